This design comes from an exercise in tuning for small area on the open sky130 flow, not from production work.
At most, simulation tests tie the RTL to the original design; equivalence was not proved.
The runs stand in the order in which they began. Some may have run side by side, so a run need not build on the results above it, and the first need not be the original design.
The series may have gaps, and a smaller design here may also do less where the tests do not look.
For runs 2, 4 to 8, 12, 13, 15, 19 and 20, only the layout was checked, not whether the RTL still works.

--- flow/design.v ---
module cordic_pipelined #(
    parameter MODE                    = 0,      
    parameter STAGES                  = 16,
    parameter CORDIC_WIDTH            = 16,
    parameter CORDIC_INTERNAL_WIDTH   = 20,
    parameter SFIXED_ZERO             = 32'd0,
    parameter SFIXED_PI               = 32'h3243F6A8,
    parameter SFIXED_PI_OVER_2        = 32'h1921FB54,
    parameter SFIXED_TWO_PI           = 32'h6487ED51
)(
    input  wire                                clk,
    input  wire                                rst,
    input  wire                                valid_in,
    input  wire  signed [CORDIC_WIDTH-1:0]      x_in,
    input  wire  signed [CORDIC_WIDTH-1:0]      y_in,
    input  wire  signed [CORDIC_INTERNAL_WIDTH-1:0] z_in,
    output reg                                 valid_out,
    output wire signed [CORDIC_WIDTH-1:0]      x_out,
    output wire signed [CORDIC_WIDTH-1:0]      y_out,
    output wire signed [CORDIC_WIDTH-1:0]      z_out
);
    wire signed [31:0] ANGLES [0:31];
    assign ANGLES[0]  = 32'h0000C90F;
    assign ANGLES[1]  = 32'h000076B1;
    assign ANGLES[2]  = 32'h00003EB6;
    assign ANGLES[3]  = 32'h00001FD5;
    assign ANGLES[4]  = 32'h00000FFA;
	 assign ANGLES[5]  = 32'h000007FF;
    assign ANGLES[6]  = 32'h000003FF;
    assign ANGLES[7]  = 32'h000001FF;
    assign ANGLES[8]  = 32'h000000FF;
    assign ANGLES[9]  = 32'h0000007F;
    assign ANGLES[10] = 32'h0000003F;
    assign ANGLES[11] = 32'h0000001F;
	  assign ANGLES[12] = 32'h0000000F;
    assign ANGLES[13] = 32'h00000007;
    assign ANGLES[14] = 32'h00000003;
    assign ANGLES[15] = 32'h00000001;
    assign ANGLES[16] = 32'h00000000;
    assign ANGLES[17] = 32'h00000000;
    assign ANGLES[18] = 32'h00000000;
	  assign ANGLES[19] = 32'h00000000;
    assign ANGLES[20] = 32'h00000000;
    assign ANGLES[21] = 32'h00000000;
    assign ANGLES[22] = 32'h00000000;
    assign ANGLES[23] = 32'h00000000;
    assign ANGLES[24] = 32'h00000000;
    assign ANGLES[25] = 32'h00000000;
    assign ANGLES[26] = 32'h00000000;
    assign ANGLES[27] = 32'h00000000;
	  assign ANGLES[28] = 32'h00000000;
    assign ANGLES[29] = 32'h00000000;
    assign ANGLES[30] = 32'h00000000;
    assign ANGLES[31] = 32'h00000000;
	  reg signed [CORDIC_INTERNAL_WIDTH-1:0] x_pipe [0:STAGES];
    reg signed [CORDIC_INTERNAL_WIDTH-1:0] y_pipe [0:STAGES];
    reg signed [CORDIC_INTERNAL_WIDTH-1:0] z_pipe [0:STAGES];
    reg [1:0]  quadrant_stages [0:STAGES];
    reg        valid_pipe      [0:STAGES];
    reg signed [CORDIC_INTERNAL_WIDTH-1:0] x_corrected,y_corrected,z_wrapped;
    localparam [31:0] PI_SH         = SFIXED_PI        >> 12;
    localparam [31:0] PI_OVER_2_SH  = SFIXED_PI_OVER_2 >> 12;
    localparam [31:0] TWO_PI_SH     = SFIXED_TWO_PI    >> 12;
    localparam signed [CORDIC_INTERNAL_WIDTH-1:0] Z_ZERO      = 0;
    localparam signed [CORDIC_INTERNAL_WIDTH-1:0] Z_PI        = PI_SH[CORDIC_INTERNAL_WIDTH-1:0];
    localparam signed [CORDIC_INTERNAL_WIDTH-1:0] Z_PI_OVER_2 = PI_OVER_2_SH[CORDIC_INTERNAL_WIDTH-1:0];
    localparam signed [CORDIC_INTERNAL_WIDTH-1:0] Z_TWO_PI    = TWO_PI_SH[CORDIC_INTERNAL_WIDTH-1:0];
    always @(posedge clk) begin
      if (rst) begin
         x_pipe[0] <= 0; y_pipe[0] <= 0; z_pipe[0] <= 0;
         quadrant_stages[0] <= 2'b00;
         valid_pipe[0] <= 0;
      end else begin
         z_wrapped = z_in;
         if (z_wrapped >  Z_PI)   z_wrapped =  z_wrapped-Z_TWO_PI;
         else if (z_wrapped <= -Z_PI) z_wrapped =  z_wrapped+Z_TWO_PI;
         if((z_wrapped>=Z_ZERO)&&(z_wrapped<=Z_PI_OVER_2)) begin
            quadrant_stages[0]<=2'b00;  z_pipe[0]<=z_wrapped;
         end
			else if((z_wrapped>Z_PI_OVER_2)&&((z_wrapped<=Z_PI)||(z_wrapped>= -Z_PI_OVER_2))) begin
            quadrant_stages[0]<=2'b01;  z_pipe[0]<=Z_PI-z_wrapped;
         end
         else if((z_wrapped<Z_ZERO)&&(z_wrapped>=-Z_PI_OVER_2)) begin
            quadrant_stages[0]<=2'b11;  z_pipe[0]<= -z_wrapped;
         end
			else begin
            quadrant_stages[0]<=2'b10;  z_pipe[0]<= -(Z_PI+z_wrapped);
         end
         x_pipe[0] <= {{(CORDIC_INTERNAL_WIDTH-CORDIC_WIDTH){x_in[CORDIC_WIDTH-1]}},x_in};
         y_pipe[0] <= {{(CORDIC_INTERNAL_WIDTH-CORDIC_WIDTH){y_in[CORDIC_WIDTH-1]}},y_in};
         valid_pipe[0] <= valid_in;
      end
   end
   genvar i;
   generate
      for (i=0; i<STAGES; i=i+1) begin : STAGES_GEN
         reg signed [CORDIC_INTERNAL_WIDTH-1:0] angle, dx, dy;
         reg sigma;
         always @(posedge clk) begin
           angle = ANGLES[i];
           sigma = (MODE==0) ? z_pipe[i][CORDIC_INTERNAL_WIDTH-1] : y_pipe[i][CORDIC_INTERNAL_WIDTH-1];
            dx    = (y_pipe[i] >>> i);
            dy    = (x_pipe[i] >>> i);
            if (sigma==0) begin
               x_pipe[i+1] <= x_pipe[i] - dx;
               y_pipe[i+1] <= y_pipe[i] + dy;
               z_pipe[i+1] <= z_pipe[i] - angle;
            end else begin
              x_pipe[i+1] <= x_pipe[i] + dx;
               y_pipe[i+1] <= y_pipe[i] - dy;
               z_pipe[i+1] <= z_pipe[i] + angle;
            end
            valid_pipe[i+1]      <= rst ? 1'b0 : valid_pipe[i];
            quadrant_stages[i+1] <= quadrant_stages[i];
         end
      end
   endgenerate
	 always @(posedge clk) begin
      case(quadrant_stages[STAGES])
         2'b00:  begin x_corrected <=  x_pipe[STAGES]; y_corrected <= y_pipe[STAGES]; end
         2'b11:  begin x_corrected <=  x_pipe[STAGES]; y_corrected <= -y_pipe[STAGES];end
         default:begin x_corrected <= -x_pipe[STAGES]; y_corrected <=  y_pipe[STAGES];end
      endcase
      valid_out <= rst ? 1'b0 : valid_pipe[STAGES];
   end
   assign x_out = x_corrected[CORDIC_WIDTH-1:0];
   assign y_out = y_corrected[CORDIC_WIDTH-1:0];
   assign z_out = z_pipe[STAGES][CORDIC_WIDTH-1:0];
endmodule
module cordic_oscillator #(
    parameter SFIXED_WIDTH = 32,            
    parameter CORDIC_WIDTH = 16,            
    parameter SFIXED_TWO_PI = 32'h6487ED51,          
    parameter SFIXED_ZERO   = 32'd0,
    parameter CORDIC_GAIN   = 16'h26DD           
	 )(
    input  wire                      clk,
    input  wire                      rst,
    input  wire                      ce,
    input  wire signed [SFIXED_WIDTH-1:0] tuning_word,
    output wire signed [CORDIC_WIDTH-1:0] sin_out,
    output wire signed [CORDIC_WIDTH-1:0] cos_out,
    output wire                      valid_out
);
    reg signed [SFIXED_WIDTH-1:0] phase_acc;
    reg signed [SFIXED_WIDTH-1:0] next_phase;
    localparam signed [SFIXED_WIDTH-1:0] TWO_PI_S = SFIXED_TWO_PI;
    always @(posedge clk) begin
        if (rst) begin
            phase_acc <= {SFIXED_WIDTH{1'b0}};
        end
		  else if (ce) begin
            next_phase = phase_acc + tuning_word;
            if (next_phase >= TWO_PI_S)
                phase_acc <= next_phase - TWO_PI_S;
            else if (next_phase < 0)
                phase_acc <= next_phase + TWO_PI_S;
            else
                phase_acc <= next_phase;
        end
    end
    wire signed [CORDIC_WIDTH-1:0] x_fixed  = CORDIC_GAIN;   
    wire signed [CORDIC_WIDTH-1:0] y_fixed  = {CORDIC_WIDTH{1'b0}};
    wire signed [CORDIC_WIDTH-1:0] x_out;
    wire signed [CORDIC_WIDTH-1:0] y_out;
    wire        valid_pipe;
	 cordic_pipelined cordic_inst (
        .clk       (clk),
        .rst       (rst),
        .x_in      (x_fixed),
        .y_in      (y_fixed),
        .z_in      (phase_acc[31:12]),
        .x_out     (x_out),
        .y_out     (y_out),
        .z_out     (),           
        .valid_in  (1'b1),
        .valid_out (valid_pipe)
    );
    assign sin_out   = y_out;
    assign cos_out   = x_out;
    assign valid_out = valid_pipe;
endmodule
--- flow/run.sh ---
#!/bin/bash
# synth_recipe.tcl (not shown) runs the flow's synth.tcl, then flattens the netlist and writes it again
# the make line also repeats each setting of config.mk as NAME=value (left out here)
make -C /OpenROAD-flow-scripts/flow DESIGN_CONFIG=/design/flow/config.mk WORK_HOME=/design/flow/orfs CLKGATE_MAP_FILE= SYNTH_SCRIPT=/design/flow/synth_recipe.tcl finish
--- flow/config.mk ---
export PLATFORM = sky130hd
export DESIGN_NAME = cordic_oscillator
export DESIGN_NICKNAME = cordic_oscillator
export VERILOG_FILES = /design/flow/design.v
export SDC_FILE = /design/flow/constraint.sdc
export NUM_CORES = 4
export LEC_CHECK = 0
export CAP_MARGIN = 20
export CORE_MARGIN = 2
export CORE_UTILIZATION = 40
export SLEW_MARGIN = 20
--- flow/constraint.sdc ---
create_clock -name core_clock -period 5.5 [get_ports {clk}]
set_input_delay 1.1000 -clock core_clock [delete_from_list [all_inputs] [get_ports {clk}]]
set_output_delay 1.1000 -clock core_clock [all_outputs]
set_load 0.01 [all_outputs]
==> flow_metrics.py, run 1 <==
metrics = {
    "worst_setup_path": {
        "crit_arrival_ns": 5.60,
        "critPathKind": "flip-flop to flip-flop",
        "crit-reg2reg-capture": "cordic_inst.z_pipe[0][3]",
        "crit_required_ns": 6.17,
        "r2r_setup_slack_ns": 0.57,
        "reg2reg_depth": 12,
        "start_kind": "flip-flop",
        "endpoint_kind": "flip-flop",
        "worstPathMaxFanout": 17,
        "reg2reg_from": "phase_acc[22]",
    },
    "timing": {
        "fmax_ghz": 0.2030,
        "fin_skew_ns": 0.07252,
        "slew_viol_final": 0,
        "fin_crit_ns": 4.926,
        "tightest_slew_ns": 0.9581,
        "finalSetupViolations": 0,
        "hold_violations": 0,
        "hold_ws_ns": 0.3247,
        "setup-tns-final_ns": 0,
        "fin_crit_sh_pct": 89.56,
        "rsz0062_at_grt": "no",
        "slew_headroom_pct": 35.67,
    },
    "floorplan": {
        "core_sq_um": 171000,
        "die_x_um": 418.3,
        "rows": 152,
        "dieHeight_um": 418.3,
        "die_area_sq_um": 174900,
        "pin_count": 68,
        "initial_utilization_pct": 40.15,
    },
    "placed_design": {
        "gp_congestion": 0.8837,
        "numPlacedInstances": 10211,
        "io_buffers": 67,
        "hpwl_mm": 132.5,
    },
    "clocking": {
        "cts_setup_buffers": 0,
        "hold_buffers": 0,
        "cts_root_buf": "clkbuf_16",
        "cts-htree-levels": 3,
        "cts_tree": "yes",
        "cts_buffers": 114,
        "clkTransAtPathRegs_ns": 0.06,
        "clk_latency_ns": 0.76,
        "cts-resized-gates": 0,
        "numClockSinks": 1011,
        "cts_buffer_depth": 3,
    },
    "logic_synthesis": {
        "synth_flop_cell": "dfxtp_1",
        "yosysWarningCount": 7,
        "avgSynthCellArea_sq_um": 8.654,
        "synth_top_area_cell": "dfxtp_1",
        "syn-cell-area_sq_um": 68640,
        "syn_inst": 7932,
        "synth.most_common_cell": "dfxtp_1",
        "synthesis.nets": 8925,
        "synth_edf_count": 0,
        "netlist.area_leader.share_pct": 29.48,
        "async_flop_share_pct": 0,
        "synth.distinct_cells": 100,
        "yosysSeqAreaShare_pct": 29.48,
        "synth_area_leaders": "dfxtp_1, ha_1, xnor2_1",
        "ys_ff_latch": 1011,
        "synth_common_cells": "dfxtp_1, ha_1, nor2_1",
    },
    "route": {
        "via_per_inst": 5.335,
        "drc_errors": 0,
        "drt_iter0_drc": 2998,
        "routed_wl_mm": 164.8,
        "dr.pass1.iters": 5,
        "wl_per_cell_um": 15.81,
        "via_count": 55627,
        "drtAntennaViolNets": 0,
    },
    "cells_and_area": {
        "num-fill-cells": 16462,
        "nNetsFinal": 9087,
        "fin_cells": 10427,
        "syn_to_final_growth_pct": 11.64,
        "drive_gt1_share_pct": 5.285,
    },
    "global_routing": {
        "antenna_found_initial": 1,
        "first_global_vias": 53042,
        "grt_max_degree": 43,
        "gr-total-overflow": 0,
        "grt_pass1_wl_mm": 268.3,
        "grt_usage_pct": 18.38,
    },
    "worst_hold_path": {
        "hp-start": "cordic_inst.quadrant_stages[2][0]",
        "min_path_type": "flip-flop to flip-flop",
        "hold_path_end": "cordic_inst.quadrant_stages[3][0]",
        "worstHoldPathCells": 0,
    },
    "run": {
        "cap_violations": 0,
    },
    "outcome": {
        "status": "finished clean",
    },
}
[cells in the final DEF, fill, tap and decap left out, drive strengths merged, types with 29 or more instances in the layout]
| master | synthesis | final |
|---|---|---|
| mux2 | 31 | 31 |
| o21a | 93 | 93 |
| o21bai | 94 | 94 |
| a211oi | 117 | 117 |
| a21o | 230 | 230 |
| inv | 404 | 410 |
| nand4 | 30 | 30 |
| and3 | 55 | 55 |
| o211ai | 42 | 42 |
| nand2b | 61 | 61 |
| or2 | 42 | 42 |
| xnor2 | 704 | 704 |
| nor4 | 58 | 58 |
| and2 | 50 | 50 |
| fa | 44 | 44 |
| buf | 41 | 114 |
| a21oi | 601 | 601 |
| clkbuf | 94 | 152 |
| a31oi | 113 | 113 |
| mux2i | 45 | 45 |
| nor2b | 157 | 157 |
| nand3 | 150 | 150 |
| or4 | 29 | 29 |
| a21boi | 53 | 53 |
| o21ai | 451 | 451 |
| nand2 | 391 | 391 |
| nor3 | 354 | 354 |
| o41ai | 45 | 45 |
| clkdlybuf4s50 | 0 | 67 |
| xor2 | 331 | 331 |
| dfxtp | 1011 | 1011 |
| nor2 | 729 | 729 |
| o31ai | 32 | 32 |
| or3 | 43 | 43 |
| ha | 914 | 914 |
[worst max-delay path, stage by stage, from the launching register on]
cell and delay, ns:
dfxtp_1 0.82, o41ai_2 0.21, a32oi_1 0.74, a21oi_1 0.23
a2111oi_4 0.70, ha_1 0.31, and3_1 0.19, o2111ai_1 0.12
o2bb2ai_2 0.63, buf_4 0.28, a21oi_1 0.09, or3_1 0.34
a21oi_1 0.18
[worst max path at each step]
stage	from	end	cells after the start	slack (ns)
global route	phase_acc[22]	cordic_inst.z_pipe[0][3]	12	0.17
detailed placement	tuning_word[0]	phase_acc[16]	16	-0.07
global placement	tuning_word[0]	phase_acc[16]	16	-0.09
floorplan	tuning_word[0]	phase_acc[22]	15	0.80
finish	phase_acc[22]	cordic_inst.z_pipe[0][3]	12	0.57
CTS	phase_acc[22]	cordic_inst.z_pipe[0][3]	12	0.71
[routing by layer]
| layer | routed length, um | GRT usage [%] |
|---|---|---|
| met4 | 4039 | 4.816 |
| met5 | 0 | 0 |
| met1 | 77600 | 23.98 |
| met2 | 77630 | 31.89 |
| met3 | 5576 | 2.236 |
[layout make-up]
class	instances	area, sq um	area share (%)
multi-input cells	6379	46320	60.45
clock inverters	63	991.0	1.293
clock buffers	152	3206	4.183
inverters	407	1528	1.993
well taps	2233	2794	3.646
diodes	1	2.502	0.003265
flip-flops and latches	1011	20240	26.41
repair buffers	181	1551	2.024
[state kept, by name, indices dropped and copies added (netlist names)]
signal,flops
cordic_inst.y_corrected,16
cordic_inst.x_corrected,16
cordic_inst.y_pipe,299
cordic_inst.valid_out,1
cordic_inst.z_pipe,301
cordic_inst.quadrant_stages,34
phase_acc,32
cordic_inst.x_pipe,296
cordic_inst.valid_pipe,16
[cell families after synthesis]
| kind of cell | share of synthesized area (%) |
|---|---|
| AO/OA/AOI/OAI | 19.85 |
| XOR/XNOR | 13.21 |
| adder cells (fa/ha/maj) | 17.94 |
| buffers and inverters | 3.039 |
| flip-flops | 29.48 |
| multiplexers | 1.165 |
| AND/OR/NAND/NOR | 15.31 |
[per-stage QoR]
step	util, %	worst slack, ns	area, sq um
final	44.82	0.5744	76640
after detailed placement	42.37	-0.07431	72440
after global routing	44.82	0.1731	76630
after global placement	42.37	-0.08771	72440
after CTS	44.82	0.7145	76630
after floorplan	-	0.7975	68640
Power of run 1 is left out: the tool's default activity adds up to more than one toggle a clock period on the data nets, which glitch-free logic cannot reach.
==> inputs of run 2 (changes only) <==
==> flow/design.v (replaced) <==
module cordic_pipelined (
    input  wire        clk,
    input  wire        rst,
    input  wire [19:0] z_in,
    output reg  [15:0] x_out,
    output reg  [15:0] y_out,
    output wire        valid_out
);
    reg signed [15:0] z_2_q1;
    reg signed [12:0] z_5_q2;
    reg signed [10:0] z_8_q3;
    reg signed [7:0] z_11_q4;
    reg signed [4:0] z_14_q5;
    reg [0:0] d_4_q2;
    reg [0:0] d_3_q2;
    reg [0:0] d_2_q2;
    reg [0:0] d_1_q1;
    reg [0:0] d_1_q2;
    reg [0:0] d_0_q1;
    reg [0:0] d_0_q2;
    reg signed [15:0] x_5_q3;
    reg signed [15:0] y_5_q3;
    reg [0:0] d_5_q3;
    reg [0:0] d_6_q3;
    reg signed [15:0] x_7_q4;
    reg signed [15:0] y_7_q4;
    reg [0:0] d_7_q3;
    reg [0:0] d_7_q4;
    reg [0:0] d_8_q4;
    reg signed [15:0] x_9_q5;
    reg signed [15:0] y_9_q5;
    reg [0:0] d_9_q4;
    reg [0:0] d_9_q5;
    reg [0:0] d_10_q4;
    reg [0:0] d_10_q5;
    reg signed [15:0] x_11_q6;
    reg signed [15:0] y_11_q6;
    reg [0:0] d_11_q5;
    reg [0:0] d_11_q6;
    reg [0:0] d_12_q5;
    reg [0:0] d_12_q6;
    reg signed [15:0] x_13_q7;
    reg signed [15:0] y_13_q7;
    reg [0:0] d_13_q5;
    reg [0:0] d_13_q6;
    reg [0:0] d_13_q7;
    reg [0:0] d_14_q6;
    reg [0:0] d_14_q7;
    reg signed [15:0] x_15_q8;
    reg signed [15:0] y_15_q8;
    reg [0:0] d_15_q6;
    reg [0:0] d_15_q7;
    reg [0:0] d_15_q8;
    reg [0:0] negx_q1;
    reg [0:0] negx_q2;
    reg [0:0] negx_q3;
    reg [0:0] negx_q4;
    reg [0:0] negx_q5;
    reg [0:0] negx_q6;
    reg [0:0] negx_q7;
    reg [0:0] negx_q8;
    reg [0:0] negy_q1;
    reg [0:0] negy_q2;
    reg [0:0] negy_q3;
    reg [0:0] negy_q4;
    reg [0:0] negy_q5;
    reg [0:0] negy_q6;
    reg [0:0] negy_q7;
    reg [0:0] negy_q8;
    always @(posedge clk) begin   
        z_2_q1 <= z_2;
        d_1_q1 <= d_1;
        d_0_q1 <= d_0;
        negx_q1 <= negx;
        negy_q1 <= negy;
    end
    always @(posedge clk) begin   
        z_5_q2 <= z_5;
        d_4_q2 <= d_4;
        d_3_q2 <= d_3;
        d_2_q2 <= d_2;
        d_1_q2 <= d_1_q1;
        d_0_q2 <= d_0_q1;
        negx_q2 <= negx_q1;
        negy_q2 <= negy_q1;
    end
    always @(posedge clk) begin   
        z_8_q3 <= z_8;
        x_5_q3 <= x_5;
        y_5_q3 <= y_5;
        d_5_q3 <= d_5;
        d_6_q3 <= d_6;
        d_7_q3 <= d_7;
        negx_q3 <= negx_q2;
        negy_q3 <= negy_q2;
    end
    always @(posedge clk) begin   
        z_11_q4 <= z_11;
        x_7_q4 <= x_7;
        y_7_q4 <= y_7;
        d_7_q4 <= d_7_q3;
        d_8_q4 <= d_8;
        d_9_q4 <= d_9;
        d_10_q4 <= d_10;
        negx_q4 <= negx_q3;
        negy_q4 <= negy_q3;
    end
    always @(posedge clk) begin   
        z_14_q5 <= z_14;
        x_9_q5 <= x_9;
        y_9_q5 <= y_9;
        d_9_q5 <= d_9_q4;
        d_10_q5 <= d_10_q4;
        d_11_q5 <= d_11;
        d_12_q5 <= d_12;
        d_13_q5 <= d_13;
        negx_q5 <= negx_q4;
        negy_q5 <= negy_q4;
    end
    always @(posedge clk) begin   
        x_11_q6 <= x_11;
        y_11_q6 <= y_11;
        d_11_q6 <= d_11_q5;
        d_12_q6 <= d_12_q5;
        d_13_q6 <= d_13_q5;
        d_14_q6 <= d_14;
        d_15_q6 <= d_15;
        negx_q6 <= negx_q5;
        negy_q6 <= negy_q5;
    end
    always @(posedge clk) begin   
        x_13_q7 <= x_13;
        y_13_q7 <= y_13;
        d_13_q7 <= d_13_q6;
        d_14_q7 <= d_14_q6;
        d_15_q7 <= d_15_q6;
        negx_q7 <= negx_q6;
        negy_q7 <= negy_q6;
    end
    always @(posedge clk) begin   
        x_15_q8 <= x_15;
        y_15_q8 <= y_15;
        d_15_q8 <= d_15_q7;
        negx_q8 <= negx_q7;
        negy_q8 <= negy_q7;
    end
    localparam signed [19:0] Z_PI = 20'h3243F, Z_PI2 = 20'h1921F, Z_2PI = 20'h6487E;
    reg signed [19:0] zw, zf;
    reg [1:0] qf;
    always @* begin
        zw = z_in;
        if (zw > Z_PI) zw = zw - Z_2PI;
        else if (zw <= -Z_PI) zw = zw + Z_2PI;
        if (zw >= 0 && zw <= Z_PI2) begin qf = 2'b00; zf = zw; end
        else if (zw > Z_PI2) begin qf = 2'b01; zf = Z_PI - zw; end
        else if (zw >= -Z_PI2) begin qf = 2'b11; zf = -zw; end
        else begin qf = 2'b10; zf = -(Z_PI + zw); end
    end
    wire signed [17:0] z_0 = zf[17:0];
    wire negx = qf == 2'b01 || qf == 2'b10;
    wire negy = qf == 2'b11;
    wire [0:0] d_0 = z_0[17];
    wire signed [16:0] z_1 = z_0 + (d_0 ? 17'sd51471 : -17'sd51471);
    wire [0:0] d_1 = z_1[16];
    wire signed [15:0] z_2 = z_1 + (d_1 ? 16'sd30385 : -16'sd30385);
    wire [0:0] d_2 = z_2_q1[15];
    wire signed [14:0] z_3 = z_2_q1 + (d_2 ? 15'sd16054 : -15'sd16054);
    wire [0:0] d_3 = z_3[14];
    wire signed [13:0] z_4 = z_3 + (d_3 ? 14'sd8149 : -14'sd8149);
    wire [0:0] d_4 = z_4[13];
    wire signed [12:0] z_5 = z_4 + (d_4 ? 13'sd4090 : -13'sd4090);
    wire [0:0] d_5 = z_5_q2[12];
    wire signed [11:0] z_6 = z_5_q2 + (d_5 ? 12'sd2047 : -12'sd2047);
    wire [0:0] d_6 = z_6[11];
    wire signed [10:0] z_7 = z_6 + (d_6 ? 11'sd1023 : -11'sd1023);
    wire [0:0] d_7 = z_7[10];
    wire signed [10:0] z_8 = z_7 + (d_7 ? 11'sd511 : -11'sd511);
    wire [0:0] d_8 = z_8_q3[10];
    wire signed [9:0] z_9 = z_8_q3 + (d_8 ? 10'sd255 : -10'sd255);
    wire [0:0] d_9 = z_9[9];
    wire signed [8:0] z_10 = z_9 + (d_9 ? 9'sd127 : -9'sd127);
    wire [0:0] d_10 = z_10[8];
    wire signed [7:0] z_11 = z_10 + (d_10 ? 8'sd63 : -8'sd63);
    wire [0:0] d_11 = z_11_q4[7];
    wire signed [6:0] z_12 = z_11_q4 + (d_11 ? 7'sd31 : -7'sd31);
    wire [0:0] d_12 = z_12[6];
    wire signed [5:0] z_13 = z_12 + (d_12 ? 6'sd15 : -6'sd15);
    wire [0:0] d_13 = z_13[5];
    wire signed [4:0] z_14 = z_13 + (d_13 ? 5'sd7 : -5'sd7);
    wire [0:0] d_14 = z_14_q5[4];
    wire signed [4:0] z_15 = z_14_q5 + (d_14 ? 5'sd3 : -5'sd3);
    wire [0:0] d_15 = z_15[4];
    function [31:0] xy_table(input [4:0] d);
        case (d)
            5'd0: xy_table = {16'hf8fd, 16'h3f90};
            5'd1: xy_table = {16'h3f94, 16'h0705};
            5'd2: xy_table = {16'h2ea6, 16'h2bc2};
            5'd3: xy_table = {16'h2bc2, 16'hd15a};
            5'd4: xy_table = {16'h17b8, 16'h3b65};
            5'd5: xy_table = {16'h3b67, 16'he847};
            5'd6: xy_table = {16'h3dbf, 16'h10a9};
            5'd7: xy_table = {16'h10a9, 16'hc241};
            5'd8: xy_table = {16'h08d9, 16'h3f57};
            5'd9: xy_table = {16'h3f59, 16'hf727};
            5'd10: xy_table = {16'h37fb, 16'h1eee};
            5'd11: xy_table = {16'h1eee, 16'hc805};
            5'd12: xy_table = {16'h259c, 16'h33ba};
            5'd13: xy_table = {16'h33ba, 16'hda62};
            5'd14: xy_table = {16'h3ff2, 16'h00f5};
            5'd15: xy_table = {16'h00f3, 16'hc00e};
            5'd16: xy_table = {16'h00f5, 16'h3ff2};
            5'd17: xy_table = {16'h3ff4, 16'hff0d};
            5'd18: xy_table = {16'h33ba, 16'h259c};
            5'd19: xy_table = {16'h259c, 16'hcc46};
            5'd20: xy_table = {16'h1eee, 16'h37fb};
            5'd21: xy_table = {16'h37fb, 16'he111};
            5'd22: xy_table = {16'h3f57, 16'h08d9};
            5'd23: xy_table = {16'h08d7, 16'hc0a9};
            5'd24: xy_table = {16'h10a9, 16'h3dbf};
            5'd25: xy_table = {16'h3dbf, 16'hef57};
            5'd26: xy_table = {16'h3b65, 16'h17b8};
            5'd27: xy_table = {16'h17b8, 16'hc49b};
            5'd28: xy_table = {16'h2bc2, 16'h2ea6};
            5'd29: xy_table = {16'h2ea4, 16'hd43e};
            5'd30: xy_table = {16'h3f90, 16'hf8fd};
            5'd31: xy_table = {16'hf8f9, 16'hc070};
        endcase
    endfunction
    wire [31:0] tab = xy_table({d_4_q2, d_3_q2, d_2_q2, d_1_q2, d_0_q2});
    wire signed [15:0] x_5 = tab[31:16];
    wire signed [15:0] y_5 = tab[15:0];
    wire signed [15:0] xo_5 = (y_5_q3 >>> 5) ^ $signed({16{~d_5_q3}});
    wire signed [15:0] yo_5 = (x_5_q3 >>> 5) ^ $signed({16{d_5_q3}});
    wire signed [15:0] x_6 = x_5_q3 + xo_5 + $signed({15'd0, ~d_5_q3});
    wire signed [15:0] y_6 = y_5_q3 + yo_5 + $signed({15'd0, d_5_q3});
    wire signed [15:0] xo_6 = (y_6 >>> 6) ^ $signed({16{~d_6_q3}});
    wire signed [15:0] yo_6 = (x_6 >>> 6) ^ $signed({16{d_6_q3}});
    wire signed [15:0] x_7 = x_6 + xo_6 + $signed({15'd0, ~d_6_q3});
    wire signed [15:0] y_7 = y_6 + yo_6 + $signed({15'd0, d_6_q3});
    wire signed [15:0] xo_7 = (y_7_q4 >>> 7) ^ $signed({16{~d_7_q4}});
    wire signed [15:0] yo_7 = (x_7_q4 >>> 7) ^ $signed({16{d_7_q4}});
    wire signed [15:0] x_8 = x_7_q4 + xo_7 + $signed({15'd0, ~d_7_q4});
    wire signed [15:0] y_8 = y_7_q4 + yo_7 + $signed({15'd0, d_7_q4});
    wire signed [15:0] xo_8 = (y_8 >>> 8) ^ $signed({16{~d_8_q4}});
    wire signed [15:0] yo_8 = (x_8 >>> 8) ^ $signed({16{d_8_q4}});
    wire signed [15:0] x_9 = x_8 + xo_8 + $signed({15'd0, ~d_8_q4});
    wire signed [15:0] y_9 = y_8 + yo_8 + $signed({15'd0, d_8_q4});
    wire signed [15:0] xo_9 = (y_9_q5 >>> 9) ^ $signed({16{~d_9_q5}});
    wire signed [15:0] yo_9 = (x_9_q5 >>> 9) ^ $signed({16{d_9_q5}});
    wire signed [15:0] x_10 = x_9_q5 + xo_9 + $signed({15'd0, ~d_9_q5});
    wire signed [15:0] y_10 = y_9_q5 + yo_9 + $signed({15'd0, d_9_q5});
    wire signed [15:0] xo_10 = (y_10 >>> 10) ^ $signed({16{~d_10_q5}});
    wire signed [15:0] yo_10 = (x_10 >>> 10) ^ $signed({16{d_10_q5}});
    wire signed [15:0] x_11 = x_10 + xo_10 + $signed({15'd0, ~d_10_q5});
    wire signed [15:0] y_11 = y_10 + yo_10 + $signed({15'd0, d_10_q5});
    wire signed [15:0] xo_11 = (y_11_q6 >>> 11) ^ $signed({16{~d_11_q6}});
    wire signed [15:0] yo_11 = (x_11_q6 >>> 11) ^ $signed({16{d_11_q6}});
    wire signed [15:0] x_12 = x_11_q6 + xo_11 + $signed({15'd0, ~d_11_q6});
    wire signed [15:0] y_12 = y_11_q6 + yo_11 + $signed({15'd0, d_11_q6});
    wire signed [15:0] xo_12 = (y_12 >>> 12) ^ $signed({16{~d_12_q6}});
    wire signed [15:0] yo_12 = (x_12 >>> 12) ^ $signed({16{d_12_q6}});
    wire signed [15:0] x_13 = x_12 + xo_12 + $signed({15'd0, ~d_12_q6});
    wire signed [15:0] y_13 = y_12 + yo_12 + $signed({15'd0, d_12_q6});
    wire signed [15:0] xo_13 = (y_13_q7 >>> 13) ^ $signed({16{~d_13_q7}});
    wire signed [15:0] yo_13 = (x_13_q7 >>> 13) ^ $signed({16{d_13_q7}});
    wire signed [15:0] x_14 = x_13_q7 + xo_13 + $signed({15'd0, ~d_13_q7});
    wire signed [15:0] y_14 = y_13_q7 + yo_13 + $signed({15'd0, d_13_q7});
    wire signed [15:0] xo_14 = (y_14 >>> 14) ^ $signed({16{~d_14_q7}});
    wire signed [15:0] yo_14 = (x_14 >>> 14) ^ $signed({16{d_14_q7}});
    wire signed [15:0] x_15 = x_14 + xo_14 + $signed({15'd0, ~d_14_q7});
    wire signed [15:0] y_15 = y_14 + yo_14 + $signed({15'd0, d_14_q7});
    wire signed [15:0] xo_15 = (y_15_q8 >>> 15) ^ $signed({16{~d_15_q8}});
    wire signed [15:0] yo_15 = (x_15_q8 >>> 15) ^ $signed({16{d_15_q8}});
    wire signed [15:0] x_16 = x_15_q8 + xo_15 + $signed({15'd0, ~d_15_q8});
    wire signed [15:0] y_16 = y_15_q8 + yo_15 + $signed({15'd0, d_15_q8});
    always @(posedge clk) begin
        x_out <= negx_q8 ? -x_16 : x_16;
        y_out <= negy_q8 ? -y_16 : y_16;
    end
    reg [3:0] vcnt;
    always @(posedge clk)
        if (rst) vcnt <= 0;
        else if (vcnt != 9) vcnt <= vcnt + 1'b1;
    assign valid_out = vcnt == 9;
endmodule
module add_rca #(parameter W = 16) (
    input  wire [W-1:0] a,
    input  wire [W-1:0] b,
    input  wire         ci,
    output wire [W-1:0] s
);
    wire [W:0] c;
    assign c[0] = ci;
    genvar i;
    generate
        for (i = 0; i < W; i = i + 1) begin : bit_
            assign s[i]   = a[i] ^ b[i] ^ c[i];
            assign c[i+1] = (a[i] & b[i]) | (c[i] & (a[i] ^ b[i]));
        end
    endgenerate
endmodule
module add_csel #(parameter W = 16, parameter LO = 8) (
    input  wire [W-1:0] a,
    input  wire [W-1:0] b,
    input  wire         ci,
    output wire [W-1:0] s
);
    wire [LO:0] c;
    assign c[0] = ci;
    wire [W-1:LO] h0, h1;
    wire [W:LO] c0, c1;
    assign c0[LO] = 1'b0;
    assign c1[LO] = 1'b1;
    genvar i;
    generate
        for (i = 0; i < LO; i = i + 1) begin : lo_
            assign s[i]   = a[i] ^ b[i] ^ c[i];
            assign c[i+1] = (a[i] & b[i]) | (c[i] & (a[i] ^ b[i]));
        end
        for (i = LO; i < W; i = i + 1) begin : hi_
            assign h0[i]   = a[i] ^ b[i] ^ c0[i];
            assign c0[i+1] = (a[i] & b[i]) | (c0[i] & (a[i] ^ b[i]));
            assign h1[i]   = a[i] ^ b[i] ^ c1[i];
            assign c1[i+1] = (a[i] & b[i]) | (c1[i] & (a[i] ^ b[i]));
        end
    endgenerate
    assign s[W-1:LO] = c[LO] ? h1 : h0;
endmodule
module add_cla2 #(parameter W = 16) (
    input  wire [W-1:0] a,
    input  wire [W-1:0] b,
    input  wire         ci,
    output wire [W-1:0] s
);
    wire [W-1:0] g = a & b;
    wire [W-1:0] p = a ^ b;
    wire [W:0] c;
    assign c[0] = ci;
    genvar i;
    generate
        for (i = 0; i < W; i = i + 1) begin : bit_
            if (i % 2 == 0)
                assign c[i+1] = g[i] | (p[i] & c[i]);
            else
                assign c[i+1] = g[i] | (p[i] & g[i-1]) | (p[i] & p[i-1] & c[i-1]);
        end
    endgenerate
    assign s = p ^ c[W-1:0];
endmodule
module cordic_oscillator (
    input  wire               clk,
    input  wire               rst,
    input  wire               ce,
    input  wire signed [31:0] tuning_word,
    output wire signed [15:0] sin_out,
    output wire signed [15:0] cos_out,
    output wire               valid_out
);
    localparam signed [31:0] TWO_PI = 32'h6487ED51;
    reg  signed [31:0] phase_acc;
    wire signed [31:0] n = phase_acc + tuning_word;
    wire signed [31:0] corr = (n >= TWO_PI) ? -TWO_PI : (n < 0) ? TWO_PI : 32'sd0;
    always @(posedge clk) begin
        if (rst)
            phase_acc <= 32'd0;
        else if (ce)
            phase_acc <= n + corr;
    end
    cordic_pipelined core (
        .clk(clk), .rst(rst), .z_in(phase_acc[31:12]),
        .x_out(cos_out), .y_out(sin_out), .valid_out(valid_out));
endmodule
==> run 2 against run 1 <==
Now fails the layout checks on setup timing. Count of clock-buffer cells in the layout down 97. Final cell count shrank 40%. Wire length fell by 45%. First-iteration DRC count is 50% lower. Sequential cell count shrank 656. Synthesized cell count decreased by 50%. Setup slack got worse by 3.5 ns. Worst hold slack about the same. Final area down 37%. Register-to-register slack worse by 3.3 ns. Fmax fell by 42%. Global-route usage is 1.5 points higher.
==> flow_metrics.py, run 2 <==
metrics = {
    "outcome": {
        "status": "finished with violations",
        "violations": "setup timing",
    },
    "global_routing": {
        "first_global_vias": 31298,
        "grtUsageMet3_pct": 2.022,
        "grt_usage_pct": 19.91,
        "top_usage_layer": "met2",
        "gr-total-overflow": 0,
        "met1_usage_pct": 24.18,
        "grt_pass1_wl_mm": 146.0,
        "grt_use_met2_pct": 36.97,
        "antenna_found_initial": 3,
        "grt_max_degree": 57,
    },
    "logic_synthesis": {
        "synthSimpleGateAreaFrac_pct": 12.50,
        "synth.most_common_cell": "ha_1",
        "synth_edf_count": 0,
        "yosysWarningCount": 2,
        "synth_area_leaders": "dfxtp_1, ha_1, xnor2_1",
        "async_flop_share_pct": 0,
        "avgSynthCellArea_sq_um": 8.498,
        "muxShareOfSynthArea_pct": 1.769,
        "yosysSeqAreaShare_pct": 20.93,
        "synth_common_cells": "ha_1, xnor2_1, a21oi_1",
        "synth_compound_area_share_pct": 21.72,
        "synth_flop_cell": "dfxtp_1",
        "synth_top_area_cell": "dfxtp_1",
        "synth_xor_area_share_pct": 17.85,
        "synthesis.nets": 4582,
        "synth.distinct_cells": 109,
        "ys_ff_latch": 355,
        "synth_top_family_by_area": "compound AO/OA/AOI/OAI gates",
        "yosys.area_share.adder_pct": 21.02,
        "netlist.area_leader.share_pct": 20.93,
        "syn_inst": 3996,
        "syn-cell-area_sq_um": 33960,
    },
    "clocking": {
        "cts_buffer_depth": 3,
        "cts_tree": "yes",
        "clkTransAtPathRegs_ns": 0.06,
        "clk_latency_ns": 0.61,
        "numClockSinks": 355,
        "cts-htree-levels": 2,
        "cts_root_buf": "clkbuf_16",
        "hold_buffers": 0,
        "cts_buffers": 46,
    },
    "timing": {
        "fmax_ghz": 0.1181,
        "hold_ws_ns": 0.3245,
        "fin_crit_sh_pct": 154.0,
        "fin_ws_ns": -2.967,
        "slew_viol_final": 0,
        "hold_violations": 0,
        "setup-tns-final_ns": -97.62,
        "finalSetupViolations": 62,
        "fin_crit_ns": 8.467,
        "tightest_slew_ns": 1.080,
        "slew_headroom_pct": 27.78,
        "fin_skew_ns": 0.03239,
        "rsz0062_at_grt": "yes",
    },
    "cells_and_area": {
        "multiInputGateArea_sq_um": 28260,
        "top_register": "phase_acc",
        "syn_to_final_growth_pct": 43.03,
        "final_cell_area_sq_um": 48570,
        "largest_reg_flops": 32,
        "seq_area_sq_um": 7146,
        "fin_cells": 6279,
        "final_common_cell": "buf_4",
        "num-fill-cells": 7338,
        "most-common-layout-cells": "buf_4, ha_1, xnor2_1, dfxtp_1, inv_1",
        "nNetsFinal": 5691,
        "drive_gt1_share_pct": 32.64,
    },
    "placed_design": {
        "gp_congestion": 0.8818,
        "placed_area_sq_um": 42980,
        "hpwl_mm": 67.99,
        "numPlacedInstances": 5954,
        "io_buffers": 67,
    },
    "worst_setup_path": {
        "max_stage_delay_ns": 0.56,
        "critPathKind": "input pin to flip-flop",
        "crit_required_ns": 6.01,
        "cp_common_cell": "a21oi_2",
        "crit_arrival_ns": 8.97,
        "start_kind": "input pin",
        "cp_slowest_cell": "or4_4",
        "reg2reg_depth": 43,
        "endpoint_kind": "flip-flop",
        "worstPathMaxFanout": 2,
    },
    "floorplan": {
        "rows": 106,
        "die_x_um": 295.4,
        "initial_utilization_pct": 40.51,
        "core_sq_um": 83820,
        "pin_count": 68,
        "die_area_sq_um": 87240,
        "dieHeight_um": 295.4,
    },
    "route": {
        "routed_wl_mm": 90.52,
        "drtAntennaViolNets": 0,
        "dr.pass1.iters": 5,
        "wl_per_cell_um": 14.42,
        "drc_errors": 0,
        "via_count": 31670,
        "drt_iter0_drc": 1498,
        "via_per_inst": 5.044,
    },
    "run": {
        "cap_violations": 0,
    },
    "worst_hold_path": {
        "worstHoldPathCells": 0,
        "min_path_type": "flip-flop to flip-flop",
    },
}
## run 2: final cells by class
type,instances,area share [%]
antenna,4,0.02061
tap,1134,2.921
sequential,355,14.71
clock buffer,55,2.563
clock inverter,29,0.7187
multi-input combinational,3269,58.18
inverter,287,2.270
timing repair buffer,1146,18.62
## run 2: layer usage
layer	up-vias	part of all wire [%]
met3	133	2.7
met1	14704	44
li1	16419	-
met2	414	51
met5	-	0
met4	0	2.3
## run 2: kinds of logic after synthesis
| group | Yosys count |
|---|---|
| muxes | 54 |
| xor gates and xnor gates | 681 |
| adders and majority gates | 552 |
| buffers and inverters | 372 |
| DFF | 355 |
| and+or+nand+nor | 864 |
| AOI/OAI and AO/OA | 1118 |
## run 2: final timing paths
path	endpoint	start	slack, ns
setup / recovery	phase_acc[29]	tuning_word[0]	-2.97
hold / removal	core.negx_q3	core.negx_q2	0.32
setup reg to reg	phase_acc[29]	phase_acc[0]	-2.74
hold reg to reg	core.negx_q3	core.negx_q2	0.32
## run 2: worst max-delay path: cells and delay by family
family	cells	cell delay, ns
AOI/OAI and AO/OA	30	5.29
adders and majority gates	4	0.67
and+or+nand+nor	5	1.41
xor gates and xnor gates	1	0.16
buffers and inverters	4	0.30
## run 2: timing repair
action                     4_1_cts  5_1_grt
gates resized for setup        220      263
pin swaps                      217      294
setup endpoints to repair       88      114
gates cloned                     0        0
setup buffers                  173       94
## run 2: through the flow
step / setup WS [ns] / utilization (%)
3_5_place_dp: -4.087 / 51.28
5_1_grt: -3.313 / 57.94
6_report: -2.967 / 57.94
2_1_floorplan: -2.798 / -
3_3_place_gp: -3.987 / 51.28
4_1_cts: -2.724 / 55.80
Power of run 2 is left out for the same reason.
==> inputs of run 3 (changes only) <==
--- a/flow/design.v
+++ b/flow/design.v
@@ -6,15 +6,13 @@
     output reg  [15:0] y_out,
     output wire        valid_out
 );
-    reg signed [15:0] z_2_q1;
+    reg signed [16:0] z_1_q1;
     reg signed [12:0] z_5_q2;
-    reg signed [10:0] z_8_q3;
-    reg signed [7:0] z_11_q4;
-    reg signed [4:0] z_14_q5;
+    reg signed [9:0] z_9_q3;
+    reg signed [5:0] z_13_q4;
     reg [0:0] d_4_q2;
     reg [0:0] d_3_q2;
     reg [0:0] d_2_q2;
-    reg [0:0] d_1_q1;
     reg [0:0] d_1_q2;
     reg [0:0] d_0_q1;
     reg [0:0] d_0_q2;
@@ -26,6 +24,7 @@
     reg signed [15:0] y_7_q4;
     reg [0:0] d_7_q3;
     reg [0:0] d_7_q4;
+    reg [0:0] d_8_q3;
     reg [0:0] d_8_q4;
     reg signed [15:0] x_9_q5;
     reg signed [15:0] y_9_q5;
@@ -35,8 +34,10 @@
     reg [0:0] d_10_q5;
     reg signed [15:0] x_11_q6;
     reg signed [15:0] y_11_q6;
+    reg [0:0] d_11_q4;
     reg [0:0] d_11_q5;
     reg [0:0] d_11_q6;
+    reg [0:0] d_12_q4;
     reg [0:0] d_12_q5;
     reg [0:0] d_12_q6;
     reg signed [15:0] x_13_q7;
@@ -44,10 +45,12 @@
     reg [0:0] d_13_q5;
     reg [0:0] d_13_q6;
     reg [0:0] d_13_q7;
+    reg [0:0] d_14_q5;
     reg [0:0] d_14_q6;
     reg [0:0] d_14_q7;
     reg signed [15:0] x_15_q8;
     reg signed [15:0] y_15_q8;
+    reg [0:0] d_15_q5;
     reg [0:0] d_15_q6;
     reg [0:0] d_15_q7;
     reg [0:0] d_15_q8;
@@ -68,8 +71,7 @@
     reg [0:0] negy_q7;
     reg [0:0] negy_q8;
     always @(posedge clk) begin   
-        z_2_q1 <= z_2;
-        d_1_q1 <= d_1;
+        z_1_q1 <= z_1;
         d_0_q1 <= d_0;
         negx_q1 <= negx;
         negy_q1 <= negy;
@@ -79,41 +81,45 @@
         d_4_q2 <= d_4;
         d_3_q2 <= d_3;
         d_2_q2 <= d_2;
-        d_1_q2 <= d_1_q1;
+        d_1_q2 <= d_1;
         d_0_q2 <= d_0_q1;
         negx_q2 <= negx_q1;
         negy_q2 <= negy_q1;
     end
     always @(posedge clk) begin   
-        z_8_q3 <= z_8;
+        z_9_q3 <= z_9;
         x_5_q3 <= x_5;
         y_5_q3 <= y_5;
         d_5_q3 <= d_5;
         d_6_q3 <= d_6;
         d_7_q3 <= d_7;
+        d_8_q3 <= d_8;
         negx_q3 <= negx_q2;
         negy_q3 <= negy_q2;
     end
     always @(posedge clk) begin   
-        z_11_q4 <= z_11;
+        z_13_q4 <= z_13;
         x_7_q4 <= x_7;
         y_7_q4 <= y_7;
         d_7_q4 <= d_7_q3;
-        d_8_q4 <= d_8;
+        d_8_q4 <= d_8_q3;
         d_9_q4 <= d_9;
         d_10_q4 <= d_10;
+        d_11_q4 <= d_11;
+        d_12_q4 <= d_12;
         negx_q4 <= negx_q3;
         negy_q4 <= negy_q3;
     end
     always @(posedge clk) begin   
-        z_14_q5 <= z_14;
         x_9_q5 <= x_9;
         y_9_q5 <= y_9;
         d_9_q5 <= d_9_q4;
         d_10_q5 <= d_10_q4;
-        d_11_q5 <= d_11;
-        d_12_q5 <= d_12;
+        d_11_q5 <= d_11_q4;
+        d_12_q5 <= d_12_q4;
         d_13_q5 <= d_13;
+        d_14_q5 <= d_14;
+        d_15_q5 <= d_15;
         negx_q5 <= negx_q4;
         negy_q5 <= negy_q4;
     end
@@ -123,8 +129,8 @@
         d_11_q6 <= d_11_q5;
         d_12_q6 <= d_12_q5;
         d_13_q6 <= d_13_q5;
-        d_14_q6 <= d_14;
-        d_15_q6 <= d_15;
+        d_14_q6 <= d_14_q5;
+        d_15_q6 <= d_15_q5;
         negx_q6 <= negx_q5;
         negy_q6 <= negy_q5;
     end
@@ -161,10 +167,10 @@
     wire negy = qf == 2'b11;
     wire [0:0] d_0 = z_0[17];
     wire signed [16:0] z_1 = z_0 + (d_0 ? 17'sd51471 : -17'sd51471);
-    wire [0:0] d_1 = z_1[16];
-    wire signed [15:0] z_2 = z_1 + (d_1 ? 16'sd30385 : -16'sd30385);
-    wire [0:0] d_2 = z_2_q1[15];
-    wire signed [14:0] z_3 = z_2_q1 + (d_2 ? 15'sd16054 : -15'sd16054);
+    wire [0:0] d_1 = z_1_q1[16];
+    wire signed [15:0] z_2 = z_1_q1 + (d_1 ? 16'sd30385 : -16'sd30385);
+    wire [0:0] d_2 = z_2[15];
+    wire signed [14:0] z_3 = z_2 + (d_2 ? 15'sd16054 : -15'sd16054);
     wire [0:0] d_3 = z_3[14];
     wire signed [13:0] z_4 = z_3 + (d_3 ? 14'sd8149 : -14'sd8149);
     wire [0:0] d_4 = z_4[13];
@@ -175,20 +181,20 @@
     wire signed [10:0] z_7 = z_6 + (d_6 ? 11'sd1023 : -11'sd1023);
     wire [0:0] d_7 = z_7[10];
     wire signed [10:0] z_8 = z_7 + (d_7 ? 11'sd511 : -11'sd511);
-    wire [0:0] d_8 = z_8_q3[10];
-    wire signed [9:0] z_9 = z_8_q3 + (d_8 ? 10'sd255 : -10'sd255);
-    wire [0:0] d_9 = z_9[9];
-    wire signed [8:0] z_10 = z_9 + (d_9 ? 9'sd127 : -9'sd127);
+    wire [0:0] d_8 = z_8[10];
+    wire signed [9:0] z_9 = z_8 + (d_8 ? 10'sd255 : -10'sd255);
+    wire [0:0] d_9 = z_9_q3[9];
+    wire signed [8:0] z_10 = z_9_q3 + (d_9 ? 9'sd127 : -9'sd127);
     wire [0:0] d_10 = z_10[8];
     wire signed [7:0] z_11 = z_10 + (d_10 ? 8'sd63 : -8'sd63);
-    wire [0:0] d_11 = z_11_q4[7];
-    wire signed [6:0] z_12 = z_11_q4 + (d_11 ? 7'sd31 : -7'sd31);
+    wire [0:0] d_11 = z_11[7];
+    wire signed [6:0] z_12 = z_11 + (d_11 ? 7'sd31 : -7'sd31);
     wire [0:0] d_12 = z_12[6];
     wire signed [5:0] z_13 = z_12 + (d_12 ? 6'sd15 : -6'sd15);
-    wire [0:0] d_13 = z_13[5];
-    wire signed [4:0] z_14 = z_13 + (d_13 ? 5'sd7 : -5'sd7);
-    wire [0:0] d_14 = z_14_q5[4];
-    wire signed [4:0] z_15 = z_14_q5 + (d_14 ? 5'sd3 : -5'sd3);
+    wire [0:0] d_13 = z_13_q4[5];
+    wire signed [4:0] z_14 = z_13_q4 + (d_13 ? 5'sd7 : -5'sd7);
+    wire [0:0] d_14 = z_14[4];
+    wire signed [4:0] z_15 = z_14 + (d_14 ? 5'sd3 : -5'sd3);
     wire [0:0] d_15 = z_15[4];
     function [31:0] xy_table(input [4:0] d);
         case (d)
@@ -229,50 +235,72 @@
     wire [31:0] tab = xy_table({d_4_q2, d_3_q2, d_2_q2, d_1_q2, d_0_q2});
     wire signed [15:0] x_5 = tab[31:16];
     wire signed [15:0] y_5 = tab[15:0];
-    wire signed [15:0] xo_5 = (y_5_q3 >>> 5) ^ $signed({16{~d_5_q3}});
-    wire signed [15:0] yo_5 = (x_5_q3 >>> 5) ^ $signed({16{d_5_q3}});
-    wire signed [15:0] x_6 = x_5_q3 + xo_5 + $signed({15'd0, ~d_5_q3});
-    wire signed [15:0] y_6 = y_5_q3 + yo_5 + $signed({15'd0, d_5_q3});
-    wire signed [15:0] xo_6 = (y_6 >>> 6) ^ $signed({16{~d_6_q3}});
-    wire signed [15:0] yo_6 = (x_6 >>> 6) ^ $signed({16{d_6_q3}});
-    wire signed [15:0] x_7 = x_6 + xo_6 + $signed({15'd0, ~d_6_q3});
-    wire signed [15:0] y_7 = y_6 + yo_6 + $signed({15'd0, d_6_q3});
-    wire signed [15:0] xo_7 = (y_7_q4 >>> 7) ^ $signed({16{~d_7_q4}});
-    wire signed [15:0] yo_7 = (x_7_q4 >>> 7) ^ $signed({16{d_7_q4}});
-    wire signed [15:0] x_8 = x_7_q4 + xo_7 + $signed({15'd0, ~d_7_q4});
-    wire signed [15:0] y_8 = y_7_q4 + yo_7 + $signed({15'd0, d_7_q4});
-    wire signed [15:0] xo_8 = (y_8 >>> 8) ^ $signed({16{~d_8_q4}});
-    wire signed [15:0] yo_8 = (x_8 >>> 8) ^ $signed({16{d_8_q4}});
-    wire signed [15:0] x_9 = x_8 + xo_8 + $signed({15'd0, ~d_8_q4});
-    wire signed [15:0] y_9 = y_8 + yo_8 + $signed({15'd0, d_8_q4});
-    wire signed [15:0] xo_9 = (y_9_q5 >>> 9) ^ $signed({16{~d_9_q5}});
-    wire signed [15:0] yo_9 = (x_9_q5 >>> 9) ^ $signed({16{d_9_q5}});
-    wire signed [15:0] x_10 = x_9_q5 + xo_9 + $signed({15'd0, ~d_9_q5});
-    wire signed [15:0] y_10 = y_9_q5 + yo_9 + $signed({15'd0, d_9_q5});
-    wire signed [15:0] xo_10 = (y_10 >>> 10) ^ $signed({16{~d_10_q5}});
-    wire signed [15:0] yo_10 = (x_10 >>> 10) ^ $signed({16{d_10_q5}});
-    wire signed [15:0] x_11 = x_10 + xo_10 + $signed({15'd0, ~d_10_q5});
-    wire signed [15:0] y_11 = y_10 + yo_10 + $signed({15'd0, d_10_q5});
-    wire signed [15:0] xo_11 = (y_11_q6 >>> 11) ^ $signed({16{~d_11_q6}});
-    wire signed [15:0] yo_11 = (x_11_q6 >>> 11) ^ $signed({16{d_11_q6}});
-    wire signed [15:0] x_12 = x_11_q6 + xo_11 + $signed({15'd0, ~d_11_q6});
-    wire signed [15:0] y_12 = y_11_q6 + yo_11 + $signed({15'd0, d_11_q6});
-    wire signed [15:0] xo_12 = (y_12 >>> 12) ^ $signed({16{~d_12_q6}});
-    wire signed [15:0] yo_12 = (x_12 >>> 12) ^ $signed({16{d_12_q6}});
-    wire signed [15:0] x_13 = x_12 + xo_12 + $signed({15'd0, ~d_12_q6});
-    wire signed [15:0] y_13 = y_12 + yo_12 + $signed({15'd0, d_12_q6});
-    wire signed [15:0] xo_13 = (y_13_q7 >>> 13) ^ $signed({16{~d_13_q7}});
-    wire signed [15:0] yo_13 = (x_13_q7 >>> 13) ^ $signed({16{d_13_q7}});
-    wire signed [15:0] x_14 = x_13_q7 + xo_13 + $signed({15'd0, ~d_13_q7});
-    wire signed [15:0] y_14 = y_13_q7 + yo_13 + $signed({15'd0, d_13_q7});
-    wire signed [15:0] xo_14 = (y_14 >>> 14) ^ $signed({16{~d_14_q7}});
-    wire signed [15:0] yo_14 = (x_14 >>> 14) ^ $signed({16{d_14_q7}});
-    wire signed [15:0] x_15 = x_14 + xo_14 + $signed({15'd0, ~d_14_q7});
-    wire signed [15:0] y_15 = y_14 + yo_14 + $signed({15'd0, d_14_q7});
-    wire signed [15:0] xo_15 = (y_15_q8 >>> 15) ^ $signed({16{~d_15_q8}});
-    wire signed [15:0] yo_15 = (x_15_q8 >>> 15) ^ $signed({16{d_15_q8}});
-    wire signed [15:0] x_16 = x_15_q8 + xo_15 + $signed({15'd0, ~d_15_q8});
-    wire signed [15:0] y_16 = y_15_q8 + yo_15 + $signed({15'd0, d_15_q8});
+    wire signed [15:0] mx_5 = {16{~d_5_q3}}, my_5 = {16{d_5_q3}};
+    wire signed [15:0] xo_5 = (y_5_q3 >>> 5) ^ mx_5;
+    wire signed [15:0] yo_5 = (x_5_q3 >>> 5) ^ my_5;
+    wire signed [15:0] cx_5 = {15'd0, ~d_5_q3}, cy_5 = {15'd0, d_5_q3};
+    wire signed [15:0] x_6 = x_5_q3 + xo_5 + cx_5;
+    wire signed [15:0] y_6 = y_5_q3 + yo_5 + cy_5;
+    wire signed [15:0] mx_6 = {16{~d_6_q3}}, my_6 = {16{d_6_q3}};
+    wire signed [15:0] xo_6 = (y_6 >>> 6) ^ mx_6;
+    wire signed [15:0] yo_6 = (x_6 >>> 6) ^ my_6;
+    wire signed [15:0] cx_6 = {15'd0, ~d_6_q3}, cy_6 = {15'd0, d_6_q3};
+    wire signed [15:0] x_7 = x_6 + xo_6 + cx_6;
+    wire signed [15:0] y_7 = y_6 + yo_6 + cy_6;
+    wire signed [15:0] mx_7 = {16{~d_7_q4}}, my_7 = {16{d_7_q4}};
+    wire signed [15:0] xo_7 = (y_7_q4 >>> 7) ^ mx_7;
+    wire signed [15:0] yo_7 = (x_7_q4 >>> 7) ^ my_7;
+    wire signed [15:0] cx_7 = {15'd0, ~d_7_q4}, cy_7 = {15'd0, d_7_q4};
+    wire signed [15:0] x_8 = x_7_q4 + xo_7 + cx_7;
+    wire signed [15:0] y_8 = y_7_q4 + yo_7 + cy_7;
+    wire signed [15:0] mx_8 = {16{~d_8_q4}}, my_8 = {16{d_8_q4}};
+    wire signed [15:0] xo_8 = (y_8 >>> 8) ^ mx_8;
+    wire signed [15:0] yo_8 = (x_8 >>> 8) ^ my_8;
+    wire signed [15:0] cx_8 = {15'd0, ~d_8_q4}, cy_8 = {15'd0, d_8_q4};
+    wire signed [15:0] x_9 = x_8 + xo_8 + cx_8;
+    wire signed [15:0] y_9 = y_8 + yo_8 + cy_8;
+    wire signed [15:0] mx_9 = {16{~d_9_q5}}, my_9 = {16{d_9_q5}};
+    wire signed [15:0] xo_9 = (y_9_q5 >>> 9) ^ mx_9;
+    wire signed [15:0] yo_9 = (x_9_q5 >>> 9) ^ my_9;
+    wire signed [15:0] cx_9 = {15'd0, ~d_9_q5}, cy_9 = {15'd0, d_9_q5};
+    wire signed [15:0] x_10 = x_9_q5 + xo_9 + cx_9;
+    wire signed [15:0] y_10 = y_9_q5 + yo_9 + cy_9;
+    wire signed [15:0] mx_10 = {16{~d_10_q5}}, my_10 = {16{d_10_q5}};
+    wire signed [15:0] xo_10 = (y_10 >>> 10) ^ mx_10;
+    wire signed [15:0] yo_10 = (x_10 >>> 10) ^ my_10;
+    wire signed [15:0] cx_10 = {15'd0, ~d_10_q5}, cy_10 = {15'd0, d_10_q5};
+    wire signed [15:0] x_11 = x_10 + xo_10 + cx_10;
+    wire signed [15:0] y_11 = y_10 + yo_10 + cy_10;
+    wire signed [15:0] mx_11 = {16{~d_11_q6}}, my_11 = {16{d_11_q6}};
+    wire signed [15:0] xo_11 = (y_11_q6 >>> 11) ^ mx_11;
+    wire signed [15:0] yo_11 = (x_11_q6 >>> 11) ^ my_11;
+    wire signed [15:0] cx_11 = {15'd0, ~d_11_q6}, cy_11 = {15'd0, d_11_q6};
+    wire signed [15:0] x_12 = x_11_q6 + xo_11 + cx_11;
+    wire signed [15:0] y_12 = y_11_q6 + yo_11 + cy_11;
+    wire signed [15:0] mx_12 = {16{~d_12_q6}}, my_12 = {16{d_12_q6}};
+    wire signed [15:0] xo_12 = (y_12 >>> 12) ^ mx_12;
+    wire signed [15:0] yo_12 = (x_12 >>> 12) ^ my_12;
+    wire signed [15:0] cx_12 = {15'd0, ~d_12_q6}, cy_12 = {15'd0, d_12_q6};
+    wire signed [15:0] x_13 = x_12 + xo_12 + cx_12;
+    wire signed [15:0] y_13 = y_12 + yo_12 + cy_12;
+    wire signed [15:0] mx_13 = {16{~d_13_q7}}, my_13 = {16{d_13_q7}};
+    wire signed [15:0] xo_13 = (y_13_q7 >>> 13) ^ mx_13;
+    wire signed [15:0] yo_13 = (x_13_q7 >>> 13) ^ my_13;
+    wire signed [15:0] cx_13 = {15'd0, ~d_13_q7}, cy_13 = {15'd0, d_13_q7};
+    wire signed [15:0] x_14 = x_13_q7 + xo_13 + cx_13;
+    wire signed [15:0] y_14 = y_13_q7 + yo_13 + cy_13;
+    wire signed [15:0] mx_14 = {16{~d_14_q7}}, my_14 = {16{d_14_q7}};
+    wire signed [15:0] xo_14 = (y_14 >>> 14) ^ mx_14;
+    wire signed [15:0] yo_14 = (x_14 >>> 14) ^ my_14;
+    wire signed [15:0] cx_14 = {15'd0, ~d_14_q7}, cy_14 = {15'd0, d_14_q7};
+    wire signed [15:0] x_15 = x_14 + xo_14 + cx_14;
+    wire signed [15:0] y_15 = y_14 + yo_14 + cy_14;
+    wire signed [15:0] mx_15 = {16{~d_15_q8}}, my_15 = {16{d_15_q8}};
+    wire signed [15:0] xo_15 = (y_15_q8 >>> 15) ^ mx_15;
+    wire signed [15:0] yo_15 = (x_15_q8 >>> 15) ^ my_15;
+    wire signed [15:0] cx_15 = {15'd0, ~d_15_q8}, cy_15 = {15'd0, d_15_q8};
+    wire signed [15:0] x_16 = x_15_q8 + xo_15 + cx_15;
+    wire signed [15:0] y_16 = y_15_q8 + yo_15 + cy_15;
     always @(posedge clk) begin
         x_out <= negx_q8 ? -x_16 : x_16;
         y_out <= negy_q8 ? -y_16 : y_16;
@@ -356,15 +384,16 @@
     output wire signed [15:0] cos_out,
     output wire               valid_out
 );
-    localparam signed [31:0] TWO_PI = 32'h6487ED51;
-    reg  signed [31:0] phase_acc;
-    wire signed [31:0] n = phase_acc + tuning_word;
-    wire signed [31:0] corr = (n >= TWO_PI) ? -TWO_PI : (n < 0) ? TWO_PI : 32'sd0;
+    localparam [31:0] TWO_PI = 32'h6487ED51;
+    reg  [31:0] phase_acc;
+    wire [31:0] n  = phase_acc + tuning_word;
+    wire [31:0] n1 = phase_acc + tuning_word - TWO_PI;
+    wire [31:0] n2 = phase_acc + tuning_word + TWO_PI;
     always @(posedge clk) begin
         if (rst)
             phase_acc <= 32'd0;
         else if (ce)
-            phase_acc <= n + corr;
+            phase_acc <= (!n[31] && !n1[31]) ? n1 : n[31] ? n2 : n;
     end
     cordic_pipelined core (
         .clk(clk), .rst(rst), .z_in(phase_acc[31:12]),
--- a/flow/config.mk
+++ b/flow/config.mk
@@ -5,6 +5,7 @@
 export SDC_FILE = /design/flow/constraint.sdc
 export NUM_CORES = 4
 export LEC_CHECK = 0
+export ABC_AREA = 1
 export CAP_MARGIN = 20
 export CORE_MARGIN = 2
 export CORE_UTILIZATION = 40
==> run 3 against run 2 <==
Non-clock buffer count shrank 452. Worst hold slack lost 0.012 ns. Final area shrank 7.7%. The layout still fails its checks (setup timing). Count of clock-buffer cells in the layout grew 4. Area after synthesis grew 2.0%.
==> flow_metrics.py, run 3 <==
metrics = {
    "clocking": {
        "clkTransAtPathRegs_ns": 0.06,
        "clk_latency_ns": 0.62,
        "cts_buffer_depth": 3,
        "cts_tree": "yes",
        "cts_buffers": 46,
        "cts_root_buf": "clkbuf_16",
        "numClockSinks": 352,
        "cts-htree-levels": 2,
    },
    "worst_setup_path": {
        "max_stage_delay_ns": 0.39,
        "critPathKind": "flip-flop to flip-flop",
        "r2r_setup_slack_ns": -0.21,
        "crit_arrival_ns": 6.25,
        "crit_family": "compound AO/OA/AOI/OAI gates",
        "cp_common_cell": "a21oi_2",
        "crit_buf_inv": 3,
        "crit_required_ns": 6.04,
        "cp_slowest_cell": "dfxtp_4",
        "worstPathMaxFanout": 7,
        "endpoint_kind": "flip-flop",
        "start_kind": "flip-flop",
    },
    "logic_synthesis": {
        "syn-cell-area_sq_um": 34630,
        "async_flop_share_pct": 0,
        "synth_common_cells": "nand2_1, inv_1, ha_1",
        "synth_flop_cell": "dfxtp_1",
        "synthesis.nets": 5414,
        "avgSynthCellArea_sq_um": 7.106,
        "synth_edf_count": 0,
        "ys_ff_latch": 352,
        "synth_area_leaders": "dfxtp_1, ha_1, xor2_1",
        "synth.distinct_cells": 68,
        "syn_inst": 4873,
        "netlist.area_leader.share_pct": 20.35,
        "synth_top_area_cell": "dfxtp_1",
        "yosysSeqAreaShare_pct": 20.35,
        "yosysWarningCount": 2,
        "synth.most_common_cell": "nand2_1",
    },
    "route": {
        "via_per_inst": 4.908,
        "drt_iter0_drc": 1811,
        "drc_errors": 0,
        "drtAntennaViolNets": 0,
        "routed_wl_mm": 90.50,
        "wl_per_cell_um": 13.44,
        "via_count": 33048,
        "dr.pass1.iters": 8,
    },
    "placed_design": {
        "hpwl_mm": 72.30,
        "io_buffers": 67,
        "placed_area_sq_um": 40820,
        "gp_congestion": 0.9112,
    },
    "cells_and_area": {
        "most-common-layout-cells": "nand2_1, inv_1, buf_4, xor2_1, a21oi_1",
        "nNetsFinal": 6100,
        "syn_to_final_growth_pct": 29.40,
        "final_cell_area_sq_um": 44810,
        "largest_reg_flops": 32,
        "drive_gt1_share_pct": 20.09,
        "antennaDiodeCount": 0,
        "top_register": "phase_acc",
        "final_common_cell": "nand2_1",
    },
    "timing": {
        "tightest_slew_ns": 0.8906,
        "fin_crit_sh_pct": 103.8,
        "hold_violations": 0,
        "fin_crit_ns": 5.708,
        "finalSetupViolations": 2,
        "setup-tns-final_ns": -0.2386,
        "fin_ws_ns": -0.2079,
        "slew_headroom_pct": 40.56,
        "fin_skew_ns": 0.05671,
        "slew_viol_final": 0,
        "fmax_ghz": 0.1752,
        "rsz0062_at_grt": "yes",
    },
    "global_routing": {
        "first_global_vias": 31328,
        "grt_max_degree": 49,
        "gr-total-overflow": 0,
        "antenna_found_initial": 0,
        "grt_usage_pct": 19.69,
        "grt_pass1_wl_mm": 148.0,
    },
    "floorplan": {
        "core_sq_um": 85410,
        "dieHeight_um": 298.2,
        "die_area_sq_um": 88940,
        "die_x_um": 298.2,
        "initial_utilization_pct": 40.54,
        "rows": 107,
        "pin_count": 68,
    },
    "outcome": {
        "violations": "setup timing",
        "status": "finished with violations",
    },
    "run": {
        "cap_violations": 0,
    },
    "worst_hold_path": {
        "min_path_type": "flip-flop to flip-flop",
    },
}
[run 3: changes by cell type in the layout (fill, tap and decap cells not counted), moves of 72 or more]
cell / previous run / this run
o21bai_1: 152 / 80
xor2_1: 173 / 448
buf_4: 1012 / 598
nand3_1: 70 / 236
a21oi_2: 153 / 50
a21o_1: 129 / 16
inv_1: 270 / 657
xnor2_1: 435 / 160
a21oi_1: 200 / 425
nand2_1: 168 / 836
[run 3: per-layer routing]
layer / global-route usage, % / vias up / part of all wire, %
li1: - / 17458 / -
met1: 25.53 / 14913 / 47
met2: 34.40 / 569 / 47
met3: 2.246 / 108 / 3.8
met4: 5.288 / 0 / 2.1
met5: 0 / - / 0
[run 3: cells by family after synthesis]
group           share of synthesized area (%)
flops                                   20.35
mux                                   0.09033
xor+xnor                                16.17
fa+ha+maj                               18.89
buf+inv                                 8.321
simple gates                            20.20
compound gates                          15.97
[run 3: area by class of cell]
class / instances / area [sq um]
fillers: 8398 / 40600
multi-input cells: 3761 / 26610
flip-flops and latches: 352 / 7089
repair buffers: 694 / 5518
inverters: 704 / 2660
well taps: 1144 / 1431
clock buffers: 59 / 1280
clock inverters: 20 / 224.0
[run 3: final timing paths]
path | start | to | cells past startpoint
worst max-delay path | core.z_5_q2[12] | core.z_9_q3[9] | 38
worst min-delay path | core.d_11_q5 | core.d_11_q6 | 0
worst max register to register | core.z_5_q2[12] | core.z_9_q3[9] | 38
worst min register to register | core.d_11_q5 | core.d_11_q6 | 0
[run 3: per-stage QoR]
| stage | utilization, % | worst slack (ns) | hold slack [ns] | cells |
|---|---|---|---|---|
| global route | 52.46 | -0.6488 | 0.3236 | 6734 |
| finish | 52.46 | -0.2079 | 0.3124 | 6734 |
| detailed placement | 47.79 | -0.6554 | 0.3121 | 6567 |
| global placement | 47.79 | -0.5869 | 0.3104 | 6567 |
| CTS | 50.01 | -0.2054 | 0.3141 | 6660 |
| floorplan | - | -0.2528 | 0.3096 | 4873 |
[run 3: timing repair]
item,in CTS,in global routing
gates resized for setup,66,379
setup buffers,14,72
cloned,0,2
hold buffers,0,0
pin swaps,49,224
hold endpoints to repair,0,0
setup endpoints to repair,17,86
Power of run 3 is left out for the same reason.
==> inputs of run 4 (changes only) <==
--- a/flow/design.v
+++ b/flow/design.v
@@ -150,23 +150,38 @@
         negx_q8 <= negx_q7;
         negy_q8 <= negy_q7;
     end
-    localparam signed [19:0] Z_PI = 20'h3243F, Z_PI2 = 20'h1921F, Z_2PI = 20'h6487E;
-    reg signed [19:0] zw, zf;
-    reg [1:0] qf;
+    wire signed [19:0] z = z_in;
+    wire w_dn = z > 20'sd205887;             
+    wire w_up = z <= -20'sd205887;           
+    wire ge0   = w_dn ? z >= 20'sd411774 : w_up ? z >= -20'sd411774 : z >= 20'sd0;
+    wire lepi2 = w_dn ? z <= 20'sd514717 : w_up ? z <= -20'sd308831 : z <= 20'sd102943;
+    wire gempi2 = w_dn ? z >= 20'sd308831 : w_up ? z >= -20'sd514717 : z >= -20'sd102943;
+    wire [1:0] qf = !ge0 ? (gempi2 ? 2'b11 : 2'b10) : (lepi2 ? 2'b00 : 2'b01);
+    wire negz = qf != 2'b00;
+    reg [16:0] c1;
     always @* begin
-        zw = z_in;
-        if (zw > Z_PI) zw = zw - Z_2PI;
-        else if (zw <= -Z_PI) zw = zw + Z_2PI;
-        if (zw >= 0 && zw <= Z_PI2) begin qf = 2'b00; zf = zw; end
-        else if (zw > Z_PI2) begin qf = 2'b01; zf = Z_PI - zw; end
-        else if (zw >= -Z_PI2) begin qf = 2'b11; zf = -zw; end
-        else begin qf = 2'b10; zf = -(Z_PI + zw); end
+        case ({w_dn, w_up, qf})
+            4'b0000: c1 = 17'h136f1;
+            4'b0001: c1 = 17'h05b30;
+            4'b0010: c1 = 17'h1a4d0;
+            4'b0011: c1 = 17'h136f1;
+            4'b1000: c1 = 17'h0ee73;
+            4'b1001: c1 = 17'h0a3ae;
+            4'b1010: c1 = 17'h1ed4e;
+            4'b1011: c1 = 17'h17f6f;
+            4'b0100: c1 = 17'h17f6f;
+            4'b0101: c1 = 17'h012b2;
+            4'b0110: c1 = 17'h15c52;
+            4'b0111: c1 = 17'h0ee73;
+            default: c1 = 17'h00000;
+        endcase
     end
-    wire signed [17:0] z_0 = zf[17:0];
+    wire d_0 = qf == 2'b10;
     wire negx = qf == 2'b01 || qf == 2'b10;
     wire negy = qf == 2'b11;
-    wire [0:0] d_0 = z_0[17];
-    wire signed [16:0] z_1 = z_0 + (d_0 ? 17'sd51471 : -17'sd51471);
+    wire [16:0] zn = z[16:0] ^ {17{negz}};
+    wire [16:0] zn1 = {16'd0, negz};
+    wire signed [16:0] z_1 = zn + c1 + zn1;
     wire [0:0] d_1 = z_1_q1[16];
     wire signed [15:0] z_2 = z_1_q1 + (d_1 ? 16'sd30385 : -16'sd30385);
     wire [0:0] d_2 = z_2[15];
--- a/flow/config.mk
+++ b/flow/config.mk
@@ -9,4 +9,5 @@
 export CAP_MARGIN = 20
 export CORE_MARGIN = 2
 export CORE_UTILIZATION = 40
+export GPL_TIMING_DRIVEN = 0
 export SLEW_MARGIN = 20
==> run 4 against run 3 <==
Still fails the layout checks on setup timing. Die area is 3.4% lower. Final area is 8.6% lower. Utilization is 3.2 points lower. Critical endpoint unchanged.
==> flow_metrics.py, run 4 <==
metrics = {
    "logic_synthesis": {
        "async_flop_share_pct": 0,
        "yosysSeqAreaShare_pct": 21.08,
        "avgSynthCellArea_sq_um": 7.288,
        "synth_edf_count": 0,
        "netlist.area_leader.share_pct": 21.08,
        "synth_area_leaders": "dfxtp_1, ha_1, xor2_1",
        "yosysWarningCount": 2,
        "ys_ff_latch": 352,
        "syn-cell-area_sq_um": 33420,
        "synth_flop_cell": "dfxtp_1",
        "synth.distinct_cells": 61,
        "synth.most_common_cell": "nand2_1",
        "syn_inst": 4586,
        "synth_common_cells": "nand2_1, inv_1, ha_1",
        "synth_top_area_cell": "dfxtp_1",
        "synthesis.nets": 5117,
    },
    "clocking": {
        "cts_buffers": 44,
        "cts_buffer_depth": 3,
        "cts_root_buf": "clkbuf_16",
        "cts-htree-levels": 2,
        "hold_buffers": 0,
        "clk_latency_ns": 0.60,
        "cts_tree": "yes",
        "clkTransAtPathRegs_ns": 0.05,
        "numClockSinks": 352,
    },
    "worst_hold_path": {
        "hp-start": "core.d_7_q3",
        "worstHoldPathCells": 0,
        "min_path_type": "flip-flop to flip-flop",
        "hold_path_end": "core.d_7_q4",
    },
    "cells_and_area": {
        "fin_cells": 6009,
        "drive_gt1_share_pct": 14.87,
        "most-common-layout-cells": "nand2_1, inv_1, xor2_1, ha_1, a21oi_1",
        "seq_area_sq_um": 7079,
        "multiInputGateArea_sq_um": 25880,
        "final_core_util_pct": 49.24,
        "final_common_cell": "nand2_1",
        "nNetsFinal": 5427,
        "syn_to_final_growth_pct": 22.51,
        "num-fill-cells": 7981,
        "largest_reg_flops": 32,
        "top_register": "phase_acc",
        "antennaDiodeCount": 0,
    },
    "worst_setup_path": {
        "reg2reg_depth": 40,
        "reg2reg_from": "core.z_5_q2[12]",
        "crit-reg2reg-capture": "core.z_9_q3[9]",
        "start_kind": "flip-flop",
        "endpoint_kind": "flip-flop",
        "cp_common_cell": "o21bai_1",
        "max_stage_delay_ns": 0.38,
        "cp_slowest_cell": "dfxtp_4",
        "critPathKind": "flip-flop to flip-flop",
        "crit_arrival_ns": 7.03,
        "r2r_setup_slack_ns": -1.02,
        "worstPathMaxFanout": 6,
        "crit_required_ns": 6.02,
    },
    "floorplan": {
        "core_sq_um": 83160,
        "die_area_sq_um": 85880,
        "dieHeight_um": 293.1,
        "rows": 106,
        "initial_utilization_pct": 40.19,
        "die_x_um": 293.1,
        "pin_count": 68,
    },
    "timing": {
        "fin_ws_ns": -1.019,
        "slew_viol_final": 0,
        "hold_violations": 0,
        "rsz0062_at_grt": "yes",
        "slew_headroom_pct": 41.64,
        "tightest_slew_ns": 0.8724,
        "fin_crit_sh_pct": 118.5,
        "fin_crit_ns": 6.519,
        "hold_ws_ns": 0.3237,
        "finalSetupViolations": 8,
        "fin_skew_ns": 0.04337,
        "fmax_ghz": 0.1534,
    },
    "outcome": {
        "violations": "setup timing",
        "status": "finished with violations",
    },
    "route": {
        "drt_iter0_drc": 1416,
        "via_count": 29954,
        "via_per_inst": 4.985,
        "routed_wl_mm": 83.29,
        "drc_errors": 0,
        "wl_per_cell_um": 13.86,
        "dr.pass1.iters": 5,
        "drtAntennaViolNets": 0,
    },
    "global_routing": {
        "gr-total-overflow": 0,
        "antenna_found_initial": 0,
        "grt_max_degree": 17,
        "grt_pass1_wl_mm": 133.0,
        "grt_usage_pct": 18.44,
        "first_global_vias": 28238,
    },
    "run": {
        "cap_violations": 0,
    },
    "placed_design": {
        "io_buffers": 67,
        "hpwl_mm": 63.55,
        "gp_congestion": 0.8806,
        "numPlacedInstances": 5733,
    },
}
run 4: metrics by stage:
| step | setup TNS, ns | area [sq um] | worst slack (ns) |
|---|---|---|---|
| after CTS | -1.367 | 38660 | -0.6228 |
| final | -2.881 | 40950 | -1.019 |
| after global routing | -5.650 | 40950 | -1.358 |
| after global placement | -85.69 | 35700 | -1.824 |
| after detailed placement | -87.19 | 35710 | -1.831 |
| after floorplan | -0.5065 | 33680 | -0.4391 |
run 4: per-layer routing:
layer	global-route usage (%)	vias up	wire, um
li1	-	15793	-
met2	33.52	480	40710
met1	22.94	13558	37530
met4	4.640	0	1999
met5	0	-	0
met3	2.216	123	3048
run 4: worst max path at each step:
stage	start	to	slack [ns]
floorplan	core.z_5_q2[12]	core.z_9_q3[9]	-0.44
global placement	tuning_word[0]	phase_acc[19]	-1.82
detailed placement	tuning_word[0]	phase_acc[19]	-1.83
CTS	core.z_5_q2[12]	core.z_9_q3[9]	-0.62
global route	core.z_5_q2[12]	core.z_9_q3[9]	-1.36
finish	core.z_5_q2[12]	core.z_9_q3[9]	-1.02
run 4: logic make-up (layout without fill, tap and decap cells):
group                      Yosys count  count (layout)  synth area share [%]
xor gates and xnor gates           624             624                 16.42
and+or+nand+nor                   1449            1452                 18.91
muxes                                3               3                0.1011
AOI/OAI and AO/OA                  948             948                 16.27
adders and majority gates          496             496                 19.20
buffers and inverters              714            1054                 8.026
DFF                                352             352                 21.08
run 4: cell type report:
type                            instances  area share, %
Clock buffer                           57          2.958
Buffer                                 51         0.6111
Tap cell                             1080          3.300
Clock inverter                         22          1.024
Multi-Input combinational cell       3523          63.20
Timing Repair inverter                  1        0.01528
Inverter                              658          6.093
Sequential cell                       352          17.29
Timing Repair Buffer                  265          5.506
run 4: timing repair:
action | 4_1_cts | 5_1_grt
endpoints found under the setup margin | 126 | 90
pin swaps | 61 | 181
cloned | 1 | 3
setup buffers | 84 | 123
resized for setup | 134 | 313
run 4: critical path: cells and delay by family, from the launching register on:
| family | cells | cell delay, ns |
|---|---|---|
| AOI/OAI and AO/OA | 16 | 2.54 |
| xor gates and xnor gates | 5 | 0.71 |
| adders and majority gates | 4 | 1.12 |
| buffers and inverters | 4 | 0.57 |
| DFF | 1 | 0.38 |
| and+or+nand+nor | 11 | 1.11 |
Power of run 4 is left out for the same reason.
==> inputs of run 5 (changes only) <==
--- a/flow/config.mk
+++ b/flow/config.mk
@@ -6,8 +6,8 @@
 export NUM_CORES = 4
 export LEC_CHECK = 0
 export ABC_AREA = 1
-export CAP_MARGIN = 20
+export CAP_MARGIN = 0
 export CORE_MARGIN = 2
 export CORE_UTILIZATION = 40
 export GPL_TIMING_DRIVEN = 0
-export SLEW_MARGIN = 20
+export SLEW_MARGIN = 0
==> run 5 against run 4 <==
Still fails the layout checks on setup timing. Non-clock buffer count down 26. Utilization decreased by 0.32 points. Global-route usage hardly changed. Worst hold slack got worse by 0.0033 ns. Clock skew fell by 0.0063 ns. Die area unchanged. First-iteration DRC count fell by 8.3%. Final cell count shrank 0.47%. Largest cell class unchanged.
==> flow_metrics.py, run 5 <==
metrics = {
    "outcome": {
        "status": "finished with violations",
        "violations": "setup timing",
    },
    "run": {
        "cap_violations": 0,
    },
    "logic_synthesis": {
        "synth_edf_count": 0,
        "syn-cell-area_sq_um": 33420,
        "synth.most_common_cell": "nand2_1",
        "synthesis.nets": 5117,
        "synth_area_leaders": "dfxtp_1, ha_1, xor2_1",
        "yosysWarningCount": 2,
        "yosysSeqAreaShare_pct": 21.08,
        "yosys.area_share.adder_pct": 19.20,
        "syn_inst": 4586,
        "ys_ff_latch": 352,
        "synth_top_family_by_area": "adder cells",
        "synth_compound_area_share_pct": 16.27,
        "muxShareOfSynthArea_pct": 0.1011,
        "synth.distinct_cells": 61,
        "netlist.area_leader.share_pct": 21.08,
        "avgSynthCellArea_sq_um": 7.288,
        "synth_xor_area_share_pct": 16.42,
        "async_flop_share_pct": 0,
        "synth_flop_cell": "dfxtp_1",
        "synth_top_area_cell": "dfxtp_1",
        "synth_common_cells": "nand2_1, inv_1, ha_1",
        "synthSimpleGateAreaFrac_pct": 18.91,
    },
    "cells_and_area": {
        "most-common-layout-cells": "nand2_1, inv_1, xor2_1, ha_1, a21oi_1",
        "antennaDiodeCount": 0,
        "num-fill-cells": 8013,
        "fin_cells": 5981,
        "largest_reg_flops": 32,
        "top_register": "phase_acc",
        "syn_to_final_growth_pct": 21.71,
        "drive_gt1_share_pct": 14.10,
        "nNetsFinal": 5401,
        "final_common_cell": "nand2_1",
    },
    "global_routing": {
        "gr-total-overflow": 0,
        "grt_max_degree": 17,
        "grt_pass1_wl_mm": 133.1,
        "first_global_vias": 28271,
        "grt_usage_pct": 18.47,
        "antenna_found_initial": 1,
    },
    "floorplan": {
        "die_area_sq_um": 85880,
        "dieHeight_um": 293.1,
        "initial_utilization_pct": 40.19,
        "core_sq_um": 83160,
        "die_x_um": 293.1,
        "pin_count": 68,
        "rows": 106,
    },
    "timing": {
        "fin_ws_ns": -0.8121,
        "slew_viol_final": 0,
        "hold_violations": 0,
        "hold_ws_ns": 0.3204,
        "fin_skew_ns": 0.03709,
        "fin_crit_ns": 6.312,
        "slew_headroom_pct": 27.60,
        "fin_crit_sh_pct": 114.8,
        "finalSetupViolations": 7,
        "fmax_ghz": 0.1584,
        "rsz0062_at_grt": "yes",
        "tightest_slew_ns": 1.082,
    },
    "worst_setup_path": {
        "worstPathMaxFanout": 5,
        "r2r_setup_slack_ns": -0.81,
        "crit_required_ns": 6.02,
        "endpoint_kind": "flip-flop",
        "critPathKind": "flip-flop to flip-flop",
        "cp_slowest_cell": "dfxtp_4",
        "max_stage_delay_ns": 0.38,
        "start_kind": "flip-flop",
        "crit-reg2reg-capture": "core.z_9_q3[9]",
        "cp_common_cell": "o21bai_1",
        "reg2reg_from": "core.z_5_q2[12]",
        "crit_arrival_ns": 6.84,
        "reg2reg_depth": 41,
    },
    "worst_hold_path": {
        "hold_path_end": "core.d_11_q6",
        "min_path_type": "flip-flop to flip-flop",
        "worstHoldPathCells": 0,
        "hp-start": "core.d_11_q5",
    },
    "clocking": {
        "cts_tree": "yes",
        "cts_root_buf": "clkbuf_16",
        "clkTransAtPathRegs_ns": 0.06,
        "cts_buffer_depth": 3,
        "cts-htree-levels": 2,
        "cts_buffers": 44,
        "hold_buffers": 0,
        "clk_latency_ns": 0.59,
        "numClockSinks": 352,
    },
    "placed_design": {
        "hpwl_mm": 64.07,
        "gp_congestion": 0.8806,
        "numPlacedInstances": 5733,
        "io_buffers": 67,
    },
    "route": {
        "drc_errors": 0,
        "routed_wl_mm": 82.47,
        "dr.pass1.iters": 5,
        "via_per_inst": 4.973,
        "wl_per_cell_um": 13.79,
        "via_count": 29744,
        "drt_iter0_drc": 1298,
        "drtAntennaViolNets": 0,
    },
}
-- run 5: changes by cell type in the layout (fill, tap and decap cells not counted), sizes merged --
cell / change
buf: -26
bufinv: -2
clkinv: -2
inv: +2
clkbuf: -1
clkinvlp: +1
-- run 5: layout make-up --
class	count	area [sq um]	share of cell area (%)
inverter	658	2494	6.130
sequential	352	7076	17.39
tap	1080	1351	3.322
buffer	51	249.0	0.6121
timing repair buffer	239	2103	5.171
clock inverter	21	385.4	0.9474
multi-input combinational	3523	25760	63.34
timing repair inverter	1	7.507	0.01846
clock buffer	56	1247	3.067
-- run 5: worst max-delay path: cells and delay by family (launching register included) --
kind | cells | cell delay, ns
buf+inv | 4 | 0.45
flops | 1 | 0.38
simple gates | 8 | 0.56
xor+xnor | 5 | 0.77
compound gates | 20 | 3.01
fa+ha+maj | 4 | 1.11
-- run 5: kinds of logic after synthesis --
family                     after synthesis
AOI/OAI and AO/OA                      948
xor gates and xnor gates               624
buffers and inverters                  714
adders and majority gates              496
muxes                                    3
and+or+nand+nor                       1449
DFF                                    352
-- run 5: timing repair --
action | in CTS | in global routing
setup endpoints to repair | 126 | 89
pin swaps | 63 | 187
cloned | 2 | 2
resized for setup | 136 | 295
buffers inserted | 70 | 104
-- run 5: routing by layer --
layer  track usage [%]  vias up  wire length, um
met4             3.827        2             1398
met3             2.148       97             2928
li1                  -    15760                -
met1             23.08    13449            37660
met2             33.89      436            40470
met5                 0        -               13
-- run 5: worst max-delay path by stage --
stage	from	to	slack [ns]
after floorplan	core.z_5_q2[12]	core.z_9_q3[9]	-0.44
after global placement	tuning_word[0]	phase_acc[19]	-1.82
after detailed placement	tuning_word[0]	phase_acc[19]	-1.88
after CTS	core.z_5_q2[12]	core.z_9_q3[9]	-0.63
after global routing	core.z_5_q2[12]	core.z_9_q3[9]	-1.31
final	core.z_5_q2[12]	core.z_9_q3[9]	-0.81
-- run 5: through the flow --
stage                     cell area [sq um]  setup TNS (ns)  setup WS (ns)  util (%)
after global placement                35700          -85.69         -1.824     42.93
after CTS                             38550          -1.883        -0.6252     46.36
after detailed placement              35700          -88.34         -1.883     42.93
after global routing                  40680          -9.782         -1.314     48.92
final                                 40680          -2.620        -0.8121     48.92
after floorplan                       33680         -0.5065        -0.4391         -
Power of run 5 is left out for the same reason.
==> inputs of run 6 (changes only) <==
==> flow/design.v (replaced) <==
module cordic_pipelined (
    input  wire        clk,
    input  wire        rst,
    input  wire [19:0] z_in,
    output reg  [15:0] x_out,
    output reg  [15:0] y_out,
    output wire        valid_out
);
    reg signed [16:0] z_1_q1;
    reg signed [14:0] z_3_q2;
    reg signed [11:0] z_6_q3;
    reg signed [9:0] z_9_q4;
    reg signed [6:0] z_12_q5;
    reg signed [4:0] z_15_q6;
    reg [0:0] d_4_q3;
    reg [0:0] d_3_q3;
    reg [0:0] d_2_q2;
    reg [0:0] d_2_q3;
    reg [0:0] d_1_q2;
    reg [0:0] d_1_q3;
    reg [0:0] d_0_q1;
    reg [0:0] d_0_q2;
    reg [0:0] d_0_q3;
    reg [0:0] d_5_q3;
    reg [0:0] d_6_q4;
    reg signed [15:0] x_6_q4;
    reg signed [15:0] y_6_q4;
    reg [0:0] d_7_q4;
    reg [0:0] d_8_q4;
    reg [0:0] d_8_q5;
    reg signed [15:0] x_8_q5;
    reg signed [15:0] y_8_q5;
    reg [0:0] d_9_q5;
    reg [0:0] d_10_q5;
    reg [0:0] d_10_q6;
    reg signed [15:0] x_10_q6;
    reg signed [15:0] y_10_q6;
    reg [0:0] d_11_q5;
    reg [0:0] d_11_q6;
    reg [0:0] d_12_q6;
    reg [0:0] d_12_q7;
    reg signed [15:0] x_12_q7;
    reg signed [15:0] y_12_q7;
    reg [0:0] d_13_q6;
    reg [0:0] d_13_q7;
    reg [0:0] d_14_q6;
    reg [0:0] d_14_q7;
    reg [0:0] d_14_q8;
    reg signed [15:0] x_14_q8;
    reg signed [15:0] y_14_q8;
    reg [0:0] d_15_q7;
    reg [0:0] d_15_q8;
    reg [0:0] negx_q1;
    reg [0:0] negx_q2;
    reg [0:0] negx_q3;
    reg [0:0] negx_q4;
    reg [0:0] negx_q5;
    reg [0:0] negx_q6;
    reg [0:0] negx_q7;
    reg [0:0] negx_q8;
    reg [0:0] negy_q1;
    reg [0:0] negy_q2;
    reg [0:0] negy_q3;
    reg [0:0] negy_q4;
    reg [0:0] negy_q5;
    reg [0:0] negy_q6;
    reg [0:0] negy_q7;
    reg [0:0] negy_q8;
    always @(posedge clk) begin   
        z_1_q1 <= z_1;
        d_0_q1 <= d_0;
        negx_q1 <= negx;
        negy_q1 <= negy;
    end
    always @(posedge clk) begin   
        z_3_q2 <= z_3;
        d_2_q2 <= d_2;
        d_1_q2 <= d_1;
        d_0_q2 <= d_0_q1;
        negx_q2 <= negx_q1;
        negy_q2 <= negy_q1;
    end
    always @(posedge clk) begin   
        z_6_q3 <= z_6;
        d_4_q3 <= d_4;
        d_3_q3 <= d_3;
        d_2_q3 <= d_2_q2;
        d_1_q3 <= d_1_q2;
        d_0_q3 <= d_0_q2;
        d_5_q3 <= d_5;
        negx_q3 <= negx_q2;
        negy_q3 <= negy_q2;
    end
    always @(posedge clk) begin   
        z_9_q4 <= z_9;
        d_6_q4 <= d_6;
        x_6_q4 <= x_6;
        y_6_q4 <= y_6;
        d_7_q4 <= d_7;
        d_8_q4 <= d_8;
        negx_q4 <= negx_q3;
        negy_q4 <= negy_q3;
    end
    always @(posedge clk) begin   
        z_12_q5 <= z_12;
        d_8_q5 <= d_8_q4;
        x_8_q5 <= x_8;
        y_8_q5 <= y_8;
        d_9_q5 <= d_9;
        d_10_q5 <= d_10;
        d_11_q5 <= d_11;
        negx_q5 <= negx_q4;
        negy_q5 <= negy_q4;
    end
    always @(posedge clk) begin   
        z_15_q6 <= z_15;
        d_10_q6 <= d_10_q5;
        x_10_q6 <= x_10;
        y_10_q6 <= y_10;
        d_11_q6 <= d_11_q5;
        d_12_q6 <= d_12;
        d_13_q6 <= d_13;
        d_14_q6 <= d_14;
        negx_q6 <= negx_q5;
        negy_q6 <= negy_q5;
    end
    always @(posedge clk) begin   
        d_12_q7 <= d_12_q6;
        x_12_q7 <= x_12;
        y_12_q7 <= y_12;
        d_13_q7 <= d_13_q6;
        d_14_q7 <= d_14_q6;
        d_15_q7 <= d_15;
        negx_q7 <= negx_q6;
        negy_q7 <= negy_q6;
    end
    always @(posedge clk) begin   
        d_14_q8 <= d_14_q7;
        x_14_q8 <= x_14;
        y_14_q8 <= y_14;
        d_15_q8 <= d_15_q7;
        negx_q8 <= negx_q7;
        negy_q8 <= negy_q7;
    end
    wire signed [19:0] z = z_in;
    wire w_dn = z > 20'sd205887;             
    wire w_up = z <= -20'sd205887;           
    wire ge0   = w_dn ? z >= 20'sd411774 : w_up ? z >= -20'sd411774 : z >= 20'sd0;
    wire lepi2 = w_dn ? z <= 20'sd514717 : w_up ? z <= -20'sd308831 : z <= 20'sd102943;
    wire gempi2 = w_dn ? z >= 20'sd308831 : w_up ? z >= -20'sd514717 : z >= -20'sd102943;
    wire [1:0] qf = !ge0 ? (gempi2 ? 2'b11 : 2'b10) : (lepi2 ? 2'b00 : 2'b01);
    wire negz = qf != 2'b00;
    reg [16:0] c1;
    always @* begin
        case ({w_dn, w_up, qf})
            4'b0000: c1 = 17'h136f1;
            4'b0001: c1 = 17'h05b30;
            4'b0010: c1 = 17'h1a4d0;
            4'b0011: c1 = 17'h136f1;
            4'b1000: c1 = 17'h0ee73;
            4'b1001: c1 = 17'h0a3ae;
            4'b1010: c1 = 17'h1ed4e;
            4'b1011: c1 = 17'h17f6f;
            4'b0100: c1 = 17'h17f6f;
            4'b0101: c1 = 17'h012b2;
            4'b0110: c1 = 17'h15c52;
            4'b0111: c1 = 17'h0ee73;
            default: c1 = 17'h00000;
        endcase
    end
    wire d_0 = qf == 2'b10;
    wire negx = qf == 2'b01 || qf == 2'b10;
    wire negy = qf == 2'b11;
    wire [16:0] zn = z[16:0] ^ {17{negz}};
    wire [16:0] zn1 = {16'd0, negz};
    wire signed [16:0] z_1 = zn + c1 + zn1;
    wire [0:0] d_1 = z_1_q1[16];
    wire signed [15:0] z_2 = z_1_q1 + (d_1 ? 16'sd30385 : -16'sd30385);
    wire [0:0] d_2 = z_2[15];
    wire signed [14:0] z_3 = z_2 + (d_2 ? 15'sd16054 : -15'sd16054);
    wire [0:0] d_3 = z_3_q2[14];
    wire signed [13:0] z_4 = z_3_q2 + (d_3 ? 14'sd8149 : -14'sd8149);
    wire [0:0] d_4 = z_4[13];
    wire signed [12:0] z_5 = z_4 + (d_4 ? 13'sd4090 : -13'sd4090);
    wire [0:0] d_5 = z_5[12];
    wire signed [11:0] z_6 = z_5 + (d_5 ? 12'sd2047 : -12'sd2047);
    wire [0:0] d_6 = z_6_q3[11];
    wire signed [10:0] z_7 = z_6_q3 + (d_6 ? 11'sd1023 : -11'sd1023);
    wire [0:0] d_7 = z_7[10];
    wire signed [10:0] z_8 = z_7 + (d_7 ? 11'sd511 : -11'sd511);
    wire [0:0] d_8 = z_8[10];
    wire signed [9:0] z_9 = z_8 + (d_8 ? 10'sd255 : -10'sd255);
    wire [0:0] d_9 = z_9_q4[9];
    wire signed [8:0] z_10 = z_9_q4 + (d_9 ? 9'sd127 : -9'sd127);
    wire [0:0] d_10 = z_10[8];
    wire signed [7:0] z_11 = z_10 + (d_10 ? 8'sd63 : -8'sd63);
    wire [0:0] d_11 = z_11[7];
    wire signed [6:0] z_12 = z_11 + (d_11 ? 7'sd31 : -7'sd31);
    wire [0:0] d_12 = z_12_q5[6];
    wire signed [5:0] z_13 = z_12_q5 + (d_12 ? 6'sd15 : -6'sd15);
    wire [0:0] d_13 = z_13[5];
    wire signed [4:0] z_14 = z_13 + (d_13 ? 5'sd7 : -5'sd7);
    wire [0:0] d_14 = z_14[4];
    wire signed [4:0] z_15 = z_14 + (d_14 ? 5'sd3 : -5'sd3);
    wire [0:0] d_15 = z_15_q6[4];
    function [31:0] xy_table(input [4:0] d);
        case (d)
            5'd0: xy_table = {16'hf8fd, 16'h3f90};
            5'd1: xy_table = {16'h3f94, 16'h0705};
            5'd2: xy_table = {16'h2ea6, 16'h2bc2};
            5'd3: xy_table = {16'h2bc2, 16'hd15a};
            5'd4: xy_table = {16'h17b8, 16'h3b65};
            5'd5: xy_table = {16'h3b67, 16'he847};
            5'd6: xy_table = {16'h3dbf, 16'h10a9};
            5'd7: xy_table = {16'h10a9, 16'hc241};
            5'd8: xy_table = {16'h08d9, 16'h3f57};
            5'd9: xy_table = {16'h3f59, 16'hf727};
            5'd10: xy_table = {16'h37fb, 16'h1eee};
            5'd11: xy_table = {16'h1eee, 16'hc805};
            5'd12: xy_table = {16'h259c, 16'h33ba};
            5'd13: xy_table = {16'h33ba, 16'hda62};
            5'd14: xy_table = {16'h3ff2, 16'h00f5};
            5'd15: xy_table = {16'h00f3, 16'hc00e};
            5'd16: xy_table = {16'h00f5, 16'h3ff2};
            5'd17: xy_table = {16'h3ff4, 16'hff0d};
            5'd18: xy_table = {16'h33ba, 16'h259c};
            5'd19: xy_table = {16'h259c, 16'hcc46};
            5'd20: xy_table = {16'h1eee, 16'h37fb};
            5'd21: xy_table = {16'h37fb, 16'he111};
            5'd22: xy_table = {16'h3f57, 16'h08d9};
            5'd23: xy_table = {16'h08d7, 16'hc0a9};
            5'd24: xy_table = {16'h10a9, 16'h3dbf};
            5'd25: xy_table = {16'h3dbf, 16'hef57};
            5'd26: xy_table = {16'h3b65, 16'h17b8};
            5'd27: xy_table = {16'h17b8, 16'hc49b};
            5'd28: xy_table = {16'h2bc2, 16'h2ea6};
            5'd29: xy_table = {16'h2ea4, 16'hd43e};
            5'd30: xy_table = {16'h3f90, 16'hf8fd};
            5'd31: xy_table = {16'hf8f9, 16'hc070};
        endcase
    endfunction
    wire [31:0] tab = xy_table({d_4_q3, d_3_q3, d_2_q3, d_1_q3, d_0_q3});
    wire signed [15:0] x_5 = tab[31:16];
    wire signed [15:0] y_5 = tab[15:0];
    wire signed [15:0] mx_5 = {16{~d_5_q3}}, my_5 = {16{d_5_q3}};
    wire signed [15:0] xo_5 = (y_5 >>> 5) ^ mx_5;
    wire signed [15:0] yo_5 = (x_5 >>> 5) ^ my_5;
    wire signed [15:0] cx_5 = {15'd0, ~d_5_q3}, cy_5 = {15'd0, d_5_q3};
    wire signed [15:0] x_6 = x_5 + xo_5 + cx_5;
    wire signed [15:0] y_6 = y_5 + yo_5 + cy_5;
    wire signed [15:0] mx_6 = {16{~d_6_q4}}, my_6 = {16{d_6_q4}};
    wire signed [15:0] xo_6 = (y_6_q4 >>> 6) ^ mx_6;
    wire signed [15:0] yo_6 = (x_6_q4 >>> 6) ^ my_6;
    wire signed [15:0] cx_6 = {15'd0, ~d_6_q4}, cy_6 = {15'd0, d_6_q4};
    wire signed [15:0] x_7 = x_6_q4 + xo_6 + cx_6;
    wire signed [15:0] y_7 = y_6_q4 + yo_6 + cy_6;
    wire signed [15:0] mx_7 = {16{~d_7_q4}}, my_7 = {16{d_7_q4}};
    wire signed [15:0] xo_7 = (y_7 >>> 7) ^ mx_7;
    wire signed [15:0] yo_7 = (x_7 >>> 7) ^ my_7;
    wire signed [15:0] cx_7 = {15'd0, ~d_7_q4}, cy_7 = {15'd0, d_7_q4};
    wire signed [15:0] x_8 = x_7 + xo_7 + cx_7;
    wire signed [15:0] y_8 = y_7 + yo_7 + cy_7;
    wire signed [7:0] xh5 = x_8_q5[15:8];
    wire signed [7:0] yh5 = y_8_q5[15:8];
    wire signed [9:0] rxe_8 = {2'd0, x_8_q5[7:0]};
    wire signed [9:0] rye_8 = {2'd0, y_8_q5[7:0]};
    wire signed [9:0] mx_8 = {10{~d_8_q5}}, my_8 = {10{d_8_q5}};
    wire signed [9:0] ox_8 = yh5 >>> 0, oy_8 = xh5 >>> 0;
    wire signed [9:0] cx_8 = {9'd0, ~d_8_q5}, cy_8 = {9'd0, d_8_q5};
    wire signed [9:0] rx_9 = rxe_8 + (ox_8 ^ mx_8) + cx_8;
    wire signed [9:0] ry_9 = rye_8 + (oy_8 ^ my_8) + cy_8;
    wire signed [7:0] xh_p5 = xh5 + 8'sd1, xh_m5 = xh5 - 8'sd1;
    wire signed [7:0] xs_9 = rx_9[9] ? xh_m5 : rx_9[8] ? xh_p5 : xh5;
    wire signed [7:0] yh_p5 = yh5 + 8'sd1, yh_m5 = yh5 - 8'sd1;
    wire signed [7:0] ys_9 = ry_9[9] ? yh_m5 : ry_9[8] ? yh_p5 : yh5;
    wire signed [9:0] mx_9 = {10{~d_9_q5}}, my_9 = {10{d_9_q5}};
    wire signed [9:0] ox_9 = ys_9 >>> 1, oy_9 = xs_9 >>> 1;
    wire signed [9:0] cx_9 = {9'd0, ~d_9_q5}, cy_9 = {9'd0, d_9_q5};
    wire signed [9:0] rx_10 = rx_9 + (ox_9 ^ mx_9) + cx_9;
    wire signed [9:0] ry_10 = ry_9 + (oy_9 ^ my_9) + cy_9;
    wire signed [7:0] xs_10 = rx_10[9] ? xh_m5 : rx_10[8] ? xh_p5 : xh5;
    wire signed [7:0] ys_10 = ry_10[9] ? yh_m5 : ry_10[8] ? yh_p5 : yh5;
    wire signed [15:0] x_10 = {xs_10, rx_10[7:0]};
    wire signed [15:0] y_10 = {ys_10, ry_10[7:0]};
    wire signed [7:0] xh6 = x_10_q6[15:8];
    wire signed [7:0] yh6 = y_10_q6[15:8];
    wire signed [9:0] rxe_10 = {2'd0, x_10_q6[7:0]};
    wire signed [9:0] rye_10 = {2'd0, y_10_q6[7:0]};
    wire signed [9:0] mx_10 = {10{~d_10_q6}}, my_10 = {10{d_10_q6}};
    wire signed [9:0] ox_10 = yh6 >>> 2, oy_10 = xh6 >>> 2;
    wire signed [9:0] cx_10 = {9'd0, ~d_10_q6}, cy_10 = {9'd0, d_10_q6};
    wire signed [9:0] rx_11 = rxe_10 + (ox_10 ^ mx_10) + cx_10;
    wire signed [9:0] ry_11 = rye_10 + (oy_10 ^ my_10) + cy_10;
    wire signed [7:0] xh_p6 = xh6 + 8'sd1, xh_m6 = xh6 - 8'sd1;
    wire signed [7:0] xs_11 = rx_11[9] ? xh_m6 : rx_11[8] ? xh_p6 : xh6;
    wire signed [7:0] yh_p6 = yh6 + 8'sd1, yh_m6 = yh6 - 8'sd1;
    wire signed [7:0] ys_11 = ry_11[9] ? yh_m6 : ry_11[8] ? yh_p6 : yh6;
    wire signed [9:0] mx_11 = {10{~d_11_q6}}, my_11 = {10{d_11_q6}};
    wire signed [9:0] ox_11 = ys_11 >>> 3, oy_11 = xs_11 >>> 3;
    wire signed [9:0] cx_11 = {9'd0, ~d_11_q6}, cy_11 = {9'd0, d_11_q6};
    wire signed [9:0] rx_12 = rx_11 + (ox_11 ^ mx_11) + cx_11;
    wire signed [9:0] ry_12 = ry_11 + (oy_11 ^ my_11) + cy_11;
    wire signed [7:0] xs_12 = rx_12[9] ? xh_m6 : rx_12[8] ? xh_p6 : xh6;
    wire signed [7:0] ys_12 = ry_12[9] ? yh_m6 : ry_12[8] ? yh_p6 : yh6;
    wire signed [15:0] x_12 = {xs_12, rx_12[7:0]};
    wire signed [15:0] y_12 = {ys_12, ry_12[7:0]};
    wire signed [7:0] xh7 = x_12_q7[15:8];
    wire signed [7:0] yh7 = y_12_q7[15:8];
    wire signed [9:0] rxe_12 = {2'd0, x_12_q7[7:0]};
    wire signed [9:0] rye_12 = {2'd0, y_12_q7[7:0]};
    wire signed [9:0] mx_12 = {10{~d_12_q7}}, my_12 = {10{d_12_q7}};
    wire signed [9:0] ox_12 = yh7 >>> 4, oy_12 = xh7 >>> 4;
    wire signed [9:0] cx_12 = {9'd0, ~d_12_q7}, cy_12 = {9'd0, d_12_q7};
    wire signed [9:0] rx_13 = rxe_12 + (ox_12 ^ mx_12) + cx_12;
    wire signed [9:0] ry_13 = rye_12 + (oy_12 ^ my_12) + cy_12;
    wire signed [7:0] xh_p7 = xh7 + 8'sd1, xh_m7 = xh7 - 8'sd1;
    wire signed [7:0] xs_13 = rx_13[9] ? xh_m7 : rx_13[8] ? xh_p7 : xh7;
    wire signed [7:0] yh_p7 = yh7 + 8'sd1, yh_m7 = yh7 - 8'sd1;
    wire signed [7:0] ys_13 = ry_13[9] ? yh_m7 : ry_13[8] ? yh_p7 : yh7;
    wire signed [9:0] mx_13 = {10{~d_13_q7}}, my_13 = {10{d_13_q7}};
    wire signed [9:0] ox_13 = ys_13 >>> 5, oy_13 = xs_13 >>> 5;
    wire signed [9:0] cx_13 = {9'd0, ~d_13_q7}, cy_13 = {9'd0, d_13_q7};
    wire signed [9:0] rx_14 = rx_13 + (ox_13 ^ mx_13) + cx_13;
    wire signed [9:0] ry_14 = ry_13 + (oy_13 ^ my_13) + cy_13;
    wire signed [7:0] xs_14 = rx_14[9] ? xh_m7 : rx_14[8] ? xh_p7 : xh7;
    wire signed [7:0] ys_14 = ry_14[9] ? yh_m7 : ry_14[8] ? yh_p7 : yh7;
    wire signed [15:0] x_14 = {xs_14, rx_14[7:0]};
    wire signed [15:0] y_14 = {ys_14, ry_14[7:0]};
    wire signed [7:0] xh8 = x_14_q8[15:8];
    wire signed [7:0] yh8 = y_14_q8[15:8];
    wire signed [9:0] rxe_14 = {2'd0, x_14_q8[7:0]};
    wire signed [9:0] rye_14 = {2'd0, y_14_q8[7:0]};
    wire signed [9:0] mx_14 = {10{~d_14_q8}}, my_14 = {10{d_14_q8}};
    wire signed [9:0] ox_14 = yh8 >>> 6, oy_14 = xh8 >>> 6;
    wire signed [9:0] cx_14 = {9'd0, ~d_14_q8}, cy_14 = {9'd0, d_14_q8};
    wire signed [9:0] rx_15 = rxe_14 + (ox_14 ^ mx_14) + cx_14;
    wire signed [9:0] ry_15 = rye_14 + (oy_14 ^ my_14) + cy_14;
    wire signed [7:0] xh_p8 = xh8 + 8'sd1, xh_m8 = xh8 - 8'sd1;
    wire signed [7:0] xs_15 = rx_15[9] ? xh_m8 : rx_15[8] ? xh_p8 : xh8;
    wire signed [7:0] yh_p8 = yh8 + 8'sd1, yh_m8 = yh8 - 8'sd1;
    wire signed [7:0] ys_15 = ry_15[9] ? yh_m8 : ry_15[8] ? yh_p8 : yh8;
    wire signed [9:0] mx_15 = {10{~d_15_q8}}, my_15 = {10{d_15_q8}};
    wire signed [9:0] ox_15 = ys_15 >>> 7, oy_15 = xs_15 >>> 7;
    wire signed [9:0] cx_15 = {9'd0, ~d_15_q8}, cy_15 = {9'd0, d_15_q8};
    wire signed [9:0] rx_16 = rx_15 + (ox_15 ^ mx_15) + cx_15;
    wire signed [9:0] ry_16 = ry_15 + (oy_15 ^ my_15) + cy_15;
    wire signed [7:0] xs_16 = rx_16[9] ? xh_m8 : rx_16[8] ? xh_p8 : xh8;
    wire signed [7:0] ys_16 = ry_16[9] ? yh_m8 : ry_16[8] ? yh_p8 : yh8;
    wire signed [15:0] x_16 = {xs_16, rx_16[7:0]};
    wire signed [15:0] y_16 = {ys_16, ry_16[7:0]};
    always @* begin
        x_out = negx_q8 ? -x_16 : x_16;
        y_out = negy_q8 ? -y_16 : y_16;
    end
    reg [3:0] vcnt;
    always @(posedge clk)
        if (rst) vcnt <= 0;
        else if (vcnt != 8) vcnt <= vcnt + 1'b1;
    assign valid_out = vcnt == 8;
endmodule
module add_rca #(parameter W = 16) (
    input  wire [W-1:0] a,
    input  wire [W-1:0] b,
    input  wire         ci,
    output wire [W-1:0] s
);
    wire [W:0] c;
    assign c[0] = ci;
    genvar i;
    generate
        for (i = 0; i < W; i = i + 1) begin : bit_
            assign s[i]   = a[i] ^ b[i] ^ c[i];
            assign c[i+1] = (a[i] & b[i]) | (c[i] & (a[i] ^ b[i]));
        end
    endgenerate
endmodule
module add_csel #(parameter W = 16, parameter LO = 8) (
    input  wire [W-1:0] a,
    input  wire [W-1:0] b,
    input  wire         ci,
    output wire [W-1:0] s
);
    wire [LO:0] c;
    assign c[0] = ci;
    wire [W-1:LO] h0, h1;
    wire [W:LO] c0, c1;
    assign c0[LO] = 1'b0;
    assign c1[LO] = 1'b1;
    genvar i;
    generate
        for (i = 0; i < LO; i = i + 1) begin : lo_
            assign s[i]   = a[i] ^ b[i] ^ c[i];
            assign c[i+1] = (a[i] & b[i]) | (c[i] & (a[i] ^ b[i]));
        end
        for (i = LO; i < W; i = i + 1) begin : hi_
            assign h0[i]   = a[i] ^ b[i] ^ c0[i];
            assign c0[i+1] = (a[i] & b[i]) | (c0[i] & (a[i] ^ b[i]));
            assign h1[i]   = a[i] ^ b[i] ^ c1[i];
            assign c1[i+1] = (a[i] & b[i]) | (c1[i] & (a[i] ^ b[i]));
        end
    endgenerate
    assign s[W-1:LO] = c[LO] ? h1 : h0;
endmodule
module add_cla2 #(parameter W = 16) (
    input  wire [W-1:0] a,
    input  wire [W-1:0] b,
    input  wire         ci,
    output wire [W-1:0] s
);
    wire [W-1:0] g = a & b;
    wire [W-1:0] p = a ^ b;
    wire [W:0] c;
    assign c[0] = ci;
    genvar i;
    generate
        for (i = 0; i < W; i = i + 1) begin : bit_
            if (i % 2 == 0)
                assign c[i+1] = g[i] | (p[i] & c[i]);
            else
                assign c[i+1] = g[i] | (p[i] & g[i-1]) | (p[i] & p[i-1] & c[i-1]);
        end
    endgenerate
    assign s = p ^ c[W-1:0];
endmodule
module cordic_oscillator (
    input  wire               clk,
    input  wire               rst,
    input  wire               ce,
    input  wire signed [31:0] tuning_word,
    output wire signed [15:0] sin_out,
    output wire signed [15:0] cos_out,
    output wire               valid_out
);
    localparam [31:0] TWO_PI = 32'h6487ED51;
    reg  [31:0] phase_acc;
    wire [31:0] n  = phase_acc + tuning_word;
    wire [31:0] n1 = phase_acc + tuning_word - TWO_PI;
    wire [31:0] n2 = phase_acc + tuning_word + TWO_PI;
    always @(posedge clk) begin
        if (rst)
            phase_acc <= 32'd0;
        else if (ce)
            phase_acc <= (!n[31] && !n1[31]) ? n1 : n[31] ? n2 : n;
    end
    cordic_pipelined core (
        .clk(clk), .rst(rst), .z_in(phase_acc[31:12]),
        .x_out(cos_out), .y_out(sin_out), .valid_out(valid_out));
endmodule
--- a/flow/config.mk
+++ b/flow/config.mk
@@ -6,8 +6,8 @@
 export NUM_CORES = 4
 export LEC_CHECK = 0
 export ABC_AREA = 1
-export CAP_MARGIN = 0
+export CAP_MARGIN = 20
 export CORE_MARGIN = 2
-export CORE_UTILIZATION = 40
+export CORE_UTILIZATION = 70
 export GPL_TIMING_DRIVEN = 0
-export SLEW_MARGIN = 0
+export SLEW_MARGIN = 20
==> run 6 against run 5 <==
The run now fails in global routing. Synthesized cell count rose by 16%. Area after synthesis rose by 5.1%.
==> flow_metrics.py, run 6 <==
metrics = {
    "clocking": {
        "cts_buffers": 39,
        "cts-htree-levels": 2,
        "cts_root_buf": "clkbuf_16",
        "hold_buffers": 0,
        "cts_buffer_depth": 3,
        "numClockSinks": 327,
    },
    "logic_synthesis": {
        "synth_top_area_cell": "dfxtp_1",
        "yosys.area_share.adder_pct": 16.02,
        "ys_ff_latch": 327,
        "synth.distinct_cells": 63,
        "syn_inst": 5320,
        "yosysSeqAreaShare_pct": 18.64,
        "synth_xor_area_share_pct": 14.35,
        "synth.most_common_cell": "nand2_1",
        "netlist.area_leader.share_pct": 18.64,
        "synthesis.nets": 5786,
        "synthSimpleGateAreaFrac_pct": 26.94,
        "synth_flop_cell": "dfxtp_1",
        "muxShareOfSynthArea_pct": 0.02851,
        "synth_common_cells": "nand2_1, inv_1, xor2_1",
        "async_flop_share_pct": 0,
        "synth_edf_count": 0,
        "avgSynthCellArea_sq_um": 6.600,
        "synth_area_leaders": "dfxtp_1, ha_1, nand2_1",
        "synth_compound_area_share_pct": 14.67,
        "syn-cell-area_sq_um": 35110,
        "synth_top_family_by_area": "simple AND/OR/NAND/NOR gates",
        "yosysWarningCount": 2,
    },
    "floorplan": {
        "dieHeight_um": 228.0,
        "die_x_um": 228.0,
        "pin_count": 68,
        "initial_utilization_pct": 70.42,
        "rows": 82,
    },
    "placed_design": {
        "placed_area_sq_um": 36620,
        "numPlacedInstances": 6058,
        "io_buffers": 66,
        "hpwl_mm": 74.53,
        "gp_congestion": 0.9864,
    },
    "outcome": {
        "stop_stage": "global routing",
        "status": "stopped before the end",
        "toolErrorMsg": "[ERROR GRT-0232] Routing congestion too high. Check the congestion heatmap in the GUI.",
    },
    "global_routing": {
        "gr-total-overflow": 768,
        "grt_max_degree": 19,
        "grt_usage_pct": 77.95,
    },
    "timing": {
        "grt-worst-endpoint": "sin_out[15]",
        "endpoint_type": "primary output",
    },
}
[run 6: worst min-delay path by stage]
| stage | from | end | slack [ns] | depth (start not counted) |
|---|---|---|---|---|
| after floorplan | core.d_0_q1 | core.d_0_q2 | 0.31 | 0 |
| after global placement | core.negx_q7 | core.negx_q8 | 0.31 | 0 |
| after detailed placement | core.negy_q1 | core.negy_q2 | 0.31 | 0 |
| after CTS | core.negx_q2 | core.negx_q3 | 0.31 | 0 |
[run 6: logic make-up after synthesis]
logic type,after synthesis
buffers and inverters,855
adders and majority gates,431
AOI/OAI and AO/OA,924
xor gates and xnor gates,568
and+or+nand+nor,2214
DFF,327
muxes,1
[run 6: per-stage QoR]
stage                     setup WS [ns]  TNS [ns]  hold slack, ns
after floorplan               -0.007447  -0.01068          0.3096
after global placement           -1.572    -52.51          0.3109
after detailed placement         -1.587    -58.72          0.3121
after CTS                       -0.6174    -8.580          0.3150
[run 6: repair_timing]
action,in CTS
setup endpoints to repair,80
gates resized for setup,321
buffers inserted,98
endpoints found under the hold margin,0
pin swaps,106
gates cloned,5
[run 6: per-layer routing]
metal  GRT overflow  GRT usage, %
met1             95         80.25
met2            394         92.85
met3             90         65.06
met4            178         68.50
met5             11         44.39
==> inputs of run 7 (changes only) <==
--- a/flow/config.mk
+++ b/flow/config.mk
@@ -9,5 +9,4 @@
 export CAP_MARGIN = 20
 export CORE_MARGIN = 2
 export CORE_UTILIZATION = 70
-export GPL_TIMING_DRIVEN = 0
 export SLEW_MARGIN = 20
==> run 7 against run 6 <==
Now fails the layout checks on setup timing. Synthesized cell count stayed put. Area after synthesis unchanged.
==> flow_metrics.py, run 7 <==
metrics = {
    "logic_synthesis": {
        "ys_ff_latch": 327,
        "synth_edf_count": 0,
        "synthesis.nets": 5786,
        "syn_inst": 5320,
        "syn-cell-area_sq_um": 35110,
        "yosysSeqAreaShare_pct": 18.64,
        "synth_common_cells": "nand2_1, inv_1, xor2_1",
        "netlist.area_leader.share_pct": 18.64,
        "synth.distinct_cells": 63,
        "synth.most_common_cell": "nand2_1",
        "yosysWarningCount": 2,
        "async_flop_share_pct": 0,
        "avgSynthCellArea_sq_um": 6.600,
        "synth_top_area_cell": "dfxtp_1",
        "synth_area_leaders": "dfxtp_1, ha_1, nand2_1",
        "synth_flop_cell": "dfxtp_1",
    },
    "route": {
        "via_per_inst": 5.890,
        "via_count": 37123,
        "wl_per_cell_um": 16.76,
        "routed_wl_mm": 105.6,
        "dr.pass1.iters": 10,
        "drt_iter0_drc": 3061,
        "drc_errors": 0,
        "drtAntennaViolNets": 0,
    },
    "clocking": {
        "clkTransAtPathRegs_ns": 0.07,
        "cts_buffers": 40,
        "numClockSinks": 327,
        "cts_root_buf": "clkbuf_16",
        "clk_latency_ns": 0.59,
        "cts_tree": "yes",
        "cts-htree-levels": 2,
        "cts_buffer_depth": 3,
        "hold_buffers": 0,
    },
    "timing": {
        "fin_ws_ns": -2.341,
        "fmax_ghz": 0.1275,
        "rsz0062_at_grt": "yes",
        "slew_headroom_pct": 26.56,
        "slew_viol_final": 0,
        "fin_skew_ns": 0.01750,
        "fin_crit_ns": 7.841,
        "fin_crit_sh_pct": 142.6,
        "hold_violations": 0,
        "tightest_slew_ns": 1.100,
        "finalSetupViolations": 37,
    },
    "cells_and_area": {
        "final_core_util_pct": 81.82,
        "top_register": "phase_acc",
        "largest_reg_flops": 32,
        "antennaDiodeCount": 0,
        "multiInputGateArea_sq_um": 26410,
        "nNetsFinal": 6065,
        "drive_gt1_share_pct": 12.38,
        "most-common-layout-cells": "nand2_1, inv_1, xor2_1, ha_1, a21oi_1",
        "final_cell_area_sq_um": 40800,
        "seq_area_sq_um": 6563,
        "num-fill-cells": 3459,
        "syn_to_final_growth_pct": 16.20,
        "final_common_cell": "nand2_1",
    },
    "global_routing": {
        "grt_usage_pct": 36.80,
        "first_global_vias": 35149,
        "grt_pass1_wl_mm": 162.6,
        "antenna_found_initial": 1,
        "grt_max_degree": 38,
        "gr-total-overflow": 0,
    },
    "worst_setup_path": {
        "crit_arrival_ns": 6.74,
        "max_stage_delay_ns": 0.85,
        "crit_required_ns": 4.40,
        "reg2reg_depth": 28,
        "worstPathMaxFanout": 6,
        "start_kind": "flip-flop",
        "critPathKind": "flip-flop to output port",
        "cp_slowest_cell": "xor2_1",
        "r2r_setup_slack_ns": -0.19,
        "endpoint_kind": "output port",
        "crit-reg2reg-capture": "core.y_14_q8[12]",
        "reg2reg_from": "core.y_12_q7[15]",
    },
    "floorplan": {
        "die_area_sq_um": 51970,
        "initial_utilization_pct": 70.42,
        "pin_count": 68,
        "dieHeight_um": 228.0,
        "rows": 82,
        "core_sq_um": 49860,
        "die_x_um": 228.0,
    },
    "outcome": {
        "status": "finished with violations",
        "violations": "setup timing",
    },
    "placed_design": {
        "hpwl_mm": 73.24,
        "placed_area_sq_um": 37810,
        "io_buffers": 67,
        "gp_congestion": 1.008,
    },
    "worst_hold_path": {
        "hold_path_end": "core.negx_q3",
        "hp-start": "core.negx_q2",
        "worstHoldPathCells": 0,
        "min_path_type": "flip-flop to flip-flop",
    },
    "run": {
        "cap_violations": 0,
    },
}
## run 7: worst max-delay path by stage
stage | startpoint | end | slack (ns) | cells after the start
floorplan | core.d_14_q8 | sin_out[14] | -0.007 | 34
global placement | core.d_14_q8 | sin_out[10] | -0.57 | 33
detailed placement | core.d_14_q8 | sin_out[10] | -0.74 | 32
CTS | core.d_14_q8 | sin_out[12] | -0.66 | 36
global route | core.x_14_q8[15] | sin_out[10] | -2.28 | 26
finish | core.x_14_q8[15] | sin_out[10] | -2.34 | 26
## run 7: per-layer routing
layer  vias up  share of wire, %  track usage, %
met3       608               7.6           4.638
met5         -             0.013               0
li1      17952                 -               -
met2      1707                47           66.40
met4         2               6.4           16.20
met1     16854                39           43.65
## run 7: area by class of cell
cell class / instances / share of cell area [%]
Multi-Input combinational cell: 4139 / 64.72
Sequential cell: 327 / 16.09
Inverter: 757 / 7.004
Timing Repair Buffer: 332 / 6.649
Clock buffer: 50 / 2.693
Tap cell: 672 / 2.061
Clock inverter: 24 / 0.7483
Timing Repair inverter: 2 / 0.03680
## run 7: cell families (layout without fill, tap and decap cells)
family                     count (synthesis)  after routing  synth area share, %
buffers and inverters                    855           1165                9.340
adders and majority gates                431            431                16.02
xor gates and xnor gates                 568            568                14.35
AOI/OAI and AO/OA                        924            924                14.67
muxes                                      1              1              0.02851
and+or+nand+nor                         2214           2215                26.94
DFF                                      327            327                18.64
## run 7: metrics by stage
stage / hold slack, ns / setup TNS, ns / setup slack, ns / std cells
2_1_floorplan: 0.3096 / -0.01068 / -0.007447 / 5320
3_3_place_gp: 0.3096 / -7.209 / -0.5716 / 6175
3_5_place_dp: 0.3121 / -9.471 / -0.7448 / 6175
4_1_cts: 0.3244 / -11.23 / -0.6565 / 6289
5_1_grt: 0.3301 / -42.48 / -2.277 / 6303
6_report: 0.3218 / -36.17 / -2.341 / 6303
## run 7: what timing repair did
action                     CTS  global route
cloned                       4             0
setup buffers               37            17
gates resized for setup    258           158
pin swaps                  101            75
setup endpoints to repair   29            91
## run 7: critical path: cells and delay by family (launching register included)
| family | cells | cell delay [ns] |
|---|---|---|
| AO/OA/AOI/OAI | 5 | 1.10 |
| adder cells (fa/ha/maj) | 2 | 0.65 |
| buffers and inverters | 8 | 1.44 |
| AND/OR/NAND/NOR | 8 | 0.79 |
| XOR/XNOR | 3 | 1.66 |
| flip-flops | 1 | 0.48 |
Power of run 7 is left out for the same reason.
==> inputs of run 8 (changes only) <==
--- a/flow/config.mk
+++ b/flow/config.mk
@@ -8,5 +8,5 @@
 export ABC_AREA = 1
 export CAP_MARGIN = 20
 export CORE_MARGIN = 2
-export CORE_UTILIZATION = 70
+export CORE_UTILIZATION = 55
 export SLEW_MARGIN = 20
==> run 8 against run 7 <==
Non-clock buffer count increased by 46. Global-route usage decreased by 8.8 points. Wire length decreased by 10%. Register-to-register slack improved by 0.61 ns. Final area increased by 1.1%. Critical path depth increased by 9. The layout still fails its checks (setup timing). Clock skew decreased by 0.0035 ns. Utilization decreased by 16 points. Setup slack improved by 1.5 ns. Largest cell class unchanged.
==> flow_metrics.py, run 8 <==
metrics = {
    "outcome": {
        "status": "finished with violations",
        "violations": "setup timing",
    },
    "logic_synthesis": {
        "netlist.area_leader.share_pct": 18.64,
        "yosysWarningCount": 2,
        "synthesis.nets": 5786,
        "synth_common_cells": "nand2_1, inv_1, xor2_1",
        "synth.distinct_cells": 63,
        "syn_inst": 5320,
        "synth_flop_cell": "dfxtp_1",
        "synth_edf_count": 0,
        "synth_top_area_cell": "dfxtp_1",
        "synth.most_common_cell": "nand2_1",
        "syn-cell-area_sq_um": 35110,
        "async_flop_share_pct": 0,
        "ys_ff_latch": 327,
        "yosysSeqAreaShare_pct": 18.64,
        "synth_area_leaders": "dfxtp_1, ha_1, nand2_1",
        "avgSynthCellArea_sq_um": 6.600,
    },
    "timing": {
        "fin_crit_ns": 6.368,
        "fin_ws_ns": -0.8682,
        "hold_violations": 0,
        "rsz0062_at_grt": "yes",
        "slew_viol_final": 0,
        "fin_crit_sh_pct": 115.8,
        "slew_headroom_pct": 39.80,
        "finalSetupViolations": 22,
        "tightest_slew_ns": 0.9018,
        "fin_skew_ns": 0.01399,
        "setup-tns-final_ns": -13.32,
        "fmax_ghz": 0.1570,
    },
    "route": {
        "via_per_inst": 5.292,
        "wl_per_cell_um": 14.54,
        "routed_wl_mm": 94.87,
        "drtAntennaViolNets": 0,
        "dr.pass1.iters": 7,
        "drc_errors": 0,
        "drt_iter0_drc": 1977,
        "via_count": 34520,
    },
    "worst_setup_path": {
        "r2r_setup_slack_ns": 0.42,
        "critPathKind": "flip-flop to output port",
        "endpoint_kind": "output port",
        "crit_required_ns": 4.40,
        "max_stage_delay_ns": 0.40,
        "crit-reg2reg-capture": "core.x_14_q8[15]",
        "cp_common_cell": "nand2_1",
        "start_kind": "flip-flop",
        "cp_slowest_cell": "fa_2",
        "reg2reg_from": "core.d_12_q7",
        "crit_arrival_ns": 5.27,
        "reg2reg_depth": 32,
        "worstPathMaxFanout": 6,
    },
    "clocking": {
        "clk_latency_ns": 0.56,
        "clkTransAtPathRegs_ns": 0.06,
        "cts-htree-levels": 2,
        "cts_buffers": 40,
        "cts_tree": "yes",
        "hold_buffers": 0,
        "cts_buffer_depth": 3,
        "numClockSinks": 327,
        "cts_root_buf": "clkbuf_16",
    },
    "global_routing": {
        "grt_usage_pct": 27.98,
        "grt_pass1_wl_mm": 156.4,
        "first_global_vias": 33030,
        "grt_max_degree": 38,
        "gr-total-overflow": 0,
        "antenna_found_initial": 0,
    },
    "cells_and_area": {
        "num-fill-cells": 5913,
        "nNetsFinal": 6112,
        "most-common-layout-cells": "nand2_1, inv_1, xor2_1, ha_1, a21oi_1",
        "final_cell_area_sq_um": 41250,
        "final_common_cell": "nand2_1",
        "syn_to_final_growth_pct": 17.49,
        "final_core_util_pct": 65.40,
        "largest_reg_flops": 32,
        "antennaDiodeCount": 0,
        "drive_gt1_share_pct": 12.91,
        "top_register": "phase_acc",
    },
    "worst_hold_path": {
        "worstHoldPathCells": 0,
        "min_path_type": "flip-flop to flip-flop",
        "hp-start": "core.d_12_q6",
        "hold_path_end": "core.d_12_q7",
    },
    "floorplan": {
        "die_x_um": 256.7,
        "rows": 92,
        "core_sq_um": 63080,
        "pin_count": 68,
        "initial_utilization_pct": 55.66,
        "dieHeight_um": 256.7,
        "die_area_sq_um": 65880,
    },
    "placed_design": {
        "io_buffers": 67,
        "hpwl_mm": 74.53,
        "gp_congestion": 0.9534,
        "placed_area_sq_um": 38170,
        "place_ws_ns": -0.6667,
    },
    "run": {
        "cap_violations": 0,
    },
}
-- run 8: cell types whose count changed in the layout (fill, tap and decap cells not counted), moves of 5 or more --
cell,previous run,this run
buf_6,33,23
clkinv_2,7,12
clkinv_4,6,1
a21oi_1,351,357
inv_6,1,8
buf_4,231,282
-- run 8: how the worst max path moves through the flow --
stage,cells after the start,slack (ns),start,end
floorplan,34,-0.007,core.d_14_q8,sin_out[14]
global placement,36,-0.54,core.d_14_q8,sin_out[15]
detailed placement,33,-0.67,core.d_14_q8,sin_out[10]
CTS,37,-0.62,core.d_14_q8,sin_out[15]
global route,38,-1.15,core.d_14_q8,sin_out[15]
finish,35,-0.87,core.d_14_q8,sin_out[10]
-- run 8: kinds of logic after synthesis --
kind of cell / share of synthesized area (%)
DFF: 18.64
buffers and inverters: 9.340
muxes: 0.02851
xor gates and xnor gates: 14.35
adders and majority gates: 16.02
and+or+nand+nor: 26.94
AOI/OAI and AO/OA: 14.67
-- run 8: area by class of cell --
| type | count | area (sq um) | area share [%] |
|---|---|---|---|
| Tap cell | 846 | 1059 | 2.566 |
| Inverter | 757 | 2856 | 6.924 |
| Sequential cell | 327 | 6564 | 15.91 |
| Multi-Input combinational cell | 4140 | 26430 | 64.06 |
| Clock inverter | 26 | 224.0 | 0.5429 |
| Clock buffer | 47 | 1069 | 2.590 |
| Timing Repair inverter | 2 | 15.01 | 0.03639 |
| Timing Repair Buffer | 378 | 3039 | 7.367 |
-- run 8: metrics by stage --
| stage | hold WS, ns | instances |
|---|---|---|
| 6_report | 0.3180 | 6523 |
| 5_1_grt | 0.3163 | 6523 |
| 4_1_cts | 0.3154 | 6501 |
| 3_5_place_dp | 0.3121 | 6366 |
| 3_3_place_gp | 0.3110 | 6366 |
| 2_1_floorplan | 0.3096 | 5320 |
-- run 8: critical path: cells and delay by family (launching register included) --
family,cells,cell delay [ns]
AO/OA/AOI/OAI,2,0.16
XOR/XNOR,3,0.49
adder cells (fa/ha/maj),2,0.78
buffers and inverters,6,0.70
flip-flops,1,0.39
AND/OR/NAND/NOR,22,2.16
-- run 8: layer usage --
metal  global-route usage (%)  routed length [um]
met1                    34.78               42330
met2                    50.73               46580
met3                    2.580                3054
met4                    8.737                2906
met5                        0                   0
-- run 8: repair_timing --
item / 4_1_cts / 5_1_grt
setup endpoints to repair: 29 / 81
pin swaps: 79 / 69
buffers inserted: 58 / 22
gates resized for setup: 253 / 156
gates cloned: 5 / 0
Power of run 8 is left out for the same reason.
==> inputs of run 9 (changes only) <==
--- a/flow/design.v
+++ b/flow/design.v
@@ -348,15 +348,15 @@
     wire signed [7:0] ys_16 = ry_16[9] ? yh_m8 : ry_16[8] ? yh_p8 : yh8;
     wire signed [15:0] x_16 = {xs_16, rx_16[7:0]};
     wire signed [15:0] y_16 = {ys_16, ry_16[7:0]};
-    always @* begin
-        x_out = negx_q8 ? -x_16 : x_16;
-        y_out = negy_q8 ? -y_16 : y_16;
+    always @(posedge clk) begin
+        x_out <= negx_q8 ? -x_16 : x_16;
+        y_out <= negy_q8 ? -y_16 : y_16;
     end
     reg [3:0] vcnt;
     always @(posedge clk)
         if (rst) vcnt <= 0;
-        else if (vcnt != 8) vcnt <= vcnt + 1'b1;
-    assign valid_out = vcnt == 8;
+        else if (vcnt != 9) vcnt <= vcnt + 1'b1;
+    assign valid_out = vcnt == 9;
 endmodule
 module add_rca #(parameter W = 16) (
     input  wire [W-1:0] a,
==> run 9 against run 8 <==
Highest routed layer unchanged. Now clean on timing, DRC and antenna. Largest cell class unchanged. Critical endpoint is now core.x_14_q8[12]. Clock skew increased by 0.011 ns. Sequential cell count rose by 32. Area after synthesis increased by 2.2%.
==> flow_metrics.py, run 9 <==
metrics = {
    "logic_synthesis": {
        "synth_edf_count": 0,
        "synth_common_cells": "nand2_1, inv_1, xor2_1",
        "synth_area_leaders": "dfxtp_1, ha_1, nand2_1",
        "synth_flop_cell": "dfxtp_1",
        "async_flop_share_pct": 0,
        "synthesis.nets": 5818,
        "syn_inst": 5352,
        "yosysWarningCount": 2,
        "synth.most_common_cell": "nand2_1",
        "ys_ff_latch": 359,
        "netlist.area_leader.share_pct": 20.02,
        "syn-cell-area_sq_um": 35900,
        "yosysSeqAreaShare_pct": 20.02,
        "synth.distinct_cells": 66,
        "avgSynthCellArea_sq_um": 6.708,
        "synth_top_area_cell": "dfxtp_1",
    },
    "placed_design": {
        "io_buffers": 67,
        "gp_congestion": 0.9569,
        "numPlacedInstances": 6220,
        "hpwl_mm": 74.69,
    },
    "worst_setup_path": {
        "endpoint_kind": "flip-flop",
        "critPathKind": "flip-flop to flip-flop",
        "crit-reg2reg-capture": "core.x_14_q8[12]",
        "reg2reg_depth": 28,
        "max_stage_delay_ns": 0.55,
        "cp_common_cell": "nand2_1",
        "crit_arrival_ns": 5.65,
        "reg2reg_from": "core.x_12_q7[15]",
        "cp_slowest_cell": "dfxtp_1",
        "worstPathMaxFanout": 12,
        "crit_required_ns": 6.01,
        "r2r_setup_slack_ns": 0.37,
        "start_kind": "flip-flop",
    },
    "cells_and_area": {
        "largest_reg_flops": 32,
        "final_common_cell": "nand2_1",
        "nNetsFinal": 5877,
        "fin_cells": 6302,
        "most-common-layout-cells": "nand2_1, inv_1, xor2_1, ha_1, a21oi_1",
        "antennaDiodeCount": 0,
        "syn_to_final_growth_pct": 9.257,
        "num-fill-cells": 6284,
        "drive_gt1_share_pct": 5.765,
        "top_register": "phase_acc",
    },
    "route": {
        "dr.pass1.iters": 6,
        "drtAntennaViolNets": 0,
        "routed_wl_mm": 91.54,
        "drc_errors": 0,
        "wl_per_cell_um": 14.52,
        "drt_iter0_drc": 2021,
        "via_count": 33137,
        "via_per_inst": 5.258,
    },
    "clocking": {
        "clk_latency_ns": 0.59,
        "cts_buffer_depth": 3,
        "cts_root_buf": "clkbuf_16",
        "cts_buffers": 44,
        "clkTransAtPathRegs_ns": 0.06,
        "cts_tree": "yes",
        "numClockSinks": 359,
        "cts_setup_buffers": 0,
        "cts-htree-levels": 2,
    },
    "floorplan": {
        "rows": 93,
        "die_x_um": 259.5,
        "initial_utilization_pct": 55.69,
        "die_area_sq_um": 67330,
        "dieHeight_um": 259.5,
        "pin_count": 68,
        "core_sq_um": 64460,
    },
    "global_routing": {
        "grt_max_degree": 40,
        "grt_pass1_wl_mm": 151.7,
        "grt_usage_pct": 26.93,
        "antenna_found_initial": 0,
        "gr-total-overflow": 0,
        "first_global_vias": 31251,
    },
    "outcome": {
        "status": "finished clean",
    },
    "worst_hold_path": {
        "min_path_type": "flip-flop to flip-flop",
        "hp-start": "core.negx_q6",
        "worstHoldPathCells": 0,
        "hold_path_end": "core.negx_q7",
    },
    "timing": {
        "fmax_ghz": 0.1949,
        "fin_crit_ns": 5.132,
        "hold_violations": 0,
        "tightest_slew_ns": 0.9115,
        "finalSetupViolations": 0,
        "fin_skew_ns": 0.02542,
        "fin_crit_sh_pct": 93.30,
        "slew_viol_final": 0,
        "slew_headroom_pct": 38.86,
    },
    "run": {
        "cap_violations": 0,
    },
}
[run 9: changes by cell type after synthesis, moves of 7 or more]
cell,before,now
a21oi_1,369,378
dfxtp_1,327,359
inv_1,729,696
inv_2,26,37
nand2_1,1238,1258
nand3_1,370,355
nor2_1,343,351
o21ai_0,316,291
o21ai_1,37,30
[run 9: area by class of cell]
class                   count  area (sq um)  share of cell area (%)
clock buffers              59          1280                   3.263
clock inverters            23         297.8                  0.7592
inverters                 734          2755                   7.024
multi-input cells        4159         25600                   65.27
flip-flops and latches    359          7199                   18.35
well taps                 855          1070                   2.727
repair buffers            113          1020                   2.600
[run 9: per-layer routing]
metal / wire length (um) / up-vias / global-route usage, %
li1: - / 17550 / -
met1: 44350 / 14810 / 36.36
met2: 41500 / 620 / 45.55
met3: 3467 / 157 / 2.929
met4: 2220 / 0 / 7.168
met5: 0 / - / 0
[run 9: repair_timing]
action,CTS,global route
endpoints found under the setup margin,0,57
hold buffers,0,0
gates resized for setup,0,38
hold endpoints to repair,0,0
[run 9: how the worst max path moves through the flow]
stage,end,cells past startpoint,from
2_1_floorplan,core.z_6_q3[9],30,core.z_3_q2[14]
3_3_place_gp,core.x_14_q8[12],28,core.d_12_q7
3_5_place_dp,core.y_14_q8[12],29,core.d_12_q7
4_1_cts,core.x_14_q8[12],28,core.d_12_q7
5_1_grt,core.x_14_q8[12],28,core.x_12_q7[15]
6_report,core.x_14_q8[12],28,core.x_12_q7[15]
[run 9: cell families (layout without fill, tap and decap cells)]
logic type	after synthesis	count (layout)	synth area share (%)
simple gates	2259	2259	27.13
buf+inv	834	929	8.922
flops	359	359	20.02
mux	2	2	0.05576
compound gates	895	895	13.97
fa+ha+maj	431	431	15.67
xor+xnor	572	572	14.23
[run 9: critical path, delay by kind of cell, from the launching register on]
family                   cells  cell delay [ns]
buffers and inverters        5             0.62
adder cells (fa/ha/maj)      2             0.86
flip-flops                   1             0.55
XOR/XNOR                     3             0.68
AO/OA/AOI/OAI                9             1.42
AND/OR/NAND/NOR              9             0.91
[run 9: through the flow]
step           area, sq um  worst slack, ns  utilization, %  hold slack [ns]  setup TNS, ns
2_1_floorplan        35900           0.4256               -           0.3096              0
3_3_place_gp         37540           0.1705           58.23           0.3097              0
3_5_place_dp         37540          0.07605           58.23           0.3121              0
4_1_cts              39120          0.01099           60.68           0.3240              0
5_1_grt              39220         -0.02706           60.85           0.3308       -0.02706
6_report             39220           0.3684           60.85           0.3242              0
Power of run 9 is left out for the same reason.
==> inputs of run 10 (changes only) <==
--- a/flow/config.mk
+++ b/flow/config.mk
@@ -9,4 +9,5 @@
 export CAP_MARGIN = 20
 export CORE_MARGIN = 2
 export CORE_UTILIZATION = 55
+export CTS_BUF_LIST = sky130_fd_sc_hd__clkbuf_8
 export SLEW_MARGIN = 20
==> run 10 against run 9 <==
Non-clock buffer count stayed put. Synthesized cell count stayed put. Die area stayed put. Sequential share of layout area is 0.059 points higher. Area after synthesis stayed put. Worst hold slack worse by 0.016 ns. Clock skew is 0.017 ns higher. Fmax is 0.89% higher. Count of clock-buffer cells in the layout is 21 higher. Via count is 0.44% higher. Sequential cell count stayed put. Global-route usage is 0.16 points higher. Critical endpoint unchanged.
==> flow_metrics.py, run 10 <==
metrics = {
    "outcome": {
        "status": "finished clean",
    },
    "logic_synthesis": {
        "ys_ff_latch": 359,
        "synth_area_leaders": "dfxtp_1, ha_1, nand2_1",
        "yosysSeqAreaShare_pct": 20.02,
        "netlist.area_leader.share_pct": 20.02,
        "synth.most_common_cell": "nand2_1",
        "synthesis.nets": 5818,
        "avgSynthCellArea_sq_um": 6.708,
        "synth.distinct_cells": 66,
        "syn-cell-area_sq_um": 35900,
        "synth_edf_count": 0,
        "synth_top_area_cell": "dfxtp_1",
        "yosysWarningCount": 2,
        "synth_common_cells": "nand2_1, inv_1, xor2_1",
        "syn_inst": 5352,
        "async_flop_share_pct": 0,
        "synth_flop_cell": "dfxtp_1",
    },
    "clocking": {
        "cts_buffer_depth": 3,
        "numClockSinks": 359,
        "clkTransAtPathRegs_ns": 0.06,
        "clk_latency_ns": 0.68,
        "hold_buffers": 0,
        "cts_buffers": 69,
        "cts_root_buf": "clkbuf_8",
        "cts-htree-levels": 3,
        "cts_tree": "yes",
    },
    "global_routing": {
        "grt_use_met2_pct": 45.56,
        "first_global_vias": 31499,
        "top_usage_layer": "met2",
        "grt_usage_pct": 27.09,
        "grtUsageMet3_pct": 3.359,
        "gr-total-overflow": 0,
        "antenna_found_initial": 1,
        "grt_max_degree": 40,
        "grt_pass1_wl_mm": 152.0,
        "met1_usage_pct": 36.22,
    },
    "worst_setup_path": {
        "critPathKind": "flip-flop to flip-flop",
        "cp_common_cell": "nand2_1",
        "cp_slowest_cell": "dfxtp_1",
        "crit-reg2reg-capture": "core.x_14_q8[12]",
        "r2r_setup_slack_ns": 0.41,
        "reg2reg_from": "core.x_12_q7[15]",
        "worstPathMaxFanout": 12,
        "crit_required_ns": 6.12,
        "max_stage_delay_ns": 0.54,
        "crit_arrival_ns": 5.71,
        "endpoint_kind": "flip-flop",
        "start_kind": "flip-flop",
        "reg2reg_depth": 28,
    },
    "route": {
        "wl_per_cell_um": 14.48,
        "drt_iter0_drc": 2126,
        "drtAntennaViolNets": 0,
        "dr.pass1.iters": 6,
        "via_count": 33284,
        "routed_wl_mm": 91.79,
        "via_per_inst": 5.250,
        "drc_errors": 0,
    },
    "timing": {
        "finalSetupViolations": 0,
        "slew_viol_final": 0,
        "fin_skew_ns": 0.04206,
        "fmax_ghz": 0.1966,
        "fin_crit_ns": 5.086,
        "slew_headroom_pct": 37.43,
        "hold_violations": 0,
        "fin_crit_sh_pct": 92.48,
        "tightest_slew_ns": 0.9328,
    },
    "run": {
        "cap_violations": 0,
    },
    "placed_design": {
        "gp_congestion": 0.9569,
        "hpwl_mm": 74.69,
        "io_buffers": 67,
        "numPlacedInstances": 6220,
    },
    "cells_and_area": {
        "seq_area_sq_um": 7198,
        "most-common-layout-cells": "nand2_1, inv_1, xor2_1, ha_1, a21oi_1",
        "drive_gt1_share_pct": 6.291,
        "num-fill-cells": 6338,
        "largest_reg_flops": 32,
        "top_register": "phase_acc",
        "multiInputGateArea_sq_um": 25610,
        "nNetsFinal": 5902,
        "syn_to_final_growth_pct": 8.887,
        "final_common_cell": "nand2_1",
        "fin_cells": 6340,
    },
    "worst_hold_path": {
        "min_path_type": "flip-flop to flip-flop",
        "worstHoldPathCells": 0,
        "hp-start": "core.negy_q5",
        "hold_path_end": "core.negy_q6",
    },
    "floorplan": {
        "die_area_sq_um": 67330,
        "core_sq_um": 64460,
        "rows": 93,
        "die_x_um": 259.5,
        "initial_utilization_pct": 55.69,
        "pin_count": 68,
        "dieHeight_um": 259.5,
    },
}
[run 10: cell counts after synthesis]
No cell type changed its count.
[run 10: worst max path at each step]
stage	slack, ns	endpoint	startpoint
floorplan	0.43	core.z_6_q3[9]	core.z_3_q2[14]
global placement	0.17	core.x_14_q8[12]	core.d_12_q7
detailed placement	0.08	core.y_14_q8[12]	core.d_12_q7
CTS	0.02	core.y_14_q8[12]	core.d_12_q7
global route	-0.0002	core.x_10_q6[15]	core.d_8_q5
finish	0.41	core.x_14_q8[12]	core.x_12_q7[15]
[run 10: through the flow]
step | area (sq um) | hold slack (ns) | setup TNS [ns] | setup slack, ns | utilization [%]
finish | 39090 | 0.3082 | 0 | 0.4138 | 60.64
global route | 39090 | 0.3042 | -0.0002403 | -0.0002403 | 60.64
CTS | 38980 | 0.2976 | 0 | 0.02400 | 60.46
detailed placement | 37540 | 0.3121 | 0 | 0.07605 | 58.23
global placement | 37540 | 0.3097 | 0 | 0.1705 | 58.23
floorplan | 35900 | 0.3096 | 0 | 0.4256 | -
[run 10: cell type report]
class	instances	share of cell area, %
Sequential cell	359	18.41
Clock inverter	39	0.8610
Antenna cell	1	0.006401
Clock buffer	80	2.817
Multi-Input combinational cell	4159	65.51
Tap cell	855	2.737
Inverter	734	7.048
Timing Repair Buffer	113	2.609
[run 10: cell families (layout without fill, tap and decap cells)]
logic type | count (synthesis) | after routing | synth area share (%)
xor+xnor | 572 | 572 | 14.23
compound gates | 895 | 895 | 13.97
flops | 359 | 359 | 20.02
buf+inv | 834 | 966 | 8.922
simple gates | 2259 | 2259 | 27.13
fa+ha+maj | 431 | 431 | 15.67
other cells | 0 | 1 | 0
mux | 2 | 2 | 0.05576
[run 10: repair_timing]
| item | in CTS | in global routing |
|---|---|---|
| resized for setup | 0 | 39 |
| endpoints found under the setup margin | 0 | 59 |
| buffers inserted | 0 | 0 |
[run 10: critical path, delay by kind of cell, from the launching register on]
| family | cells | cell delay (ns) |
|---|---|---|
| AO/OA/AOI/OAI | 9 | 1.42 |
| XOR/XNOR | 3 | 0.67 |
| adder cells (fa/ha/maj) | 2 | 0.86 |
| buffers and inverters | 5 | 0.60 |
| flip-flops | 1 | 0.54 |
| AND/OR/NAND/NOR | 9 | 0.92 |
[run 10: per-layer routing]
layer / vias to the layer above / wire (um)
met5: - / 0
met2: 651 / 41700
met4: 0 / 2122
met3: 148 / 3844
li1: 17609 / -
met1: 14876 / 44120
Power of run 10 is left out for the same reason.
==> inputs of run 11 (changes only) <==
--- a/flow/config.mk
+++ b/flow/config.mk
@@ -9,5 +9,6 @@
 export CAP_MARGIN = 20
 export CORE_MARGIN = 2
 export CORE_UTILIZATION = 55
-export CTS_BUF_LIST = sky130_fd_sc_hd__clkbuf_8
+export CTS_BUF_LIST = sky130_fd_sc_hd__clkbuf_8 sky130_fd_sc_hd__clkbuf_16
+export CTS_CLUSTER_SIZE = 20
 export SLEW_MARGIN = 20
==> run 11 against run 10 <==
Highest routed layer unchanged. Critical path type unchanged. Setup slack got worse by 0.042 ns. Global-route usage fell by 0.16 points. Fmax fell by 0.82%.
==> flow_metrics.py, run 11 <==
metrics = {
    "route": {
        "wl_per_cell_um": 14.52,
        "via_count": 33116,
        "drtAntennaViolNets": 0,
        "drt_iter0_drc": 2018,
        "routed_wl_mm": 91.49,
        "dr.pass1.iters": 6,
        "via_per_inst": 5.255,
        "drc_errors": 0,
    },
    "floorplan": {
        "rows": 93,
        "pin_count": 68,
        "core_sq_um": 64460,
        "die_area_sq_um": 67330,
        "dieHeight_um": 259.5,
        "initial_utilization_pct": 55.69,
        "die_x_um": 259.5,
    },
    "clocking": {
        "cts_tree": "yes",
        "cts_buffers": 44,
        "cts_root_buf": "clkbuf_16",
        "cts-htree-levels": 2,
        "numClockSinks": 359,
        "cts_setup_buffers": 0,
        "cts_buffer_depth": 3,
        "clkTransAtPathRegs_ns": 0.06,
        "clk_latency_ns": 0.59,
    },
    "run": {
        "cap_violations": 0,
    },
    "logic_synthesis": {
        "synth_top_area_cell": "dfxtp_1",
        "synth_xor_area_share_pct": 14.23,
        "synth_common_cells": "nand2_1, inv_1, xor2_1",
        "yosysWarningCount": 2,
        "muxShareOfSynthArea_pct": 0.05576,
        "yosysSeqAreaShare_pct": 20.02,
        "synth_flop_cell": "dfxtp_1",
        "yosys.area_share.adder_pct": 15.67,
        "netlist.area_leader.share_pct": 20.02,
        "ys_ff_latch": 359,
        "synthesis.nets": 5818,
        "synthSimpleGateAreaFrac_pct": 27.13,
        "synth.distinct_cells": 66,
        "synth.most_common_cell": "nand2_1",
        "async_flop_share_pct": 0,
        "synth_edf_count": 0,
        "synth_compound_area_share_pct": 13.97,
        "synth_area_leaders": "dfxtp_1, ha_1, nand2_1",
        "syn_inst": 5352,
        "syn-cell-area_sq_um": 35900,
        "avgSynthCellArea_sq_um": 6.708,
        "synth_top_family_by_area": "simple AND/OR/NAND/NOR gates",
    },
    "global_routing": {
        "grt_pass1_wl_mm": 151.7,
        "grt_max_degree": 40,
        "first_global_vias": 31250,
        "gr-total-overflow": 0,
        "grt_usage_pct": 26.93,
        "antenna_found_initial": 0,
    },
    "cells_and_area": {
        "num-fill-cells": 6284,
        "nNetsFinal": 5877,
        "most-common-layout-cells": "nand2_1, inv_1, xor2_1, ha_1, a21oi_1",
        "fin_cells": 6302,
        "top_register": "phase_acc",
        "final_common_cell": "nand2_1",
        "largest_reg_flops": 32,
        "drive_gt1_share_pct": 5.765,
        "antennaDiodeCount": 0,
        "syn_to_final_growth_pct": 9.257,
    },
    "placed_design": {
        "gp_congestion": 0.9569,
        "numPlacedInstances": 6220,
        "io_buffers": 67,
        "hpwl_mm": 74.69,
    },
    "timing": {
        "finalSetupViolations": 0,
        "slew_headroom_pct": 39.05,
        "hold_violations": 0,
        "setup-tns-final_ns": 0,
        "fmax_ghz": 0.1950,
        "fin_crit_ns": 5.128,
        "hold_ws_ns": 0.3242,
        "tightest_slew_ns": 0.9086,
        "fin_crit_sh_pct": 93.24,
        "slew_viol_final": 0,
        "fin_skew_ns": 0.02545,
    },
    "worst_setup_path": {
        "crit-reg2reg-capture": "core.x_14_q8[12]",
        "reg2reg_from": "core.x_12_q7[15]",
        "endpoint_kind": "flip-flop",
        "critPathKind": "flip-flop to flip-flop",
        "cp_slowest_cell": "dfxtp_1",
        "start_kind": "flip-flop",
        "crit_required_ns": 6.01,
        "cp_common_cell": "nand2_1",
        "r2r_setup_slack_ns": 0.37,
        "crit_arrival_ns": 5.64,
        "worstPathMaxFanout": 12,
        "max_stage_delay_ns": 0.55,
        "reg2reg_depth": 28,
    },
    "outcome": {
        "status": "finished clean",
    },
    "worst_hold_path": {
        "hold_path_end": "core.negx_q7",
        "worstHoldPathCells": 0,
        "hp-start": "core.negx_q6",
        "min_path_type": "flip-flop to flip-flop",
    },
}
-- run 11: per-stage QoR --
stage	utilization, %	cell area (sq um)	setup WS, ns
after floorplan	-	35900	0.4256
after global placement	58.23	37540	0.1705
after global routing	60.85	39220	-0.02706
final	60.85	39220	0.3717
after detailed placement	58.23	37540	0.07605
after CTS	60.68	39120	0.01099
-- run 11: final cells by class --
class	instances	area (sq um)	share of cell area, %
sequential	359	7199	18.35
clock inverter	28	316.6	0.8070
inverter	734	2755	7.024
clock buffer	54	1261	3.215
multi-input combinational	4159	25600	65.27
timing repair buffer	113	1020	2.600
tap	855	1070	2.727
-- run 11: critical path, delay by kind of cell (launching register included) --
kind | cells | cell delay (ns)
AO/OA/AOI/OAI | 9 | 1.42
AND/OR/NAND/NOR | 9 | 0.91
adder cells (fa/ha/maj) | 2 | 0.86
XOR/XNOR | 3 | 0.68
buffers and inverters | 5 | 0.62
flip-flops | 1 | 0.55
-- run 11: cell families after synthesis --
group | after synthesis
DFF | 359
and+or+nand+nor | 2259
adders and majority gates | 431
buffers and inverters | 834
AOI/OAI and AO/OA | 895
muxes | 2
xor gates and xnor gates | 572
-- run 11: repair_timing --
action / CTS / global route
endpoints found under the setup margin: 0 / 57
hold buffers: 0 / 0
resized for setup: 0 / 38
-- run 11: layer usage --
metal	up-vias	wire [um]	GRT usage, %
met1	14790	44320	36.35
met3	157	3488	2.929
met2	619	41470	45.55
met5	-	0	0
li1	17550	-	-
met4	0	2221	7.168
-- run 11: how the worst max path moves through the flow --
stage                           from               end  slack, ns  depth (start not counted)
CTS                     core.d_12_q7  core.x_14_q8[12]       0.01                         28
global placement        core.d_12_q7  core.x_14_q8[12]       0.17                         28
finish              core.x_12_q7[15]  core.x_14_q8[12]       0.37                         28
floorplan            core.z_3_q2[14]    core.z_6_q3[9]       0.43                         30
detailed placement      core.d_12_q7  core.y_14_q8[12]       0.08                         29
global route        core.x_12_q7[15]  core.x_14_q8[12]      -0.03                         28
Power of run 11 is left out for the same reason.
==> inputs of run 12 (changes only) <==
==> flow/design.v (replaced) <==
module cordic_pipelined (
    input  wire        clk,
    input  wire        rst,
    input  wire [19:0] z_in,
    output reg  [15:0] x_out,
    output reg  [15:0] y_out,
    output wire        valid_out
);
    reg signed [16:0] z_1_q1;
    reg signed [14:0] z_3_q2;
    reg signed [12:0] z_5_q3;
    reg signed [10:0] z_7_q4;
    reg signed [8:0] z_10_q5;
    reg signed [5:0] z_13_q6;
    reg [0:0] d_6_q4;
    reg [0:0] d_5_q4;
    reg [0:0] d_4_q3;
    reg [0:0] d_4_q4;
    reg [0:0] d_3_q3;
    reg [0:0] d_3_q4;
    reg [0:0] d_2_q2;
    reg [0:0] d_2_q3;
    reg [0:0] d_2_q4;
    reg [0:0] d_1_q2;
    reg [0:0] d_1_q3;
    reg [0:0] d_1_q4;
    reg [0:0] d_0_q1;
    reg [0:0] d_0_q2;
    reg [0:0] d_0_q3;
    reg [0:0] d_0_q4;
    reg [0:0] d_8_q5;
    reg signed [15:0] x_8_q5;
    reg signed [15:0] y_8_q5;
    reg [0:0] d_9_q5;
    reg [0:0] d_10_q6;
    reg signed [15:0] x_10_q6;
    reg signed [15:0] y_10_q6;
    reg [0:0] d_11_q6;
    reg [0:0] d_12_q6;
    reg [0:0] d_13_q7;
    reg signed [15:0] x_13_q7;
    reg signed [15:0] y_13_q7;
    reg [0:0] d_14_q7;
    reg [0:0] d_15_q7;
    reg [0:0] negx_q1;
    reg [0:0] negx_q2;
    reg [0:0] negx_q3;
    reg [0:0] negx_q4;
    reg [0:0] negx_q5;
    reg [0:0] negx_q6;
    reg [0:0] negx_q7;
    reg [0:0] negy_q1;
    reg [0:0] negy_q2;
    reg [0:0] negy_q3;
    reg [0:0] negy_q4;
    reg [0:0] negy_q5;
    reg [0:0] negy_q6;
    reg [0:0] negy_q7;
    always @(posedge clk) begin   
        z_1_q1 <= z_1;
        d_0_q1 <= d_0;
        negx_q1 <= negx;
        negy_q1 <= negy;
    end
    always @(posedge clk) begin   
        z_3_q2 <= z_3;
        d_2_q2 <= d_2;
        d_1_q2 <= d_1;
        d_0_q2 <= d_0_q1;
        negx_q2 <= negx_q1;
        negy_q2 <= negy_q1;
    end
    always @(posedge clk) begin   
        z_5_q3 <= z_5;
        d_4_q3 <= d_4;
        d_3_q3 <= d_3;
        d_2_q3 <= d_2_q2;
        d_1_q3 <= d_1_q2;
        d_0_q3 <= d_0_q2;
        negx_q3 <= negx_q2;
        negy_q3 <= negy_q2;
    end
    always @(posedge clk) begin   
        z_7_q4 <= z_7;
        d_6_q4 <= d_6;
        d_5_q4 <= d_5;
        d_4_q4 <= d_4_q3;
        d_3_q4 <= d_3_q3;
        d_2_q4 <= d_2_q3;
        d_1_q4 <= d_1_q3;
        d_0_q4 <= d_0_q3;
        negx_q4 <= negx_q3;
        negy_q4 <= negy_q3;
    end
    always @(posedge clk) begin   
        z_10_q5 <= z_10;
        d_8_q5 <= d_8;
        x_8_q5 <= x_8;
        y_8_q5 <= y_8;
        d_9_q5 <= d_9;
        negx_q5 <= negx_q4;
        negy_q5 <= negy_q4;
    end
    always @(posedge clk) begin   
        z_13_q6 <= z_13;
        d_10_q6 <= d_10;
        x_10_q6 <= x_10;
        y_10_q6 <= y_10;
        d_11_q6 <= d_11;
        d_12_q6 <= d_12;
        negx_q6 <= negx_q5;
        negy_q6 <= negy_q5;
    end
    always @(posedge clk) begin   
        d_13_q7 <= d_13;
        x_13_q7 <= x_13;
        y_13_q7 <= y_13;
        d_14_q7 <= d_14;
        d_15_q7 <= d_15;
        negx_q7 <= negx_q6;
        negy_q7 <= negy_q6;
    end
    wire signed [19:0] z = z_in;
    wire w_dn = z > 20'sd205887;             
    wire w_up = z <= -20'sd205887;           
    wire ge0   = w_dn ? z >= 20'sd411774 : w_up ? z >= -20'sd411774 : z >= 20'sd0;
    wire lepi2 = w_dn ? z <= 20'sd514717 : w_up ? z <= -20'sd308831 : z <= 20'sd102943;
    wire gempi2 = w_dn ? z >= 20'sd308831 : w_up ? z >= -20'sd514717 : z >= -20'sd102943;
    wire [1:0] qf = !ge0 ? (gempi2 ? 2'b11 : 2'b10) : (lepi2 ? 2'b00 : 2'b01);
    wire negz = qf != 2'b00;
    reg [16:0] c1;
    always @* begin
        case ({w_dn, w_up, qf})
            4'b0000: c1 = 17'h136f1;
            4'b0001: c1 = 17'h05b30;
            4'b0010: c1 = 17'h1a4d0;
            4'b0011: c1 = 17'h136f1;
            4'b1000: c1 = 17'h0ee73;
            4'b1001: c1 = 17'h0a3ae;
            4'b1010: c1 = 17'h1ed4e;
            4'b1011: c1 = 17'h17f6f;
            4'b0100: c1 = 17'h17f6f;
            4'b0101: c1 = 17'h012b2;
            4'b0110: c1 = 17'h15c52;
            4'b0111: c1 = 17'h0ee73;
            default: c1 = 17'h00000;
        endcase
    end
    wire d_0 = qf == 2'b10;
    wire negx = qf == 2'b01 || qf == 2'b10;
    wire negy = qf == 2'b11;
    wire [16:0] zn = z[16:0] ^ {17{negz}};
    wire [16:0] zn1 = {16'd0, negz};
    wire signed [16:0] z_1 = zn + c1 + zn1;
    wire [0:0] d_1 = z_1_q1[16];
    wire signed [15:0] z_2 = z_1_q1 + (d_1 ? 16'sd30385 : -16'sd30385);
    wire [0:0] d_2 = z_2[15];
    wire signed [14:0] z_3 = z_2 + (d_2 ? 15'sd16054 : -15'sd16054);
    wire [0:0] d_3 = z_3_q2[14];
    wire signed [13:0] z_4 = z_3_q2 + (d_3 ? 14'sd8149 : -14'sd8149);
    wire [0:0] d_4 = z_4[13];
    wire signed [12:0] z_5 = z_4 + (d_4 ? 13'sd4090 : -13'sd4090);
    wire [0:0] d_5 = z_5_q3[12];
    wire signed [11:0] z_6 = z_5_q3 + (d_5 ? 12'sd2047 : -12'sd2047);
    wire [0:0] d_6 = z_6[11];
    wire signed [10:0] z_7 = z_6 + (d_6 ? 11'sd1023 : -11'sd1023);
    wire [0:0] d_7 = z_7_q4[10];
    wire signed [10:0] z_8 = z_7_q4 + (d_7 ? 11'sd511 : -11'sd511);
    wire [0:0] d_8 = z_8[10];
    wire signed [9:0] z_9 = z_8 + (d_8 ? 10'sd255 : -10'sd255);
    wire [0:0] d_9 = z_9[9];
    wire signed [8:0] z_10 = z_9 + (d_9 ? 9'sd127 : -9'sd127);
    wire [0:0] d_10 = z_10_q5[8];
    wire signed [7:0] z_11 = z_10_q5 + (d_10 ? 8'sd63 : -8'sd63);
    wire [0:0] d_11 = z_11[7];
    wire signed [6:0] z_12 = z_11 + (d_11 ? 7'sd31 : -7'sd31);
    wire [0:0] d_12 = z_12[6];
    wire signed [5:0] z_13 = z_12 + (d_12 ? 6'sd15 : -6'sd15);
    wire [0:0] d_13 = z_13_q6[5];
    wire signed [4:0] z_14 = z_13_q6 + (d_13 ? 5'sd7 : -5'sd7);
    wire [0:0] d_14 = z_14[4];
    wire signed [4:0] z_15 = z_14 + (d_14 ? 5'sd3 : -5'sd3);
    wire [0:0] d_15 = z_15[4];
    function [31:0] xy_table(input [6:0] d);
        case (d)
            7'd0: xy_table = {16'hf604, 16'h3f33};
            7'd1: xy_table = {16'h3f38, 16'h09fe};
            7'd2: xy_table = {16'h2c94, 16'h2dec};
            7'd3: xy_table = {16'h2dee, 16'hd36c};
            7'd4: xy_table = {16'h14ed, 16'h3c79};
            7'd5: xy_table = {16'h3c7d, 16'heb12};
            7'd6: xy_table = {16'h3cf0, 16'h138a};
            7'd7: xy_table = {16'h138c, 16'hc310};
            7'd8: xy_table = {16'h05e1, 16'h3fb8};
            7'd9: xy_table = {16'h3fbc, 16'hfa1f};
            7'd10: xy_table = {16'h3682, 16'h2189};
            7'd11: xy_table = {16'h218b, 16'hc97e};
            7'd12: xy_table = {16'h232c, 16'h3575};
            7'd13: xy_table = {16'h3578, 16'hdcd2};
            7'd14: xy_table = {16'h3fe0, 16'h03f3};
            7'd15: xy_table = {16'h03f3, 16'hc020};
            7'd16: xy_table = {16'hfdf7, 16'h3ff4};
            7'd17: xy_table = {16'h3ff8, 16'h020b};
            7'd18: xy_table = {16'h31f2, 16'h2803};
            7'd19: xy_table = {16'h2805, 16'hce0e};
            7'd20: xy_table = {16'h1c4c, 16'h3966};
            7'd21: xy_table = {16'h3968, 16'he3b3};
            7'd22: xy_table = {16'h3ee6, 16'h0bcf};
            7'd23: xy_table = {16'h0bcf, 16'hc11a};
            7'd24: xy_table = {16'h0dc3, 16'h3e7e};
            7'd25: xy_table = {16'h3e80, 16'hf23d};
            7'd26: xy_table = {16'h3a42, 16'h1a7d};
            7'd27: xy_table = {16'h1a7f, 16'hc5be};
            7'd28: xy_table = {16'h298d, 16'h30ad};
            7'd29: xy_table = {16'h30ad, 16'hd673};
            7'd30: xy_table = {16'h3fde, 16'hfbf8};
            7'd31: xy_table = {16'hfbf6, 16'hc022};
            7'd32: xy_table = {16'hf9fa, 16'h3fb4};
            7'd33: xy_table = {16'h3fb8, 16'h0608};
            7'd34: xy_table = {16'h2f5b, 16'h2b0d};
            7'd35: xy_table = {16'h2b0d, 16'hd0a5};
            7'd36: xy_table = {16'h18a9, 16'h3b0e};
            7'd37: xy_table = {16'h3b10, 16'he756};
            7'd38: xy_table = {16'h3e0a, 16'h0fb5};
            7'd39: xy_table = {16'h0fb5, 16'hc1f6};
            7'd40: xy_table = {16'h09d7, 16'h3f3c};
            7'd41: xy_table = {16'h3f3e, 16'hf629};
            7'd42: xy_table = {16'h387e, 16'h1e12};
            7'd43: xy_table = {16'h1e12, 16'hc782};
            7'd44: xy_table = {16'h266f, 16'h332a};
            7'd45: xy_table = {16'h332a, 16'hd98f};
            7'd46: xy_table = {16'h3ffe, 16'hfff5};
            7'd47: xy_table = {16'hfff3, 16'hc002};
            7'd48: xy_table = {16'h01f5, 16'h3ff6};
            7'd49: xy_table = {16'h3ff8, 16'hfe0d};
            7'd50: xy_table = {16'h3457, 16'h24d2};
            7'd51: xy_table = {16'h24d2, 16'hcba9};
            7'd52: xy_table = {16'h1fd1, 16'h3786};
            7'd53: xy_table = {16'h3786, 16'he02e};
            7'd54: xy_table = {16'h3f82, 16'h07dd};
            7'd55: xy_table = {16'h07db, 16'hc07e};
            7'd56: xy_table = {16'h11a2, 16'h3d84};
            7'd57: xy_table = {16'h3d84, 16'hee5e};
            7'd58: xy_table = {16'h3bcb, 16'h16cd};
            7'd59: xy_table = {16'h16cd, 16'hc435};
            7'd60: xy_table = {16'h2c82, 16'h2dfc};
            7'd61: xy_table = {16'h2dfa, 16'hd37e};
            7'd62: xy_table = {16'h3f7b, 16'hf7fe};
            7'd63: xy_table = {16'hf7fa, 16'hc084};
            7'd64: xy_table = {16'hf7fe, 16'h3f7b};
            7'd65: xy_table = {16'h3f80, 16'h0804};
            7'd66: xy_table = {16'h2dfc, 16'h2c82};
            7'd67: xy_table = {16'h2c82, 16'hd204};
            7'd68: xy_table = {16'h16cd, 16'h3bcb};
            7'd69: xy_table = {16'h3bcd, 16'he932};
            7'd70: xy_table = {16'h3d84, 16'h11a2};
            7'd71: xy_table = {16'h11a2, 16'hc27c};
            7'd72: xy_table = {16'h07dd, 16'h3f82};
            7'd73: xy_table = {16'h3f84, 16'hf823};
            7'd74: xy_table = {16'h3786, 16'h1fd1};
            7'd75: xy_table = {16'h1fd1, 16'hc87a};
            7'd76: xy_table = {16'h24d2, 16'h3457};
            7'd77: xy_table = {16'h3456, 16'hdb2c};
            7'd78: xy_table = {16'h3ff6, 16'h01f5};
            7'd79: xy_table = {16'h01f3, 16'hc00a};
            7'd80: xy_table = {16'hfff5, 16'h3ffe};
            7'd81: xy_table = {16'h4000, 16'h000d};
            7'd82: xy_table = {16'h332a, 16'h266f};
            7'd83: xy_table = {16'h266f, 16'hccd6};
            7'd84: xy_table = {16'h1e12, 16'h387e};
            7'd85: xy_table = {16'h387e, 16'he1ed};
            7'd86: xy_table = {16'h3f3c, 16'h09d7};
            7'd87: xy_table = {16'h09d5, 16'hc0c4};
            7'd88: xy_table = {16'h0fb5, 16'h3e0a};
            7'd89: xy_table = {16'h3e0a, 16'hf04b};
            7'd90: xy_table = {16'h3b0e, 16'h18a9};
            7'd91: xy_table = {16'h18a9, 16'hc4f2};
            7'd92: xy_table = {16'h2b0d, 16'h2f5b};
            7'd93: xy_table = {16'h2f59, 16'hd4f3};
            7'd94: xy_table = {16'h3fb4, 16'hf9fa};
            7'd95: xy_table = {16'hf9f6, 16'hc04c};
            7'd96: xy_table = {16'hfbf8, 16'h3fde};
            7'd97: xy_table = {16'h3fe0, 16'h040a};
            7'd98: xy_table = {16'h30ad, 16'h298d};
            7'd99: xy_table = {16'h298b, 16'hcf53};
            7'd100: xy_table = {16'h1a7d, 16'h3a42};
            7'd101: xy_table = {16'h3a42, 16'he582};
            7'd102: xy_table = {16'h3e7e, 16'h0dc3};
            7'd103: xy_table = {16'h0dc1, 16'hc182};
            7'd104: xy_table = {16'h0bcf, 16'h3ee6};
            7'd105: xy_table = {16'h3ee6, 16'hf431};
            7'd106: xy_table = {16'h3966, 16'h1c4c};
            7'd107: xy_table = {16'h1c4a, 16'hc69a};
            7'd108: xy_table = {16'h2803, 16'h31f2};
            7'd109: xy_table = {16'h31f0, 16'hd7fb};
            7'd110: xy_table = {16'h3ff4, 16'hfdf7};
            7'd111: xy_table = {16'hfdf3, 16'hc00c};
            7'd112: xy_table = {16'h03f3, 16'h3fe0};
            7'd113: xy_table = {16'h3fe0, 16'hfc0f};
            7'd114: xy_table = {16'h3575, 16'h232c};
            7'd115: xy_table = {16'h232a, 16'hca8b};
            7'd116: xy_table = {16'h2189, 16'h3682};
            7'd117: xy_table = {16'h3680, 16'hde76};
            7'd118: xy_table = {16'h3fb8, 16'h05e1};
            7'd119: xy_table = {16'h05dd, 16'hc048};
            7'd120: xy_table = {16'h138a, 16'h3cf0};
            7'd121: xy_table = {16'h3cee, 16'hec76};
            7'd122: xy_table = {16'h3c79, 16'h14ed};
            7'd123: xy_table = {16'h14eb, 16'hc387};
            7'd124: xy_table = {16'h2dec, 16'h2c94};
            7'd125: xy_table = {16'h2c90, 16'hd214};
            7'd126: xy_table = {16'h3f33, 16'hf604};
            7'd127: xy_table = {16'hf5fe, 16'hc0ce};
        endcase
    endfunction
    wire [31:0] tab = xy_table({d_6_q4, d_5_q4, d_4_q4, d_3_q4, d_2_q4, d_1_q4, d_0_q4});
    wire signed [15:0] x_7 = tab[31:16];
    wire signed [15:0] y_7 = tab[15:0];
    wire signed [15:0] mx_7 = {16{~d_7}}, my_7 = {16{d_7}};
    wire signed [15:0] xo_7 = (y_7 >>> 7) ^ mx_7;
    wire signed [15:0] yo_7 = (x_7 >>> 7) ^ my_7;
    wire signed [15:0] cx_7 = {15'd0, ~d_7}, cy_7 = {15'd0, d_7};
    wire signed [15:0] x_8 = x_7 + xo_7 + cx_7;
    wire signed [15:0] y_8 = y_7 + yo_7 + cy_7;
    wire signed [8:0] xh5 = x_8_q5[15:7];
    wire signed [8:0] yh5 = y_8_q5[15:7];
    wire signed [8:0] rxe_8 = {2'd0, x_8_q5[6:0]};
    wire signed [8:0] rye_8 = {2'd0, y_8_q5[6:0]};
    wire signed [8:0] mx_8 = {9{~d_8_q5}}, my_8 = {9{d_8_q5}};
    wire signed [8:0] ox_8 = yh5 >>> 1, oy_8 = xh5 >>> 1;
    wire signed [8:0] cx_8 = {8'd0, ~d_8_q5}, cy_8 = {8'd0, d_8_q5};
    wire signed [8:0] rx_9 = rxe_8 + (ox_8 ^ mx_8) + cx_8;
    wire signed [8:0] ry_9 = rye_8 + (oy_8 ^ my_8) + cy_8;
    wire signed [8:0] xh_p5 = xh5 + 9'sd1, xh_m5 = xh5 - 9'sd1;
    wire signed [8:0] xs_9 = rx_9[8] ? xh_m5 : rx_9[7] ? xh_p5 : xh5;
    wire signed [8:0] yh_p5 = yh5 + 9'sd1, yh_m5 = yh5 - 9'sd1;
    wire signed [8:0] ys_9 = ry_9[8] ? yh_m5 : ry_9[7] ? yh_p5 : yh5;
    wire signed [8:0] mx_9 = {9{~d_9_q5}}, my_9 = {9{d_9_q5}};
    wire signed [8:0] ox_9 = ys_9 >>> 2, oy_9 = xs_9 >>> 2;
    wire signed [8:0] cx_9 = {8'd0, ~d_9_q5}, cy_9 = {8'd0, d_9_q5};
    wire signed [8:0] rx_10 = rx_9 + (ox_9 ^ mx_9) + cx_9;
    wire signed [8:0] ry_10 = ry_9 + (oy_9 ^ my_9) + cy_9;
    wire signed [8:0] xs_10 = rx_10[8] ? xh_m5 : rx_10[7] ? xh_p5 : xh5;
    wire signed [8:0] ys_10 = ry_10[8] ? yh_m5 : ry_10[7] ? yh_p5 : yh5;
    wire signed [15:0] x_10 = {xs_10, rx_10[6:0]};
    wire signed [15:0] y_10 = {ys_10, ry_10[6:0]};
    wire signed [10:0] xh6 = x_10_q6[15:5];
    wire signed [10:0] yh6 = y_10_q6[15:5];
    wire signed [6:0] rxe_10 = {2'd0, x_10_q6[4:0]};
    wire signed [6:0] rye_10 = {2'd0, y_10_q6[4:0]};
    wire signed [6:0] mx_10 = {7{~d_10_q6}}, my_10 = {7{d_10_q6}};
    wire signed [6:0] ox_10 = yh6 >>> 5, oy_10 = xh6 >>> 5;
    wire signed [6:0] cx_10 = {6'd0, ~d_10_q6}, cy_10 = {6'd0, d_10_q6};
    wire signed [6:0] rx_11 = rxe_10 + (ox_10 ^ mx_10) + cx_10;
    wire signed [6:0] ry_11 = rye_10 + (oy_10 ^ my_10) + cy_10;
    wire signed [10:0] xh_p6 = xh6 + 11'sd1, xh_m6 = xh6 - 11'sd1;
    wire signed [10:0] xs_11 = rx_11[6] ? xh_m6 : rx_11[5] ? xh_p6 : xh6;
    wire signed [10:0] yh_p6 = yh6 + 11'sd1, yh_m6 = yh6 - 11'sd1;
    wire signed [10:0] ys_11 = ry_11[6] ? yh_m6 : ry_11[5] ? yh_p6 : yh6;
    wire signed [6:0] mx_11 = {7{~d_11_q6}}, my_11 = {7{d_11_q6}};
    wire signed [6:0] ox_11 = ys_11 >>> 6, oy_11 = xs_11 >>> 6;
    wire signed [6:0] cx_11 = {6'd0, ~d_11_q6}, cy_11 = {6'd0, d_11_q6};
    wire signed [6:0] rx_12 = rx_11 + (ox_11 ^ mx_11) + cx_11;
    wire signed [6:0] ry_12 = ry_11 + (oy_11 ^ my_11) + cy_11;
    wire signed [10:0] xs_12 = rx_12[6] ? xh_m6 : rx_12[5] ? xh_p6 : xh6;
    wire signed [10:0] ys_12 = ry_12[6] ? yh_m6 : ry_12[5] ? yh_p6 : yh6;
    wire signed [6:0] mx_12 = {7{~d_12_q6}}, my_12 = {7{d_12_q6}};
    wire signed [6:0] ox_12 = ys_12 >>> 7, oy_12 = xs_12 >>> 7;
    wire signed [6:0] cx_12 = {6'd0, ~d_12_q6}, cy_12 = {6'd0, d_12_q6};
    wire signed [6:0] rx_13 = rx_12 + (ox_12 ^ mx_12) + cx_12;
    wire signed [6:0] ry_13 = ry_12 + (oy_12 ^ my_12) + cy_12;
    wire signed [10:0] xs_13 = rx_13[6] ? xh_m6 : rx_13[5] ? xh_p6 : xh6;
    wire signed [10:0] ys_13 = ry_13[6] ? yh_m6 : ry_13[5] ? yh_p6 : yh6;
    wire signed [15:0] x_13 = {xs_13, rx_13[4:0]};
    wire signed [15:0] y_13 = {ys_13, ry_13[4:0]};
    wire signed [12:0] xh7 = x_13_q7[15:3];
    wire signed [12:0] yh7 = y_13_q7[15:3];
    wire signed [4:0] rxe_13 = {2'd0, x_13_q7[2:0]};
    wire signed [4:0] rye_13 = {2'd0, y_13_q7[2:0]};
    wire signed [4:0] mx_13 = {5{~d_13_q7}}, my_13 = {5{d_13_q7}};
    wire signed [4:0] ox_13 = yh7 >>> 10, oy_13 = xh7 >>> 10;
    wire signed [4:0] cx_13 = {4'd0, ~d_13_q7}, cy_13 = {4'd0, d_13_q7};
    wire signed [4:0] rx_14 = rxe_13 + (ox_13 ^ mx_13) + cx_13;
    wire signed [4:0] ry_14 = rye_13 + (oy_13 ^ my_13) + cy_13;
    wire signed [12:0] xh_p7 = xh7 + 13'sd1, xh_m7 = xh7 - 13'sd1;
    wire signed [12:0] xs_14 = rx_14[4] ? xh_m7 : rx_14[3] ? xh_p7 : xh7;
    wire signed [12:0] yh_p7 = yh7 + 13'sd1, yh_m7 = yh7 - 13'sd1;
    wire signed [12:0] ys_14 = ry_14[4] ? yh_m7 : ry_14[3] ? yh_p7 : yh7;
    wire signed [4:0] mx_14 = {5{~d_14_q7}}, my_14 = {5{d_14_q7}};
    wire signed [4:0] ox_14 = ys_14 >>> 11, oy_14 = xs_14 >>> 11;
    wire signed [4:0] cx_14 = {4'd0, ~d_14_q7}, cy_14 = {4'd0, d_14_q7};
    wire signed [4:0] rx_15 = rx_14 + (ox_14 ^ mx_14) + cx_14;
    wire signed [4:0] ry_15 = ry_14 + (oy_14 ^ my_14) + cy_14;
    wire signed [12:0] xs_15 = rx_15[4] ? xh_m7 : rx_15[3] ? xh_p7 : xh7;
    wire signed [12:0] ys_15 = ry_15[4] ? yh_m7 : ry_15[3] ? yh_p7 : yh7;
    wire signed [4:0] mx_15 = {5{~d_15_q7}}, my_15 = {5{d_15_q7}};
    wire signed [4:0] ox_15 = ys_15 >>> 12, oy_15 = xs_15 >>> 12;
    wire signed [4:0] cx_15 = {4'd0, ~d_15_q7}, cy_15 = {4'd0, d_15_q7};
    wire signed [4:0] rx_16 = rx_15 + (ox_15 ^ mx_15) + cx_15;
    wire signed [4:0] ry_16 = ry_15 + (oy_15 ^ my_15) + cy_15;
    wire signed [12:0] xh_m27 = xh7 - 13'sd2;
    wire x_z = rx_16[2:0] == 3'd0;
    wire [1:0] x_eff = {rx_16[4], rx_16[3]} - {1'b0, negx_q7 & x_z};
    reg signed [12:0] x_hv;
    always @* case (x_eff) 2'b10: x_hv = xh_m27; 2'b11: x_hv = xh_m7; 2'b01: x_hv = xh_p7; default: x_hv = xh7; endcase
    wire [2:0] x_lo = (rx_16[2:0] ^ {3{negx_q7}}) + {2'd0, negx_q7};
    wire [15:0] x_fin = {x_hv ^ {13{negx_q7}}, x_lo};
    wire signed [12:0] yh_m27 = yh7 - 13'sd2;
    wire y_z = ry_16[2:0] == 3'd0;
    wire [1:0] y_eff = {ry_16[4], ry_16[3]} - {1'b0, negy_q7 & y_z};
    reg signed [12:0] y_hv;
    always @* case (y_eff) 2'b10: y_hv = yh_m27; 2'b11: y_hv = yh_m7; 2'b01: y_hv = yh_p7; default: y_hv = yh7; endcase
    wire [2:0] y_lo = (ry_16[2:0] ^ {3{negy_q7}}) + {2'd0, negy_q7};
    wire [15:0] y_fin = {y_hv ^ {13{negy_q7}}, y_lo};
    always @(posedge clk) begin
        x_out <= x_fin;
        y_out <= y_fin;
    end
    reg [3:0] vcnt;
    always @(posedge clk)
        if (rst) vcnt <= 0;
        else if (vcnt != 8) vcnt <= vcnt + 1'b1;
    assign valid_out = vcnt == 8;
endmodule
module add_rca #(parameter W = 16) (
    input  wire [W-1:0] a,
    input  wire [W-1:0] b,
    input  wire         ci,
    output wire [W-1:0] s
);
    wire [W:0] c;
    assign c[0] = ci;
    genvar i;
    generate
        for (i = 0; i < W; i = i + 1) begin : bit_
            assign s[i]   = a[i] ^ b[i] ^ c[i];
            assign c[i+1] = (a[i] & b[i]) | (c[i] & (a[i] ^ b[i]));
        end
    endgenerate
endmodule
module add_csel #(parameter W = 16, parameter LO = 8) (
    input  wire [W-1:0] a,
    input  wire [W-1:0] b,
    input  wire         ci,
    output wire [W-1:0] s
);
    wire [LO:0] c;
    assign c[0] = ci;
    wire [W-1:LO] h0, h1;
    wire [W:LO] c0, c1;
    assign c0[LO] = 1'b0;
    assign c1[LO] = 1'b1;
    genvar i;
    generate
        for (i = 0; i < LO; i = i + 1) begin : lo_
            assign s[i]   = a[i] ^ b[i] ^ c[i];
            assign c[i+1] = (a[i] & b[i]) | (c[i] & (a[i] ^ b[i]));
        end
        for (i = LO; i < W; i = i + 1) begin : hi_
            assign h0[i]   = a[i] ^ b[i] ^ c0[i];
            assign c0[i+1] = (a[i] & b[i]) | (c0[i] & (a[i] ^ b[i]));
            assign h1[i]   = a[i] ^ b[i] ^ c1[i];
            assign c1[i+1] = (a[i] & b[i]) | (c1[i] & (a[i] ^ b[i]));
        end
    endgenerate
    assign s[W-1:LO] = c[LO] ? h1 : h0;
endmodule
module add_cla2 #(parameter W = 16) (
    input  wire [W-1:0] a,
    input  wire [W-1:0] b,
    input  wire         ci,
    output wire [W-1:0] s
);
    wire [W-1:0] g = a & b;
    wire [W-1:0] p = a ^ b;
    wire [W:0] c;
    assign c[0] = ci;
    genvar i;
    generate
        for (i = 0; i < W; i = i + 1) begin : bit_
            if (i % 2 == 0)
                assign c[i+1] = g[i] | (p[i] & c[i]);
            else
                assign c[i+1] = g[i] | (p[i] & g[i-1]) | (p[i] & p[i-1] & c[i-1]);
        end
    endgenerate
    assign s = p ^ c[W-1:0];
endmodule
module cordic_oscillator (
    input  wire               clk,
    input  wire               rst,
    input  wire               ce,
    input  wire signed [31:0] tuning_word,
    output wire signed [15:0] sin_out,
    output wire signed [15:0] cos_out,
    output wire               valid_out
);
    localparam [31:0] TWO_PI = 32'h6487ED51;
    reg  [31:0] phase_acc;
    wire [31:0] n  = phase_acc + tuning_word;
    wire [31:0] n1 = phase_acc + tuning_word - TWO_PI;
    wire [31:0] n2 = phase_acc + tuning_word + TWO_PI;
    always @(posedge clk) begin
        if (rst)
            phase_acc <= 32'd0;
        else if (ce)
            phase_acc <= (!n[31] && !n1[31]) ? n1 : n[31] ? n2 : n;
    end
    cordic_pipelined core (
        .clk(clk), .rst(rst), .z_in(phase_acc[31:12]),
        .x_out(cos_out), .y_out(sin_out), .valid_out(valid_out));
endmodule
--- a/flow/config.mk
+++ b/flow/config.mk
@@ -9,6 +9,5 @@
 export CAP_MARGIN = 20
 export CORE_MARGIN = 2
 export CORE_UTILIZATION = 55
-export CTS_BUF_LIST = sky130_fd_sc_hd__clkbuf_8 sky130_fd_sc_hd__clkbuf_16
-export CTS_CLUSTER_SIZE = 20
+export CTS_BUF_LIST = sky130_fd_sc_hd__clkbuf_8
 export SLEW_MARGIN = 20
==> run 12 against run 11 <==
Count of clock-buffer cells in the layout increased by 10. Final area decreased by 0.70%. The layout now fails its checks (setup timing). Non-clock buffer count increased by 384. Final cell count decreased by 4.0%. Sequential cell count decreased by 62. Wire length increased by 18%. Critical path depth increased by 17. Sequential share of layout area decreased by 3.0 points. Via count increased by 3.3%. Register-to-register slack got worse by 0.71 ns. Largest cell class unchanged. Utilization increased by 6.9 points.
==> flow_metrics.py, run 12 <==
metrics = {
    "global_routing": {
        "grt_pass1_wl_mm": 166.6,
        "antenna_found_initial": 1,
        "grt_usage_pct": 34.13,
        "first_global_vias": 32061,
        "gr-total-overflow": 0,
        "grt_max_degree": 76,
    },
    "logic_synthesis": {
        "synth_area_leaders": "dfxtp_1, ha_1, nand2_1",
        "async_flop_share_pct": 0,
        "synth_common_cells": "nand2_1, inv_1, nand3_1",
        "ys_ff_latch": 297,
        "yosysWarningCount": 2,
        "yosysSeqAreaShare_pct": 18.66,
        "syn_inst": 4835,
        "avgSynthCellArea_sq_um": 6.591,
        "synth_flop_cell": "dfxtp_1",
        "syn-cell-area_sq_um": 31870,
        "synthesis.nets": 5195,
        "synth.distinct_cells": 72,
        "synth.most_common_cell": "nand2_1",
        "netlist.area_leader.share_pct": 18.66,
        "synth_top_area_cell": "dfxtp_1",
        "synth_edf_count": 0,
    },
    "worst_setup_path": {
        "max_stage_delay_ns": 0.38,
        "crit_required_ns": 6.15,
        "crit_cells": 45,
        "worstPathMaxFanout": 5,
        "cp_common_cell": "nand2_1",
        "start_kind": "flip-flop",
        "endpoint_kind": "flip-flop",
        "cp_slowest_cell": "fa_2",
        "crit_family": "simple AND/OR/NAND/NOR gates",
        "crit_start": "core.d_13_q7",
        "crit_arrival_ns": 6.48,
        "critPathKind": "flip-flop to flip-flop",
        "reg2reg_depth": 45,
        "crit_buf_inv": 10,
        "reg2reg_from": "core.d_13_q7",
    },
    "timing": {
        "fmax_ghz": 0.1714,
        "fin_ws_ns": -0.3345,
        "slew_viol_final": 0,
        "setup-tns-final_ns": -10.06,
        "hold_ws_ns": 0.3122,
        "hold_violations": 0,
        "slew_headroom_pct": 29.07,
        "rsz0062_at_grt": "yes",
        "fin_crit_ns": 5.834,
        "finalSetupViolations": 46,
        "tightest_slew_ns": 1.061,
        "fin_skew_ns": 0.05123,
        "fin_crit_sh_pct": 106.1,
    },
    "floorplan": {
        "die_x_um": 244.7,
        "initial_utilization_pct": 55.44,
        "pin_count": 68,
        "die_area_sq_um": 59880,
        "dieHeight_um": 244.7,
        "rows": 88,
        "core_sq_um": 57480,
    },
    "worst_hold_path": {
        "hp-start": "core.negx_q5",
        "worstHoldPathCells": 0,
        "min_path_type": "flip-flop to flip-flop",
    },
    "cells_and_area": {
        "largest_reg_flops": 32,
        "drive_gt1_share_pct": 16.78,
        "final_common_cell": "nand2_1",
        "syn_to_final_growth_pct": 22.23,
        "top_register": "phase_acc",
        "num-fill-cells": 5011,
        "most-common-layout-cells": "nand2_1, inv_1, buf_4, nor2_1, nand3_1",
        "nNetsFinal": 5600,
    },
    "route": {
        "via_count": 34210,
        "drtAntennaViolNets": 0,
        "routed_wl_mm": 108.1,
        "via_per_inst": 5.652,
        "dr.pass1.iters": 6,
        "drc_errors": 0,
        "drt_iter0_drc": 2828,
        "wl_per_cell_um": 17.87,
    },
    "clocking": {
        "cts_buffer_depth": 3,
        "cts-htree-levels": 2,
        "numClockSinks": 297,
        "cts_buffers": 56,
        "cts_root_buf": "clkbuf_8",
        "cts_tree": "yes",
        "clk_latency_ns": 0.69,
        "hold_buffers": 0,
        "clkTransAtPathRegs_ns": 0.07,
    },
    "outcome": {
        "status": "finished with violations",
        "violations": "setup timing",
    },
    "placed_design": {
        "gp_congestion": 1.024,
        "hpwl_mm": 80.97,
        "io_buffers": 67,
    },
    "run": {
        "cap_violations": 0,
    },
}
[run 12: cell types whose count changed after synthesis, sizes merged, moves of 32 or more]
cell	delta
nand2	-350
ha	-102
xor2	-73
a21oi	-68
dfxtp	-62
o211ai	+61
inv	-45
nand3	+42
o21ai	-41
nor2	+32
[run 12: through the flow]
stage                     worst slack, ns  cells  cell area [sq um]  util (%)
after floorplan                  -0.01096   4835              31930         -
after global placement            -0.1993   5883              35670     62.06
after detailed placement          -0.3474   5883              35670     62.06
after CTS                         -0.1954   6008              37540     65.32
after global routing              -0.7507   6052              38950     67.77
final                             -0.3345   6053              38950     67.77
[run 12: worst register-to-register path: cells and delay by family (launching register included)]
| family | cells | cell delay [ns] |
|---|---|---|
| flops | 1 | 0.36 |
| simple gates | 27 | 2.80 |
| buf+inv | 10 | 0.77 |
| fa+ha+maj | 4 | 1.12 |
| xor+xnor | 4 | 0.71 |
[run 12: path summary, 6_finish.rpt]
check | endpoint | slack, ns
setup / recovery | core.x_out[7] | -0.33
hold / removal | core.negx_q6 | 0.31
setup reg to reg | core.x_out[7] | -0.33
hold reg to reg | core.negx_q6 | 0.31
[run 12: kinds of logic (layout without fill, tap and decap cells)]
logic type,count (synthesis),after routing,share of synthesized area [%]
other,0,1,0
xor gates and xnor gates,465,465,13.02
DFF,297,297,18.66
AOI/OAI and AO/OA,924,924,17.09
buffers and inverters,845,1295,10.55
muxes,3,3,0.09816
adders and majority gates,325,325,13.40
and+or+nand+nor,1976,1978,27.19
[run 12: repair_timing]
action | CTS | global route
pin swaps | 47 | 140
buffers inserted | 18 | 39
endpoints found under the setup margin | 48 | 61
gates cloned | 3 | 5
resized for setup | 81 | 240
[run 12: final cells by class]
type | count | area [sq um] | share of cell area (%)
clock buffers | 64 | 880.8 | 2.261
inverters | 693 | 2641 | 6.781
multi-input cells | 3695 | 23830 | 61.18
flip-flops and latches | 297 | 5963 | 15.31
clock inverters | 41 | 495.5 | 1.272
well taps | 765 | 957.2 | 2.457
diodes | 1 | 2.502 | 0.006424
repair buffers | 497 | 4182 | 10.74
[run 12: per-layer routing]
layer	track usage (%)	up-vias	part of all wire, %
met3	4.942	337	6.9
met5	0	-	0
met2	56.72	1335	46
li1	-	16860	-
met1	44.10	15678	43
met4	14.38	0	4.6
Power of run 12 is left out for the same reason.
==> inputs of run 13 (changes only) <==
--- a/flow/config.mk
+++ b/flow/config.mk
@@ -5,7 +5,7 @@
 export SDC_FILE = /design/flow/constraint.sdc
 export NUM_CORES = 4
 export LEC_CHECK = 0
-export ABC_AREA = 1
+export ABC_AREA = 0
 export CAP_MARGIN = 20
 export CORE_MARGIN = 2
 export CORE_UTILIZATION = 55
==> run 13 against run 12 <==
The layout still fails its checks (setup timing). First-iteration DRC count grew 22%. Via count is 1.0% lower. Die area decreased by 3.2%. Critical path type unchanged. Critical endpoint is now core.x_out[6]. Largest cell class unchanged.
==> flow_metrics.py, run 13 <==
metrics = {
    "route": {
        "drc_errors": 0,
        "drtAntennaViolNets": 0,
        "wl_per_cell_um": 20.83,
        "highest-signal-layer": "met5",
        "wl_met2_mm": 52.42,
        "route.met3.wl_mm": 9.347,
        "via_count": 33852,
        "dr.pass1.iters": 6,
        "wl_met1_mm": 44.77,
        "via_per_inst": 6.247,
        "routed_wl_mm": 112.9,
        "drt_iter0_drc": 3458,
    },
    "clocking": {
        "cts_buffers": 54,
        "cts_tree": "yes",
        "cts-htree-levels": 2,
        "cts_root_buf": "clkbuf_8",
        "cts_buffer_depth": 3,
        "numClockSinks": 297,
        "clk_latency_ns": 0.72,
        "clkTransAtPathRegs_ns": 0.06,
    },
    "timing": {
        "rsz0062_at_grt": "yes",
        "fin_crit_ns": 7.291,
        "fin_skew_ns": 0.07496,
        "slew_viol_final": 0,
        "finalSetupViolations": 55,
        "hold_violations": 0,
        "fin_ws_ns": -1.791,
        "fmax_ghz": 0.1372,
        "fin_crit_sh_pct": 132.6,
        "slew_headroom_pct": 23.22,
        "tightest_slew_ns": 1.149,
    },
    "worst_setup_path": {
        "r2r_setup_slack_ns": -1.79,
        "crit-reg2reg-capture": "core.x_out[6]",
        "reg2reg_depth": 32,
        "crit_buf_inv": 4,
        "crit_family": "simple AND/OR/NAND/NOR gates",
        "max_stage_delay_ns": 0.55,
        "crit_required_ns": 6.12,
        "start_kind": "flip-flop",
        "endpoint_kind": "flip-flop",
        "critPathKind": "flip-flop to flip-flop",
        "crit_arrival_ns": 7.91,
        "worstPathMaxFanout": 8,
        "cp_slowest_cell": "or4_4",
        "reg2reg_from": "core.d_13_q7",
        "cp_common_cell": "fa_2",
    },
    "cells_and_area": {
        "nNetsFinal": 4990,
        "final_common_cell": "buf_4",
        "final_cell_area_sq_um": 40430,
        "syn_to_final_growth_pct": 31.09,
        "most-common-layout-cells": "buf_4, nor2_1, xnor2_1, a21oi_1, nand2_1",
        "drive_gt1_share_pct": 25.81,
        "top_register": "phase_acc",
        "largest_reg_flops": 32,
    },
    "floorplan": {
        "rows": 86,
        "initial_utilization_pct": 55.76,
        "core_sq_um": 55310,
        "die_x_um": 240.8,
        "die_area_sq_um": 57980,
        "pin_count": 68,
        "dieHeight_um": 240.8,
    },
    "global_routing": {
        "gr-total-overflow": 0,
        "grt_max_degree": 86,
        "grt_usage_pct": 36.36,
        "first_global_vias": 32642,
        "antenna_found_initial": 3,
        "grt_pass1_wl_mm": 170.7,
    },
    "outcome": {
        "status": "finished with violations",
        "violations": "setup timing",
    },
    "logic_synthesis": {
        "synth_flop_cell": "dfxtp_1",
        "synth_top_area_cell": "dfxtp_1",
        "synth_area_leaders": "dfxtp_1, ha_1, xnor2_1",
        "avgSynthCellArea_sq_um": 7.641,
        "synth_common_cells": "a21oi_1, nor2_1, xnor2_1",
        "async_flop_share_pct": 0,
        "synth.distinct_cells": 112,
        "yosysWarningCount": 2,
        "netlist.area_leader.share_pct": 19.28,
        "synthesis.nets": 4396,
        "ys_ff_latch": 297,
        "synth_edf_count": 0,
        "yosysSeqAreaShare_pct": 19.28,
        "syn-cell-area_sq_um": 30840,
        "syn_inst": 4036,
    },
    "run": {
        "cap_violations": 0,
    },
    "worst_hold_path": {
        "hold_path_end": "core.negx_q5",
        "worstHoldPathCells": 0,
        "hp-start": "core.negx_q4",
        "min_path_type": "flip-flop to flip-flop",
    },
    "placed_design": {
        "gp_congestion": 1.037,
        "placed_area_sq_um": 36500,
        "hpwl_mm": 79.83,
        "io_buffers": 67,
    },
}
## run 13: cell types whose count changed after synthesis, sizes merged, moves of 60 or more
cell    previous run  this run
nand2b             0        60
xor2             363       167
clkbuf            77       175
xnor2            102       327
nand2            956       295
inv              688       227
nand3            414       127
nor2             397       326
## run 13: how the worst max path moves through the flow
stage	from	to	slack, ns	depth (start not counted)
4_1_cts	core.d_13_q7	core.x_out[10]	-1.72	29
2_1_floorplan	core.d_13_q7	core.x_out[15]	-1.69	32
3_5_place_dp	core.d_13_q7	core.x_out[10]	-2.01	29
3_3_place_gp	core.d_13_q7	core.x_out[10]	-1.79	29
5_1_grt	core.d_13_q7	core.x_out[6]	-2.05	32
6_report	core.d_13_q7	core.x_out[6]	-1.79	32
## run 13: per-layer routing
metal	track usage, %	up-vias
li1	-	15718
met1	45.16	15940
met2	61.45	1716
met3	6.405	476
met4	16.24	2
met5	1.178	-
## run 13: cells by family after synthesis
group | Yosys count | synth area share (%)
AO/OA/AOI/OAI | 1182 | 24.82
XOR/XNOR | 498 | 14.57
adder cells (fa/ha/maj) | 325 | 13.84
buffers and inverters | 454 | 5.753
flip-flops | 297 | 19.28
multiplexers | 71 | 2.491
AND/OR/NAND/NOR | 1209 | 19.25
## run 13: timing repair
item | in CTS | in global routing
pin swaps | 126 | 220
setup buffers | 71 | 57
endpoints found under the hold margin | 0 | 0
setup endpoints to repair | 79 | 126
cloned | 2 | 1
resized for setup | 151 | 274
hold buffers | 0 | 0
## run 13: stage by stage
stage,util [%],worst slack [ns],TNS [ns],hold WS (ns),instances
2_1_floorplan,-,-1.686,-52.33,0.3096,4036
3_3_place_gp,65.99,-1.787,-78.16,0.3098,5213
3_5_place_dp,65.99,-2.007,-94.88,0.3138,5213
4_1_cts,70.28,-1.722,-62.52,0.3183,5373
5_1_grt,73.08,-2.054,-82.33,0.3254,5417
6_report,73.09,-1.791,-68.40,0.3058,5419
## run 13: area by class of cell
type,count,area (sq um)
Antenna cell,3,7.507
Sequential cell,297,5988
Clock buffer,64,880.8
Fill cell,4089,14880
Timing Repair Buffer,763,6147
Inverter,229,870.8
Multi-Input combinational cell,3285,25260
Clock inverter,30,336.6
Tap cell,748,935.9
Power of run 13 is left out for the same reason.
==> inputs of run 14 (changes only) <==
--- a/flow/design.v
+++ b/flow/design.v
@@ -37,11 +37,16 @@
     reg signed [15:0] y_10_q6;
     reg [0:0] d_11_q6;
     reg [0:0] d_12_q6;
+    reg [0:0] d_12_q7;
+    reg signed [15:0] x_12_q7;
+    reg signed [15:0] y_12_q7;
     reg [0:0] d_13_q7;
-    reg signed [15:0] x_13_q7;
-    reg signed [15:0] y_13_q7;
     reg [0:0] d_14_q7;
+    reg [0:0] d_14_q8;
+    reg signed [15:0] x_14_q8;
+    reg signed [15:0] y_14_q8;
     reg [0:0] d_15_q7;
+    reg [0:0] d_15_q8;
     reg [0:0] negx_q1;
     reg [0:0] negx_q2;
     reg [0:0] negx_q3;
@@ -49,6 +54,7 @@
     reg [0:0] negx_q5;
     reg [0:0] negx_q6;
     reg [0:0] negx_q7;
+    reg [0:0] negx_q8;
     reg [0:0] negy_q1;
     reg [0:0] negy_q2;
     reg [0:0] negy_q3;
@@ -56,6 +62,7 @@
     reg [0:0] negy_q5;
     reg [0:0] negy_q6;
     reg [0:0] negy_q7;
+    reg [0:0] negy_q8;
     always @(posedge clk) begin   
         z_1_q1 <= z_1;
         d_0_q1 <= d_0;
@@ -112,14 +119,23 @@
         negy_q6 <= negy_q5;
     end
     always @(posedge clk) begin   
+        d_12_q7 <= d_12_q6;
+        x_12_q7 <= x_12;
+        y_12_q7 <= y_12;
         d_13_q7 <= d_13;
-        x_13_q7 <= x_13;
-        y_13_q7 <= y_13;
         d_14_q7 <= d_14;
         d_15_q7 <= d_15;
         negx_q7 <= negx_q6;
         negy_q7 <= negy_q6;
     end
+    always @(posedge clk) begin   
+        d_14_q8 <= d_14_q7;
+        x_14_q8 <= x_14;
+        y_14_q8 <= y_14;
+        d_15_q8 <= d_15_q7;
+        negx_q8 <= negx_q7;
+        negy_q8 <= negy_q7;
+    end
     wire signed [19:0] z = z_in;
     wire w_dn = z > 20'sd205887;             
     wire w_up = z <= -20'sd205887;           
@@ -364,63 +380,61 @@
     wire signed [6:0] ry_12 = ry_11 + (oy_11 ^ my_11) + cy_11;
     wire signed [10:0] xs_12 = rx_12[6] ? xh_m6 : rx_12[5] ? xh_p6 : xh6;
     wire signed [10:0] ys_12 = ry_12[6] ? yh_m6 : ry_12[5] ? yh_p6 : yh6;
-    wire signed [6:0] mx_12 = {7{~d_12_q6}}, my_12 = {7{d_12_q6}};
-    wire signed [6:0] ox_12 = ys_12 >>> 7, oy_12 = xs_12 >>> 7;
-    wire signed [6:0] cx_12 = {6'd0, ~d_12_q6}, cy_12 = {6'd0, d_12_q6};
-    wire signed [6:0] rx_13 = rx_12 + (ox_12 ^ mx_12) + cx_12;
-    wire signed [6:0] ry_13 = ry_12 + (oy_12 ^ my_12) + cy_12;
-    wire signed [10:0] xs_13 = rx_13[6] ? xh_m6 : rx_13[5] ? xh_p6 : xh6;
-    wire signed [10:0] ys_13 = ry_13[6] ? yh_m6 : ry_13[5] ? yh_p6 : yh6;
-    wire signed [15:0] x_13 = {xs_13, rx_13[4:0]};
-    wire signed [15:0] y_13 = {ys_13, ry_13[4:0]};
-    wire signed [12:0] xh7 = x_13_q7[15:3];
-    wire signed [12:0] yh7 = y_13_q7[15:3];
-    wire signed [4:0] rxe_13 = {2'd0, x_13_q7[2:0]};
-    wire signed [4:0] rye_13 = {2'd0, y_13_q7[2:0]};
+    wire signed [15:0] x_12 = {xs_12, rx_12[4:0]};
+    wire signed [15:0] y_12 = {ys_12, ry_12[4:0]};
+    wire signed [12:0] xh7 = x_12_q7[15:3];
+    wire signed [12:0] yh7 = y_12_q7[15:3];
+    wire signed [4:0] rxe_12 = {2'd0, x_12_q7[2:0]};
+    wire signed [4:0] rye_12 = {2'd0, y_12_q7[2:0]};
+    wire signed [4:0] mx_12 = {5{~d_12_q7}}, my_12 = {5{d_12_q7}};
+    wire signed [4:0] ox_12 = yh7 >>> 9, oy_12 = xh7 >>> 9;
+    wire signed [4:0] cx_12 = {4'd0, ~d_12_q7}, cy_12 = {4'd0, d_12_q7};
+    wire signed [4:0] rx_13 = rxe_12 + (ox_12 ^ mx_12) + cx_12;
+    wire signed [4:0] ry_13 = rye_12 + (oy_12 ^ my_12) + cy_12;
+    wire signed [12:0] xh_p7 = xh7 + 13'sd1, xh_m7 = xh7 - 13'sd1;
+    wire signed [12:0] xs_13 = rx_13[4] ? xh_m7 : rx_13[3] ? xh_p7 : xh7;
+    wire signed [12:0] yh_p7 = yh7 + 13'sd1, yh_m7 = yh7 - 13'sd1;
+    wire signed [12:0] ys_13 = ry_13[4] ? yh_m7 : ry_13[3] ? yh_p7 : yh7;
     wire signed [4:0] mx_13 = {5{~d_13_q7}}, my_13 = {5{d_13_q7}};
-    wire signed [4:0] ox_13 = yh7 >>> 10, oy_13 = xh7 >>> 10;
+    wire signed [4:0] ox_13 = ys_13 >>> 10, oy_13 = xs_13 >>> 10;
     wire signed [4:0] cx_13 = {4'd0, ~d_13_q7}, cy_13 = {4'd0, d_13_q7};
-    wire signed [4:0] rx_14 = rxe_13 + (ox_13 ^ mx_13) + cx_13;
-    wire signed [4:0] ry_14 = rye_13 + (oy_13 ^ my_13) + cy_13;
-    wire signed [12:0] xh_p7 = xh7 + 13'sd1, xh_m7 = xh7 - 13'sd1;
+    wire signed [4:0] rx_14 = rx_13 + (ox_13 ^ mx_13) + cx_13;
+    wire signed [4:0] ry_14 = ry_13 + (oy_13 ^ my_13) + cy_13;
     wire signed [12:0] xs_14 = rx_14[4] ? xh_m7 : rx_14[3] ? xh_p7 : xh7;
-    wire signed [12:0] yh_p7 = yh7 + 13'sd1, yh_m7 = yh7 - 13'sd1;
     wire signed [12:0] ys_14 = ry_14[4] ? yh_m7 : ry_14[3] ? yh_p7 : yh7;
-    wire signed [4:0] mx_14 = {5{~d_14_q7}}, my_14 = {5{d_14_q7}};
-    wire signed [4:0] ox_14 = ys_14 >>> 11, oy_14 = xs_14 >>> 11;
-    wire signed [4:0] cx_14 = {4'd0, ~d_14_q7}, cy_14 = {4'd0, d_14_q7};
-    wire signed [4:0] rx_15 = rx_14 + (ox_14 ^ mx_14) + cx_14;
-    wire signed [4:0] ry_15 = ry_14 + (oy_14 ^ my_14) + cy_14;
-    wire signed [12:0] xs_15 = rx_15[4] ? xh_m7 : rx_15[3] ? xh_p7 : xh7;
-    wire signed [12:0] ys_15 = ry_15[4] ? yh_m7 : ry_15[3] ? yh_p7 : yh7;
-    wire signed [4:0] mx_15 = {5{~d_15_q7}}, my_15 = {5{d_15_q7}};
-    wire signed [4:0] ox_15 = ys_15 >>> 12, oy_15 = xs_15 >>> 12;
-    wire signed [4:0] cx_15 = {4'd0, ~d_15_q7}, cy_15 = {4'd0, d_15_q7};
-    wire signed [4:0] rx_16 = rx_15 + (ox_15 ^ mx_15) + cx_15;
-    wire signed [4:0] ry_16 = ry_15 + (oy_15 ^ my_15) + cy_15;
-    wire signed [12:0] xh_m27 = xh7 - 13'sd2;
-    wire x_z = rx_16[2:0] == 3'd0;
-    wire [1:0] x_eff = {rx_16[4], rx_16[3]} - {1'b0, negx_q7 & x_z};
-    reg signed [12:0] x_hv;
-    always @* case (x_eff) 2'b10: x_hv = xh_m27; 2'b11: x_hv = xh_m7; 2'b01: x_hv = xh_p7; default: x_hv = xh7; endcase
-    wire [2:0] x_lo = (rx_16[2:0] ^ {3{negx_q7}}) + {2'd0, negx_q7};
-    wire [15:0] x_fin = {x_hv ^ {13{negx_q7}}, x_lo};
-    wire signed [12:0] yh_m27 = yh7 - 13'sd2;
-    wire y_z = ry_16[2:0] == 3'd0;
-    wire [1:0] y_eff = {ry_16[4], ry_16[3]} - {1'b0, negy_q7 & y_z};
-    reg signed [12:0] y_hv;
-    always @* case (y_eff) 2'b10: y_hv = yh_m27; 2'b11: y_hv = yh_m7; 2'b01: y_hv = yh_p7; default: y_hv = yh7; endcase
-    wire [2:0] y_lo = (ry_16[2:0] ^ {3{negy_q7}}) + {2'd0, negy_q7};
-    wire [15:0] y_fin = {y_hv ^ {13{negy_q7}}, y_lo};
+    wire signed [15:0] x_14 = {xs_14, rx_14[2:0]};
+    wire signed [15:0] y_14 = {ys_14, ry_14[2:0]};
+    wire signed [13:0] xh8 = x_14_q8[15:2];
+    wire signed [13:0] yh8 = y_14_q8[15:2];
+    wire signed [3:0] rxe_14 = {2'd0, x_14_q8[1:0]};
+    wire signed [3:0] rye_14 = {2'd0, y_14_q8[1:0]};
+    wire signed [3:0] mx_14 = {4{~d_14_q8}}, my_14 = {4{d_14_q8}};
+    wire signed [3:0] ox_14 = yh8 >>> 12, oy_14 = xh8 >>> 12;
+    wire signed [3:0] cx_14 = {3'd0, ~d_14_q8}, cy_14 = {3'd0, d_14_q8};
+    wire signed [3:0] rx_15 = rxe_14 + (ox_14 ^ mx_14) + cx_14;
+    wire signed [3:0] ry_15 = rye_14 + (oy_14 ^ my_14) + cy_14;
+    wire signed [13:0] xh_p8 = xh8 + 14'sd1, xh_m8 = xh8 - 14'sd1;
+    wire signed [13:0] xs_15 = rx_15[3] ? xh_m8 : rx_15[2] ? xh_p8 : xh8;
+    wire signed [13:0] yh_p8 = yh8 + 14'sd1, yh_m8 = yh8 - 14'sd1;
+    wire signed [13:0] ys_15 = ry_15[3] ? yh_m8 : ry_15[2] ? yh_p8 : yh8;
+    wire signed [3:0] mx_15 = {4{~d_15_q8}}, my_15 = {4{d_15_q8}};
+    wire signed [3:0] ox_15 = ys_15 >>> 13, oy_15 = xs_15 >>> 13;
+    wire signed [3:0] cx_15 = {3'd0, ~d_15_q8}, cy_15 = {3'd0, d_15_q8};
+    wire signed [3:0] rx_16 = rx_15 + (ox_15 ^ mx_15) + cx_15;
+    wire signed [3:0] ry_16 = ry_15 + (oy_15 ^ my_15) + cy_15;
+    wire signed [13:0] xs_16 = rx_16[3] ? xh_m8 : rx_16[2] ? xh_p8 : xh8;
+    wire signed [13:0] ys_16 = ry_16[3] ? yh_m8 : ry_16[2] ? yh_p8 : yh8;
+    wire signed [15:0] x_16 = {xs_16, rx_16[1:0]};
+    wire signed [15:0] y_16 = {ys_16, ry_16[1:0]};
     always @(posedge clk) begin
-        x_out <= x_fin;
-        y_out <= y_fin;
+        x_out <= negx_q8 ? -x_16 : x_16;
+        y_out <= negy_q8 ? -y_16 : y_16;
     end
     reg [3:0] vcnt;
     always @(posedge clk)
         if (rst) vcnt <= 0;
-        else if (vcnt != 8) vcnt <= vcnt + 1'b1;
-    assign valid_out = vcnt == 8;
+        else if (vcnt != 9) vcnt <= vcnt + 1'b1;
+    assign valid_out = vcnt == 9;
 endmodule
 module add_rca #(parameter W = 16) (
     input  wire [W-1:0] a,
--- a/flow/config.mk
+++ b/flow/config.mk
@@ -5,9 +5,9 @@
 export SDC_FILE = /design/flow/constraint.sdc
 export NUM_CORES = 4
 export LEC_CHECK = 0
-export ABC_AREA = 0
+export ABC_AREA = 1
 export CAP_MARGIN = 20
 export CORE_MARGIN = 2
-export CORE_UTILIZATION = 55
+export CORE_UTILIZATION = 40
 export CTS_BUF_LIST = sky130_fd_sc_hd__clkbuf_8
 export SLEW_MARGIN = 20
==> run 14 against run 13 <==
Now clean on timing, DRC and antenna. Utilization down 29 points. Area after synthesis up 9.7%. Register-to-register slack better by 2.2 ns. Fmax up 44%. Clock skew down 0.040 ns. Wire length down 3.4%. Final cell count up 20%. Count of clock-buffer cells in the layout up 21. Sequential share of layout area up 3.2 points. Critical endpoint is now core.x_10_q6[10].
==> flow_metrics.py, run 14 <==
metrics = {
    "worst_hold_path": {
        "hold_path_end": "core.negx_q5",
        "worstHoldPathCells": 0,
        "hp-start": "core.negx_q4",
        "min_path_type": "flip-flop to flip-flop",
    },
    "worst_setup_path": {
        "start_kind": "flip-flop",
        "reg2reg_depth": 26,
        "worstPathMaxFanout": 17,
        "crit_arrival_ns": 5.68,
        "endpoint_kind": "flip-flop",
        "r2r_setup_slack_ns": 0.43,
        "reg2reg_from": "core.d_8_q5",
        "crit-reg2reg-capture": "core.x_10_q6[10]",
        "critPathKind": "flip-flop to flip-flop",
        "crit_required_ns": 6.11,
    },
    "outcome": {
        "status": "finished clean",
    },
    "logic_synthesis": {
        "synth_flop_cell": "dfxtp_1",
        "synth_top_area_cell": "dfxtp_1",
        "yosysSeqAreaShare_pct": 19.76,
        "netlist.area_leader.share_pct": 19.76,
        "synthesis.nets": 5613,
        "async_flop_share_pct": 0,
        "ys_ff_latch": 334,
        "synth_edf_count": 0,
        "syn_inst": 5268,
        "synth_area_leaders": "dfxtp_1, nand2_1, ha_1",
        "synth_common_cells": "nand2_1, inv_1, nor2_1",
        "synth.most_common_cell": "nand2_1",
        "synth.distinct_cells": 66,
        "syn-cell-area_sq_um": 33830,
        "yosysWarningCount": 2,
        "avgSynthCellArea_sq_um": 6.422,
    },
    "cells_and_area": {
        "final_common_cell": "nand2_1",
        "largest_reg_flops": 32,
        "num-fill-cells": 8898,
        "most-common-layout-cells": "nand2_1, inv_1, nor2_1, nand3_1, xor2_1",
        "top_register": "phase_acc",
        "syn_to_final_growth_pct": 10.03,
        "drive_gt1_share_pct": 6.420,
        "nNetsFinal": 5675,
    },
    "timing": {
        "tightest_slew_ns": 1.059,
        "fin_skew_ns": 0.03491,
        "slew_viol_final": 0,
        "fin_crit_ns": 5.074,
        "fmax_ghz": 0.1971,
        "fin_crit_sh_pct": 92.25,
        "rsz0062_at_grt": "no",
        "fin_ws_ns": 0.4262,
        "hold_violations": 0,
        "slew_headroom_pct": 29.19,
        "hold_ws_ns": 0.3176,
        "setup-tns-final_ns": 0,
        "finalSetupViolations": 0,
    },
    "clocking": {
        "cts_root_buf": "clkbuf_8",
        "clk_latency_ns": 0.68,
        "cts_buffer_depth": 3,
        "numClockSinks": 334,
        "cts_tree": "yes",
        "cts-htree-levels": 3,
        "clkTransAtPathRegs_ns": 0.05,
        "cts_buffers": 67,
    },
    "floorplan": {
        "rows": 106,
        "die_area_sq_um": 86920,
        "pin_count": 68,
        "core_sq_um": 83690,
        "die_x_um": 294.8,
        "dieHeight_um": 294.8,
        "initial_utilization_pct": 40.43,
    },
    "route": {
        "routed_wl_mm": 109.0,
        "wl_per_cell_um": 16.75,
        "drtAntennaViolNets": 0,
        "drc_errors": 0,
        "dr.pass1.iters": 6,
        "drt_iter0_drc": 2880,
        "via_per_inst": 5.255,
        "via_count": 34222,
    },
    "placed_design": {
        "place_ws_ns": 0.1541,
        "gp_congestion": 1.035,
        "hpwl_mm": 86.23,
        "io_buffers": 67,
    },
    "global_routing": {
        "gr-total-overflow": 0,
        "grt_pass1_wl_mm": 174.0,
        "antenna_found_initial": 4,
        "first_global_vias": 32320,
        "grt_max_degree": 59,
        "grt_usage_pct": 24.92,
    },
    "run": {
        "cap_violations": 0,
    },
}
[run 14: final cells by class]
type | instances | area (sq um) | area share [%]
antenna | 4 | 10.01 | 0.02689
clock buffer | 85 | 1170 | 3.143
clock inverter | 28 | 235.2 | 0.6319
inverter | 662 | 2489 | 6.685
multi-input combinational | 4117 | 23930 | 64.29
sequential | 334 | 6691 | 17.98
tap | 1134 | 1419 | 3.812
timing repair buffer | 148 | 1279 | 3.435
[run 14: cell families (layout without fill, tap and decap cells)]
group | after synthesis | after routing | share of synthesized area, %
simple gates | 2459 | 2459 | 31.33
compound gates | 860 | 860 | 14.61
buf+inv | 817 | 923 | 9.523
xor+xnor | 486 | 486 | 12.65
flops | 334 | 334 | 19.76
fa+ha+maj | 310 | 310 | 12.06
mux | 2 | 2 | 0.05918
other cells | 0 | 4 | 0
[run 14: repair_timing]
item | CTS | global route
gates resized for setup | 0 | 6
endpoints found under the setup margin | 0 | 13
hold buffers | 0 | 0
setup buffers | 0 | 4
[run 14: how the worst max path moves through the flow]
stage / start / endpoint / slack, ns / cells past startpoint
after floorplan: core.d_8_q5 / core.y_10_q6[7] / 0.74 / 32
after global placement: tuning_word[0] / phase_acc[17] / 0.23 / 32
after detailed placement: tuning_word[0] / phase_acc[17] / 0.15 / 32
after CTS: core.d_8_q5 / core.y_10_q6[10] / 0.38 / 27
after global routing: core.z_7_q4[10] / core.z_10_q5[7] / 0.02 / 28
final: core.d_8_q5 / core.x_10_q6[10] / 0.43 / 26
[run 14: worst max-delay path: stages (launching register included)]
cell,delay [ns]
dfxtp_1,0.30
buf_4,0.26
xnor2_1,0.21
inv_1,0.07
ha_1,0.27
nand2_1,0.05
o21ai_1,0.28
nand3_1,0.14
nand3_1,0.09
nand2_1,0.14
inv_1,0.34
nand2_1,0.10
o211ai_1,0.09
o21ai_0,0.16
xor2_1,0.21
fa_1,0.48
nand3_1,0.08
nand2_1,0.10
a21oi_1,0.15
o21bai_1,0.11
a21o_1,0.18
a21oi_1,0.16
xor2_1,0.22
or2_1,0.16
nand2_2,0.19
or2_2,0.33
nand2_1,0.11
[run 14: metal layers]
| layer | routed length, um | up-vias | part of all wire, % | track usage (%) |
|---|---|---|---|---|
| met3 | 7503 | 272 | 6.9 | 4.592 |
| met2 | 47980 | 1091 | 44 | 40.08 |
| li1 | - | 17380 | - | - |
| met1 | 49230 | 15479 | 45 | 32.87 |
| met5 | 0 | - | 0 | 0 |
| met4 | 4335 | 0 | 4.0 | 9.694 |
[run 14: metrics by stage]
stage | instances | cell area (sq um) | util [%]
floorplan | 5268 | 33830 | -
global placement | 6391 | 35770 | 42.74
detailed placement | 6391 | 35770 | 42.74
CTS | 6504 | 37180 | 44.42
global route | 6509 | 37220 | 44.47
finish | 6512 | 37230 | 44.48
Power of run 14 is left out for the same reason.
==> inputs of run 15 (changes only) <==
--- a/flow/design.v
+++ b/flow/design.v
@@ -28,25 +28,18 @@
     reg [0:0] d_0_q2;
     reg [0:0] d_0_q3;
     reg [0:0] d_0_q4;
-    reg [0:0] d_8_q5;
-    reg signed [15:0] x_8_q5;
-    reg signed [15:0] y_8_q5;
     reg [0:0] d_9_q5;
-    reg [0:0] d_10_q6;
-    reg signed [15:0] x_10_q6;
-    reg signed [15:0] y_10_q6;
-    reg [0:0] d_11_q6;
+    reg signed [15:0] x_9_q5;
+    reg signed [15:0] y_9_q5;
+    reg [0:0] dn_9_q5;
     reg [0:0] d_12_q6;
-    reg [0:0] d_12_q7;
-    reg signed [15:0] x_12_q7;
-    reg signed [15:0] y_12_q7;
-    reg [0:0] d_13_q7;
-    reg [0:0] d_14_q7;
-    reg [0:0] d_14_q8;
-    reg signed [15:0] x_14_q8;
-    reg signed [15:0] y_14_q8;
+    reg signed [15:0] x_12_q6;
+    reg signed [15:0] y_12_q6;
+    reg [0:0] dn_12_q6;
     reg [0:0] d_15_q7;
-    reg [0:0] d_15_q8;
+    reg signed [15:0] x_15_q7;
+    reg signed [15:0] y_15_q7;
+    reg [0:0] dn_15_q7;
     reg [0:0] negx_q1;
     reg [0:0] negx_q2;
     reg [0:0] negx_q3;
@@ -54,7 +47,6 @@
     reg [0:0] negx_q5;
     reg [0:0] negx_q6;
     reg [0:0] negx_q7;
-    reg [0:0] negx_q8;
     reg [0:0] negy_q1;
     reg [0:0] negy_q2;
     reg [0:0] negy_q3;
@@ -62,7 +54,6 @@
     reg [0:0] negy_q5;
     reg [0:0] negy_q6;
     reg [0:0] negy_q7;
-    reg [0:0] negy_q8;
     always @(posedge clk) begin   
         z_1_q1 <= z_1;
         d_0_q1 <= d_0;
@@ -101,41 +92,30 @@
     end
     always @(posedge clk) begin   
         z_10_q5 <= z_10;
-        d_8_q5 <= d_8;
-        x_8_q5 <= x_8;
-        y_8_q5 <= y_8;
         d_9_q5 <= d_9;
+        x_9_q5 <= x_9;
+        y_9_q5 <= y_9;
+        dn_9_q5 <= dn_9;
         negx_q5 <= negx_q4;
         negy_q5 <= negy_q4;
     end
     always @(posedge clk) begin   
         z_13_q6 <= z_13;
-        d_10_q6 <= d_10;
-        x_10_q6 <= x_10;
-        y_10_q6 <= y_10;
-        d_11_q6 <= d_11;
         d_12_q6 <= d_12;
+        x_12_q6 <= x_12;
+        y_12_q6 <= y_12;
+        dn_12_q6 <= dn_12;
         negx_q6 <= negx_q5;
         negy_q6 <= negy_q5;
     end
     always @(posedge clk) begin   
-        d_12_q7 <= d_12_q6;
-        x_12_q7 <= x_12;
-        y_12_q7 <= y_12;
-        d_13_q7 <= d_13;
-        d_14_q7 <= d_14;
         d_15_q7 <= d_15;
+        x_15_q7 <= x_15;
+        y_15_q7 <= y_15;
+        dn_15_q7 <= dn_15;
         negx_q7 <= negx_q6;
         negy_q7 <= negy_q6;
     end
-    always @(posedge clk) begin   
-        d_14_q8 <= d_14_q7;
-        x_14_q8 <= x_14;
-        y_14_q8 <= y_14;
-        d_15_q8 <= d_15_q7;
-        negx_q8 <= negx_q7;
-        negy_q8 <= negy_q7;
-    end
     wire signed [19:0] z = z_in;
     wire w_dn = z > 20'sd205887;             
     wire w_up = z <= -20'sd205887;           
@@ -338,103 +318,111 @@
     wire signed [15:0] cx_7 = {15'd0, ~d_7}, cy_7 = {15'd0, d_7};
     wire signed [15:0] x_8 = x_7 + xo_7 + cx_7;
     wire signed [15:0] y_8 = y_7 + yo_7 + cy_7;
-    wire signed [8:0] xh5 = x_8_q5[15:7];
-    wire signed [8:0] yh5 = y_8_q5[15:7];
-    wire signed [8:0] rxe_8 = {2'd0, x_8_q5[6:0]};
-    wire signed [8:0] rye_8 = {2'd0, y_8_q5[6:0]};
-    wire signed [8:0] mx_8 = {9{~d_8_q5}}, my_8 = {9{d_8_q5}};
-    wire signed [8:0] ox_8 = yh5 >>> 1, oy_8 = xh5 >>> 1;
-    wire signed [8:0] cx_8 = {8'd0, ~d_8_q5}, cy_8 = {8'd0, d_8_q5};
-    wire signed [8:0] rx_9 = rxe_8 + (ox_8 ^ mx_8) + cx_8;
-    wire signed [8:0] ry_9 = rye_8 + (oy_8 ^ my_8) + cy_8;
-    wire signed [8:0] xh_p5 = xh5 + 9'sd1, xh_m5 = xh5 - 9'sd1;
-    wire signed [8:0] xs_9 = rx_9[8] ? xh_m5 : rx_9[7] ? xh_p5 : xh5;
-    wire signed [8:0] yh_p5 = yh5 + 9'sd1, yh_m5 = yh5 - 9'sd1;
-    wire signed [8:0] ys_9 = ry_9[8] ? yh_m5 : ry_9[7] ? yh_p5 : yh5;
-    wire signed [8:0] mx_9 = {9{~d_9_q5}}, my_9 = {9{d_9_q5}};
-    wire signed [8:0] ox_9 = ys_9 >>> 2, oy_9 = xs_9 >>> 2;
-    wire signed [8:0] cx_9 = {8'd0, ~d_9_q5}, cy_9 = {8'd0, d_9_q5};
-    wire signed [8:0] rx_10 = rx_9 + (ox_9 ^ mx_9) + cx_9;
-    wire signed [8:0] ry_10 = ry_9 + (oy_9 ^ my_9) + cy_9;
-    wire signed [8:0] xs_10 = rx_10[8] ? xh_m5 : rx_10[7] ? xh_p5 : xh5;
-    wire signed [8:0] ys_10 = ry_10[8] ? yh_m5 : ry_10[7] ? yh_p5 : yh5;
-    wire signed [15:0] x_10 = {xs_10, rx_10[6:0]};
-    wire signed [15:0] y_10 = {ys_10, ry_10[6:0]};
-    wire signed [10:0] xh6 = x_10_q6[15:5];
-    wire signed [10:0] yh6 = y_10_q6[15:5];
-    wire signed [6:0] rxe_10 = {2'd0, x_10_q6[4:0]};
-    wire signed [6:0] rye_10 = {2'd0, y_10_q6[4:0]};
-    wire signed [6:0] mx_10 = {7{~d_10_q6}}, my_10 = {7{d_10_q6}};
-    wire signed [6:0] ox_10 = yh6 >>> 5, oy_10 = xh6 >>> 5;
-    wire signed [6:0] cx_10 = {6'd0, ~d_10_q6}, cy_10 = {6'd0, d_10_q6};
-    wire signed [6:0] rx_11 = rxe_10 + (ox_10 ^ mx_10) + cx_10;
-    wire signed [6:0] ry_11 = rye_10 + (oy_10 ^ my_10) + cy_10;
-    wire signed [10:0] xh_p6 = xh6 + 11'sd1, xh_m6 = xh6 - 11'sd1;
-    wire signed [10:0] xs_11 = rx_11[6] ? xh_m6 : rx_11[5] ? xh_p6 : xh6;
-    wire signed [10:0] yh_p6 = yh6 + 11'sd1, yh_m6 = yh6 - 11'sd1;
-    wire signed [10:0] ys_11 = ry_11[6] ? yh_m6 : ry_11[5] ? yh_p6 : yh6;
-    wire signed [6:0] mx_11 = {7{~d_11_q6}}, my_11 = {7{d_11_q6}};
-    wire signed [6:0] ox_11 = ys_11 >>> 6, oy_11 = xs_11 >>> 6;
-    wire signed [6:0] cx_11 = {6'd0, ~d_11_q6}, cy_11 = {6'd0, d_11_q6};
-    wire signed [6:0] rx_12 = rx_11 + (ox_11 ^ mx_11) + cx_11;
-    wire signed [6:0] ry_12 = ry_11 + (oy_11 ^ my_11) + cy_11;
-    wire signed [10:0] xs_12 = rx_12[6] ? xh_m6 : rx_12[5] ? xh_p6 : xh6;
-    wire signed [10:0] ys_12 = ry_12[6] ? yh_m6 : ry_12[5] ? yh_p6 : yh6;
-    wire signed [15:0] x_12 = {xs_12, rx_12[4:0]};
-    wire signed [15:0] y_12 = {ys_12, ry_12[4:0]};
-    wire signed [12:0] xh7 = x_12_q7[15:3];
-    wire signed [12:0] yh7 = y_12_q7[15:3];
-    wire signed [4:0] rxe_12 = {2'd0, x_12_q7[2:0]};
-    wire signed [4:0] rye_12 = {2'd0, y_12_q7[2:0]};
-    wire signed [4:0] mx_12 = {5{~d_12_q7}}, my_12 = {5{d_12_q7}};
-    wire signed [4:0] ox_12 = yh7 >>> 9, oy_12 = xh7 >>> 9;
-    wire signed [4:0] cx_12 = {4'd0, ~d_12_q7}, cy_12 = {4'd0, d_12_q7};
-    wire signed [4:0] rx_13 = rxe_12 + (ox_12 ^ mx_12) + cx_12;
-    wire signed [4:0] ry_13 = rye_12 + (oy_12 ^ my_12) + cy_12;
-    wire signed [12:0] xh_p7 = xh7 + 13'sd1, xh_m7 = xh7 - 13'sd1;
-    wire signed [12:0] xs_13 = rx_13[4] ? xh_m7 : rx_13[3] ? xh_p7 : xh7;
-    wire signed [12:0] yh_p7 = yh7 + 13'sd1, yh_m7 = yh7 - 13'sd1;
-    wire signed [12:0] ys_13 = ry_13[4] ? yh_m7 : ry_13[3] ? yh_p7 : yh7;
-    wire signed [4:0] mx_13 = {5{~d_13_q7}}, my_13 = {5{d_13_q7}};
-    wire signed [4:0] ox_13 = ys_13 >>> 10, oy_13 = xs_13 >>> 10;
-    wire signed [4:0] cx_13 = {4'd0, ~d_13_q7}, cy_13 = {4'd0, d_13_q7};
-    wire signed [4:0] rx_14 = rx_13 + (ox_13 ^ mx_13) + cx_13;
-    wire signed [4:0] ry_14 = ry_13 + (oy_13 ^ my_13) + cy_13;
-    wire signed [12:0] xs_14 = rx_14[4] ? xh_m7 : rx_14[3] ? xh_p7 : xh7;
-    wire signed [12:0] ys_14 = ry_14[4] ? yh_m7 : ry_14[3] ? yh_p7 : yh7;
-    wire signed [15:0] x_14 = {xs_14, rx_14[2:0]};
-    wire signed [15:0] y_14 = {ys_14, ry_14[2:0]};
-    wire signed [13:0] xh8 = x_14_q8[15:2];
-    wire signed [13:0] yh8 = y_14_q8[15:2];
-    wire signed [3:0] rxe_14 = {2'd0, x_14_q8[1:0]};
-    wire signed [3:0] rye_14 = {2'd0, y_14_q8[1:0]};
-    wire signed [3:0] mx_14 = {4{~d_14_q8}}, my_14 = {4{d_14_q8}};
-    wire signed [3:0] ox_14 = yh8 >>> 12, oy_14 = xh8 >>> 12;
-    wire signed [3:0] cx_14 = {3'd0, ~d_14_q8}, cy_14 = {3'd0, d_14_q8};
-    wire signed [3:0] rx_15 = rxe_14 + (ox_14 ^ mx_14) + cx_14;
-    wire signed [3:0] ry_15 = rye_14 + (oy_14 ^ my_14) + cy_14;
-    wire signed [13:0] xh_p8 = xh8 + 14'sd1, xh_m8 = xh8 - 14'sd1;
-    wire signed [13:0] xs_15 = rx_15[3] ? xh_m8 : rx_15[2] ? xh_p8 : xh8;
-    wire signed [13:0] yh_p8 = yh8 + 14'sd1, yh_m8 = yh8 - 14'sd1;
-    wire signed [13:0] ys_15 = ry_15[3] ? yh_m8 : ry_15[2] ? yh_p8 : yh8;
-    wire signed [3:0] mx_15 = {4{~d_15_q8}}, my_15 = {4{d_15_q8}};
-    wire signed [3:0] ox_15 = ys_15 >>> 13, oy_15 = xs_15 >>> 13;
-    wire signed [3:0] cx_15 = {3'd0, ~d_15_q8}, cy_15 = {3'd0, d_15_q8};
-    wire signed [3:0] rx_16 = rx_15 + (ox_15 ^ mx_15) + cx_15;
-    wire signed [3:0] ry_16 = ry_15 + (oy_15 ^ my_15) + cy_15;
-    wire signed [13:0] xs_16 = rx_16[3] ? xh_m8 : rx_16[2] ? xh_p8 : xh8;
-    wire signed [13:0] ys_16 = ry_16[3] ? yh_m8 : ry_16[2] ? yh_p8 : yh8;
-    wire signed [15:0] x_16 = {xs_16, rx_16[1:0]};
-    wire signed [15:0] y_16 = {ys_16, ry_16[1:0]};
+    wire signed [7:0] xh4 = x_8[15:8];
+    wire signed [7:0] yh4 = y_8[15:8];
+    wire signed [9:0] rxe_8 = {2'd0, x_8[7:0]};
+    wire signed [9:0] rye_8 = {2'd0, y_8[7:0]};
+    wire dn_8 = ~d_8;
+    wire signed [9:0] mx_8 = {10{dn_8}}, my_8 = {10{d_8}};
+    wire signed [9:0] ox_8 = yh4 >>> 0, oy_8 = xh4 >>> 0;
+    wire signed [9:0] cx_8 = {9'd0, dn_8}, cy_8 = {9'd0, d_8};
+    wire signed [9:0] rx_9 = rxe_8 + (ox_8 ^ mx_8) + cx_8;
+    wire signed [9:0] ry_9 = rye_8 + (oy_8 ^ my_8) + cy_8;
+    wire signed [7:0] xh_p4 = xh4 + 8'sd1, xh_m4 = xh4 - 8'sd1;
+    wire signed [7:0] xs_9 = rx_9[9] ? xh_m4 : rx_9[8] ? xh_p4 : xh4;
+    wire signed [7:0] yh_p4 = yh4 + 8'sd1, yh_m4 = yh4 - 8'sd1;
+    wire signed [7:0] ys_9 = ry_9[9] ? yh_m4 : ry_9[8] ? yh_p4 : yh4;
+    wire signed [15:0] x_9 = {xs_9, rx_9[7:0]};
+    wire signed [15:0] y_9 = {ys_9, ry_9[7:0]};
+    wire signed [9:0] xh5 = x_9_q5[15:6];
+    wire signed [9:0] yh5 = y_9_q5[15:6];
+    wire signed [7:0] rxe_9 = {2'd0, x_9_q5[5:0]};
+    wire signed [7:0] rye_9 = {2'd0, y_9_q5[5:0]};
+    wire dn_9 = ~d_9;
+    wire signed [7:0] mx_9 = {8{dn_9_q5}}, my_9 = {8{d_9_q5}};
+    wire signed [7:0] ox_9 = yh5 >>> 3, oy_9 = xh5 >>> 3;
+    wire signed [7:0] cx_9 = {7'd0, dn_9_q5}, cy_9 = {7'd0, d_9_q5};
+    wire signed [7:0] rx_10 = rxe_9 + (ox_9 ^ mx_9) + cx_9;
+    wire signed [7:0] ry_10 = rye_9 + (oy_9 ^ my_9) + cy_9;
+    wire signed [9:0] xh_p5 = xh5 + 10'sd1, xh_m5 = xh5 - 10'sd1;
+    wire signed [9:0] xs_10 = rx_10[7] ? xh_m5 : rx_10[6] ? xh_p5 : xh5;
+    wire signed [9:0] yh_p5 = yh5 + 10'sd1, yh_m5 = yh5 - 10'sd1;
+    wire signed [9:0] ys_10 = ry_10[7] ? yh_m5 : ry_10[6] ? yh_p5 : yh5;
+    wire dn_10 = ~d_10;
+    wire signed [7:0] mx_10 = {8{dn_10}}, my_10 = {8{d_10}};
+    wire signed [7:0] ox_10 = ys_10 >>> 4, oy_10 = xs_10 >>> 4;
+    wire signed [7:0] cx_10 = {7'd0, dn_10}, cy_10 = {7'd0, d_10};
+    wire signed [7:0] rx_11 = rx_10 + (ox_10 ^ mx_10) + cx_10;
+    wire signed [7:0] ry_11 = ry_10 + (oy_10 ^ my_10) + cy_10;
+    wire signed [9:0] xs_11 = rx_11[7] ? xh_m5 : rx_11[6] ? xh_p5 : xh5;
+    wire signed [9:0] ys_11 = ry_11[7] ? yh_m5 : ry_11[6] ? yh_p5 : yh5;
+    wire dn_11 = ~d_11;
+    wire signed [7:0] mx_11 = {8{dn_11}}, my_11 = {8{d_11}};
+    wire signed [7:0] ox_11 = ys_11 >>> 5, oy_11 = xs_11 >>> 5;
+    wire signed [7:0] cx_11 = {7'd0, dn_11}, cy_11 = {7'd0, d_11};
+    wire signed [7:0] rx_12 = rx_11 + (ox_11 ^ mx_11) + cx_11;
+    wire signed [7:0] ry_12 = ry_11 + (oy_11 ^ my_11) + cy_11;
+    wire signed [9:0] xs_12 = rx_12[7] ? xh_m5 : rx_12[6] ? xh_p5 : xh5;
+    wire signed [9:0] ys_12 = ry_12[7] ? yh_m5 : ry_12[6] ? yh_p5 : yh5;
+    wire signed [15:0] x_12 = {xs_12, rx_12[5:0]};
+    wire signed [15:0] y_12 = {ys_12, ry_12[5:0]};
+    wire signed [11:0] xh6 = x_12_q6[15:4];
+    wire signed [11:0] yh6 = y_12_q6[15:4];
+    wire signed [5:0] rxe_12 = {2'd0, x_12_q6[3:0]};
+    wire signed [5:0] rye_12 = {2'd0, y_12_q6[3:0]};
+    wire dn_12 = ~d_12;
+    wire signed [5:0] mx_12 = {6{dn_12_q6}}, my_12 = {6{d_12_q6}};
+    wire signed [5:0] ox_12 = yh6 >>> 8, oy_12 = xh6 >>> 8;
+    wire signed [5:0] cx_12 = {5'd0, dn_12_q6}, cy_12 = {5'd0, d_12_q6};
+    wire signed [5:0] rx_13 = rxe_12 + (ox_12 ^ mx_12) + cx_12;
+    wire signed [5:0] ry_13 = rye_12 + (oy_12 ^ my_12) + cy_12;
+    wire signed [11:0] xh_p6 = xh6 + 12'sd1, xh_m6 = xh6 - 12'sd1;
+    wire signed [11:0] xs_13 = rx_13[5] ? xh_m6 : rx_13[4] ? xh_p6 : xh6;
+    wire signed [11:0] yh_p6 = yh6 + 12'sd1, yh_m6 = yh6 - 12'sd1;
+    wire signed [11:0] ys_13 = ry_13[5] ? yh_m6 : ry_13[4] ? yh_p6 : yh6;
+    wire dn_13 = ~d_13;
+    wire signed [5:0] mx_13 = {6{dn_13}}, my_13 = {6{d_13}};
+    wire signed [5:0] ox_13 = ys_13 >>> 9, oy_13 = xs_13 >>> 9;
+    wire signed [5:0] cx_13 = {5'd0, dn_13}, cy_13 = {5'd0, d_13};
+    wire signed [5:0] rx_14 = rx_13 + (ox_13 ^ mx_13) + cx_13;
+    wire signed [5:0] ry_14 = ry_13 + (oy_13 ^ my_13) + cy_13;
+    wire signed [11:0] xs_14 = rx_14[5] ? xh_m6 : rx_14[4] ? xh_p6 : xh6;
+    wire signed [11:0] ys_14 = ry_14[5] ? yh_m6 : ry_14[4] ? yh_p6 : yh6;
+    wire dn_14 = ~d_14;
+    wire signed [5:0] mx_14 = {6{dn_14}}, my_14 = {6{d_14}};
+    wire signed [5:0] ox_14 = ys_14 >>> 10, oy_14 = xs_14 >>> 10;
+    wire signed [5:0] cx_14 = {5'd0, dn_14}, cy_14 = {5'd0, d_14};
+    wire signed [5:0] rx_15 = rx_14 + (ox_14 ^ mx_14) + cx_14;
+    wire signed [5:0] ry_15 = ry_14 + (oy_14 ^ my_14) + cy_14;
+    wire signed [11:0] xs_15 = rx_15[5] ? xh_m6 : rx_15[4] ? xh_p6 : xh6;
+    wire signed [11:0] ys_15 = ry_15[5] ? yh_m6 : ry_15[4] ? yh_p6 : yh6;
+    wire signed [15:0] x_15 = {xs_15, rx_15[3:0]};
+    wire signed [15:0] y_15 = {ys_15, ry_15[3:0]};
+    wire signed [14:0] xh7 = x_15_q7[15:1];
+    wire signed [14:0] yh7 = y_15_q7[15:1];
+    wire signed [2:0] rxe_15 = {2'd0, x_15_q7[0:0]};
+    wire signed [2:0] rye_15 = {2'd0, y_15_q7[0:0]};
+    wire dn_15 = ~d_15;
+    wire signed [2:0] mx_15 = {3{dn_15_q7}}, my_15 = {3{d_15_q7}};
+    wire signed [2:0] ox_15 = yh7 >>> 14, oy_15 = xh7 >>> 14;
+    wire signed [2:0] cx_15 = {2'd0, dn_15_q7}, cy_15 = {2'd0, d_15_q7};
+    wire signed [2:0] rx_16 = rxe_15 + (ox_15 ^ mx_15) + cx_15;
+    wire signed [2:0] ry_16 = rye_15 + (oy_15 ^ my_15) + cy_15;
+    wire signed [14:0] xh_p7 = xh7 + 15'sd1, xh_m7 = xh7 - 15'sd1;
+    wire signed [14:0] xs_16 = rx_16[2] ? xh_m7 : rx_16[1] ? xh_p7 : xh7;
+    wire signed [14:0] yh_p7 = yh7 + 15'sd1, yh_m7 = yh7 - 15'sd1;
+    wire signed [14:0] ys_16 = ry_16[2] ? yh_m7 : ry_16[1] ? yh_p7 : yh7;
+    wire signed [15:0] x_16 = {xs_16, rx_16[0:0]};
+    wire signed [15:0] y_16 = {ys_16, ry_16[0:0]};
     always @(posedge clk) begin
-        x_out <= negx_q8 ? -x_16 : x_16;
-        y_out <= negy_q8 ? -y_16 : y_16;
+        x_out <= negx_q7 ? -x_16 : x_16;
+        y_out <= negy_q7 ? -y_16 : y_16;
     end
     reg [3:0] vcnt;
     always @(posedge clk)
         if (rst) vcnt <= 0;
-        else if (vcnt != 9) vcnt <= vcnt + 1'b1;
-    assign valid_out = vcnt == 9;
+        else if (vcnt != 8) vcnt <= vcnt + 1'b1;
+    assign valid_out = vcnt == 8;
 endmodule
 module add_rca #(parameter W = 16) (
     input  wire [W-1:0] a,
==> run 15 against run 14 <==
Non-clock buffer count is 240 higher. Wire length grew 0.64%. Count of clock-buffer cells in the layout down 18. Critical path depth up 13. Utilization up 3.9 points. Synthesized cell count fell by 6.4%. Area after synthesis decreased by 5.6%. Fmax is 6.0% lower. Global-route usage increased by 0.94 points.
==> flow_metrics.py, run 15 <==
metrics = {
    "outcome": {
        "status": "finished clean",
    },
    "cells_and_area": {
        "final_core_util_pct": 48.38,
        "nNetsFinal": 5602,
        "top_register": "phase_acc",
        "final_common_cell": "nand2_1",
        "largest_reg_flops": 32,
        "drive_gt1_share_pct": 13.86,
        "syn_to_final_growth_pct": 19.63,
        "most-common-layout-cells": "nand2_1, inv_1, nor2_1, nand3_1, xor2_1",
    },
    "logic_synthesis": {
        "synthesis.nets": 5286,
        "ys_ff_latch": 295,
        "avgSynthCellArea_sq_um": 6.481,
        "netlist.area_leader.share_pct": 18.48,
        "syn_inst": 4930,
        "synth_area_leaders": "dfxtp_1, nand2_1, ha_1",
        "synth.distinct_cells": 73,
        "yosysWarningCount": 2,
        "synth_edf_count": 0,
        "syn-cell-area_sq_um": 31950,
        "yosysSeqAreaShare_pct": 18.48,
        "synth_flop_cell": "dfxtp_1",
        "async_flop_share_pct": 0,
        "synth_top_area_cell": "dfxtp_1",
        "synth.most_common_cell": "nand2_1",
        "synth_common_cells": "nand2_1, inv_1, nor2_1",
    },
    "clocking": {
        "hold_buffers": 0,
        "numClockSinks": 295,
        "cts-htree-levels": 2,
        "cts_buffers": 56,
        "cts_tree": "yes",
        "cts_buffer_depth": 3,
        "clkTransAtPathRegs_ns": 0.07,
        "cts_root_buf": "clkbuf_8",
        "clk_latency_ns": 0.72,
    },
    "floorplan": {
        "initial_utilization_pct": 40.45,
        "pin_count": 68,
        "dieHeight_um": 286.6,
        "core_sq_um": 79000,
        "rows": 103,
        "die_area_sq_um": 82160,
        "die_x_um": 286.6,
    },
    "worst_setup_path": {
        "critPathKind": "flip-flop to flip-flop",
        "cp_slowest_cell": "dfxtp_4",
        "max_stage_delay_ns": 0.39,
        "crit_required_ns": 6.16,
        "worstPathMaxFanout": 8,
        "endpoint_kind": "flip-flop",
        "reg2reg_depth": 39,
        "reg2reg_from": "core.d_9_q5",
        "crit-reg2reg-capture": "core.y_12_q6[9]",
        "crit_arrival_ns": 6.06,
        "r2r_setup_slack_ns": 0.10,
        "start_kind": "flip-flop",
        "cp_common_cell": "o21ai_2",
    },
    "route": {
        "dr.pass1.iters": 6,
        "drtAntennaViolNets": 0,
        "via_count": 33629,
        "drc_errors": 0,
        "via_per_inst": 5.303,
        "routed_wl_mm": 109.8,
        "drt_iter0_drc": 2592,
        "wl_per_cell_um": 17.31,
    },
    "timing": {
        "fin_crit_sh_pct": 98.11,
        "fin_ws_ns": 0.1042,
        "finalSetupViolations": 0,
        "slew_viol_final": 0,
        "fin_crit_ns": 5.396,
        "tightest_slew_ns": 0.9138,
        "slew_headroom_pct": 38.85,
        "rsz0062_at_grt": "yes",
        "fin_skew_ns": 0.07274,
        "hold_violations": 0,
        "fmax_ghz": 0.1853,
    },
    "global_routing": {
        "gr-total-overflow": 0,
        "grt_pass1_wl_mm": 171.3,
        "grt_max_degree": 65,
        "grt_usage_pct": 25.86,
        "first_global_vias": 32079,
        "antenna_found_initial": 3,
    },
    "worst_hold_path": {
        "hp-start": "core.negy_q3",
        "min_path_type": "flip-flop to flip-flop",
        "worstHoldPathCells": 0,
        "hold_path_end": "core.negy_q4",
    },
    "placed_design": {
        "place_ws_ns": -0.3777,
        "hpwl_mm": 86.07,
        "gp_congestion": 1.031,
        "io_buffers": 67,
    },
    "run": {
        "cap_violations": 0,
    },
}
-- run 15: cell types whose count changed in the layout (fill, tap and decap cells not counted), moves of 25 or more --
cell,delta
a21oi_1,-25
xor2_1,-28
nor2_1,-47
o21ai_2,+27
nand3_1,-53
buf_4,+224
o211ai_1,-32
dfxtp_1,-50
nand2_1,-220
-- run 15: what timing repair did --
item,4_1_cts,5_1_grt
endpoints found under the setup margin,35,57
pin swaps,2,95
gates resized for setup,17,251
setup buffers,2,31
gates cloned,0,8
-- run 15: cell type report --
cell class	instances	area, sq um
Multi-Input combinational cell	3845	23920
Antenna cell	2	5.005
Inverter	660	2482
Clock inverter	35	457.9
Timing Repair Buffer	388	3178
Tap cell	1050	1314
Clock buffer	67	922.1
Sequential cell	295	5942
Fill cell	8095	40780
-- run 15: worst max-delay path by stage --
stage	slack (ns)	startpoint	endpoint	cells past startpoint
global route	-0.34	core.d_9_q5	core.y_12_q6[9]	37
CTS	0.01	core.z_7_q4[10]	core.z_10_q5[7]	33
finish	0.10	core.d_9_q5	core.y_12_q6[9]	39
floorplan	-0.008	core.x_9_q5[10]	core.y_12_q6[9]	37
detailed placement	-0.38	core.dn_9_q5	core.x_12_q6[7]	36
global placement	-0.27	core.d_9_q5	core.y_12_q6[9]	35
-- run 15: kinds of logic after synthesis --
kind of cell | share of synthesized area, %
AOI/OAI and AO/OA | 16.98
xor gates and xnor gates | 13.02
muxes | 0.2193
adders and majority gates | 13.16
and+or+nand+nor | 28.38
buffers and inverters | 9.762
DFF | 18.48
-- run 15: metal layers --
layer	wire length (um)	GRT usage (%)
met5	13	0
met4	5035	10.88
met3	7379	4.444
met2	49290	42.50
met1	48030	33.33
-- run 15: critical path: cells and delay by family, from the launching register on --
family / cells / cell delay, ns
AND/OR/NAND/NOR: 14 / 1.56
buffers and inverters: 5 / 0.41
AO/OA/AOI/OAI: 12 / 1.34
XOR/XNOR: 4 / 0.62
adder cells (fa/ha/maj): 3 / 0.99
flip-flops: 1 / 0.39
multiplexers: 1 / 0.10
-- run 15: through the flow --
step	instance area, sq um	setup TNS, ns	cells	hold WS (ns)
floorplan	31950	-0.008225	4930	0.3096
detailed placement	35490	-6.009	6198	0.3121
CTS	36940	0	6302	0.2899
finish	38220	0	6342	0.3060
global route	38220	-3.592	6341	0.3035
global placement	35490	-4.570	6198	0.3106
Power of run 15 is left out for the same reason.
==> inputs of run 16 (changes only) <==
--- a/flow/design.v
+++ b/flow/design.v
@@ -10,8 +10,8 @@
     reg signed [14:0] z_3_q2;
     reg signed [12:0] z_5_q3;
     reg signed [10:0] z_7_q4;
-    reg signed [8:0] z_10_q5;
-    reg signed [5:0] z_13_q6;
+    reg signed [9:0] z_9_q5;
+    reg signed [6:0] z_12_q6;
     reg [0:0] d_6_q4;
     reg [0:0] d_5_q4;
     reg [0:0] d_4_q3;
@@ -28,17 +28,17 @@
     reg [0:0] d_0_q2;
     reg [0:0] d_0_q3;
     reg [0:0] d_0_q4;
-    reg [0:0] d_9_q5;
     reg signed [15:0] x_9_q5;
     reg signed [15:0] y_9_q5;
-    reg [0:0] dn_9_q5;
-    reg [0:0] d_12_q6;
-    reg signed [15:0] x_12_q6;
-    reg signed [15:0] y_12_q6;
-    reg [0:0] dn_12_q6;
+    reg [0:0] d_11_q6;
+    reg signed [15:0] x_11_q6;
+    reg signed [15:0] y_11_q6;
+    reg [0:0] dn_11_q6;
+    reg [0:0] d_14_q7;
+    reg signed [15:0] x_14_q7;
+    reg signed [15:0] y_14_q7;
+    reg [0:0] dn_14_q7;
     reg [0:0] d_15_q7;
-    reg signed [15:0] x_15_q7;
-    reg signed [15:0] y_15_q7;
     reg [0:0] dn_15_q7;
     reg [0:0] negx_q1;
     reg [0:0] negx_q2;
@@ -91,27 +91,27 @@
         negy_q4 <= negy_q3;
     end
     always @(posedge clk) begin   
-        z_10_q5 <= z_10;
-        d_9_q5 <= d_9;
+        z_9_q5 <= z_9;
         x_9_q5 <= x_9;
         y_9_q5 <= y_9;
-        dn_9_q5 <= dn_9;
         negx_q5 <= negx_q4;
         negy_q5 <= negy_q4;
     end
     always @(posedge clk) begin   
-        z_13_q6 <= z_13;
-        d_12_q6 <= d_12;
-        x_12_q6 <= x_12;
-        y_12_q6 <= y_12;
-        dn_12_q6 <= dn_12;
+        z_12_q6 <= z_12;
+        d_11_q6 <= d_11;
+        x_11_q6 <= x_11;
+        y_11_q6 <= y_11;
+        dn_11_q6 <= dn_11;
         negx_q6 <= negx_q5;
         negy_q6 <= negy_q5;
     end
     always @(posedge clk) begin   
+        d_14_q7 <= d_14;
+        x_14_q7 <= x_14;
+        y_14_q7 <= y_14;
+        dn_14_q7 <= dn_14;
         d_15_q7 <= d_15;
-        x_15_q7 <= x_15;
-        y_15_q7 <= y_15;
         dn_15_q7 <= dn_15;
         negx_q7 <= negx_q6;
         negy_q7 <= negy_q6;
@@ -164,16 +164,16 @@
     wire signed [10:0] z_8 = z_7_q4 + (d_7 ? 11'sd511 : -11'sd511);
     wire [0:0] d_8 = z_8[10];
     wire signed [9:0] z_9 = z_8 + (d_8 ? 10'sd255 : -10'sd255);
-    wire [0:0] d_9 = z_9[9];
-    wire signed [8:0] z_10 = z_9 + (d_9 ? 9'sd127 : -9'sd127);
-    wire [0:0] d_10 = z_10_q5[8];
-    wire signed [7:0] z_11 = z_10_q5 + (d_10 ? 8'sd63 : -8'sd63);
+    wire [0:0] d_9 = z_9_q5[9];
+    wire signed [8:0] z_10 = z_9_q5 + (d_9 ? 9'sd127 : -9'sd127);
+    wire [0:0] d_10 = z_10[8];
+    wire signed [7:0] z_11 = z_10 + (d_10 ? 8'sd63 : -8'sd63);
     wire [0:0] d_11 = z_11[7];
     wire signed [6:0] z_12 = z_11 + (d_11 ? 7'sd31 : -7'sd31);
-    wire [0:0] d_12 = z_12[6];
-    wire signed [5:0] z_13 = z_12 + (d_12 ? 6'sd15 : -6'sd15);
-    wire [0:0] d_13 = z_13_q6[5];
-    wire signed [4:0] z_14 = z_13_q6 + (d_13 ? 5'sd7 : -5'sd7);
+    wire [0:0] d_12 = z_12_q6[6];
+    wire signed [5:0] z_13 = z_12_q6 + (d_12 ? 6'sd15 : -6'sd15);
+    wire [0:0] d_13 = z_13[5];
+    wire signed [4:0] z_14 = z_13 + (d_13 ? 5'sd7 : -5'sd7);
     wire [0:0] d_14 = z_14[4];
     wire signed [4:0] z_15 = z_14 + (d_14 ? 5'sd3 : -5'sd3);
     wire [0:0] d_15 = z_15[4];
@@ -339,9 +339,9 @@
     wire signed [7:0] rxe_9 = {2'd0, x_9_q5[5:0]};
     wire signed [7:0] rye_9 = {2'd0, y_9_q5[5:0]};
     wire dn_9 = ~d_9;
-    wire signed [7:0] mx_9 = {8{dn_9_q5}}, my_9 = {8{d_9_q5}};
+    wire signed [7:0] mx_9 = {8{dn_9}}, my_9 = {8{d_9}};
     wire signed [7:0] ox_9 = yh5 >>> 3, oy_9 = xh5 >>> 3;
-    wire signed [7:0] cx_9 = {7'd0, dn_9_q5}, cy_9 = {7'd0, d_9_q5};
+    wire signed [7:0] cx_9 = {7'd0, dn_9}, cy_9 = {7'd0, d_9};
     wire signed [7:0] rx_10 = rxe_9 + (ox_9 ^ mx_9) + cx_9;
     wire signed [7:0] ry_10 = rye_9 + (oy_9 ^ my_9) + cy_9;
     wire signed [9:0] xh_p5 = xh5 + 10'sd1, xh_m5 = xh5 - 10'sd1;
@@ -356,64 +356,64 @@
     wire signed [7:0] ry_11 = ry_10 + (oy_10 ^ my_10) + cy_10;
     wire signed [9:0] xs_11 = rx_11[7] ? xh_m5 : rx_11[6] ? xh_p5 : xh5;
     wire signed [9:0] ys_11 = ry_11[7] ? yh_m5 : ry_11[6] ? yh_p5 : yh5;
+    wire signed [15:0] x_11 = {xs_11, rx_11[5:0]};
+    wire signed [15:0] y_11 = {ys_11, ry_11[5:0]};
+    wire signed [10:0] xh6 = x_11_q6[15:5];
+    wire signed [10:0] yh6 = y_11_q6[15:5];
+    wire signed [6:0] rxe_11 = {2'd0, x_11_q6[4:0]};
+    wire signed [6:0] rye_11 = {2'd0, y_11_q6[4:0]};
     wire dn_11 = ~d_11;
-    wire signed [7:0] mx_11 = {8{dn_11}}, my_11 = {8{d_11}};
-    wire signed [7:0] ox_11 = ys_11 >>> 5, oy_11 = xs_11 >>> 5;
-    wire signed [7:0] cx_11 = {7'd0, dn_11}, cy_11 = {7'd0, d_11};
-    wire signed [7:0] rx_12 = rx_11 + (ox_11 ^ mx_11) + cx_11;
-    wire signed [7:0] ry_12 = ry_11 + (oy_11 ^ my_11) + cy_11;
-    wire signed [9:0] xs_12 = rx_12[7] ? xh_m5 : rx_12[6] ? xh_p5 : xh5;
-    wire signed [9:0] ys_12 = ry_12[7] ? yh_m5 : ry_12[6] ? yh_p5 : yh5;
-    wire signed [15:0] x_12 = {xs_12, rx_12[5:0]};
-    wire signed [15:0] y_12 = {ys_12, ry_12[5:0]};
-    wire signed [11:0] xh6 = x_12_q6[15:4];
-    wire signed [11:0] yh6 = y_12_q6[15:4];
-    wire signed [5:0] rxe_12 = {2'd0, x_12_q6[3:0]};
-    wire signed [5:0] rye_12 = {2'd0, y_12_q6[3:0]};
+    wire signed [6:0] mx_11 = {7{dn_11_q6}}, my_11 = {7{d_11_q6}};
+    wire signed [6:0] ox_11 = yh6 >>> 6, oy_11 = xh6 >>> 6;
+    wire signed [6:0] cx_11 = {6'd0, dn_11_q6}, cy_11 = {6'd0, d_11_q6};
+    wire signed [6:0] rx_12 = rxe_11 + (ox_11 ^ mx_11) + cx_11;
+    wire signed [6:0] ry_12 = rye_11 + (oy_11 ^ my_11) + cy_11;
+    wire signed [10:0] xh_p6 = xh6 + 11'sd1, xh_m6 = xh6 - 11'sd1;
+    wire signed [10:0] xs_12 = rx_12[6] ? xh_m6 : rx_12[5] ? xh_p6 : xh6;
+    wire signed [10:0] yh_p6 = yh6 + 11'sd1, yh_m6 = yh6 - 11'sd1;
+    wire signed [10:0] ys_12 = ry_12[6] ? yh_m6 : ry_12[5] ? yh_p6 : yh6;
     wire dn_12 = ~d_12;
-    wire signed [5:0] mx_12 = {6{dn_12_q6}}, my_12 = {6{d_12_q6}};
-    wire signed [5:0] ox_12 = yh6 >>> 8, oy_12 = xh6 >>> 8;
-    wire signed [5:0] cx_12 = {5'd0, dn_12_q6}, cy_12 = {5'd0, d_12_q6};
-    wire signed [5:0] rx_13 = rxe_12 + (ox_12 ^ mx_12) + cx_12;
-    wire signed [5:0] ry_13 = rye_12 + (oy_12 ^ my_12) + cy_12;
-    wire signed [11:0] xh_p6 = xh6 + 12'sd1, xh_m6 = xh6 - 12'sd1;
-    wire signed [11:0] xs_13 = rx_13[5] ? xh_m6 : rx_13[4] ? xh_p6 : xh6;
-    wire signed [11:0] yh_p6 = yh6 + 12'sd1, yh_m6 = yh6 - 12'sd1;
-    wire signed [11:0] ys_13 = ry_13[5] ? yh_m6 : ry_13[4] ? yh_p6 : yh6;
+    wire signed [6:0] mx_12 = {7{dn_12}}, my_12 = {7{d_12}};
+    wire signed [6:0] ox_12 = ys_12 >>> 7, oy_12 = xs_12 >>> 7;
+    wire signed [6:0] cx_12 = {6'd0, dn_12}, cy_12 = {6'd0, d_12};
+    wire signed [6:0] rx_13 = rx_12 + (ox_12 ^ mx_12) + cx_12;
+    wire signed [6:0] ry_13 = ry_12 + (oy_12 ^ my_12) + cy_12;
+    wire signed [10:0] xs_13 = rx_13[6] ? xh_m6 : rx_13[5] ? xh_p6 : xh6;
+    wire signed [10:0] ys_13 = ry_13[6] ? yh_m6 : ry_13[5] ? yh_p6 : yh6;
     wire dn_13 = ~d_13;
-    wire signed [5:0] mx_13 = {6{dn_13}}, my_13 = {6{d_13}};
-    wire signed [5:0] ox_13 = ys_13 >>> 9, oy_13 = xs_13 >>> 9;
-    wire signed [5:0] cx_13 = {5'd0, dn_13}, cy_13 = {5'd0, d_13};
-    wire signed [5:0] rx_14 = rx_13 + (ox_13 ^ mx_13) + cx_13;
-    wire signed [5:0] ry_14 = ry_13 + (oy_13 ^ my_13) + cy_13;
-    wire signed [11:0] xs_14 = rx_14[5] ? xh_m6 : rx_14[4] ? xh_p6 : xh6;
-    wire signed [11:0] ys_14 = ry_14[5] ? yh_m6 : ry_14[4] ? yh_p6 : yh6;
+    wire signed [6:0] mx_13 = {7{dn_13}}, my_13 = {7{d_13}};
+    wire signed [6:0] ox_13 = ys_13 >>> 8, oy_13 = xs_13 >>> 8;
+    wire signed [6:0] cx_13 = {6'd0, dn_13}, cy_13 = {6'd0, d_13};
+    wire signed [6:0] rx_14 = rx_13 + (ox_13 ^ mx_13) + cx_13;
+    wire signed [6:0] ry_14 = ry_13 + (oy_13 ^ my_13) + cy_13;
+    wire signed [10:0] xs_14 = rx_14[6] ? xh_m6 : rx_14[5] ? xh_p6 : xh6;
+    wire signed [10:0] ys_14 = ry_14[6] ? yh_m6 : ry_14[5] ? yh_p6 : yh6;
+    wire signed [15:0] x_14 = {xs_14, rx_14[4:0]};
+    wire signed [15:0] y_14 = {ys_14, ry_14[4:0]};
+    wire signed [13:0] xh7 = x_14_q7[15:2];
+    wire signed [13:0] yh7 = y_14_q7[15:2];
+    wire signed [3:0] rxe_14 = {2'd0, x_14_q7[1:0]};
+    wire signed [3:0] rye_14 = {2'd0, y_14_q7[1:0]};
     wire dn_14 = ~d_14;
-    wire signed [5:0] mx_14 = {6{dn_14}}, my_14 = {6{d_14}};
-    wire signed [5:0] ox_14 = ys_14 >>> 10, oy_14 = xs_14 >>> 10;
-    wire signed [5:0] cx_14 = {5'd0, dn_14}, cy_14 = {5'd0, d_14};
-    wire signed [5:0] rx_15 = rx_14 + (ox_14 ^ mx_14) + cx_14;
-    wire signed [5:0] ry_15 = ry_14 + (oy_14 ^ my_14) + cy_14;
-    wire signed [11:0] xs_15 = rx_15[5] ? xh_m6 : rx_15[4] ? xh_p6 : xh6;
-    wire signed [11:0] ys_15 = ry_15[5] ? yh_m6 : ry_15[4] ? yh_p6 : yh6;
-    wire signed [15:0] x_15 = {xs_15, rx_15[3:0]};
-    wire signed [15:0] y_15 = {ys_15, ry_15[3:0]};
-    wire signed [14:0] xh7 = x_15_q7[15:1];
-    wire signed [14:0] yh7 = y_15_q7[15:1];
-    wire signed [2:0] rxe_15 = {2'd0, x_15_q7[0:0]};
-    wire signed [2:0] rye_15 = {2'd0, y_15_q7[0:0]};
+    wire signed [3:0] mx_14 = {4{dn_14_q7}}, my_14 = {4{d_14_q7}};
+    wire signed [3:0] ox_14 = yh7 >>> 12, oy_14 = xh7 >>> 12;
+    wire signed [3:0] cx_14 = {3'd0, dn_14_q7}, cy_14 = {3'd0, d_14_q7};
+    wire signed [3:0] rx_15 = rxe_14 + (ox_14 ^ mx_14) + cx_14;
+    wire signed [3:0] ry_15 = rye_14 + (oy_14 ^ my_14) + cy_14;
+    wire signed [13:0] xh_p7 = xh7 + 14'sd1, xh_m7 = xh7 - 14'sd1;
+    wire signed [13:0] xs_15 = rx_15[3] ? xh_m7 : rx_15[2] ? xh_p7 : xh7;
+    wire signed [13:0] yh_p7 = yh7 + 14'sd1, yh_m7 = yh7 - 14'sd1;
+    wire signed [13:0] ys_15 = ry_15[3] ? yh_m7 : ry_15[2] ? yh_p7 : yh7;
     wire dn_15 = ~d_15;
-    wire signed [2:0] mx_15 = {3{dn_15_q7}}, my_15 = {3{d_15_q7}};
-    wire signed [2:0] ox_15 = yh7 >>> 14, oy_15 = xh7 >>> 14;
-    wire signed [2:0] cx_15 = {2'd0, dn_15_q7}, cy_15 = {2'd0, d_15_q7};
-    wire signed [2:0] rx_16 = rxe_15 + (ox_15 ^ mx_15) + cx_15;
-    wire signed [2:0] ry_16 = rye_15 + (oy_15 ^ my_15) + cy_15;
-    wire signed [14:0] xh_p7 = xh7 + 15'sd1, xh_m7 = xh7 - 15'sd1;
-    wire signed [14:0] xs_16 = rx_16[2] ? xh_m7 : rx_16[1] ? xh_p7 : xh7;
-    wire signed [14:0] yh_p7 = yh7 + 15'sd1, yh_m7 = yh7 - 15'sd1;
-    wire signed [14:0] ys_16 = ry_16[2] ? yh_m7 : ry_16[1] ? yh_p7 : yh7;
-    wire signed [15:0] x_16 = {xs_16, rx_16[0:0]};
-    wire signed [15:0] y_16 = {ys_16, ry_16[0:0]};
+    wire signed [3:0] mx_15 = {4{dn_15_q7}}, my_15 = {4{d_15_q7}};
+    wire signed [3:0] ox_15 = ys_15 >>> 13, oy_15 = xs_15 >>> 13;
+    wire signed [3:0] cx_15 = {3'd0, dn_15_q7}, cy_15 = {3'd0, d_15_q7};
+    wire signed [3:0] rx_16 = rx_15 + (ox_15 ^ mx_15) + cx_15;
+    wire signed [3:0] ry_16 = ry_15 + (oy_15 ^ my_15) + cy_15;
+    wire signed [13:0] xs_16 = rx_16[3] ? xh_m7 : rx_16[2] ? xh_p7 : xh7;
+    wire signed [13:0] ys_16 = ry_16[3] ? yh_m7 : ry_16[2] ? yh_p7 : yh7;
+    wire signed [15:0] x_16 = {xs_16, rx_16[1:0]};
+    wire signed [15:0] y_16 = {ys_16, ry_16[1:0]};
     always @(posedge clk) begin
         x_out <= negx_q7 ? -x_16 : x_16;
         y_out <= negy_q7 ? -y_16 : y_16;
==> run 16 against run 15 <==
Setup slack gained 0.16 ns. Still clean on timing, DRC and antenna. Critical path type unchanged. First-iteration DRC count grew 1.9%. Non-clock buffer count down 129. Global-route usage down 3.1 points. Fmax increased by 3.0%. Sequential cell count rose by 2. Utilization shrank 2.4 points. Final area fell by 5.2%. Critical path depth shrank 5. Clock skew about the same. Worst hold slack improved by 0.019 ns.
==> flow_metrics.py, run 16 <==
metrics = {
    "floorplan": {
        "rows": 103,
        "core_sq_um": 78740,
        "die_x_um": 285.8,
        "initial_utilization_pct": 40.34,
        "dieHeight_um": 285.8,
        "die_area_sq_um": 81680,
        "pin_count": 68,
    },
    "logic_synthesis": {
        "syn_inst": 4813,
        "synth_edf_count": 0,
        "synthesis.nets": 5172,
        "synth_common_cells": "nand2_1, inv_1, nor2_1",
        "yosysSeqAreaShare_pct": 18.72,
        "synth_flop_cell": "dfxtp_1",
        "yosysWarningCount": 2,
        "netlist.area_leader.share_pct": 18.72,
        "syn-cell-area_sq_um": 31760,
        "avgSynthCellArea_sq_um": 6.599,
        "ys_ff_latch": 297,
        "synth_area_leaders": "dfxtp_1, nand2_1, ha_1",
        "synth_top_area_cell": "dfxtp_1",
        "synth.distinct_cells": 72,
        "synth.most_common_cell": "nand2_1",
        "async_flop_share_pct": 0,
    },
    "run": {
        "cap_violations": 0,
    },
    "clocking": {
        "cts_root_buf": "clkbuf_8",
        "clk_latency_ns": 0.69,
        "hold_buffers": 0,
        "clkTransAtPathRegs_ns": 0.06,
        "cts-htree-levels": 2,
        "cts_buffer_depth": 3,
        "cts_buffers": 55,
        "cts_tree": "yes",
        "numClockSinks": 297,
    },
    "placed_design": {
        "gp_congestion": 1.041,
        "io_buffers": 67,
        "hpwl_mm": 74.88,
        "placed_area_sq_um": 34400,
    },
    "worst_setup_path": {
        "r2r_setup_slack_ns": 0.26,
        "worstPathMaxFanout": 11,
        "reg2reg_depth": 34,
        "start_kind": "flip-flop",
        "crit-reg2reg-capture": "core.x_14_q7[7]",
        "reg2reg_from": "core.dn_11_q6",
        "cp_slowest_cell": "dfxtp_4",
        "crit_required_ns": 6.07,
        "max_stage_delay_ns": 0.39,
        "crit_arrival_ns": 5.81,
        "critPathKind": "flip-flop to flip-flop",
        "endpoint_kind": "flip-flop",
    },
    "outcome": {
        "status": "finished clean",
    },
    "cells_and_area": {
        "top_register": "phase_acc",
        "final_cell_area_sq_um": 36220,
        "nNetsFinal": 5350,
        "most-common-layout-cells": "nand2_1, inv_1, nor2_1, xor2_1, nand3_1",
        "final_common_cell": "nand2_1",
        "syn_to_final_growth_pct": 14.04,
        "num-fill-cells": 8206,
        "drive_gt1_share_pct": 9.445,
        "largest_reg_flops": 32,
    },
    "timing": {
        "finalSetupViolations": 0,
        "hold_violations": 0,
        "tightest_slew_ns": 1.149,
        "rsz0062_at_grt": "yes",
        "fin_crit_sh_pct": 95.27,
        "fmax_ghz": 0.1908,
        "setup-tns-final_ns": 0,
        "slew_headroom_pct": 23.14,
        "fin_skew_ns": 0.07233,
        "slew_viol_final": 0,
        "fin_crit_ns": 5.240,
    },
    "worst_hold_path": {
        "min_path_type": "flip-flop to flip-flop",
        "worstHoldPathCells": 0,
        "hp-start": "core.negx_q4",
        "hold_path_end": "core.negx_q5",
    },
    "route": {
        "via_count": 31738,
        "drc_errors": 0,
        "via_per_inst": 5.219,
        "routed_wl_mm": 95.04,
        "drtAntennaViolNets": 0,
        "dr.pass1.iters": 6,
        "wl_per_cell_um": 15.63,
        "drt_iter0_drc": 2642,
    },
    "global_routing": {
        "grt_pass1_wl_mm": 153.5,
        "met1_usage_pct": 29.96,
        "top_usage_layer": "met2",
        "grtUsageMet3_pct": 3.780,
        "grt_max_degree": 75,
        "gr-total-overflow": 0,
        "antenna_found_initial": 2,
        "first_global_vias": 30254,
        "grt_usage_pct": 22.78,
        "grt_use_met2_pct": 36.88,
    },
}
-- run 16: logic make-up after synthesis --
logic type	Yosys count	share of synthesized area, %
compound gates	930	17.09
xor+xnor	504	14.28
fa+ha+maj	324	13.42
buf+inv	806	10.03
flops	297	18.72
mux	8	0.2561
simple gates	1944	26.20
-- run 16: critical path: cells and delay by family (launching register included) --
family	cells	cell delay (ns)
buffers and inverters	3	0.32
DFF	1	0.39
and+or+nand+nor	15	1.48
adders and majority gates	3	0.94
AOI/OAI and AO/OA	9	1.20
xor gates and xnor gates	4	0.82
-- run 16: through the flow --
stage	hold slack (ns)	setup slack (ns)	instances	util (%)
after detailed placement	0.3121	-0.2958	5963	43.69
after CTS	0.3264	0.03260	6058	45.16
after global placement	0.3103	-0.1410	5963	43.69
after floorplan	0.3096	0.2189	4813	-
final	0.3253	0.2602	6081	46.00
after global routing	0.3347	-0.06347	6080	46.00
-- run 16: area by class of cell --
cell class                      instances  area, sq um  share of cell area, %
Multi-Input combinational cell       3712        23130                  63.84
Tap cell                             1050         1314                  3.627
Clock inverter                         26        181.4                 0.5008
Sequential cell                       297         5956                  16.44
Clock buffer                           69        949.7                  2.622
Antenna cell                            2        5.005                0.01382
Inverter                              666         2506                  6.919
Timing Repair Buffer                  259         2186                  6.034
-- run 16: worst max path at each step --
stage	cells past startpoint	to	start
after detailed placement	26	phase_acc[12]	tuning_word[0]
after global placement	28	phase_acc[10]	tuning_word[0]
after global routing	34	core.x_14_q7[5]	core.dn_11_q6
after floorplan	35	core.z_3_q2[14]	core.z_1_q1[16]
final	34	core.x_14_q7[7]	core.dn_11_q6
after CTS	32	core.x_14_q7[8]	core.y_11_q6[15]
-- run 16: timing repair --
action,4_1_cts,5_1_grt
endpoints found under the setup margin,11,41
pin swaps,0,40
gates resized for setup,8,111
buffers inserted,0,18
gates cloned,0,3
endpoints found under the hold margin,0,0
-- run 16: metal layers --
metal | up-vias | wire length, um
met5 | - | 0
met4 | 0 | 4138
met3 | 266 | 5939
met2 | 961 | 41640
met1 | 14281 | 43330
li1 | 16230 | -
Power of run 16 is left out for the same reason.
==> inputs of run 17 (changes only) <==
--- a/flow/config.mk
+++ b/flow/config.mk
@@ -10,4 +10,6 @@
 export CORE_MARGIN = 2
 export CORE_UTILIZATION = 40
 export CTS_BUF_LIST = sky130_fd_sc_hd__clkbuf_8
+export CTS_CLUSTER_DIAMETER = 60
+export CTS_CLUSTER_SIZE = 16
 export SLEW_MARGIN = 20
==> run 17 against run 16 <==
Non-clock buffer count grew 3. Critical path depth is the same. Sequential share of layout area grew 0.064 points. Area after synthesis is the same. Sequential cell count is the same. Final area shrank 0.39%. Count of clock-buffer cells in the layout shrank 29. Register-to-register slack is essentially flat. Still clean on timing, DRC and antenna. Final cell count shrank 0.35%. First-iteration DRC count shrank 5.3%. Clock skew shrank 0.029 ns. Die area is the same.
==> flow_metrics.py, run 17 <==
metrics = {
    "cells_and_area": {
        "top_register": "phase_acc",
        "drive_gt1_share_pct": 9.447,
        "largest_reg_flops": 32,
        "num-fill-cells": 8200,
        "multiInputGateArea_sq_um": 23210,
        "fin_cells": 6060,
        "seq_area_sq_um": 5956,
        "most-common-layout-cells": "nand2_1, inv_1, nor2_1, xor2_1, nand3_1",
        "nNetsFinal": 5338,
        "final_common_cell": "nand2_1",
        "syn_to_final_growth_pct": 13.60,
    },
    "timing": {
        "hold_violations": 0,
        "fin_crit_ns": 5.252,
        "slew_viol_final": 0,
        "finalSetupViolations": 0,
        "slew_headroom_pct": 21.40,
        "tightest_slew_ns": 1.175,
        "fin_skew_ns": 0.04319,
        "rsz0062_at_grt": "yes",
        "fmax_ghz": 0.1904,
        "fin_crit_sh_pct": 95.49,
    },
    "worst_setup_path": {
        "crit_required_ns": 6.02,
        "cp_slowest_cell": "dfxtp_4",
        "max_stage_delay_ns": 0.40,
        "endpoint_kind": "flip-flop",
        "start_kind": "flip-flop",
        "critPathKind": "flip-flop to flip-flop",
        "worstPathMaxFanout": 11,
        "crit_arrival_ns": 5.78,
    },
    "clocking": {
        "clkTransAtPathRegs_ns": 0.09,
        "cts-htree-levels": 2,
        "cts_tree": "yes",
        "numClockSinks": 297,
        "clk_latency_ns": 0.63,
        "cts_root_buf": "clkbuf_8",
        "cts_buffer_depth": 3,
        "cts_buffers": 37,
    },
    "route": {
        "drt_iter0_drc": 2501,
        "via_per_inst": 5.238,
        "wl_per_cell_um": 15.67,
        "drtAntennaViolNets": 0,
        "drc_errors": 0,
        "dr.pass1.iters": 8,
        "routed_wl_mm": 94.97,
        "via_count": 31744,
    },
    "global_routing": {
        "grt_pass1_wl_mm": 152.7,
        "antenna_found_initial": 2,
        "gr-total-overflow": 0,
        "grt_max_degree": 75,
        "first_global_vias": 30065,
        "grt_usage_pct": 22.65,
    },
    "worst_hold_path": {
        "min_path_type": "flip-flop to flip-flop",
    },
    "logic_synthesis": {
        "synth_common_cells": "nand2_1, inv_1, nor2_1",
        "synth_area_leaders": "dfxtp_1, nand2_1, ha_1",
        "yosysSeqAreaShare_pct": 18.72,
        "synth_top_area_cell": "dfxtp_1",
        "async_flop_share_pct": 0,
        "avgSynthCellArea_sq_um": 6.599,
        "netlist.area_leader.share_pct": 18.72,
        "syn_inst": 4813,
        "synthesis.nets": 5172,
        "yosysWarningCount": 2,
        "syn-cell-area_sq_um": 31760,
        "synth_edf_count": 0,
        "ys_ff_latch": 297,
        "synth_flop_cell": "dfxtp_1",
        "synth.most_common_cell": "nand2_1",
        "synth.distinct_cells": 72,
    },
    "placed_design": {
        "gp_congestion": 1.041,
        "io_buffers": 67,
        "numPlacedInstances": 5963,
        "hpwl_mm": 74.88,
    },
    "floorplan": {
        "initial_utilization_pct": 40.34,
        "dieHeight_um": 285.8,
        "core_sq_um": 78740,
        "die_x_um": 285.8,
        "pin_count": 68,
        "rows": 103,
        "die_area_sq_um": 81680,
    },
    "run": {
        "cap_violations": 0,
    },
    "outcome": {
        "status": "finished clean",
    },
}
[run 17: cells by family after synthesis]
logic type	synth area share, %
AND/OR/NAND/NOR	26.20
AO/OA/AOI/OAI	17.09
adder cells (fa/ha/maj)	13.42
flip-flops	18.72
buffers and inverters	10.03
XOR/XNOR	14.28
multiplexers	0.2561
[run 17: layer usage]
metal | vias up | GRT usage (%) | share of wire [%]
met1 | 14229 | 29.84 | 45
met4 | 0 | 9.725 | 4.5
met3 | 272 | 3.365 | 6.5
met5 | - | 0 | 0
li1 | 16218 | - | -
met2 | 1025 | 36.80 | 44
[run 17: through the flow]
step / utilization, % / setup slack (ns) / TNS, ns / hold slack [ns] / instance area [sq um]
2_1_floorplan: - / 0.2189 / 0 / 0.3096 / 31760
3_3_place_gp: 43.69 / -0.1410 / -2.656 / 0.3103 / 34400
3_5_place_dp: 43.69 / -0.2958 / -7.493 / 0.3121 / 34400
4_1_cts: 44.81 / 0.006519 / 0 / 0.3340 / 35280
5_1_grt: 45.82 / -0.08624 / -0.9137 / 0.3432 / 36080
6_report: 45.82 / 0.2482 / 0 / 0.3324 / 36080
[run 17: layout make-up]
type	count	area share (%)
clock inverter	27	0.8287
antenna	3	0.02081
sequential	297	16.51
timing repair inverter	1	0.02081
multi-input combinational	3714	64.31
inverter	666	6.956
clock buffer	40	1.526
timing repair buffer	262	6.190
tap	1050	3.641
[run 17: critical path: cells and delay by family, from the launching register on]
| family | cells | cell delay [ns] |
|---|---|---|
| simple gates | 15 | 1.51 |
| compound gates | 9 | 1.21 |
| fa+ha+maj | 3 | 0.92 |
| xor+xnor | 4 | 0.81 |
| flops | 1 | 0.40 |
| buf+inv | 3 | 0.31 |
[run 17: worst paths after layout]
| kind | start | endpoint | slack, ns | cells after the start |
|---|---|---|---|---|
| worst max register to register | core.dn_11_q6 | core.x_14_q7[9] | 0.25 | 34 |
| worst min register to register | core.negx_q4 | core.negx_q5 | 0.33 | 0 |
| worst min-delay path | core.negx_q4 | core.negx_q5 | 0.33 | 0 |
| worst max-delay path | core.dn_11_q6 | core.x_14_q7[9] | 0.25 | 34 |
[run 17: what timing repair did]
action / in CTS / in global routing
pin swaps: 0 / 43
cloned: 0 / 7
resized for setup: 9 / 123
buffers inserted: 0 / 20
setup endpoints to repair: 12 / 53
hold buffers: 0 / 0
Power of run 17 is left out for the same reason.
==> inputs of run 18 (changes only) <==
--- a/flow/config.mk
+++ b/flow/config.mk
@@ -10,6 +10,5 @@
 export CORE_MARGIN = 2
 export CORE_UTILIZATION = 40
 export CTS_BUF_LIST = sky130_fd_sc_hd__clkbuf_8
-export CTS_CLUSTER_DIAMETER = 60
-export CTS_CLUSTER_SIZE = 16
+export GPL_TIMING_DRIVEN = 0
 export SLEW_MARGIN = 20
==> run 18 against run 17 <==
Still clean on timing, DRC and antenna. Count of clock-buffer cells in the layout grew 32. Non-clock buffer count increased by 4. Sequential cell count stayed put. Utilization grew 0.40 points. First-iteration DRC count increased by 1.6%. Die area did not move. Critical path type unchanged.
==> flow_metrics.py, run 18 <==
metrics = {
    "outcome": {
        "status": "finished clean",
    },
    "route": {
        "via_count": 32630,
        "routed_wl_mm": 111.1,
        "drc_errors": 0,
        "drtAntennaViolNets": 0,
        "drt_iter0_drc": 2542,
        "via_per_inst": 5.355,
        "wl_per_cell_um": 18.23,
        "dr.pass1.iters": 6,
    },
    "worst_setup_path": {
        "crit_family": "simple AND/OR/NAND/NOR gates",
        "crit_required_ns": 6.04,
        "r2r_setup_slack_ns": 0.10,
        "worstPathMaxFanout": 8,
        "endpoint_kind": "flip-flop",
        "max_stage_delay_ns": 0.39,
        "crit_end": "core.x_14_q7[11]",
        "cp_common_cell": "nand2_1",
        "crit_buf_inv": 2,
        "critPathKind": "flip-flop to flip-flop",
        "crit_start": "core.dn_11_q6",
        "reg2reg_from": "core.dn_11_q6",
        "cp_slowest_cell": "dfxtp_4",
        "crit_arrival_ns": 5.94,
        "crit_cells": 32,
        "start_kind": "flip-flop",
        "crit-reg2reg-capture": "core.x_14_q7[11]",
        "reg2reg_depth": 32,
    },
    "placed_design": {
        "gp_congestion": 1.120,
        "placed_area_sq_um": 33750,
        "hpwl_mm": 86.44,
        "io_buffers": 65,
    },
    "clocking": {
        "cts_buffer_depth": 3,
        "clkTransAtPathRegs_ns": 0.06,
        "cts_tree": "yes",
        "cts-htree-levels": 2,
        "clk_latency_ns": 0.69,
        "numClockSinks": 297,
        "cts_buffers": 56,
        "cts_root_buf": "clkbuf_8",
    },
    "timing": {
        "fin_crit_ns": 5.397,
        "fmax_ghz": 0.1853,
        "slew_headroom_pct": 24.28,
        "finalSetupViolations": 0,
        "slew_viol_final": 0,
        "fin_crit_sh_pct": 98.12,
        "fin_skew_ns": 0.08326,
        "tightest_slew_ns": 1.132,
        "hold_violations": 0,
        "rsz0062_at_grt": "yes",
    },
    "logic_synthesis": {
        "netlist.area_leader.share_pct": 18.72,
        "synthSimpleGateAreaFrac_pct": 26.20,
        "synth_xor_area_share_pct": 14.28,
        "synth_compound_area_share_pct": 17.09,
        "yosysWarningCount": 2,
        "synth.most_common_cell": "nand2_1",
        "muxShareOfSynthArea_pct": 0.2560,
        "ys_ff_latch": 297,
        "synth_flop_cell": "dfxtp_1",
        "async_flop_share_pct": 0,
        "synth_common_cells": "nand2_1, inv_1, nor2_1",
        "synth.distinct_cells": 72,
        "syn-cell-area_sq_um": 31760,
        "yosysSeqAreaShare_pct": 18.72,
        "synth_top_family_by_area": "simple AND/OR/NAND/NOR gates",
        "synth_edf_count": 0,
        "synth_area_leaders": "dfxtp_1, nand2_1, ha_1",
        "synthesis.nets": 5172,
        "syn_inst": 4813,
        "yosys.area_share.adder_pct": 13.42,
        "avgSynthCellArea_sq_um": 6.599,
        "synth_top_area_cell": "dfxtp_1",
    },
    "global_routing": {
        "grt_usage_pct": 26.24,
        "gr-total-overflow": 0,
        "first_global_vias": 30462,
        "antenna_found_initial": 6,
        "grt_pass1_wl_mm": 169.8,
        "grt_max_degree": 19,
    },
    "cells_and_area": {
        "nNetsFinal": 5356,
        "most-common-layout-cells": "nand2_1, inv_1, nor2_1, xor2_1, nand3_1",
        "final_common_cell": "nand2_1",
        "largest_reg_flops": 32,
        "top_register": "phase_acc",
        "drive_gt1_share_pct": 9.663,
        "final_cell_area_sq_um": 36400,
        "final_core_util_pct": 46.22,
        "syn_to_final_growth_pct": 14.59,
    },
    "floorplan": {
        "die_area_sq_um": 81680,
        "rows": 103,
        "core_sq_um": 78740,
        "initial_utilization_pct": 40.34,
        "pin_count": 68,
        "die_x_um": 285.8,
        "dieHeight_um": 285.8,
    },
    "worst_hold_path": {
        "hp-start": "core.d_2_q2",
        "min_path_type": "flip-flop to flip-flop",
    },
    "run": {
        "cap_violations": 0,
    },
}
-- run 18: metrics by stage --
| step | setup WS (ns) | TNS [ns] | hold slack [ns] | instances |
|---|---|---|---|---|
| after global placement | -1.200 | -58.54 | 0.3099 | 5928 |
| after global routing | -0.2891 | -4.125 | 0.3334 | 6091 |
| after CTS | -0.09712 | -0.4945 | 0.3251 | 6043 |
| after floorplan | 0.2189 | 0 | 0.3096 | 4813 |
| final | 0.1034 | 0 | 0.3250 | 6093 |
| after detailed placement | -1.179 | -58.58 | 0.3121 | 5930 |
-- run 18: logic make-up after synthesis --
group,after synthesis
AO/OA/AOI/OAI,930
XOR/XNOR,504
adder cells (fa/ha/maj),324
buffers and inverters,806
flip-flops,297
multiplexers,8
AND/OR/NAND/NOR,1944
-- run 18: routing by layer --
| metal | up-vias | GRT usage, % | routed length [um] |
|---|---|---|---|
| met3 | 296 | 5.694 | 8755 |
| met2 | 1135 | 41.15 | 48370 |
| met5 | - | 0 | 11 |
| met4 | 2 | 10.37 | 4552 |
| li1 | 16242 | - | - |
| met1 | 14955 | 34.99 | 49400 |
-- run 18: worst min-delay path by stage --
stage	endpoint	slack, ns	cells after the start
global placement	core.d_0_q2	0.31	0
CTS	core.d_2_q3	0.33	0
finish	core.d_2_q3	0.32	0
detailed placement	core.d_2_q3	0.31	0
floorplan	core.d_0_q2	0.31	0
global route	core.negx_q6	0.33	0
-- run 18: cell type report --
| type | count | area, sq um |
|---|---|---|
| repair buffers | 128 | 1159 |
| diodes | 3 | 7.507 |
| inverters | 666 | 2506 |
| plain buffers | 138 | 762.0 |
| clock buffers | 72 | 991.0 |
| clock inverters | 29 | 254.0 |
| flip-flops and latches | 297 | 5973 |
| fillers | 8270 | 42340 |
| well taps | 1050 | 1314 |
| multi-input cells | 3710 | 23430 |
-- run 18: worst reg2reg max path, delay by kind of cell, from the launching register on --
family	cells	cell delay (ns)
xor gates and xnor gates	4	0.84
AOI/OAI and AO/OA	8	1.22
DFF	1	0.39
adders and majority gates	3	1.03
and+or+nand+nor	15	1.60
buffers and inverters	2	0.25
-- run 18: timing repair --
action / in CTS / in global routing
cloned: 0 / 4
buffers inserted: 13 / 44
endpoints found under the setup margin: 88 / 101
pin swaps: 10 / 65
gates resized for setup: 48 / 209
hold buffers: 0 / 0
Power of run 18 is left out for the same reason.
==> inputs of run 19 (changes only) <==
--- a/flow/design.v
+++ b/flow/design.v
@@ -410,19 +410,29 @@
     wire signed [3:0] cx_15 = {3'd0, dn_15_q7}, cy_15 = {3'd0, d_15_q7};
     wire signed [3:0] rx_16 = rx_15 + (ox_15 ^ mx_15) + cx_15;
     wire signed [3:0] ry_16 = ry_15 + (oy_15 ^ my_15) + cy_15;
-    wire signed [13:0] xs_16 = rx_16[3] ? xh_m7 : rx_16[2] ? xh_p7 : xh7;
-    wire signed [13:0] ys_16 = ry_16[3] ? yh_m7 : ry_16[2] ? yh_p7 : yh7;
-    wire signed [15:0] x_16 = {xs_16, rx_16[1:0]};
-    wire signed [15:0] y_16 = {ys_16, ry_16[1:0]};
-    always @(posedge clk) begin
-        x_out <= negx_q7 ? -x_16 : x_16;
-        y_out <= negy_q7 ? -y_16 : y_16;
+    wire signed [13:0] xh_m27 = xh7 - 14'sd2;
+    wire x_z = rx_16[1:0] == 2'd0;
+    wire [1:0] x_eff = {rx_16[3], rx_16[2]} - {1'b0, negx_q7 & x_z};
+    reg signed [13:0] x_hv;
+    always @* case (x_eff) 2'b10: x_hv = xh_m27; 2'b11: x_hv = xh_m7; 2'b01: x_hv = xh_p7; default: x_hv = xh7; endcase
+    wire [1:0] x_lo = (rx_16[1:0] ^ {2{negx_q7}}) + {1'd0, negx_q7};
+    wire [15:0] x_fin = {x_hv ^ {14{negx_q7}}, x_lo};
+    wire signed [13:0] yh_m27 = yh7 - 14'sd2;
+    wire y_z = ry_16[1:0] == 2'd0;
+    wire [1:0] y_eff = {ry_16[3], ry_16[2]} - {1'b0, negy_q7 & y_z};
+    reg signed [13:0] y_hv;
+    always @* case (y_eff) 2'b10: y_hv = yh_m27; 2'b11: y_hv = yh_m7; 2'b01: y_hv = yh_p7; default: y_hv = yh7; endcase
+    wire [1:0] y_lo = (ry_16[1:0] ^ {2{negy_q7}}) + {1'd0, negy_q7};
+    wire [15:0] y_fin = {y_hv ^ {14{negy_q7}}, y_lo};
+    always @* begin
+        x_out = x_fin;
+        y_out = y_fin;
     end
-    reg [3:0] vcnt;
+    reg [2:0] vcnt;
     always @(posedge clk)
         if (rst) vcnt <= 0;
-        else if (vcnt != 8) vcnt <= vcnt + 1'b1;
-    assign valid_out = vcnt == 8;
+        else if (vcnt != 7) vcnt <= vcnt + 1'b1;
+    assign valid_out = vcnt == 7;
 endmodule
 module add_rca #(parameter W = 16) (
     input  wire [W-1:0] a,
--- a/flow/config.mk
+++ b/flow/config.mk
@@ -10,5 +10,6 @@
 export CORE_MARGIN = 2
 export CORE_UTILIZATION = 40
 export CTS_BUF_LIST = sky130_fd_sc_hd__clkbuf_8
-export GPL_TIMING_DRIVEN = 0
+export CTS_CLUSTER_DIAMETER = 60
+export CTS_CLUSTER_SIZE = 16
 export SLEW_MARGIN = 20
==> run 19 against run 18 <==
The layout now fails its checks (setup timing). Fmax is 8.8% lower. Non-clock buffer count is 181 higher. Die area is 2.3% lower. Critical path depth is 2 lower. Setup slack worse by 0.52 ns. Clock skew is 0.033 ns lower. Utilization is 2.1 points higher. Sequential cell count is 33 lower. Via count is 1.5% lower. First-iteration DRC count is 22% lower. Critical endpoint is now sin_out[15].
==> flow_metrics.py, run 19 <==
metrics = {
    "timing": {
        "hold_ws_ns": 0.3227,
        "hold_violations": 0,
        "finalSetupViolations": 25,
        "fin_crit_sh_pct": 107.6,
        "fin_ws_ns": -0.4171,
        "slew_headroom_pct": 40.69,
        "slew_viol_final": 0,
        "fin_crit_ns": 5.917,
        "tightest_slew_ns": 0.8841,
        "fin_skew_ns": 0.05028,
        "rsz0062_at_grt": "yes",
        "fmax_ghz": 0.1690,
    },
    "route": {
        "via_per_inst": 5.228,
        "drc_errors": 0,
        "dr.pass1.iters": 6,
        "drt_iter0_drc": 1987,
        "wl_per_cell_um": 16.63,
        "routed_wl_mm": 102.3,
        "via_count": 32152,
        "drtAntennaViolNets": 0,
    },
    "cells_and_area": {
        "drive_gt1_share_pct": 16.48,
        "nNetsFinal": 5447,
        "largest_reg_flops": 32,
        "fin_cells": 6150,
        "final_common_cell": "nand2_1",
        "final_core_util_pct": 48.33,
        "syn_to_final_growth_pct": 20.02,
        "num-fill-cells": 8041,
        "top_register": "phase_acc",
        "most-common-layout-cells": "nand2_1, inv_1, nor2_1, xor2_1, buf_4",
    },
    "logic_synthesis": {
        "ys_ff_latch": 264,
        "yosysSeqAreaShare_pct": 17.03,
        "synth_common_cells": "nand2_1, inv_1, nor2_1",
        "synth.distinct_cells": 78,
        "synth.most_common_cell": "nand2_1",
        "netlist.area_leader.share_pct": 17.03,
        "syn_inst": 4732,
        "yosysWarningCount": 2,
        "synthesis.nets": 5100,
        "synth_top_area_cell": "dfxtp_1",
        "avgSynthCellArea_sq_um": 6.559,
        "async_flop_share_pct": 0,
        "synth_area_leaders": "dfxtp_1, ha_1, nand2_1",
        "syn-cell-area_sq_um": 31040,
        "synth_flop_cell": "dfxtp_1",
        "synth_edf_count": 0,
    },
    "global_routing": {
        "first_global_vias": 30317,
        "grt_pass1_wl_mm": 159.8,
        "grt_max_degree": 55,
        "grt_usage_pct": 24.92,
        "antenna_found_initial": 5,
        "gr-total-overflow": 0,
    },
    "floorplan": {
        "die_area_sq_um": 79840,
        "rows": 102,
        "initial_utilization_pct": 40.27,
        "core_sq_um": 77080,
        "dieHeight_um": 282.6,
        "pin_count": 68,
        "die_x_um": 282.6,
    },
    "clocking": {
        "clk_latency_ns": 0.63,
        "cts_tree": "yes",
        "clkTransAtPathRegs_ns": 0.09,
        "cts_buffer_depth": 3,
        "cts_buffers": 38,
        "cts_root_buf": "clkbuf_8",
        "cts-htree-levels": 2,
        "numClockSinks": 264,
    },
    "worst_setup_path": {
        "cp_slowest_cell": "fa_1",
        "worstPathMaxFanout": 5,
        "crit_arrival_ns": 4.82,
        "start_kind": "flip-flop",
        "critPathKind": "flip-flop to output port",
        "max_stage_delay_ns": 0.46,
        "crit_required_ns": 4.40,
        "endpoint_kind": "output port",
    },
    "placed_design": {
        "place_ws_ns": -0.2902,
        "numPlacedInstances": 6028,
        "hpwl_mm": 80.61,
        "gp_congestion": 1.017,
        "io_buffers": 67,
    },
    "outcome": {
        "violations": "setup timing",
        "status": "finished with violations",
    },
    "worst_hold_path": {
        "min_path_type": "flip-flop to flip-flop",
    },
    "run": {
        "cap_violations": 0,
    },
}
[run 19: repair_timing]
action | 4_1_cts | 5_1_grt
pin swaps | 43 | 140
cloned | 4 | 3
gates resized for setup | 189 | 238
endpoints found under the hold margin | 0 | 0
setup buffers | 27 | 24
hold buffers | 0 | 0
endpoints found under the setup margin | 40 | 79
[run 19: cells by family (layout without fill, tap and decap cells)]
family                     count (synthesis)  count (layout)  share of synthesized area [%]
xor gates and xnor gates                 499             499                          14.35
DFF                                      264             264                          17.03
AOI/OAI and AO/OA                        898             898                          17.05
other                                      0               2                              0
and+or+nand+nor                         1953            1953                          27.42
buffers and inverters                    783            1159                          9.985
muxes                                      2               2                        0.06450
adders and majority gates                333             333                          14.10
[run 19: final cells by class]
class	count	area (sq um)	share of cell area, %
Inverter	641	2426	6.512
Antenna cell	2	5.005	0.01343
Clock inverter	28	300.3	0.8061
Timing Repair inverter	2	12.51	0.03359
Clock buffer	41	564.3	1.515
Multi-Input combinational cell	3685	23700	63.62
Tap cell	1040	1301	3.493
Timing Repair Buffer	447	3630	9.743
Sequential cell	264	5315	14.27
[run 19: worst paths after layout]
check | start | to | slack [ns] | cells past startpoint
hold reg to reg | core.negy_q2 | core.negy_q3 | 0.32 | 0
hold / removal | core.negy_q2 | core.negy_q3 | 0.32 | 0
setup / recovery | core.x_14_q7[3] | sin_out[15] | -0.42 | 30
setup reg to reg | core.x_11_q6[12] | core.y_14_q7[7] | 0.12 | 38
[run 19: metrics by stage]
stage | area [sq um] | setup TNS [ns]
floorplan | 31040 | 0
global placement | 34850 | -4.885
detailed placement | 34850 | -9.368
CTS | 36230 | -11.07
global route | 37250 | -19.38
finish | 37250 | -8.368
[run 19: worst max-delay path, delay by kind of cell, from the launching register on]
family	cells	cell delay (ns)
AO/OA/AOI/OAI	1	0.07
XOR/XNOR	1	0.20
adder cells (fa/ha/maj)	3	0.81
buffers and inverters	3	0.38
flip-flops	1	0.36
AND/OR/NAND/NOR	22	2.36
[run 19: per-layer routing]
layer  GRT usage [%]  share of wire (%)  up-vias  routed length, um
met5               0              0.028        -                 29
met4           9.985                4.0        4               4120
met3           3.874                5.7      266               5864
met2           43.18                 47      901              48300
met1           30.74                 43    14587              43940
li1                -                  -    16394                  -
Power of run 19 is left out for the same reason.
==> inputs of run 20 (changes only) <==
--- a/flow/design.v
+++ b/flow/design.v
@@ -151,7 +151,9 @@
     wire [0:0] d_1 = z_1_q1[16];
     wire signed [15:0] z_2 = z_1_q1 + (d_1 ? 16'sd30385 : -16'sd30385);
     wire [0:0] d_2 = z_2[15];
-    wire signed [14:0] z_3 = z_2 + (d_2 ? 15'sd16054 : -15'sd16054);
+    wire signed [14:0] zpa_1 = z_1_q1 + (d_1 ? 15'sd46439 : -15'sd14331);
+    wire signed [14:0] zpb_1 = z_1_q1 + (d_1 ? 15'sd14331 : -15'sd46439);
+    wire signed [14:0] z_3 = d_2 ? zpa_1 : zpb_1;
     wire [0:0] d_3 = z_3_q2[14];
     wire signed [13:0] z_4 = z_3_q2 + (d_3 ? 14'sd8149 : -14'sd8149);
     wire [0:0] d_4 = z_4[13];
@@ -410,29 +412,19 @@
     wire signed [3:0] cx_15 = {3'd0, dn_15_q7}, cy_15 = {3'd0, d_15_q7};
     wire signed [3:0] rx_16 = rx_15 + (ox_15 ^ mx_15) + cx_15;
     wire signed [3:0] ry_16 = ry_15 + (oy_15 ^ my_15) + cy_15;
-    wire signed [13:0] xh_m27 = xh7 - 14'sd2;
-    wire x_z = rx_16[1:0] == 2'd0;
-    wire [1:0] x_eff = {rx_16[3], rx_16[2]} - {1'b0, negx_q7 & x_z};
-    reg signed [13:0] x_hv;
-    always @* case (x_eff) 2'b10: x_hv = xh_m27; 2'b11: x_hv = xh_m7; 2'b01: x_hv = xh_p7; default: x_hv = xh7; endcase
-    wire [1:0] x_lo = (rx_16[1:0] ^ {2{negx_q7}}) + {1'd0, negx_q7};
-    wire [15:0] x_fin = {x_hv ^ {14{negx_q7}}, x_lo};
-    wire signed [13:0] yh_m27 = yh7 - 14'sd2;
-    wire y_z = ry_16[1:0] == 2'd0;
-    wire [1:0] y_eff = {ry_16[3], ry_16[2]} - {1'b0, negy_q7 & y_z};
-    reg signed [13:0] y_hv;
-    always @* case (y_eff) 2'b10: y_hv = yh_m27; 2'b11: y_hv = yh_m7; 2'b01: y_hv = yh_p7; default: y_hv = yh7; endcase
-    wire [1:0] y_lo = (ry_16[1:0] ^ {2{negy_q7}}) + {1'd0, negy_q7};
-    wire [15:0] y_fin = {y_hv ^ {14{negy_q7}}, y_lo};
-    always @* begin
-        x_out = x_fin;
-        y_out = y_fin;
+    wire signed [13:0] xs_16 = rx_16[3] ? xh_m7 : rx_16[2] ? xh_p7 : xh7;
+    wire signed [13:0] ys_16 = ry_16[3] ? yh_m7 : ry_16[2] ? yh_p7 : yh7;
+    wire signed [15:0] x_16 = {xs_16, rx_16[1:0]};
+    wire signed [15:0] y_16 = {ys_16, ry_16[1:0]};
+    always @(posedge clk) begin
+        x_out <= negx_q7 ? -x_16 : x_16;
+        y_out <= negy_q7 ? -y_16 : y_16;
     end
-    reg [2:0] vcnt;
+    reg [3:0] vcnt;
     always @(posedge clk)
         if (rst) vcnt <= 0;
-        else if (vcnt != 7) vcnt <= vcnt + 1'b1;
-    assign valid_out = vcnt == 7;
+        else if (vcnt != 8) vcnt <= vcnt + 1'b1;
+    assign valid_out = vcnt == 8;
 endmodule
 module add_rca #(parameter W = 16) (
     input  wire [W-1:0] a,
==> run 20 against run 19 <==
Now clean on timing, DRC and antenna. Fmax grew 13%. Sequential cell count is 33 higher. Utilization shrank 1.7 points. Final area is 3.4% lower. Sequential share of layout area rose by 2.3 points. Count of clock-buffer cells in the layout is 2 lower. Synthesized cell count is essentially flat. Critical endpoint is now core.y_14_q7[7].
==> flow_metrics.py, run 20 <==
metrics = {
    "logic_synthesis": {
        "yosysSeqAreaShare_pct": 19.14,
        "synth.most_common_cell": "nand2_1",
        "synthesis.nets": 5084,
        "synth_top_family_by_area": "simple AND/OR/NAND/NOR gates",
        "synth_flop_cell": "dfxtp_1",
        "synth_edf_count": 0,
        "avgSynthCellArea_sq_um": 6.567,
        "synth_compound_area_share_pct": 17.53,
        "synth_area_leaders": "dfxtp_1, nand2_1, ha_1",
        "async_flop_share_pct": 0,
        "synth_xor_area_share_pct": 13.92,
        "netlist.area_leader.share_pct": 19.14,
        "synth_top_area_cell": "dfxtp_1",
        "synth_common_cells": "nand2_1, inv_1, xor2_1",
        "muxShareOfSynthArea_pct": 0.06445,
        "synthSimpleGateAreaFrac_pct": 25.62,
        "yosysWarningCount": 4,
        "syn_inst": 4730,
        "synth.distinct_cells": 68,
        "syn-cell-area_sq_um": 31060,
        "ys_ff_latch": 297,
        "yosys.area_share.adder_pct": 13.50,
    },
    "timing": {
        "fin_ws_ns": 0.2773,
        "fin_crit_ns": 5.223,
        "rsz0062_at_grt": "yes",
        "slew_viol_final": 0,
        "slew_headroom_pct": 48.22,
        "fmax_ghz": 0.1915,
        "finalSetupViolations": 0,
        "hold_violations": 0,
        "fin_crit_sh_pct": 94.96,
        "hold_ws_ns": 0.3300,
        "tightest_slew_ns": 0.7739,
        "fin_skew_ns": 0.07455,
    },
    "floorplan": {
        "dieHeight_um": 282.7,
        "rows": 102,
        "core_sq_um": 77210,
        "initial_utilization_pct": 40.23,
        "pin_count": 68,
        "die_x_um": 282.7,
        "die_area_sq_um": 79890,
    },
    "worst_setup_path": {
        "crit-reg2reg-capture": "core.y_14_q7[7]",
        "max_stage_delay_ns": 0.42,
        "crit_buf_inv": 6,
        "worstPathMaxFanout": 6,
        "crit_required_ns": 6.03,
        "crit_family": "compound AO/OA/AOI/OAI gates",
        "cp_slowest_cell": "dfxtp_4",
        "reg2reg_from": "core.d_11_q6",
        "critPathKind": "flip-flop to flip-flop",
        "cp_common_cell": "nand2_1",
        "crit_arrival_ns": 5.75,
        "start_kind": "flip-flop",
        "r2r_setup_slack_ns": 0.28,
        "reg2reg_depth": 35,
        "endpoint_kind": "flip-flop",
        "crit_end": "core.y_14_q7[7]",
        "crit_cells": 35,
        "crit_start": "core.d_11_q6",
    },
    "worst_hold_path": {
        "worstHoldPathCells": 0,
        "min_path_type": "flip-flop to flip-flop",
        "hp-start": "core.negx_q6",
    },
    "placed_design": {
        "hpwl_mm": 79.46,
        "placed_area_sq_um": 34310,
        "place_ws_ns": -0.3111,
        "numPlacedInstances": 5946,
        "io_buffers": 67,
        "gp_congestion": 1.051,
    },
    "global_routing": {
        "grt_max_degree": 46,
        "grt_usage_pct": 24.40,
        "first_global_vias": 29407,
        "grt_pass1_wl_mm": 156.0,
        "antenna_found_initial": 3,
        "gr-total-overflow": 0,
    },
    "cells_and_area": {
        "top_register": "phase_acc",
        "seq_area_sq_um": 5968,
        "fin_cells": 6033,
        "nNetsFinal": 5317,
        "final_cell_area_sq_um": 35970,
        "syn_to_final_growth_pct": 15.80,
        "drive_gt1_share_pct": 10.58,
        "most-common-layout-cells": "nand2_1, inv_1, xor2_1, nor2_1, o21ai_0",
        "num-fill-cells": 8092,
        "final_common_cell": "nand2_1",
        "largest_reg_flops": 32,
        "multiInputGateArea_sq_um": 22480,
    },
    "route": {
        "route.met3.wl_mm": 6.395,
        "wl_met1_mm": 42.46,
        "drtAntennaViolNets": 0,
        "wl_met2_mm": 46.20,
        "routed_wl_mm": 99.95,
        "via_count": 31569,
        "drt_iter0_drc": 2419,
        "via_per_inst": 5.233,
        "dr.pass1.iters": 6,
        "highest-signal-layer": "met5",
        "drc_errors": 0,
        "wl_per_cell_um": 16.57,
    },
    "run": {
        "cap_violations": 0,
    },
    "clocking": {
        "hold_buffers": 0,
        "clkTransAtPathRegs_ns": 0.09,
        "cts_buffers": 37,
        "cts_tree": "yes",
        "clk_latency_ns": 0.64,
        "numClockSinks": 297,
        "cts-htree-levels": 2,
        "cts_root_buf": "clkbuf_8",
        "cts_buffer_depth": 3,
    },
    "outcome": {
        "status": "finished clean",
    },
}
run 20: final cells by class:
| cell class | count | share of cell area, % |
|---|---|---|
| Timing Repair inverter | 2 | 0.04174 |
| Timing Repair Buffer | 320 | 7.336 |
| Tap cell | 1040 | 3.618 |
| Antenna cell | 2 | 0.01391 |
| Clock inverter | 28 | 1.106 |
| Sequential cell | 297 | 16.59 |
| Inverter | 697 | 7.305 |
| Multi-Input combinational cell | 3608 | 62.49 |
| Clock buffer | 39 | 1.492 |
run 20: kinds of logic after synthesis:
| family | count (synthesis) |
|---|---|
| AO/OA/AOI/OAI | 936 |
| buffers and inverters | 826 |
| XOR/XNOR | 486 |
| AND/OR/NAND/NOR | 1864 |
| multiplexers | 2 |
| flip-flops | 297 |
| adder cells (fa/ha/maj) | 319 |
run 20: routing by layer:
| metal | up-vias | track usage (%) |
|---|---|---|
| li1 | 15974 | - |
| met1 | 14291 | 30.35 |
| met3 | 268 | 3.386 |
| met4 | 2 | 11.02 |
| met2 | 1034 | 41.69 |
| met5 | - | 0 |
run 20: worst reg2reg max path, delay by kind of cell, from the launching register on:
| kind | cells | cell delay (ns) |
|---|---|---|
| simple gates | 14 | 1.19 |
| xor+xnor | 3 | 0.50 |
| compound gates | 9 | 1.25 |
| buf+inv | 6 | 0.67 |
| flops | 1 | 0.42 |
| fa+ha+maj | 3 | 1.12 |
run 20: stage by stage:
stage	TNS (ns)	utilization (%)
after floorplan	0	-
after global placement	-4.372	44.44
after detailed placement	-7.062	44.44
after CTS	0	45.66
after global routing	-0.5219	46.58
final	0	46.58
run 20: worst min-delay path by stage:
stage,slack (ns),to
3_3_place_gp,0.31,core.negy_q7
2_1_floorplan,0.31,core.d_0_q2
5_1_grt,0.34,core.negy_q5
4_1_cts,0.33,core.negx_q7
3_5_place_dp,0.31,core.negx_q3
6_report,0.33,core.negx_q7
run 20: what timing repair did:
action,4_1_cts,5_1_grt
setup endpoints to repair,11,76
setup buffers,0,13
gates cloned,0,4
gates resized for setup,4,137
pin swaps,0,47
hold endpoints to repair,0,0
Power of run 20 is left out for the same reason.
==> inputs of run 21 (changes only) <==
--- a/flow/design.v
+++ b/flow/design.v
@@ -157,7 +157,9 @@
     wire [0:0] d_3 = z_3_q2[14];
     wire signed [13:0] z_4 = z_3_q2 + (d_3 ? 14'sd8149 : -14'sd8149);
     wire [0:0] d_4 = z_4[13];
-    wire signed [12:0] z_5 = z_4 + (d_4 ? 13'sd4090 : -13'sd4090);
+    wire signed [12:0] zpa_3 = z_3_q2 + (d_3 ? 13'sd12239 : -13'sd4059);
+    wire signed [12:0] zpb_3 = z_3_q2 + (d_3 ? 13'sd4059 : -13'sd12239);
+    wire signed [12:0] z_5 = d_4 ? zpa_3 : zpb_3;
     wire [0:0] d_5 = z_5_q3[12];
     wire signed [11:0] z_6 = z_5_q3 + (d_5 ? 12'sd2047 : -12'sd2047);
     wire [0:0] d_6 = z_6[11];
==> run 21 against run 20 <==
Global-route usage shrank 0.45 points. First-iteration DRC count grew 24%. Fmax shrank 1.1%. Final area shrank 2.2%. Synthesized cell count grew 0.21%. Final cell count shrank 0.94%. Critical endpoint is now core.y_14_q7[14]. Area after synthesis shrank 0.23%. Wire length shrank 2.7%.
==> flow_metrics.py, run 21 <==
metrics = {
    "placed_design": {
        "hpwl_mm": 76.78,
        "io_buffers": 67,
        "gp_congestion": 1.038,
    },
    "worst_setup_path": {
        "max_stage_delay_ns": 0.41,
        "endpoint_kind": "flip-flop",
        "critPathKind": "flip-flop to flip-flop",
        "worstPathMaxFanout": 5,
        "crit_arrival_ns": 5.82,
        "crit_required_ns": 6.05,
        "cp_slowest_cell": "fa_2",
        "cp_common_cell": "nand2_2",
        "start_kind": "flip-flop",
    },
    "timing": {
        "fmax_ghz": 0.1894,
        "hold_ws_ns": 0.3186,
        "rsz0062_at_grt": "yes",
        "fin_skew_ns": 0.05524,
        "hold_violations": 0,
        "fin_crit_sh_pct": 95.98,
        "finalSetupViolations": 0,
        "setup-tns-final_ns": 0,
        "tightest_slew_ns": 1.098,
        "fin_crit_ns": 5.279,
        "slew_viol_final": 0,
        "slew_headroom_pct": 26.69,
    },
    "global_routing": {
        "first_global_vias": 29597,
        "grt_usage_pct": 23.94,
        "gr-total-overflow": 0,
        "grt_pass1_wl_mm": 154.6,
        "antenna_found_initial": 4,
        "grt_max_degree": 62,
    },
    "floorplan": {
        "core_sq_um": 77080,
        "pin_count": 68,
        "initial_utilization_pct": 40.20,
        "rows": 102,
        "die_x_um": 282.3,
        "dieHeight_um": 282.3,
        "die_area_sq_um": 79720,
    },
    "clocking": {
        "cts_tree": "yes",
        "cts_root_buf": "clkbuf_8",
        "cts_buffer_depth": 3,
        "clkTransAtPathRegs_ns": 0.09,
        "numClockSinks": 297,
        "clk_latency_ns": 0.66,
        "cts-htree-levels": 2,
        "cts_buffers": 40,
    },
    "route": {
        "via_count": 31488,
        "drtAntennaViolNets": 0,
        "routed_wl_mm": 97.24,
        "dr.pass1.iters": 8,
        "wl_per_cell_um": 16.27,
        "drt_iter0_drc": 2988,
        "via_per_inst": 5.269,
        "drc_errors": 0,
    },
    "cells_and_area": {
        "seq_area_sq_um": 5962,
        "top_register": "phase_acc",
        "drive_gt1_share_pct": 8.816,
        "final_common_cell": "nand2_1",
        "largest_reg_flops": 32,
        "nNetsFinal": 5248,
        "num-fill-cells": 8172,
        "final_core_util_pct": 45.65,
        "syn_to_final_growth_pct": 13.55,
        "multiInputGateArea_sq_um": 22310,
        "most-common-layout-cells": "nand2_1, inv_1, nor2_1, xor2_1, o21ai_0",
    },
    "logic_synthesis": {
        "synth.most_common_cell": "nand2_1",
        "synth_edf_count": 0,
        "synth_top_family_by_area": "simple AND/OR/NAND/NOR gates",
        "synthSimpleGateAreaFrac_pct": 26.37,
        "muxShareOfSynthArea_pct": 0.1655,
        "syn_inst": 4740,
        "synth_flop_cell": "dfxtp_1",
        "ys_ff_latch": 297,
        "yosysWarningCount": 6,
        "synth_area_leaders": "dfxtp_1, nand2_1, ha_1",
        "async_flop_share_pct": 0,
        "netlist.area_leader.share_pct": 19.19,
        "synth_xor_area_share_pct": 13.52,
        "synth.distinct_cells": 70,
        "synth_common_cells": "nand2_1, inv_1, nor2_1",
        "syn-cell-area_sq_um": 30990,
        "synth_compound_area_share_pct": 17.51,
        "synth_top_area_cell": "dfxtp_1",
        "yosysSeqAreaShare_pct": 19.19,
        "avgSynthCellArea_sq_um": 6.538,
        "yosys.area_share.adder_pct": 13.19,
        "synthesis.nets": 5086,
    },
    "run": {
        "cap_violations": 0,
    },
    "outcome": {
        "status": "finished clean",
    },
    "worst_hold_path": {
        "min_path_type": "flip-flop to flip-flop",
    },
}
-- run 21: through the flow --
stage | setup slack (ns) | std cells | cell area (sq um)
5_1_grt | -0.07946 | 5975 | 35190
6_report | 0.2213 | 5976 | 35190
3_3_place_gp | 0.07983 | 5884 | 33670
3_5_place_dp | -0.1418 | 5884 | 33670
2_1_floorplan | 0.3443 | 4740 | 30990
4_1_cts | 0.04057 | 5959 | 34670
-- run 21: final timing paths --
| kind | startpoint | end | slack (ns) | cells past startpoint |
|---|---|---|---|---|
| hold / removal | core.d_1_q2 | core.d_1_q3 | 0.32 | 0 |
| setup reg to reg | core.d_11_q6 | core.y_14_q7[14] | 0.22 | 31 |
| hold reg to reg | core.d_1_q2 | core.d_1_q3 | 0.32 | 0 |
| setup / recovery | core.d_11_q6 | core.y_14_q7[14] | 0.22 | 31 |
-- run 21: kinds of logic after synthesis --
family | Yosys count
simple gates | 1927
compound gates | 934
buf+inv | 797
xor+xnor | 469
fa+ha+maj | 311
flops | 297
mux | 5
-- run 21: per-layer routing --
layer	vias up	track usage [%]	routed length, um
met4	2	9.212	4116
met3	267	4.056	6063
met2	987	41.57	46000
li1	15960	-	-
met5	-	0	16
met1	14272	29.42	41050
-- run 21: critical path, delay by kind of cell, from the launching register on --
kind	cells	cell delay, ns
AOI/OAI and AO/OA	9	1.31
buffers and inverters	4	0.54
adders and majority gates	3	0.97
and+or+nand+nor	10	1.02
DFF	1	0.37
xor gates and xnor gates	5	0.93
-- run 21: area by class of cell --
cell class	count	share of cell area [%]
repair buffers	256	6.102
diodes	2	0.01422
clock inverters	29	1.020
inverters	660	7.058
clock buffers	45	1.760
well taps	1040	3.698
multi-input cells	3647	63.41
flip-flops and latches	297	16.94
-- run 21: what timing repair did --
item,CTS,global route
endpoints found under the setup margin,11,48
cloned,0,3
resized for setup,3,94
hold buffers,0,0
setup buffers,1,13
pin swaps,1,27
Power of run 21 is left out for the same reason.
==> inputs of run 22 (changes only) <==
--- a/flow/config.mk
+++ b/flow/config.mk
@@ -8,8 +8,9 @@
 export ABC_AREA = 1
 export CAP_MARGIN = 20
 export CORE_MARGIN = 2
-export CORE_UTILIZATION = 40
+export CORE_UTILIZATION = 50
 export CTS_BUF_LIST = sky130_fd_sc_hd__clkbuf_8
 export CTS_CLUSTER_DIAMETER = 60
 export CTS_CLUSTER_SIZE = 16
+export PLACE_DENSITY = 0.8
 export SLEW_MARGIN = 20
==> run 22 against run 21 <==
Wire length rose by 2.0%. Global-route usage rose by 6.3 points. Count of clock-buffer cells in the layout fell by 3. Setup slack got worse by 0.090 ns. Via count rose by 2.6%. Register-to-register slack got worse by 0.09 ns. Sequential cell count did not move.
==> flow_metrics.py, run 22 <==
metrics = {
    "outcome": {
        "status": "finished clean",
    },
    "logic_synthesis": {
        "syn_inst": 4740,
        "async_flop_share_pct": 0,
        "ys_ff_latch": 297,
        "yosysWarningCount": 6,
        "synth_edf_count": 0,
        "netlist.area_leader.share_pct": 19.19,
        "syn-cell-area_sq_um": 30990,
        "synth_flop_cell": "dfxtp_1",
        "synth_top_area_cell": "dfxtp_1",
        "synth.distinct_cells": 70,
        "synth_common_cells": "nand2_1, inv_1, nor2_1",
        "avgSynthCellArea_sq_um": 6.538,
        "yosysSeqAreaShare_pct": 19.19,
        "synthesis.nets": 5086,
        "synth.most_common_cell": "nand2_1",
        "synth_area_leaders": "dfxtp_1, nand2_1, ha_1",
    },
    "cells_and_area": {
        "most-common-layout-cells": "nand2_1, inv_1, nor2_1, xor2_1, o21ai_0",
        "final_common_cell": "nand2_1",
        "syn_to_final_growth_pct": 13.29,
        "largest_reg_flops": 32,
        "drive_gt1_share_pct": 9.530,
        "fin_cells": 5765,
        "top_register": "phase_acc",
        "num-fill-cells": 5759,
        "nNetsFinal": 5288,
    },
    "floorplan": {
        "rows": 91,
        "pin_count": 68,
        "die_x_um": 253.0,
        "dieHeight_um": 253.0,
        "core_sq_um": 61480,
        "die_area_sq_um": 63990,
        "initial_utilization_pct": 50.40,
    },
    "timing": {
        "finalSetupViolations": 0,
        "hold_violations": 0,
        "rsz0062_at_grt": "yes",
        "slew_headroom_pct": 36.99,
        "fin_crit_ns": 5.369,
        "fin_ws_ns": 0.1314,
        "fin_skew_ns": 0.04480,
        "slew_viol_final": 0,
        "fmax_ghz": 0.1863,
        "tightest_slew_ns": 0.9421,
        "hold_ws_ns": 0.2955,
        "fin_crit_sh_pct": 97.61,
    },
    "worst_setup_path": {
        "cp_slowest_cell": "fa_2",
        "max_stage_delay_ns": 0.39,
        "cp_common_cell": "nand2_2",
        "critPathKind": "flip-flop to flip-flop",
        "crit_family": "simple AND/OR/NAND/NOR gates",
        "start_kind": "flip-flop",
        "crit_required_ns": 6.07,
        "crit_buf_inv": 3,
        "endpoint_kind": "flip-flop",
        "crit_arrival_ns": 5.94,
        "worstPathMaxFanout": 7,
    },
    "route": {
        "drt_iter0_drc": 3247,
        "via_count": 32294,
        "wl_per_cell_um": 17.20,
        "drc_errors": 0,
        "dr.pass1.iters": 6,
        "drtAntennaViolNets": 0,
        "routed_wl_mm": 99.17,
        "via_per_inst": 5.602,
    },
    "global_routing": {
        "antenna_found_initial": 3,
        "first_global_vias": 30637,
        "grt_pass1_wl_mm": 155.8,
        "gr-total-overflow": 0,
        "grt_usage_pct": 30.20,
        "grt_max_degree": 70,
    },
    "clocking": {
        "hold_buffers": 0,
        "clkTransAtPathRegs_ns": 0.10,
        "numClockSinks": 297,
        "cts_buffers": 40,
        "cts-htree-levels": 2,
        "clk_latency_ns": 0.67,
        "cts_tree": "yes",
        "cts_buffer_depth": 3,
        "cts_root_buf": "clkbuf_8",
    },
    "placed_design": {
        "gp_congestion": 1.035,
        "io_buffers": 67,
        "place_ws_ns": -0.2755,
        "numPlacedInstances": 5669,
        "hpwl_mm": 78.01,
    },
    "worst_hold_path": {
        "min_path_type": "flip-flop to flip-flop",
    },
    "run": {
        "cap_violations": 0,
    },
}
-- run 22: cell types whose count changed in the layout (fill, tap and decap cells not counted), sizes merged --
cell | before | now
inv | 665 | 670
clkinv | 15 | 13
diode | 2 | 1
bufinv | 5 | 1
buf | 189 | 228
clkbuf | 45 | 43
clkinvlp | 4 | 8
-- run 22: cell type report --
class	count	area, sq um	area share, %
inverters	660	2484	7.074
well taps	790	988.4	2.815
diodes	1	2.502	0.007128
clock buffers	42	578.1	1.647
flip-flops and latches	297	5959	16.97
clock inverters	32	321.6	0.9159
multi-input cells	3647	22330	63.59
repair buffers	296	2447	6.971
-- run 22: worst reg2reg max path: cells and delay by family (launching register included) --
family	cells	cell delay [ns]
fa+ha+maj	3	1.05
buf+inv	3	0.27
flops	1	0.38
xor+xnor	4	0.81
simple gates	15	1.43
compound gates	8	1.34
-- run 22: final timing paths --
| kind | slack [ns] | cells past startpoint | from | endpoint |
|---|---|---|---|---|
| worst max-delay path | 0.13 | 33 | core.d_11_q6 | core.y_14_q7[6] |
| worst min-delay path | 0.30 | 0 | core.negx_q2 | core.negx_q3 |
| worst max register to register | 0.13 | 33 | core.d_11_q6 | core.y_14_q7[6] |
| worst min register to register | 0.30 | 0 | core.negx_q2 | core.negx_q3 |
-- run 22: cell families after synthesis --
family,synth area share [%]
AND/OR/NAND/NOR,26.37
AO/OA/AOI/OAI,17.51
buffers and inverters,10.06
XOR/XNOR,13.52
adder cells (fa/ha/maj),13.19
flip-flops,19.19
multiplexers,0.1655
-- run 22: timing repair --
item | in CTS | in global routing
endpoints found under the setup margin | 22 | 24
buffers inserted | 0 | 17
pin swaps | 1 | 40
gates resized for setup | 13 | 84
hold endpoints to repair | 0 | 0
cloned | 0 | 3
-- run 22: stage by stage --
stage          util [%]  TNS (ns)  instance area (sq um)
5_1_grt           57.10    -3.977                  35110
3_5_place_dp      54.71    -4.421                  33640
3_3_place_gp      54.71   -0.5370                  33640
6_report          57.10         0                  35110
4_1_cts           56.27         0                  34600
2_1_floorplan         -         0                  30990
-- run 22: layer usage --
| metal | track usage [%] | wire length (um) | share of wire [%] |
|---|---|---|---|
| met2 | 52.94 | 47190 | 48 |
| met5 | 0 | 13 | 0.013 |
| met1 | 33.02 | 37330 | 38 |
| met3 | 4.986 | 6710 | 6.8 |
| met4 | 21.78 | 7936 | 8.0 |
Power of run 22 is left out for the same reason.
==> inputs of run 23 (changes only) <==
--- a/flow/design.v
+++ b/flow/design.v
@@ -163,7 +163,9 @@
     wire [0:0] d_5 = z_5_q3[12];
     wire signed [11:0] z_6 = z_5_q3 + (d_5 ? 12'sd2047 : -12'sd2047);
     wire [0:0] d_6 = z_6[11];
-    wire signed [10:0] z_7 = z_6 + (d_6 ? 11'sd1023 : -11'sd1023);
+    wire signed [10:0] zpa_5 = z_5_q3 + (d_5 ? 11'sd3070 : -11'sd1024);
+    wire signed [10:0] zpb_5 = z_5_q3 + (d_5 ? 11'sd1024 : -11'sd3070);
+    wire signed [10:0] z_7 = d_6 ? zpa_5 : zpb_5;
     wire [0:0] d_7 = z_7_q4[10];
     wire signed [10:0] z_8 = z_7_q4 + (d_7 ? 11'sd511 : -11'sd511);
     wire [0:0] d_8 = z_8[10];
--- a/flow/config.mk
+++ b/flow/config.mk
@@ -8,9 +8,8 @@
 export ABC_AREA = 1
 export CAP_MARGIN = 20
 export CORE_MARGIN = 2
-export CORE_UTILIZATION = 50
+export CORE_UTILIZATION = 40
 export CTS_BUF_LIST = sky130_fd_sc_hd__clkbuf_8
 export CTS_CLUSTER_DIAMETER = 60
 export CTS_CLUSTER_SIZE = 16
-export PLACE_DENSITY = 0.8
 export SLEW_MARGIN = 20
==> run 23 against run 22 <==
Critical path type unchanged. Final cell count increased by 2.5%. Via count decreased by 4.0%. Final area decreased by 0.27%. Count of clock-buffer cells in the layout increased by 3. Critical endpoint is now core.y_9_q5[8]. Register-to-register slack improved by 0.24 ns. Die area increased by 24%. Non-clock buffer count decreased by 26. Setup slack improved by 0.24 ns.
==> flow_metrics.py, run 23 <==
metrics = {
    "worst_setup_path": {
        "endpoint_kind": "flip-flop",
        "crit_required_ns": 6.04,
        "start_kind": "flip-flop",
        "crit_arrival_ns": 5.67,
        "worstPathMaxFanout": 26,
        "critPathKind": "flip-flop to flip-flop",
        "reg2reg_depth": 26,
    },
    "global_routing": {
        "antenna_found_initial": 2,
        "grt_max_degree": 64,
        "grt_usage_pct": 25.19,
        "grt_pass1_wl_mm": 158.9,
        "first_global_vias": 29677,
        "gr-total-overflow": 0,
    },
    "logic_synthesis": {
        "synth_area_leaders": "dfxtp_1, ha_1, nand2_1",
        "synth_flop_cell": "dfxtp_1",
        "yosysWarningCount": 8,
        "netlist.area_leader.share_pct": 19.35,
        "synth.distinct_cells": 73,
        "syn-cell-area_sq_um": 30730,
        "yosysSeqAreaShare_pct": 19.35,
        "synth.most_common_cell": "nand2_1",
        "avgSynthCellArea_sq_um": 6.592,
        "async_flop_share_pct": 0,
        "synth_common_cells": "nand2_1, inv_1, nor2_1",
        "syn_inst": 4661,
        "synth_top_area_cell": "dfxtp_1",
        "ys_ff_latch": 297,
        "synthesis.nets": 5008,
        "synth_edf_count": 0,
    },
    "route": {
        "via_per_inst": 5.243,
        "via_count": 30993,
        "drc_errors": 0,
        "routed_wl_mm": 100.6,
        "dr.pass1.iters": 7,
        "drtAntennaViolNets": 0,
        "wl_per_cell_um": 17.02,
        "drt_iter0_drc": 2206,
    },
    "cells_and_area": {
        "drive_gt1_share_pct": 8.977,
        "top_register": "phase_acc",
        "most-common-layout-cells": "nand2_1, inv_1, nor2_1, xor2_1, nand3_1",
        "num-fill-cells": 7968,
        "syn_to_final_growth_pct": 13.95,
        "fin_cells": 5911,
        "nNetsFinal": 5195,
        "largest_reg_flops": 32,
        "final_common_cell": "nand2_1",
    },
    "clocking": {
        "numClockSinks": 297,
        "clk_latency_ns": 0.66,
        "clkTransAtPathRegs_ns": 0.08,
        "cts_root_buf": "clkbuf_8",
        "cts_buffers": 42,
        "cts-htree-levels": 2,
        "cts_buffer_depth": 3,
        "cts_tree": "yes",
    },
    "run": {
        "cap_violations": 0,
    },
    "timing": {
        "rsz0062_at_grt": "yes",
        "slew_headroom_pct": 25.06,
        "fin_crit_ns": 5.131,
        "fin_ws_ns": 0.3691,
        "slew_viol_final": 0,
        "hold_ws_ns": 0.3164,
        "fmax_ghz": 0.1949,
        "hold_violations": 0,
        "finalSetupViolations": 0,
        "fin_crit_sh_pct": 93.29,
        "fin_skew_ns": 0.05007,
        "tightest_slew_ns": 1.120,
    },
    "worst_hold_path": {
        "worstHoldPathCells": 0,
        "min_path_type": "flip-flop to flip-flop",
    },
    "placed_design": {
        "hpwl_mm": 80.13,
        "numPlacedInstances": 5825,
        "io_buffers": 67,
        "gp_congestion": 1.032,
        "place_ws_ns": -0.3738,
    },
    "floorplan": {
        "die_x_um": 281.2,
        "rows": 101,
        "dieHeight_um": 281.2,
        "die_area_sq_um": 79050,
        "pin_count": 68,
        "initial_utilization_pct": 40.46,
        "core_sq_um": 75950,
    },
    "outcome": {
        "status": "finished clean",
    },
}
==> run 23: changes by cell type after synthesis, sizes merged, moves of 6 or more <==
cell	change
a21oi	-21
nor2	+22
nand3	+45
nand2	-94
nor4	-8
xor2	-17
a31oi	+7
xnor2	+12
o21ai	-18
buf	-6
inv	-10
==> run 23: timing repair <==
action,CTS,global route
gates resized for setup,0,75
buffers inserted,0,6
setup endpoints to repair,0,56
hold buffers,0,0
hold endpoints to repair,0,0
==> run 23: worst max-delay path, cell delays in order, from the launching register on <==
cell	delay, ns
dfxtp_1	0.33
buf_12	0.17
ha_1	0.36
nand3_1	0.09
nand2_1	0.10
a21oi_1	0.07
o21bai_1	0.20
nand2_1	0.07
nand2_1	0.06
a21oi_1	0.08
nor2_1	0.09
o21ai_0	0.07
nand2_1	0.47
clkinvlp_4	0.47
xor2_1	0.26
ha_1	0.36
a21oi_1	0.15
nand2_1	0.09
a21oi_1	0.13
inv_1	0.06
a21oi_1	0.20
nor2_1	0.06
nor2_1	0.08
o21ai_0	0.18
xnor2_1	0.38
nand2_1	0.11
xor2_1	0.30
==> run 23: layer usage <==
layer  wire, um  up-vias  track usage (%)  part of all wire, %
li1           -    15777                -                    -
met2      47510      961            43.87                   47
met3       5966      275            3.575                  5.9
met1      42080    13980            30.48                   42
met4       5046        0            11.71                  5.0
met5          0        -                0                    0
==> run 23: path summary, 6_finish.rpt <==
kind	from	end	slack (ns)
worst max register to register	core.z_7_q4[10]	core.y_9_q5[8]	0.37
worst max-delay path	core.z_7_q4[10]	core.y_9_q5[8]	0.37
worst min register to register	core.negy_q1	core.negy_q2	0.32
worst min-delay path	core.negy_q1	core.negy_q2	0.32
==> run 23: cells by family (layout without fill, tap and decap cells) <==
kind of cell    after synthesis  in the layout  synth area share, %
fa+ha+maj                   312            312                13.34
flops                       297            297                19.35
mux                           2              2              0.06516
xor+xnor                    464            464                13.67
buf+inv                     784            999                9.851
other cells                   0              2                    0
compound gates              904            904                17.28
simple gates               1898           1901                26.45
==> run 23: area by class of cell <==
cell class              instances  area (sq um)  area share (%)
well taps                    1030          1289           3.681
flip-flops and latches        297          5961           17.02
inverters                     654          2464           7.036
clock inverters                30         366.6           1.047
multi-input cells            3583         22030           62.93
diodes                          2         5.005         0.01429
repair buffers                270          2273           6.493
clock buffers                  45         619.3           1.769
==> run 23: per-stage QoR <==
| step | instance area, sq um | TNS [ns] | utilization (%) |
|---|---|---|---|
| floorplan | 30730 | 0 | - |
| global placement | 33660 | -6.639 | 44.32 |
| detailed placement | 33660 | -8.342 | 44.32 |
| CTS | 34640 | 0 | 45.62 |
| global route | 35010 | -0.2363 | 46.10 |
| finish | 35010 | 0 | 46.10 |
Power of run 23 is left out for the same reason.
==> inputs of run 24 (changes only) <==
--- a/flow/design.v
+++ b/flow/design.v
@@ -163,13 +163,13 @@
     wire [0:0] d_5 = z_5_q3[12];
     wire signed [11:0] z_6 = z_5_q3 + (d_5 ? 12'sd2047 : -12'sd2047);
     wire [0:0] d_6 = z_6[11];
-    wire signed [10:0] zpa_5 = z_5_q3 + (d_5 ? 11'sd3070 : -11'sd1024);
-    wire signed [10:0] zpb_5 = z_5_q3 + (d_5 ? 11'sd1024 : -11'sd3070);
-    wire signed [10:0] z_7 = d_6 ? zpa_5 : zpb_5;
+    wire signed [10:0] z_7 = z_6 + (d_6 ? 11'sd1023 : -11'sd1023);
     wire [0:0] d_7 = z_7_q4[10];
     wire signed [10:0] z_8 = z_7_q4 + (d_7 ? 11'sd511 : -11'sd511);
     wire [0:0] d_8 = z_8[10];
-    wire signed [9:0] z_9 = z_8 + (d_8 ? 10'sd255 : -10'sd255);
+    wire signed [9:0] zpa_7 = z_7_q4 + (d_7 ? 10'sd766 : -10'sd256);
+    wire signed [9:0] zpb_7 = z_7_q4 + (d_7 ? 10'sd256 : -10'sd766);
+    wire signed [9:0] z_9 = d_8 ? zpa_7 : zpb_7;
     wire [0:0] d_9 = z_9_q5[9];
     wire signed [8:0] z_10 = z_9_q5 + (d_9 ? 9'sd127 : -9'sd127);
     wire [0:0] d_10 = z_10[8];
==> run 24 against run 23 <==
Still clean on timing, DRC and antenna. Synthesized cell count shrank 1.2%. Fmax shrank 3.3%. Via count shrank 2.0%. Sequential cell count is the same. Area after synthesis shrank 1.3%. Final cell count shrank 1.9%. Clock skew grew 0.0073 ns. Critical path depth grew 16. Wire length shrank 5.7%. Highest routed layer unchanged.
==> flow_metrics.py, run 24 <==
metrics = {
    "cells_and_area": {
        "top_register": "phase_acc",
        "largest_reg_flops": 32,
        "final_common_cell": "nand2_1",
        "drive_gt1_share_pct": 9.871,
        "nNetsFinal": 5138,
        "most-common-layout-cells": "nand2_1, inv_1, nor2_1, xor2_1, o21ai_0",
        "num-fill-cells": 7795,
        "syn_to_final_growth_pct": 14.32,
    },
    "floorplan": {
        "pin_count": 68,
        "rows": 100,
        "dieHeight_um": 279.4,
        "core_sq_um": 74820,
        "initial_utilization_pct": 40.54,
        "die_area_sq_um": 78060,
        "die_x_um": 279.4,
    },
    "global_routing": {
        "grt_pass1_wl_mm": 150.1,
        "met1_usage_pct": 29.89,
        "grt_use_met2_pct": 40.60,
        "grtUsageMet3_pct": 3.862,
        "grt_max_degree": 53,
        "antenna_found_initial": 2,
        "gr-total-overflow": 0,
        "top_usage_layer": "met2",
        "grt_usage_pct": 23.71,
        "first_global_vias": 28647,
    },
    "timing": {
        "slew_viol_final": 0,
        "slew_headroom_pct": 42.18,
        "setup-tns-final_ns": 0,
        "fin_crit_sh_pct": 96.47,
        "tightest_slew_ns": 0.8664,
        "fin_skew_ns": 0.05742,
        "fmax_ghz": 0.1885,
        "finalSetupViolations": 0,
        "hold_violations": 0,
        "rsz0062_at_grt": "yes",
        "fin_crit_ns": 5.306,
    },
    "clocking": {
        "hold_buffers": 0,
        "cts_buffers": 39,
        "numClockSinks": 297,
        "cts_buffer_depth": 3,
        "cts_root_buf": "clkbuf_8",
        "clk_latency_ns": 0.66,
        "cts_tree": "yes",
        "cts-htree-levels": 2,
        "clkTransAtPathRegs_ns": 0.08,
    },
    "worst_setup_path": {
        "worstPathMaxFanout": 6,
        "cp_slowest_cell": "dfxtp_4",
        "r2r_setup_slack_ns": 0.19,
        "crit_required_ns": 6.01,
        "start_kind": "flip-flop",
        "crit_family": "simple AND/OR/NAND/NOR gates",
        "reg2reg_from": "core.dn_11_q6",
        "crit-reg2reg-capture": "core.x_14_q7[7]",
        "endpoint_kind": "flip-flop",
        "max_stage_delay_ns": 0.37,
        "reg2reg_depth": 42,
        "crit_arrival_ns": 5.82,
        "critPathKind": "flip-flop to flip-flop",
        "crit_buf_inv": 4,
        "cp_common_cell": "nand2_2",
    },
    "route": {
        "wl_per_cell_um": 16.36,
        "drc_errors": 0,
        "via_count": 30363,
        "via_per_inst": 5.239,
        "routed_wl_mm": 94.83,
        "drtAntennaViolNets": 0,
        "drt_iter0_drc": 2247,
        "dr.pass1.iters": 6,
    },
    "logic_synthesis": {
        "yosysWarningCount": 6,
        "avgSynthCellArea_sq_um": 6.590,
        "synth_area_leaders": "dfxtp_1, ha_1, nand2_1",
        "netlist.area_leader.share_pct": 19.60,
        "synth.most_common_cell": "nand2_1",
        "yosysSeqAreaShare_pct": 19.60,
        "synth_flop_cell": "dfxtp_1",
        "syn-cell-area_sq_um": 30340,
        "synthesis.nets": 4950,
        "ys_ff_latch": 297,
        "synth_top_area_cell": "dfxtp_1",
        "syn_inst": 4603,
        "synth_edf_count": 0,
        "synth_common_cells": "nand2_1, inv_1, nor2_1",
        "synth.distinct_cells": 70,
        "async_flop_share_pct": 0,
    },
    "outcome": {
        "status": "finished clean",
    },
    "worst_hold_path": {
        "hp-start": "core.negx_q4",
        "hold_path_end": "core.negx_q5",
        "min_path_type": "flip-flop to flip-flop",
        "worstHoldPathCells": 0,
    },
    "placed_design": {
        "gp_congestion": 1.026,
        "hpwl_mm": 75.53,
        "io_buffers": 67,
    },
    "run": {
        "cap_violations": 0,
    },
}
==> run 24: cell types whose count changed after synthesis, sizes merged, moves of 6 or more <==
| cell | previous run | this run |
|---|---|---|
| a21oi | 264 | 288 |
| inv | 646 | 667 |
| nand2 | 964 | 942 |
| nand3 | 353 | 272 |
| nand4 | 54 | 48 |
| nor3 | 64 | 78 |
| o211ai | 63 | 57 |
| o221ai | 25 | 32 |
| o31ai | 19 | 12 |
| xnor2 | 108 | 97 |
| xor2 | 356 | 362 |
==> run 24: logic make-up after synthesis <==
| family | Yosys count | synth area share (%) |
|---|---|---|
| flip-flops | 297 | 19.60 |
| XOR/XNOR | 459 | 13.66 |
| adder cells (fa/ha/maj) | 312 | 13.51 |
| AO/OA/AOI/OAI | 920 | 17.74 |
| buffers and inverters | 807 | 10.30 |
| AND/OR/NAND/NOR | 1808 | 25.19 |
==> run 24: metal layers <==
layer  part of all wire, %  vias up
li1                      -    15519
met1                    44    13710
met2                    46      893
met3                   6.1      241
met4                   3.9        0
met5                     0        -
==> run 24: worst reg2reg max path: cells and delay by family, from the launching register on <==
family / cells / cell delay (ns)
adders and majority gates: 3 / 1.00
DFF: 1 / 0.37
AOI/OAI and AO/OA: 6 / 0.83
buffers and inverters: 4 / 0.49
and+or+nand+nor: 27 / 2.18
xor gates and xnor gates: 2 / 0.30
==> run 24: final cells by class <==
cell class,count,area (sq um),area share (%)
clock buffer,41,564.3,1.627
inverter,673,2535,7.310
timing repair buffer,281,2359,6.801
sequential,297,5963,17.20
multi-input combinational,3499,21680,62.51
antenna,5,12.51,0.03608
tap,969,1212,3.496
clock inverter,31,355.3,1.025
==> run 24: through the flow <==
step	hold slack, ns	utilization (%)	cell area (sq um)	setup WS, ns	cells
2_1_floorplan	0.3096	-	30340	0.2330	4603
3_3_place_gp	0.3116	44.31	33150	-0.3082	5703
3_5_place_dp	0.3121	44.31	33150	-0.3773	5703
4_1_cts	0.3321	45.59	34110	0.02482	5775
5_1_grt	0.3334	46.34	34670	-0.2065	5794
6_report	0.3272	46.35	34680	0.1940	5796
==> run 24: worst max path at each step <==
stage	startpoint	to	cells past startpoint
3_5_place_dp	tuning_word[0]	phase_acc[15]	27
2_1_floorplan	core.y_11_q6[11]	core.x_14_q7[11]	41
5_1_grt	core.dn_11_q6	core.x_14_q7[11]	42
6_report	core.dn_11_q6	core.x_14_q7[7]	42
4_1_cts	core.y_11_q6[11]	core.x_14_q7[7]	42
3_3_place_gp	tuning_word[0]	phase_acc[15]	27
==> run 24: repair_timing <==
item,in CTS,in global routing
pin swaps,0,44
buffers inserted,0,15
setup endpoints to repair,11,73
resized for setup,9,123
endpoints found under the hold margin,0,0
cloned,0,1
Power of run 24 is left out for the same reason.
==> inputs of run 25 (changes only) <==
--- a/flow/design.v
+++ b/flow/design.v
@@ -163,7 +163,9 @@
     wire [0:0] d_5 = z_5_q3[12];
     wire signed [11:0] z_6 = z_5_q3 + (d_5 ? 12'sd2047 : -12'sd2047);
     wire [0:0] d_6 = z_6[11];
-    wire signed [10:0] z_7 = z_6 + (d_6 ? 11'sd1023 : -11'sd1023);
+    wire signed [10:0] zpa_5 = z_5_q3 + (d_5 ? 11'sd3070 : -11'sd1024);
+    wire signed [10:0] zpb_5 = z_5_q3 + (d_5 ? 11'sd1024 : -11'sd3070);
+    wire signed [10:0] z_7 = d_6 ? zpa_5 : zpb_5;
     wire [0:0] d_7 = z_7_q4[10];
     wire signed [10:0] z_8 = z_7_q4 + (d_7 ? 11'sd511 : -11'sd511);
     wire [0:0] d_8 = z_8[10];
==> run 25 against run 24 <==
Critical path type unchanged. Sequential cell count is the same. Utilization decreased by 0.19 points. Sequential share of layout area increased by 0.11 points. Largest cell class unchanged.
==> flow_metrics.py, run 25 <==
metrics = {
    "worst_setup_path": {
        "crit_family": "simple AND/OR/NAND/NOR gates",
        "crit_required_ns": 6.07,
        "max_stage_delay_ns": 0.41,
        "cp_common_cell": "nand2_1",
        "crit_arrival_ns": 5.76,
        "endpoint_kind": "flip-flop",
        "worstPathMaxFanout": 8,
        "cp_slowest_cell": "fa_2",
        "crit_buf_inv": 4,
        "start_kind": "flip-flop",
        "critPathKind": "flip-flop to flip-flop",
    },
    "route": {
        "drtAntennaViolNets": 0,
        "drt_iter0_drc": 2067,
        "routed_wl_mm": 97.89,
        "dr.pass1.iters": 9,
        "wl_per_cell_um": 17.03,
        "via_count": 30421,
        "drc_errors": 0,
        "via_per_inst": 5.292,
    },
    "worst_hold_path": {
        "min_path_type": "flip-flop to flip-flop",
    },
    "logic_synthesis": {
        "synth.distinct_cells": 71,
        "async_flop_share_pct": 0,
        "synth_compound_area_share_pct": 17.30,
        "yosysSeqAreaShare_pct": 19.62,
        "synth_top_area_cell": "dfxtp_1",
        "synth_xor_area_share_pct": 13.25,
        "avgSynthCellArea_sq_um": 6.638,
        "synth_flop_cell": "dfxtp_1",
        "syn-cell-area_sq_um": 30300,
        "ys_ff_latch": 297,
        "synthesis.nets": 4914,
        "synth_common_cells": "nand2_1, inv_1, xor2_1",
        "syn_inst": 4565,
        "synth_top_family_by_area": "simple AND/OR/NAND/NOR gates",
        "netlist.area_leader.share_pct": 19.62,
        "synth.most_common_cell": "nand2_1",
        "yosysWarningCount": 8,
        "synth_area_leaders": "dfxtp_1, ha_1, nand2_1",
        "synth_edf_count": 0,
        "muxShareOfSynthArea_pct": 0.1652,
        "yosys.area_share.adder_pct": 13.61,
        "synthSimpleGateAreaFrac_pct": 26.00,
    },
    "global_routing": {
        "first_global_vias": 28845,
        "grt_pass1_wl_mm": 154.5,
        "grt_usage_pct": 24.61,
        "grt_max_degree": 66,
        "gr-total-overflow": 0,
        "antenna_found_initial": 1,
    },
    "placed_design": {
        "placed_area_sq_um": 33160,
        "gp_congestion": 1.037,
        "io_buffers": 67,
        "hpwl_mm": 77.61,
    },
    "floorplan": {
        "pin_count": 68,
        "core_sq_um": 74700,
        "initial_utilization_pct": 40.57,
        "dieHeight_um": 279.2,
        "rows": 100,
        "die_area_sq_um": 77980,
        "die_x_um": 279.2,
    },
    "clocking": {
        "cts-htree-levels": 2,
        "cts_buffers": 36,
        "clk_latency_ns": 0.63,
        "hold_buffers": 0,
        "clkTransAtPathRegs_ns": 0.09,
        "cts_root_buf": "clkbuf_8",
        "cts_tree": "yes",
        "cts_buffer_depth": 3,
        "numClockSinks": 297,
    },
    "timing": {
        "hold_violations": 0,
        "fin_skew_ns": 0.04623,
        "finalSetupViolations": 0,
        "slew_viol_final": 0,
        "fin_crit_ns": 5.194,
        "fmax_ghz": 0.1925,
        "slew_headroom_pct": 28.88,
        "fin_crit_sh_pct": 94.43,
        "tightest_slew_ns": 1.066,
    },
    "cells_and_area": {
        "final_cell_area_sq_um": 34480,
        "largest_reg_flops": 32,
        "syn_to_final_growth_pct": 13.78,
        "num-fill-cells": 7770,
        "drive_gt1_share_pct": 9.711,
        "final_core_util_pct": 46.16,
        "top_register": "phase_acc",
        "most-common-layout-cells": "nand2_1, inv_1, xor2_1, nor2_1, o21ai_0",
        "final_common_cell": "nand2_1",
        "nNetsFinal": 5100,
    },
    "run": {
        "cap_violations": 0,
    },
    "outcome": {
        "status": "finished clean",
    },
}
run 25: cell count changes after synthesis, sizes merged, moves of 8 or more:
cell | before | now
o211ai | 57 | 71
o311ai | 15 | 7
o221ai | 32 | 19
nand4 | 48 | 60
nor3 | 78 | 68
xnor2 | 97 | 83
a41oi | 1 | 12
clkbuf | 87 | 97
nand3 | 272 | 299
nor2 | 408 | 361
o22ai | 17 | 25
a31oi | 46 | 27
inv | 667 | 643
nand2 | 942 | 963
run 25: worst paths after layout:
| check | cells past startpoint | startpoint | endpoint | slack [ns] |
|---|---|---|---|---|
| worst max-delay path | 35 | core.d_11_q6 | core.y_14_q7[12] | 0.31 |
| worst min-delay path | 0 | core.negx_q5 | core.negx_q6 | 0.33 |
| worst max register to register | 35 | core.d_11_q6 | core.y_14_q7[12] | 0.31 |
| worst min register to register | 0 | core.negx_q5 | core.negx_q6 | 0.33 |
run 25: cell families (layout without fill, tap and decap cells):
family / after synthesis / after routing
AND/OR/NAND/NOR: 1807 / 1809
flip-flops: 297 / 297
AO/OA/AOI/OAI: 903 / 903
XOR/XNOR: 452 / 452
other: 0 / 2
buffers and inverters: 787 / 998
multiplexers: 5 / 5
adder cells (fa/ha/maj): 314 / 314
run 25: repair_timing:
item                                    in CTS  in global routing
setup buffers                                0                 12
gates cloned                                 0                  2
pin swaps                                    0                 24
gates resized for setup                      6                 89
endpoints found under the setup margin      11                 71
run 25: cell type report:
type                            count  area, sq um  area share (%)
Antenna cell                        2        5.005         0.01452
Clock buffer                       38        523.0           1.517
Clock inverter                     27        302.8          0.8782
Inverter                          650         2442           7.083
Multi-Input combinational cell   3483        21690           62.91
Sequential cell                   297         5967           17.31
Tap cell                          969         1212           3.516
Timing Repair Buffer              283         2337           6.779
run 25: layer usage:
metal  routed length [um]  track usage, %  vias to the layer above
met4                 4942           11.79                        0
li1                     -               -                    15447
met2                45770           42.35                      928
met3                 5524           2.887                      268
met5                    0               0                        -
met1                41660           30.47                    13778
run 25: through the flow:
stage	TNS, ns	cells	setup WS, ns	hold slack (ns)
2_1_floorplan	0	4565	0.06054	0.3096
3_3_place_gp	-4.137	5668	-0.2184	0.3098
3_5_place_dp	-7.216	5668	-0.2765	0.3146
4_1_cts	0	5733	0.04082	0.3360
5_1_grt	-0.3586	5748	-0.04295	0.3417
6_report	0	5749	0.3062	0.3329
Power of run 25 is left out for the same reason.

-- port drivers added, routing unchanged --
No port has a modelled driver above. Below, the same layouts with a new extraction and two added sets of constraints. Step 1 assumes that a clkbuf_16 drives the clock port and a buf_2 every other input. Step 2 adds t to the input delays and takes it off the output delays; t is the mean of the earliest and latest rising clock arrival at the registers after step 1. Input paths then give back, and output paths get back, about the clock's delay inside the block. Three values: ideal ports, drivers, drivers and shift; two values: the first two.
| run | shift t [ns] | slack for setup (ns) | worst data-port slew with drivers (ns) | pins driven straight from the clock port |
|---|---|---|---|---|
| run 1 | 0.801 | 0.574 / 0.574 / -0.066 | 0.04 | 1 |
| run 2 | 0.657 | -2.967 / -2.937 / -3.594 | 0.08 | 1 |
| run 3 | 0.648 | -0.208 / -0.208 / -0.208 | 0.06 | 1 |
| run 4 | 0.639 | -1.019 / -1.019 / -1.019 | 0.04 | 1 |
| run 5 | 0.637 | -0.812 / -0.812 / -0.812 | 0.04 | 1 |
| run 7 | 0.647 | -2.341 / -2.409 / -1.762 | 0.07 | 1 |
| run 8 | 0.626 | -0.868 / -0.937 / -0.311 | 0.06 | 1 |
| run 9 | 0.639 | 0.368 / 0.368 / 0.247 | 0.05 | 1 |
| run 10 | 0.722 | 0.414 / 0.414 / 0.255 | 0.05 | 1 |
| run 11 | 0.639 | 0.372 / 0.372 / 0.245 | 0.05 | 1 |
| run 12 | 0.732 | -0.334 / -0.334 / -0.334 | 0.06 | 1 |
| run 13 | 0.744 | -1.791 / -1.791 / -1.791 | 0.07 | 1 |
| run 14 | 0.724 | 0.426 / 0.426 / 0.106 | 0.05 | 1 |
| run 15 | 0.739 | 0.104 / 0.104 / 0.010 | 0.06 | 1 |
| run 16 | 0.717 | 0.260 / 0.260 / -0.210 | 0.07 | 1 |
| run 17 | 0.666 | 0.248 / 0.248 / -0.194 | 0.07 | 1 |
| run 18 | 0.709 | 0.103 / 0.103 / -0.420 | 0.07 | 1 |
| run 19 | 0.663 | -0.417 / -0.473 / -0.182 | 0.03 | 1 |
| run 20 | 0.650 | 0.277 / 0.277 / -0.211 | 0.07 | 1 |
| run 21 | 0.695 | 0.221 / 0.221 / -0.037 | 0.05 | 1 |
| run 22 | 0.708 | 0.131 / 0.131 / -0.158 | 0.04 | 1 |
| run 23 | 0.701 | 0.369 / 0.369 / -0.237 | 0.05 | 1 |
| run 24 | 0.686 | 0.194 / 0.194 / -0.154 | 0.06 | 1 |
| run 25 | 0.665 | 0.306 / 0.306 / -0.183 | 0.06 | 1 |
Met with ideal ports but missed after step 2: setup timing in 10 of these runs. For run 1, which loses most, drivers alone change the setup slack by 0.000 ns; drivers and shift together by -0.640 ns.
